Source: an optimization exercise on an open RTL-to-GDS flow (aim: small area, a short achievable clock period and few clock cycles). Production flows keep margins and buffers that such runs may drop. Where RTL was checked, it was by simulation tests only, not by an equivalence proof against the original. Order is by start time. A run may have started before the one above it ended, and the first run may already hold edits. The series may have gaps, and a smaller design here may also do less where the tests do not look. For runs 2, 3, 5, 14, 17 to 19, 23 and 26, only the layout was checked, not whether the RTL still works. In runs 11 to 30 the design's own scripts or RTL, not TritonCTS, make the clock network. The clock port is modelled as an ideal driver, which makes a skipped or thinned clock tree look cheaper than it is; a real chip needs a root buffer or a tree.

<file path="config.mk">
export PLATFORM = sky130hd
export DESIGN_NAME = HT_TOP
export DESIGN_NICKNAME = HT_TOP
export VERILOG_FILES = /design/flow/design.v
export SDC_FILE = /design/flow/constraint.sdc
export NUM_CORES = 4
export LEC_CHECK = 0
export CAP_MARGIN = 20
export CELL_PAD_IN_SITES_DETAIL_PLACEMENT = 2
export CELL_PAD_IN_SITES_GLOBAL_PLACEMENT = 2
export CORE_MARGIN = 2
export CORE_UTILIZATION = 25
export PLACE_DENSITY = 0.3
export SLEW_MARGIN = 20
</file>
<file path="constraint.sdc">
create_clock -name core_clock -period 20.0 [get_ports {clk}]
set_input_delay 4.0000 -clock core_clock [delete_from_list [all_inputs] [get_ports {clk}]]
set_output_delay 4.0000 -clock core_clock [all_outputs]
set_load 0.01 [all_outputs]
</file>
<file path="design.v">
module SORT_IP #(parameter IP_WIDTH = 8) (
    IN_character, IN_weight,
    OUT_character
);
input [IP_WIDTH*4-1:0]  IN_character;
input [IP_WIDTH*5-1:0]  IN_weight;
output reg [IP_WIDTH*4-1:0] OUT_character;
genvar a, b;
integer i,j;
wire [3:0] array_char [IP_WIDTH:0][IP_WIDTH - 1:0];
wire [4:0] array_weight [IP_WIDTH:0][IP_WIDTH - 1:0];
reg [3:0] temp_char;
reg [4:0] temp_weight;
generate
    for(a = 1; a <= IP_WIDTH; a = a + 1)begin
        assign array_char[0][a - 1] = IN_character[a*4 - 1 -: 4];
        assign array_weight[0][a - 1] = IN_weight[a*5 - 1 -: 5];
    end
    if(IP_WIDTH % 2 == 0)begin
        for(a = 0; a < IP_WIDTH; a = a + 1)begin
            if(a % 2 == 0)begin
                for(b = 0; b < IP_WIDTH - 1;b = b + 2)begin
                    assign array_weight[a + 1][b] = (array_weight[a][b] > array_weight[a][b + 1])? array_weight[a][b + 1] : array_weight[a][b];
                    assign array_weight[a + 1][b + 1] = (array_weight[a][b] > array_weight[a][b + 1])? array_weight[a][b] : array_weight[a][b + 1];
                    assign array_char[a + 1][b] = (array_weight[a][b] > array_weight[a][b + 1])? array_char[a][b + 1] : array_char[a][b];
                    assign array_char[a + 1][b + 1] = (array_weight[a][b] > array_weight[a][b + 1])? array_char[a][b] : array_char[a][b + 1];
                end
            end
            else begin
                assign array_weight[a + 1][0] = array_weight[a][0];
                assign array_weight[a + 1][IP_WIDTH - 1] = array_weight[a][IP_WIDTH - 1];
                assign array_char[a + 1][0] = array_char[a][0]; 
                assign array_char[a + 1][IP_WIDTH-1] = array_char[a][IP_WIDTH - 1];
                for(b = 1; b < IP_WIDTH - 1;b = b + 2)begin
                    assign array_weight[a + 1][b] = (array_weight[a][b] > array_weight[a][b + 1])? array_weight[a][b + 1] : array_weight[a][b];
                    assign array_weight[a + 1][b + 1] = (array_weight[a][b] > array_weight[a][b + 1])? array_weight[a][b] : array_weight[a][b + 1];
                    assign array_char[a + 1][b] = (array_weight[a][b] > array_weight[a][b + 1])? array_char[a][b + 1] : array_char[a][b] ;
                    assign array_char[a + 1][b + 1] = (array_weight[a][b] > array_weight[a][b + 1])? array_char[a][b] : array_char[a][b + 1];
                end
            end
        end
    end
    else begin
        for(a = 0; a < IP_WIDTH; a = a + 1)begin
            if(a % 2 == 0)begin
                assign array_weight[a + 1][IP_WIDTH - 1] = array_weight[a][IP_WIDTH - 1];
                assign array_char[a + 1][IP_WIDTH - 1] = array_char[a][IP_WIDTH - 1]; 
                for(b = 0; b < IP_WIDTH - 1;b = b + 2)begin
                    assign array_weight[a + 1][b] = (array_weight[a][b] > array_weight[a][b + 1])? array_weight[a][b + 1] : array_weight[a][b];
                    assign array_weight[a + 1][b + 1] = (array_weight[a][b] > array_weight[a][b + 1])? array_weight[a][b] : array_weight[a][b + 1];
                    assign array_char[a + 1][b] = (array_weight[a][b] > array_weight[a][b + 1])? array_char[a][b + 1] : array_char[a][b];
                    assign array_char[a + 1][b + 1] = (array_weight[a][b] > array_weight[a][b + 1])? array_char[a][b] : array_char[a][b + 1];
                end
            end
            else begin
                assign array_weight[a + 1][0] = array_weight[a][0];
                assign array_char[a + 1][0] = array_char[a][0]; 
                for(b = 1; b < IP_WIDTH - 1;b = b + 2)begin
                    assign array_weight[a + 1][b] = (array_weight[a][b] > array_weight[a][b + 1])? array_weight[a][b + 1] : array_weight[a][b];
                    assign array_weight[a + 1][b + 1] = (array_weight[a][b] > array_weight[a][b + 1])? array_weight[a][b] : array_weight[a][b + 1];
                    assign array_char[a + 1][b] = (array_weight[a][b] > array_weight[a][b + 1])? array_char[a][b + 1] : array_char[a][b] ;
                    assign array_char[a + 1][b + 1] = (array_weight[a][b] > array_weight[a][b + 1])? array_char[a][b] : array_char[a][b + 1];
                end
            end
        end
    end
    for(a = 1; a <= IP_WIDTH; a = a + 1)begin
        assign OUT_character[a*4-1 -: 4] = array_char[IP_WIDTH][a-1];
    end
endgenerate
endmodule
module HT_TOP(
    clk,
	rst_n,
	in_valid,
    in_weight, 
	out_mode,
    out_valid, 
	out_code
);
input clk, rst_n, in_valid, out_mode;
input [2:0] in_weight;
output reg out_valid, out_code;
parameter Input = 0;
parameter Sort_Huffman = 1;
parameter Huffman = 2;
parameter Out1 = 3;
parameter Out2 = 4;
parameter Out3 = 5;
parameter Out4 = 6;
parameter Out5 = 7;
integer i,j;
reg [4:0] array_weight    [7:0];
reg [4:0] array_weight_dff[7:0];
reg [7:0] Node    [7:0];
reg [7:0] Node_dff[7:0];
reg [3:0] count_8, count_8_dff;
reg [2:0] cur_state, nxt_state;
reg [6:0] huffman    [7:0];
reg [6:0] huffman_dff[7:0];
reg [3:0] length     [7:0];
reg [3:0] length_dff [7:0];
reg [31:0] IN_character;
wire [31:0] OUT_character;
reg [39:0] IN_weight;
reg out_valid_comb, out_code_comb, mode, mode_dff;
always @(posedge clk or negedge rst_n) begin
    if(!rst_n)begin
        cur_state <= 0;
        count_8_dff <= 0;
        mode_dff <= 0;
        Node_dff[7] <= 8'b1000_0000;
        Node_dff[6] <= 8'b0100_0000;
        Node_dff[5] <= 8'b0010_0000;
        Node_dff[4] <= 8'b0001_0000;
        Node_dff[3] <= 8'b0000_1000;
        Node_dff[2] <= 8'b0000_0100;
        Node_dff[1] <= 8'b0000_0010;
        Node_dff[0] <= 8'b0000_0001;
        for(i = 0; i <= 7; i = i + 1)begin
            length_dff[i] <= 0;
            huffman_dff[i] <= 0;
            array_weight_dff[i] <= 0;
        end
    end
    else begin
        cur_state <= nxt_state;
        count_8_dff <= count_8;
        mode_dff <= mode;
        for(i = 0; i <= 7; i = i + 1)begin
            huffman_dff[i] <= huffman[i];
            length_dff[i] <= length[i];
            Node_dff[i] <= Node[i]; 
            array_weight_dff[i] <= array_weight[i];
        end
    end
end
SORT_IP #(.IP_WIDTH(8)) I_SORT_IP(.IN_character(IN_character), .IN_weight(IN_weight), .OUT_character(OUT_character));
assign IN_character = { 4'd7, 4'd6, 4'd5, 4'd4, 4'd3, 4'd2, 4'd1, 4'd0};
assign IN_weight = {array_weight_dff[7], array_weight_dff[6], array_weight_dff[5], array_weight_dff[4], array_weight_dff[3], array_weight_dff[2], array_weight_dff[1], array_weight_dff[0]};
always @(*) begin
    if(cur_state == Input)begin
        out_code = 0;
        out_valid = 0;
        count_8 = 0;
        if(in_valid)begin
            count_8 = count_8_dff + 1;
        end
        if(count_8_dff == 7)begin
            nxt_state = Sort_Huffman;  
            count_8 = 7;   
        end
        else begin
            nxt_state = Input;
        end
    end
    else if(cur_state == Sort_Huffman)begin
        out_code = 0;
        out_valid = 0;
        nxt_state = Huffman;
        count_8 = count_8_dff - 1;
        if(count_8_dff == 0)begin
            nxt_state = Out1;
        end
        else begin
            nxt_state = Sort_Huffman;
        end
    end
    else if(cur_state == Out1)begin
        count_8 = 0;
        out_valid = 1;
        out_code = huffman_dff[3][6];
        if(length_dff[3] == 1)begin
            nxt_state = Out2;
        end
        else begin
            nxt_state = Out1;
        end
    end
    else if(cur_state == Out2)begin
        count_8 = 0;
        out_valid = 1;
        if(mode_dff == 0)begin
            out_code = huffman_dff[2][6];
            if(length_dff[2] == 1)begin
                nxt_state = Out3;
            end
            else begin
                nxt_state = Out2;
            end
        end
        else begin
            out_code = huffman_dff[5][6];
            if(length_dff[5] == 1)begin
                nxt_state = Out3;
            end
            else begin
                nxt_state = Out2;
            end
        end
    end
    else if(cur_state == Out3)begin
        count_8 = 0;
        out_valid = 1;
        if(mode_dff == 0)begin
            out_code = huffman_dff[1][6];
            if(length_dff[1] == 1)begin
                nxt_state = Out4;
            end
            else begin
                nxt_state = Out3;
            end
        end
        else begin
            out_code = huffman_dff[2][6];
            if(length_dff[2] == 1)begin
                nxt_state = Out4;
            end
            else begin
                nxt_state = Out3;
            end
        end
    end
    else if(cur_state == Out4)begin
        count_8 = 0;
        out_valid = 1;
        if(mode_dff == 0)begin
            out_code = huffman_dff[0][6];
            if(length_dff[0] == 1)begin
                nxt_state = Out5;
            end
            else begin
                nxt_state = Out4;
            end
        end
        else begin
            out_code = huffman_dff[7][6];
            if(length_dff[7] == 1)begin
                nxt_state = Out5;
            end
            else begin
                nxt_state = Out4;
            end
        end
    end
    else begin
        count_8 = 0;
        out_valid = 1;
        if(mode_dff == 0)begin
            out_code = huffman_dff[4][6];
            if(length_dff[4] == 1)begin
                nxt_state = Input;
            end
            else begin
                nxt_state = Out5;
            end
        end
        else begin
            out_code = huffman_dff[6][6];
            if(length_dff[6] == 1)begin
                nxt_state = Input;
            end
            else begin
                nxt_state = Out5;
            end
        end
    end
end
always @(*) begin
    if(cur_state == Input)begin
        for(i = 0; i < 8; i = i + 1)begin
            array_weight[i] = array_weight_dff[i];
        end
        mode = mode_dff;
        if(in_valid)begin
            for(i = 7; i > 0; i = i - 1)begin
                array_weight[i] = array_weight_dff[i - 1];
            end
            array_weight[0] = in_weight;
        end
        if(in_valid && count_8_dff == 0)begin
            mode = out_mode;
        end
    end
    else if(cur_state == Sort_Huffman)begin
        mode = mode_dff;
        for(i = 0; i < 8; i = i + 1)begin
            array_weight[i] = array_weight_dff[i];
        end
        if(count_8_dff == 7)begin
            for(i = 7; i >= 0; i = i - 1)begin
                case(OUT_character[(i + 1)*4 - 1 -: 4])
                    0:array_weight[i] = array_weight_dff[0];
                    1:array_weight[i] = array_weight_dff[1];
                    2:array_weight[i] = array_weight_dff[2];
                    3:array_weight[i] = array_weight_dff[3];
                    4:array_weight[i] = array_weight_dff[4];
                    5:array_weight[i] = array_weight_dff[5];
                    6:array_weight[i] = array_weight_dff[6];
                    7:array_weight[i] = array_weight_dff[7];
                    default:array_weight[i] = 0;
                endcase
            end
            array_weight[0] = 0;
            array_weight[1] = array_weight_dff[OUT_character[3:0]] + array_weight_dff[OUT_character[7:4]];
        end
        else if(count_8_dff == 6)begin
            for(i = 7; i >= 1; i = i - 1)begin
                case(OUT_character[(i + 1)*4 - 1 -: 4])
                    1:array_weight[i] = array_weight_dff[1];
                    2:array_weight[i] = array_weight_dff[2];
                    3:array_weight[i] = array_weight_dff[3];
                    4:array_weight[i] = array_weight_dff[4];
                    5:array_weight[i] = array_weight_dff[5];
                    6:array_weight[i] = array_weight_dff[6];
                    7:array_weight[i] = array_weight_dff[7];
                    default:array_weight[i] = 0;
                endcase
            end
            array_weight[1] = 0;
            array_weight[2] = array_weight_dff[OUT_character[7:4]] + array_weight_dff[OUT_character[11:8]];
        end
        else if(count_8_dff == 5)begin
            for(i = 7; i >= 2; i = i - 1)begin
                case(OUT_character[(i + 1)*4 - 1 -: 4])
                    2:array_weight[i] = array_weight_dff[2];
                    3:array_weight[i] = array_weight_dff[3];
                    4:array_weight[i] = array_weight_dff[4];
                    5:array_weight[i] = array_weight_dff[5];
                    6:array_weight[i] = array_weight_dff[6];
                    7:array_weight[i] = array_weight_dff[7];
                    default:array_weight[i] = 0;
                endcase
            end
            array_weight[2] = 0;
            array_weight[3] = array_weight_dff[OUT_character[11:8]] + array_weight_dff[OUT_character[15:12]];
        end
        else if(count_8_dff == 4)begin
            for(i = 7; i >= 3; i = i - 1)begin
                case(OUT_character[(i + 1)*4 - 1 -: 4])
                    3:array_weight[i] = array_weight_dff[3];
                    4:array_weight[i] = array_weight_dff[4];
                    5:array_weight[i] = array_weight_dff[5];
                    6:array_weight[i] = array_weight_dff[6];
                    7:array_weight[i] = array_weight_dff[7];
                    default:array_weight[i] = 0;
                endcase
            end
            array_weight[3] = 0;
            array_weight[4] = array_weight_dff[OUT_character[15:12]] + array_weight_dff[OUT_character[19:16]];
        end
        else if(count_8_dff == 3)begin
            for(i = 7; i >= 4; i = i - 1)begin
                case(OUT_character[(i + 1)*4 - 1 -: 4])
                    4:array_weight[i] = array_weight_dff[4];
                    5:array_weight[i] = array_weight_dff[5];
                    6:array_weight[i] = array_weight_dff[6];
                    7:array_weight[i] = array_weight_dff[7];
                    default:array_weight[i] = 0;
                endcase
            end
            array_weight[4] = 0;
            array_weight[5] = array_weight_dff[OUT_character[19:16]] + array_weight_dff[OUT_character[23:20]];
        end
        else if(count_8_dff == 2)begin
            for(i = 7; i >= 5; i = i - 1)begin
                case(OUT_character[(i + 1)*4 - 1 -: 4])
                    5:array_weight[i] = array_weight_dff[5];
                    6:array_weight[i] = array_weight_dff[6];
                    7:array_weight[i] = array_weight_dff[7];
                    default:array_weight[i] = 0;
                endcase
            end
            array_weight[5] = 0;
            array_weight[6] = array_weight_dff[OUT_character[23:20]] + array_weight_dff[OUT_character[27:24]];
        end
        else if(count_8_dff == 1)begin
            for(i = 0; i < 8; i = i + 1)begin
                array_weight[i] = array_weight_dff[i];
            end
        end
        else begin
            array_weight[6] = 0;
            array_weight[7] = 0;
        end
    end
    else begin
        for(i = 0; i < 8; i = i + 1)begin
            array_weight[i] = array_weight_dff[i];
        end
        mode = mode_dff;
    end
end
always @(*) begin
    if(cur_state == Sort_Huffman)begin
        for(i = 0 ; i < 8; i = i + 1)begin
            Node[i] = Node_dff[i];
            huffman[i] = huffman_dff[i];
            length[i] = length_dff[i];
        end
        if(count_8_dff == 7)begin
            for(i = 7 ; i >= 0 ; i = i - 1)begin
                case(OUT_character[(i + 1)*4 - 1 -: 4])
                    0:Node[i] = Node_dff[0];
                    1:Node[i] = Node_dff[1];
                    2:Node[i] = Node_dff[2];
                    3:Node[i] = Node_dff[3];
                    4:Node[i] = Node_dff[4];
                    5:Node[i] = Node_dff[5];
                    6:Node[i] = Node_dff[6];
                    7:Node[i] = Node_dff[7];
                    default:Node[i] = 0;
                endcase
            end
        end
        else if(count_8_dff == 6)begin
            for(i = 7; i >= 0; i = i - 1)begin
                if(Node_dff[0][i] == 1)begin
                    huffman[i] = huffman_dff[i] >> 1;
                    huffman[i][6] = 1'b1;
                    length[i] = length_dff[i] + 1;
                end
            end
            for(i = 7;i >= 0;i = i - 1)begin
                if(Node_dff[1][i] == 1)begin
                    huffman[i] = huffman_dff[i] >> 1;
                    huffman[i][6] = 1'b0;
                    length[i] = length_dff[i] + 1;
                end
            end
            Node[0] = 0;
            for(i = 7 ; i >= 1; i = i - 1)begin
                case(OUT_character[(i+1)*4 -1 -: 4])
                    7:Node[i] = Node_dff[7];
                    6:Node[i] = Node_dff[6];
                    5:Node[i] = Node_dff[5];
                    4:Node[i] = Node_dff[4];
                    3:Node[i] = Node_dff[3];
                    2:Node[i] = Node_dff[2];
                    1:Node[i] = Node_dff[0] | Node_dff[1];
                    default: Node[i] = 0;
                endcase
            end
        end
        else if(count_8_dff == 5)begin
            for(i = 7; i >= 0; i = i - 1)begin
                if(Node_dff[1][i] == 1)begin
                    huffman[i] = huffman_dff[i] >> 1;
                    huffman[i][6] = 1'b1;
                    length[i] = length_dff[i] + 1;
                end
            end
            for(i = 7; i >= 0; i = i - 1)begin
                if(Node_dff[2][i] == 1)begin
                    huffman[i] = huffman_dff[i] >> 1;
                    huffman[i][6] = 1'b0;
                    length[i] = length_dff[i] + 1;
                end
            end
            Node[1] = 0;
            for(i = 7 ; i >= 2; i = i - 1)begin
                case(OUT_character[(i+1)*4 -1 -: 4])
                    7:Node[i] = Node_dff[7];
                    6:Node[i] = Node_dff[6];
                    5:Node[i] = Node_dff[5];
                    4:Node[i] = Node_dff[4];
                    3:Node[i] = Node_dff[3];
                    2:Node[i] = Node_dff[2] | Node_dff[1];
                    default: Node[i] = 0;
                endcase
            end
        end
        else if(count_8_dff == 4)begin
            for(i = 7; i >= 0; i = i - 1)begin
                if(Node_dff[2][i] == 1)begin
                    huffman[i] = huffman_dff[i] >> 1;
                    huffman[i][6] = 1'b1;
                    length[i] = length_dff[i] + 1;
                end
            end
            for(i = 7; i >= 0; i = i - 1)begin
                if(Node_dff[3][i] == 1)begin
                    huffman[i] = huffman_dff[i] >> 1;
                    huffman[i][6] = 1'b0;
                    length[i] = length_dff[i] + 1;
                end
            end
            Node[2] = 0;
            for(i = 7;i >= 3; i = i - 1)begin
                case(OUT_character[(i+1)*4 -1 -: 4])
                    7:Node[i] = Node_dff[7];
                    6:Node[i] = Node_dff[6];
                    5:Node[i] = Node_dff[5];
                    4:Node[i] = Node_dff[4];
                    3:Node[i] = Node_dff[3] | Node_dff[2];
                    default: Node[i] = 0;
                endcase
            end
        end
        else if(count_8_dff == 3)begin
            for(i = 7; i >= 0; i = i - 1)begin
                if(Node_dff[3][i] == 1)begin
                    huffman[i] = huffman_dff[i] >> 1;
                    huffman[i][6] = 1'b1;
                    length[i] = length_dff[i] + 1;
                end
            end
            for(i = 7;i >= 0;i = i - 1)begin
                if(Node_dff[4][i] == 1)begin
                    huffman[i] = huffman_dff[i] >> 1;
                    huffman[i][6] = 1'b0;
                    length[i] = length_dff[i] + 1;
                end
            end
            Node[3] = 0;
            for(i = 7;i >= 4; i = i - 1)begin
                case(OUT_character[(i+1)*4 -1 -: 4])
                    7:Node[i] = Node_dff[7];
                    6:Node[i] = Node_dff[6];
                    5:Node[i] = Node_dff[5];
                    4:Node[i] = Node_dff[4] | Node_dff[3];
                    default: Node[i] = 0;
                endcase
            end
        end
        else if(count_8_dff == 2)begin
            for(i = 7; i >= 0;i = i - 1)begin
                if(Node_dff[4][i] == 1)begin
                    huffman[i] = huffman_dff[i] >> 1;
                    huffman[i][6] = 1'b1;
                    length[i] = length_dff[i] + 1;
                end
            end
            for(i = 7; i >= 0;i = i - 1)begin
                if(Node_dff[5][i] == 1)begin
                    huffman[i] = huffman_dff[i] >> 1;
                    huffman[i][6] = 1'b0;
                    length[i] = length_dff[i] + 1;
                end
            end
            Node[4] = 0;
            for(i = 7;i >= 5; i = i - 1)begin
                case(OUT_character[(i+1)*4 -1 -: 4])
                    7:Node[i] = Node_dff[7];
                    6:Node[i] = Node_dff[6];
                    5:Node[i] = Node_dff[5] | Node_dff[4];
                    default: Node[i] = 0;
                endcase
            end
        end
        else if(count_8_dff == 1)begin
            for(i = 7 ; i >= 0; i = i - 1)begin
                if(Node_dff[5][i] == 1)begin
                    huffman[i] = huffman_dff[i] >> 1;
                    huffman[i][6] = 1'b1;
                    length[i] = length_dff[i] + 1;
                end
            end
            for(i = 7; i >= 0;i = i - 1)begin
                if(Node_dff[6][i] == 1)begin
                    huffman[i] = huffman_dff[i] >> 1;
                    huffman[i][6] = 1'b0;
                    length[i] = length_dff[i] + 1;
                end
            end
            Node[5] = 0;
            if(array_weight_dff[7] < array_weight_dff[6])begin
                Node[7] = Node_dff[6] | Node_dff[5];
                Node[6] = Node_dff[7];
            end
            else begin
                Node[7] = Node_dff[7];
                Node[6] = Node_dff[6] | Node_dff[5]; 
            end
        end
        else if(count_8_dff == 0)begin
            for(i = 7 ; i >= 0; i = i - 1)begin
                if(Node_dff[7][i] == 1)begin
                    huffman[i] = huffman_dff[i] >> 1;
                    huffman[i][6] = 1'b0;
                    length[i] = length_dff[i] + 1;
                end
            end
            for(i = 7; i >= 0;i = i - 1)begin
                if(Node_dff[6][i] == 1)begin
                    huffman[i] = huffman_dff[i] >> 1;
                    huffman[i][6] = 1'b1;
                    length[i] = length_dff[i] + 1;
                end
            end
            Node[6] = 0;
            Node[7] = 0; 
        end
    end
    else if(cur_state == Out1)begin
        Node[7] = 8'b1000_0000;
        Node[6] = 8'b0100_0000;
        Node[5] = 8'b0010_0000;
        Node[4] = 8'b0001_0000;
        Node[3] = 8'b0000_1000;
        Node[2] = 8'b0000_0100;
        Node[1] = 8'b0000_0010;
        Node[0] = 8'b0000_0001;
        for(i = 0; i < 8;i = i + 1)begin
            huffman[i] = huffman_dff[i];
            length[i] = length_dff[i];
        end
        for(i = 6;i > 0; i = i - 1)begin
            huffman[3][i] = huffman_dff[3][i - 1];
        end
        huffman[3][0] = 0;
        length[3] = length_dff[3] - 1;
    end
    else if(cur_state == Out2)begin
        for(i = 0; i < 8;i = i + 1)begin
            huffman[i] = huffman_dff[i];
            length[i] = length_dff[i];
            Node[i] = Node_dff[i];
        end
        if(mode_dff == 0)begin
            for(i = 6;i > 0; i = i - 1)begin
                huffman[2][i] = huffman_dff[2][i - 1];
            end
            huffman[2][0] = 0;
            length[2] = length_dff[2] - 1;
        end
        else begin
            for(i = 6;i > 0; i = i - 1)begin
                huffman[5][i] = huffman_dff[5][i - 1];
            end
            huffman[5][0] = 0;
            length[5] = length_dff[5] - 1;
        end
    end
    else if(cur_state == Out3)begin
        for(i = 0; i < 8;i = i + 1)begin
            huffman[i] = huffman_dff[i];
            length[i] = length_dff[i];
            Node[i] = Node_dff[i];
        end
        if(mode_dff == 0)begin
            for(i = 6;i > 0; i = i - 1)begin
                huffman[1][i] = huffman_dff[1][i - 1];
            end
            huffman[1][0] = 0;
            length[1] = length_dff[1] - 1;
        end
        else begin
            for(i = 6;i > 0; i = i - 1)begin
                huffman[2][i] = huffman_dff[2][i - 1];
            end
            huffman[2][0] = 0;
            length[2] = length_dff[2] - 1;
        end
    end
    else if(cur_state == Out4)begin
        for(i = 0; i < 8;i = i + 1)begin
            huffman[i] = huffman_dff[i];
            length[i] = length_dff[i];
            Node[i] = Node_dff[i];
        end
        if(mode_dff == 0)begin
            for(i = 6;i > 0; i = i - 1)begin
                huffman[0][i] = huffman_dff[0][i - 1];
            end
            huffman[0][0] = 0;
            length[0] = length_dff[0] - 1;
        end
        else begin
            for(i = 6;i > 0; i = i - 1)begin
                huffman[7][i] = huffman_dff[7][i - 1];
            end
            huffman[7][0] = 0;
            length[7] = length_dff[7] - 1;
        end
    end
    else if(cur_state == Out5)begin
        for(i = 0; i < 8;i = i + 1)begin
            huffman[i] = huffman_dff[i];
            length[i] = length_dff[i];
            Node[i] = Node_dff[i];
        end
        if(mode_dff == 0)begin
            for(i = 6;i > 0; i = i - 1)begin
                huffman[4][i] = huffman_dff[4][i - 1];
            end
            huffman[4][0] = 0;
            length[4] = length_dff[4] - 1;
        end
        else begin
            for(i = 6;i > 0; i = i - 1)begin
                huffman[6][i] = huffman_dff[6][i - 1];
            end
            huffman[6][0] = 0;
            length[6] = length_dff[6] - 1;
        end
    end
    else begin
        for(i = 0; i < 8; i = i + 1)begin
            Node[i] = Node_dff[i];
            huffman[i] = 0;
            length[i] = 0;
        end
    end
end
endmodule
</file>
<file path="run.sh">
#!/bin/bash
# synth_recipe.tcl (not shown) runs the flow's synth.tcl, then flattens the netlist and writes it again
# the make line also repeats each setting of config.mk as NAME=value (left out here)
make -C /OpenROAD-flow-scripts/flow DESIGN_CONFIG=/design/flow/config.mk WORK_HOME=/design/flow/orfs CLKGATE_MAP_FILE= SYNTH_SCRIPT=/design/flow/synth_recipe.tcl finish
</file>
==> results of run 1 <==
## worst max-delay path by stage
| stage | end | cells past startpoint | slack, ps |
|---|---|---|---|
| after CTS | array_weight_dff[3][4] | 63 | 680 |
| after detailed placement | array_weight_dff[3][4] | 63 | 780 |
| after floorplan | array_weight_dff[3][4] | 78 | 3560 |
| after global placement | array_weight_dff[6][3] | 63 | 1520 |
| after global routing | array_weight_dff[3][4] | 65 | 30 |
| final | array_weight_dff[3][4] | 62 | 1010 |
## metal layers
layer	up-vias	track usage	share of wire
li1	16000	-	-
met1	19600	0.400	0.42
met2	1342	0.551	0.48
met3	475	0.0435	0.047
met4	4	0.171	0.057
met5	-	0	0.00014
## cells in the mapped netlist, types with 39 or more instances
| cell type | instances |
|---|---|
| inv_1 | 157 |
| ha_1 | 190 |
| a211oi_1 | 60 |
| mux2i_1 | 248 |
| a22oi_1 | 154 |
| a21o_1 | 46 |
| o21ai_0 | 371 |
| nand2_1 | 395 |
| and3_1 | 40 |
| o221ai_1 | 47 |
| a22o_1 | 45 |
| nor3_1 | 93 |
| o211ai_1 | 62 |
| o22ai_1 | 50 |
| a21oi_1 | 364 |
| dfrtp_1 | 190 |
| buf_2 | 56 |
| mux2_2 | 46 |
| nor2_1 | 398 |
| nand3_1 | 108 |
| a221oi_1 | 42 |
| nand2b_1 | 39 |
| clkbuf_1 | 304 |
| o21a_1 | 41 |
| a31oi_1 | 56 |
## worst register-to-register path: cells and delay by family, from the launching register on
kind / cells / cell delay, ps
AOI/OAI and AO/OA: 20 / 6400
and+or+nand+nor: 19 / 3990
muxes: 8 / 3690
adders and majority gates: 10 / 3290
buffers and inverters: 5 / 840
DFF: 1 / 660
## stage by stage
step	setup WS [ps]	util
floorplan	3560	-
global route	30.8	0.281
finish	1010	0.281
CTS	683	0.280
detailed placement	775	0.276
global placement	1520	0.276
## final cells by class
type	count	area, um2
inverter	158	593
multi-input combinational	3519	23900
clock buffer	20	437
fill	14300	87800
antenna	3	7.51
tap	1625	2030
timing repair buffer	285	2170
clock inverter	12	151
sequential	198	4960
## cell families after synthesis
kind of cell | Yosys count
buffers and inverters | 548
DFF | 198
AOI/OAI and AO/OA | 1700
adders and majority gates | 196
other | 1
muxes | 321
and+or+nand+nor | 1270
xor gates and xnor gates | 29
## what timing repair did
item	4_1_cts	5_1_grt
gates resized for setup	0	3
setup endpoints to repair	0	11
buffers inserted	0	0
==> impl_metrics.py, run 1 <==
metrics = {
    "outcome": {
        "status": "timing/DRC/antenna clean",
    },
    "timing": {
        "max_freq_mhz": 52.7,
        "slew_violations": 0,
        "hold_ws_ps": 494,
        "rsz0062_at_grt": "false",
        "setup_tns_ps": 0,
        "max_slew_margin": 0.264,
        "tightest_slew_ps": 1100,
        "fin_crit_sh": 0.950,
        "setup_viol": 0,
        "hold_violations": 0,
        "min_period_ps": 18990,
        "finClkSkew_ps": 27.7,
    },
    "logic_synthesis": {
        "synth-warning-count": 20,
        "avgSynthCellArea_um2": 7.22,
        "synth_compound_area_frac": 0.375,
        "synthAdderAreaFrac": 0.0811,
        "async_flop_share": 1.00,
        "synth_top_family_by_area": "compound AO/OA/AOI/OAI gates",
        "synth_ff_type": "dfrtp_1",
        "yosysUniqueCellTypes": 105,
        "ys_top_cells_by_area": "dfrtp_1 15%, mux2i_1 8.1%, ha_1 7.7%",
        "yosysTopAreaCell": "dfrtp_1",
        "synth_edf_count": 0,
        "synthXorXnorAreaFrac": 0.00825,
        "syn_inst": 4263,
        "synth_mux_area_frac": 0.116,
        "synth-simple-area-share": 0.189,
        "yosys_register_bits": 198,
        "synth_top_area_frac": 0.154,
        "syn-cell-area_um2": 30800,
        "seq_area_frac_synth": 0.161,
    },
    "die": {
        "ios": 9,
        "rows": 128,
        "fp.dieW_um": 355,
        "dieArea_um2": 126000,
        "core_um2": 122000,
        "die_y_um": 355,
        "start_util": 0.252,
    },
    "min_path": {
        "whs_path_depth": 1,
        "holdCritStartpoint": "length_dff[4][3]",
        "min_path_type": "flop to flop",
        "holdPathEnd": "length_dff[4][3]",
    },
    "route": {
        "drtIter0Drc": 3100,
        "num_vias": 37400,
        "firstDrtPassIters": 6,
        "wl_per_cell_um": 36.0,
        "vias_per_cell": 6.43,
        "ant_nets": 0,
        "postRouteWirelength_um": 210000,
        "drc_errors": 0,
    },
    "critical_path": {
        "cp_slowest_cell": "dfrtp_1",
        "cp_common_cell": "ha_1",
        "worst-setup-path-type": "flop to flop",
        "crit_path_max_fanout": 14,
        "regToRegSetupSlack_ps": 1010,
        "cp.required_ps": 20410,
        "cp.arrival_ps": 19400,
        "critPathTopFamily": "compound AO/OA/AOI/OAI gates",
        "critPathMaxStageDelay_ps": 660,
        "crit_buf_inv": 5,
        "critPathLaunch": "array_weight_dff[5][4]",
        "rr_worst_depth": 62,
        "timing.rr.end": "array_weight_dff[3][4]",
        "critPathCaptureType": "flop",
        "r2r-start": "array_weight_dff[5][4]",
        "critPathLaunchType": "flop",
    },
    "cells_and_area": {
        "final_nets": 4382,
        "regMostFlops": "Node_dff",
        "final_common_cell": "nand2_1",
        "largest_registers": "Node_dff (64), huffman_dff (56), array_weight_dff (38)",
        "final_cells": 5820,
        "drive_gt1_frac": 0.120,
        "final_cell_mix": "391 x nand2_1, 389 x nor2_1, 370 x o21ai_0, 361 x a21oi_1, 274 x buf_4",
        "fin_area_um2": 34300,
        "area_growth_pct": 11.4,
        "largest_reg_flops": 64,
    },
    "clocking": {
        "clk_latency_ps": 560,
        "cts_max_level": 4,
        "root_buffer": "clkbuf_16",
        "cts-buffers-inserted": 17,
        "cts_hold_buf": 0,
        "path_clk_slew_ps": 90,
        "cts_tree": "built",
        "cts_max_path_buffers": 2,
        "clkSinkCount": 198,
    },
    "placement": {
        "globalplace.congestion": 0.955,
        "dp_hpwl_um": 156000,
        "placed_cells": 5783,
        "io_buffer_count": 8,
        "place_area_um2": 33600,
    },
    "global_route": {
        "grt_max_degree": 121,
        "globalRouteOverflowTotal": 0,
        "grt_pass1_wl_um": 299000,
        "grt_pass1_vias": 39800,
        "grt_usage": 0.325,
        "antenna_found_initial": 8,
    },
    "job": {
        "maxCapViolCount": 0,
    },
}
Testbench counts, summed over its fixed seeds: cycles 40,138.
Power of run 1 is not shown: default switching activity piles up to over one toggle a cycle in this logic, so the estimate is an artifact.
==> run 2: changes to the inputs <==
==> design.v (replaced) <==
module HT_TOP(
    clk,
    rst_n,
    in_valid,
    in_weight,
    out_mode,
    out_valid,
    out_code
);
input clk, rst_n, in_valid, out_mode;
input [2:0] in_weight;
output out_valid, out_code;
integer i;
reg       iv_r;
reg [2:0] w_in;
reg       mode;
reg [3:0] s;
reg [2:0] ci;
reg       inbody;
reg       ov_r, oc_r;
reg [2:0] w0, w1, w2, w3;
reg [3:0] w4, w5, w6;
reg [4:0] w7;
wire [4:0] w [0:7];
assign w[0] = {2'b0, w0};
assign w[1] = {2'b0, w1};
assign w[2] = {2'b0, w2};
assign w[3] = {2'b0, w3};
assign w[4] = {1'b0, w4};
assign w[5] = {1'b0, w5};
assign w[6] = {1'b0, w6};
assign w[7] = w7;
reg [2:0] pos [0:4];
reg [6:0] c   [0:4];
wire in_ph  = (s[3] == 1'b0) & iv_r;
wire mg_ph  = (s[3] == 1'b1) & (s != 4'd14) & (s != 4'd15);
wire out_ph = (s == 4'd14);
wire upd    = in_ph | mg_ph;
wire [2:0] k = s[2:0];
reg [4:0] x;
always @(*) begin
    if (!s[3]) x = {2'b0, w_in};
    else begin
        case (k)
            3'd0: x = w[0] + w[1];
            3'd1: x = w[1] + w[2];
            3'd2: x = w[2] + w[3];
            3'd3: x = w[3] + w[4];
            3'd4: x = w[4] + w[5];
            default: x = w[5] + w[6];
        endcase
    end
end
reg [8:0] lt;
always @(*) begin
    for (i = 0; i < 8; i = i + 1) begin
        if (!s[3]) lt[i] = (i + s < 8) | (w[i] < x);
        else       lt[i] = (i + 6 < s) | (w[i] < x);
    end
    lt[8] = 1'b0;
end
wire [2:0] p;
assign p[2] = lt[4];
assign p[1] = lt[6] | (lt[2] & ~lt[4]);
assign p[0] = lt[7] | (lt[5] & ~lt[6]) | (lt[3] & ~lt[4]) | (lt[1] & ~lt[2]);
reg [2:0] arr [0:4];
always @(*) begin
    arr[0] = 3'd4;
    arr[1] = mode ? 3'd2 : 3'd5;
    arr[2] = mode ? 3'd5 : 3'd6;
    arr[3] = mode ? 3'd0 : 3'd7;
    arr[4] = mode ? 3'd1 : 3'd3;
end
reg [2:0] npos [0:4];
reg       rem  [0:4];
always @(*) begin
    for (i = 0; i < 5; i = i + 1) begin
        rem[i] = mg_ph & (pos[i] <= k + 3'd1);
        if ((in_ph & (s[2:0] == arr[i])) | rem[i]) npos[i] = p;
        else if (pos[i] <= p) npos[i] = pos[i] - 3'd1;
        else npos[i] = pos[i];
    end
end
wire [6:0] cc   = c[ci];
wire       root_nxt = ~pos[ci + 3'd1][0];
wire       last = inbody ? (cc[6:1] == 6'd1) : (cc == 7'd1);
always @(posedge clk or negedge rst_n) begin
    if (!rst_n) begin
        iv_r <= 1'b0;
        s    <= 4'd0;
        ov_r <= 1'b0;
        oc_r <= 1'b0;
    end else begin
        iv_r <= in_valid;
        if (upd) s <= s + 4'd1;
        if (mg_ph && k == 3'd5) begin
            ov_r <= 1'b1;
            oc_r <= ~npos[0][0];
        end else if (out_ph) begin
            if (last) begin
                if (ci == 3'd4) begin
                    s    <= 4'd0;
                    ov_r <= 1'b0;
                    oc_r <= 1'b0;
                end else
                    oc_r <= root_nxt;
            end else
                oc_r <= inbody ? cc[1] : cc[0];
        end
    end
end
always @(posedge clk) begin
    w_in <= in_weight;
    if (in_valid & ~iv_r) mode <= out_mode;
    if (mg_ph && k == 3'd5) begin
        ci     <= 3'd0;
        inbody <= 1'b0;
    end else if (out_ph) begin
        if (last) begin
            ci     <= ci + 3'd1;
            inbody <= 1'b0;
        end else
            inbody <= 1'b1;
    end
    if (upd) begin
        w0 <= lt[1] ? w[1][2:0] : (lt[0] ? x[2:0] : w0);
        w1 <= lt[2] ? w[2][2:0] : (lt[1] ? x[2:0] : w1);
        w2 <= lt[3] ? w[3][2:0] : (lt[2] ? x[2:0] : w2);
        w3 <= lt[4] ? w[4][2:0] : (lt[3] ? x[2:0] : w3);
        w4 <= lt[5] ? w[5][3:0] : (lt[4] ? x[3:0] : w4);
        w5 <= lt[6] ? w[6][3:0] : (lt[5] ? x[3:0] : w5);
        w6 <= lt[7] ? w[7][3:0] : (lt[6] ? x[3:0] : w6);
        w7 <= lt[7] ? x : w7;
    end
    for (i = 0; i < 5; i = i + 1) begin
        if (upd) pos[i] <= npos[i];
        if (in_ph) c[i] <= 7'd1;
        else if (rem[i]) c[i] <= {c[i][5:0], pos[i] == k};
        else if (out_ph && inbody && !last && ci == i) c[i] <= c[i] >> 1;
    end
end
assign out_valid = ov_r;
assign out_code  = oc_r;
endmodule
==> run 2 against run 1 <==
  * Routed wire length is 89% lower
  * First-iteration DRC count decreased by 91%
  * Sequential share of layout area up 18 points
  * Utilization grew 0.081 points
  * Flip-flop and latch count decreased by 104
  * Die area is 78% lower
  * Count of clock-buffer cells in the layout down 9
  * Via count down 85%
  * Critical endpoint is now pos[0][2]
  * Highest routed layer is now met4
==> impl_metrics.py, run 2 <==
metrics = {
    "logic_synthesis": {
        "yosys_register_bits": 94,
        "seq_area_frac_synth": 0.360,
        "yosysMostFrequentCell": "ha_1",
        "syn-cell-area_um2": 6580,
        "yosysTopAreaCell": "edfxtp_1",
        "synth_ff_type": "edfxtp_1",
        "yosysUniqueCellTypes": 67,
        "avgSynthCellArea_um2": 9.42,
        "synth_top_area_frac": 0.205,
        "synth_commonest_cells": "73 x ha_1, 71 x a21oi_1, 54 x nand2_1, 48 x nor2_1, 45 x edfxtp_1",
        "async_flop_share": 0.0745,
        "synth-warning-count": 6,
        "ys_top_cells_by_area": "edfxtp_1 21%, ha_1 14%, dfxtp_1 13%",
        "synth_edf_count": 45,
        "syn_inst": 698,
    },
    "route": {
        "drc_errors": 0,
        "firstDrtPassIters": 4,
        "num_vias": 5446,
        "ant_nets": 0,
        "wl_per_cell_um": 22.9,
        "postRouteWirelength_um": 23800,
        "drtIter0Drc": 268,
        "vias_per_cell": 5.24,
    },
    "cells_and_area": {
        "num_antenna_cells": 0,
        "regArea_um2": 2370,
        "drive_gt1_frac": 0.0866,
        "nFillCells": 2880,
        "largest_registers": "c (35), pos (15), w7 (5)",
        "regMostFlops": "c",
        "final_nets": 783,
        "final_cell_mix": "73 x ha_1, 70 x a21oi_1, 54 x nand2_1, 47 x nor2_1, 45 x edfxtp_1",
        "multiInputGateArea_um2": 3940,
        "final_common_cell": "ha_1",
        "final_cells": 1039,
        "fin_area_um2": 7300,
        "largest_reg_flops": 35,
        "area_growth_pct": 11.0,
    },
    "placement": {
        "place_area_um2": 7020,
        "dp_hpwl_um": 18500,
        "placed_cells": 1023,
        "io_buffer_count": 8,
        "globalplace.congestion": 0.757,
        "dp_slack_ps": 11890,
    },
    "critical_path": {
        "cp.arrival_ps": 8140,
        "r2r-start": "s[1]",
        "crit_path_max_fanout": 20,
        "critPathCaptureType": "flop",
        "regToRegSetupSlack_ps": 11920,
        "critPathLaunchType": "flop",
        "cp.required_ps": 20060,
        "crit_end": "pos[0][2]",
        "worst-setup-path-type": "flop to flop",
        "timing.rr.end": "pos[0][2]",
        "rr_worst_depth": 24,
        "critPathLaunch": "s[1]",
    },
    "timing": {
        "slew_violations": 0,
        "hold_violations": 0,
        "fin_crit_sh": 0.404,
        "tightest_slew_ps": 1100,
        "rsz0062_at_grt": "false",
        "max_freq_mhz": 124,
        "min_period_ps": 8080,
        "setup_viol": 0,
        "max_slew_margin": 0.265,
        "setup_tns_ps": 0,
        "fin_ws_ps": 11920,
        "finClkSkew_ps": 16.1,
    },
    "die": {
        "ios": 9,
        "start_util": 0.254,
        "rows": 59,
        "core_um2": 25900,
        "dieArea_um2": 27600,
        "fp.dieW_um": 166,
        "die_y_um": 166,
    },
    "clocking": {
        "cts_max_level": 3,
        "cts-buffers-inserted": 9,
        "clk_latency_ps": 360,
        "cts_hold_buf": 0,
        "post_cts_buffers": 0,
        "ctsResizeCount": 0,
        "cts_tree": "built",
        "path_clk_slew_ps": 80,
        "root_buffer": "clkbuf_16",
        "clkSinkCount": 94,
        "cts_max_path_buffers": 2,
    },
    "global_route": {
        "globalRouteOverflowTotal": 0,
        "grt_usage": 0.177,
        "grt_max_degree": 26,
        "antenna_found_initial": 1,
        "grt_pass1_vias": 6015,
        "grt_pass1_wl_um": 37600,
    },
    "min_path": {
        "whs_path_depth": 2,
        "min_path_type": "flop to flop",
    },
    "outcome": {
        "status": "timing/DRC/antenna clean",
    },
    "job": {
        "maxCapViolCount": 0,
    },
}
-- run 2: worst max-delay path, stage by stage, from the launching register on --
cell and delay [ps]:
dfrtp_1 830, inv_1 220, ha_1 400, nand2_1 250
mux2_2 360, ha_1 210, fa_1 430, xnor2_1 150
o32ai_1 120, a21oi_1 80, a21oi_1 580, inv_1 400
ha_1 390, o21a_1 120, o211ai_1 80, a211oi_1 770
nand2b_1 210, o2111a_1 480, inv_1 250, ha_1 350
nand2_1 70, a211o_1 260, a32oi_1 310, nand2_1 190
a21oi_1 260
-- run 2: cell families (layout without fill, tap and decap cells) --
family          after synthesis  count (layout)  share of synthesized area
buf+inv                      70              76                     0.0422
xor+xnor                     30              30                     0.0399
fa+ha+maj                    81              81                      0.157
simple gates                168             168                      0.119
flops                        94              94                      0.360
mux                          43              43                     0.0700
compound gates              212             212                      0.212
-- run 2: area by class of cell --
| class | count | share of cell area |
|---|---|---|
| sequential | 94 | 0.324 |
| clock inverter | 5 | 0.00429 |
| timing repair buffer | 14 | 0.0171 |
| inverter | 46 | 0.0237 |
| clock buffer | 11 | 0.0333 |
| tap | 335 | 0.0574 |
| multi-input combinational | 534 | 0.540 |
-- run 2: worst min-delay path by stage --
stage                 start  slack, ps  endpoint
floorplan           c[2][0]        430   c[2][0]
global placement    c[1][0]        450   c[1][0]
detailed placement  c[1][0]        470   c[1][0]
CTS                 c[1][0]        480   c[1][0]
global route        c[1][0]        500   c[1][0]
finish              c[1][0]        470   c[1][0]
-- run 2: per-layer routing --
metal / up-vias / track usage / wire [um]
li1: 2579 / - / -
met1: 2788 / 0.259 / 12400
met2: 60 / 0.277 / 10600
met3: 19 / 0.0219 / 566
met4: 0 / 0.0382 / 296
met5: - / 0 / 0
-- run 2: metrics by stage --
| stage | hold slack (ps) | util |
|---|---|---|
| final | 475 | 0.282 |
| after global routing | 501 | 0.282 |
| after CTS | 482 | 0.282 |
| after detailed placement | 472 | 0.271 |
| after global placement | 454 | 0.271 |
| after floorplan | 431 | - |
Power of run 2 is left out for the same reason.
==> run 3: changes to the inputs <==
--- a/design.v
+++ b/design.v
@@ -37,20 +37,8 @@
 wire out_ph = (s == 4'd14);
 wire upd    = in_ph | mg_ph;
 wire [2:0] k = s[2:0];
-reg [4:0] x;
-always @(*) begin
-    if (!s[3]) x = {2'b0, w_in};
-    else begin
-        case (k)
-            3'd0: x = w[0] + w[1];
-            3'd1: x = w[1] + w[2];
-            3'd2: x = w[2] + w[3];
-            3'd3: x = w[3] + w[4];
-            3'd4: x = w[4] + w[5];
-            default: x = w[5] + w[6];
-        endcase
-    end
-end
+reg  [4:0] xr;
+wire [4:0] x = s[3] ? xr : {2'b0, w_in};
 reg [8:0] lt;
 always @(*) begin
     for (i = 0; i < 8; i = i + 1) begin
@@ -63,6 +51,21 @@
 assign p[2] = lt[4];
 assign p[1] = lt[6] | (lt[2] & ~lt[4]);
 assign p[0] = lt[7] | (lt[5] & ~lt[6]) | (lt[3] & ~lt[4]) | (lt[1] & ~lt[2]);
+reg [4:0] wm, wm1;
+reg       ltm1;
+always @(*) begin
+    case (s)
+        4'd8:  begin wm = w[2]; wm1 = w[3]; ltm1 = lt[3]; end
+        4'd9:  begin wm = w[3]; wm1 = w[4]; ltm1 = lt[4]; end
+        4'd10: begin wm = w[4]; wm1 = w[5]; ltm1 = lt[5]; end
+        4'd11: begin wm = w[5]; wm1 = w[6]; ltm1 = lt[6]; end
+        4'd12: begin wm = w[6]; wm1 = w[7]; ltm1 = lt[7]; end
+        default: begin wm = w[1]; wm1 = w[2]; ltm1 = lt[2]; end
+    endcase
+end
+wire [4:0] sa = wm + wm1;
+wire [4:0] sb = wm + x;
+wire [4:0] xr_nxt = ltm1 ? sa : sb;
 reg [2:0] arr [0:4];
 always @(*) begin
     arr[0] = 3'd4;
@@ -111,6 +114,7 @@
 end
 always @(posedge clk) begin
     w_in <= in_weight;
+    if (upd) xr <= xr_nxt;
     if (in_valid & ~iv_r) mode <= out_mode;
     if (mg_ph && k == 3'd5) begin
         ci     <= 3'd0;
==> run 3 against run 2 <==
  * Die area hardly changed
  * Sequential share of layout area grew 0.83 points
  * First-iteration DRC count grew 13%
  * Maximum frequency rose by 53%
  * Still clean on timing, DRC and antenna
==> impl_metrics.py, run 3 <==
metrics = {
    "critical_path": {
        "critPathMaxStageDelay_ps": 550,
        "critPathCaptureType": "output pin",
        "worst-setup-path-type": "flop to output pin",
        "cp.required_ps": 16000,
        "cp.arrival_ps": 1290,
        "cp_slowest_cell": "clkdlybuf4s50_1",
        "crit_path_max_fanout": 2,
        "crit_chain": "clkdlybuf4s50_1",
        "critPathTopFamily": "buffers and inverters",
        "critPathLaunchType": "flop",
        "crit_buf_inv": 1,
    },
    "placement": {
        "io_buffer_count": 8,
        "dp_slack_ps": 15070,
        "placed_cells": 1029,
        "dp_hpwl_um": 18000,
        "globalplace.congestion": 0.757,
    },
    "route": {
        "num_vias": 5456,
        "ant_nets": 0,
        "drc_errors": 0,
        "drtIter0Drc": 303,
        "firstDrtPassIters": 5,
        "postRouteWirelength_um": 23700,
        "wl_per_cell_um": 22.7,
        "vias_per_cell": 5.22,
    },
    "timing": {
        "setup_tns_ps": 0,
        "fin_crit_sh": 0.264,
        "max_freq_mhz": 189,
        "hold_violations": 0,
        "finClkSkew_ps": 7.87,
        "min_period_ps": 5290,
        "tightest_slew_ps": 1080,
        "rsz0062_at_grt": "false",
        "setup_viol": 0,
        "slew_violations": 0,
        "fin_ws_ps": 14710,
        "max_slew_margin": 0.275,
    },
    "clocking": {
        "cts_max_path_buffers": 2,
        "root_buffer": "clkbuf_16",
        "clk_latency_ps": 360,
        "cts-buffers-inserted": 9,
        "ctsResizeCount": 0,
        "cts_tree": "built",
        "path_clk_slew_ps": 70,
        "cts_hold_buf": 0,
        "clkSinkCount": 96,
        "post_cts_buffers": 0,
        "cts_max_level": 3,
    },
    "cells_and_area": {
        "regMostFlops": "c",
        "multiInputGateArea_um2": 3820,
        "final_nets": 781,
        "num_antenna_cells": 0,
        "largest_reg_flops": 35,
        "nFillCells": 2904,
        "area_growth_pct": 10.8,
        "largest_registers": "c (35), pos (15)",
        "final_cell_mix": "89 x a21oi_1, 68 x ha_1, 66 x nor2_1, 47 x edfxtp_1, 42 x dfxtp_1",
        "final_cells": 1045,
        "final_common_cell": "a21oi_1",
        "drive_gt1_frac": 0.0831,
        "regArea_um2": 2430,
    },
    "logic_synthesis": {
        "yosysUniqueCellTypes": 77,
        "synth_commonest_cells": "89 x a21oi_1, 68 x ha_1, 66 x nor2_1, 47 x edfxtp_1, 42 x dfxtp_1",
        "synth_top_area_frac": 0.214,
        "synth_ff_type": "edfxtp_1",
        "syn_inst": 705,
        "yosysMostFrequentCell": "a21oi_1",
        "avgSynthCellArea_um2": 9.34,
        "synth_edf_count": 47,
        "syn-cell-area_um2": 6580,
        "async_flop_share": 0.0729,
        "seq_area_frac_synth": 0.369,
        "ys_top_cells_by_area": "edfxtp_1 21%, ha_1 13%, dfxtp_1 13%",
        "yosysTopAreaCell": "edfxtp_1",
        "yosys_register_bits": 96,
        "synth-warning-count": 6,
    },
    "die": {
        "die_y_um": 166,
        "dieArea_um2": 27600,
        "core_um2": 26000,
        "start_util": 0.253,
        "ios": 9,
        "rows": 59,
        "fp.dieW_um": 166,
    },
    "global_route": {
        "antenna_found_initial": 0,
        "grt_max_degree": 32,
        "grt_usage": 0.175,
        "grt_pass1_vias": 5854,
        "grt_pass1_wl_um": 37100,
        "globalRouteOverflowTotal": 0,
    },
    "outcome": {
        "status": "timing/DRC/antenna clean",
    },
    "job": {
        "maxCapViolCount": 0,
    },
    "min_path": {
        "min_path_type": "flop to flop",
    },
}
[run 3: area by class of cell]
cell class	count	area share
Timing Repair Buffer	22	0.0250
Clock buffer	12	0.0341
Multi-Input combinational cell	537	0.524
Sequential cell	96	0.333
Inverter	39	0.0201
Clock inverter	4	0.00686
Tap cell	335	0.0574
[run 3: cell families (layout without fill, tap and decap cells)]
kind of cell | count (synthesis) | after routing | synth area share
flip-flops | 96 | 96 | 0.369
multiplexers | 35 | 35 | 0.0559
buffers and inverters | 72 | 77 | 0.0507
adder cells (fa/ha/maj) | 69 | 69 | 0.132
AND/OR/NAND/NOR | 180 | 180 | 0.132
AO/OA/AOI/OAI | 228 | 228 | 0.227
XOR/XNOR | 25 | 25 | 0.0333
[run 3: path summary, 6_finish.rpt]
check	from	slack (ps)	endpoint	cells past startpoint
max	oc_r	14710	out_code	1
min	c[0][5]	500	c[0][5]	2
max reg2reg	s[3]	15290	oc_r	14
min reg2reg	c[0][5]	500	c[0][5]	2
max in group asynchronous	rst_n	15720	oc_r	1
min in group asynchronous	rst_n	3960	ov_r	1
[run 3: routing by layer]
layer | wire (um) | up-vias | GRT usage
met5 | 0 | - | 0
met4 | 295 | 0 | 0.0397
met3 | 455 | 16 | 0.0214
met2 | 10600 | 56 | 0.273
met1 | 12400 | 2761 | 0.259
li1 | - | 2623 | -
[run 3: per-stage QoR]
step	util	hold WS (ps)	area [um2]
6_report	0.281	503	7300
5_1_grt	0.281	529	7300
4_1_cts	0.281	509	7300
3_5_place_dp	0.269	495	7000
3_3_place_gp	0.269	479	6990
2_1_floorplan	-	454	6580
Power of run 3 is left out for the same reason.
==> run 4: changes to the inputs <==
==> design.v (replaced) <==
module HT_TOP(
    clk,
    rst_n,
    in_valid,
    in_weight,
    out_mode,
    out_valid,
    out_code
);
input clk, rst_n, in_valid, out_mode;
input [2:0] in_weight;
output out_valid, out_code;
integer i;
function lt5;
    input [4:0] a, b;
    integer n;
    reg r;
    begin
        r = 1'b0;
        for (n = 0; n < 5; n = n + 1)
            r = (~a[n] & b[n]) | ((~a[n] | b[n]) & r);
        lt5 = r;
    end
endfunction
reg       iv_r;
reg [2:0] w_in;
reg       mode;
reg [3:0] s;
reg       inbody;
reg       ov_r, oc_r;
reg [2:0] w1, w2, w3;
reg [3:0] w4, w5, w6;
reg [4:0] w7;
wire [4:0] w [1:7];
assign w[1] = {2'b0, w1};
assign w[2] = {2'b0, w2};
assign w[3] = {2'b0, w3};
assign w[4] = {1'b0, w4};
assign w[5] = {1'b0, w5};
assign w[6] = {1'b0, w6};
assign w[7] = w7;
reg [2:0] pos [0:4];
reg [6:0] c   [0:4];
wire in_ph  = ~s[3] & iv_r;
wire mg_ph  = s[3] & ~(s[2] & s[1]);
wire out_ph = s[3] & s[2] & s[1] & ~s[0];
wire upd    = in_ph | mg_ph;
wire [2:0] k = s[2:0];
reg [7:0] force_lo;
reg [5:0] kh;
always @(*) begin
    case (s)
        4'd0:  force_lo = 8'b1111_1111;
        4'd1:  force_lo = 8'b0111_1111;
        4'd2:  force_lo = 8'b0011_1111;
        4'd3:  force_lo = 8'b0001_1111;
        4'd4:  force_lo = 8'b0000_1111;
        4'd5:  force_lo = 8'b0000_0111;
        4'd6:  force_lo = 8'b0000_0011;
        4'd7:  force_lo = 8'b0000_0001;
        4'd8:  force_lo = 8'b0000_0011;
        4'd9:  force_lo = 8'b0000_0111;
        4'd10: force_lo = 8'b0000_1111;
        4'd11: force_lo = 8'b0001_1111;
        4'd12: force_lo = 8'b0011_1111;
        default: force_lo = 8'b0111_1111;
    endcase
    case (s)
        4'd8:  kh = 6'b000001;
        4'd9:  kh = 6'b000010;
        4'd10: kh = 6'b000100;
        4'd11: kh = 6'b001000;
        4'd12: kh = 6'b010000;
        4'd13: kh = 6'b100000;
        default: kh = 6'b000000;
    endcase
end
reg  [4:0] xr;
wire [4:0] x = s[3] ? xr : {2'b0, w_in};
reg [8:0] lt;
always @(*) begin
    lt[0] = 1'b1;
    for (i = 1; i < 8; i = i + 1)
        lt[i] = force_lo[i] | lt5(w[i], x);
    lt[8] = 1'b0;
end
wire [2:0] p;
assign p[2] = lt[4];
assign p[1] = lt[6] | (lt[2] & ~lt[4]);
assign p[0] = lt[7] | (lt[5] & ~lt[6]) | (lt[3] & ~lt[4]) | (lt[1] & ~lt[2]);
reg [4:0] wm, wm1;
reg       ltm1;
always @(*) begin
    case (s)
        4'd8:  begin wm = w[2]; wm1 = w[3]; ltm1 = lt[3]; end
        4'd9:  begin wm = w[3]; wm1 = w[4]; ltm1 = lt[4]; end
        4'd10: begin wm = w[4]; wm1 = w[5]; ltm1 = lt[5]; end
        4'd11: begin wm = w[5]; wm1 = w[6]; ltm1 = lt[6]; end
        4'd12: begin wm = w[6]; wm1 = w[7]; ltm1 = lt[7]; end
        default: begin wm = w[1]; wm1 = w[2]; ltm1 = lt[2]; end
    endcase
end
wire [4:0] xr_nxt = wm + (ltm1 ? wm1 : x);
reg [2:0] arr [0:4];
always @(*) begin
    arr[0] = 3'd4;
    arr[1] = mode ? 3'd2 : 3'd5;
    arr[2] = mode ? 3'd5 : 3'd6;
    arr[3] = mode ? 3'd0 : 3'd7;
    arr[4] = mode ? 3'd1 : 3'd3;
end
reg [2:0] pdec [0:4];
reg [2:0] npos [0:4];
reg       rem  [0:4];
reg       bit0 [0:4];
always @(*) begin
    for (i = 0; i < 5; i = i + 1) begin
        case (pos[i])
            3'd0: pdec[i] = 3'd7;
            3'd1: pdec[i] = 3'd0;
            3'd2: pdec[i] = 3'd1;
            3'd3: pdec[i] = 3'd2;
            3'd4: pdec[i] = 3'd3;
            3'd5: pdec[i] = 3'd4;
            3'd6: pdec[i] = 3'd5;
            default: pdec[i] = 3'd6;
        endcase
        rem[i]  = mg_ph & force_lo[pos[i]];
        bit0[i] = ~(pos[i][0] ^ k[0]);
        if ((in_ph & (k == arr[i])) | rem[i]) npos[i] = p;
        else if (lt[pos[i]]) npos[i] = pdec[i];
        else npos[i] = pos[i];
    end
end
wire cur_done = inbody ? (c[0][6:1] == 6'd1) : (c[0] == 7'd1);
wire rot      = out_ph & cur_done;
always @(posedge clk or negedge rst_n) begin
    if (!rst_n) begin
        iv_r <= 1'b0;
        s    <= 4'd0;
        ov_r <= 1'b0;
        oc_r <= 1'b0;
    end else begin
        iv_r <= in_valid;
        if (upd) s <= s + 4'd1;
        if (kh[5]) begin
            ov_r <= 1'b1;
            oc_r <= ~npos[0][0];
        end else if (out_ph) begin
            if (cur_done) begin
                if (c[1] == 7'd0) begin
                    s    <= 4'd0;
                    ov_r <= 1'b0;
                    oc_r <= 1'b0;
                end else
                    oc_r <= ~pos[1][0];
            end else
                oc_r <= inbody ? c[0][1] : c[0][0];
        end
    end
end
always @(posedge clk) begin
    w_in <= in_weight;
    if (in_valid & ~iv_r) mode <= out_mode;
    if (upd) xr <= xr_nxt;
    if (kh[5] | rot) inbody <= 1'b0;
    else if (out_ph) inbody <= 1'b1;
    if (upd) begin
        w1 <= lt[2] ? w[2][2:0] : (lt[1] ? x[2:0] : w1);
        w2 <= lt[3] ? w[3][2:0] : (lt[2] ? x[2:0] : w2);
        w3 <= lt[4] ? w[4][2:0] : (lt[3] ? x[2:0] : w3);
        w4 <= lt[5] ? w[5][3:0] : (lt[4] ? x[3:0] : w4);
        w5 <= lt[6] ? w[6][3:0] : (lt[5] ? x[3:0] : w5);
        w6 <= lt[7] ? w[7][3:0] : (lt[6] ? x[3:0] : w6);
        w7 <= lt[7] ? x : w7;
    end
    for (i = 0; i < 5; i = i + 1) begin
        if (upd) pos[i] <= npos[i];
        else if (rot && i < 4) pos[i][0] <= pos[i + 1][0];
        if (in_ph) c[i] <= 7'd1;
        else if (rem[i]) c[i] <= {c[i][5:0], bit0[i]};
        else if (rot) c[i] <= (i < 4) ? c[i + 1] : 7'd0;
        else if (i == 0 && out_ph && inbody) c[i] <= c[i] >> 1;
    end
end
assign out_valid = ov_r;
assign out_code  = oc_r;
endmodule
==> run 4 against run 3 <==
  * Sequential share of layout area fell by 0.22 points
  * Count of clock-buffer cells in the layout fell by 1
  * Utilization fell by 0.34 points
  * Still clean on timing, DRC and antenna
==> impl_metrics.py, run 4 <==
metrics = {
    "outcome": {
        "status": "timing/DRC/antenna clean",
    },
    "logic_synthesis": {
        "synth_ff_type": "edfxtp_1",
        "ys_top_cells_by_area": "edfxtp_1 22%, dfxtp_1 12%, a21oi_1 7.3%",
        "syn_inst": 780,
        "synth_top_area_frac": 0.216,
        "async_flop_share": 0.0753,
        "synth-warning-count": 8,
        "synth_edf_count": 47,
        "seq_area_frac_synth": 0.362,
        "yosysTopAreaCell": "edfxtp_1",
        "syn-cell-area_um2": 6540,
        "yosysMostFrequentCell": "nand2_1",
        "synth_commonest_cells": "99 x nand2_1, 95 x a21oi_1, 76 x nor2_1, 47 x edfxtp_1, 40 x o21ai_0",
        "avgSynthCellArea_um2": 8.38,
        "yosys_register_bits": 93,
        "yosysUniqueCellTypes": 80,
    },
    "die": {
        "rows": 59,
        "core_um2": 25800,
        "ios": 9,
        "die_y_um": 166,
        "dieArea_um2": 27500,
        "start_util": 0.253,
        "fp.dieW_um": 166,
    },
    "clocking": {
        "cts_max_level": 3,
        "clkSinkCount": 93,
        "root_buffer": "clkbuf_16",
        "path_clk_slew_ps": 80,
        "cts_max_path_buffers": 2,
        "ctsResizeCount": 0,
        "clk_latency_ps": 360,
        "cts-buffers-inserted": 9,
        "post_cts_buffers": 0,
        "cts_hold_buf": 0,
        "cts_tree": "built",
    },
    "critical_path": {
        "rr_worst_depth": 17,
        "crit_chain": "clkdlybuf4s50_1",
        "critPathLaunchType": "flop",
        "critPathMaxStageDelay_ps": 550,
        "cp.arrival_ps": 1260,
        "regToRegSetupSlack_ps": 14820,
        "cp.required_ps": 16000,
        "cp_slowest_cell": "clkdlybuf4s50_1",
        "crit_buf_inv": 1,
        "critPathCaptureType": "output pin",
        "worst-setup-path-type": "flop to output pin",
        "r2r-start": "s[1]",
        "worst-path-stages": 1,
        "critPathTopFamily": "buffers and inverters",
        "timing.rr.end": "xr[4]",
        "crit_path_max_fanout": 2,
    },
    "cells_and_area": {
        "nFillCells": 2937,
        "fin_util": 0.277,
        "largest_reg_flops": 35,
        "largest_registers": "c (35), pos (15)",
        "fin_area_um2": 7170,
        "final_cell_mix": "99 x nand2_1, 94 x a21oi_1, 76 x nor2_1, 47 x edfxtp_1, 40 x o21ai_0",
        "regMostFlops": "c",
        "area_growth_pct": 9.62,
        "drive_gt1_frac": 0.0819,
        "num_antenna_cells": 0,
        "final_common_cell": "nand2_1",
        "final_nets": 772,
    },
    "global_route": {
        "grt_pass1_vias": 6468,
        "grt_pass1_wl_um": 40600,
        "globalRouteOverflowTotal": 0,
        "grt_max_degree": 52,
        "antenna_found_initial": 0,
        "grt_usage": 0.194,
    },
    "placement": {
        "io_buffer_count": 8,
        "dp_hpwl_um": 19800,
        "globalplace.congestion": 0.755,
        "dp_slack_ps": 14910,
        "place_area_um2": 6860,
    },
    "timing": {
        "rsz0062_at_grt": "false",
        "max_slew_margin": 0.344,
        "fin_ws_ps": 14740,
        "setup_tns_ps": 0,
        "setup_viol": 0,
        "tightest_slew_ps": 980,
        "slew_violations": 0,
        "fin_crit_sh": 0.263,
        "finClkSkew_ps": 10.2,
        "max_freq_mhz": 190,
        "min_period_ps": 5260,
        "hold_violations": 0,
    },
    "min_path": {
        "min_path_type": "flop to flop",
        "holdCritStartpoint": "c[0][6]",
        "holdPathEnd": "c[0][6]",
        "whs_path_depth": 2,
    },
    "route": {
        "wl_met1_um": 11200,
        "num_vias": 5899,
        "firstDrtPassIters": 5,
        "wl_met2_um": 14600,
        "postRouteWirelength_um": 26500,
        "ant_nets": 0,
        "vias_per_cell": 5.40,
        "wl_met3_um": 275,
        "top_layer_used": "met4",
        "drc_errors": 0,
        "wl_per_cell_um": 24.3,
        "drtIter0Drc": 297,
    },
    "job": {
        "maxCapViolCount": 0,
    },
}
-- run 4: cell types whose count changed after synthesis, moves of 9 or more --
cell / delta
ha_1: -56
nand2_1: +60
xor2_1: -14
nor2_1: +10
clkbuf_1: +22
a221oi_1: +9
a21o_1: -12
nor2b_1: +14
-- run 4: area by class of cell --
| cell class | instances | area, um2 | share of cell area |
|---|---|---|---|
| clock buffer | 11 | 254 | 0.0354 |
| clock inverter | 5 | 43.8 | 0.00611 |
| inverter | 35 | 131 | 0.0183 |
| multi-input combinational | 594 | 3790 | 0.529 |
| sequential | 93 | 2370 | 0.330 |
| tap | 335 | 419 | 0.0585 |
| timing repair buffer | 19 | 163 | 0.0227 |
-- run 4: metal layers --
metal,vias to the layer above,GRT usage
met5,-,0
met3,17,0.0198
met4,0,0.0473
met1,3046,0.226
li1,2802,-
met2,34,0.377
-- run 4: how the worst max path moves through the flow --
stage	from	end	slack [ps]
finish	oc_r	out_code	14740
global route	s[1]	xr[4]	14390
CTS	oc_r	out_code	14710
detailed placement	s[1]	xr[4]	14910
global placement	s[1]	xr[4]	15070
floorplan	in_valid	mode	15590
-- run 4: tightest hold or removal path: stages (launching register included) --
cell,delay (ps)
dfxtp_1,330
nand2_1,60
a21oi_1,50
-- run 4: kinds of logic after synthesis --
logic type,Yosys count,share of synthesized area
adders and majority gates,14,0.0276
xor gates and xnor gates,19,0.0254
DFF,93,0.362
buffers and inverters,93,0.0595
muxes,37,0.0731
AOI/OAI and AO/OA,266,0.270
and+or+nand+nor,258,0.182
-- run 4: metrics by stage --
step,cells,hold slack (ps)
after global placement,1075,462
after CTS,1091,483
after global routing,1092,506
after detailed placement,1075,477
after floorplan,780,439
final,1092,480
Testbench counts for the RTL of run 4, summed over its fixed seeds: cycles 38,938.
Power of run 4 is not shown: the default activity estimate is doubtful for this run.
==> run 5: changes to the inputs <==
==> design.v (replaced) <==
module HT_TOP(
    clk,
    rst_n,
    in_valid,
    in_weight,
    out_mode,
    out_valid,
    out_code
);
input clk, rst_n, in_valid, out_mode;
input [2:0] in_weight;
output out_valid, out_code;
integer i;
function lt5;
    input [4:0] a, b;
    integer n;
    reg r;
    begin
        r = 1'b0;
        for (n = 0; n < 5; n = n + 1)
            r = (~a[n] & b[n]) | ((~a[n] | b[n]) & r);
        lt5 = r;
    end
endfunction
reg       iv_r;
reg [2:0] w_in;
reg       mode;
reg [3:0] s;
reg       inbody;
reg       ov_r, oc_r;
reg [4:0] w0;
reg [3:0] w1, w2, w3, w4;
reg [2:0] w5, w6;
wire [4:0] w [0:8];
assign w[0] = w0;
assign w[1] = {1'b0, w1};
assign w[2] = {1'b0, w2};
assign w[3] = {1'b0, w3};
assign w[4] = {1'b0, w4};
assign w[5] = {2'b0, w5};
assign w[6] = {2'b0, w6};
assign w[7] = 5'd0;
assign w[8] = 5'd0;
reg [2:0] q [0:4];
reg [6:0] c [0:4];
wire in_ph  = ~s[3] & iv_r;               
wire mg_ph  = s[3] & ~(s[2] & s[1]);      
wire out_ph = s[3] & s[2] & s[1] & ~s[0];
wire upd    = in_ph | mg_ph;
wire mform  = (s[3] | (s[2] & s[1] & s[0]));   
wire last_m = (s == 4'd13);
reg [6:0] lo_in, in_r;
always @(*) begin
    case (s[2:0])
        3'd0: lo_in = 7'b111_1111;
        3'd1: lo_in = 7'b011_1111;
        3'd2: lo_in = 7'b001_1111;
        3'd3: lo_in = 7'b000_1111;
        3'd4: lo_in = 7'b000_0111;
        3'd5: lo_in = 7'b000_0011;
        default: lo_in = 7'b000_0001;
    endcase
    case (s)
        4'd7:  in_r = 7'b111_1111;
        4'd8:  in_r = 7'b011_1111;
        4'd9:  in_r = 7'b001_1111;
        4'd10: in_r = 7'b000_1111;
        4'd11: in_r = 7'b000_0111;
        4'd12: in_r = 7'b000_0011;
        default: in_r = 7'b000_0001;
    endcase
end
reg  [4:0] xr;
wire [4:0] x = s[3] ? xr : {2'b0, w_in};
reg [8:0] lt;
always @(*) begin
    for (i = 0; i < 7; i = i + 1) begin
        if (mform) lt[i] = in_r[i] & lt5(w[i], x);
        else       lt[i] = lo_in[i] | lt5(w[i], x);
    end
    lt[7] = 1'b0;
    lt[8] = 1'b0;
end
wire [2:0] pc;
assign pc[2] = lt[3];
assign pc[1] = (lt[1] & ~lt[3]) | lt[5];
assign pc[0] = (lt[0] & ~lt[1]) | (lt[2] & ~lt[3]) | (lt[4] & ~lt[5]) | lt[6];
wire [4:0] xr_nxt = w[0] + (lt[1] ? w[1] : x);
reg [2:0] arr [0:4];
always @(*) begin
    arr[0] = 3'd4;
    arr[1] = mode ? 3'd2 : 3'd5;
    arr[2] = mode ? 3'd5 : 3'd6;
    arr[3] = mode ? 3'd0 : 3'd7;
    arr[4] = mode ? 3'd1 : 3'd3;
end
wire [7:0] ltq = s[3] ? {lt[5:0], 2'b00} : {lt[6:0], 1'b0};
reg [2:0] nq  [0:4];
reg       rem [0:4];
always @(*) begin
    for (i = 0; i < 5; i = i + 1) begin
        rem[i] = s[3] & ~q[i][2] & ~q[i][1];
        if ((in_ph & (s[2:0] == arr[i])) | rem[i]) nq[i] = pc;
        else case ({s[3], ltq[q[i]]})
            2'b00: nq[i] = q[i];
            2'b01, 2'b10: nq[i] = q[i] - 3'd1;
            default: nq[i] = q[i] - 3'd2;
        endcase
    end
end
wire cur_done = inbody ? (c[0][6:1] == 6'd1) : (c[0] == 7'd1);
wire rot      = out_ph & cur_done;
always @(posedge clk or negedge rst_n) begin
    if (!rst_n) begin
        iv_r <= 1'b0;
        s    <= 4'd0;
        ov_r <= 1'b0;
        oc_r <= 1'b0;
    end else begin
        iv_r <= in_valid;
        if (upd) s <= s + 4'd1;
        if (last_m) begin
            ov_r <= 1'b1;
            oc_r <= ~nq[0][0];
        end else if (out_ph) begin
            if (cur_done) begin
                if (c[1] == 7'd0) begin
                    s    <= 4'd0;
                    ov_r <= 1'b0;
                    oc_r <= 1'b0;
                end else
                    oc_r <= ~q[1][0];
            end else
                oc_r <= inbody ? c[0][1] : c[0][0];
        end
    end
end
always @(posedge clk) begin
    w_in <= in_weight;
    if (in_valid & ~iv_r) mode <= out_mode;
    if (upd) xr <= xr_nxt;
    if (last_m | rot) inbody <= 1'b0;
    else if (out_ph) inbody <= 1'b1;
    if (upd) begin
        if (mform) begin
            w0 <= lt[2] ? w[2][4:0] : (lt[1] ? x[4:0] : w[1][4:0]);
            w1 <= lt[3] ? w[3][3:0] : (lt[2] ? x[3:0] : w[2][3:0]);
            w2 <= lt[4] ? w[4][3:0] : (lt[3] ? x[3:0] : w[3][3:0]);
            w3 <= lt[5] ? w[5][3:0] : (lt[4] ? x[3:0] : w[4][3:0]);
            w4 <= lt[6] ? w[6][3:0] : (lt[5] ? x[3:0] : w[5][3:0]);
            w5 <= lt[7] ? w[7][2:0] : (lt[6] ? x[2:0] : w[6][2:0]);
        end else begin
            w0 <= lt[1] ? w[1][4:0] : (lt[0] ? x[4:0] : w[0][4:0]);
            w1 <= lt[2] ? w[2][3:0] : (lt[1] ? x[3:0] : w[1][3:0]);
            w2 <= lt[3] ? w[3][3:0] : (lt[2] ? x[3:0] : w[2][3:0]);
            w3 <= lt[4] ? w[4][3:0] : (lt[3] ? x[3:0] : w[3][3:0]);
            w4 <= lt[5] ? w[5][3:0] : (lt[4] ? x[3:0] : w[4][3:0]);
            w5 <= lt[6] ? w[6][2:0] : (lt[5] ? x[2:0] : w[5][2:0]);
            w6 <= lt[6] ? x[2:0] : w6;
        end
    end
    for (i = 0; i < 5; i = i + 1) begin
        if (upd) q[i] <= nq[i];
        else if (rot && i < 4) q[i][0] <= q[i + 1][0];
        if (in_ph) c[i] <= 7'd1;
        else if (rem[i] & mg_ph) c[i] <= {c[i][5:0], ~q[i][0]};
        else if (rot) c[i] <= (i < 4) ? c[i + 1] : 7'd0;
        else if (i == 0 && out_ph && inbody) c[i] <= c[i] >> 1;
    end
end
assign out_valid = ov_r;
assign out_code  = oc_r;
endmodule
==> run 5 against run 4 <==
  * Still clean on timing, DRC and antenna
  * Final area grew 3.2%
  * Via count grew 3.9%
  * Synthesized cell count grew 4.7%
  * Critical path depth is the same
==> impl_metrics.py, run 5 <==
metrics = {
    "outcome": {
        "status": "timing/DRC/antenna clean",
    },
    "route": {
        "firstDrtPassIters": 16,
        "drtIter0Drc": 289,
        "postRouteWirelength_um": 26300,
        "drc_errors": 0,
        "ant_nets": 0,
        "vias_per_cell": 5.37,
        "num_vias": 6128,
        "wl_per_cell_um": 23.0,
    },
    "cells_and_area": {
        "drive_gt1_frac": 0.0756,
        "regArea_um2": 2400,
        "area_growth_pct": 11.0,
        "fin_area_um2": 7400,
        "largest_registers": "c (35), q (15)",
        "nFillCells": 3007,
        "largest_reg_flops": 35,
        "final_cell_mix": "115 x nand2_1, 84 x nor2_1, 75 x a21oi_1, 63 x o21ai_0, 48 x edfxtp_1",
        "regMostFlops": "c",
        "multiInputGateArea_um2": 3940,
        "final_nets": 830,
        "final_common_cell": "nand2_1",
        "num_antenna_cells": 0,
    },
    "clocking": {
        "clkSinkCount": 94,
        "cts-buffers-inserted": 9,
        "cts_max_path_buffers": 2,
        "path_clk_slew_ps": 80,
        "cts_tree": "built",
        "cts_hold_buf": 0,
        "cts_max_level": 3,
        "clk_latency_ps": 360,
        "post_cts_buffers": 0,
        "ctsResizeCount": 0,
        "root_buffer": "clkbuf_16",
    },
    "logic_synthesis": {
        "synth_top_area_frac": 0.216,
        "yosysUniqueCellTypes": 71,
        "ys_top_cells_by_area": "edfxtp_1 22%, dfxtp_1 12%, mux2i_1 6.8%",
        "avgSynthCellArea_um2": 8.16,
        "synth_ff_type": "edfxtp_1",
        "synth_edf_count": 48,
        "seq_area_frac_synth": 0.360,
        "yosysMostFrequentCell": "nand2_1",
        "yosys_register_bits": 94,
        "async_flop_share": 0.0745,
        "yosysTopAreaCell": "edfxtp_1",
        "synth-warning-count": 6,
        "synth_commonest_cells": "115 x nand2_1, 84 x nor2_1, 75 x a21oi_1, 63 x o21ai_0, 48 x edfxtp_1",
        "syn-cell-area_um2": 6670,
        "syn_inst": 817,
    },
    "die": {
        "die_y_um": 167,
        "fp.dieW_um": 167,
        "start_util": 0.255,
        "rows": 59,
        "dieArea_um2": 28000,
        "core_um2": 26100,
        "ios": 9,
    },
    "timing": {
        "tightest_slew_ps": 931,
        "setup_viol": 0,
        "finClkSkew_ps": 11.1,
        "max_slew_margin": 0.380,
        "slew_violations": 0,
        "rsz0062_at_grt": "false",
        "min_period_ps": 5260,
        "max_freq_mhz": 190,
        "setup_tns_ps": 0,
        "fin_crit_sh": 0.263,
        "hold_violations": 0,
    },
    "critical_path": {
        "crit_path_max_fanout": 2,
        "rr_worst_depth": 19,
        "r2r-start": "s[1]",
        "crit_buf_inv": 1,
        "regToRegSetupSlack_ps": 14870,
        "critPathMaxStageDelay_ps": 540,
        "critPathCaptureType": "output pin",
        "cp_slowest_cell": "clkdlybuf4s50_1",
        "crit_chain": "clkdlybuf4s50_1",
        "critPathLaunchType": "flop",
        "cp.required_ps": 16000,
        "timing.rr.end": "q[0][0]",
        "critPathTopFamily": "buffers and inverters",
        "worst-setup-path-type": "flop to output pin",
        "cp.arrival_ps": 1260,
    },
    "global_route": {
        "grt_pass1_wl_um": 41300,
        "grt_max_degree": 54,
        "antenna_found_initial": 0,
        "grt_pass1_vias": 6607,
        "grt_usage": 0.193,
        "globalRouteOverflowTotal": 0,
    },
    "job": {
        "maxCapViolCount": 0,
    },
    "min_path": {
        "whs_path_depth": 2,
        "holdCritStartpoint": "c[4][2]",
        "holdPathEnd": "c[4][3]",
        "min_path_type": "flop to flop",
    },
    "placement": {
        "io_buffer_count": 8,
        "dp_hpwl_um": 19300,
        "place_area_um2": 7100,
        "globalplace.congestion": 0.779,
    },
}
==> run 5: final cells by class <==
cell class / count / area share
flip-flops and latches: 94 / 0.324
multi-input cells: 634 / 0.532
clock buffers: 9 / 0.0305
well taps: 335 / 0.0567
clock inverters: 7 / 0.00863
inverters: 37 / 0.0188
repair buffers: 26 / 0.0291
==> run 5: worst max-delay path by stage <==
stage	startpoint	to	slack [ps]	cells after the start
after global routing	s[1]	q[0][0]	14330	20
after global placement	s[2]	q[0][0]	14970	19
final	oc_r	out_code	14740	1
after detailed placement	s[1]	q[0][0]	14780	19
after CTS	oc_r	out_code	14710	1
after floorplan	s[3]	q[4][2]	15460	20
==> run 5: metrics by stage <==
stage	utilization	std cells	hold slack (ps)	setup slack (ps)
2_1_floorplan	-	817	445	15460
3_3_place_gp	0.272	1126	465	14970
3_5_place_dp	0.272	1126	470	14780
4_1_cts	0.283	1142	482	14710
5_1_grt	0.283	1142	514	14330
6_report	0.283	1142	475	14740
==> run 5: worst register-to-register path: stages (launching register included) <==
cell and delay (ps):
dfrtp_1 610, inv_1 200, nor2_1 260, nand2_1 90, ha_1 190, buf_4 260, a211oi_2 550, a21boi_0 560
a311oi_4 50, buf_4 250, inv_1 460, o211ai_1 150, a21oi_1 190, a311oi_1 70, ha_1 250, or3_1 310
o21ai_0 80, nand2_1 60, o21ai_0 160, a21oi_1 120
==> run 5: per-layer routing <==
layer	global-route usage	wire length (um)	up-vias
li1	-	-	2926
met3	0.0196	535	12
met5	0	0	-
met2	0.311	12000	56
met1	0.280	13500	3134
met4	0.0397	254	0
==> run 5: kinds of logic (layout without fill, tap and decap cells) <==
kind of cell,count (synthesis),in the layout,synth area share
and+or+nand+nor,293,293,0.195
AOI/OAI and AO/OA,247,247,0.240
buffers and inverters,89,79,0.0535
adders and majority gates,22,22,0.0421
xor gates and xnor gates,13,13,0.0171
DFF,94,94,0.360
muxes,59,59,0.0924
Power of run 5 is not shown: default switching activity piles up to over one toggle a cycle in this logic, so the estimate is an artifact.
==> run 6: changes to the inputs <==
==> design.v: back to that of run 4 <==
==> flow/run.sh (new file) <==
#!/bin/bash
# The standard layout (standard.sh, unchanged synthesis), with a
# faster buffer on the ports than the one buffer_ports picks by default.
set -euo pipefail
export BUFFER_PORTS_ARGS="-buffer_cell sky130_fd_sc_hd__buf_4"
bash standard.sh > standard_flow.log 2>&1
==> standard.sh (new file) <==
#!/bin/bash
# synth_recipe.tcl (not shown) runs the flow's synth.tcl, then flattens the netlist and writes it again
# the make line also repeats each setting of config.mk as NAME=value (left out here)
make -C /OpenROAD-flow-scripts/flow DESIGN_CONFIG=/design/flow/config.mk WORK_HOME=/design/flow/orfs CLKGATE_MAP_FILE= SYNTH_SCRIPT=/design/flow/synth_recipe.tcl "${@:-finish}"
removed: run.sh
==> run 6 against run 5 <==
  * Worst hold slack got worse by 1.8 ps
  * Routed wire length increased by 5.2%
  * Final area decreased by 3.5%
  * Worst setup slack improved by 350 ps
  * Count of clock-buffer cells in the layout increased by 3
  * First-iteration DRC count decreased by 25%
  * Sequential share of layout area increased by 0.75 points
==> impl_metrics.py, run 6 <==
metrics = {
    "route": {
        "drtIter0Drc": 218,
        "postRouteWirelength_um": 27600,
        "ant_nets": 0,
        "num_vias": 5918,
        "vias_per_cell": 5.43,
        "drc_errors": 0,
        "firstDrtPassIters": 4,
        "wl_per_cell_um": 25.4,
    },
    "die": {
        "core_um2": 25800,
        "rows": 59,
        "fp.dieW_um": 166,
        "ios": 9,
        "start_util": 0.253,
        "die_y_um": 166,
        "dieArea_um2": 27500,
    },
    "min_path": {
        "whs_path_depth": 2,
        "min_path_type": "flop to flop",
        "holdCritStartpoint": "c[4][2]",
    },
    "clocking": {
        "post_cts_buffers": 0,
        "cts_max_path_buffers": 2,
        "cts_max_level": 3,
        "cts-buffers-inserted": 9,
        "cts_tree": "built",
        "root_buffer": "clkbuf_16",
        "path_clk_slew_ps": 70,
        "cts_hold_buf": 0,
        "ctsResizeCount": 0,
        "clk_latency_ps": 360,
        "clkSinkCount": 93,
    },
    "timing": {
        "max_slew_margin": 0.325,
        "min_period_ps": 4920,
        "rsz0062_at_grt": "false",
        "fin_crit_sh": 0.246,
        "tightest_slew_ps": 1010,
        "max_freq_mhz": 203,
        "hold_violations": 0,
        "setup_tns_ps": 0,
        "slew_violations": 0,
        "setup_viol": 0,
        "finClkSkew_ps": 10.0,
    },
    "cells_and_area": {
        "largest_registers": "c (35), pos (15)",
        "final_cell_mix": "99 x nand2_1, 94 x a21oi_1, 76 x nor2_1, 47 x edfxtp_1, 40 x o21ai_0",
        "fin_util": 0.276,
        "largest_reg_flops": 35,
        "nFillCells": 2956,
        "final_cells": 1090,
        "final_common_cell": "nand2_1",
        "regArea_um2": 2370,
        "multiInputGateArea_um2": 3790,
        "drive_gt1_frac": 0.0901,
        "area_growth_pct": 9.17,
        "num_antenna_cells": 0,
        "final_nets": 770,
        "regMostFlops": "c",
    },
    "critical_path": {
        "critPathLaunch": "oc_r",
        "critPathLaunchType": "flop",
        "cp.arrival_ps": 920,
        "r2r-start": "s[1]",
        "cp.required_ps": 16000,
        "cp_slowest_cell": "dfrtp_1",
        "worst-path-stages": 1,
        "rr_worst_depth": 17,
        "critPathCaptureType": "output pin",
        "critPathTopFamily": "flip-flops",
        "worst-setup-path-type": "flop to output pin",
        "crit_path_max_fanout": 2,
        "critPathMaxStageDelay_ps": 410,
        "regToRegSetupSlack_ps": 15170,
        "crit_chain": "buf_4",
        "crit_buf_inv": 1,
    },
    "logic_synthesis": {
        "synth-warning-count": 8,
        "synth_top_area_frac": 0.216,
        "synth_commonest_cells": "99 x nand2_1, 95 x a21oi_1, 76 x nor2_1, 47 x edfxtp_1, 40 x o21ai_0",
        "synth_ff_type": "edfxtp_1",
        "avgSynthCellArea_um2": 8.38,
        "synth_compound_area_frac": 0.270,
        "ys_top_cells_by_area": "edfxtp_1 22%, dfxtp_1 12%, a21oi_1 7.3%",
        "synthXorXnorAreaFrac": 0.0254,
        "yosys_register_bits": 93,
        "syn_inst": 780,
        "synth_top_family_by_area": "compound AO/OA/AOI/OAI gates",
        "synth_mux_area_frac": 0.0731,
        "synthAdderAreaFrac": 0.0276,
        "syn-cell-area_um2": 6540,
        "yosysTopAreaCell": "edfxtp_1",
        "synth-simple-area-share": 0.182,
        "yosysMostFrequentCell": "nand2_1",
        "seq_area_frac_synth": 0.362,
        "yosysUniqueCellTypes": 80,
        "async_flop_share": 0.0753,
        "synth_edf_count": 47,
    },
    "outcome": {
        "status": "timing/DRC/antenna clean",
    },
    "global_route": {
        "grt_pass1_wl_um": 41900,
        "antenna_found_initial": 0,
        "grt_max_degree": 52,
        "grt_usage": 0.201,
        "globalRouteOverflowTotal": 0,
        "grt_pass1_vias": 6442,
    },
    "job": {
        "maxCapViolCount": 0,
    },
    "placement": {
        "dp_hpwl_um": 20800,
        "placed_cells": 1074,
        "io_buffer_count": 8,
        "globalplace.congestion": 0.776,
    },
}
[run 6: logic make-up after synthesis]
group	count (synthesis)
and+or+nand+nor	258
AOI/OAI and AO/OA	266
buffers and inverters	93
xor gates and xnor gates	19
adders and majority gates	14
muxes	37
DFF	93
[run 6: worst paths after layout]
| path | to |
|---|---|
| worst min register to register | c[4][3] |
| worst min-delay path | c[4][3] |
| max in group asynchronous | s[3] |
| worst max register to register | xr[4] |
| min in group asynchronous | ov_r |
| worst max-delay path | out_code |
[run 6: through the flow]
step / setup WS [ps] / hold slack (ps) / instance area [um2]
2_1_floorplan: 15590 / 439 / 6540
3_3_place_gp: 15370 / 467 / 6840
3_5_place_dp: 15250 / 473 / 6840
5_1_grt: 14740 / 503 / 7140
6_report: 15080 / 474 / 7140
4_1_cts: 15070 / 482 / 7140
[run 6: layer usage]
layer  track usage  routed length [um]  vias to the layer above
li1              -                   -                     2801
met1         0.235               11700                     3036
met2         0.389               15200                       58
met3        0.0201                 384                       23
met4        0.0526                 449                        0
met5             0                   0                        -
[run 6: layout make-up]
type	count	share of cell area
multi-input cells	594	0.531
flip-flops and latches	93	0.332
well taps	335	0.0587
clock buffers	12	0.0375
inverters	35	0.0184
repair buffers	17	0.0179
clock inverters	4	0.00491
Testbench counts for the RTL of run 6, summed over its fixed seeds: cycles 38,938.
Power of run 6 is not shown: the default activity estimate is doubtful for this run.
==> run 7: changes to the inputs <==
--- a/config.mk
+++ b/config.mk
@@ -5,6 +5,7 @@
 export SDC_FILE = /design/flow/constraint.sdc
 export NUM_CORES = 4
 export LEC_CHECK = 0
+export ABC_AREA = 1
 export CAP_MARGIN = 20
 export CELL_PAD_IN_SITES_DETAIL_PLACEMENT = 2
 export CELL_PAD_IN_SITES_GLOBAL_PLACEMENT = 2
==> run 7 against run 6 <==
  * Synthesized area shrank 5.4%
  * Clock skew grew 2.8 ps
  * Maximum frequency grew 0.51%
  * Routed wire length shrank 14%
  * Worst setup slack gained 25 ps
  * Non-clock buffer count shrank 8
  * Die area shrank 5.3%
  * Worst hold slack lost 6.1 ps
  * Critical path depth is the same
  * Flip-flop and latch count is the same
==> impl_metrics.py, run 7 <==
metrics = {
    "logic_synthesis": {
        "async_flop_share": 0.0753,
        "synth_top_area_frac": 0.228,
        "synth_edf_count": 47,
        "seq_area_frac_synth": 0.383,
        "syn-cell-area_um2": 6180,
        "ys_top_cells_by_area": "edfxtp_1 23%, nand2_1 14%, dfxtp_1 13%",
        "syn_inst": 852,
        "synth_commonest_cells": "226 x nand2_1, 112 x inv_1, 65 x o21ai_0, 53 x nor2_1, 47 x edfxtp_1",
        "yosysTopAreaCell": "edfxtp_1",
        "synth_ff_type": "edfxtp_1",
        "yosysMostFrequentCell": "nand2_1",
        "synth-warning-count": 8,
        "avgSynthCellArea_um2": 7.26,
        "yosysUniqueCellTypes": 52,
        "yosys_register_bits": 93,
    },
    "clocking": {
        "cts-buffers-inserted": 9,
        "clk_latency_ps": 360,
        "cts_max_path_buffers": 2,
        "cts_hold_buf": 0,
        "post_cts_buffers": 0,
        "clkSinkCount": 93,
        "root_buffer": "clkbuf_16",
        "ctsResizeCount": 0,
        "cts_max_level": 3,
        "path_clk_slew_ps": 80,
        "cts_tree": "built",
    },
    "die": {
        "fp.dieW_um": 161,
        "ios": 9,
        "dieArea_um2": 26000,
        "die_y_um": 161,
        "start_util": 0.254,
        "rows": 57,
        "core_um2": 24300,
    },
    "route": {
        "wl_per_cell_um": 20.1,
        "ant_nets": 0,
        "drtIter0Drc": 206,
        "wl_met2_um": 12800,
        "postRouteWirelength_um": 23800,
        "wl_met3_um": 425,
        "vias_per_cell": 4.95,
        "drc_errors": 0,
        "num_vias": 5850,
        "firstDrtPassIters": 5,
        "wl_met1_um": 10100,
        "top_layer_used": "met4",
    },
    "global_route": {
        "grt_usage": 0.190,
        "grt_pass1_wl_um": 37600,
        "grt_max_degree": 33,
        "antenna_found_initial": 0,
        "globalRouteOverflowTotal": 0,
        "grt_pass1_vias": 6291,
    },
    "cells_and_area": {
        "regMostFlops": "c",
        "area_growth_pct": 11.0,
        "num_antenna_cells": 0,
        "drive_gt1_frac": 0.121,
        "largest_reg_flops": 35,
        "final_cell_mix": "226 x nand2_1, 112 x inv_1, 65 x o21ai_0, 53 x nor2_1, 47 x edfxtp_1",
        "final_common_cell": "nand2_1",
        "final_nets": 873,
        "largest_registers": "c (35), pos (15)",
    },
    "critical_path": {
        "cp.required_ps": 16000,
        "cp.arrival_ps": 890,
        "cp_slowest_cell": "dfrtp_1",
        "timing.rr.end": "xr[4]",
        "critPathCaptureType": "output pin",
        "crit_chain": "buf_4",
        "critPathMaxStageDelay_ps": 390,
        "rr_worst_depth": 21,
        "critPathTopFamily": "flip-flops",
        "worst-setup-path-type": "flop to output pin",
        "crit_buf_inv": 1,
        "regToRegSetupSlack_ps": 15910,
        "r2r-start": "s[0]",
        "crit_path_max_fanout": 2,
        "critPathLaunchType": "flop",
    },
    "timing": {
        "finClkSkew_ps": 12.8,
        "rsz0062_at_grt": "false",
        "max_slew_margin": 0.536,
        "hold_violations": 0,
        "fin_crit_sh": 0.245,
        "setup_viol": 0,
        "max_freq_mhz": 204,
        "tightest_slew_ps": 695,
        "slew_violations": 0,
        "setup_tns_ps": 0,
        "min_period_ps": 4890,
    },
    "job": {
        "maxCapViolCount": 0,
    },
    "min_path": {
        "whs_path_depth": 2,
        "holdCritStartpoint": "c[4][6]",
        "holdPathEnd": "c[4][6]",
        "min_path_type": "flop to flop",
    },
    "placement": {
        "globalplace.congestion": 0.784,
        "dp_hpwl_um": 18600,
        "io_buffer_count": 8,
    },
    "outcome": {
        "status": "timing/DRC/antenna clean",
    },
}
run 7: cell count changes after synthesis, moves of 10 or more:
cell      before  now
nand2_1       99  226
inv_1         32  112
a21oi_1       95   46
clkbuf_1      38    7
nand3_1       12   39
o21ai_0       40   65
nor2_1        76   53
mux2i_1       23    1
nor2b_1       20    0
nand2_2        0   19
inv_2          3   19
o22ai_1        7   21
a31oi_1        9   19
xnor2_1       16    6
run 7: worst max-delay path by stage:
stage | from | endpoint | cells after the start
after global placement | in_valid | mode | 3
after CTS | oc_r | out_code | 1
after floorplan | in_valid | mode | 2
after detailed placement | in_valid | mode | 3
after global routing | ov_r | out_valid | 1
final | ov_r | out_valid | 1
run 7: layout make-up:
class                           instances  area (um2)
Tap cell                              324         405
Multi-Input combinational cell        606        3200
Sequential cell                        93        2370
Timing Repair Buffer                    9        67.6
Fill cell                            2889       17500
Clock buffer                            9         225
Inverter                              134         508
Clock inverter                          7        92.6
run 7: cell families after synthesis:
| group | after synthesis | synth area share |
|---|---|---|
| flops | 93 | 0.383 |
| xor+xnor | 10 | 0.0142 |
| compound gates | 208 | 0.202 |
| buf+inv | 153 | 0.100 |
| fa+ha+maj | 13 | 0.0275 |
| mux | 1 | 0.00162 |
| simple gates | 374 | 0.271 |
run 7: per-stage QoR:
stage          std cells  utilization  hold slack [ps]  instance area (um2)  setup WS, ps
2_1_floorplan        852            -              440                 6180         15610
3_3_place_gp        1166        0.269              457                 6540         15490
3_5_place_dp        1166        0.269              461                 6540         15440
4_1_cts             1182        0.282              474                 6860         15090
5_1_grt             1182        0.282              495                 6860         15080
6_report            1182        0.282              468                 6860         15110
run 7: routing by layer:
metal  global-route usage  vias up
met2                0.367       49
met3               0.0200       22
met5                    0        -
met4               0.0483        0
li1                     -     2848
met1                0.222     2931
Power of run 7 is left out: the tool's default activity adds up to more than one toggle a clock period on the data nets, which glitch-free logic cannot reach.
==> run 8: changes to the inputs <==
--- a/config.mk
+++ b/config.mk
@@ -10,6 +10,8 @@
 export CELL_PAD_IN_SITES_DETAIL_PLACEMENT = 2
 export CELL_PAD_IN_SITES_GLOBAL_PLACEMENT = 2
 export CORE_MARGIN = 2
-export CORE_UTILIZATION = 25
-export PLACE_DENSITY = 0.3
+export CORE_UTILIZATION = 50
+export CTS_CLUSTER_DIAMETER = 300
+export CTS_CLUSTER_SIZE = 60
+export PLACE_DENSITY = 0.6
 export SLEW_MARGIN = 20
==> run 8 against run 7 <==
  * The run now fails in global placement without I/O
  * Synthesized area stayed put
  * Synthesized cell count stayed put
==> impl_metrics.py, run 8 <==
metrics = {
    "outcome": {
        "status": "stopped before the end",
        "haltStage": "global placement without I/O",
        "error": "[ERROR GPL-0301] Utilization 100.500 % exceeds 100%.",
    },
    "logic_synthesis": {
        "synth_top_area_frac": 0.228,
        "syn_inst": 852,
        "yosysTopAreaCell": "edfxtp_1",
        "synth-warning-count": 8,
        "yosysUniqueCellTypes": 52,
        "yosysMostFrequentCell": "nand2_1",
        "yosys_register_bits": 93,
        "async_flop_share": 0.0753,
        "synth_edf_count": 47,
        "synth_ff_type": "edfxtp_1",
        "synth_commonest_cells": "226 x nand2_1, 112 x inv_1, 65 x o21ai_0, 53 x nor2_1, 47 x edfxtp_1",
        "syn-cell-area_um2": 6180,
        "ys_top_cells_by_area": "edfxtp_1 23%, nand2_1 14%, dfxtp_1 13%",
        "seq_area_frac_synth": 0.383,
        "avgSynthCellArea_um2": 7.26,
    },
    "die": {
        "die_y_um": 115,
        "rows": 40,
        "start_util": 0.513,
        "fp.dieW_um": 115,
    },
}
## run 8: cell counts after synthesis
Identical to the previous run, type by type.
## run 8: cell families after synthesis
| group | after synthesis | share of synthesized area |
|---|---|---|
| XOR/XNOR | 10 | 0.0142 |
| flip-flops | 93 | 0.383 |
| AO/OA/AOI/OAI | 208 | 0.202 |
| buffers and inverters | 153 | 0.100 |
| multiplexers | 1 | 0.00162 |
| adder cells (fa/ha/maj) | 13 | 0.0275 |
| AND/OR/NAND/NOR | 374 | 0.271 |
==> run 9: changes to the inputs <==
--- a/config.mk
+++ b/config.mk
@@ -10,8 +10,7 @@
 export CELL_PAD_IN_SITES_DETAIL_PLACEMENT = 2
 export CELL_PAD_IN_SITES_GLOBAL_PLACEMENT = 2
 export CORE_MARGIN = 2
-export CORE_UTILIZATION = 50
-export CTS_CLUSTER_DIAMETER = 300
-export CTS_CLUSTER_SIZE = 60
-export PLACE_DENSITY = 0.6
+export CORE_UTILIZATION = 25
+export CTS_BUF_LIST = sky130_fd_sc_hd__clkbuf_8
+export PLACE_DENSITY = 0.3
 export SLEW_MARGIN = 20
==> run 9 against run 8 <==
  * The run now finishes clean
  * Synthesized area unchanged
  * Synthesized cell count stayed put
==> impl_metrics.py, run 9 <==
metrics = {
    "outcome": {
        "status": "timing/DRC/antenna clean",
    },
    "route": {
        "wl_per_cell_um": 20.1,
        "vias_per_cell": 4.93,
        "drc_errors": 0,
        "firstDrtPassIters": 4,
        "num_vias": 5831,
        "drtIter0Drc": 179,
        "postRouteWirelength_um": 23800,
        "ant_nets": 0,
    },
    "timing": {
        "setup_tns_ps": 0,
        "max_freq_mhz": 203,
        "min_period_ps": 4930,
        "slew_violations": 0,
        "setup_viol": 0,
        "fin_crit_sh": 0.247,
        "max_slew_margin": 0.534,
        "hold_violations": 0,
        "rsz0062_at_grt": "false",
        "tightest_slew_ps": 698,
        "finClkSkew_ps": 13.9,
        "hold_ws_ps": 473,
    },
    "cells_and_area": {
        "num_antenna_cells": 0,
        "largest_reg_flops": 35,
        "final_cell_mix": "226 x nand2_1, 112 x inv_1, 65 x o21ai_0, 53 x nor2_1, 47 x edfxtp_1",
        "largest_registers": "c (35), pos (15)",
        "fin_area_um2": 6760,
        "drive_gt1_frac": 0.121,
        "final_common_cell": "nand2_1",
        "regMostFlops": "c",
        "final_nets": 873,
        "area_growth_pct": 9.33,
    },
    "critical_path": {
        "worst-setup-path-type": "flop to output pin",
        "critPathMaxStageDelay_ps": 400,
        "crit_chain": "buf_4",
        "cp.required_ps": 16000,
        "crit_buf_inv": 1,
        "critPathLaunchType": "flop",
        "critPathTopFamily": "flip-flops",
        "cp.arrival_ps": 930,
        "cp_slowest_cell": "dfrtp_1",
        "crit_path_max_fanout": 2,
        "critPathCaptureType": "output pin",
    },
    "global_route": {
        "met2_usage": 0.367,
        "grt-busiest-layer": "met2",
        "grt_pass1_wl_um": 37500,
        "grt_util_met3": 0.0200,
        "grt_max_degree": 33,
        "grt_usage": 0.189,
        "globalRouteOverflowTotal": 0,
        "antenna_found_initial": 0,
        "grt_pass1_vias": 6300,
        "met1_usage": 0.221,
    },
    "clocking": {
        "cts_tree": "built",
        "cts_hold_buf": 0,
        "root_buffer": "clkbuf_8",
        "cts-buffers-inserted": 9,
        "clkSinkCount": 93,
        "post_cts_buffers": 0,
        "ctsResizeCount": 0,
        "cts_max_path_buffers": 2,
        "path_clk_slew_ps": 120,
        "clk_latency_ps": 390,
        "cts_max_level": 3,
    },
    "logic_synthesis": {
        "yosys_register_bits": 93,
        "synth_commonest_cells": "226 x nand2_1, 112 x inv_1, 65 x o21ai_0, 53 x nor2_1, 47 x edfxtp_1",
        "async_flop_share": 0.0753,
        "ys_top_cells_by_area": "edfxtp_1 23%, nand2_1 14%, dfxtp_1 13%",
        "synth-warning-count": 8,
        "syn-cell-area_um2": 6180,
        "yosysUniqueCellTypes": 52,
        "avgSynthCellArea_um2": 7.26,
        "seq_area_frac_synth": 0.383,
        "synth_top_area_frac": 0.228,
        "syn_inst": 852,
        "synth_edf_count": 47,
        "yosysTopAreaCell": "edfxtp_1",
        "yosysMostFrequentCell": "nand2_1",
        "synth_ff_type": "edfxtp_1",
    },
    "placement": {
        "dp_hpwl_um": 18600,
        "globalplace.congestion": 0.784,
        "io_buffer_count": 8,
        "place_area_um2": 6540,
    },
    "die": {
        "rows": 57,
        "ios": 9,
        "start_util": 0.254,
        "fp.dieW_um": 161,
        "dieArea_um2": 26000,
        "die_y_um": 161,
        "core_um2": 24300,
    },
    "min_path": {
        "min_path_type": "flop to flop",
    },
    "job": {
        "maxCapViolCount": 0,
    },
}
## run 9: stage by stage
stage          worst slack [ps]  std cells  utilization
6_report                  15070       1182        0.278
5_1_grt                   15030       1182        0.278
4_1_cts                   15040       1182        0.278
3_5_place_dp              15440       1166        0.269
3_3_place_gp              15490       1166        0.269
2_1_floorplan             15610        852            -
## run 9: final timing paths
path / endpoint / slack (ps) / cells past startpoint / startpoint
min: c[4][6] / 470 / 2 / c[4][6]
max reg2reg: xr[4] / 15900 / 16 / s[0]
min reg2reg: c[4][6] / 470 / 2 / c[4][6]
max in group asynchronous: s[3] / 16470 / 1 / rst_n
max: out_valid / 15070 / 1 / ov_r
min in group asynchronous: s[1] / 3400 / 1 / rst_n
## run 9: layer usage
metal  vias up  part of all wire  routed length [um]
li1       2847                 -                   -
met2        42              0.54               12800
met4         0             0.015                 367
met5         -                 0                   0
met1      2924              0.43               10100
met3        18             0.019                 444
## run 9: final cells by class
class / instances / area [um2]
repair buffers: 9 / 67.6
flip-flops and latches: 93 / 2370
clock buffers: 9 / 124
inverters: 134 / 508
fillers: 2894 / 17600
well taps: 324 / 405
clock inverters: 7 / 92.6
multi-input cells: 606 / 3200
## run 9: kinds of logic (layout without fill, tap and decap cells)
family / count (synthesis) / in the layout / share of synthesized area
muxes: 1 / 1 / 0.00162
xor gates and xnor gates: 10 / 10 / 0.0142
buffers and inverters: 153 / 159 / 0.100
and+or+nand+nor: 374 / 374 / 0.271
AOI/OAI and AO/OA: 208 / 208 / 0.202
DFF: 93 / 93 / 0.383
adders and majority gates: 13 / 13 / 0.0275
Power of run 9 is left out for the same reason.
==> run 10: changes to the inputs <==
--- a/config.mk
+++ b/config.mk
@@ -10,7 +10,8 @@
 export CELL_PAD_IN_SITES_DETAIL_PLACEMENT = 2
 export CELL_PAD_IN_SITES_GLOBAL_PLACEMENT = 2
 export CORE_MARGIN = 2
-export CORE_UTILIZATION = 25
-export CTS_BUF_LIST = sky130_fd_sc_hd__clkbuf_8
-export PLACE_DENSITY = 0.3
+export CORE_UTILIZATION = 35
+export CTS_CLUSTER_DIAMETER = 300
+export CTS_CLUSTER_SIZE = 60
+export PLACE_DENSITY = 0.5
 export SLEW_MARGIN = 20
==> run 10 against run 9 <==
  * Clock skew fell by 5.5 ps
  * Via count up 0.21%
  * First-iteration DRC count is 28% higher
  * Flip-flop and latch count is the same
  * Synthesized area is the same
  * Utilization increased by 11 points
  * Routed wire length shrank 7.2%
  * Non-clock buffer count down 1
  * Worst hold slack better by 4.3 ps
  * Register-to-register slack hardly changed
==> impl_metrics.py, run 10 <==
metrics = {
    "critical_path": {
        "worst-setup-path-type": "flop to output pin",
        "worst-path-stages": 1,
        "rr_worst_depth": 19,
        "critPathMaxStageDelay_ps": 390,
        "cp.required_ps": 16000,
        "critPathTopFamily": "flip-flops",
        "crit_path_max_fanout": 2,
        "cp_slowest_cell": "dfrtp_1",
        "critPathLaunchType": "flop",
        "crit_chain": "buf_4",
        "critPathCaptureType": "output pin",
        "cp.arrival_ps": 890,
        "crit_buf_inv": 1,
    },
    "cells_and_area": {
        "final_common_cell": "nand2_1",
        "regMostFlops": "c",
        "final_cell_mix": "226 x nand2_1, 112 x inv_1, 65 x o21ai_0, 53 x nor2_1, 47 x edfxtp_1",
        "fin_util": 0.388,
        "num_antenna_cells": 0,
        "fin_area_um2": 6700,
        "drive_gt1_frac": 0.118,
        "area_growth_pct": 8.42,
        "largest_reg_flops": 35,
        "final_nets": 872,
        "largest_registers": "c (35), pos (15)",
    },
    "min_path": {
        "min_path_type": "flop to flop",
        "whs_path_depth": 2,
    },
    "die": {
        "dieArea_um2": 18700,
        "core_um2": 17300,
        "start_util": 0.357,
        "rows": 48,
        "die_y_um": 137,
        "fp.dieW_um": 137,
        "ios": 9,
    },
    "placement": {
        "globalplace.congestion": 0.841,
        "dp_slack_ps": 15490,
        "place_area_um2": 6410,
        "dp_hpwl_um": 17200,
        "io_buffer_count": 8,
    },
    "global_route": {
        "grt_pass1_vias": 6487,
        "antenna_found_initial": 0,
        "grt_pass1_wl_um": 35400,
        "grt_max_degree": 33,
        "grt_usage": 0.248,
        "globalRouteOverflowTotal": 0,
    },
    "timing": {
        "min_period_ps": 4890,
        "setup_tns_ps": 0,
        "max_slew_margin": 0.452,
        "fin_crit_sh": 0.244,
        "finClkSkew_ps": 8.39,
        "fin_ws_ps": 15110,
        "tightest_slew_ps": 820,
        "hold_violations": 0,
        "setup_viol": 0,
        "slew_violations": 0,
        "rsz0062_at_grt": "false",
        "max_freq_mhz": 205,
    },
    "route": {
        "vias_per_cell": 5.40,
        "num_vias": 5843,
        "wl_per_cell_um": 20.4,
        "firstDrtPassIters": 6,
        "ant_nets": 0,
        "postRouteWirelength_um": 22100,
        "drtIter0Drc": 230,
        "drc_errors": 0,
    },
    "logic_synthesis": {
        "async_flop_share": 0.0753,
        "syn_inst": 852,
        "yosysUniqueCellTypes": 52,
        "yosysMostFrequentCell": "nand2_1",
        "syn-cell-area_um2": 6180,
        "yosys_register_bits": 93,
        "synth_edf_count": 47,
        "synth-warning-count": 8,
        "synth_top_area_frac": 0.228,
        "avgSynthCellArea_um2": 7.26,
        "synth_ff_type": "edfxtp_1",
        "seq_area_frac_synth": 0.383,
        "synth_commonest_cells": "226 x nand2_1, 112 x inv_1, 65 x o21ai_0, 53 x nor2_1, 47 x edfxtp_1",
        "ys_top_cells_by_area": "edfxtp_1 23%, nand2_1 14%, dfxtp_1 13%",
        "yosysTopAreaCell": "edfxtp_1",
    },
    "clocking": {
        "post_cts_buffers": 0,
        "cts-buffers-inserted": 9,
        "cts_hold_buf": 0,
        "clkSinkCount": 93,
        "root_buffer": "clkbuf_16",
        "cts_max_level": 3,
        "cts_max_path_buffers": 2,
        "path_clk_slew_ps": 70,
        "clk_latency_ps": 360,
        "cts_tree": "built",
        "ctsResizeCount": 0,
    },
    "job": {
        "maxCapViolCount": 0,
    },
    "outcome": {
        "status": "timing/DRC/antenna clean",
    },
}
-- run 10: worst paths after layout --
kind,from,end,slack (ps)
max,ov_r,out_valid,15110
min,c[4][0],c[4][1],480
max reg2reg,s[0],xr[4],15900
min reg2reg,c[4][0],c[4][1],480
max in group asynchronous,rst_n,s[3],16420
min in group asynchronous,rst_n,s[1],3450
-- run 10: layout make-up --
| cell class | count | area [um2] |
|---|---|---|
| sequential | 93 | 2370 |
| clock inverter | 2 | 15.0 |
| clock buffer | 14 | 277 |
| fill | 2088 | 10600 |
| inverter | 134 | 508 |
| multi-input combinational | 606 | 3200 |
| tap | 225 | 282 |
| timing repair buffer | 8 | 60.1 |
-- run 10: metal layers --
layer  vias up  GRT usage  part of all wire
met5         -          0                 0
met3        39     0.0233             0.016
met1      2897      0.289              0.42
li1       2849          -                 -
met2        58      0.463              0.52
met4         0      0.103             0.035
-- run 10: per-stage QoR --
step | cells | hold slack (ps)
after floorplan | 852 | 440
after global placement | 1066 | 458
after detailed placement | 1066 | 472
after CTS | 1082 | 482
after global routing | 1082 | 505
final | 1082 | 477
-- run 10: logic make-up after synthesis --
family / after synthesis / share of synthesized area
compound gates: 208 / 0.202
xor+xnor: 10 / 0.0142
fa+ha+maj: 13 / 0.0275
buf+inv: 153 / 0.100
flops: 93 / 0.383
mux: 1 / 0.00162
simple gates: 374 / 0.271
Power of run 10 is left out for the same reason.
==> run 11: changes to the inputs <==
==> flow/run.sh (replaced) <==
#!/bin/bash
# The standard layout (standard.sh, unchanged synthesis), with a
# faster buffer on the ports than the one buffer_ports picks by default,
# and a single-level clock tree in place of TritonCTS's two levels
# (flow/cts_post.tcl, run at the end of the CTS step).
set -euo pipefail
export BUFFER_PORTS_ARGS="-buffer_cell sky130_fd_sc_hd__buf_4"
export POST_CTS_TCL="$(pwd)/flow/cts_post.tcl"
bash standard.sh > standard_flow.log 2>&1
==> flow/cts_post.tcl (new file) <==
# Runs at the end of ORFS's CTS step (POST_CTS_TCL hook).
# Replaces the two-level tree TritonCTS built with a single level: the clock
# port drives four clkbuf_16 buffers, each driving the flip-flops of one
# quadrant of the placed flip-flops, so every flip-flop sees one buffer delay.
set block [ord::get_db_block]
set db [ord::get_db]
set master [$db findMaster sky130_fd_sc_hd__clkbuf_16]
set port_net [$block findNet clk]

# clock sinks: the CLK pins of all flip-flops
set sinks {}
foreach inst [$block getInsts] {
  set mname [[$inst getMaster] getName]
  if {![string match "sky130_fd_sc_hd__*df*" $mname]} { continue }
  set it [$inst findITerm CLK]
  if {$it eq "NULL" || $it eq ""} { continue }
  set bb [$inst getBBox]
  lappend sinks [list $it [expr {([$bb xMin] + [$bb xMax]) / 2}] [expr {([$bb yMin] + [$bb yMax]) / 2}]]
}
puts "manual cts: [llength $sinks] sinks"

# remove TritonCTS's buffers and their nets
set old_nets {}
foreach inst [$block getInsts] {
  if {[string match "clkbuf_*" [$inst getName]] || [string match "clkload*" [$inst getName]]} {
    set out [$inst findITerm X]
    if {$out ne "NULL" && $out ne ""} {
      set n [$out getNet]
      if {$n ne "NULL" && $n ne ""} { lappend old_nets $n }
    }
    puts "manual cts: removing [$inst getName] ([[$inst getMaster] getName])"
    odb::dbInst_destroy $inst
  }
}
foreach s $sinks { [lindex $s 0] disconnect }
foreach n [lsort -unique $old_nets] {
  if {[$n getName] ne "clk"} { odb::dbNet_destroy $n }
}

# split the sinks into quadrants: halves by x, then each half by y
set sorted [lsort -integer -index 1 $sinks]
set half [expr {[llength $sorted] / 2}]
set groups {}
foreach part [list [lrange $sorted 0 [expr {$half - 1}]] [lrange $sorted $half end]] {
  set ys [lsort -integer -index 2 $part]
  set h2 [expr {[llength $ys] / 2}]
  lappend groups [lrange $ys 0 [expr {$h2 - 1}]] [lrange $ys $h2 end]
}
set g 0
foreach grp $groups {
  if {[llength $grp] == 0} { continue }
  set sx 0; set sy 0
  foreach s $grp { incr sx [lindex $s 1]; incr sy [lindex $s 2] }
  set cx [expr {$sx / [llength $grp]}]
  set cy [expr {$sy / [llength $grp]}]
  set inst [odb::dbInst_create $block $master "clkbuf_manual_$g"]
  $inst setLocation $cx $cy
  $inst setPlacementStatus PLACED
  set net [odb::dbNet_create $block "clknet_manual_$g"]
  $net setSigType CLOCK
  [$inst findITerm A] connect $port_net
  [$inst findITerm X] connect $net
  foreach s $grp { [lindex $s 0] connect $net }
  puts "manual cts: buffer $g at ($cx, $cy) drives [llength $grp] sinks"
  incr g
}
$port_net setSigType CLOCK

detailed_placement
check_placement -verbose
estimate_parasitics -placement
report_clock_skew
repair_timing -hold -verbose
detailed_placement
check_placement -verbose
report_checks -path_delay max -to [all_outputs]
--- a/config.mk
+++ b/config.mk
@@ -10,8 +10,6 @@
 export CELL_PAD_IN_SITES_DETAIL_PLACEMENT = 2
 export CELL_PAD_IN_SITES_GLOBAL_PLACEMENT = 2
 export CORE_MARGIN = 2
-export CORE_UTILIZATION = 35
-export CTS_CLUSTER_DIAMETER = 300
-export CTS_CLUSTER_SIZE = 60
-export PLACE_DENSITY = 0.5
+export CORE_UTILIZATION = 25
+export PLACE_DENSITY = 0.3
 export SLEW_MARGIN = 20
==> run 11 against run 10 <==
  * Final cell count increased by 8.1%
  * Critical endpoint unchanged
  * Worst setup slack gained 190 ps
  * Synthesized area unchanged
  * Global-route usage decreased by 6.1 points
  * Via count shrank 0.60%
  * Still clean on timing, DRC and antenna
  * Maximum frequency grew 4.1%
  * Routed wire length up 7.1%
  * Critical path type unchanged
  * Critical path depth unchanged
  * Register-to-register slack about the same
  * Sequential share of layout area up 0.32 points
==> impl_metrics.py, run 11 <==
metrics = {
    "logic_synthesis": {
        "seq_area_frac_synth": 0.383,
        "synth-warning-count": 8,
        "syn-cell-area_um2": 6180,
        "avgSynthCellArea_um2": 7.26,
        "yosysMostFrequentCell": "nand2_1",
        "synth_top_area_frac": 0.228,
        "yosysTopAreaCell": "edfxtp_1",
        "synth_ff_type": "edfxtp_1",
        "syn_inst": 852,
        "yosys_register_bits": 93,
        "ys_top_cells_by_area": "edfxtp_1 23%, nand2_1 14%, dfxtp_1 13%",
        "yosysUniqueCellTypes": 52,
        "async_flop_share": 0.0753,
        "synth_commonest_cells": "226 x nand2_1, 112 x inv_1, 65 x o21ai_0, 53 x nor2_1, 47 x edfxtp_1",
        "synth_edf_count": 47,
    },
    "cells_and_area": {
        "fin_area_um2": 6640,
        "regMostFlops": "c",
        "final_nets": 868,
        "drive_gt1_frac": 0.109,
        "largest_reg_flops": 35,
        "nFillCells": 2897,
        "num_antenna_cells": 0,
        "final_cells": 1170,
        "final_cell_mix": "226 x nand2_1, 112 x inv_1, 65 x o21ai_0, 53 x nor2_1, 47 x edfxtp_1",
        "final_common_cell": "nand2_1",
        "area_growth_pct": 7.45,
        "largest_registers": "c (35), pos (15)",
    },
    "route": {
        "num_vias": 5808,
        "drc_errors": 0,
        "firstDrtPassIters": 4,
        "vias_per_cell": 4.96,
        "postRouteWirelength_um": 23600,
        "wl_per_cell_um": 20.2,
        "drtIter0Drc": 178,
        "ant_nets": 0,
    },
    "timing": {
        "max_freq_mhz": 213,
        "setup_viol": 0,
        "slew_violations": 0,
        "rsz0062_at_grt": "false",
        "min_period_ps": 4700,
        "fin_crit_sh": 0.235,
        "tightest_slew_ps": 691,
        "finClkSkew_ps": 24.6,
        "max_slew_margin": 0.538,
        "setup_tns_ps": 0,
        "hold_violations": 0,
    },
    "global_route": {
        "grt_pass1_wl_um": 37300,
        "antenna_found_initial": 0,
        "grt_usage": 0.187,
        "grt_pass1_vias": 6232,
        "globalRouteOverflowTotal": 0,
        "grt_max_degree": 33,
    },
    "critical_path": {
        "worst-setup-path-type": "flop to output pin",
        "regToRegSetupSlack_ps": 15890,
        "cp.required_ps": 16000,
        "critPathLaunchType": "flop",
        "critPathLaunch": "ov_r",
        "crit_chain": "buf_4",
        "r2r-start": "s[0]",
        "crit_buf_inv": 1,
        "crit_path_max_fanout": 2,
        "critPathTopFamily": "flip-flops",
        "cp_slowest_cell": "dfrtp_1",
        "critPathMaxStageDelay_ps": 390,
        "critPathCaptureType": "output pin",
        "cp.arrival_ps": 700,
    },
    "clocking": {
        "path_clk_slew_ps": 100,
        "clk_latency_ps": 180,
        "clkSinkCount": 93,
    },
    "min_path": {
        "holdCritStartpoint": "c[4][6]",
        "min_path_type": "flop to flop",
    },
    "placement": {
        "dp_hpwl_um": 18600,
        "io_buffer_count": 8,
        "place_area_um2": 6540,
        "globalplace.congestion": 0.784,
        "placed_cells": 1166,
    },
    "outcome": {
        "status": "timing/DRC/antenna clean",
    },
    "job": {
        "maxCapViolCount": 0,
    },
    "die": {
        "rows": 57,
        "ios": 9,
        "core_um2": 24300,
        "start_util": 0.254,
        "die_y_um": 161,
        "fp.dieW_um": 161,
        "dieArea_um2": 26000,
    },
}
-- run 11: cells by family after synthesis --
family          synth area share
buf+inv                    0.100
compound gates             0.202
simple gates               0.271
flops                      0.383
fa+ha+maj                 0.0275
xor+xnor                  0.0142
mux                      0.00162
-- run 11: worst paths after layout --
path | to | cells past startpoint
hold / removal | c[4][6] | 2
hold reg to reg | c[4][6] | 2
min in group asynchronous | s[2] | 1
setup reg to reg | xr[4] | 16
max in group asynchronous | ov_r | 1
setup / recovery | out_valid | 1
-- run 11: per-layer routing --
layer / GRT usage / share of wire
met5: 0 / 0
met4: 0.0345 / 0.014
met3: 0.0223 / 0.017
met2: 0.364 / 0.54
met1: 0.222 / 0.43
-- run 11: per-stage QoR --
step	hold slack (ps)	setup WS (ps)	util
final	469	15300	0.273
after global routing	497	15270	0.273
after detailed placement	461	15440	0.269
after global placement	457	15490	0.269
after floorplan	440	15610	-
-- run 11: final cells by class --
type                       count  area, um2  share of cell area
inverter                     134        508              0.0765
buffer                         4        100              0.0151
timing repair buffer           9       67.6              0.0102
multi-input combinational    606       3200               0.481
tap                          324        405              0.0610
sequential                    93       2370               0.356
-- run 11: tightest hold or removal path, delay by kind of cell, from the launching register on --
family	cells	cell delay, ps
DFF	1	320
and+or+nand+nor	1	60
AOI/OAI and AO/OA	1	50
Power of run 11 is left out for the same reason.
==> run 12: changes to the inputs <==
--- a/flow/cts_post.tcl
+++ b/flow/cts_post.tcl
@@ -66,6 +66,17 @@
 }
 $port_net setSigType CLOCK
 
+# the output flip-flops drive the output buffers: use a stronger drive
+foreach inst [$block getInsts] {
+  set n [$inst getName]
+  if {[string match "ov_r*" $n] || [string match "oc_r*" $n]} {
+    set m [[$inst getMaster] getName]
+    regsub {_[0-9]+$} $m {_4} m4
+    puts "manual cts: $n $m -> $m4"
+    $inst swapMaster [$db findMaster $m4]
+  }
+}
+
 detailed_placement
 check_placement -verbose
 estimate_parasitics -placement
==> run 12 against run 11 <==
  * Global-route usage is the same
  * Still clean on timing, DRC and antenna
  * Sequential share of layout area rose by 0.073 points
  * Worst setup slack worse by 92 ps
  * Worst hold slack is essentially flat
  * Maximum frequency shrank 1.9%
  * Highest routed layer unchanged
  * Critical endpoint is now out_code
==> impl_metrics.py, run 12 <==
metrics = {
    "outcome": {
        "status": "timing/DRC/antenna clean",
    },
    "critical_path": {
        "timing.rr.end": "xr[4]",
        "critPathLaunchType": "flop",
        "r2r-start": "s[0]",
        "crit_end": "out_code",
        "critPathCaptureType": "output pin",
        "cp.arrival_ps": 790,
        "worst-path-stages": 1,
        "rr_worst_depth": 16,
        "cp_slowest_cell": "dfrtp_4",
        "critPathTopFamily": "flip-flops",
        "crit_path_max_fanout": 2,
        "critPathMaxStageDelay_ps": 480,
        "worst-setup-path-type": "flop to output pin",
        "crit_chain": "buf_4",
        "cp.required_ps": 16000,
        "critPathLaunch": "oc_r",
        "regToRegSetupSlack_ps": 15880,
        "crit_buf_inv": 1,
    },
    "placement": {
        "io_buffer_count": 8,
        "globalplace.congestion": 0.784,
        "dp_hpwl_um": 18600,
    },
    "clocking": {
        "clkSinkCount": 93,
        "path_clk_slew_ps": 100,
        "clk_latency_ps": 180,
    },
    "logic_synthesis": {
        "async_flop_share": 0.0753,
        "synth_top_area_frac": 0.228,
        "ys_top_cells_by_area": "edfxtp_1 23%, nand2_1 14%, dfxtp_1 13%",
        "yosys_register_bits": 93,
        "yosysUniqueCellTypes": 52,
        "seq_area_frac_synth": 0.383,
        "synth_ff_type": "edfxtp_1",
        "synth_edf_count": 47,
        "syn-cell-area_um2": 6180,
        "synth_commonest_cells": "226 x nand2_1, 112 x inv_1, 65 x o21ai_0, 53 x nor2_1, 47 x edfxtp_1",
        "synth-warning-count": 8,
        "yosysMostFrequentCell": "nand2_1",
        "syn_inst": 852,
        "avgSynthCellArea_um2": 7.26,
        "yosysTopAreaCell": "edfxtp_1",
    },
    "global_route": {
        "antenna_found_initial": 0,
        "grt_usage": 0.187,
        "grt_pass1_wl_um": 37300,
        "grt_pass1_vias": 6232,
        "grt_max_degree": 33,
        "globalRouteOverflowTotal": 0,
    },
    "cells_and_area": {
        "final_common_cell": "nand2_1",
        "num_antenna_cells": 0,
        "final_nets": 868,
        "area_growth_pct": 7.57,
        "drive_gt1_frac": 0.111,
        "largest_registers": "c (35), pos (15)",
        "fin_util": 0.273,
        "largest_reg_flops": 35,
        "final_cell_mix": "226 x nand2_1, 112 x inv_1, 65 x o21ai_0, 53 x nor2_1, 47 x edfxtp_1",
        "regMostFlops": "c",
    },
    "die": {
        "dieArea_um2": 26000,
        "die_y_um": 161,
        "ios": 9,
        "start_util": 0.254,
        "core_um2": 24300,
        "fp.dieW_um": 161,
        "rows": 57,
    },
    "job": {
        "maxCapViolCount": 0,
    },
    "timing": {
        "setup_viol": 0,
        "slew_violations": 0,
        "fin_crit_sh": 0.239,
        "max_slew_margin": 0.540,
        "rsz0062_at_grt": "false",
        "min_period_ps": 4790,
        "finClkSkew_ps": 24.7,
        "max_freq_mhz": 209,
        "setup_tns_ps": 0,
        "hold_violations": 0,
        "tightest_slew_ps": 689,
    },
    "min_path": {
        "min_path_type": "flop to flop",
        "holdCritStartpoint": "c[4][6]",
    },
    "route": {
        "postRouteWirelength_um": 23600,
        "wl_per_cell_um": 20.2,
        "vias_per_cell": 4.95,
        "drc_errors": 0,
        "drtIter0Drc": 173,
        "num_vias": 5787,
        "firstDrtPassIters": 4,
        "ant_nets": 0,
    },
}
[run 12: cell count changes in the layout (fill, tap and decap cells not counted)]
cell / before / now
dfrtp_4: 0 / 2
dfrtp_1: 7 / 5
[run 12: stage by stage]
step	hold WS, ps	std cells	setup WS, ps	area (um2)
detailed placement	461	1166	15440	6540
global placement	457	1166	15490	6540
floorplan	440	852	15610	6180
global route	497	1170	15180	6650
finish	469	1170	15210	6650
[run 12: cell type report]
type | instances | area (um2)
plain buffers | 4 | 100
fillers | 2895 | 17700
inverters | 134 | 508
multi-input cells | 606 | 3200
flip-flops and latches | 93 | 2370
well taps | 324 | 405
repair buffers | 9 | 67.6
[run 12: how the worst min path moves through the flow]
| stage | end | slack (ps) | cells past startpoint |
|---|---|---|---|
| 6_report | c[4][6] | 470 | 2 |
| 5_1_grt | c[4][6] | 500 | 2 |
| 3_5_place_dp | c[4][6] | 460 | 2 |
| 3_3_place_gp | c[4][6] | 460 | 2 |
| 2_1_floorplan | c[4][6] | 440 | 2 |
[run 12: logic make-up after synthesis]
family	share of synthesized area
AO/OA/AOI/OAI	0.202
adder cells (fa/ha/maj)	0.0275
AND/OR/NAND/NOR	0.271
flip-flops	0.383
buffers and inverters	0.100
XOR/XNOR	0.0142
multiplexers	0.00162
[run 12: metal layers]
metal	GRT usage	routed length, um	vias up
met5	0	0	-
met4	0.0345	319	0
met3	0.0223	432	14
met2	0.364	12700	32
met1	0.222	10100	2911
li1	-	-	2830
Power of run 12 is left out for the same reason.
==> run 13: changes to the inputs <==
--- a/flow/cts_post.tcl
+++ b/flow/cts_post.tcl
@@ -66,17 +66,6 @@
 }
 $port_net setSigType CLOCK
 
-# the output flip-flops drive the output buffers: use a stronger drive
-foreach inst [$block getInsts] {
-  set n [$inst getName]
-  if {[string match "ov_r*" $n] || [string match "oc_r*" $n]} {
-    set m [[$inst getMaster] getName]
-    regsub {_[0-9]+$} $m {_4} m4
-    puts "manual cts: $n $m -> $m4"
-    $inst swapMaster [$db findMaster $m4]
-  }
-}
-
 detailed_placement
 check_placement -verbose
 estimate_parasitics -placement
--- a/config.mk
+++ b/config.mk
@@ -10,6 +10,6 @@
 export CELL_PAD_IN_SITES_DETAIL_PLACEMENT = 2
 export CELL_PAD_IN_SITES_GLOBAL_PLACEMENT = 2
 export CORE_MARGIN = 2
-export CORE_UTILIZATION = 25
-export PLACE_DENSITY = 0.3
+export CORE_UTILIZATION = 35
+export PLACE_DENSITY = 0.5
 export SLEW_MARGIN = 20
==> run 13 against run 12 <==
  * Worst setup slack improved by 85 ps
  * Register-to-register slack better by 20 ps
  * Synthesized cell count unchanged
  * Utilization increased by 10 points
  * Critical path depth is the same
  * Synthesized area is the same
  * Maximum frequency increased by 1.8%
  * Final area decreased by 2.1%
  * First-iteration DRC count grew 47%
  * Clock skew decreased by 9.3 ps
  * Die area fell by 28%
  * Via count rose by 0.76%
  * Critical endpoint is now out_valid
  * Largest cell class unchanged
==> impl_metrics.py, run 13 <==
metrics = {
    "cells_and_area": {
        "area_growth_pct": 5.32,
        "num_antenna_cells": 0,
        "drive_gt1_frac": 0.108,
        "final_cell_mix": "226 x nand2_1, 112 x inv_1, 65 x o21ai_0, 53 x nor2_1, 47 x edfxtp_1",
        "regArea_um2": 2370,
        "regMostFlops": "c",
        "largest_registers": "c (35), pos (15)",
        "final_common_cell": "nand2_1",
        "nFillCells": 2099,
        "final_nets": 867,
        "largest_reg_flops": 35,
        "multiInputGateArea_um2": 3200,
    },
    "placement": {
        "globalplace.congestion": 0.841,
        "dp_hpwl_um": 17200,
        "io_buffer_count": 8,
    },
    "logic_synthesis": {
        "yosys_register_bits": 93,
        "ys_top_cells_by_area": "edfxtp_1 23%, nand2_1 14%, dfxtp_1 13%",
        "synth_edf_count": 47,
        "yosysUniqueCellTypes": 52,
        "async_flop_share": 0.0753,
        "yosysMostFrequentCell": "nand2_1",
        "avgSynthCellArea_um2": 7.26,
        "synth_top_area_frac": 0.228,
        "synth_ff_type": "edfxtp_1",
        "synth_commonest_cells": "226 x nand2_1, 112 x inv_1, 65 x o21ai_0, 53 x nor2_1, 47 x edfxtp_1",
        "seq_area_frac_synth": 0.383,
        "syn_inst": 852,
        "yosysTopAreaCell": "edfxtp_1",
        "synth-warning-count": 8,
        "syn-cell-area_um2": 6180,
    },
    "critical_path": {
        "crit_path_max_fanout": 2,
        "critPathCaptureType": "output pin",
        "crit_buf_inv": 1,
        "worst-setup-path-type": "flop to output pin",
        "rr_worst_depth": 19,
        "cp.required_ps": 16000,
        "cp.arrival_ps": 700,
        "r2r-start": "s[0]",
        "regToRegSetupSlack_ps": 15900,
        "critPathLaunchType": "flop",
        "crit_chain": "buf_4",
        "cp_slowest_cell": "dfrtp_1",
        "timing.rr.end": "xr[4]",
        "critPathTopFamily": "flip-flops",
        "critPathMaxStageDelay_ps": 400,
    },
    "die": {
        "ios": 9,
        "start_util": 0.357,
        "fp.dieW_um": 137,
        "core_um2": 17300,
        "dieArea_um2": 18700,
        "rows": 48,
        "die_y_um": 137,
    },
    "timing": {
        "setup_tns_ps": 0,
        "slew_violations": 0,
        "max_freq_mhz": 213,
        "min_period_ps": 4700,
        "fin_crit_sh": 0.235,
        "rsz0062_at_grt": "false",
        "max_slew_margin": 0.460,
        "hold_violations": 0,
        "setup_viol": 0,
        "finClkSkew_ps": 15.5,
        "tightest_slew_ps": 808,
    },
    "route": {
        "firstDrtPassIters": 6,
        "postRouteWirelength_um": 21900,
        "num_vias": 5831,
        "drc_errors": 0,
        "ant_nets": 0,
        "drtIter0Drc": 254,
        "wl_per_cell_um": 20.5,
        "vias_per_cell": 5.45,
    },
    "clocking": {
        "clkSinkCount": 93,
        "clk_latency_ps": 170,
        "path_clk_slew_ps": 100,
    },
    "job": {
        "maxCapViolCount": 0,
    },
    "min_path": {
        "whs_path_depth": 2,
        "min_path_type": "flop to flop",
        "holdCritStartpoint": "c[4][0]",
        "holdPathEnd": "c[4][1]",
    },
    "global_route": {
        "grt_max_degree": 33,
        "grt_pass1_wl_um": 35300,
        "antenna_found_initial": 0,
        "grt_usage": 0.246,
        "globalRouteOverflowTotal": 0,
        "grt_pass1_vias": 6440,
    },
    "outcome": {
        "status": "timing/DRC/antenna clean",
    },
}
-- run 13: changes by cell type in the layout (fill, tap and decap cells not counted), sizes merged --
cell,before,now
buf,9,8
-- run 13: layer usage --
layer  global-route usage  vias to the layer above  share of wire
li1                     -                     2820              -
met1                0.288                     2929           0.43
met2                0.464                       53           0.53
met3               0.0289                       29          0.017
met4               0.0745                        0          0.028
met5                    0                        -              0
-- run 13: worst max-delay path by stage --
stage	to	slack, ps	cells after the start	from
3_3_place_gp	mode	15500	3	in_valid
2_1_floorplan	mode	15610	2	in_valid
6_report	out_valid	15300	1	ov_r
5_1_grt	out_code	15270	1	oc_r
3_5_place_dp	mode	15490	3	in_valid
-- run 13: kinds of logic (layout without fill, tap and decap cells) --
kind of cell,count (synthesis),in the layout,synth area share
buffers and inverters,153,146,0.100
muxes,1,1,0.00162
DFF,93,93,0.383
adders and majority gates,13,13,0.0275
and+or+nand+nor,374,374,0.271
xor gates and xnor gates,10,10,0.0142
AOI/OAI and AO/OA,208,208,0.202
-- run 13: area by class of cell --
cell class / count / share of cell area
plain buffers: 4 / 0.0154
inverters: 134 / 0.0780
multi-input cells: 606 / 0.491
flip-flops and latches: 93 / 0.363
well taps: 225 / 0.0432
repair buffers: 8 / 0.00922
-- run 13: worst reg2reg max path, cell delays in order (launching register included) --
cell and delay, ps:
dfrtp_1 610, inv_1 270, ha_1 280, inv_1 130, nor2_2 390, inv_1 190, nand3_1 130, nor3_2 80
inv_2 170, nor2_1 50, a2111oi_0 360, o21ai_0 150, ha_1 240, inv_1 80, fa_1 210, inv_1 70
a31oi_1 270, inv_1 90, nand2_1 70, nand2_1 50
-- run 13: through the flow --
step / utilization / instances / setup slack (ps) / hold slack [ps] / instance area (um2)
after global placement: 0.371 / 1066 / 15500 / 458 / 6410
after detailed placement: 0.371 / 1066 / 15490 / 472 / 6410
final: 0.377 / 1070 / 15300 / 482 / 6510
after global routing: 0.377 / 1070 / 15270 / 509 / 6510
after floorplan: - / 852 / 15610 / 440 / 6180
Power of run 13 is left out for the same reason.
==> run 14: changes to the inputs <==
==> design.v (replaced) <==
module HT_TOP(
    clk,
    rst_n,
    in_valid,
    in_weight,
    out_mode,
    out_valid,
    out_code
);
input clk, rst_n, in_valid, out_mode;
input [2:0] in_weight;
output out_valid, out_code;
integer i;
function lt5;
    input [4:0] a, b;
    integer n;
    reg r;
    begin
        r = 1'b0;
        for (n = 0; n < 5; n = n + 1)
            r = (~a[n] & b[n]) | ((~a[n] | b[n]) & r);
        lt5 = r;
    end
endfunction
reg       mode;
reg [3:0] s;
reg       inbody;
reg       ov_r, oc_r;
reg [2:0] w1, w2, w3;
reg [3:0] w4, w5, w6;
reg [4:0] w7;
wire [4:0] w [1:7];
assign w[1] = {2'b0, w1};
assign w[2] = {2'b0, w2};
assign w[3] = {2'b0, w3};
assign w[4] = {1'b0, w4};
assign w[5] = {1'b0, w5};
assign w[6] = {1'b0, w6};
assign w[7] = w7;
reg [2:0] pos [0:4];
reg [6:0] c   [0:4];
wire in_ph  = (s != 4'd0) & ((~s[3]) | (s == 4'd8));
wire mg_ph  = s[3] & (s != 4'd8) & (s != 4'd15);
wire out_ph = (s == 4'd15);
wire upd    = in_ph | mg_ph;
wire last_m = (s == 4'd14);
reg [7:0] force_lo;
reg [5:0] kh;
always @(*) begin
    case (s)
        4'd2:  force_lo = 8'b0111_1111;
        4'd3:  force_lo = 8'b0011_1111;
        4'd4:  force_lo = 8'b0001_1111;
        4'd5:  force_lo = 8'b0000_1111;
        4'd6:  force_lo = 8'b0000_0111;
        4'd7:  force_lo = 8'b0000_0011;
        4'd8:  force_lo = 8'b0000_0001;
        4'd9:  force_lo = 8'b0000_0011;
        4'd10: force_lo = 8'b0000_0111;
        4'd11: force_lo = 8'b0000_1111;
        4'd12: force_lo = 8'b0001_1111;
        4'd13: force_lo = 8'b0011_1111;
        4'd14: force_lo = 8'b0111_1111;
        default: force_lo = 8'b1111_1111;
    endcase
    case (s)
        4'd9:  kh = 6'b000001;
        4'd10: kh = 6'b000010;
        4'd11: kh = 6'b000100;
        4'd12: kh = 6'b001000;
        4'd13: kh = 6'b010000;
        4'd14: kh = 6'b100000;
        default: kh = 6'b000000;
    endcase
end
reg  [4:0] xr;
wire [4:0] x = xr;
reg [8:0] lt;
always @(*) begin
    lt[0] = 1'b1;
    for (i = 1; i < 8; i = i + 1)
        lt[i] = force_lo[i] | lt5(w[i], x);
    lt[8] = 1'b0;
end
wire [2:0] p;
assign p[2] = lt[4];
assign p[1] = lt[6] | (lt[2] & ~lt[4]);
assign p[0] = lt[7] | (lt[5] & ~lt[6]) | (lt[3] & ~lt[4]) | (lt[1] & ~lt[2]);
reg [4:0] wm, wm1;
reg       ltm1;
always @(*) begin
    case (s)
        4'd9:  begin wm = w[2]; wm1 = w[3]; ltm1 = lt[3]; end
        4'd10: begin wm = w[3]; wm1 = w[4]; ltm1 = lt[4]; end
        4'd11: begin wm = w[4]; wm1 = w[5]; ltm1 = lt[5]; end
        4'd12: begin wm = w[5]; wm1 = w[6]; ltm1 = lt[6]; end
        4'd13: begin wm = w[6]; wm1 = w[7]; ltm1 = lt[7]; end
        default: begin wm = w[1]; wm1 = w[2]; ltm1 = lt[2]; end
    endcase
end
wire [4:0] xr_nxt = wm + (ltm1 ? wm1 : x);
wire [4:0] newc;
assign newc[0] = in_ph & (s == 4'd5);
assign newc[1] = in_ph & (s == (mode ? 4'd3 : 4'd6));
assign newc[2] = in_ph & (s == (mode ? 4'd6 : 4'd7));
assign newc[3] = in_ph & (s == (mode ? 4'd1 : 4'd8));
assign newc[4] = in_ph & (s == (mode ? 4'd2 : 4'd4));
reg [2:0] pdec [0:4];
reg [2:0] npos [0:4];
reg       rem  [0:4];
reg       bit0 [0:4];
always @(*) begin
    for (i = 0; i < 5; i = i + 1) begin
        case (pos[i])
            3'd0: pdec[i] = 3'd7;
            3'd1: pdec[i] = 3'd0;
            3'd2: pdec[i] = 3'd1;
            3'd3: pdec[i] = 3'd2;
            3'd4: pdec[i] = 3'd3;
            3'd5: pdec[i] = 3'd4;
            3'd6: pdec[i] = 3'd5;
            default: pdec[i] = 3'd6;
        endcase
        rem[i]  = mg_ph & force_lo[pos[i]];
        bit0[i] = pos[i][0] ^ s[0];      
        if (newc[i] | rem[i]) npos[i] = p;
        else if (lt[pos[i]]) npos[i] = pdec[i];
        else npos[i] = pos[i];
    end
end
wire cur_done = inbody ? (c[0][6:1] == 6'd1) : (c[0] == 7'd1);
wire rot      = out_ph & cur_done;
reg [6:0] cn [0:4];
reg       shr0, hold;
always @(*) begin
    shr0 = out_ph & inbody & ~cur_done;
    for (i = 0; i < 5; i = i + 1) begin
        hold = ~in_ph & ~rem[i] & ~rot & ~(i == 0 && shr0);
        cn[i] = ({6'd0, in_ph})
              | ({7{rem[i]}} & {c[i][5:0], bit0[i]})
              | ({7{rot & (i < 4)}} & c[(i < 4) ? i + 1 : 4])
              | ({7{(i == 0) & shr0}} & {1'b0, c[i][6:1]})
              | ({7{hold}} & c[i]);
    end
end
always @(posedge clk or negedge rst_n) begin
    if (!rst_n) begin
        s    <= 4'd0;
        ov_r <= 1'b0;
        oc_r <= 1'b0;
    end else begin
        if (s == 4'd0) begin
            if (in_valid) s <= 4'd1;
        end else if (!out_ph)
            s <= s + 4'd1;
        if (last_m) begin
            ov_r <= 1'b1;
            oc_r <= ~npos[0][0];
        end else if (out_ph) begin
            if (cur_done) begin
                if (c[1] == 7'd0) begin
                    s    <= 4'd0;
                    ov_r <= 1'b0;
                    oc_r <= 1'b0;
                end else
                    oc_r <= ~pos[1][0];
            end else
                oc_r <= inbody ? c[0][1] : c[0][0];
        end
    end
end
always @(posedge clk) begin
    if (in_valid & (s == 4'd0)) mode <= out_mode;
    xr <= in_valid ? {2'b0, in_weight} : xr_nxt;
    if (last_m | rot) inbody <= 1'b0;
    else if (out_ph) inbody <= 1'b1;
    w1 <= lt[2] ? w[2][2:0] : (lt[1] ? x[2:0] : w1);
    w2 <= lt[3] ? w[3][2:0] : (lt[2] ? x[2:0] : w2);
    w3 <= lt[4] ? w[4][2:0] : (lt[3] ? x[2:0] : w3);
    w4 <= lt[5] ? w[5][3:0] : (lt[4] ? x[3:0] : w4);
    w5 <= lt[6] ? w[6][3:0] : (lt[5] ? x[3:0] : w5);
    w6 <= lt[7] ? w[7][3:0] : (lt[6] ? x[3:0] : w6);
    w7 <= lt[7] ? x : w7;
    for (i = 0; i < 5; i = i + 1) begin
        if (upd) pos[i] <= npos[i];
        else if (rot && i < 4) pos[i][0] <= pos[i + 1][0];
        c[i] <= cn[i];
    end
end
assign out_valid = ov_r;
assign out_code  = oc_r;
endmodule
==> run 14 against run 13 <==
  * Synthesized cell count fell by 5.4%
  * Register-to-register slack worse by 370 ps
  * Worst setup slack improved by 12 ps
  * Critical path depth stayed put
  * Via count fell by 4.5%
  * Maximum frequency is 0.26% higher
  * Die area decreased by 5.6%
  * Clock skew up 5.3 ps
  * Flip-flop and latch count shrank 4
  * Routed wire length is 4.9% lower
  * Final area is 5.0% lower
  * Largest cell class unchanged
==> impl_metrics.py, run 14 <==
metrics = {
    "clocking": {
        "clk_latency_ps": 170,
        "clkSinkCount": 89,
        "path_clk_slew_ps": 90,
    },
    "critical_path": {
        "cp_slowest_cell": "dfrtp_1",
        "crit_chain": "buf_4",
        "r2r-start": "s[0]",
        "cp.required_ps": 16000,
        "worst-setup-path-type": "flop to output pin",
        "critPathCaptureType": "output pin",
        "regToRegSetupSlack_ps": 15530,
        "critPathMaxStageDelay_ps": 390,
        "timing.rr.end": "xr[4]",
        "cp.arrival_ps": 690,
        "crit_buf_inv": 1,
        "rr_worst_depth": 21,
        "critPathLaunchType": "flop",
        "crit_path_max_fanout": 2,
        "critPathTopFamily": "flip-flops",
    },
    "global_route": {
        "met1_usage": 0.290,
        "grt_pass1_vias": 6107,
        "met2_usage": 0.476,
        "grt-busiest-layer": "met2",
        "grt_pass1_wl_um": 34000,
        "globalRouteOverflowTotal": 0,
        "antenna_found_initial": 0,
        "grt_max_degree": 24,
        "grt_usage": 0.247,
        "grt_util_met3": 0.0330,
    },
    "logic_synthesis": {
        "synth_edf_count": 42,
        "yosysTopAreaCell": "edfxtp_1",
        "yosys_register_bits": 89,
        "synthAdderAreaFrac": 0.0292,
        "async_flop_share": 0.0674,
        "seq_area_frac_synth": 0.383,
        "synth_ff_type": "edfxtp_1",
        "synth_compound_area_frac": 0.212,
        "synth-warning-count": 8,
        "syn-cell-area_um2": 5830,
        "synthXorXnorAreaFrac": 0.0120,
        "ys_top_cells_by_area": "edfxtp_1 22%, nand2_1 14%, dfxtp_1 14%",
        "synth_top_family_by_area": "simple AND/OR/NAND/NOR gates",
        "yosysMostFrequentCell": "nand2_1",
        "syn_inst": 806,
        "avgSynthCellArea_um2": 7.23,
        "synth-simple-area-share": 0.254,
        "synth_mux_area_frac": 0.00515,
        "synth_top_area_frac": 0.216,
        "yosysUniqueCellTypes": 49,
        "synth_commonest_cells": "222 x nand2_1, 130 x inv_1, 63 x o21ai_0, 56 x nor2_1, 42 x edfxtp_1",
    },
    "cells_and_area": {
        "regMostFlops": "c",
        "final_cell_mix": "222 x nand2_1, 130 x inv_1, 63 x o21ai_0, 56 x nor2_1, 42 x edfxtp_1",
        "num_antenna_cells": 0,
        "largest_reg_flops": 35,
        "drive_gt1_frac": 0.0722,
        "final_nets": 825,
        "fin_util": 0.377,
        "largest_registers": "c (35), pos (15)",
        "final_common_cell": "nand2_1",
        "nFillCells": 1956,
        "area_growth_pct": 6.14,
    },
    "timing": {
        "fin_crit_sh": 0.235,
        "rsz0062_at_grt": "false",
        "slew_violations": 0,
        "setup_tns_ps": 0,
        "finClkSkew_ps": 20.7,
        "max_slew_margin": 0.465,
        "max_freq_mhz": 213,
        "hold_violations": 0,
        "min_period_ps": 4690,
        "setup_viol": 0,
        "tightest_slew_ps": 800,
    },
    "min_path": {
        "whs_path_depth": 2,
        "holdCritStartpoint": "c[3][3]",
        "min_path_type": "flop to flop",
        "holdPathEnd": "c[3][3]",
    },
    "route": {
        "drtIter0Drc": 198,
        "vias_per_cell": 5.44,
        "wl_per_cell_um": 20.4,
        "ant_nets": 0,
        "drc_errors": 0,
        "postRouteWirelength_um": 20900,
        "firstDrtPassIters": 6,
        "num_vias": 5570,
    },
    "die": {
        "rows": 47,
        "fp.dieW_um": 133,
        "ios": 9,
        "dieArea_um2": 17700,
        "start_util": 0.355,
        "die_y_um": 133,
        "core_um2": 16400,
    },
    "outcome": {
        "status": "timing/DRC/antenna clean",
    },
    "placement": {
        "dp_hpwl_um": 16500,
        "globalplace.congestion": 0.860,
        "io_buffer_count": 8,
    },
    "job": {
        "maxCapViolCount": 0,
    },
}
[run 14: worst max path at each step]
stage	slack, ps	endpoint	cells after the start	start
6_report	15310	out_valid	1	ov_r
5_1_grt	15000	xr[4]	21	s[0]
3_5_place_dp	15110	s[1]	4	in_valid
3_3_place_gp	15190	s[1]	4	in_valid
2_1_floorplan	15440	s[1]	3	in_valid
[run 14: worst reg2reg max path: stages, from the launching register on]
cell and delay (ps):
dfrtp_1 700, inv_1 260, ha_1 270, inv_1 190, nand2_1 140, nand2_1 110, nand2_2 140, nor2_1 120
nand2_1 380, nand2_1 180, nand2_1 80, a21oi_2 150, nand3_2 190, o21ai_0 220, ha_1 190, inv_1 60
fa_1 450, o21ai_0 200, a21oi_1 110, nand3_1 100, nand2_1 70, nor2_1 90
[run 14: logic make-up (layout without fill, tap and decap cells)]
group           Yosys count  count (layout)
xor+xnor                  8               8
simple gates            343             343
mux                       3               3
compound gates          194             194
fa+ha+maj                13              13
flops                    89              89
buf+inv                 156             153
[run 14: through the flow]
step / hold WS [ps] / instances / area, um2 / worst slack, ps
3_3_place_gp: 448 / 1019 / 6080 / 15190
5_1_grt: 516 / 1023 / 6180 / 15000
2_1_floorplan: 436 / 806 / 5830 / 15440
3_5_place_dp: 462 / 1019 / 6080 / 15110
6_report: 477 / 1023 / 6180 / 15310
[run 14: per-layer routing]
metal  share of wire  vias up
met5               0        -
met4           0.015        0
met3           0.016       21
met2            0.54       44
met1            0.43     2802
li1                -     2703
[run 14: final cells by class]
cell class	instances	area, um2	area share
Buffer	4	100	0.0162
Timing Repair Buffer	8	60.1	0.00971
Tap cell	220	275	0.0445
Sequential cell	89	2230	0.361
Multi-Input combinational cell	561	2990	0.483
Inverter	141	532	0.0860
Power of run 14 is not shown: the default activity estimate is doubtful for this run.
==> run 15: changes to the inputs <==
--- a/design.v
+++ b/design.v
@@ -20,6 +20,17 @@
         for (n = 0; n < 5; n = n + 1)
             r = (~a[n] & b[n]) | ((~a[n] | b[n]) & r);
         lt5 = r;
+    end
+endfunction
+function le3;
+    input [2:0] a, b;
+    integer n;
+    reg r;
+    begin
+        r = 1'b1;
+        for (n = 0; n < 3; n = n + 1)
+            r = (~a[n] & b[n]) | ((~a[n] | b[n]) & r);
+        le3 = r;
     end
 endfunction
 reg       mode;
@@ -121,10 +132,10 @@
             3'd6: pdec[i] = 3'd5;
             default: pdec[i] = 3'd6;
         endcase
-        rem[i]  = mg_ph & force_lo[pos[i]];
+        rem[i]  = mg_ph & le3(pos[i], s[2:0]);    
         bit0[i] = pos[i][0] ^ s[0];      
         if (newc[i] | rem[i]) npos[i] = p;
-        else if (lt[pos[i]]) npos[i] = pdec[i];
+        else if (le3(pos[i], p)) npos[i] = pdec[i];
         else npos[i] = pos[i];
     end
 end
==> run 15 against run 14 <==
  * Final area decreased by 5.1%
  * Clock skew decreased by 6.8 ps
  * Sequential share of layout area increased by 1.9 points
  * First-iteration DRC count increased by 23%
  * Critical path depth unchanged
  * Synthesized area decreased by 5.0%
  * Critical endpoint is now out_code
  * Largest cell class unchanged
  * Highest routed layer unchanged
==> impl_metrics.py, run 15 <==
metrics = {
    "clocking": {
        "clkSinkCount": 89,
        "clk_latency_ps": 160,
        "path_clk_slew_ps": 90,
    },
    "logic_synthesis": {
        "seq_area_frac_synth": 0.403,
        "synth-warning-count": 8,
        "synth_commonest_cells": "213 x nand2_1, 109 x inv_1, 56 x o21ai_0, 42 x edfxtp_1, 41 x dfxtp_1",
        "yosysTopAreaCell": "edfxtp_1",
        "synth_ff_type": "edfxtp_1",
        "async_flop_share": 0.0674,
        "syn_inst": 744,
        "yosys_register_bits": 89,
        "avgSynthCellArea_um2": 7.44,
        "ys_top_cells_by_area": "edfxtp_1 23%, dfxtp_1 15%, nand2_1 14%",
        "yosysUniqueCellTypes": 48,
        "yosysMostFrequentCell": "nand2_1",
        "synth_top_area_frac": 0.228,
        "synth_edf_count": 42,
        "syn-cell-area_um2": 5540,
    },
    "global_route": {
        "antenna_found_initial": 0,
        "grt_usage": 0.236,
        "grt_pass1_wl_um": 30800,
        "grt_pass1_vias": 5549,
        "grt_max_degree": 28,
        "globalRouteOverflowTotal": 0,
    },
    "timing": {
        "slew_violations": 0,
        "rsz0062_at_grt": "false",
        "fin_crit_sh": 0.235,
        "max_slew_margin": 0.497,
        "min_period_ps": 4700,
        "finClkSkew_ps": 13.9,
        "max_freq_mhz": 213,
        "hold_violations": 0,
        "setup_tns_ps": 0,
        "tightest_slew_ps": 749,
        "setup_viol": 0,
    },
    "cells_and_area": {
        "largest_registers": "c (35), pos (15)",
        "area_growth_pct": 6.04,
        "multiInputGateArea_um2": 2720,
        "drive_gt1_frac": 0.0863,
        "final_cell_mix": "212 x nand2_1, 109 x inv_1, 56 x o21ai_0, 42 x edfxtp_1, 41 x dfxtp_1",
        "final_nets": 768,
        "nFillCells": 1840,
        "largest_reg_flops": 35,
        "regArea_um2": 2230,
        "num_antenna_cells": 0,
        "final_common_cell": "nand2_1",
        "regMostFlops": "c",
    },
    "placement": {
        "io_buffer_count": 8,
        "globalplace.congestion": 0.857,
        "dp_hpwl_um": 14700,
    },
    "critical_path": {
        "critPathCaptureType": "output pin",
        "critPathLaunchType": "flop",
        "crit_chain": "buf_4",
        "cp.required_ps": 16000,
        "cp_slowest_cell": "dfrtp_1",
        "critPathMaxStageDelay_ps": 400,
        "crit_buf_inv": 1,
        "cp.arrival_ps": 700,
        "worst-setup-path-type": "flop to output pin",
        "critPathTopFamily": "flip-flops",
        "crit_path_max_fanout": 2,
    },
    "job": {
        "maxCapViolCount": 0,
    },
    "die": {
        "ios": 9,
        "start_util": 0.361,
        "core_um2": 15300,
        "rows": 45,
        "die_y_um": 130,
        "dieArea_um2": 16800,
        "fp.dieW_um": 130,
    },
    "route": {
        "num_vias": 5132,
        "ant_nets": 0,
        "wl_per_cell_um": 19.8,
        "postRouteWirelength_um": 18900,
        "firstDrtPassIters": 4,
        "drc_errors": 0,
        "vias_per_cell": 5.39,
        "drtIter0Drc": 244,
    },
    "outcome": {
        "status": "timing/DRC/antenna clean",
    },
    "min_path": {
        "min_path_type": "flop to flop",
    },
}
run 15: routing by layer:
layer,part of all wire,up-vias,GRT usage
li1,-,2491,-
met1,0.52,2595,0.365
met2,0.45,36,0.367
met3,0.021,10,0.0160
met4,0.0080,0,0.0380
met5,0,-,0
run 15: cell families (layout without fill, tap and decap cells):
kind of cell	after synthesis	in the layout	share of synthesized area
flops	89	89	0.403
fa+ha+maj	17	17	0.0398
simple gates	316	316	0.242
xor+xnor	7	7	0.0111
buf+inv	143	141	0.105
compound gates	172	172	0.199
run 15: final cells by class:
| type | instances | share of cell area |
|---|---|---|
| inverter | 129 | 0.0834 |
| timing repair buffer | 8 | 0.0102 |
| sequential | 89 | 0.380 |
| tap | 211 | 0.0450 |
| multi-input combinational | 512 | 0.464 |
| buffer | 4 | 0.0171 |
run 15: worst paths after layout:
path | start | end | slack (ps) | cells after the start
max | oc_r | out_code | 15300 | 1
min | c[2][4] | c[2][4] | 480 | 2
max reg2reg | s[1] | xr[4] | 15880 | 24
min reg2reg | c[2][4] | c[2][4] | 480 | 2
max in group asynchronous | rst_n | oc_r | 16250 | 1
min in group asynchronous | rst_n | s[0] | 3630 | 1
run 15: per-stage QoR:
step	setup WS, ps	util	instance area [um2]	instances	hold WS (ps)
after detailed placement	15180	0.377	5770	949	461
after global placement	15230	0.377	5770	949	448
after floorplan	15480	-	5540	744	409
final	15300	0.383	5870	953	481
after global routing	15270	0.383	5870	953	512
Testbench counts for the RTL of run 15, summed over its fixed seeds: cycles 38,938.
Power of run 15 is not shown: the default activity estimate is doubtful for this run.
==> run 16: changes to the inputs <==
--- a/flow/run.sh
+++ b/flow/run.sh
@@ -4,6 +4,6 @@
 # and a single-level clock tree in place of TritonCTS's two levels
 # (flow/cts_post.tcl, run at the end of the CTS step).
 set -euo pipefail
-export BUFFER_PORTS_ARGS="-buffer_cell sky130_fd_sc_hd__buf_4"
+export BUFFER_PORTS_ARGS="-buffer_cell sky130_fd_sc_hd__buf_1"
 export POST_CTS_TCL="$(pwd)/flow/cts_post.tcl"
 bash standard.sh > standard_flow.log 2>&1
==> run 16 against run 15 <==
  * Worst hold slack gained 2.4 ps
  * Synthesized cell count is the same
  * Maximum frequency shrank 1.9%
  * Critical endpoint is now mode
  * Final area shrank 0.51%
  * Clock skew grew 2.6 ps
  * Highest routed layer unchanged
  * Utilization shrank 0.20 points
==> impl_metrics.py, run 16 <==
metrics = {
    "clocking": {
        "clkSinkCount": 89,
        "clk_latency_ps": 170,
        "path_clk_slew_ps": 110,
    },
    "cells_and_area": {
        "final_cells": 953,
        "final_cell_mix": "212 x nand2_1, 109 x inv_1, 56 x o21ai_0, 42 x edfxtp_1, 41 x dfxtp_1",
        "regMostFlops": "c",
        "largest_registers": "c (35), pos (15)",
        "drive_gt1_frac": 0.0755,
        "final_nets": 768,
        "num_antenna_cells": 0,
        "largest_reg_flops": 35,
        "area_growth_pct": 5.49,
        "fin_util": 0.381,
        "final_common_cell": "nand2_1",
    },
    "die": {
        "start_util": 0.361,
        "dieArea_um2": 16800,
        "ios": 9,
        "core_um2": 15300,
        "die_y_um": 130,
        "fp.dieW_um": 130,
        "rows": 45,
    },
    "route": {
        "drc_errors": 0,
        "vias_per_cell": 5.38,
        "firstDrtPassIters": 4,
        "postRouteWirelength_um": 18900,
        "ant_nets": 0,
        "num_vias": 5128,
        "wl_per_cell_um": 19.9,
        "drtIter0Drc": 267,
    },
    "global_route": {
        "grt_pass1_vias": 5422,
        "antenna_found_initial": 0,
        "grt_pass1_wl_um": 30700,
        "globalRouteOverflowTotal": 0,
        "grt_usage": 0.237,
        "grt_max_degree": 28,
    },
    "logic_synthesis": {
        "synth-warning-count": 8,
        "syn_inst": 744,
        "syn-cell-area_um2": 5540,
        "seq_area_frac_synth": 0.403,
        "avgSynthCellArea_um2": 7.44,
        "synth_top_area_frac": 0.228,
        "yosys_register_bits": 89,
        "async_flop_share": 0.0674,
        "synth_ff_type": "edfxtp_1",
        "synth_commonest_cells": "213 x nand2_1, 109 x inv_1, 56 x o21ai_0, 42 x edfxtp_1, 41 x dfxtp_1",
        "yosysMostFrequentCell": "nand2_1",
        "synth_edf_count": 42,
        "yosysUniqueCellTypes": 48,
        "yosysTopAreaCell": "edfxtp_1",
        "ys_top_cells_by_area": "edfxtp_1 23%, dfxtp_1 15%, nand2_1 14%",
    },
    "critical_path": {
        "crit_chain": "buf_1, inv_1, nor2_1",
        "crit_path_max_fanout": 6,
        "critPathMaxStageDelay_ps": 250,
        "critPathCaptureType": "flop",
        "timing.rr.end": "xr[4]",
        "critPathLaunchType": "primary input",
        "cp.required_ps": 19870,
        "cp_slowest_cell": "nor2_1",
        "cp.arrival_ps": 4660,
        "critPathLaunch": "in_valid",
        "rr_worst_depth": 24,
        "regToRegSetupSlack_ps": 15940,
        "r2r-start": "s[1]",
        "worst-setup-path-type": "primary input to flop",
    },
    "timing": {
        "max_slew_margin": 0.489,
        "fin_crit_sh": 0.240,
        "rsz0062_at_grt": "false",
        "tightest_slew_ps": 760,
        "finClkSkew_ps": 16.5,
        "slew_violations": 0,
        "hold_ws_ps": 483,
        "max_freq_mhz": 209,
        "setup_viol": 0,
        "min_period_ps": 4790,
        "setup_tns_ps": 0,
        "hold_violations": 0,
    },
    "placement": {
        "io_buffer_count": 8,
        "globalplace.congestion": 0.892,
        "placed_cells": 949,
        "dp_hpwl_um": 14600,
    },
    "min_path": {
        "min_path_type": "flop to flop",
        "holdCritStartpoint": "c[1][4]",
        "holdPathEnd": "c[1][4]",
        "whs_path_depth": 2,
    },
    "job": {
        "maxCapViolCount": 0,
    },
    "outcome": {
        "status": "timing/DRC/antenna clean",
    },
}
run 16: cell counts after synthesis:
Identical to the previous run, type by type.
run 16: how the worst max path moves through the flow:
stage | to | slack [ps] | depth (start not counted)
floorplan | mode | 15480 | 2
global route | mode | 15120 | 3
global placement | mode | 15110 | 3
detailed placement | mode | 15020 | 3
finish | mode | 15210 | 3
run 16: routing by layer:
layer,part of all wire,track usage,wire [um]
met1,0.52,0.360,9890
met2,0.44,0.370,8280
met3,0.031,0.0303,588
met4,0.0085,0.0323,161
met5,0,0,0
run 16: per-stage QoR:
step                cell area (um2)  setup slack, ps
floorplan                      5540            15480
global placement               5740            15110
detailed placement             5740            15020
global route                   5840            15120
finish                         5840            15210
run 16: worst max-delay path: cells and delay by family:
kind / cells / cell delay [ps]
buffers and inverters: 2 / 400
AND/OR/NAND/NOR: 1 / 250
run 16: logic make-up (layout without fill, tap and decap cells):
| family | count (synthesis) | in the layout | synth area share |
|---|---|---|---|
| simple gates | 316 | 316 | 0.242 |
| compound gates | 172 | 172 | 0.199 |
| fa+ha+maj | 17 | 17 | 0.0398 |
| xor+xnor | 7 | 7 | 0.0111 |
| buf+inv | 143 | 141 | 0.105 |
| flops | 89 | 89 | 0.403 |
run 16: layout make-up:
class,instances,area [um2]
Buffer,4,100
Fill cell,1856,9480
Inverter,129,489
Multi-Input combinational cell,512,2720
Sequential cell,89,2230
Tap cell,211,264
Timing Repair Buffer,8,30.0
Power of run 16 is not shown: the default activity estimate is doubtful for this run.
==> run 17: changes to the inputs <==
--- a/design.v
+++ b/design.v
@@ -164,19 +164,23 @@
             if (in_valid) s <= 4'd1;
         end else if (!out_ph)
             s <= s + 4'd1;
+        ov_r <= 1'b0;
+        oc_r <= 1'b0;
         if (last_m) begin
             ov_r <= 1'b1;
             oc_r <= ~npos[0][0];
         end else if (out_ph) begin
             if (cur_done) begin
-                if (c[1] == 7'd0) begin
-                    s    <= 4'd0;
-                    ov_r <= 1'b0;
-                    oc_r <= 1'b0;
-                end else
+                if (c[1] == 7'd0)
+                    s <= 4'd0;
+                else begin
+                    ov_r <= 1'b1;
                     oc_r <= ~pos[1][0];
-            end else
+                end
+            end else begin
+                ov_r <= 1'b1;
                 oc_r <= inbody ? c[0][1] : c[0][0];
+            end
         end
     end
 end
--- a/flow/run.sh
+++ b/flow/run.sh
@@ -4,6 +4,6 @@
 # and a single-level clock tree in place of TritonCTS's two levels
 # (flow/cts_post.tcl, run at the end of the CTS step).
 set -euo pipefail
-export BUFFER_PORTS_ARGS="-buffer_cell sky130_fd_sc_hd__buf_1"
+export BUFFER_PORTS_ARGS="-buffer_cell sky130_fd_sc_hd__buf_4"
 export POST_CTS_TCL="$(pwd)/flow/cts_post.tcl"
 bash standard.sh > standard_flow.log 2>&1
==> run 17 against run 16 <==
  * Register-to-register slack worse by 50 ps
  * Synthesized cell count down 0.40%
  * Sequential share of layout area down 0.27 points
==> impl_metrics.py, run 17 <==
metrics = {
    "logic_synthesis": {
        "yosysTopAreaCell": "edfxtp_1",
        "synth_commonest_cells": "213 x nand2_1, 119 x inv_1, 52 x o21ai_0, 42 x edfxtp_1, 41 x dfxtp_1",
        "yosys_register_bits": 89,
        "syn_inst": 741,
        "seq_area_frac_synth": 0.404,
        "synth_edf_count": 42,
        "async_flop_share": 0.0674,
        "synth_top_area_frac": 0.228,
        "synth-warning-count": 8,
        "synth_ff_type": "edfxtp_1",
        "yosysUniqueCellTypes": 49,
        "avgSynthCellArea_um2": 7.45,
        "syn-cell-area_um2": 5520,
        "ys_top_cells_by_area": "edfxtp_1 23%, dfxtp_1 15%, nand2_1 14%",
        "yosysMostFrequentCell": "nand2_1",
    },
    "die": {
        "ios": 9,
        "start_util": 0.361,
        "core_um2": 15300,
        "die_y_um": 130,
        "fp.dieW_um": 130,
        "dieArea_um2": 16800,
        "rows": 45,
    },
    "min_path": {
        "whs_path_depth": 2,
        "holdPathEnd": "c[0][5]",
        "holdCritStartpoint": "c[0][5]",
        "min_path_type": "flop to flop",
    },
    "cells_and_area": {
        "drive_gt1_frac": 0.0769,
        "largest_reg_flops": 35,
        "final_cell_mix": "213 x nand2_1, 119 x inv_1, 52 x o21ai_0, 42 x edfxtp_1, 41 x dfxtp_1",
        "largest_registers": "c (35), pos (15)",
        "multiInputGateArea_um2": 2720,
        "regMostFlops": "c",
        "final_common_cell": "nand2_1",
        "area_growth_pct": 6.50,
        "num_antenna_cells": 0,
        "regArea_um2": 2230,
        "final_nets": 767,
        "fin_util": 0.384,
        "nFillCells": 1810,
    },
    "timing": {
        "finClkSkew_ps": 18.6,
        "max_slew_margin": 0.629,
        "max_freq_mhz": 212,
        "slew_violations": 0,
        "setup_viol": 0,
        "setup_tns_ps": 0,
        "min_period_ps": 4710,
        "tightest_slew_ps": 555,
        "fin_crit_sh": 0.235,
        "hold_violations": 0,
        "rsz0062_at_grt": "false",
    },
    "critical_path": {
        "crit_path_max_fanout": 6,
        "r2r-start": "s[1]",
        "critPathCaptureType": "flop",
        "rr_worst_depth": 22,
        "cp.arrival_ps": 4780,
        "cp.required_ps": 20070,
        "worst-setup-path-type": "primary input to flop",
        "timing.rr.end": "xr[4]",
        "critPathLaunchType": "primary input",
        "regToRegSetupSlack_ps": 15890,
    },
    "global_route": {
        "globalRouteOverflowTotal": 0,
        "antenna_found_initial": 0,
        "grt_usage": 0.239,
        "grt_pass1_vias": 5641,
        "grt_pass1_wl_um": 31200,
        "grt_max_degree": 24,
    },
    "clocking": {
        "clkSinkCount": 89,
        "clk_latency_ps": 170,
        "path_clk_slew_ps": 100,
    },
    "route": {
        "num_vias": 5140,
        "wl_per_cell_um": 19.8,
        "drtIter0Drc": 277,
        "ant_nets": 0,
        "drc_errors": 0,
        "postRouteWirelength_um": 18800,
        "firstDrtPassIters": 4,
        "vias_per_cell": 5.40,
    },
    "job": {
        "maxCapViolCount": 0,
    },
    "placement": {
        "io_buffer_count": 8,
        "globalplace.congestion": 0.888,
        "dp_hpwl_um": 14600,
    },
    "outcome": {
        "status": "timing/DRC/antenna clean",
    },
}
[run 17: cell types whose count changed in the layout (fill, tap and decap cells not counted), sizes merged, moves of 3 or more]
cell / before / now
o211ai: 8 / 11
a22oi: 1 / 4
inv: 126 / 132
nand2: 226 / 219
nor2: 47 / 43
[run 17: area by class of cell]
type,instances,share of cell area
timing repair buffer,9,0.0115
tap,211,0.0449
buffer,4,0.0170
inverter,133,0.0853
multi-input combinational,506,0.462
sequential,89,0.380
[run 17: how the worst max path moves through the flow]
stage / from / end / slack, ps / cells after the start
after floorplan: in_valid / s[0] / 15440 / 4
after global placement: in_valid / s[0] / 15180 / 5
after detailed placement: in_valid / s[0] / 15110 / 5
after global routing: in_valid / s[0] / 15140 / 5
final: in_valid / s[0] / 15290 / 5
[run 17: worst max-delay path, cell delays in order]
cell,delay [ps]
buf_4,110
inv_1,120
nor2_1,230
nor3_1,90
a211oi_1,230
[run 17: per-stage QoR]
step           setup slack [ps]  hold slack, ps  std cells  cell area, um2
2_1_floorplan             15440             409        741            5520
3_3_place_gp              15180             437        948            5780
3_5_place_dp              15110             453        948            5780
5_1_grt                   15140             493        952            5880
6_report                  15290             461        952            5880
[run 17: kinds of logic after synthesis]
| group | count (synthesis) | share of synthesized area |
|---|---|---|
| AND/OR/NAND/NOR | 307 | 0.237 |
| AO/OA/AOI/OAI | 176 | 0.206 |
| buffers and inverters | 146 | 0.104 |
| flip-flops | 89 | 0.404 |
| adder cells (fa/ha/maj) | 17 | 0.0399 |
| XOR/XNOR | 6 | 0.00952 |
[run 17: layer usage]
metal	vias to the layer above	share of wire	GRT usage
met5	-	0	0
met4	0	0.0077	0.0411
met3	8	0.037	0.0314
met2	55	0.46	0.385
met1	2591	0.50	0.349
li1	2486	-	-
Power of run 17 is not shown: the default activity estimate is doubtful for this run.
==> run 18: changes to the inputs <==
--- a/design.v
+++ b/design.v
@@ -33,6 +33,7 @@
         le3 = r;
     end
 endfunction
+reg       iv_r;      
 reg       mode;
 reg [3:0] s;
 reg       inbody;
@@ -50,38 +51,29 @@
 assign w[7] = w7;
 reg [2:0] pos [0:4];
 reg [6:0] c   [0:4];
-wire in_ph  = (s != 4'd0) & ((~s[3]) | (s == 4'd8));
-wire mg_ph  = s[3] & (s != 4'd8) & (s != 4'd15);
-wire out_ph = (s == 4'd15);
+wire in_ph  = ~s[3] & iv_r;
+wire mg_ph  = s[3] & ~(s[2] & s[1]);
+wire out_ph = (s == 4'd14);
 wire upd    = in_ph | mg_ph;
-wire last_m = (s == 4'd14);
+wire last_m = (s == 4'd13);
+wire [2:0] k = s[2:0];
 reg [7:0] force_lo;
-reg [5:0] kh;
 always @(*) begin
     case (s)
-        4'd2:  force_lo = 8'b0111_1111;
-        4'd3:  force_lo = 8'b0011_1111;
-        4'd4:  force_lo = 8'b0001_1111;
-        4'd5:  force_lo = 8'b0000_1111;
-        4'd6:  force_lo = 8'b0000_0111;
-        4'd7:  force_lo = 8'b0000_0011;
-        4'd8:  force_lo = 8'b0000_0001;
-        4'd9:  force_lo = 8'b0000_0011;
-        4'd10: force_lo = 8'b0000_0111;
-        4'd11: force_lo = 8'b0000_1111;
-        4'd12: force_lo = 8'b0001_1111;
-        4'd13: force_lo = 8'b0011_1111;
-        4'd14: force_lo = 8'b0111_1111;
+        4'd1:  force_lo = 8'b0111_1111;
+        4'd2:  force_lo = 8'b0011_1111;
+        4'd3:  force_lo = 8'b0001_1111;
+        4'd4:  force_lo = 8'b0000_1111;
+        4'd5:  force_lo = 8'b0000_0111;
+        4'd6:  force_lo = 8'b0000_0011;
+        4'd7:  force_lo = 8'b0000_0001;
+        4'd8:  force_lo = 8'b0000_0011;
+        4'd9:  force_lo = 8'b0000_0111;
+        4'd10: force_lo = 8'b0000_1111;
+        4'd11: force_lo = 8'b0001_1111;
+        4'd12: force_lo = 8'b0011_1111;
+        4'd13: force_lo = 8'b0111_1111;
         default: force_lo = 8'b1111_1111;
-    endcase
-    case (s)
-        4'd9:  kh = 6'b000001;
-        4'd10: kh = 6'b000010;
-        4'd11: kh = 6'b000100;
-        4'd12: kh = 6'b001000;
-        4'd13: kh = 6'b010000;
-        4'd14: kh = 6'b100000;
-        default: kh = 6'b000000;
     endcase
 end
 reg  [4:0] xr;
@@ -101,21 +93,32 @@
 reg       ltm1;
 always @(*) begin
     case (s)
-        4'd9:  begin wm = w[2]; wm1 = w[3]; ltm1 = lt[3]; end
-        4'd10: begin wm = w[3]; wm1 = w[4]; ltm1 = lt[4]; end
-        4'd11: begin wm = w[4]; wm1 = w[5]; ltm1 = lt[5]; end
-        4'd12: begin wm = w[5]; wm1 = w[6]; ltm1 = lt[6]; end
-        4'd13: begin wm = w[6]; wm1 = w[7]; ltm1 = lt[7]; end
+        4'd8:  begin wm = w[2]; wm1 = w[3]; ltm1 = lt[3]; end
+        4'd9:  begin wm = w[3]; wm1 = w[4]; ltm1 = lt[4]; end
+        4'd10: begin wm = w[4]; wm1 = w[5]; ltm1 = lt[5]; end
+        4'd11: begin wm = w[5]; wm1 = w[6]; ltm1 = lt[6]; end
+        4'd12: begin wm = w[6]; wm1 = w[7]; ltm1 = lt[7]; end
         default: begin wm = w[1]; wm1 = w[2]; ltm1 = lt[2]; end
     endcase
 end
 wire [4:0] xr_nxt = wm + (ltm1 ? wm1 : x);
 wire [4:0] newc;
-assign newc[0] = in_ph & (s == 4'd5);
-assign newc[1] = in_ph & (s == (mode ? 4'd3 : 4'd6));
-assign newc[2] = in_ph & (s == (mode ? 4'd6 : 4'd7));
-assign newc[3] = in_ph & (s == (mode ? 4'd1 : 4'd8));
-assign newc[4] = in_ph & (s == (mode ? 4'd2 : 4'd4));
+assign newc[0] = in_ph & (k == 3'd4);
+assign newc[1] = in_ph & (k == (mode ? 3'd2 : 3'd5));
+assign newc[2] = in_ph & (k == (mode ? 3'd5 : 3'd6));
+assign newc[3] = in_ph & (k == (mode ? 3'd0 : 3'd7));
+assign newc[4] = in_ph & (k == (mode ? 3'd1 : 3'd3));
+reg [2:0] k1;
+always @(*) begin
+    case (k)
+        3'd0: k1 = 3'd1;
+        3'd1: k1 = 3'd2;
+        3'd2: k1 = 3'd3;
+        3'd3: k1 = 3'd4;
+        3'd4: k1 = 3'd5;
+        default: k1 = 3'd6;
+    endcase
+end
 reg [2:0] pdec [0:4];
 reg [2:0] npos [0:4];
 reg       rem  [0:4];
@@ -132,8 +135,8 @@
             3'd6: pdec[i] = 3'd5;
             default: pdec[i] = 3'd6;
         endcase
-        rem[i]  = mg_ph & le3(pos[i], s[2:0]);    
-        bit0[i] = pos[i][0] ^ s[0];      
+        rem[i]  = mg_ph & le3(pos[i], k1);     
+        bit0[i] = ~(pos[i][0] ^ k[0]);         
         if (newc[i] | rem[i]) npos[i] = p;
         else if (le3(pos[i], p)) npos[i] = pdec[i];
         else npos[i] = pos[i];
@@ -156,14 +159,13 @@
 end
 always @(posedge clk or negedge rst_n) begin
     if (!rst_n) begin
+        iv_r <= 1'b0;
         s    <= 4'd0;
         ov_r <= 1'b0;
         oc_r <= 1'b0;
     end else begin
-        if (s == 4'd0) begin
-            if (in_valid) s <= 4'd1;
-        end else if (!out_ph)
-            s <= s + 4'd1;
+        iv_r <= in_valid;
+        if (upd) s <= s + 4'd1;
         ov_r <= 1'b0;
         oc_r <= 1'b0;
         if (last_m) begin
@@ -185,7 +187,7 @@
     end
 end
 always @(posedge clk) begin
-    if (in_valid & (s == 4'd0)) mode <= out_mode;
+    if (in_valid & ~iv_r) mode <= out_mode;
     xr <= in_valid ? {2'b0, in_weight} : xr_nxt;
     if (last_m | rot) inbody <= 1'b0;
     else if (out_ph) inbody <= 1'b1;
==> run 18 against run 17 <==
  * Global-route usage shrank 0.43 points
  * Routed wire length grew 1.3%
  * Critical path depth shrank 4
  * First-iteration DRC count shrank 35%
  * Register-to-register slack gained 140 ps
  * Via count is essentially flat
  * Flip-flop and latch count grew 1
  * Final cell count grew 0.84%
  * Final area grew 0.51%
  * Worst hold slack gained 24 ps
  * Die area grew 1.6%
  * Maximum frequency grew 0.48%
  * Largest cell class unchanged
==> impl_metrics.py, run 18 <==
metrics = {
    "route": {
        "ant_nets": 0,
        "drc_errors": 0,
        "firstDrtPassIters": 5,
        "postRouteWirelength_um": 19100,
        "vias_per_cell": 5.35,
        "drtIter0Drc": 181,
        "wl_per_cell_um": 19.9,
        "num_vias": 5135,
    },
    "logic_synthesis": {
        "avgSynthCellArea_um2": 7.49,
        "async_flop_share": 0.0778,
        "yosysUniqueCellTypes": 51,
        "syn-cell-area_um2": 5610,
        "synth_edf_count": 42,
        "synth-warning-count": 8,
        "yosysTopAreaCell": "edfxtp_1",
        "seq_area_frac_synth": 0.402,
        "yosys_register_bits": 90,
        "synth_ff_type": "edfxtp_1",
        "synth_top_area_frac": 0.225,
        "synth_commonest_cells": "199 x nand2_1, 111 x inv_1, 58 x o21ai_0, 46 x nor2_1, 42 x edfxtp_1",
        "syn_inst": 749,
        "yosysMostFrequentCell": "nand2_1",
        "ys_top_cells_by_area": "edfxtp_1 22%, dfxtp_1 15%, nand2_1 13%",
    },
    "job": {
        "maxCapViolCount": 0,
    },
    "cells_and_area": {
        "regArea_um2": 2260,
        "drive_gt1_frac": 0.0833,
        "final_cell_mix": "199 x nand2_1, 111 x inv_1, 58 x o21ai_0, 46 x nor2_1, 42 x edfxtp_1",
        "nFillCells": 1900,
        "num_antenna_cells": 0,
        "final_nets": 765,
        "fin_area_um2": 5910,
        "multiInputGateArea_um2": 2750,
        "largest_reg_flops": 35,
        "largest_registers": "c (35), pos (15)",
        "area_growth_pct": 5.33,
        "final_common_cell": "nand2_1",
        "regMostFlops": "c",
    },
    "critical_path": {
        "critPathCaptureType": "output pin",
        "worst-setup-path-type": "flop to output pin",
        "critPathLaunchType": "flop",
        "cp_slowest_cell": "dfrtp_1",
        "crit_buf_inv": 1,
        "critPathTopFamily": "flip-flops",
        "crit_chain": "buf_4",
        "worst-path-stages": 1,
        "timing.rr.end": "xr[4]",
        "crit_path_max_fanout": 1,
        "critPathMaxStageDelay_ps": 380,
        "cp.required_ps": 16000,
        "rr_worst_depth": 21,
        "r2r-start": "s[0]",
        "regToRegSetupSlack_ps": 16030,
        "cp.arrival_ps": 690,
    },
    "die": {
        "die_y_um": 131,
        "start_util": 0.356,
        "core_um2": 15800,
        "ios": 9,
        "dieArea_um2": 17100,
        "fp.dieW_um": 131,
        "rows": 46,
    },
    "timing": {
        "setup_viol": 0,
        "max_freq_mhz": 213,
        "finClkSkew_ps": 14.4,
        "rsz0062_at_grt": "false",
        "setup_tns_ps": 0,
        "slew_violations": 0,
        "max_slew_margin": 0.428,
        "fin_crit_sh": 0.234,
        "tightest_slew_ps": 854,
        "min_period_ps": 4690,
        "hold_violations": 0,
    },
    "global_route": {
        "grt_usage": 0.235,
        "antenna_found_initial": 1,
        "grt_max_degree": 24,
        "grt_pass1_wl_um": 30700,
        "grt_pass1_vias": 5580,
        "globalRouteOverflowTotal": 0,
    },
    "min_path": {
        "whs_path_depth": 2,
        "min_path_type": "flop to flop",
        "holdCritStartpoint": "c[2][4]",
        "holdPathEnd": "c[2][4]",
    },
    "placement": {
        "io_buffer_count": 8,
        "place_area_um2": 5810,
        "dp_hpwl_um": 15000,
        "globalplace.congestion": 0.800,
    },
    "clocking": {
        "clkSinkCount": 90,
        "path_clk_slew_ps": 100,
        "clk_latency_ps": 170,
    },
    "outcome": {
        "status": "timing/DRC/antenna clean",
    },
}
## run 18: cell count changes in the layout (fill, tap and decap cells not counted), sizes merged, moves of 5 or more
cell     before  now
o311ai        0    5
ha           16   11
nand2       219  209
a31oi         0    5
inv         132  124
xor2          3    8
o221ai       23   11
nor2         43   59
o2111ai       8    3
o21ai        65   79
o22ai        22   16
o211ai       11   17
## run 18: worst max path at each step
stage,startpoint,to,slack [ps]
after floorplan,in_valid,mode,15570
after global placement,in_valid,mode,15370
after detailed placement,in_valid,mode,15360
after global routing,oc_r,out_code,15300
final,oc_r,out_code,15310
## run 18: cell families (layout without fill, tap and decap cells)
logic type,after synthesis,in the layout,synth area share
simple gates,311,311,0.243
compound gates,183,183,0.203
buf+inv,143,138,0.108
flops,90,90,0.402
fa+ha+maj,12,12,0.0281
xor+xnor,10,10,0.0156
## run 18: stage by stage
stage	instances	worst slack [ps]	utilization	hold slack [ps]
final	960	15310	0.375	485
after global routing	960	15300	0.375	506
after detailed placement	956	15360	0.368	451
after global placement	956	15370	0.368	449
after floorplan	749	15570	-	409
## run 18: area by class of cell
type,count,share of cell area
well taps,216,0.0457
repair buffers,8,0.0102
multi-input cells,516,0.465
flip-flops and latches,90,0.382
plain buffers,4,0.0169
inverters,126,0.0807
## run 18: routing by layer
metal	routed length, um	GRT usage
met1	8140	0.276
met2	10200	0.449
met3	372	0.0248
met4	417	0.0707
met5	13	0
Power of run 18 is not shown: default switching activity piles up to over one toggle a cycle in this logic, so the estimate is an artifact.
==> run 19: changes to the inputs <==
--- a/design.v
+++ b/design.v
@@ -36,7 +36,8 @@
 reg       iv_r;      
 reg       mode;
 reg [3:0] s;
-reg       inbody;
+reg [1:0] ph;        
+reg       rf;
 reg       ov_r, oc_r;
 reg [2:0] w1, w2, w3;
 reg [3:0] w4, w5, w6;
@@ -50,12 +51,12 @@
 assign w[6] = {1'b0, w6};
 assign w[7] = w7;
 reg [2:0] pos [0:4];
-reg [6:0] c   [0:4];
+reg [5:0] c   [0:4];
 wire in_ph  = ~s[3] & iv_r;
-wire mg_ph  = s[3] & ~(s[2] & s[1]);
-wire out_ph = (s == 4'd14);
+wire mg_ph  = s[3] & ~(s[2] & s[0]) & ~(s[2] & s[1]);
+wire out_ph = (s == 4'd13);
 wire upd    = in_ph | mg_ph;
-wire last_m = (s == 4'd13);
+wire last_m = (s == 4'd12);
 wire [2:0] k = s[2:0];
 reg [7:0] force_lo;
 always @(*) begin
@@ -72,7 +73,6 @@
         4'd10: force_lo = 8'b0000_1111;
         4'd11: force_lo = 8'b0001_1111;
         4'd12: force_lo = 8'b0011_1111;
-        4'd13: force_lo = 8'b0111_1111;
         default: force_lo = 8'b1111_1111;
     endcase
 end
@@ -102,6 +102,8 @@
     endcase
 end
 wire [4:0] xr_nxt = wm + (ltm1 ? wm1 : x);
+wire [4:0] r_last = lt[7] ? x : w[7];
+wire       rf_nxt = ~lt5(r_last, xr_nxt);
 wire [4:0] newc;
 assign newc[0] = in_ph & (k == 3'd4);
 assign newc[1] = in_ph & (k == (mode ? 3'd2 : 3'd5));
@@ -142,19 +144,22 @@
         else npos[i] = pos[i];
     end
 end
-wire cur_done = inbody ? (c[0][6:1] == 6'd1) : (c[0] == 7'd1);
+wire has_m5   = ~(pos[0][1] & pos[0][0]);
+wire c0_empty = (c[0] == 6'd1);
+wire cur_done = (ph == 2'd0) ? (~has_m5 & c0_empty) :
+                (ph == 2'd1) ? c0_empty : (c[0][5:1] == 5'd1);
 wire rot      = out_ph & cur_done;
-reg [6:0] cn [0:4];
+reg [5:0] cn [0:4];
 reg       shr0, hold;
 always @(*) begin
-    shr0 = out_ph & inbody & ~cur_done;
+    shr0 = out_ph & (ph == 2'd2) & ~cur_done;
     for (i = 0; i < 5; i = i + 1) begin
         hold = ~in_ph & ~rem[i] & ~rot & ~(i == 0 && shr0);
-        cn[i] = ({6'd0, in_ph})
-              | ({7{rem[i]}} & {c[i][5:0], bit0[i]})
-              | ({7{rot & (i < 4)}} & c[(i < 4) ? i + 1 : 4])
-              | ({7{(i == 0) & shr0}} & {1'b0, c[i][6:1]})
-              | ({7{hold}} & c[i]);
+        cn[i] = ({5'd0, in_ph})
+              | ({6{rem[i]}} & {c[i][4:0], bit0[i]})
+              | ({6{rot & (i < 4)}} & c[(i < 4) ? i + 1 : 4])
+              | ({6{(i == 0) & shr0}} & {1'b0, c[i][5:1]})
+              | ({6{hold}} & c[i]);
     end
 end
 always @(posedge clk or negedge rst_n) begin
@@ -170,18 +175,22 @@
         oc_r <= 1'b0;
         if (last_m) begin
             ov_r <= 1'b1;
-            oc_r <= ~npos[0][0];
+            oc_r <= rf_nxt ^ (npos[0] == 3'd7);
         end else if (out_ph) begin
             if (cur_done) begin
-                if (c[1] == 7'd0)
+                if (c[1] == 6'd0)
                     s <= 4'd0;
                 else begin
                     ov_r <= 1'b1;
-                    oc_r <= ~pos[1][0];
+                    oc_r <= rf ^ (pos[1][1] & pos[1][0]);
                 end
             end else begin
                 ov_r <= 1'b1;
-                oc_r <= inbody ? c[0][1] : c[0][0];
+                case (ph)
+                    2'd0: oc_r <= has_m5 ? ~pos[0][1] : c[0][0];
+                    2'd1: oc_r <= c[0][0];
+                    default: oc_r <= c[0][1];
+                endcase
             end
         end
     end
@@ -189,8 +198,9 @@
 always @(posedge clk) begin
     if (in_valid & ~iv_r) mode <= out_mode;
     xr <= in_valid ? {2'b0, in_weight} : xr_nxt;
-    if (last_m | rot) inbody <= 1'b0;
-    else if (out_ph) inbody <= 1'b1;
+    if (last_m) rf <= rf_nxt;
+    if (last_m | rot) ph <= 2'd0;
+    else if (out_ph) ph <= (ph == 2'd0 && has_m5) ? 2'd1 : 2'd2;
     w1 <= lt[2] ? w[2][2:0] : (lt[1] ? x[2:0] : w1);
     w2 <= lt[3] ? w[3][2:0] : (lt[2] ? x[2:0] : w2);
     w3 <= lt[4] ? w[4][2:0] : (lt[3] ? x[2:0] : w3);
@@ -200,7 +210,7 @@
     w7 <= lt[7] ? x : w7;
     for (i = 0; i < 5; i = i + 1) begin
         if (upd) pos[i] <= npos[i];
-        else if (rot && i < 4) pos[i][0] <= pos[i + 1][0];
+        else if (rot && i < 4) pos[i][1:0] <= pos[i + 1][1:0];
         c[i] <= cn[i];
     end
 end
==> run 19 against run 18 <==
  * Critical path depth unchanged
  * Register-to-register slack got worse by 690 ps
  * Synthesized cell count up 7.6%
  * Global-route usage grew 0.080 points
  * First-iteration DRC count rose by 41%
  * Maximum frequency increased by 0.13%
  * Final area is 1.1% higher
  * Synthesized area increased by 1.1%
  * Die area up 1.1%
==> impl_metrics.py, run 19 <==
metrics = {
    "cells_and_area": {
        "area_growth_pct": 5.29,
        "largest_reg_flops": 30,
        "final_cell_mix": "245 x nand2_1, 115 x inv_1, 70 x o21ai_0, 58 x nor2_1, 42 x dfxtp_1",
        "regMostFlops": "c",
        "drive_gt1_frac": 0.0626,
        "final_nets": 821,
        "num_antenna_cells": 0,
        "final_common_cell": "nand2_1",
        "fin_area_um2": 5980,
        "largest_registers": "c (30), pos (15)",
    },
    "timing": {
        "max_slew_margin": 0.467,
        "setup_viol": 0,
        "tightest_slew_ps": 795,
        "rsz0062_at_grt": "false",
        "min_period_ps": 4680,
        "fin_crit_sh": 0.234,
        "setup_tns_ps": 0,
        "hold_violations": 0,
        "slew_violations": 0,
        "hold_ws_ps": 481,
        "finClkSkew_ps": 12.4,
        "max_freq_mhz": 214,
    },
    "route": {
        "num_vias": 5505,
        "drtIter0Drc": 256,
        "vias_per_cell": 5.42,
        "firstDrtPassIters": 4,
        "postRouteWirelength_um": 19900,
        "drc_errors": 0,
        "ant_nets": 0,
        "wl_per_cell_um": 19.6,
    },
    "die": {
        "rows": 46,
        "dieArea_um2": 17300,
        "fp.dieW_um": 131,
        "ios": 9,
        "core_um2": 15900,
        "die_y_um": 131,
        "start_util": 0.357,
    },
    "global_route": {
        "grt_usage": 0.236,
        "grt_max_degree": 23,
        "globalRouteOverflowTotal": 0,
        "grt_pass1_wl_um": 32300,
        "grt_pass1_vias": 5821,
        "antenna_found_initial": 0,
    },
    "logic_synthesis": {
        "yosysMostFrequentCell": "nand2_1",
        "yosys_register_bits": 87,
        "async_flop_share": 0.0805,
        "ys_top_cells_by_area": "edfxtp_1 20%, nand2_1 16%, dfxtp_1 15%",
        "yosysTopAreaCell": "edfxtp_1",
        "syn_inst": 806,
        "synth_top_area_frac": 0.201,
        "synth_edf_count": 38,
        "yosysUniqueCellTypes": 48,
        "synth_ff_type": "dfxtp_1",
        "synth_commonest_cells": "245 x nand2_1, 115 x inv_1, 70 x o21ai_0, 58 x nor2_1, 42 x dfxtp_1",
        "avgSynthCellArea_um2": 7.04,
        "syn-cell-area_um2": 5680,
        "seq_area_frac_synth": 0.380,
        "synth-warning-count": 8,
    },
    "placement": {
        "place_area_um2": 5880,
        "globalplace.congestion": 0.818,
        "dp_hpwl_um": 15600,
        "io_buffer_count": 8,
    },
    "clocking": {
        "clkSinkCount": 87,
        "clk_latency_ps": 160,
        "path_clk_slew_ps": 90,
    },
    "critical_path": {
        "cp.required_ps": 16000,
        "critPathTopFamily": "flip-flops",
        "crit_buf_inv": 1,
        "critPathCaptureType": "output pin",
        "worst-setup-path-type": "flop to output pin",
        "cp.arrival_ps": 680,
        "crit_path_max_fanout": 1,
        "critPathLaunchType": "flop",
        "critPathMaxStageDelay_ps": 380,
        "crit_chain": "buf_4",
        "cp_slowest_cell": "dfrtp_1",
    },
    "outcome": {
        "status": "timing/DRC/antenna clean",
    },
    "min_path": {
        "min_path_type": "flop to flop",
    },
    "job": {
        "maxCapViolCount": 0,
    },
}
==> run 19: layer usage <==
| metal | vias to the layer above | share of wire | track usage |
|---|---|---|---|
| li1 | 2659 | - | - |
| met1 | 2778 | 0.52 | 0.353 |
| met2 | 57 | 0.45 | 0.375 |
| met3 | 11 | 0.024 | 0.0174 |
| met4 | 0 | 0.0098 | 0.0459 |
| met5 | - | 0 | 0 |
==> run 19: cell type report <==
type	instances	area, um2
repair buffers	10	75.1
well taps	216	270
flip-flops and latches	87	2160
inverters	125	474
fillers	1948	9910
plain buffers	4	100
multi-input cells	573	2900
==> run 19: path summary, 6_finish.rpt <==
kind,from,to,slack [ps],cells after the start
setup / recovery,oc_r,out_code,15320,1
hold / removal,c[2][2],c[2][2],480,2
setup reg to reg,s[0],oc_r,15340,24
hold reg to reg,c[2][2],c[2][2],480,2
max in group asynchronous,rst_n,oc_r,16200,1
min in group asynchronous,rst_n,s[1],3650,1
==> run 19: logic make-up (layout without fill, tap and decap cells) <==
| kind of cell | Yosys count | count (layout) | share of synthesized area |
|---|---|---|---|
| flops | 87 | 87 | 0.380 |
| simple gates | 371 | 371 | 0.269 |
| compound gates | 178 | 178 | 0.194 |
| xor+xnor | 9 | 9 | 0.0139 |
| buf+inv | 146 | 139 | 0.109 |
| fa+ha+maj | 15 | 15 | 0.0339 |
==> run 19: per-stage QoR <==
step	instances	worst slack, ps	utilization
finish	1015	15320	0.376
global route	1015	14860	0.376
detailed placement	1011	15370	0.370
global placement	1011	15410	0.370
floorplan	806	15350	-
Power of run 19 is left out for the same reason.
==> run 20: changes to the inputs <==
--- a/design.v
+++ b/design.v
@@ -103,7 +103,8 @@
 end
 wire [4:0] xr_nxt = wm + (ltm1 ? wm1 : x);
 wire [4:0] r_last = lt[7] ? x : w[7];
-wire       rf_nxt = ~lt5(r_last, xr_nxt);
+wire [4:0] p_last = w[6] + (lt[7] ? w[7] : x);
+wire       rf_nxt = ~lt5(r_last, p_last);
 wire [4:0] newc;
 assign newc[0] = in_ph & (k == 3'd4);
 assign newc[1] = in_ph & (k == (mode ? 3'd2 : 3'd5));
==> run 20 against run 19 <==
  * First-iteration DRC count is 16% lower
  * Die area up 1.2%
  * Register-to-register slack improved by 100 ps
  * Critical path depth did not move
  * Critical endpoint is now out_valid
  * Via count is 0.53% lower
  * Synthesized cell count is 2.1% lower
  * Clock skew increased by 5.6 ps
  * Final cell count is 1.3% lower
  * Critical path type unchanged
  * Flip-flop and latch count stayed put
  * Utilization grew 0.54 points
  * Global-route usage increased by 0.064 points
==> impl_metrics.py, run 20 <==
metrics = {
    "outcome": {
        "status": "timing/DRC/antenna clean",
    },
    "cells_and_area": {
        "fin_util": 0.382,
        "multiInputGateArea_um2": 2970,
        "final_common_cell": "nand2_1",
        "nFillCells": 1944,
        "largest_reg_flops": 30,
        "largest_registers": "c (30), pos (15)",
        "num_antenna_cells": 0,
        "regArea_um2": 2160,
        "drive_gt1_frac": 0.0878,
        "final_cell_mix": "216 x nand2_1, 110 x inv_1, 54 x o21ai_0, 49 x nor2_1, 42 x dfxtp_1",
        "regMostFlops": "c",
        "final_nets": 813,
        "area_growth_pct": 5.83,
    },
    "critical_path": {
        "cp.arrival_ps": 660,
        "r2r-start": "s[0]",
        "critPathMaxStageDelay_ps": 370,
        "critPathCaptureType": "output pin",
        "crit_chain": "buf_4",
        "worst-setup-path-type": "flop to output pin",
        "crit_path_max_fanout": 1,
        "critPathLaunchType": "flop",
        "critPathTopFamily": "flip-flops",
        "cp.required_ps": 16000,
        "crit_buf_inv": 1,
        "critPathLaunch": "ov_r",
        "cp_slowest_cell": "dfrtp_1",
    },
    "global_route": {
        "grt_max_degree": 23,
        "antenna_found_initial": 0,
        "globalRouteOverflowTotal": 0,
        "grt_usage": 0.236,
        "grt_pass1_wl_um": 32700,
        "grt_pass1_vias": 5987,
    },
    "die": {
        "rows": 46,
        "ios": 9,
        "dieArea_um2": 17500,
        "start_util": 0.361,
        "fp.dieW_um": 132,
        "die_y_um": 132,
        "core_um2": 15900,
    },
    "timing": {
        "setup_viol": 0,
        "rsz0062_at_grt": "false",
        "max_slew_margin": 0.328,
        "slew_violations": 0,
        "finClkSkew_ps": 18.0,
        "hold_violations": 0,
        "max_freq_mhz": 215,
        "min_period_ps": 4660,
        "hold_ws_ps": 482,
        "setup_tns_ps": 0,
        "tightest_slew_ps": 999,
        "fin_crit_sh": 0.233,
    },
    "job": {
        "maxCapViolCount": 0,
    },
    "route": {
        "drc_errors": 0,
        "firstDrtPassIters": 4,
        "vias_per_cell": 5.47,
        "drtIter0Drc": 215,
        "num_vias": 5476,
        "ant_nets": 0,
        "postRouteWirelength_um": 19900,
        "wl_per_cell_um": 19.9,
    },
    "logic_synthesis": {
        "yosys_register_bits": 87,
        "synth_ff_type": "dfxtp_1",
        "synth_edf_count": 38,
        "ys_top_cells_by_area": "edfxtp_1 20%, dfxtp_1 15%, nand2_1 14%",
        "yosysTopAreaCell": "edfxtp_1",
        "syn-cell-area_um2": 5750,
        "yosysMostFrequentCell": "nand2_1",
        "syn_inst": 789,
        "avgSynthCellArea_um2": 7.29,
        "synth_top_area_frac": 0.199,
        "async_flop_share": 0.0805,
        "synth-warning-count": 8,
        "yosysUniqueCellTypes": 51,
        "synth_commonest_cells": "216 x nand2_1, 110 x inv_1, 54 x o21ai_0, 49 x nor2_1, 42 x dfxtp_1",
        "seq_area_frac_synth": 0.375,
    },
    "min_path": {
        "min_path_type": "flop to flop",
        "holdCritStartpoint": "c[3][2]",
    },
    "clocking": {
        "clkSinkCount": 87,
        "clk_latency_ps": 160,
        "path_clk_slew_ps": 90,
    },
    "placement": {
        "dp_hpwl_um": 15700,
        "globalplace.congestion": 0.789,
        "io_buffer_count": 8,
    },
}
## run 20: cell types whose count changed after synthesis, moves of 4 or more
| cell | previous run | this run |
|---|---|---|
| a21oi_1 | 26 | 20 |
| ha_1 | 12 | 16 |
| o221ai_1 | 14 | 9 |
| inv_1 | 115 | 110 |
| nand2_1 | 245 | 216 |
| o21ai_0 | 70 | 54 |
| inv_2 | 7 | 17 |
| nor2_1 | 58 | 49 |
| o21ai_1 | 5 | 17 |
| o22ai_1 | 21 | 31 |
| a221oi_1 | 0 | 5 |
| buf_6 | 7 | 3 |
## run 20: final timing paths
kind                              to  slack [ps]  cells past startpoint
min in group asynchronous       iv_r        3650                      1
min                          c[3][2]         480                      2
max in group asynchronous       s[0]       16230                      1
max                        out_valid       15340                      1
max reg2reg                     oc_r       15440                     24
min reg2reg                  c[3][2]         480                      2
## run 20: cell type report
type | instances | share of cell area
Multi-Input combinational cell | 552 | 0.489
Sequential cell | 87 | 0.355
Inverter | 133 | 0.0833
Tap cell | 216 | 0.0444
Buffer | 4 | 0.0165
Timing Repair Buffer | 10 | 0.0123
## run 20: cell families after synthesis
| family | synth area share |
|---|---|
| fa+ha+maj | 0.0418 |
| simple gates | 0.242 |
| flops | 0.375 |
| compound gates | 0.215 |
| buf+inv | 0.107 |
| xor+xnor | 0.0183 |
## run 20: layer usage
layer,share of wire,GRT usage,vias to the layer above,routed length [um]
li1,-,-,2647,-
met1,0.42,0.275,2749,8340
met2,0.54,0.445,49,10700
met3,0.014,0.0250,31,280
met4,0.028,0.0888,0,566
met5,0,0,-,0
## run 20: worst register-to-register path, delay by kind of cell, from the launching register on
family	cells	cell delay (ps)
adders and majority gates	3	1090
and+or+nand+nor	11	1060
AOI/OAI and AO/OA	4	690
DFF	1	760
xor gates and xnor gates	1	90
buffers and inverters	5	770
## run 20: stage by stage
stage	setup WS, ps	std cells	cell area [um2]
final	15340	1002	6080
after global routing	15110	1002	6080
after detailed placement	15360	998	5980
after global placement	15390	998	5980
after floorplan	15560	789	5750
Testbench counts for the RTL of run 20, summed over its fixed seeds: cycles 37,738.
Power of run 20 is left out for the same reason.
==> run 21: changes to the inputs <==
==> config.mk (replaced) <==
export PLATFORM = sky130hd
export DESIGN_NAME = HT_TOP
export DESIGN_NICKNAME = HT_TOP
export VERILOG_FILES = /design/flow/design.v
export SDC_FILE = /design/flow/constraint.sdc
export NUM_CORES = 4
export LEC_CHECK = 0
export ABC_AREA = 1
export CAP_MARGIN = 20
export CELL_PAD_IN_SITES_DETAIL_PLACEMENT = 1
export CELL_PAD_IN_SITES_GLOBAL_PLACEMENT = 1
export CORE_MARGIN = 2
export CORE_UTILIZATION = 45
export PLACE_DENSITY = 0.65
export SLEW_MARGIN = 20
==> run 21 against run 20 <==
  * Still clean on timing, DRC and antenna
  * Flip-flop and latch count is the same
  * Synthesized area is the same
  * Final cell count shrank 4.5%
  * Maximum frequency grew 0.11%
  * First-iteration DRC count grew 12%
  * Final area shrank 1.0%
  * Utilization grew 9.7 points
  * Critical path type unchanged
  * Synthesized cell count is the same
  * Sequential share of layout area grew 0.37 points
  * Routed wire length shrank 12%
  * Die area shrank 22%
  * Via count shrank 1.7%
==> impl_metrics.py, run 21 <==
metrics = {
    "outcome": {
        "status": "timing/DRC/antenna clean",
    },
    "job": {
        "maxCapViolCount": 0,
    },
    "logic_synthesis": {
        "synth_top_area_frac": 0.199,
        "seq_area_frac_synth": 0.375,
        "yosys_register_bits": 87,
        "yosysTopAreaCell": "edfxtp_1",
        "yosysUniqueCellTypes": 51,
        "synth_ff_type": "dfxtp_1",
        "synth-warning-count": 8,
        "ys_top_cells_by_area": "edfxtp_1 20%, dfxtp_1 15%, nand2_1 14%",
        "syn-cell-area_um2": 5750,
        "avgSynthCellArea_um2": 7.29,
        "yosysMostFrequentCell": "nand2_1",
        "syn_inst": 789,
        "async_flop_share": 0.0805,
        "synth_edf_count": 38,
        "synth_commonest_cells": "216 x nand2_1, 110 x inv_1, 54 x o21ai_0, 49 x nor2_1, 42 x dfxtp_1",
    },
    "route": {
        "wl_per_cell_um": 18.3,
        "ant_nets": 0,
        "vias_per_cell": 5.62,
        "postRouteWirelength_um": 17500,
        "drc_errors": 0,
        "drtIter0Drc": 241,
        "firstDrtPassIters": 5,
        "num_vias": 5381,
    },
    "die": {
        "core_um2": 12600,
        "fp.dieW_um": 117,
        "die_y_um": 117,
        "ios": 9,
        "dieArea_um2": 13700,
        "start_util": 0.457,
        "rows": 41,
    },
    "global_route": {
        "antenna_found_initial": 0,
        "globalRouteOverflowTotal": 0,
        "grt_util_met3": 0.0376,
        "grt-busiest-layer": "met2",
        "grt_pass1_wl_um": 28500,
        "met2_usage": 0.501,
        "grt_max_degree": 23,
        "grt_pass1_vias": 5626,
        "met1_usage": 0.312,
        "grt_usage": 0.267,
    },
    "clocking": {
        "path_clk_slew_ps": 90,
        "clkSinkCount": 87,
        "clk_latency_ps": 160,
    },
    "timing": {
        "fin_ws_ps": 15340,
        "max_slew_margin": 0.314,
        "hold_violations": 0,
        "tightest_slew_ps": 1020,
        "min_period_ps": 4660,
        "slew_violations": 0,
        "finClkSkew_ps": 17.0,
        "fin_crit_sh": 0.233,
        "rsz0062_at_grt": "false",
        "setup_tns_ps": 0,
        "max_freq_mhz": 215,
        "setup_viol": 0,
    },
    "cells_and_area": {
        "area_growth_pct": 4.75,
        "final_common_cell": "nand2_1",
        "multiInputGateArea_um2": 2970,
        "num_antenna_cells": 0,
        "final_nets": 812,
        "regMostFlops": "c",
        "nFillCells": 1634,
        "regArea_um2": 2160,
        "drive_gt1_frac": 0.0866,
        "largest_registers": "c (30), pos (15)",
        "largest_reg_flops": 30,
        "final_cell_mix": "216 x nand2_1, 110 x inv_1, 54 x o21ai_0, 49 x nor2_1, 42 x dfxtp_1",
        "fin_area_um2": 6020,
    },
    "critical_path": {
        "critPathTopFamily": "flip-flops",
        "critPathLaunch": "ov_r",
        "cp.arrival_ps": 660,
        "crit_path_max_fanout": 1,
        "rr_worst_depth": 24,
        "cp.required_ps": 16000,
        "crit_chain": "buf_4",
        "critPathCaptureType": "output pin",
        "worst-setup-path-type": "flop to output pin",
        "r2r-start": "s[0]",
        "timing.rr.end": "oc_r",
        "worst-path-stages": 1,
        "critPathMaxStageDelay_ps": 370,
        "regToRegSetupSlack_ps": 15640,
        "crit_buf_inv": 1,
        "cp_slowest_cell": "dfrtp_1",
        "critPathLaunchType": "flop",
    },
    "placement": {
        "globalplace.congestion": 0.894,
        "dp_hpwl_um": 13500,
        "io_buffer_count": 8,
        "place_area_um2": 5920,
        "dp_slack_ps": 15370,
    },
    "min_path": {
        "whs_path_depth": 2,
        "holdCritStartpoint": "c[2][3]",
        "holdPathEnd": "c[2][3]",
        "min_path_type": "flop to flop",
    },
}
[run 21: metrics by stage]
step	cells	utilization	hold WS, ps
2_1_floorplan	789	-	436
3_3_place_gp	953	0.471	450
3_5_place_dp	953	0.471	456
5_1_grt	957	0.479	507
6_report	957	0.479	485
[run 21: logic make-up (layout without fill, tap and decap cells)]
group / Yosys count / count (layout) / synth area share
simple gates: 332 / 332 / 0.242
fa+ha+maj: 18 / 18 / 0.0418
compound gates: 190 / 190 / 0.215
xor+xnor: 12 / 12 / 0.0183
buf+inv: 150 / 146 / 0.107
flops: 87 / 87 / 0.375
[run 21: layout make-up]
class                   instances  area share
plain buffers                   4      0.0166
well taps                     172      0.0357
repair buffers                  9      0.0112
inverters                     133      0.0842
flip-flops and latches         87       0.358
multi-input cells             552       0.494
[run 21: worst max-delay path by stage]
stage / to / slack [ps]
6_report: out_valid / 15340
5_1_grt: out_valid / 15320
3_5_place_dp: mode / 15370
3_3_place_gp: mode / 15390
2_1_floorplan: mode / 15560
[run 21: layer usage]
metal	part of all wire	wire, um
met4	0.030	535
met1	0.42	7430
met2	0.52	9180
met5	0	0
met3	0.023	395
Power of run 21 is left out for the same reason.
==> run 22: changes to the inputs <==
==> flow/run.sh (replaced) <==
#!/bin/bash
# The standard layout (standard.sh, unchanged synthesis) with three
# changes made through ORFS's hooks and variables:
#  - every combinational gate starts at its smallest drive after floorplan
#    (flow/downsize.tcl);
#  - a faster buffer on the ports than the one buffer_ports picks by default;
#  - a single-level clock tree in place of TritonCTS's two levels
#    (flow/cts_post.tcl, run at the end of the CTS step).
set -euo pipefail
export BUFFER_PORTS_ARGS="-buffer_cell sky130_fd_sc_hd__buf_4"
export POST_FLOORPLAN_TCL="$(pwd)/flow/downsize.tcl"
export POST_CTS_TCL="$(pwd)/flow/cts_post.tcl"
bash standard.sh > standard_flow.log 2>&1
==> flow/downsize.tcl (new file) <==
set db [ord::get_db]
set block [ord::get_db_block]
set n 0
foreach inst [$block getInsts] {
  set m [[$inst getMaster] getName]
  if {![regexp {^(sky130_fd_sc_hd__[a-z0-9]+)_([0-9]+)$} $m -> base drv]} { continue }
  if {[string match "*df*" $base] || [string match "*conb*" $base] || [string match "*tap*" $base]} { continue }
  foreach d {0 1 2} {
    if {$d >= $drv} { break }
    set small [$db findMaster ${base}_$d]
    if {$small ne "NULL" && $small ne ""} {
      $inst swapMaster $small
      incr n
      break
    }
  }
}
puts "downsize: $n gates set to their smallest drive"
==> config.mk (replaced) <==
export PLATFORM = sky130hd
export DESIGN_NAME = HT_TOP
export DESIGN_NICKNAME = HT_TOP
export VERILOG_FILES = /design/flow/design.v
export SDC_FILE = /design/flow/constraint.sdc
export NUM_CORES = 4
export LEC_CHECK = 0
export ABC_AREA = 1
export CAP_MARGIN = 20
export CELL_PAD_IN_SITES_DETAIL_PLACEMENT = 2
export CELL_PAD_IN_SITES_GLOBAL_PLACEMENT = 2
export CORE_MARGIN = 2
export CORE_UTILIZATION = 35
export PLACE_DENSITY = 0.5
export SLEW_MARGIN = 20
==> run 22 against run 21 <==
  * Still clean
  * Final cell count rose by 4.9%
  * Synthesized cell count did not move
  * Synthesized area did not move
  * Final area shrank 1.2%
  * Global-route usage down 3.8 points
  * Worst setup slack worse by 23 ps
  * Flip-flop and latch count unchanged
  * Worst hold slack got worse by 6.3 ps
  * Clock skew is 4.4 ps lower
==> impl_metrics.py, run 22 <==
metrics = {
    "critical_path": {
        "cp.required_ps": 16000,
        "critPathMaxStageDelay_ps": 380,
        "rr_worst_depth": 24,
        "crit_path_max_fanout": 1,
        "cp.arrival_ps": 680,
        "worst-path-stages": 1,
        "cp_slowest_cell": "dfrtp_1",
        "worst-setup-path-type": "flop to output pin",
        "critPathCaptureType": "output pin",
        "critPathTopFamily": "flip-flops",
        "critPathLaunchType": "flop",
        "crit_buf_inv": 1,
        "crit_chain": "buf_4",
    },
    "global_route": {
        "grt_pass1_wl_um": 31700,
        "grt_pass1_vias": 5996,
        "grt_max_degree": 23,
        "globalRouteOverflowTotal": 0,
        "grt_usage": 0.230,
        "antenna_found_initial": 0,
    },
    "min_path": {
        "min_path_type": "flop to flop",
        "whs_path_depth": 2,
    },
    "cells_and_area": {
        "area_growth_pct": 3.46,
        "drive_gt1_frac": 0.0203,
        "regArea_um2": 2160,
        "final_nets": 815,
        "final_cell_mix": "230 x nand2_1, 130 x inv_1, 75 x o21ai_0, 53 x nor2_1, 42 x dfxtp_1",
        "regMostFlops": "c",
        "multiInputGateArea_um2": 2830,
        "num_antenna_cells": 0,
        "largest_reg_flops": 30,
        "fin_util": 0.373,
        "final_common_cell": "nand2_1",
        "final_cells": 1004,
        "largest_registers": "c (30), pos (15)",
        "nFillCells": 1958,
    },
    "clocking": {
        "clk_latency_ps": 160,
        "path_clk_slew_ps": 90,
        "clkSinkCount": 87,
    },
    "job": {
        "maxCapViolCount": 0,
    },
    "logic_synthesis": {
        "synth_top_area_frac": 0.199,
        "synth_commonest_cells": "216 x nand2_1, 110 x inv_1, 54 x o21ai_0, 49 x nor2_1, 42 x dfxtp_1",
        "ys_top_cells_by_area": "edfxtp_1 20%, dfxtp_1 15%, nand2_1 14%",
        "yosysMostFrequentCell": "nand2_1",
        "seq_area_frac_synth": 0.375,
        "syn-cell-area_um2": 5750,
        "synth_edf_count": 38,
        "avgSynthCellArea_um2": 7.29,
        "syn_inst": 789,
        "async_flop_share": 0.0805,
        "yosysTopAreaCell": "edfxtp_1",
        "synth_ff_type": "dfxtp_1",
        "synth-warning-count": 8,
        "yosysUniqueCellTypes": 51,
        "yosys_register_bits": 87,
    },
    "placement": {
        "dp_hpwl_um": 15600,
        "io_buffer_count": 8,
        "globalplace.congestion": 0.804,
        "placed_cells": 1000,
    },
    "route": {
        "postRouteWirelength_um": 19500,
        "num_vias": 5382,
        "firstDrtPassIters": 5,
        "vias_per_cell": 5.36,
        "ant_nets": 0,
        "wl_per_cell_um": 19.4,
        "drc_errors": 0,
        "drtIter0Drc": 255,
    },
    "die": {
        "fp.dieW_um": 132,
        "start_util": 0.361,
        "rows": 46,
        "core_um2": 15900,
        "dieArea_um2": 17500,
        "ios": 9,
        "die_y_um": 132,
    },
    "timing": {
        "rsz0062_at_grt": "false",
        "min_period_ps": 4680,
        "setup_viol": 0,
        "setup_tns_ps": 0,
        "max_slew_margin": 0.522,
        "hold_violations": 0,
        "tightest_slew_ps": 712,
        "finClkSkew_ps": 12.6,
        "fin_crit_sh": 0.234,
        "max_freq_mhz": 214,
        "slew_violations": 0,
    },
    "outcome": {
        "status": "timing/DRC/antenna clean",
    },
}
run 22: cell counts after synthesis:
Identical to the previous run, type by type.
run 22: cell families (layout without fill, tap and decap cells):
group,Yosys count,in the layout,share of synthesized area
XOR/XNOR,12,12,0.0183
AND/OR/NAND/NOR,332,332,0.242
adder cells (fa/ha/maj),18,18,0.0418
AO/OA/AOI/OAI,190,190,0.215
buffers and inverters,150,149,0.107
flip-flops,87,87,0.375
run 22: area by class of cell:
type / count / area share
multi-input combinational: 552 / 0.476
timing repair buffer: 12 / 0.0151
sequential: 87 / 0.363
tap: 216 / 0.0454
inverter: 133 / 0.0839
buffer: 4 / 0.0168
run 22: per-stage QoR:
step	cell area, um2	hold slack [ps]	setup WS [ps]
floorplan	5750	436	15560
global placement	5850	450	15390
detailed placement	5850	458	15340
global route	5950	518	14860
finish	5950	479	15320
run 22: metal layers:
layer | part of all wire | global-route usage | up-vias
met5 | 0 | 0 | -
met3 | 0.019 | 0.0196 | 30
met2 | 0.54 | 0.444 | 56
met1 | 0.41 | 0.260 | 2653
met4 | 0.029 | 0.0833 | 0
li1 | - | - | 2643
run 22: worst paths after layout:
check / slack (ps) / endpoint / start
worst min-delay path: 480 / c[3][2] / c[3][2]
worst min register to register: 480 / c[3][2] / c[3][2]
worst max-delay path: 15320 / out_valid / ov_r
worst max register to register: 15440 / oc_r / s[0]
min in group asynchronous: 3650 / iv_r / rst_n
max in group asynchronous: 16220 / s[0] / rst_n
Power of run 22 is left out for the same reason.
==> run 23: changes to the inputs <==
==> design.v (replaced) <==
module HT_TOP(clk, rst_n, in_valid, in_weight, out_mode, out_valid, out_code);
  input clk;
  wire clk;
  input rst_n;
  wire rst_n;
  input in_valid;
  wire in_valid;
  input [2:0] in_weight;
  wire [2:0] in_weight;
  input out_mode;
  wire out_mode;
  output out_valid;
  reg out_valid;
  output out_code;
  reg out_code;
  wire _0000_;
  wire _0001_;
  wire [1:0] _0002_;
  wire [1:0] _0003_;
  wire [1:0] _0004_;
  wire [1:0] _0005_;
  wire [3:0] _0006_;
  wire [2:0] _0007_;
  wire [2:0] _0008_;
  wire [2:0] _0009_;
  wire [3:0] _0010_;
  wire [3:0] _0011_;
  wire [2:0] _0012_;
  wire _0013_;
  wire _0014_;
  wire _0015_;
  wire _0016_;
  wire _0017_;
  wire _0018_;
  wire _0019_;
  wire _0020_;
  wire _0021_;
  wire _0022_;
  wire _0023_;
  wire _0024_;
  wire _0025_;
  wire _0026_;
  wire _0027_;
  wire _0028_;
  wire _0029_;
  wire _0030_;
  wire _0031_;
  wire _0032_;
  wire _0033_;
  wire _0034_;
  wire _0035_;
  wire _0036_;
  wire _0037_;
  wire _0038_;
  wire _0039_;
  wire _0040_;
  wire _0041_;
  wire _0042_;
  wire _0043_;
  wire _0044_;
  wire _0045_;
  wire _0046_;
  wire _0047_;
  wire _0048_;
  wire _0049_;
  wire _0050_;
  wire _0051_;
  wire _0052_;
  wire _0053_;
  wire _0054_;
  wire _0055_;
  wire _0056_;
  wire _0057_;
  wire _0058_;
  wire _0059_;
  wire _0060_;
  wire _0061_;
  wire _0062_;
  wire _0063_;
  wire _0064_;
  wire _0065_;
  wire _0066_;
  wire _0067_;
  wire _0068_;
  wire _0069_;
  wire _0070_;
  wire _0071_;
  wire _0072_;
  wire _0073_;
  wire _0074_;
  wire _0075_;
  wire _0076_;
  wire _0077_;
  wire _0078_;
  wire _0079_;
  wire _0080_;
  wire _0081_;
  wire _0082_;
  wire _0083_;
  wire _0084_;
  wire _0085_;
  wire _0086_;
  wire _0087_;
  wire _0088_;
  wire _0089_;
  wire _0090_;
  wire _0091_;
  wire _0092_;
  wire _0093_;
  wire _0094_;
  wire _0095_;
  wire _0096_;
  wire _0097_;
  wire _0098_;
  wire _0099_;
  wire _0100_;
  wire _0101_;
  wire _0102_;
  wire _0103_;
  wire _0104_;
  wire _0105_;
  wire _0106_;
  wire _0107_;
  wire _0108_;
  wire _0109_;
  wire _0110_;
  wire _0111_;
  wire _0112_;
  wire _0113_;
  wire _0114_;
  wire _0115_;
  wire _0116_;
  wire _0117_;
  wire _0118_;
  wire _0119_;
  wire _0120_;
  wire _0121_;
  wire _0122_;
  wire _0123_;
  wire _0124_;
  wire _0125_;
  wire _0126_;
  wire _0127_;
  wire _0128_;
  wire _0129_;
  wire _0130_;
  wire _0131_;
  wire _0132_;
  wire _0133_;
  wire _0134_;
  wire _0135_;
  wire _0136_;
  wire _0137_;
  wire _0138_;
  wire _0139_;
  wire _0140_;
  wire _0141_;
  wire _0142_;
  wire _0143_;
  wire _0144_;
  wire _0145_;
  wire _0146_;
  wire _0147_;
  wire _0148_;
  wire _0149_;
  wire _0150_;
  wire _0151_;
  wire _0152_;
  wire _0153_;
  wire _0154_;
  wire _0155_;
  wire _0156_;
  wire _0157_;
  wire _0158_;
  wire _0159_;
  wire _0160_;
  wire _0161_;
  wire _0162_;
  wire _0163_;
  wire _0164_;
  wire _0165_;
  wire _0166_;
  wire _0167_;
  wire _0168_;
  wire _0169_;
  wire _0170_;
  wire _0171_;
  wire _0172_;
  wire _0173_;
  wire _0174_;
  wire _0175_;
  wire _0176_;
  wire _0177_;
  wire _0178_;
  wire _0179_;
  wire _0180_;
  wire _0181_;
  wire _0182_;
  wire _0183_;
  wire _0184_;
  wire _0185_;
  wire _0186_;
  wire _0187_;
  wire _0188_;
  wire _0189_;
  wire _0190_;
  wire _0191_;
  wire _0192_;
  wire _0193_;
  wire _0194_;
  wire _0195_;
  wire _0196_;
  wire _0197_;
  wire _0198_;
  wire _0199_;
  wire _0200_;
  wire _0201_;
  wire _0202_;
  wire _0203_;
  wire _0204_;
  wire _0205_;
  wire _0206_;
  wire _0207_;
  wire _0208_;
  wire _0209_;
  wire _0210_;
  wire _0211_;
  wire _0212_;
  wire _0213_;
  wire _0214_;
  wire _0215_;
  wire _0216_;
  wire _0217_;
  wire _0218_;
  wire _0219_;
  wire _0220_;
  wire _0221_;
  wire _0222_;
  wire _0223_;
  wire _0224_;
  wire _0225_;
  wire _0226_;
  wire _0227_;
  wire _0228_;
  wire _0229_;
  wire _0230_;
  wire _0231_;
  wire _0232_;
  wire _0233_;
  wire _0234_;
  wire _0235_;
  wire _0236_;
  wire _0237_;
  wire _0238_;
  wire _0239_;
  wire _0240_;
  wire _0241_;
  wire _0242_;
  wire _0243_;
  wire _0244_;
  wire _0245_;
  wire _0246_;
  wire _0247_;
  wire _0248_;
  wire _0249_;
  wire _0250_;
  wire _0251_;
  wire _0252_;
  wire _0253_;
  wire _0254_;
  wire _0255_;
  wire _0256_;
  wire _0257_;
  wire _0258_;
  wire _0259_;
  wire _0260_;
  wire _0261_;
  wire _0262_;
  wire _0263_;
  wire _0264_;
  wire _0265_;
  wire _0266_;
  wire _0267_;
  wire _0268_;
  wire _0269_;
  wire _0270_;
  wire _0271_;
  wire _0272_;
  wire _0273_;
  wire _0274_;
  wire _0275_;
  wire _0276_;
  wire _0277_;
  wire _0278_;
  wire _0279_;
  wire _0280_;
  wire _0281_;
  wire _0282_;
  wire _0283_;
  wire _0284_;
  wire _0285_;
  wire _0286_;
  wire _0287_;
  wire _0288_;
  wire _0289_;
  wire _0290_;
  wire _0291_;
  wire _0292_;
  wire _0293_;
  wire _0294_;
  wire _0295_;
  wire _0296_;
  wire _0297_;
  wire _0298_;
  wire _0299_;
  wire _0300_;
  wire _0301_;
  wire _0302_;
  wire _0303_;
  wire _0304_;
  wire _0305_;
  wire _0306_;
  wire _0307_;
  wire _0308_;
  wire _0309_;
  wire _0310_;
  wire _0311_;
  wire _0312_;
  wire _0313_;
  wire _0314_;
  wire _0315_;
  wire _0316_;
  wire _0317_;
  wire _0318_;
  wire _0319_;
  wire _0320_;
  wire _0321_;
  wire _0322_;
  wire _0323_;
  wire _0324_;
  wire _0325_;
  wire _0326_;
  wire _0327_;
  wire _0328_;
  wire _0329_;
  wire _0330_;
  wire _0331_;
  wire _0332_;
  wire _0333_;
  wire _0334_;
  wire _0335_;
  wire _0336_;
  wire _0337_;
  wire _0338_;
  wire _0339_;
  wire _0340_;
  wire _0341_;
  wire _0342_;
  wire _0343_;
  wire _0344_;
  wire _0345_;
  wire _0346_;
  wire _0347_;
  wire _0348_;
  wire _0349_;
  wire _0350_;
  wire _0351_;
  wire _0352_;
  wire _0353_;
  wire _0354_;
  wire _0355_;
  wire _0356_;
  wire _0357_;
  wire _0358_;
  wire _0359_;
  wire _0360_;
  wire _0361_;
  wire _0362_;
  wire _0363_;
  wire _0364_;
  wire _0365_;
  wire _0366_;
  wire _0367_;
  wire _0368_;
  wire _0369_;
  wire _0370_;
  wire _0371_;
  wire _0372_;
  wire _0373_;
  wire _0374_;
  wire _0375_;
  wire _0376_;
  wire _0377_;
  wire _0378_;
  wire _0379_;
  wire _0380_;
  wire _0381_;
  wire _0382_;
  wire _0383_;
  wire _0384_;
  wire _0385_;
  wire _0386_;
  wire _0387_;
  wire _0388_;
  wire _0389_;
  wire _0390_;
  wire _0391_;
  wire _0392_;
  wire _0393_;
  wire _0394_;
  wire _0395_;
  wire _0396_;
  wire _0397_;
  wire _0398_;
  wire _0399_;
  wire _0400_;
  wire _0401_;
  wire _0402_;
  wire _0403_;
  wire _0404_;
  wire _0405_;
  wire _0406_;
  wire _0407_;
  wire _0408_;
  wire _0409_;
  wire _0410_;
  wire _0411_;
  wire _0412_;
  wire _0413_;
  wire _0414_;
  wire _0415_;
  wire _0416_;
  wire _0417_;
  wire _0418_;
  wire _0419_;
  wire _0420_;
  wire _0421_;
  wire _0422_;
  wire _0423_;
  wire _0424_;
  wire _0425_;
  wire _0426_;
  wire _0427_;
  wire _0428_;
  wire _0429_;
  wire _0430_;
  wire _0431_;
  wire _0432_;
  wire _0433_;
  wire _0434_;
  wire _0435_;
  wire _0436_;
  wire _0437_;
  wire _0438_;
  wire _0439_;
  wire _0440_;
  wire _0441_;
  wire _0442_;
  wire _0443_;
  wire _0444_;
  wire _0445_;
  wire _0446_;
  wire _0447_;
  wire _0448_;
  wire _0449_;
  wire _0450_;
  wire _0451_;
  wire _0452_;
  wire _0453_;
  wire _0454_;
  wire _0455_;
  wire _0456_;
  wire _0457_;
  wire _0458_;
  wire _0459_;
  wire _0460_;
  wire _0461_;
  wire _0462_;
  wire _0463_;
  wire _0464_;
  wire _0465_;
  wire _0466_;
  wire _0467_;
  wire _0468_;
  wire _0469_;
  wire _0470_;
  wire _0471_;
  wire _0472_;
  wire _0473_;
  wire _0474_;
  wire _0475_;
  wire _0476_;
  wire _0477_;
  wire _0478_;
  wire _0479_;
  wire _0480_;
  wire _0481_;
  wire _0482_;
  wire _0483_;
  wire _0484_;
  wire _0485_;
  wire _0486_;
  wire _0487_;
  wire _0488_;
  wire _0489_;
  wire _0490_;
  wire _0491_;
  wire _0492_;
  wire _0493_;
  wire _0494_;
  wire _0495_;
  wire _0496_;
  wire _0497_;
  wire _0498_;
  wire _0499_;
  wire _0500_;
  wire _0501_;
  wire _0502_;
  wire _0503_;
  wire _0504_;
  wire _0505_;
  wire _0506_;
  wire _0507_;
  wire _0508_;
  wire _0509_;
  wire _0510_;
  wire _0511_;
  wire _0512_;
  wire _0513_;
  wire _0514_;
  wire _0515_;
  wire _0516_;
  wire _0517_;
  wire _0518_;
  wire _0519_;
  wire _0520_;
  wire _0521_;
  wire _0522_;
  wire _0523_;
  wire _0524_;
  wire _0525_;
  wire _0526_;
  wire _0527_;
  wire _0528_;
  wire _0529_;
  wire _0530_;
  wire _0531_;
  wire _0532_;
  wire _0533_;
  wire _0534_;
  wire _0535_;
  wire _0536_;
  wire _0537_;
  wire _0538_;
  wire _0539_;
  wire _0540_;
  wire _0541_;
  wire _0542_;
  wire _0543_;
  wire _0544_;
  wire _0545_;
  wire _0546_;
  wire _0547_;
  wire _0548_;
  wire _0549_;
  wire _0550_;
  wire _0551_;
  wire _0552_;
  wire _0553_;
  wire _0554_;
  wire _0555_;
  wire _0556_;
  wire _0557_;
  wire _0558_;
  wire _0559_;
  wire _0560_;
  wire _0561_;
  wire _0562_;
  wire _0563_;
  wire _0564_;
  wire _0565_;
  wire _0566_;
  wire _0567_;
  wire _0568_;
  wire _0569_;
  wire _0570_;
  wire _0571_;
  wire _0572_;
  wire _0573_;
  wire _0574_;
  wire _0575_;
  wire _0576_;
  wire _0577_;
  wire _0578_;
  wire _0579_;
  wire _0580_;
  wire _0581_;
  wire _0582_;
  wire _0583_;
  wire _0584_;
  wire _0585_;
  wire _0586_;
  wire _0587_;
  wire _0588_;
  wire _0589_;
  wire _0590_;
  wire _0591_;
  wire _0592_;
  wire _0593_;
  wire _0594_;
  wire _0595_;
  wire _0596_;
  wire _0597_;
  wire _0598_;
  wire _0599_;
  wire _0600_;
  wire _0601_;
  wire _0602_;
  wire _0603_;
  wire _0604_;
  wire _0605_;
  wire _0606_;
  wire _0607_;
  wire _0608_;
  wire _0609_;
  wire _0610_;
  wire _0611_;
  wire _0612_;
  wire _0613_;
  wire _0614_;
  wire _0615_;
  wire _0616_;
  wire _0617_;
  wire _0618_;
  wire _0619_;
  wire _0620_;
  wire _0621_;
  wire _0622_;
  wire _0623_;
  wire _0624_;
  wire _0625_;
  wire _0626_;
  wire _0627_;
  wire _0628_;
  wire _0629_;
  wire _0630_;
  wire _0631_;
  wire _0632_;
  wire _0633_;
  wire _0634_;
  wire _0635_;
  wire _0636_;
  wire [4:0] _0637_;
  reg [5:0] \c[0] ;
  reg [5:0] \c[1] ;
  reg [5:0] \c[2] ;
  reg [5:0] \c[3] ;
  reg [5:0] \c[4] ;
  wire [5:0] \cn[0] ;
  wire [5:0] \cn[1] ;
  wire [5:0] \cn[2] ;
  wire [5:0] \cn[3] ;
  wire [5:0] \cn[4] ;
  reg iv_r;
  reg [2:0] k;
  reg mode;
  wire [2:0] \npos[0] ;
  wire [2:0] \npos[1] ;
  wire [2:0] \npos[2] ;
  wire [2:0] \npos[3] ;
  wire [2:0] \npos[4] ;
  reg [1:0] ph;
  reg [2:0] \pos[0] ;
  reg [2:0] \pos[1] ;
  reg [2:0] \pos[2] ;
  reg [2:0] \pos[3] ;
  reg [2:0] \pos[4] ;
  wire [4:0] r_last;
  reg rf;
  wire rf_nxt;
  wire [3:0] s;
  reg [2:0] w1;
  reg [2:0] w2;
  reg [2:0] w3;
  reg [3:0] w4;
  reg [3:0] w5;
  reg [3:0] w6;
  reg [4:0] w7;
  reg [4:0] x;
  wire [4:0] xr_nxt;
  assign _0034_ = (~(k[2])) | (~(s[3]));
  assign _0035_ = (~(k[0]));
  assign _0036_ = (~(k[1]));
  assign _0037_ = (~(_0035_)) | (~(_0036_));
  assign _0029_ = (~(_0034_)&~(_0037_));
  assign _0038_ = (~(k[1])&~(k[2]));
  assign _0039_ = (~(x[0]));
  assign _0040_ = (~(w3[1]));
  assign _0041_ = (~(_0040_)) | (~(x[1]));
  assign _0042_ = (~(w3[0])&~(_0039_)) | (~(_0041_));
  assign _0043_ = (~(x[1]));
  assign _0044_ = (~(_0043_)) | (~(w3[1]));
  assign _0045_ = (~(x[2]));
  assign _0046_ = (~(_0045_)) | (~(w3[2]));
  assign _0047_ = (~(_0042_)) | (~(_0044_)) | (~(_0046_));
  assign _0048_ = (~(_0038_));
  assign _0049_ = (~(x[3])&~(x[4]));
  assign _0050_ = (~(_0049_));
  assign _0051_ = (~(_0048_)&~(_0050_)) | (~(s[3])&~(_0050_));
  assign _0052_ = (~(k[0])&~(k[1])) | (~(k[2]));
  assign _0053_ = (~(s[3]));
  assign _0054_ = (~(_0052_)) | (~(_0053_));
  assign _0055_ = (~(w3[2]));
  assign _0056_ = (~(_0055_)) | (~(x[2]));
  assign _0057_ = (~(_0047_)) | (~(_0051_)) | (~(_0054_)) | (~(_0056_));
  assign _0058_ = (~(k[0])) | (~(k[1]));
  assign _0059_ = (~(_0058_));
  assign _0060_ = (~(k[2]));
  assign _0061_ = (~(_0059_)) | (~(_0060_)) | (~(s[3]));
  assign _0062_ = (~(_0052_)) | (~(s[3]));
  assign _0063_ = (~(_0048_)) | (~(_0053_));
  assign _0064_ = (~(_0062_)) | (~(_0063_));
  assign _0065_ = (~(x[4]));
  assign _0066_ = (~(_0064_)) | (~(_0065_));
  assign _0067_ = (~(w6[2]));
  assign _0068_ = (~(_0067_)) | (~(x[2]));
  assign _0069_ = (~(w6[1]));
  assign _0070_ = (~(_0069_)) | (~(x[1]));
  assign _0071_ = (~(_0068_)) | (~(_0070_));
  assign _0072_ = (~(_0071_));
  assign _0073_ = (~(w6[0])&~(_0039_));
  assign _0074_ = (~(_0043_)) | (~(w6[1]));
  assign _0075_ = (~(_0073_)) | (~(_0074_));
  assign _0076_ = (~(_0072_)) | (~(_0075_));
  assign _0077_ = (~(x[3]));
  assign _0078_ = (~(_0077_)) | (~(w6[3]));
  assign _0079_ = (~(x[2])&~(_0067_)) | (~(_0078_));
  assign _0080_ = (~(_0079_));
  assign _0081_ = (~(_0076_)) | (~(_0080_));
  assign _0082_ = (~(w6[3]));
  assign _0083_ = (~(_0082_)) | (~(x[3]));
  assign _0084_ = (~(_0081_)) | (~(_0083_));
  assign _0085_ = (~(_0066_)&~(_0084_));
  assign _0086_ = (~(_0061_)&~(_0085_));
  assign _0087_ = (~(_0035_)&~(_0086_)) | (~(_0038_)&~(_0086_)) | (~(_0057_)&~(_0086_));
  assign _0088_ = (~(w4[2]));
  assign _0089_ = (~(_0088_)) | (~(x[2]));
  assign _0090_ = (~(w4[1]));
  assign _0091_ = (~(_0090_)) | (~(x[1]));
  assign _0092_ = (~(_0089_)) | (~(_0091_));
  assign _0093_ = (~(_0092_));
  assign _0094_ = (~(_0043_)) | (~(w4[1]));
  assign _0095_ = (~(w4[0]));
  assign _0096_ = (~(_0094_)) | (~(x[0])) | (~(_0095_));
  assign _0097_ = (~(_0093_)) | (~(_0096_));
  assign _0098_ = (~(w4[3]));
  assign _0099_ = (~(_0045_)) | (~(w4[2]));
  assign _0100_ = (~(x[3])&~(_0098_)) | (~(_0099_));
  assign _0101_ = (~(_0100_));
  assign _0102_ = (~(_0097_)) | (~(_0101_));
  assign _0103_ = (~(_0058_)) | (~(_0060_));
  assign _0104_ = (~(w4[3])&~(_0077_)) | (~(_0065_));
  assign _0105_ = (~(s[3])&~(_0104_)) | (~(_0103_)&~(_0104_));
  assign _0106_ = (~(_0035_)&~(_0053_)&~(_0048_));
  assign _0107_ = (~(_0106_));
  assign _0108_ = (~(_0102_)&~(_0107_)) | (~(_0105_)&~(_0107_));
  assign _0109_ = (~(w5[2]));
  assign _0110_ = (~(_0109_)) | (~(x[2]));
  assign _0111_ = (~(w5[1])&~(_0043_)) | (~(_0110_));
  assign _0112_ = (~(_0111_));
  assign _0113_ = (~(_0043_)) | (~(w5[1]));
  assign _0114_ = (~(w5[0]));
  assign _0115_ = (~(_0113_)) | (~(x[0])) | (~(_0114_));
  assign _0116_ = (~(_0112_)) | (~(_0115_));
  assign _0117_ = (~(_0077_)) | (~(w5[3]));
  assign _0118_ = (~(x[2])&~(_0109_)) | (~(_0117_));
  assign _0119_ = (~(_0118_));
  assign _0120_ = (~(_0116_)) | (~(_0119_));
  assign _0121_ = (~(w5[3]));
  assign _0122_ = (~(_0034_)) | (~(_0065_));
  assign _0123_ = (~(_0121_)&~(_0122_)) | (~(x[3])&~(_0122_));
  assign _0124_ = (~(k[0])&~(_0053_));
  assign _0125_ = (~(_0124_)) | (~(k[1])) | (~(_0060_));
  assign _0126_ = (~(_0120_)&~(_0125_)) | (~(_0123_)&~(_0125_));
  assign _0127_ = (~(_0062_)&~(_0108_)&~(_0126_));
  assign _0128_ = (~(_0038_)) | (~(_0035_));
  assign _0129_ = (~(_0128_)) | (~(_0053_));
  assign _0130_ = (~(_0062_)) | (~(_0129_));
  assign _0131_ = (~(_0130_)) | (~(w7[4]));
  assign _0132_ = (~(_0130_)) | (~(_0065_));
  assign _0133_ = (~(_0131_)) | (~(_0132_));
  assign _0134_ = (~(_0045_)) | (~(w7[2]));
  assign _0135_ = (~(_0043_)) | (~(w7[1]));
  assign _0136_ = (~(_0134_)) | (~(_0135_));
  assign _0137_ = (~(_0136_));
  assign _0138_ = (~(w7[1]));
  assign _0139_ = (~(_0138_)) | (~(x[1]));
  assign _0140_ = (~(w7[0])&~(_0039_)) | (~(_0139_));
  assign _0141_ = (~(_0137_)) | (~(_0140_));
  assign _0142_ = (~(w7[2]));
  assign _0143_ = (~(_0142_)) | (~(x[2]));
  assign _0144_ = (~(w7[3])&~(_0077_)) | (~(_0143_));
  assign _0145_ = (~(_0144_));
  assign _0146_ = (~(_0141_)) | (~(_0145_));
  assign _0147_ = (~(w7[3]));
  assign _0148_ = (~(w7[4]));
  assign _0149_ = (~(x[4])&~(_0148_)) | (~(x[3])&~(_0147_));
  assign _0150_ = (~(_0149_));
  assign _0151_ = (~(_0146_)) | (~(_0150_));
  assign _0152_ = (~(_0133_)) | (~(_0151_));
  assign _0153_ = (~(_0152_)) | (~(_0029_));
  assign _0154_ = (~(_0087_)) | (~(_0127_)) | (~(_0153_));
  assign _0155_ = (~(_0124_)) | (~(_0038_));
  assign _0156_ = (~(_0053_)) | (~(k[1])) | (~(k[2]));
  assign _0157_ = (~(_0155_)&~(_0050_)) | (~(_0156_)&~(_0050_));
  assign _0158_ = (~(w2[2]));
  assign _0159_ = (~(_0158_)) | (~(x[2]));
  assign _0160_ = (~(w2[1]));
  assign _0161_ = (~(_0160_)) | (~(x[1]));
  assign _0162_ = (~(w2[0])&~(_0039_)) | (~(_0161_));
  assign _0163_ = (~(_0045_)) | (~(w2[2]));
  assign _0164_ = (~(_0043_)) | (~(w2[1]));
  assign _0165_ = (~(_0162_)) | (~(_0163_)) | (~(_0164_));
  assign _0166_ = (~(_0157_)) | (~(_0159_)) | (~(_0165_));
  assign _0167_ = (~(_0166_));
  assign _0168_ = (~(_0167_)) | (~(_0062_));
  assign _0169_ = (~(_0154_)) | (~(_0168_));
  assign _0170_ = (~(_0169_)) | (~(x[0]));
  assign _0171_ = (~(w2[0]));
  assign _0172_ = (~(w3[0]));
  assign _0173_ = (~(_0062_));
  assign _0174_ = (~(_0172_)&~(_0155_)) | (~(_0173_));
  assign _0175_ = (~(w7[0]));
  assign _0176_ = (~(_0060_)&~(_0037_));
  assign _0177_ = (~(_0176_));
  assign _0178_ = (~(_0175_)&~(_0177_)) | (~(_0114_)&~(_0125_));
  assign _0179_ = (~(w6[0]));
  assign _0180_ = (~(_0095_)&~(_0107_)) | (~(_0179_)&~(_0061_));
  assign _0181_ = (~(_0174_)&~(_0178_)&~(_0180_));
  assign _0182_ = (~(_0171_)&~(_0181_)) | (~(_0062_)&~(_0181_));
  assign _0183_ = (~(_0154_)) | (~(_0168_)) | (~(_0182_));
  assign _0184_ = (~(_0170_)) | (~(_0183_));
  assign _0185_ = (~(_0179_)&~(_0177_)) | (~(_0173_));
  assign _0186_ = (~(_0114_)&~(_0061_)) | (~(_0171_)&~(_0155_));
  assign _0187_ = (~(_0172_)&~(_0107_)) | (~(_0095_)&~(_0125_));
  assign _0188_ = (~(_0185_)&~(_0186_)&~(_0187_)) | (~(w1[0])&~(_0173_));
  assign _0189_ = (~(_0188_));
  assign _0190_ = (~(_0184_)) | (~(_0189_));
  assign _0191_ = (~(_0125_));
  assign _0192_ = (~(w5[1]));
  assign _0193_ = (~(_0192_)&~(_0061_)) | (~(_0160_)&~(_0155_));
  assign _0194_ = (~(w4[1])&~(w3[1])&~(_0193_)) | (~(w4[1])&~(_0106_)&~(_0193_)) | (~(_0191_)&~(w3[1])&~(_0193_)) | (~(_0191_)&~(_0106_)&~(_0193_));
  assign _0195_ = (~(w6[1])&~(_0062_)) | (~(_0176_)&~(_0062_));
  assign _0196_ = (~(w1[1])&~(_0173_));
  assign _0197_ = (~(_0194_)&~(_0196_)) | (~(_0195_)&~(_0196_));
  assign _0198_ = (~(_0169_)) | (~(x[1]));
  assign _0199_ = (~(_0059_)) | (~(_0060_));
  assign _0200_ = (~(_0040_)&~(_0155_)) | (~(_0069_)&~(_0199_));
  assign _0201_ = (~(_0090_)&~(_0107_)) | (~(_0138_)&~(_0177_));
  assign _0202_ = (~(_0200_)&~(_0201_));
  assign _0203_ = (~(_0191_)&~(_0062_)) | (~(w5[1])&~(_0062_));
  assign _0204_ = (~(_0160_)&~(_0202_)) | (~(_0160_)&~(_0203_)) | (~(_0062_)&~(_0202_)) | (~(_0062_)&~(_0203_));
  assign _0205_ = (~(_0154_)) | (~(_0204_)) | (~(_0168_));
  assign _0206_ = (~(_0198_)) | (~(_0205_));
  assign _0207_ = (~(_0197_)&~(_0206_));
  assign _0208_ = (~(_0206_)) | (~(_0197_));
  assign _0209_ = (~(_0190_)&~(_0207_)) | (~(_0208_));
  assign _0210_ = (~(_0169_));
  assign _0211_ = (~(_0158_)&~(_0173_));
  assign _0212_ = (~(_0055_)&~(_0155_));
  assign _0213_ = (~(_0029_));
  assign _0214_ = (~(_0088_)&~(_0107_)) | (~(_0142_)&~(_0213_));
  assign _0215_ = (~(_0109_)&~(_0125_)) | (~(_0067_)&~(_0061_));
  assign _0216_ = (~(_0211_)&~(_0212_)&~(_0214_)&~(_0215_));
  assign _0217_ = (~(_0210_)) | (~(_0216_));
  assign _0218_ = (~(_0169_)) | (~(_0045_));
  assign _0219_ = (~(_0217_)) | (~(_0218_));
  assign _0220_ = (~(_0055_)&~(_0107_)) | (~(_0067_)&~(_0177_));
  assign _0221_ = (~(_0088_)&~(_0125_)) | (~(_0173_));
  assign _0222_ = (~(_0109_)&~(_0061_)) | (~(_0158_)&~(_0155_));
  assign _0223_ = (~(_0220_)&~(_0221_)&~(_0222_)) | (~(w1[2])&~(_0173_));
  assign _0224_ = (~(_0219_)) | (~(_0223_));
  assign _0225_ = ((_0223_)) | (~(_0217_)) | (~(_0218_));
  assign _0226_ = (~(_0224_)) | (~(_0225_));
  assign _0227_ = (~(_0226_));
  assign _0228_ = (~(_0209_)) | (~(_0227_));
  assign _0229_ = (~(_0228_)) | (~(_0225_));
  assign _0230_ = (~(_0191_)) | (~(w4[3]));
  assign _0231_ = (~(_0082_)&~(_0213_)) | (~(_0121_)&~(_0061_)) | (~(_0230_));
  assign _0232_ = (~(_0082_)&~(_0061_));
  assign _0233_ = (~(_0121_)&~(_0125_));
  assign _0234_ = (~(_0098_)&~(_0107_)) | (~(_0147_)&~(_0213_));
  assign _0235_ = (~(_0232_)&~(_0233_)&~(_0234_)) | (~(_0154_));
  assign _0236_ = (~(_0077_)&~(_0210_)) | (~(_0235_));
  assign _0237_ = (~(_0231_)&~(_0236_)) | ((_0231_)&(_0236_));
  assign _0238_ = (~(_0237_));
  assign _0239_ = (~(_0229_)) | (~(_0238_));
  assign _0240_ = (~(_0228_)) | (~(_0225_)) | (~(_0237_));
  assign _0241_ = (~(_0239_)) | (~(_0240_));
  assign xr_nxt[3] = (~(_0241_));
  assign _0242_ = (~(_0152_)) | (~(w7[3]));
  assign _0637_[3] = (~(_0077_)&~(_0152_)) | (~(_0242_));
  assign _0243_ = (~(_0152_)) | (~(w7[1]));
  assign _0244_ = (~(_0133_)) | (~(x[1])) | (~(_0151_));
  assign _0637_[1] = (~(_0243_)) | (~(_0244_));
  assign _0245_ = (~(k[2])&~(s[3]));
  assign _0246_ = (~(_0102_)) | (~(_0105_));
  assign _0247_ = (~(_0245_)&~(_0246_));
  assign _0248_ = (~(_0247_)) | (~(_0166_));
  assign _0249_ = (~(_0248_)) | (~(_0085_));
  assign _0250_ = (~(_0249_));
  assign _0251_ = (~(_0053_)) | (~(iv_r));
  assign _0252_ = (~(k[1])&~(mode)) | ((k[1])&(mode));
  assign _0253_ = (~(_0251_)&~(_0252_));
  assign _0254_ = (~(_0103_));
  assign _0255_ = (~(_0199_)) | (~(_0037_));
  assign _0256_ = (~(_0036_)&~(_0060_)) | (~(_0035_));
  assign _0257_ = ((_0255_)&(\pos[4] [1])) | ((_0256_)&(\pos[4] [0]));
  assign _0258_ = (~(\pos[4] [1])&~(_0255_)) | (~(\pos[4] [2])&~(_0254_)) | (~(_0257_));
  assign _0259_ = (~(\pos[4] [2])&~(_0062_)) | (~(_0254_)&~(_0062_));
  assign _0260_ = (~(_0258_)) | (~(_0259_));
  assign _0261_ = (~(_0260_));
  assign _0262_ = (~(k[0])&~(_0261_)) | (~(_0060_)&~(_0261_)) | (~(_0253_)&~(_0261_));
  assign _0263_ = (~(\pos[4] [1])&~(\pos[4] [0]));
  assign _0264_ = (~(\pos[4] [1])) | (~(\pos[4] [0]));
  assign _0265_ = (~(_0264_));
  assign _0266_ = (~(_0263_)&~(_0265_)) | (~(_0262_));
  assign \npos[4] [1] = (~(_0250_)&~(_0262_)) | (~(_0266_));
  assign _0267_ = (~(_0254_)) | (~(_0053_));
  assign _0268_ = (~(_0120_)) | (~(_0123_)) | (~(_0267_));
  assign _0269_ = (~(_0085_)) | (~(_0268_));
  assign _0270_ = (~(_0152_));
  assign _0271_ = (~(_0269_)) | (~(_0270_));
  assign _0272_ = (~(_0247_)) | (~(_0057_));
  assign _0273_ = (~(_0039_)&~(w1[0])) | (~(w1[1])&~(_0043_));
  assign _0274_ = (~(_0045_)) | (~(w1[2]));
  assign _0275_ = (~(_0043_)) | (~(w1[1]));
  assign _0276_ = (~(_0273_)) | (~(_0274_)) | (~(_0275_));
  assign _0277_ = (~(w1[2])&~(_0045_));
  assign _0278_ = (~(_0049_)) | (~(_0053_));
  assign _0279_ = (~(_0059_)) | (~(k[2]));
  assign _0280_ = (~(_0277_)&~(_0278_)&~(_0279_));
  assign _0281_ = (~(_0276_)) | (~(_0280_));
  assign _0282_ = (~(_0167_)) | (~(_0281_));
  assign _0283_ = (~(_0272_)) | (~(_0282_));
  assign _0284_ = (~(_0271_)&~(_0283_));
  assign _0285_ = (~(\pos[4] [0]));
  assign _0286_ = (~(_0262_)) | (~(_0285_));
  assign \npos[4] [0] = (~(_0284_)&~(_0262_)) | (~(_0286_));
  assign _0287_ = (~(_0251_));
  assign _0030_ = (~(_0287_)&~(_0173_));
  assign _0031_ = (~(k[1])&~(_0035_)&~(_0034_));
  assign _0288_ = (~(_0030_));
  assign _0289_ = (~(_0288_)) | (~(_0059_));
  assign _0290_ = (~(_0289_)) | (~(_0060_));
  assign _0291_ = (~(_0287_)) | (~(k[2])) | (~(_0059_));
  assign _0292_ = (~(_0290_)) | (~(_0291_));
  assign _0293_ = (~(\c[1] [5])&~(\c[1] [4]));
  assign _0294_ = (~(\c[1] [3]));
  assign _0295_ = (~(\c[1] [2]));
  assign _0296_ = (~(_0293_)) | (~(_0294_)) | (~(_0295_));
  assign _0297_ = (~(\c[1] [1])&~(\c[1] [0])&~(_0296_));
  assign _0298_ = (~(_0297_));
  assign _0299_ = (~(_0031_));
  assign _0300_ = (~(\c[0] [1]));
  assign _0301_ = (~(ph[1]));
  assign _0302_ = (~(\pos[0] [1]));
  assign _0303_ = (~(\pos[0] [0]));
  assign _0304_ = (~(ph[0]));
  assign _0305_ = (~(_0302_)&~(_0303_)) | (~(_0304_));
  assign _0306_ = (~(_0305_)) | (~(\c[0] [0])) | (~(_0300_)) | (~(_0301_));
  assign _0307_ = (~(_0300_)&~(_0301_)) | (~(_0306_));
  assign _0308_ = (~(\c[0] [2])&~(\c[0] [3])&~(\c[0] [5])&~(\c[0] [4]));
  assign _0309_ = (~(_0307_)) | (~(_0308_));
  assign _0310_ = (~(_0299_)&~(_0309_));
  assign _0311_ = (~(_0310_));
  assign _0312_ = (~(_0298_)&~(_0311_));
  assign _0006_[2] = (~(_0292_)&~(_0312_));
  assign _0313_ = (~(_0288_)) | (~(k[0]));
  assign _0314_ = (~(_0313_)) | (~(_0036_));
  assign _0315_ = (~(_0314_)) | (~(_0289_));
  assign _0006_[1] = (~(_0315_));
  assign _0316_ = (~(_0312_));
  assign _0317_ = (~(_0030_)) | (~(_0035_));
  assign _0318_ = (~(_0316_)) | (~(_0313_)) | (~(_0317_));
  assign _0006_[0] = (~(_0318_));
  assign _0319_ = (~(_0249_)) | (~(_0302_));
  assign _0320_ = (~(_0284_)) | (~(\pos[0] [0])) | (~(_0319_));
  assign _0321_ = (~(\pos[0] [2]));
  assign _0322_ = (~(_0247_));
  assign _0323_ = (~(_0248_)) | (~(\pos[0] [1])) | (~(_0085_));
  assign _0324_ = (~(_0321_)&~(_0322_)) | (~(_0323_));
  assign _0325_ = (~(_0324_));
  assign _0326_ = (~(_0320_)) | (~(_0325_));
  assign _0327_ = (~(_0322_)) | (~(_0321_));
  assign _0328_ = (~(_0326_)&~(\pos[0] [0])) | (~(_0327_)&~(\pos[0] [0]));
  assign _0329_ = (~(_0326_)) | (~(\pos[0] [0])) | (~(_0327_));
  assign _0330_ = (~(_0321_)&~(_0103_));
  assign _0331_ = (~(_0255_)) | (~(\pos[0] [1]));
  assign _0332_ = (~(_0256_)) | (~(\pos[0] [0]));
  assign _0333_ = (~(_0331_)) | (~(_0332_));
  assign _0334_ = (~(\pos[0] [1])&~(_0255_)) | (~(\pos[0] [2])&~(_0254_)) | (~(_0333_));
  assign _0335_ = (~(_0334_)) | (~(_0173_));
  assign _0336_ = (~(_0330_)&~(_0335_));
  assign _0337_ = (~(_0176_)&~(_0336_)) | (~(_0287_)&~(_0336_));
  assign _0338_ = (~(_0329_)) | (~(_0337_));
  assign _0339_ = (~(_0284_));
  assign _0340_ = (~(_0339_)&~(_0337_));
  assign _0341_ = (~(_0328_)&~(_0338_)) | ((_0340_));
  assign _0342_ = (~(_0030_)) | (~(\pos[1] [0]));
  assign _0002_[0] = (~(_0030_)&~(_0341_)) | (~(_0342_));
  assign _0343_ = (~(\pos[2] [0]));
  assign _0344_ = (~(_0035_)) | (~(mode));
  assign _0345_ = (~(mode)&~(_0035_));
  assign _0346_ = (~(_0060_)&~(_0345_));
  assign _0347_ = (~(_0060_)&~(_0346_)) | (~(_0344_)&~(_0346_));
  assign _0348_ = ((_0255_)&(\pos[1] [1])) | ((_0256_)&(\pos[1] [0]));
  assign _0349_ = (~(\pos[1] [1])&~(_0255_)) | (~(\pos[1] [2])&~(_0254_)) | (~(_0348_));
  assign _0350_ = (~(\pos[1] [2])&~(_0062_)) | (~(_0254_)&~(_0062_));
  assign _0351_ = (~(_0349_)) | (~(_0350_));
  assign _0352_ = (~(_0351_));
  assign _0353_ = (~(_0287_)&~(_0352_)) | (~(_0252_)&~(_0352_)) | (~(_0347_)&~(_0352_));
  assign _0354_ = (~(_0353_)) | (~(\pos[1] [0]));
  assign _0355_ = (~(_0339_)&~(_0353_)) | (~(_0288_)) | (~(_0354_));
  assign _0003_[0] = (~(_0343_)&~(_0288_)) | (~(_0355_));
  assign _0356_ = (~(_0152_)) | (~(_0175_));
  assign _0357_ = (~(_0133_)) | (~(_0039_)) | (~(_0151_));
  assign _0358_ = (~(_0356_)) | (~(_0357_));
  assign _0637_[0] = (~(_0358_));
  assign _0359_ = (~(\pos[3] [0]));
  assign _0360_ = ((_0255_)&(\pos[2] [1])) | ((_0256_)&(\pos[2] [0]));
  assign _0361_ = (~(\pos[2] [1])&~(_0255_)) | (~(\pos[2] [2])&~(_0254_)) | (~(_0360_));
  assign _0362_ = (~(\pos[2] [2])&~(_0062_)) | (~(_0254_)&~(_0062_));
  assign _0363_ = (~(_0361_)) | (~(_0362_));
  assign _0364_ = (~(_0363_));
  assign _0365_ = (~(_0253_)&~(_0364_)) | (~(_0344_)&~(_0364_)) | (~(_0346_)&~(_0364_));
  assign _0366_ = (~(_0365_));
  assign _0367_ = (~(_0343_)&~(_0366_));
  assign _0368_ = (~(_0339_)&~(_0365_)) | (~(_0288_));
  assign _0004_[0] = (~(_0367_)&~(_0368_)) | (~(_0359_)&~(_0288_));
  assign _0369_ = ((_0255_)&(\pos[3] [1])) | ((_0256_)&(\pos[3] [0]));
  assign _0370_ = (~(\pos[3] [1])&~(_0255_)) | (~(\pos[3] [2])&~(_0254_)) | (~(_0369_));
  assign _0371_ = (~(\pos[3] [2])&~(_0062_)) | (~(_0254_)&~(_0062_));
  assign _0372_ = (~(_0370_)) | (~(_0371_));
  assign _0373_ = (~(_0372_));
  assign _0374_ = (~(_0253_)&~(_0373_)) | (~(_0347_)&~(_0373_));
  assign _0375_ = (~(_0374_));
  assign _0376_ = (~(_0359_)&~(_0375_));
  assign _0377_ = (~(_0339_)&~(_0374_)) | (~(_0288_));
  assign _0005_[0] = (~(_0376_)&~(_0377_)) | (~(_0285_)&~(_0288_));
  assign _0378_ = (~(_0152_)) | (~(x[3]));
  assign r_last[3] = (~(_0147_)&~(_0152_)) | (~(_0378_));
  assign _0379_ = (~(_0152_)) | (~(x[2]));
  assign r_last[2] = (~(_0142_)&~(_0152_)) | (~(_0379_));
  assign _0380_ = (~(_0152_)) | (~(_0043_));
  assign _0381_ = (~(w7[1])&~(_0152_)) | (~(_0380_));
  assign r_last[1] = (~(_0381_));
  assign _0382_ = (~(_0152_)) | (~(_0039_));
  assign _0383_ = (~(w7[0])&~(_0152_)) | (~(_0382_));
  assign r_last[0] = (~(_0383_));
  assign _0384_ = (~(_0152_)) | (~(w7[2]));
  assign _0637_[2] = (~(_0045_)&~(_0152_)) | (~(_0384_));
  assign _0385_ = (~(_0085_)) | (~(x[2]));
  assign _0011_[2] = (~(_0067_)&~(_0085_)) | (~(_0385_));
  assign _0386_ = (~(_0085_)) | (~(x[1]));
  assign _0011_[1] = (~(_0069_)&~(_0085_)) | (~(_0386_));
  assign _0387_ = (~(_0085_)) | (~(x[0]));
  assign _0011_[0] = (~(_0179_)&~(_0085_)) | (~(_0387_));
  assign _0388_ = (~(_0268_)) | (~(w5[2]));
  assign _0010_[2] = (~(_0045_)&~(_0268_)) | (~(_0388_));
  assign _0389_ = (~(_0268_)) | (~(w5[1]));
  assign _0010_[1] = (~(_0043_)&~(_0268_)) | (~(_0389_));
  assign _0390_ = (~(_0268_)) | (~(w5[0]));
  assign _0010_[0] = (~(_0039_)&~(_0268_)) | (~(_0390_));
  assign _0391_ = (~(_0247_)) | (~(x[1]));
  assign _0009_[1] = (~(_0090_)&~(_0247_)) | (~(_0391_));
  assign _0392_ = (~(_0247_)) | (~(x[0]));
  assign _0009_[0] = (~(_0095_)&~(_0247_)) | (~(_0392_));
  assign _0393_ = (~(_0057_)) | (~(w3[1]));
  assign _0008_[1] = (~(_0043_)&~(_0057_)) | (~(_0393_));
  assign _0394_ = (~(_0057_)) | (~(w3[0]));
  assign _0008_[0] = (~(_0039_)&~(_0057_)) | (~(_0394_));
  assign _0395_ = (~(_0166_)) | (~(w2[1]));
  assign _0007_[1] = (~(_0043_)&~(_0166_)) | (~(_0395_));
  assign _0396_ = (~(_0166_)) | (~(w2[0]));
  assign _0007_[0] = (~(_0039_)&~(_0166_)) | (~(_0396_));
  assign _0397_ = (~(_0190_));
  assign _0398_ = (~(_0197_)&~(_0206_)) | ((_0197_)&(_0206_));
  assign _0399_ = ((_0397_)&~(_0398_)) | (~(_0397_)&(_0398_));
  assign _0400_ = (~(in_valid));
  assign _0401_ = (~(in_weight[1])&~(_0400_));
  assign _0012_[1] = (~(_0399_)&~(_0401_)) | (~(_0400_)&~(_0401_));
  assign _0402_ = (~(_0189_)&~(_0184_));
  assign _0403_ = (~(in_valid)) | (~(in_weight[0]));
  assign _0012_[0] = (~(in_valid)&~(_0402_)&~(_0397_)) | (~(_0403_));
  assign _0404_ = (~(_0326_)) | (~(_0327_));
  assign _0405_ = (~(_0404_)) | (~(_0302_)) | (~(_0303_));
  assign _0406_ = (~(_0405_)) | (~(\pos[0] [2]));
  assign _0407_ = (~(_0404_)) | (~(_0302_)) | (~(_0303_)) | (~(_0321_));
  assign _0408_ = (~(_0406_)) | (~(_0407_));
  assign _0409_ = (~(_0408_)) | (~(_0337_));
  assign _0410_ = (~(_0337_));
  assign _0411_ = (~(_0410_)) | (~(_0322_));
  assign \npos[0] [2] = (~(_0409_)) | (~(_0411_));
  assign _0412_ = (~(\c[4] [3]));
  assign _0413_ = (~(\c[4] [4]));
  assign _0414_ = (~(_0311_)) | (~(_0251_));
  assign _0415_ = (~(_0414_)&~(_0261_));
  assign _0416_ = (~(_0415_));
  assign \cn[4] [4] = (~(_0413_)&~(_0416_)) | (~(_0412_)&~(_0260_));
  assign _0417_ = (~(\c[4] [2]));
  assign \cn[4] [3] = (~(_0412_)&~(_0416_)) | (~(_0417_)&~(_0260_));
  assign _0418_ = (~(\c[4] [1]));
  assign \cn[4] [2] = (~(_0417_)&~(_0416_)) | (~(_0418_)&~(_0260_));
  assign _0419_ = (~(_0261_)) | (~(\c[4] [0]));
  assign \cn[4] [1] = (~(_0418_)&~(_0416_)) | (~(_0419_));
  assign _0420_ = ((k[0])&~(\pos[4] [0])) | (~(k[0])&(\pos[4] [0]));
  assign _0421_ = (~(_0415_)&~(_0287_)) | (~(\c[4] [0])&~(_0287_));
  assign \cn[4] [0] = (~(_0260_)&~(_0420_)) | (~(_0421_));
  assign _0422_ = (~(\c[3] [3]));
  assign _0423_ = (~(_0414_)&~(_0373_));
  assign _0424_ = (~(_0423_)) | (~(\c[3] [4]));
  assign \cn[3] [4] = (~(_0422_)&~(_0372_)) | (~(_0413_)&~(_0311_)) | (~(_0424_));
  assign _0425_ = (~(\c[3] [2]));
  assign _0426_ = (~(_0423_)) | (~(\c[3] [3]));
  assign \cn[3] [3] = (~(_0425_)&~(_0372_)) | (~(_0412_)&~(_0311_)) | (~(_0426_));
  assign _0427_ = (~(\c[3] [1]));
  assign _0428_ = (~(_0423_)) | (~(\c[3] [2]));
  assign \cn[3] [2] = (~(_0427_)&~(_0372_)) | (~(_0417_)&~(_0311_)) | (~(_0428_));
  assign _0429_ = (~(_0373_)) | (~(\c[3] [0]));
  assign _0430_ = (~(_0423_)) | (~(\c[3] [1]));
  assign \cn[3] [1] = (~(_0418_)&~(_0311_)) | (~(_0429_)) | (~(_0430_));
  assign _0431_ = ((k[0])&~(\pos[3] [0])) | (~(k[0])&(\pos[3] [0]));
  assign _0432_ = (~(_0310_)&~(_0287_)) | (~(\c[4] [0])&~(_0287_));
  assign _0433_ = (~(_0423_)) | (~(\c[3] [0]));
  assign \cn[3] [0] = (~(_0372_)&~(_0431_)) | (~(_0432_)) | (~(_0433_));
  assign _0434_ = (~(\c[3] [4]));
  assign _0435_ = (~(\c[2] [3]));
  assign _0436_ = (~(_0414_)&~(_0364_));
  assign _0437_ = (~(_0436_)) | (~(\c[2] [4]));
  assign \cn[2] [4] = (~(_0435_)&~(_0363_)) | (~(_0434_)&~(_0311_)) | (~(_0437_));
  assign _0438_ = (~(\c[2] [2]));
  assign _0439_ = (~(_0436_)) | (~(\c[2] [3]));
  assign \cn[2] [3] = (~(_0438_)&~(_0363_)) | (~(_0422_)&~(_0311_)) | (~(_0439_));
  assign _0440_ = (~(\c[2] [1]));
  assign _0441_ = (~(_0436_)) | (~(\c[2] [2]));
  assign \cn[2] [2] = (~(_0440_)&~(_0363_)) | (~(_0425_)&~(_0311_)) | (~(_0441_));
  assign _0442_ = (~(_0364_)) | (~(\c[2] [0]));
  assign _0443_ = (~(_0436_)) | (~(\c[2] [1]));
  assign \cn[2] [1] = (~(_0427_)&~(_0311_)) | (~(_0442_)) | (~(_0443_));
  assign _0444_ = ((k[0])&~(\pos[2] [0])) | (~(k[0])&(\pos[2] [0]));
  assign _0445_ = (~(_0310_)&~(_0287_)) | (~(\c[3] [0])&~(_0287_));
  assign _0446_ = (~(_0436_)) | (~(\c[2] [0]));
  assign \cn[2] [0] = (~(_0363_)&~(_0444_)) | (~(_0445_)) | (~(_0446_));
  assign _0447_ = (~(\c[2] [4]));
  assign _0448_ = (~(_0414_)&~(_0352_));
  assign _0449_ = (~(_0448_)) | (~(\c[1] [4]));
  assign \cn[1] [4] = (~(_0447_)&~(_0311_)) | (~(_0294_)&~(_0351_)) | (~(_0449_));
  assign _0450_ = (~(_0448_)) | (~(\c[1] [3]));
  assign \cn[1] [3] = (~(_0435_)&~(_0311_)) | (~(_0295_)&~(_0351_)) | (~(_0450_));
  assign _0451_ = (~(_0352_)) | (~(\c[1] [1]));
  assign _0452_ = (~(_0448_)) | (~(\c[1] [2]));
  assign \cn[1] [2] = (~(_0438_)&~(_0311_)) | (~(_0451_)) | (~(_0452_));
  assign _0453_ = (~(_0352_)) | (~(\c[1] [0]));
  assign _0454_ = (~(_0448_)) | (~(\c[1] [1]));
  assign \cn[1] [1] = (~(_0440_)&~(_0311_)) | (~(_0453_)) | (~(_0454_));
  assign _0455_ = ((k[0])&~(\pos[1] [0])) | (~(k[0])&(\pos[1] [0]));
  assign _0456_ = (~(_0310_)&~(_0287_)) | (~(\c[2] [0])&~(_0287_));
  assign _0457_ = (~(_0448_)) | (~(\c[1] [0]));
  assign \cn[1] [0] = (~(_0351_)&~(_0455_)) | (~(_0456_)) | (~(_0457_));
  assign _0458_ = (~(ph[0])&~(_0301_)&~(_0299_));
  assign _0459_ = (~(_0309_)) | (~(_0458_));
  assign _0460_ = (~(_0459_));
  assign _0461_ = (~(_0460_)&~(_0336_)&~(_0414_));
  assign _0462_ = (~(_0461_)) | (~(\c[0] [4]));
  assign _0463_ = (~(_0336_)) | (~(\c[0] [3]));
  assign _0464_ = (~(_0310_)) | (~(\c[1] [4]));
  assign _0465_ = (~(_0460_)) | (~(\c[0] [5]));
  assign \cn[0] [4] = (~(_0462_)) | (~(_0463_)) | (~(_0464_)) | (~(_0465_));
  assign _0466_ = (~(\c[0] [4]));
  assign _0467_ = (~(_0294_)&~(_0311_)) | (~(_0466_)&~(_0459_));
  assign \cn[0] [3] = ((_0461_)&(\c[0] [3])) | ((\c[0] [2])&(_0336_)) | ((_0467_));
  assign _0468_ = (~(_0336_));
  assign _0469_ = (~(_0310_)) | (~(\c[1] [2]));
  assign _0470_ = (~(_0460_)) | (~(\c[0] [3]));
  assign _0471_ = (~(_0461_)) | (~(\c[0] [2]));
  assign \cn[0] [2] = (~(_0300_)&~(_0468_)) | (~(_0469_)) | (~(_0470_)) | (~(_0471_));
  assign _0472_ = (~(_0461_)) | (~(\c[0] [1]));
  assign _0473_ = (~(_0336_)) | (~(\c[0] [0]));
  assign _0474_ = (~(_0310_)) | (~(\c[1] [1]));
  assign _0475_ = (~(_0460_)) | (~(\c[0] [2]));
  assign \cn[0] [1] = (~(_0472_)) | (~(_0473_)) | (~(_0474_)) | (~(_0475_));
  assign _0476_ = (~(k[0])&~(_0303_));
  assign _0477_ = (~(\pos[0] [0])&~(_0035_));
  assign _0478_ = (~(_0461_)) | (~(\c[0] [0]));
  assign _0479_ = (~(_0310_)&~(_0460_)&~(_0287_)) | (~(_0310_)&~(\c[0] [1])&~(_0287_)) | (~(\c[1] [0])&~(_0460_)&~(_0287_)) | (~(\c[1] [0])&~(\c[0] [1])&~(_0287_));
  assign \cn[0] [0] = (~(_0476_)&~(_0468_)&~(_0477_)) | (~(_0478_)) | (~(_0479_));
  assign _0480_ = (~(_0236_)) | (~(_0231_));
  assign _0481_ = (~(_0239_)) | (~(_0480_));
  assign _0482_ = (~(_0148_)&~(_0213_));
  assign _0483_ = (~(_0482_));
  assign _0484_ = (~(_0169_)) | (~(x[4]));
  assign _0485_ = (~(_0483_)&~(_0169_)) | (~(_0484_));
  assign _0486_ = (~(_0485_));
  assign _0487_ = (~(_0481_)) | (~(_0486_));
  assign _0488_ = (~(_0239_)) | (~(_0480_)) | (~(_0485_));
  assign xr_nxt[4] = (~(_0487_)) | (~(_0488_));
  assign _0489_ = (~(_0366_)) | (~(_0249_));
  assign _0490_ = (~(\pos[2] [0])&~(\pos[2] [1]));
  assign _0491_ = (~(\pos[2] [0])) | (~(\pos[2] [1]));
  assign _0492_ = (~(_0491_));
  assign _0493_ = (~(_0490_)&~(_0492_)) | (~(_0365_));
  assign _0494_ = (~(\pos[3] [1])&~(_0288_));
  assign _0004_[1] = (~(_0489_)&~(_0494_)) | (~(_0493_)&~(_0494_)) | (~(_0288_)&~(_0494_));
  assign _0495_ = (~(\pos[3] [2]));
  assign _0496_ = (~(_0495_)&~(_0375_)) | (~(_0322_)&~(_0375_));
  assign _0497_ = (~(_0250_)) | (~(\pos[3] [1]));
  assign _0498_ = (~(_0359_)&~(_0339_)) | (~(_0497_));
  assign _0499_ = (~(\pos[3] [1])&~(_0250_)) | (~(_0498_));
  assign _0500_ = (~(_0495_)&~(_0322_)) | (~(_0499_));
  assign _0023_ = (~(_0496_)&~(_0030_)) | (~(_0500_)&~(_0030_));
  assign _0501_ = (~(_0310_)) | (~(\c[3] [5]));
  assign _0502_ = (~(_0436_)) | (~(\c[2] [5]));
  assign \cn[2] [5] = (~(_0447_)&~(_0363_)) | (~(_0501_)) | (~(_0502_));
  assign _0014_ = (~(_0311_)) | (~(_0030_));
  assign _0022_ = ((_0310_)) | ((_0023_));
  assign _0503_ = (~(\pos[1] [2]));
  assign _0504_ = (~(\pos[1] [0])&~(\pos[1] [1]));
  assign _0505_ = ((_0503_)&~(_0504_)) | (~(_0503_)&(_0504_));
  assign _0506_ = (~(_0353_));
  assign _0507_ = (~(_0506_)) | (~(_0322_));
  assign \npos[1] [2] = (~(_0505_)&~(_0506_)) | (~(_0507_));
  assign _0508_ = (~(\pos[3] [0])&~(\pos[3] [1]));
  assign _0509_ = (~(\pos[3] [0])) | (~(\pos[3] [1]));
  assign _0510_ = ((_0508_)) | (~(_0374_)) | (~(_0509_));
  assign _0511_ = (~(_0249_)&~(_0374_)) | (~(_0510_));
  assign _0512_ = (~(_0030_)) | (~(\pos[4] [1]));
  assign _0005_[1] = (~(_0030_)&~(_0511_)) | (~(_0512_));
  assign _0513_ = (~(_0057_));
  assign _0019_ = (~(_0513_)) | (~(_0167_));
  assign _0514_ = (~(_0448_)) | (~(\c[1] [5]));
  assign _0515_ = (~(_0352_)) | (~(\c[1] [4]));
  assign _0516_ = (~(_0310_)) | (~(\c[2] [5]));
  assign \cn[1] [5] = (~(_0514_)) | (~(_0515_)) | (~(_0516_));
  assign _0517_ = (~(_0503_)&~(_0506_)) | (~(_0322_)&~(_0506_));
  assign _0518_ = (~(_0250_)) | (~(\pos[1] [1]));
  assign _0519_ = (~(\pos[1] [1])&~(_0250_)) | (~(\pos[1] [0])) | (~(_0284_));
  assign _0520_ = (~(_0503_)&~(_0322_)) | (~(_0518_)) | (~(_0519_));
  assign _0027_ = (~(_0517_)&~(_0030_)) | (~(_0520_)&~(_0030_));
  assign _0020_ = (~(_0167_)) | (~(_0276_)) | (~(_0280_));
  assign _0521_ = (~(_0310_)) | (~(\c[1] [5]));
  assign _0522_ = (~(_0461_)) | (~(\c[0] [5]));
  assign \cn[0] [5] = (~(_0466_)&~(_0468_)) | (~(_0521_)) | (~(_0522_));
  assign _0523_ = (~(\pos[4] [2]));
  assign _0524_ = (~(_0250_)) | (~(\pos[4] [1]));
  assign _0525_ = (~(_0285_)&~(_0339_)) | (~(_0524_));
  assign _0526_ = (~(\pos[4] [1])&~(_0250_)) | (~(_0525_));
  assign _0527_ = (~(_0523_)&~(_0322_)) | (~(_0526_));
  assign _0528_ = (~(_0322_)) | (~(_0523_));
  assign _0021_ = (~(_0527_)&~(_0030_)) | (~(_0262_)&~(_0030_)) | (~(_0528_)&~(_0030_));
  assign r_last[4] = (~(_0131_)) | (~(_0065_));
  assign _0529_ = (~(_0404_)) | (~(_0303_));
  assign _0530_ = (~(_0529_)) | (~(\pos[0] [1]));
  assign _0531_ = (~(_0530_)) | (~(_0337_)) | (~(_0405_));
  assign _0532_ = (~(_0410_)) | (~(_0250_));
  assign _0533_ = (~(_0531_)) | (~(_0532_));
  assign _0534_ = (~(_0030_)) | (~(\pos[1] [1]));
  assign _0002_[1] = (~(_0030_)&~(_0533_)) | (~(_0534_));
  assign _0535_ = (~(\pos[2] [1]));
  assign _0536_ = (~(_0504_));
  assign _0537_ = (~(\pos[1] [0])) | (~(\pos[1] [1]));
  assign _0538_ = (~(_0536_)&~(_0506_)) | (~(_0537_)&~(_0506_));
  assign _0539_ = (~(_0249_)&~(_0030_)&~(_0538_)) | (~(_0506_)&~(_0030_)&~(_0538_));
  assign _0003_[1] = (~(_0535_)&~(_0539_)) | (~(_0030_)&~(_0539_));
  assign _0026_ = ((_0310_)) | ((_0027_));
  assign _0540_ = ((\pos[4] [2])&~(_0263_)) | (~(\pos[4] [2])&(_0263_));
  assign _0541_ = (~(_0262_)) | (~(_0540_));
  assign \npos[4] [2] = (~(_0247_)&~(_0262_)) | (~(_0541_));
  assign _0542_ = (~(\c[4] [5]));
  assign _0543_ = (~(_0423_)) | (~(\c[3] [5]));
  assign \cn[3] [5] = (~(_0542_)&~(_0311_)) | (~(_0434_)&~(_0372_)) | (~(_0543_));
  assign _0015_ = (~(_0270_)) | (~(_0085_));
  assign _0544_ = (~(_0268_));
  assign _0016_ = (~(_0544_)) | (~(_0085_));
  assign _0545_ = (~(\pos[2] [2]));
  assign _0546_ = (~(_0545_)&~(_0366_)) | (~(_0322_)&~(_0366_));
  assign _0547_ = (~(_0343_)&~(_0339_)) | (~(_0535_)&~(_0249_));
  assign _0548_ = (~(\pos[2] [1])&~(_0250_)) | (~(_0547_));
  assign _0549_ = (~(_0545_)&~(_0322_)) | (~(_0548_));
  assign _0025_ = (~(_0546_)&~(_0030_)) | (~(_0549_)&~(_0030_));
  assign _0024_ = ((_0310_)) | ((_0025_));
  assign _0550_ = (~(x[3])&~(_0066_)) | (~(w6[3]));
  assign _0011_[3] = (~(_0550_));
  assign _0551_ = (~(_0268_)) | (~(w5[3]));
  assign _0010_[3] = (~(_0077_)&~(_0268_)) | (~(_0551_));
  assign _0017_ = (~(_0544_)) | (~(_0247_));
  assign _0552_ = (~(_0247_)) | (~(x[2]));
  assign _0009_[2] = (~(_0088_)&~(_0247_)) | (~(_0552_));
  assign _0553_ = (~(_0047_)) | (~(_0051_)) | (~(_0054_));
  assign _0554_ = (~(x[2])&~(_0553_)) | (~(w3[2]));
  assign _0008_[2] = (~(_0554_));
  assign _0007_[2] = (~(_0157_)&~(_0158_)) | (~(_0045_)&~(_0158_));
  assign _0555_ = (~(_0356_)) | (~(w6[0])) | (~(_0357_));
  assign _0556_ = (~(_0243_)) | (~(_0069_)) | (~(_0244_));
  assign _0557_ = (~(_0556_));
  assign _0558_ = (~(_0152_)) | (~(_0138_));
  assign _0559_ = (~(_0133_)) | (~(_0043_)) | (~(_0151_));
  assign _0560_ = (~(_0558_)) | (~(w6[1])) | (~(_0559_));
  assign _0561_ = (~(_0555_)&~(_0557_)) | (~(_0560_));
  assign _0562_ = (~(_0045_)&~(_0152_)) | (~(_0067_)) | (~(_0384_));
  assign _0563_ = (~(_0637_[2])) | (~(w6[2]));
  assign _0564_ = (~(_0562_)) | (~(_0563_));
  assign _0565_ = (~(_0564_));
  assign _0566_ = (~(_0561_)) | (~(_0565_));
  assign _0567_ = (~(_0566_)) | (~(_0563_));
  assign _0568_ = ((_0082_)&~(_0637_[3])) | (~(_0082_)&(_0637_[3]));
  assign _0569_ = (~(_0568_));
  assign _0570_ = (~(_0567_)) | (~(_0569_));
  assign _0571_ = (~(_0637_[3])) | (~(w6[3]));
  assign _0572_ = (~(_0570_)) | (~(_0571_));
  assign _0573_ = (~(_0132_)) | (~(w7[4]));
  assign _0574_ = (~(_0573_));
  assign _0575_ = (~(_0572_)) | (~(_0574_));
  assign _0576_ = (~(r_last[4]));
  assign _0577_ = (~(_0570_)) | (~(_0571_)) | (~(_0573_));
  assign _0578_ = (~(_0575_)) | (~(_0576_)) | (~(_0577_));
  assign _0579_ = (~(_0179_)&~(_0358_));
  assign _0580_ = (~(_0579_)) | (~(_0560_)) | (~(_0556_));
  assign _0581_ = (~(_0560_)) | (~(_0556_));
  assign _0582_ = (~(_0581_)) | (~(r_last[1]));
  assign _0583_ = (~(_0580_)) | (~(_0582_));
  assign _0584_ = (~(_0583_));
  assign _0585_ = (~(r_last[2]));
  assign _0586_ = (~(_0560_)) | (~(_0556_)) | (~(_0381_));
  assign _0587_ = (~(_0358_)) | (~(_0179_));
  assign _0588_ = (~(_0587_)) | (~(_0383_));
  assign _0589_ = (~(_0586_)) | (~(_0555_)) | (~(_0588_));
  assign _0590_ = (~(_0584_)) | (~(_0585_)) | (~(_0589_));
  assign _0591_ = (~(_0580_)) | (~(_0564_)) | (~(_0560_));
  assign _0592_ = (~(_0591_)) | (~(_0566_));
  assign _0593_ = (~(_0590_)) | (~(_0592_));
  assign _0594_ = (~(_0584_)) | (~(_0589_));
  assign _0595_ = (~(_0594_)) | (~(r_last[2]));
  assign _0596_ = (~(_0593_)) | (~(_0595_));
  assign _0597_ = (~(_0596_)) | (~(r_last[3]));
  assign _0598_ = (~(_0566_)) | (~(_0563_)) | (~(_0568_));
  assign _0599_ = (~(_0570_)) | (~(_0598_));
  assign _0600_ = (~(_0599_));
  assign _0601_ = (~(_0597_)) | (~(_0600_));
  assign _0602_ = ((r_last[3])) | (~(_0593_)) | (~(_0595_));
  assign _0603_ = (~(_0578_)) | (~(_0601_)) | (~(_0602_));
  assign _0604_ = (~(_0575_)) | (~(_0577_));
  assign _0605_ = (~(_0604_)) | (~(r_last[4]));
  assign rf_nxt = (~(_0603_)) | (~(_0605_));
  assign _0028_ = (~(ph[1])&~(_0305_));
  assign _0033_ = (~(_0028_));
  assign _0032_ = (~(_0311_)) | (~(_0213_));
  assign _0606_ = (~(_0227_)&~(_0209_));
  assign _0607_ = (~(_0228_)) | (~(_0400_));
  assign _0608_ = (~(in_valid)) | (~(in_weight[2]));
  assign _0012_[2] = (~(_0606_)&~(_0607_)) | (~(_0608_));
  assign _0609_ = (~(_0291_)) | (~(_0053_));
  assign _0610_ = (~(_0316_)) | (~(_0609_));
  assign _0006_[3] = (~(_0610_));
  assign _0013_ = (~(iv_r)&~(_0400_));
  assign \cn[4] [5] = (~(_0542_)&~(_0416_)) | (~(_0413_)&~(_0260_));
  assign _0611_ = ((\pos[2] [2])&~(_0490_)) | (~(\pos[2] [2])&(_0490_));
  assign _0612_ = (~(_0365_)) | (~(_0611_));
  assign \npos[2] [2] = (~(_0247_)&~(_0365_)) | (~(_0612_));
  assign _0018_ = (~(_0513_)) | (~(_0247_));
  assign _0613_ = (~(_0601_)) | (~(_0602_));
  assign _0614_ = (~(_0613_)) | (~(_0605_));
  assign _0615_ = (~(_0406_)) | (~(_0407_)) | (~(_0337_));
  assign _0616_ = (~(_0410_)) | (~(_0247_));
  assign _0617_ = (~(_0615_)) | (~(_0616_));
  assign _0618_ = (~(_0328_)&~(_0338_));
  assign _0619_ = (~(_0340_)&~(_0618_));
  assign _0620_ = (~(_0619_)) | (~(_0531_)) | (~(_0532_));
  assign _0621_ = (~(_0617_)&~(_0620_));
  assign _0622_ = (~(_0614_)) | (~(_0621_)) | (~(_0578_));
  assign _0623_ = (~(_0341_)&~(_0533_));
  assign _0624_ = (~(_0623_)) | (~(\npos[0] [2]));
  assign _0625_ = (~(_0603_)) | (~(_0624_)) | (~(_0605_));
  assign _0626_ = (~(_0622_)) | (~(_0625_)) | (~(_0029_));
  assign _0627_ = ((rf)&~(_0537_)) | (~(rf)&(_0537_));
  assign _0628_ = (~(_0627_)&~(_0297_)) | (~(_0308_)) | (~(_0307_));
  assign _0629_ = (~(\pos[0] [0])&~(ph[0])) | (~(\c[0] [0]));
  assign _0630_ = (~(\pos[0] [1])&~(ph[0])) | (~(_0629_));
  assign _0631_ = (~(_0630_)) | (~(_0301_));
  assign _0632_ = (~(_0300_)&~(_0301_)) | (~(_0631_));
  assign _0633_ = (~(_0628_)) | (~(_0031_)) | (~(_0632_));
  assign _0000_ = (~(_0626_)) | (~(_0633_));
  assign _0634_ = (~(_0298_)&~(_0309_)) | (~(_0031_));
  assign _0001_ = (~(_0634_)) | (~(_0213_));
  assign _0635_ = ((\pos[3] [2])&~(_0508_)) | (~(\pos[3] [2])&(_0508_));
  assign _0636_ = (~(_0374_)) | (~(_0635_));
  assign \npos[3] [2] = (~(_0247_)&~(_0374_)) | (~(_0636_));
  always @(posedge clk)
    if (_0013_) mode <= out_mode;
  always @(posedge clk)
    if (_0032_) ph[0] <= 1'h0;
    else if (_0031_) ph[0] <= _0028_;
  always @(posedge clk)
    if (_0032_) ph[1] <= 1'h0;
    else if (_0031_) ph[1] <= _0033_;
  always @(posedge clk)
    if (_0029_) rf <= rf_nxt;
  always @(posedge clk)
    if (_0020_) w1[0] <= _0007_[0];
  always @(posedge clk)
    if (_0020_) w1[1] <= _0007_[1];
  always @(posedge clk)
    if (_0020_) w1[2] <= _0007_[2];
  always @(posedge clk)
    if (_0019_) w2[0] <= _0008_[0];
  always @(posedge clk)
    if (_0019_) w2[1] <= _0008_[1];
  always @(posedge clk)
    if (_0019_) w2[2] <= _0008_[2];
  always @(posedge clk)
    if (_0018_) w3[0] <= _0009_[0];
  always @(posedge clk)
    if (_0018_) w3[1] <= _0009_[1];
  always @(posedge clk)
    if (_0018_) w3[2] <= _0009_[2];
  always @(posedge clk)
    if (_0017_) w4[0] <= _0010_[0];
  always @(posedge clk)
    if (_0017_) w4[1] <= _0010_[1];
  always @(posedge clk)
    if (_0017_) w4[2] <= _0010_[2];
  always @(posedge clk)
    if (_0017_) w4[3] <= _0010_[3];
  always @(posedge clk)
    if (_0016_) w5[0] <= _0011_[0];
  always @(posedge clk)
    if (_0016_) w5[1] <= _0011_[1];
  always @(posedge clk)
    if (_0016_) w5[2] <= _0011_[2];
  always @(posedge clk)
    if (_0016_) w5[3] <= _0011_[3];
  always @(posedge clk)
    if (_0015_) w6[0] <= _0637_[0];
  always @(posedge clk)
    if (_0015_) w6[1] <= _0637_[1];
  always @(posedge clk)
    if (_0015_) w6[2] <= _0637_[2];
  always @(posedge clk)
    if (_0015_) w6[3] <= _0637_[3];
  always @(posedge clk)
    x[0] <= _0012_[0];
  always @(posedge clk)
    x[1] <= _0012_[1];
  always @(posedge clk)
    x[2] <= _0012_[2];
  always @(posedge clk)
    if (in_valid) x[3] <= 1'h0;
    else x[3] <= xr_nxt[3];
  always @(posedge clk)
    if (in_valid) x[4] <= 1'h0;
    else x[4] <= xr_nxt[4];
  always @(posedge clk)
    if (_0014_) \pos[0] [0] <= _0002_[0];
  always @(posedge clk)
    if (_0014_) \pos[0] [1] <= _0002_[1];
  always @(posedge clk)
    if (!_0030_) \pos[0] [2] <= \npos[0] [2];
  always @(posedge clk)
    if (_0027_) \pos[1] [2] <= \npos[1] [2];
  always @(posedge clk)
    if (_0026_) \pos[1] [0] <= _0003_[0];
  always @(posedge clk)
    if (_0026_) \pos[1] [1] <= _0003_[1];
  always @(posedge clk)
    if (_0025_) \pos[2] [2] <= \npos[2] [2];
  always @(posedge clk)
    if (_0024_) \pos[2] [0] <= _0004_[0];
  always @(posedge clk)
    if (_0024_) \pos[2] [1] <= _0004_[1];
  always @(posedge clk)
    if (_0023_) \pos[3] [2] <= \npos[3] [2];
  always @(posedge clk)
    if (_0022_) \pos[3] [0] <= _0005_[0];
  always @(posedge clk)
    if (_0022_) \pos[3] [1] <= _0005_[1];
  always @(posedge clk)
    if (_0021_) \pos[4] [0] <= \npos[4] [0];
  always @(posedge clk)
    if (_0021_) \pos[4] [1] <= \npos[4] [1];
  always @(posedge clk)
    if (_0021_) \pos[4] [2] <= \npos[4] [2];
  always @(posedge clk)
    w7[0] <= r_last[0];
  always @(posedge clk)
    w7[1] <= r_last[1];
  always @(posedge clk)
    w7[2] <= r_last[2];
  always @(posedge clk)
    w7[3] <= r_last[3];
  always @(posedge clk)
    w7[4] <= r_last[4];
  always @(posedge clk)
    \c[0] [0] <= \cn[0] [0];
  always @(posedge clk)
    \c[0] [1] <= \cn[0] [1];
  always @(posedge clk)
    \c[0] [2] <= \cn[0] [2];
  always @(posedge clk)
    \c[0] [3] <= \cn[0] [3];
  always @(posedge clk)
    \c[0] [4] <= \cn[0] [4];
  always @(posedge clk)
    \c[0] [5] <= \cn[0] [5];
  always @(posedge clk)
    \c[1] [0] <= \cn[1] [0];
  always @(posedge clk)
    \c[1] [1] <= \cn[1] [1];
  always @(posedge clk)
    \c[1] [2] <= \cn[1] [2];
  always @(posedge clk)
    \c[1] [3] <= \cn[1] [3];
  always @(posedge clk)
    \c[1] [4] <= \cn[1] [4];
  always @(posedge clk)
    \c[1] [5] <= \cn[1] [5];
  always @(posedge clk)
    \c[2] [0] <= \cn[2] [0];
  always @(posedge clk)
    \c[2] [1] <= \cn[2] [1];
  always @(posedge clk)
    \c[2] [2] <= \cn[2] [2];
  always @(posedge clk)
    \c[2] [3] <= \cn[2] [3];
  always @(posedge clk)
    \c[2] [4] <= \cn[2] [4];
  always @(posedge clk)
    \c[2] [5] <= \cn[2] [5];
  always @(posedge clk)
    \c[3] [0] <= \cn[3] [0];
  always @(posedge clk)
    \c[3] [1] <= \cn[3] [1];
  always @(posedge clk)
    \c[3] [2] <= \cn[3] [2];
  always @(posedge clk)
    \c[3] [3] <= \cn[3] [3];
  always @(posedge clk)
    \c[3] [4] <= \cn[3] [4];
  always @(posedge clk)
    \c[3] [5] <= \cn[3] [5];
  always @(posedge clk)
    \c[4] [0] <= \cn[4] [0];
  always @(posedge clk)
    \c[4] [1] <= \cn[4] [1];
  always @(posedge clk)
    \c[4] [2] <= \cn[4] [2];
  always @(posedge clk)
    \c[4] [3] <= \cn[4] [3];
  always @(posedge clk)
    \c[4] [4] <= \cn[4] [4];
  always @(posedge clk)
    \c[4] [5] <= \cn[4] [5];
  always @(posedge clk, negedge rst_n)
    if (!rst_n) iv_r <= 1'h0;
    else iv_r <= in_valid;
  always @(posedge clk, negedge rst_n)
    if (!rst_n) k[0] <= 1'h0;
    else k[0] <= _0006_[0];
  always @(posedge clk, negedge rst_n)
    if (!rst_n) k[1] <= 1'h0;
    else k[1] <= _0006_[1];
  always @(posedge clk, negedge rst_n)
    if (!rst_n) k[2] <= 1'h0;
    else k[2] <= _0006_[2];
  reg \s_reg[3] ;
  always @(posedge clk, negedge rst_n)
    if (!rst_n) \s_reg[3]  <= 1'h0;
    else \s_reg[3]  <= _0006_[3];
  assign s[3] = \s_reg[3] ;
  always @(posedge clk, negedge rst_n)
    if (!rst_n) out_valid <= 1'h0;
    else out_valid <= _0001_;
  always @(posedge clk, negedge rst_n)
    if (!rst_n) out_code <= 1'h0;
    else out_code <= _0000_;
  assign s[2:0] = k;
endmodule
==> run 23 against run 22 <==
  * Global-route usage rose by 1.4 points
  * Maximum frequency fell by 1.7%
  * Synthesized cell count rose by 0.76%
  * Sequential share of layout area rose by 0.90 points
  * Register-to-register slack got worse by 200 ps
  * Via count rose by 1.8%
  * Critical path depth rose by 16
  * Synthesized area fell by 2.1%
==> impl_metrics.py, run 23 <==
metrics = {
    "outcome": {
        "status": "timing/DRC/antenna clean",
    },
    "cells_and_area": {
        "final_common_cell": "nand2_1",
        "fin_area_um2": 5800,
        "area_growth_pct": 3.16,
        "final_cells": 1009,
        "largest_registers": "c (30), pos (15)",
        "nFillCells": 1984,
        "regMostFlops": "c",
        "multiInputGateArea_um2": 2760,
        "num_antenna_cells": 0,
        "final_cell_mix": "259 x nand2_1, 116 x inv_1, 67 x o21ai_0, 61 x nand3_1, 52 x nor2_1",
        "largest_reg_flops": 30,
        "regArea_um2": 2160,
        "final_nets": 809,
        "drive_gt1_frac": 0.0177,
    },
    "timing": {
        "fin_crit_sh": 0.238,
        "min_period_ps": 4760,
        "setup_viol": 0,
        "finClkSkew_ps": 11.4,
        "setup_tns_ps": 0,
        "max_slew_margin": 0.429,
        "rsz0062_at_grt": "false",
        "hold_violations": 0,
        "tightest_slew_ps": 851,
        "slew_violations": 0,
        "max_freq_mhz": 210,
    },
    "placement": {
        "placed_cells": 1005,
        "globalplace.congestion": 0.838,
        "place_area_um2": 5700,
        "io_buffer_count": 8,
        "dp_hpwl_um": 15700,
    },
    "route": {
        "num_vias": 5480,
        "drc_errors": 0,
        "postRouteWirelength_um": 20000,
        "firstDrtPassIters": 6,
        "wl_per_cell_um": 19.8,
        "vias_per_cell": 5.43,
        "drtIter0Drc": 189,
        "ant_nets": 0,
    },
    "critical_path": {
        "crit_path_max_fanout": 14,
        "worst-setup-path-type": "flop to flop",
        "cp.required_ps": 20110,
        "cp.arrival_ps": 4870,
        "crit_buf_inv": 3,
        "cp_slowest_cell": "nor2_1",
        "critPathMaxStageDelay_ps": 620,
        "critPathCaptureType": "flop",
        "critPathTopFamily": "simple AND/OR/NAND/NOR gates",
        "crit_chain": "inv_1, nand2_1, nand2_1, nand4_1, nor2_1, o22ai_1, a21oi_1, nand2_1, nand2_1, inv_1, o21ai_0, or2_0, inv_1, fa_1, a21boi_0, fa_1, nor2_1",
        "critPathLaunchType": "flop",
        "cp_common_cell": "nand2_1",
    },
    "clocking": {
        "clk_latency_ps": 170,
        "path_clk_slew_ps": 110,
        "clkSinkCount": 87,
    },
    "logic_synthesis": {
        "ys_top_cells_by_area": "edfxtp_1 20%, nand2_1 16%, dfxtp_1 15%",
        "synth_ff_type": "dfxtp_1",
        "synth_edf_count": 38,
        "seq_area_frac_synth": 0.383,
        "yosysMostFrequentCell": "nand2_1",
        "yosysUniqueCellTypes": 47,
        "yosys_register_bits": 87,
        "avgSynthCellArea_um2": 7.08,
        "synth_commonest_cells": "242 x nand2_1, 102 x inv_1, 62 x o21ai_0, 53 x nand3_1, 46 x nor2_1",
        "async_flop_share": 0.0805,
        "synth-warning-count": 1,
        "yosysTopAreaCell": "edfxtp_1",
        "syn_inst": 795,
        "syn-cell-area_um2": 5630,
        "synth_top_area_frac": 0.203,
    },
    "global_route": {
        "grt_pass1_wl_um": 31800,
        "grt_usage": 0.243,
        "antenna_found_initial": 0,
        "grt_max_degree": 23,
        "globalRouteOverflowTotal": 0,
        "grt_pass1_vias": 5969,
    },
    "die": {
        "die_y_um": 131,
        "start_util": 0.357,
        "dieArea_um2": 17100,
        "core_um2": 15800,
        "fp.dieW_um": 131,
        "ios": 9,
        "rows": 46,
    },
    "min_path": {
        "min_path_type": "flop to flop",
    },
    "job": {
        "maxCapViolCount": 0,
    },
}
## run 23: cell types whose count changed in the layout (fill, tap and decap cells not counted), moves of 4 or more
cell / delta
a31oi_1: -5
xor2_1: -5
nand3_1: +27
o211ai_1: -4
a21oi_1: +8
nor3_1: +5
o21ai_0: -8
ha_1: -12
nand2_1: +29
inv_1: -14
## run 23: path summary, 6_finish.rpt
kind                          from      end  slack [ps]  depth (start not counted)
setup / recovery              k[0]     x[3]       15240                         17
hold reg to reg            c[3][5]  c[3][5]         500                          2
setup reg to reg              k[0]     x[3]       15240                         17
min in group asynchronous    rst_n     k[2]        3630                          1
hold / removal             c[3][5]  c[3][5]         500                          2
max in group asynchronous    rst_n     k[0]       16230                          1
## run 23: logic make-up after synthesis
kind of cell | after synthesis | synth area share
DFF | 87 | 0.383
buffers and inverters | 133 | 0.0952
and+or+nand+nor | 391 | 0.306
AOI/OAI and AO/OA | 170 | 0.184
adders and majority gates | 7 | 0.0196
xor gates and xnor gates | 7 | 0.0109
## run 23: cell type report
cell class	count	share of cell area
multi-input cells	575	0.476
repair buffers	10	0.0129
flip-flops and latches	87	0.372
plain buffers	4	0.0172
inverters	117	0.0757
well taps	216	0.0466
## run 23: stage by stage
step	util	hold slack, ps	setup WS [ps]
floorplan	-	429	15560
global placement	0.362	450	15380
detailed placement	0.362	482	15260
global route	0.368	529	14690
finish	0.368	503	15240
## run 23: per-layer routing
layer  vias up  GRT usage  share of wire
met4         0     0.0788          0.030
li1       2658          -              -
met1      2732      0.283           0.43
met2        59      0.459           0.52
met3        31     0.0338          0.016
met5         -          0              0
## run 23: tightest hold or removal path: stages, from the launching register on
cell and delay (ps):
dfxtp_1 350, nand2_1 60, o211ai_1 70
Power of run 23 is not shown: the default activity estimate is doubtful for this run.
==> run 24: changes to the inputs <==
==> design.v: back to that of run 20 <==
==> flow/run.sh (replaced) <==
#!/bin/bash
# The standard layout (standard.sh, unchanged synthesis) with three
# changes made through ORFS's hooks and variables:
#  - after placement each combinational gate goes to its smallest drive
#    that keeps the worst setup slack (flow/downsize.tcl);
#  - a faster buffer on the ports than the one buffer_ports picks by default;
#  - a single-level clock tree in place of TritonCTS's two levels
#    (flow/cts_post.tcl, run at the end of the CTS step).
set -euo pipefail
export BUFFER_PORTS_ARGS="-buffer_cell sky130_fd_sc_hd__buf_4"
export POST_RESIZE_TCL="$(pwd)/flow/downsize.tcl"
export POST_CTS_TCL="$(pwd)/flow/cts_post.tcl"
bash standard.sh > standard_flow.log 2>&1
==> flow/downsize.tcl (replaced) <==
# Runs at the end of ORFS's resize step (POST_RESIZE_TCL hook), after global
# placement and repair_design.
# Synthesis maps for speed against a delay target far below what the design
# needs, so many gates come out in stronger drives than the clock period
# calls for.  Move each combinational gate to its smallest drive that does
# not make the design's worst setup slack worse than it is now (or than
# 15.45 ns, which leaves room for the clock tree's delay and the routed
# parasitics that come later).
estimate_parasitics -placement
set db [ord::get_db]
set block [ord::get_db_block]
set ws0 [sta::worst_slack -max]
set target [expr {min($ws0, 15.45)}]
puts "downsize: worst slack $ws0, keeping it at or above $target"
set n 0
set kept 0
foreach inst [$block getInsts] {
  set m [[$inst getMaster] getName]
  if {![regexp {^(sky130_fd_sc_hd__[a-z0-9]+)_([0-9]+)$} $m -> base drv]} { continue }
  if {[string match "*df*" $base] || [string match "*conb*" $base] || [string match "*tap*" $base]} { continue }
  set iname [$inst getName]
  if {[string match "input*" $iname] || [string match "output*" $iname]} { continue }
  foreach d {0 1 2 4} {
    if {$d >= $drv} { break }
    set small [$db findMaster ${base}_$d]
    if {$small eq "NULL" || $small eq ""} { continue }
    replace_cell [get_cells $iname] ${base}_$d
    if {[sta::worst_slack -max] >= $target} {
      incr n
      break
    }
    replace_cell [get_cells $iname] $m
    incr kept
  }
}
puts "downsize: $n gates made smaller, $kept tries undone; worst slack now [sta::worst_slack -max]"
==> run 24 against run 23 <==
  * Flip-flop and latch count did not move
  * Still clean
  * Final area rose by 2.1%
  * Clock skew rose by 6.0 ps
  * Global-route usage fell by 0.83 points
  * Critical path depth rose by 7
  * First-iteration DRC count fell by 9.5%
==> impl_metrics.py, run 24 <==
metrics = {
    "outcome": {
        "status": "timing/DRC/antenna clean",
    },
    "timing": {
        "max_slew_margin": 0.375,
        "finClkSkew_ps": 17.4,
        "max_freq_mhz": 206,
        "fin_crit_sh": 0.243,
        "tightest_slew_ps": 928,
        "hold_violations": 0,
        "setup_viol": 0,
        "min_period_ps": 4860,
        "slew_violations": 0,
        "setup_tns_ps": 0,
        "rsz0062_at_grt": "false",
    },
    "cells_and_area": {
        "num_antenna_cells": 0,
        "largest_registers": "c (30), pos (15)",
        "largest_reg_flops": 30,
        "final_cell_mix": "229 x nand2_1, 130 x inv_1, 75 x o21ai_0, 53 x nor2_1, 42 x dfxtp_1",
        "drive_gt1_frac": 0.0165,
        "final_common_cell": "nand2_1",
        "final_nets": 813,
        "area_growth_pct": 3.11,
        "regMostFlops": "c",
    },
    "route": {
        "num_vias": 5441,
        "drc_errors": 0,
        "wl_per_cell_um": 19.8,
        "postRouteWirelength_um": 19800,
        "top_layer_used": "met4",
        "firstDrtPassIters": 4,
        "wl_met1_um": 8380,
        "wl_met3_um": 258,
        "wl_met2_um": 10700,
        "vias_per_cell": 5.43,
        "drtIter0Drc": 171,
        "ant_nets": 0,
    },
    "logic_synthesis": {
        "synth-warning-count": 8,
        "yosys_register_bits": 87,
        "yosysTopAreaCell": "edfxtp_1",
        "synth_top_area_frac": 0.199,
        "yosysUniqueCellTypes": 51,
        "synth_edf_count": 38,
        "syn-cell-area_um2": 5750,
        "async_flop_share": 0.0805,
        "synth_commonest_cells": "216 x nand2_1, 110 x inv_1, 54 x o21ai_0, 49 x nor2_1, 42 x dfxtp_1",
        "seq_area_frac_synth": 0.375,
        "syn_inst": 789,
        "ys_top_cells_by_area": "edfxtp_1 20%, dfxtp_1 15%, nand2_1 14%",
        "yosysMostFrequentCell": "nand2_1",
        "synth_ff_type": "dfxtp_1",
        "avgSynthCellArea_um2": 7.29,
    },
    "die": {
        "dieArea_um2": 17500,
        "start_util": 0.361,
        "fp.dieW_um": 132,
        "ios": 9,
        "die_y_um": 132,
        "core_um2": 15900,
        "rows": 46,
    },
    "global_route": {
        "antenna_found_initial": 0,
        "grt_pass1_vias": 5975,
        "grt_max_degree": 23,
        "grt_usage": 0.235,
        "globalRouteOverflowTotal": 0,
        "grt_pass1_wl_um": 32700,
    },
    "critical_path": {
        "cp.arrival_ps": 4900,
        "critPathLaunchType": "flop",
        "cp_slowest_cell": "dfrtp_1",
        "cp_common_cell": "nand2_1",
        "critPathTopFamily": "simple AND/OR/NAND/NOR gates",
        "crit_buf_inv": 5,
        "critPathCaptureType": "flop",
        "crit_chain": "inv_1, ha_1, inv_1, nand2_1, o21ai_0, inv_1, nand2_1, nand2_1, nand2_2, o21ai_0, ha_1, fa_1, nand2_1, nand2_1, a21oi_1, xor2_1, inv_1, nand2_1, nand2_1, inv_1, a21oi_1, nand4_1, nand3_1, nand2_1",
        "critPathMaxStageDelay_ps": 720,
        "worst-setup-path-type": "flop to flop",
        "crit_path_max_fanout": 19,
        "regToRegSetupSlack_ps": 15140,
        "cp.required_ps": 20040,
    },
    "placement": {
        "io_buffer_count": 8,
        "globalplace.congestion": 0.789,
        "dp_hpwl_um": 15500,
    },
    "clocking": {
        "path_clk_slew_ps": 90,
        "clk_latency_ps": 160,
        "clkSinkCount": 87,
    },
    "job": {
        "maxCapViolCount": 0,
    },
    "min_path": {
        "min_path_type": "flop to flop",
    },
}
[run 24: changes by cell type after synthesis, sizes merged, moves of 3 or more]
cell,before,now
nand2,259,230
nand3,61,34
inv,116,130
ha,4,16
a21oi,32,24
o21ai,67,75
a31oi,3,8
nor3,10,5
xor2,5,10
o211ai,14,18
a21boi,3,0
nand4,6,3
o221ai,7,10
[run 24: per-stage QoR]
stage / cell area, um2 / hold slack [ps] / utilization / setup slack [ps] / instances
after detailed placement: 5830 / 459 / 0.365 / 15050 / 998
after global placement: 5980 / 449 / 0.375 / 15390 / 998
final: 5930 / 486 / 0.372 / 15140 / 1002
after floorplan: 5750 / 436 / - / 15560 / 789
after global routing: 5930 / 524 / 0.372 / 14570 / 1002
[run 24: cell families after synthesis]
kind of cell    count (synthesis)  share of synthesized area
simple gates                  332                      0.242
flops                          87                      0.375
fa+ha+maj                      18                     0.0418
compound gates                190                      0.215
buf+inv                       150                      0.107
xor+xnor                       12                     0.0183
[run 24: worst register-to-register path, cell delays in order, from the launching register on]
cell     delay, ps
dfrtp_1        720
inv_1          390
ha_1           370
inv_1          240
nand2_1        120
o21ai_0         90
inv_1           80
nand2_1         90
nand2_1         70
nand2_2        250
o21ai_0        190
ha_1           260
fa_1           440
nand2_1         90
nand2_1         60
a21oi_1        180
xor2_1         100
inv_1           90
nand2_1         50
nand2_1         60
inv_1           40
a21oi_1        400
nand4_1        170
nand3_1        130
nand2_1         70
[run 24: cell type report]
cell class | instances | area [um2]
inverter | 133 | 499
buffer | 4 | 100
timing repair buffer | 10 | 67.6
sequential | 87 | 2160
multi-input combinational | 552 | 2830
fill | 1913 | 10000
tap | 216 | 270
[run 24: worst paths after layout]
path                              start  endpoint  cells past startpoint
worst min register to register  c[3][1]   c[3][1]                      2
worst max register to register     s[0]      oc_r                     24
min in group asynchronous         rst_n      iv_r                      1
worst min-delay path            c[3][1]   c[3][1]                      2
max in group asynchronous         rst_n      s[2]                      1
worst max-delay path               s[0]      oc_r                     24
[run 24: per-layer routing]
metal  vias up  track usage
li1       2637            -
met1      2737        0.276
met2        44        0.447
met3        23       0.0204
met4         0       0.0779
met5         -            0
Testbench counts for the RTL of run 24, summed over its fixed seeds: cycles 37,738.
Power of run 24 is not shown: default switching activity piles up to over one toggle a cycle in this logic, so the estimate is an artifact.
==> run 25: changes to the inputs <==
==> flow/run.sh (replaced) <==
#!/bin/bash
# The standard layout (standard.sh, unchanged synthesis) with two
# changes made through ORFS's hooks and variables:
#  - a faster buffer on the ports than the one buffer_ports picks by default;
#  - at the end of the CTS step (flow/cts_post.tcl): a single-level clock
#    tree in place of TritonCTS's two levels, then each combinational gate
#    moved to its smallest drive that keeps the setup slack.
set -euo pipefail
export BUFFER_PORTS_ARGS="-buffer_cell sky130_fd_sc_hd__buf_4"
export POST_CTS_TCL="$(pwd)/flow/cts_post.tcl"
bash standard.sh > standard_flow.log 2>&1
--- a/flow/cts_post.tcl
+++ b/flow/cts_post.tcl
@@ -66,6 +66,47 @@
 }
 $port_net setSigType CLOCK
 
+
+# Area recovery: synthesis maps for speed against a delay target far below
+# what the design needs, so many gates come out in stronger drives than the
+# clock period calls for.  Move each combinational gate to its smallest drive
+# that keeps every path at least 0.25 ns better than the present worst setup
+# slack (the output paths, which gate sizes do not change); the margin covers
+# the routed parasitics that come later.
+set_propagated_clock [all_clocks]
+estimate_parasitics -placement
+set ws0 [sta::worst_slack -max]
+set target [expr {$ws0 + 0.25}]
+puts "downsize: worst slack $ws0"
+set n 0
+set undone 0
+foreach inst [$block getInsts] {
+  set m [[$inst getMaster] getName]
+  if {![regexp {^(sky130_fd_sc_hd__[a-z0-9]+)_([0-9]+)$} $m -> base drv]} { continue }
+  if {[string match "*df*" $base] || [string match "*conb*" $base] || [string match "*tap*" $base] || [string match "*clkbuf*" $base]} { continue }
+  set iname [$inst getName]
+  if {[string match "input*" $iname] || [string match "output*" $iname]} { continue }
+  set pins [get_pins -of_objects [get_cells $iname] -filter "direction == output"]
+  foreach d {0 1 2 4} {
+    if {$d >= $drv} { break }
+    set small [$db findMaster ${base}_$d]
+    if {$small eq "NULL" || $small eq ""} { continue }
+    replace_cell [get_cells $iname] ${base}_$d
+    set ok 1
+    foreach p $pins {
+      set path [find_timing_paths -through $p -path_delay max]
+      if {[llength $path] && [get_property [lindex $path 0] slack] < $target} { set ok 0 }
+    }
+    if {$ok && [sta::worst_slack -max] >= $ws0 - 0.001} {
+      incr n
+      break
+    }
+    replace_cell [get_cells $iname] $m
+    incr undone
+  }
+}
+puts "downsize: $n gates made smaller, $undone tries undone; worst slack now [sta::worst_slack -max]"
+
 detailed_placement
 check_placement -verbose
 estimate_parasitics -placement
removed: flow/downsize.tcl
==> run 25 against run 24 <==
  * Maximum frequency rose by 2.7%
  * Global-route usage increased by 0.11 points
  * Final area increased by 0.34%
  * Synthesized area stayed put
  * Worst setup slack improved by 130 ps
  * Largest cell class unchanged
  * Die area did not move
  * Via count up 0.61%
==> impl_metrics.py, run 25 <==
metrics = {
    "critical_path": {
        "r2r-start": "s[0]",
        "critPathMaxStageDelay_ps": 620,
        "critPathLaunch": "s[0]",
        "critPathCaptureType": "flop",
        "cp.required_ps": 20080,
        "rr_worst_depth": 19,
        "crit_path_max_fanout": 14,
        "crit_chain": "ha_1, inv_1, ha_1, o22ai_1, nor2_1, nand2_2, inv_1, o22ai_1, nor2_1, o221ai_1, nor2_1, a31oi_1, ha_1, fa_1, nand2_1, nand2_1, a21oi_1, o21ai_0, a21oi_1",
        "critPathTopFamily": "adder cells",
        "timing.rr.end": "xr[4]",
        "worst-setup-path-type": "flop to flop",
        "cp_slowest_cell": "dfrtp_1",
        "cp.arrival_ps": 4820,
        "crit_buf_inv": 2,
        "regToRegSetupSlack_ps": 15270,
        "critPathLaunchType": "flop",
    },
    "outcome": {
        "status": "timing/DRC/antenna clean",
    },
    "route": {
        "drc_errors": 0,
        "firstDrtPassIters": 4,
        "drtIter0Drc": 265,
        "ant_nets": 0,
        "wl_per_cell_um": 20.0,
        "vias_per_cell": 5.46,
        "postRouteWirelength_um": 20000,
        "num_vias": 5474,
    },
    "logic_synthesis": {
        "yosys_register_bits": 87,
        "synth-warning-count": 8,
        "yosysMostFrequentCell": "nand2_1",
        "async_flop_share": 0.0805,
        "syn_inst": 789,
        "synth_edf_count": 38,
        "synth_ff_type": "dfxtp_1",
        "seq_area_frac_synth": 0.375,
        "yosysTopAreaCell": "edfxtp_1",
        "ys_top_cells_by_area": "edfxtp_1 20%, dfxtp_1 15%, nand2_1 14%",
        "avgSynthCellArea_um2": 7.29,
        "synth_top_area_frac": 0.199,
        "yosysUniqueCellTypes": 51,
        "syn-cell-area_um2": 5750,
        "synth_commonest_cells": "216 x nand2_1, 110 x inv_1, 54 x o21ai_0, 49 x nor2_1, 42 x dfxtp_1",
    },
    "cells_and_area": {
        "final_nets": 813,
        "multiInputGateArea_um2": 2850,
        "area_growth_pct": 3.46,
        "num_antenna_cells": 0,
        "regArea_um2": 2160,
        "largest_reg_flops": 30,
        "drive_gt1_frac": 0.0254,
        "largest_registers": "c (30), pos (15)",
        "final_cell_mix": "226 x nand2_1, 128 x inv_1, 74 x o21ai_0, 53 x nor2_1, 42 x dfxtp_1",
        "regMostFlops": "c",
        "nFillCells": 1970,
        "final_common_cell": "nand2_1",
    },
    "global_route": {
        "grt_pass1_vias": 5992,
        "grt_max_degree": 23,
        "grt_pass1_wl_um": 32700,
        "grt_usage": 0.236,
        "globalRouteOverflowTotal": 0,
        "antenna_found_initial": 0,
    },
    "timing": {
        "slew_violations": 0,
        "setup_tns_ps": 0,
        "setup_viol": 0,
        "tightest_slew_ps": 1000,
        "fin_crit_sh": 0.237,
        "rsz0062_at_grt": "false",
        "finClkSkew_ps": 18.8,
        "hold_violations": 0,
        "hold_ws_ps": 482,
        "min_period_ps": 4730,
        "max_slew_margin": 0.327,
        "max_freq_mhz": 211,
    },
    "clocking": {
        "path_clk_slew_ps": 90,
        "clk_latency_ps": 170,
        "clkSinkCount": 87,
    },
    "min_path": {
        "holdPathEnd": "c[3][2]",
        "min_path_type": "flop to flop",
        "whs_path_depth": 2,
        "holdCritStartpoint": "c[3][2]",
    },
    "placement": {
        "dp_hpwl_um": 15700,
        "globalplace.congestion": 0.789,
        "io_buffer_count": 8,
    },
    "die": {
        "core_um2": 15900,
        "fp.dieW_um": 132,
        "die_y_um": 132,
        "start_util": 0.361,
        "rows": 46,
        "ios": 9,
        "dieArea_um2": 17500,
    },
    "job": {
        "maxCapViolCount": 0,
    },
}
[run 25: cell counts after synthesis]
No cell type changed its count.
[run 25: logic make-up (layout without fill, tap and decap cells)]
group	Yosys count	count (layout)	share of synthesized area
AOI/OAI and AO/OA	190	190	0.215
buffers and inverters	150	147	0.107
DFF	87	87	0.375
and+or+nand+nor	332	332	0.242
xor gates and xnor gates	12	12	0.0183
adders and majority gates	18	18	0.0418
[run 25: worst max path at each step]
stage,to,depth (start not counted)
2_1_floorplan,mode,2
3_3_place_gp,mode,3
3_5_place_dp,xr[3],4
5_1_grt,xr[4],19
6_report,xr[4],19
[run 25: area by class of cell]
class	instances	area share
buffer	4	0.0168
inverter	133	0.0839
multi-input combinational	552	0.480
sequential	87	0.363
tap	216	0.0454
timing repair buffer	10	0.0114
[run 25: layer usage]
layer / GRT usage / vias up / routed length [um] / share of wire
met5: 0 / - / 0 / 0
met4: 0.0906 / 0 / 582 / 0.029
li1: - / 2647 / - / -
met3: 0.0254 / 33 / 314 / 0.016
met1: 0.273 / 2735 / 8420 / 0.42
met2: 0.444 / 59 / 10700 / 0.53
[run 25: metrics by stage]
step,util,setup slack (ps),area [um2],instances
2_1_floorplan,-,15560,5750,789
3_3_place_gp,0.375,15390,5980,998
3_5_place_dp,0.375,15360,5980,998
5_1_grt,0.373,14790,5950,1002
6_report,0.373,15270,5950,1002
[run 25: tightest hold or removal path, stage by stage, from the launching register on]
cell and delay (ps):
dfxtp_1 340, nand2_1 60, o221ai_1 60
Power of run 25 is left out for the same reason.
==> run 26: changes to the inputs <==
==> design.v: back to that of run 23 <==
--- a/flow/cts_post.tcl
+++ b/flow/cts_post.tcl
@@ -70,13 +70,13 @@
 # Area recovery: synthesis maps for speed against a delay target far below
 # what the design needs, so many gates come out in stronger drives than the
 # clock period calls for.  Move each combinational gate to its smallest drive
-# that keeps every path at least 0.25 ns better than the present worst setup
+# that keeps every path at least 0.15 ns better than the present worst setup
 # slack (the output paths, which gate sizes do not change); the margin covers
 # the routed parasitics that come later.
 set_propagated_clock [all_clocks]
 estimate_parasitics -placement
 set ws0 [sta::worst_slack -max]
-set target [expr {$ws0 + 0.25}]
+set target [expr {$ws0 + 0.15}]
 puts "downsize: worst slack $ws0"
 set n 0
 set undone 0
@@ -92,6 +92,7 @@
     set small [$db findMaster ${base}_$d]
     if {$small eq "NULL" || $small eq ""} { continue }
     replace_cell [get_cells $iname] ${base}_$d
+    estimate_parasitics -placement
     set ok 1
     foreach p $pins {
       set path [find_timing_paths -through $p -path_delay max]
@@ -102,6 +103,7 @@
       break
     }
     replace_cell [get_cells $iname] $m
+    estimate_parasitics -placement
     incr undone
   }
 }
==> run 26 against run 25 <==
  * Critical path depth fell by 18
  * Register-to-register slack improved by 230 ps
  * Final area down 2.4%
  * Still clean on timing, DRC and antenna
  * Routed wire length rose by 0.81%
==> impl_metrics.py, run 26 <==
metrics = {
    "job": {
        "maxCapViolCount": 0,
    },
    "cells_and_area": {
        "num_antenna_cells": 0,
        "drive_gt1_frac": 0.0215,
        "final_cells": 1008,
        "fin_util": 0.368,
        "largest_reg_flops": 30,
        "final_common_cell": "nand2_1",
        "final_cell_mix": "256 x nand2_1, 115 x inv_1, 67 x o21ai_0, 61 x nand3_1, 51 x nor2_1",
        "area_growth_pct": 3.14,
        "final_nets": 808,
        "regMostFlops": "c",
        "nFillCells": 1983,
        "largest_registers": "c (30), pos (15)",
    },
    "global_route": {
        "grt_pass1_wl_um": 32500,
        "grt_max_degree": 23,
        "grt_usage": 0.247,
        "globalRouteOverflowTotal": 0,
        "antenna_found_initial": 0,
        "grt_pass1_vias": 6032,
    },
    "critical_path": {
        "cp.required_ps": 16000,
        "cp_slowest_cell": "dfrtp_1",
        "worst-setup-path-type": "flop to output pin",
        "crit_chain": "buf_4",
        "crit_path_max_fanout": 1,
        "regToRegSetupSlack_ps": 15500,
        "critPathCaptureType": "output pin",
        "critPathTopFamily": "flip-flops",
        "critPathLaunchType": "flop",
        "cp.arrival_ps": 690,
        "critPathMaxStageDelay_ps": 380,
        "crit_buf_inv": 1,
    },
    "placement": {
        "io_buffer_count": 8,
        "globalplace.congestion": 0.893,
        "placed_cells": 1004,
        "dp_hpwl_um": 15900,
    },
    "logic_synthesis": {
        "synth_edf_count": 38,
        "async_flop_share": 0.0805,
        "yosysTopAreaCell": "edfxtp_1",
        "yosysUniqueCellTypes": 47,
        "seq_area_frac_synth": 0.383,
        "synth_top_area_frac": 0.203,
        "ys_top_cells_by_area": "edfxtp_1 20%, nand2_1 16%, dfxtp_1 15%",
        "synth-warning-count": 1,
        "syn-cell-area_um2": 5630,
        "yosys_register_bits": 87,
        "synth_ff_type": "dfxtp_1",
        "synth_commonest_cells": "242 x nand2_1, 102 x inv_1, 62 x o21ai_0, 53 x nand3_1, 46 x nor2_1",
        "yosysMostFrequentCell": "nand2_1",
        "syn_inst": 795,
        "avgSynthCellArea_um2": 7.08,
    },
    "die": {
        "ios": 9,
        "dieArea_um2": 17100,
        "rows": 46,
        "core_um2": 15800,
        "die_y_um": 131,
        "fp.dieW_um": 131,
        "start_util": 0.357,
    },
    "clocking": {
        "path_clk_slew_ps": 100,
        "clkSinkCount": 87,
        "clk_latency_ps": 160,
    },
    "route": {
        "postRouteWirelength_um": 20200,
        "ant_nets": 0,
        "drtIter0Drc": 193,
        "firstDrtPassIters": 5,
        "wl_per_cell_um": 20.0,
        "vias_per_cell": 5.44,
        "drc_errors": 0,
        "num_vias": 5486,
    },
    "outcome": {
        "status": "timing/DRC/antenna clean",
    },
    "timing": {
        "slew_violations": 0,
        "max_freq_mhz": 213,
        "setup_viol": 0,
        "finClkSkew_ps": 13.4,
        "min_period_ps": 4690,
        "rsz0062_at_grt": "false",
        "tightest_slew_ps": 956,
        "hold_violations": 0,
        "hold_ws_ps": 476,
        "fin_crit_sh": 0.234,
        "max_slew_margin": 0.358,
        "setup_tns_ps": 0,
    },
    "min_path": {
        "min_path_type": "flop to flop",
    },
}
## run 26: cell types whose count changed in the layout (fill, tap and decap cells not counted), moves of 4 or more
cell      change
a21oi_1       +9
nand2_1      +30
o21ai_0       -7
ha_1         -12
xor2_1        -5
a31oi_1       -5
nand3_1      +27
nor3_1        +5
inv_1        -13
o211ai_1      -4
## run 26: path summary, 6_finish.rpt
check | endpoint | start | depth (start not counted)
worst max-delay path | out_valid | out_valid | 1
worst min register to register | c[2][5] | c[2][5] | 2
min in group asynchronous | out_code | rst_n | 1
worst min-delay path | c[2][5] | c[2][5] | 2
max in group asynchronous | iv_r | rst_n | 1
worst max register to register | x[3] | k[0] | 17
## run 26: kinds of logic (layout without fill, tap and decap cells)
| group | after synthesis | after routing | share of synthesized area |
|---|---|---|---|
| xor+xnor | 7 | 7 | 0.0109 |
| simple gates | 391 | 391 | 0.306 |
| buf+inv | 133 | 130 | 0.0952 |
| compound gates | 170 | 170 | 0.184 |
| fa+ha+maj | 7 | 7 | 0.0196 |
| flops | 87 | 87 | 0.383 |
## run 26: through the flow
| step | cell area [um2] | setup slack [ps] |
|---|---|---|
| final | 5800 | 15310 |
| after global routing | 5800 | 15050 |
| after detailed placement | 5870 | 15340 |
| after global placement | 5870 | 15370 |
| after floorplan | 5630 | 15560 |
## run 26: final cells by class
class | count | area (um2) | area share
multi-input cells | 575 | 2770 | 0.478
flip-flops and latches | 87 | 2160 | 0.372
inverters | 117 | 439 | 0.0757
well taps | 216 | 270 | 0.0466
plain buffers | 4 | 100 | 0.0173
repair buffers | 9 | 63.8 | 0.0110
## run 26: per-layer routing
| layer | part of all wire | routed length (um) | GRT usage |
|---|---|---|---|
| met1 | 0.42 | 8450 | 0.283 |
| met2 | 0.54 | 10800 | 0.479 |
| met3 | 0.016 | 317 | 0.0228 |
| met4 | 0.027 | 548 | 0.0832 |
| met5 | 0 | 0 | 0 |
Power of run 26 is not shown: the default activity estimate is doubtful for this run.
==> run 27: changes to the inputs <==
==> design.v (replaced) <==
module HT_TOP(clk, rst_n, in_valid, in_weight, out_mode, out_valid, out_code);
  input clk;
  wire clk;
  input rst_n;
  wire rst_n;
  input in_valid;
  wire in_valid;
  input [2:0] in_weight;
  wire [2:0] in_weight;
  input out_mode;
  wire out_mode;
  output out_valid;
  reg out_valid;
  output out_code;
  reg out_code;
  wire gw0000;
  wire gw0001;
  wire [1:0] gw0002;
  wire [1:0] gw0003;
  wire [1:0] gw0004;
  wire [1:0] gw0005;
  wire [3:0] gw0006;
  wire [2:0] gw0007;
  wire [2:0] gw0008;
  wire [2:0] gw0009;
  wire [3:0] gw0010;
  wire [3:0] gw0011;
  wire [2:0] gw0012;
  wire gw0013;
  wire gw0014;
  wire gw0015;
  wire gw0016;
  wire gw0017;
  wire gw0018;
  wire gw0019;
  wire gw0020;
  wire gw0021;
  wire gw0022;
  wire gw0023;
  wire gw0024;
  wire gw0025;
  wire gw0026;
  wire gw0027;
  wire gw0028;
  wire gw0029;
  wire gw0030;
  wire gw0031;
  wire gw0032;
  wire gw0033;
  wire gw0034;
  wire gw0035;
  wire gw0036;
  wire gw0037;
  wire gw0038;
  wire gw0039;
  wire gw0040;
  wire gw0041;
  wire gw0042;
  wire gw0043;
  wire gw0044;
  wire gw0045;
  wire gw0046;
  wire gw0047;
  wire gw0048;
  wire gw0049;
  wire gw0050;
  wire gw0051;
  wire gw0052;
  wire gw0053;
  wire gw0054;
  wire gw0055;
  wire gw0056;
  wire gw0057;
  wire gw0058;
  wire gw0059;
  wire gw0060;
  wire gw0061;
  wire gw0062;
  wire gw0063;
  wire gw0064;
  wire gw0065;
  wire gw0066;
  wire gw0067;
  wire gw0068;
  wire gw0069;
  wire gw0070;
  wire gw0071;
  wire gw0072;
  wire gw0073;
  wire gw0074;
  wire gw0075;
  wire gw0076;
  wire gw0077;
  wire gw0078;
  wire gw0079;
  wire gw0080;
  wire gw0081;
  wire gw0082;
  wire gw0083;
  wire gw0084;
  wire gw0085;
  wire gw0086;
  wire gw0087;
  wire gw0088;
  wire gw0089;
  wire gw0090;
  wire gw0091;
  wire gw0092;
  wire gw0093;
  wire gw0094;
  wire gw0095;
  wire gw0096;
  wire gw0097;
  wire gw0098;
  wire gw0099;
  wire gw0100;
  wire gw0101;
  wire gw0102;
  wire gw0103;
  wire gw0104;
  wire gw0105;
  wire gw0106;
  wire gw0107;
  wire gw0108;
  wire gw0109;
  wire gw0110;
  wire gw0111;
  wire gw0112;
  wire gw0113;
  wire gw0114;
  wire gw0115;
  wire gw0116;
  wire gw0117;
  wire gw0118;
  wire gw0119;
  wire gw0120;
  wire gw0121;
  wire gw0122;
  wire gw0123;
  wire gw0124;
  wire gw0125;
  wire gw0126;
  wire gw0127;
  wire gw0128;
  wire gw0129;
  wire gw0130;
  wire gw0131;
  wire gw0132;
  wire gw0133;
  wire gw0134;
  wire gw0135;
  wire gw0136;
  wire gw0137;
  wire gw0138;
  wire gw0139;
  wire gw0140;
  wire gw0141;
  wire gw0142;
  wire gw0143;
  wire gw0144;
  wire gw0145;
  wire gw0146;
  wire gw0147;
  wire gw0148;
  wire gw0149;
  wire gw0150;
  wire gw0151;
  wire gw0152;
  wire gw0153;
  wire gw0154;
  wire gw0155;
  wire gw0156;
  wire gw0157;
  wire gw0158;
  wire gw0159;
  wire gw0160;
  wire gw0161;
  wire gw0162;
  wire gw0163;
  wire gw0164;
  wire gw0165;
  wire gw0166;
  wire gw0167;
  wire gw0168;
  wire gw0169;
  wire gw0170;
  wire gw0171;
  wire gw0172;
  wire gw0173;
  wire gw0174;
  wire gw0175;
  wire gw0176;
  wire gw0177;
  wire gw0178;
  wire gw0179;
  wire gw0180;
  wire gw0181;
  wire gw0182;
  wire gw0183;
  wire gw0184;
  wire gw0185;
  wire gw0186;
  wire gw0187;
  wire gw0188;
  wire gw0189;
  wire gw0190;
  wire gw0191;
  wire gw0192;
  wire gw0193;
  wire gw0194;
  wire gw0195;
  wire gw0196;
  wire gw0197;
  wire gw0198;
  wire gw0199;
  wire gw0200;
  wire gw0201;
  wire gw0202;
  wire gw0203;
  wire gw0204;
  wire gw0205;
  wire gw0206;
  wire gw0207;
  wire gw0208;
  wire gw0209;
  wire gw0210;
  wire gw0211;
  wire gw0212;
  wire gw0213;
  wire gw0214;
  wire gw0215;
  wire gw0216;
  wire gw0217;
  wire gw0218;
  wire gw0219;
  wire gw0220;
  wire gw0221;
  wire gw0222;
  wire gw0223;
  wire gw0224;
  wire gw0225;
  wire gw0226;
  wire gw0227;
  wire gw0228;
  wire gw0229;
  wire gw0230;
  wire gw0231;
  wire gw0232;
  wire gw0233;
  wire gw0234;
  wire gw0235;
  wire gw0236;
  wire gw0237;
  wire gw0238;
  wire gw0239;
  wire gw0240;
  wire gw0241;
  wire gw0242;
  wire gw0243;
  wire gw0244;
  wire gw0245;
  wire gw0246;
  wire gw0247;
  wire gw0248;
  wire gw0249;
  wire gw0250;
  wire gw0251;
  wire gw0252;
  wire gw0253;
  wire gw0254;
  wire gw0255;
  wire gw0256;
  wire gw0257;
  wire gw0258;
  wire gw0259;
  wire gw0260;
  wire gw0261;
  wire gw0262;
  wire gw0263;
  wire gw0264;
  wire gw0265;
  wire gw0266;
  wire gw0267;
  wire gw0268;
  wire gw0269;
  wire gw0270;
  wire gw0271;
  wire gw0272;
  wire gw0273;
  wire gw0274;
  wire gw0275;
  wire gw0276;
  wire gw0277;
  wire gw0278;
  wire gw0279;
  wire gw0280;
  wire gw0281;
  wire gw0282;
  wire gw0283;
  wire gw0284;
  wire gw0285;
  wire gw0286;
  wire gw0287;
  wire gw0288;
  wire gw0289;
  wire gw0290;
  wire gw0291;
  wire gw0292;
  wire gw0293;
  wire gw0294;
  wire gw0295;
  wire gw0296;
  wire gw0297;
  wire gw0298;
  wire gw0299;
  wire gw0300;
  wire gw0301;
  wire gw0302;
  wire gw0303;
  wire gw0304;
  wire gw0305;
  wire gw0306;
  wire gw0307;
  wire gw0308;
  wire gw0309;
  wire gw0310;
  wire gw0311;
  wire gw0312;
  wire gw0313;
  wire gw0314;
  wire gw0315;
  wire gw0316;
  wire gw0317;
  wire gw0318;
  wire gw0319;
  wire gw0320;
  wire gw0321;
  wire gw0322;
  wire gw0323;
  wire gw0324;
  wire gw0325;
  wire gw0326;
  wire gw0327;
  wire gw0328;
  wire gw0329;
  wire gw0330;
  wire gw0331;
  wire gw0332;
  wire gw0333;
  wire gw0334;
  wire gw0335;
  wire gw0336;
  wire gw0337;
  wire gw0338;
  wire gw0339;
  wire gw0340;
  wire gw0341;
  wire gw0342;
  wire gw0343;
  wire gw0344;
  wire gw0345;
  wire gw0346;
  wire gw0347;
  wire gw0348;
  wire gw0349;
  wire gw0350;
  wire gw0351;
  wire gw0352;
  wire gw0353;
  wire gw0354;
  wire gw0355;
  wire gw0356;
  wire gw0357;
  wire gw0358;
  wire gw0359;
  wire gw0360;
  wire gw0361;
  wire gw0362;
  wire gw0363;
  wire gw0364;
  wire gw0365;
  wire gw0366;
  wire gw0367;
  wire gw0368;
  wire gw0369;
  wire gw0370;
  wire gw0371;
  wire gw0372;
  wire gw0373;
  wire gw0374;
  wire gw0375;
  wire gw0376;
  wire gw0377;
  wire gw0378;
  wire gw0379;
  wire gw0380;
  wire gw0381;
  wire gw0382;
  wire gw0383;
  wire gw0384;
  wire gw0385;
  wire gw0386;
  wire gw0387;
  wire gw0388;
  wire gw0389;
  wire gw0390;
  wire gw0391;
  wire gw0392;
  wire gw0393;
  wire gw0394;
  wire gw0395;
  wire gw0396;
  wire gw0397;
  wire gw0398;
  wire gw0399;
  wire gw0400;
  wire gw0401;
  wire gw0402;
  wire gw0403;
  wire gw0404;
  wire gw0405;
  wire gw0406;
  wire gw0407;
  wire gw0408;
  wire gw0409;
  wire gw0410;
  wire gw0411;
  wire gw0412;
  wire gw0413;
  wire gw0414;
  wire gw0415;
  wire gw0416;
  wire gw0417;
  wire gw0418;
  wire gw0419;
  wire gw0420;
  wire gw0421;
  wire gw0422;
  wire gw0423;
  wire gw0424;
  wire gw0425;
  wire gw0426;
  wire gw0427;
  wire gw0428;
  wire gw0429;
  wire gw0430;
  wire gw0431;
  wire gw0432;
  wire gw0433;
  wire gw0434;
  wire gw0435;
  wire gw0436;
  wire gw0437;
  wire gw0438;
  wire gw0439;
  wire gw0440;
  wire gw0441;
  wire gw0442;
  wire gw0443;
  wire gw0444;
  wire gw0445;
  wire gw0446;
  wire gw0447;
  wire gw0448;
  wire gw0449;
  wire gw0450;
  wire gw0451;
  wire gw0452;
  wire gw0453;
  wire gw0454;
  wire gw0455;
  wire gw0456;
  wire gw0457;
  wire gw0458;
  wire gw0459;
  wire gw0460;
  wire gw0461;
  wire gw0462;
  wire gw0463;
  wire gw0464;
  wire gw0465;
  wire gw0466;
  wire gw0467;
  wire gw0468;
  wire gw0469;
  wire gw0470;
  wire gw0471;
  wire gw0472;
  wire gw0473;
  wire gw0474;
  wire gw0475;
  wire gw0476;
  wire gw0477;
  wire gw0478;
  wire gw0479;
  wire gw0480;
  wire gw0481;
  wire gw0482;
  wire gw0483;
  wire gw0484;
  wire gw0485;
  wire gw0486;
  wire gw0487;
  wire gw0488;
  wire gw0489;
  wire gw0490;
  wire gw0491;
  wire gw0492;
  wire [4:0] gw0493;
  reg [5:0] \c[0] ;
  reg [5:0] \c[1] ;
  reg [5:0] \c[2] ;
  reg [5:0] \c[3] ;
  reg [5:0] \c[4] ;
  wire [5:0] \cn[0] ;
  wire [5:0] \cn[1] ;
  wire [5:0] \cn[2] ;
  wire [5:0] \cn[3] ;
  wire [5:0] \cn[4] ;
  reg iv_r;
  reg [2:0] k;
  reg mode;
  wire [2:0] \npos[0] ;
  wire [2:0] \npos[1] ;
  wire [2:0] \npos[2] ;
  wire [2:0] \npos[3] ;
  wire [2:0] \npos[4] ;
  reg [1:0] ph;
  reg [2:0] \pos[0] ;
  reg [2:0] \pos[1] ;
  reg [2:0] \pos[2] ;
  reg [2:0] \pos[3] ;
  reg [2:0] \pos[4] ;
  wire [4:0] r_last;
  reg rf;
  wire rf_nxt;
  wire [3:0] s;
  reg [2:0] w1;
  reg [2:0] w2;
  reg [2:0] w3;
  reg [3:0] w4;
  reg [3:0] w5;
  reg [3:0] w6;
  reg [4:0] w7;
  reg [4:0] x;
  wire [4:0] xr_nxt;
  assign gw0034 = (~(k[0])&~(k[1]));
  assign gw0035 = (~(gw0034));
  assign gw0036 = (~(k[2]));
  assign gw0037 = (~(s[3]));
  assign gw0038 = (~(gw0036)&~(gw0037));
  assign gw0039 = (~(gw0038));
  assign gw0029 = (~(gw0035)&~(gw0039));
  assign gw0040 = (~(w5[3]));
  assign gw0041 = (~(k[0]));
  assign gw0042 = (~(k[1]));
  assign gw0043 = (~(gw0041)&~(gw0042));
  assign gw0044 = (~(gw0043));
  assign gw0045 = (~(k[2])&~(gw0044));
  assign gw0046 = (~(gw0045));
  assign gw0047 = (~(gw0037)&~(gw0046));
  assign gw0048 = (~(gw0047));
  assign gw0049 = (~(k[2])&~(gw0042));
  assign gw0050 = (~(gw0049)) | (~(gw0041)) | (~(s[3]));
  assign gw0051 = (~(gw0050));
  assign gw0052 = (~(gw0029)&~(w4[3])) | (~(gw0029)&~(gw0051)) | (~(w6[3])&~(w4[3])) | (~(w6[3])&~(gw0051));
  assign gw0053 = (~(gw0040)&~(gw0048)) | (~(gw0052));
  assign gw0054 = (~(x[3]));
  assign gw0055 = (~(gw0035)) | (~(k[2]));
  assign gw0056 = (~(gw0055)) | (~(s[3]));
  assign gw0057 = (~(gw0056));
  assign gw0058 = (~(k[1])) | (~(k[2]));
  assign gw0059 = (~(x[3])&~(x[4]));
  assign gw0060 = (~(gw0059)) | (~(gw0037));
  assign gw0061 = (~(gw0059));
  assign gw0062 = (~(k[2])&~(gw0035));
  assign gw0063 = (~(gw0062));
  assign gw0064 = (~(gw0037)&~(gw0063));
  assign gw0065 = (~(gw0064));
  assign gw0066 = (~(gw0061)&~(gw0065)) | (~(gw0058)&~(gw0060));
  assign gw0067 = (~(w2[2]));
  assign gw0068 = (~(gw0067)) | (~(x[2]));
  assign gw0069 = (~(w2[1]));
  assign gw0070 = (~(x[1]));
  assign gw0071 = (~(x[0]));
  assign gw0072 = (~(w2[0])&~(gw0071)) | (~(w2[1])&~(gw0070));
  assign gw0073 = (~(gw0069)&~(x[1])) | (~(x[2])&~(gw0067)) | (~(gw0072));
  assign gw0074 = (~(gw0066)) | (~(gw0068)) | (~(gw0073));
  assign gw0075 = (~(gw0029));
  assign gw0076 = (~(x[2]));
  assign gw0077 = (~(w7[2]));
  assign gw0078 = (~(w7[1]));
  assign gw0079 = (~(gw0071)&~(w7[0])) | (~(w7[1])&~(gw0070));
  assign gw0080 = (~(x[1])&~(gw0078)) | (~(x[2])&~(gw0077)) | (~(gw0079));
  assign gw0081 = (~(gw0076)&~(w7[2])) | (~(gw0054)&~(w7[3])) | (~(gw0080));
  assign gw0082 = (~(x[4]));
  assign gw0083 = (~(gw0054)&~(gw0082)) | (~(gw0054)&~(w7[4])) | (~(w7[3])&~(gw0082)) | (~(w7[3])&~(w7[4]));
  assign gw0084 = (~(gw0081)) | (~(gw0083));
  assign gw0085 = (~(gw0037)&~(gw0057)) | (~(gw0063)&~(gw0057));
  assign gw0086 = (~(gw0085));
  assign gw0087 = (~(gw0086)) | (~(w7[4]));
  assign gw0088 = (~(gw0086)) | (~(gw0082));
  assign gw0089 = (~(gw0087)) | (~(gw0088));
  assign gw0090 = (~(gw0084)) | (~(gw0089));
  assign gw0091 = (~(gw0090));
  assign gw0092 = (~(k[1])&~(k[2]));
  assign gw0093 = (~(gw0092));
  assign gw0094 = (~(gw0093)) | (~(gw0037));
  assign gw0095 = (~(gw0056)&~(x[4])) | (~(gw0094)&~(x[4]));
  assign gw0096 = (~(gw0095));
  assign gw0097 = (~(w6[3]));
  assign gw0098 = (~(w6[2]));
  assign gw0099 = (~(w6[1]));
  assign gw0100 = (~(w6[0]));
  assign gw0101 = (~(x[1])&~(gw0099)) | (~(x[0])) | (~(gw0100));
  assign gw0102 = (~(gw0070)&~(w6[1])) | (~(gw0076)&~(w6[2])) | (~(gw0101));
  assign gw0103 = (~(x[2])&~(gw0098)) | (~(x[3])&~(gw0097)) | (~(gw0102));
  assign gw0104 = (~(gw0054)&~(w6[3])) | (~(gw0103));
  assign gw0105 = (~(gw0096)&~(gw0104));
  assign gw0106 = (~(gw0105));
  assign gw0107 = (~(w3[2]));
  assign gw0108 = (~(gw0055)) | (~(gw0037));
  assign gw0109 = (~(w3[1]));
  assign gw0110 = (~(gw0071)&~(w3[0])) | (~(w3[1])&~(gw0070));
  assign gw0111 = (~(x[1])&~(gw0109)) | (~(x[2])&~(gw0107)) | (~(gw0110));
  assign gw0112 = (~(gw0037)&~(gw0092)) | (~(gw0059)) | (~(gw0108)) | (~(gw0111));
  assign gw0113 = (~(x[2])&~(gw0112)) | (~(gw0107)&~(gw0112));
  assign gw0114 = (~(gw0063)&~(gw0113));
  assign gw0115 = (~(gw0106)&~(gw0114)) | (~(gw0047)&~(gw0114));
  assign gw0116 = (~(gw0041)&~(gw0037)&~(gw0093));
  assign gw0117 = (~(w4[3]));
  assign gw0118 = (~(w4[2]));
  assign gw0119 = (~(w4[1]));
  assign gw0120 = (~(w4[0]));
  assign gw0121 = (~(x[1])&~(gw0119)) | (~(x[0])) | (~(gw0120));
  assign gw0122 = (~(gw0070)&~(w4[1])) | (~(gw0076)&~(w4[2])) | (~(gw0121));
  assign gw0123 = (~(x[2])&~(gw0118)) | (~(gw0117)&~(x[3])) | (~(gw0122));
  assign gw0124 = (~(k[2])&~(gw0043));
  assign gw0125 = (~(gw0124));
  assign gw0126 = (~(gw0117)&~(gw0125)&~(x[4])) | (~(gw0117)&~(s[3])&~(x[4])) | (~(x[3])&~(gw0125)&~(x[4])) | (~(x[3])&~(s[3])&~(x[4]));
  assign gw0127 = (~(gw0123)) | (~(gw0126));
  assign gw0128 = (~(w5[2]));
  assign gw0129 = (~(w5[1]));
  assign gw0130 = (~(w5[0]));
  assign gw0131 = (~(x[1])&~(gw0129)) | (~(x[0])) | (~(gw0130));
  assign gw0132 = (~(gw0070)&~(w5[1])) | (~(gw0076)&~(w5[2])) | (~(gw0131));
  assign gw0133 = (~(x[2])&~(gw0128)) | (~(gw0040)&~(x[3])) | (~(gw0132));
  assign gw0134 = (~(w5[3])&~(gw0054)) | (~(gw0082)) | (~(gw0039)) | (~(gw0133));
  assign gw0135 = (~(gw0116)&~(gw0134)) | (~(gw0116)&~(gw0051)) | (~(gw0127)&~(gw0134)) | (~(gw0127)&~(gw0051));
  assign gw0136 = (~(gw0075)&~(gw0091)) | (~(gw0057)) | (~(gw0115)) | (~(gw0135));
  assign gw0137 = (~(gw0057)&~(gw0074)) | (~(gw0136));
  assign gw0138 = (~(gw0137));
  assign gw0139 = (~(gw0097)&~(gw0048));
  assign gw0140 = (~(gw0040)&~(gw0050));
  assign gw0141 = (~(w7[3]));
  assign gw0142 = (~(gw0116));
  assign gw0143 = (~(gw0117)&~(gw0142)) | (~(gw0141)&~(gw0075));
  assign gw0144 = (~(gw0139)&~(gw0140)&~(gw0143)) | (~(gw0136));
  assign gw0145 = (~(gw0054)&~(gw0138)) | (~(gw0144));
  assign gw0146 = ((gw0053)&~(gw0145)) | (~(gw0053)&(gw0145));
  assign gw0147 = (~(w3[0]));
  assign gw0148 = (~(gw0036)&~(gw0035));
  assign gw0149 = (~(w7[0])&~(gw0116)) | (~(w7[0])&~(w4[0])) | (~(gw0148)&~(gw0116)) | (~(gw0148)&~(w4[0]));
  assign gw0150 = (~(gw0147)&~(gw0065)) | (~(gw0149));
  assign gw0151 = (~(gw0100)&~(gw0048)) | (~(gw0130)&~(gw0050)) | (~(gw0057));
  assign gw0152 = (~(gw0150)&~(gw0151)) | (~(w2[0])&~(gw0057)) | (~(gw0138));
  assign gw0153 = (~(gw0071)&~(gw0138)) | (~(gw0152));
  assign gw0154 = (~(gw0147)&~(gw0142)) | (~(gw0120)&~(gw0050));
  assign gw0155 = (~(w2[0])&~(w5[0])&~(gw0154)) | (~(w2[0])&~(gw0047)&~(gw0154)) | (~(gw0064)&~(w5[0])&~(gw0154)) | (~(gw0064)&~(gw0047)&~(gw0154));
  assign gw0156 = (~(w6[0])&~(gw0056)) | (~(gw0148)&~(gw0056));
  assign gw0157 = (~(w1[0])&~(gw0057));
  assign gw0158 = (~(gw0155)&~(gw0157)) | (~(gw0156)&~(gw0157));
  assign gw0159 = (~(gw0153)) | (~(gw0158));
  assign gw0160 = (~(w1[1]));
  assign gw0161 = (~(gw0109)&~(gw0142)) | (~(gw0119)&~(gw0050));
  assign gw0162 = (~(w2[1])&~(w5[1])&~(gw0161)) | (~(w2[1])&~(gw0047)&~(gw0161)) | (~(gw0064)&~(w5[1])&~(gw0161)) | (~(gw0064)&~(gw0047)&~(gw0161));
  assign gw0163 = (~(w6[1])&~(gw0056)) | (~(gw0148)&~(gw0056));
  assign gw0164 = (~(gw0160)&~(gw0162)) | (~(gw0160)&~(gw0163)) | (~(gw0056)&~(gw0162)) | (~(gw0056)&~(gw0163));
  assign gw0165 = (~(gw0129)&~(gw0050)) | (~(gw0057));
  assign gw0166 = (~(gw0148));
  assign gw0167 = (~(gw0119)&~(gw0142)) | (~(gw0078)&~(gw0166));
  assign gw0168 = (~(gw0109)&~(gw0065)) | (~(gw0099)&~(gw0046));
  assign gw0169 = (~(gw0056)) | (~(gw0069));
  assign gw0170 = (~(gw0165)&~(gw0167)&~(gw0168)) | (~(gw0169)) | (~(gw0138));
  assign gw0171 = (~(gw0070)&~(gw0138)) | (~(gw0170));
  assign gw0172 = (~(gw0164)&~(gw0171)) | ((gw0164)&(gw0171));
  assign gw0173 = ((gw0159)) | ((gw0172));
  assign gw0174 = (~(gw0171)) | (~(gw0164));
  assign gw0175 = (~(gw0173)) | (~(gw0174));
  assign gw0176 = (~(gw0107)&~(gw0142)) | (~(gw0098)&~(gw0166));
  assign gw0177 = (~(w2[2])&~(w5[2])&~(gw0176)) | (~(w2[2])&~(gw0047)&~(gw0176)) | (~(gw0064)&~(w5[2])&~(gw0176)) | (~(gw0064)&~(gw0047)&~(gw0176));
  assign gw0178 = (~(gw0051)&~(gw0056)) | (~(w4[2])&~(gw0056));
  assign gw0179 = (~(w1[2])&~(gw0057));
  assign gw0180 = (~(gw0177)&~(gw0179)) | (~(gw0178)&~(gw0179));
  assign gw0181 = (~(gw0067)&~(gw0057));
  assign gw0182 = (~(gw0077)&~(gw0075)) | (~(gw0128)&~(gw0050));
  assign gw0183 = (~(gw0107)&~(gw0065)) | (~(gw0118)&~(gw0142));
  assign gw0184 = (~(w6[2])&~(gw0181)&~(gw0182)&~(gw0183)) | (~(gw0047)&~(gw0181)&~(gw0182)&~(gw0183));
  assign gw0185 = (~(gw0137)) | (~(x[2]));
  assign gw0186 = (~(gw0184)&~(gw0137)) | (~(gw0185));
  assign gw0187 = ((gw0180)&~(gw0186)) | (~(gw0180)&(gw0186));
  assign gw0188 = (~(gw0175)) | (~(gw0187));
  assign gw0189 = (~(gw0186)) | (~(gw0180));
  assign gw0190 = (~(gw0188)) | (~(gw0189));
  assign xr_nxt[3] = ((gw0146)&~(gw0190)) | (~(gw0146)&(gw0190));
  assign gw0191 = (~(gw0090)) | (~(w7[3]));
  assign gw0493[3] = (~(gw0054)&~(gw0090)) | (~(gw0191));
  assign gw0192 = (~(gw0090)) | (~(w7[1]));
  assign gw0493[1] = (~(gw0070)&~(gw0090)) | (~(gw0192));
  assign gw0193 = (~(gw0037)) | (~(iv_r));
  assign gw0194 = (~(k[1])&~(mode)) | ((k[1])&(mode));
  assign gw0195 = (~(gw0193)&~(gw0194));
  assign gw0196 = (~(gw0046)) | (~(gw0035));
  assign gw0197 = (~(gw0058)) | (~(gw0041));
  assign gw0198 = ((gw0196)&(\pos[4] [1] )) | ((\pos[4] [0] )&(gw0197));
  assign gw0199 = (~(\pos[4] [1] )&~(gw0196)) | (~(\pos[4] [2] )&~(gw0124)) | (~(gw0198));
  assign gw0200 = (~(gw0124)&~(gw0056)) | (~(\pos[4] [2] )&~(gw0056));
  assign gw0201 = (~(gw0199)) | (~(gw0200));
  assign gw0202 = (~(gw0201));
  assign gw0203 = (~(k[0])&~(gw0202)) | (~(gw0036)&~(gw0202)) | (~(gw0195)&~(gw0202));
  assign gw0204 = (~(gw0036)&~(gw0127)) | (~(gw0037)&~(gw0127));
  assign gw0205 = (~(gw0204)&~(gw0106)) | (~(gw0074)&~(gw0106));
  assign gw0206 = (~(\pos[4] [1] )&~(\pos[4] [0] ));
  assign gw0207 = (~(\pos[4] [1] ));
  assign gw0208 = (~(\pos[4] [0] ));
  assign gw0209 = (~(gw0207)&~(gw0208));
  assign gw0210 = (~(gw0206)&~(gw0209)) | (~(gw0203));
  assign \npos[4] [1]  = (~(gw0203)&~(gw0205)) | (~(gw0210));
  assign gw0211 = (~(gw0203));
  assign gw0212 = (~(w1[2])&~(gw0076)) | (~(k[2])) | (~(gw0043));
  assign gw0213 = (~(gw0071)&~(w1[0])) | (~(w1[1])&~(gw0070));
  assign gw0214 = (~(x[1])&~(gw0160)) | (~(gw0213));
  assign gw0215 = (~(gw0076)&~(gw0214)) | (~(w1[2])&~(gw0214));
  assign gw0216 = (~(gw0060)&~(gw0212)&~(gw0215));
  assign gw0217 = (~(gw0037)&~(gw0134)) | (~(gw0124)&~(gw0134));
  assign gw0218 = ((gw0074)&(gw0106)) | ((gw0216)&(gw0106)) | ((gw0074)&(gw0217)) | ((gw0216)&(gw0217));
  assign gw0219 = (~(gw0204));
  assign gw0220 = (~(gw0113)&~(gw0219));
  assign gw0221 = (~(gw0090)&~(gw0220));
  assign gw0222 = (~(gw0218)) | (~(gw0221));
  assign gw0223 = (~(gw0222)) | (~(gw0211));
  assign \npos[4] [0]  = (~(\pos[4] [0] )&~(gw0211)) | (~(gw0223));
  assign gw0224 = (~(gw0193));
  assign gw0030 = (~(gw0224)&~(gw0057));
  assign gw0031 = (~(k[1])&~(gw0041)&~(gw0039));
  assign gw0225 = (~(gw0041)&~(gw0058)&~(gw0193));
  assign gw0226 = (~(gw0044)&~(gw0030));
  assign gw0227 = (~(k[2])&~(gw0226));
  assign gw0228 = (~(\c[1] [3] )&~(\c[1] [2] )&~(\c[1] [5] )&~(\c[1] [4] ));
  assign gw0229 = (~(\c[1] [1] ));
  assign gw0230 = (~(\c[1] [0] ));
  assign gw0231 = (~(gw0228)) | (~(gw0229)) | (~(gw0230));
  assign gw0232 = (~(gw0031));
  assign gw0233 = (~(\c[0] [1] ));
  assign gw0234 = (~(ph[1]));
  assign gw0235 = (~(\pos[0] [1] ));
  assign gw0236 = (~(\pos[0] [0] ));
  assign gw0237 = (~(ph[0]));
  assign gw0238 = (~(gw0235)&~(gw0236)) | (~(gw0237));
  assign gw0239 = (~(gw0238)) | (~(\c[0] [0] )) | (~(gw0233)) | (~(gw0234));
  assign gw0240 = (~(gw0233)&~(gw0234)) | (~(gw0239));
  assign gw0241 = (~(\c[0] [4] ));
  assign gw0242 = (~(\c[0] [2] )&~(\c[0] [3] )&~(\c[0] [5] ));
  assign gw0243 = (~(gw0240)) | (~(gw0241)) | (~(gw0242));
  assign gw0244 = (~(gw0232)&~(gw0243));
  assign gw0245 = (~(gw0244));
  assign gw0246 = (~(gw0231)&~(gw0245));
  assign gw0006[2] = (~(gw0225)&~(gw0227)&~(gw0246));
  assign gw0247 = (~(gw0041)&~(gw0030));
  assign gw0248 = (~(k[1])&~(gw0247));
  assign gw0006[1] = (~(gw0226)&~(gw0248));
  assign gw0249 = (~(gw0030));
  assign gw0250 = (~(k[0])&~(gw0249));
  assign gw0006[0] = (~(gw0247)&~(gw0250)&~(gw0246));
  assign gw0251 = (~(\pos[0] [2] ));
  assign gw0252 = (~(gw0251)&~(gw0125));
  assign gw0253 = (~(\pos[0] [0] )&~(gw0196)) | (~(\pos[0] [0] )&~(\pos[0] [1] )) | (~(gw0197)&~(gw0196)) | (~(gw0197)&~(\pos[0] [1] ));
  assign gw0254 = (~(\pos[0] [1] )&~(gw0196)) | (~(\pos[0] [2] )&~(gw0124));
  assign gw0255 = (~(gw0253)&~(gw0254)) | (~(s[3])) | (~(gw0055));
  assign gw0256 = (~(gw0252)&~(gw0255));
  assign gw0257 = (~(gw0148)&~(gw0256)) | (~(gw0224)&~(gw0256));
  assign gw0258 = (~(gw0205));
  assign gw0259 = (~(gw0235)&~(gw0258)) | (~(gw0251)&~(gw0219));
  assign gw0260 = (~(gw0235)&~(gw0236)&~(gw0222)) | (~(gw0258)&~(gw0236)&~(gw0222));
  assign gw0261 = (~(gw0259)&~(gw0260)) | (~(\pos[0] [2] )&~(gw0204));
  assign gw0262 = (~(gw0236)&~(gw0261));
  assign gw0263 = (~(gw0261)) | (~(gw0236));
  assign gw0264 = (~(gw0263)) | (~(gw0257));
  assign gw0265 = (~(gw0262)&~(gw0264)) | (~(gw0222)&~(gw0257));
  assign gw0266 = (~(gw0030)) | (~(\pos[1] [0] ));
  assign gw0002[0] = (~(gw0030)&~(gw0265)) | (~(gw0266));
  assign gw0267 = (~(\pos[2] [0] ));
  assign gw0268 = (~(\pos[1] [0] ));
  assign gw0269 = (~(\pos[1] [2] ));
  assign gw0270 = (~(gw0269)&~(gw0125));
  assign gw0271 = (~(\pos[1] [0] )&~(gw0196)) | (~(\pos[1] [0] )&~(\pos[1] [1] )) | (~(gw0197)&~(gw0196)) | (~(gw0197)&~(\pos[1] [1] ));
  assign gw0272 = (~(\pos[1] [1] )&~(gw0196)) | (~(\pos[1] [2] )&~(gw0124));
  assign gw0273 = (~(gw0271)&~(gw0272)) | (~(s[3])) | (~(gw0055));
  assign gw0274 = (~(gw0270)&~(gw0273));
  assign gw0275 = (~(gw0274));
  assign gw0276 = (~(gw0041)) | (~(mode));
  assign gw0277 = (~(mode)&~(gw0041));
  assign gw0278 = (~(gw0036)&~(gw0277));
  assign gw0279 = (~(gw0036)&~(gw0278)) | (~(gw0276)&~(gw0278));
  assign gw0280 = (~(gw0279)) | (~(gw0224)) | (~(gw0194));
  assign gw0281 = (~(gw0275)) | (~(gw0280));
  assign gw0282 = (~(gw0222));
  assign gw0283 = (~(gw0282)&~(gw0030)) | (~(gw0281)&~(gw0030));
  assign gw0284 = (~(gw0268)&~(gw0281)) | (~(gw0283));
  assign gw0003[0] = (~(gw0267)&~(gw0249)) | (~(gw0284));
  assign gw0285 = (~(gw0090)) | (~(w7[0]));
  assign gw0493[0] = (~(gw0071)&~(gw0090)) | (~(gw0285));
  assign gw0286 = (~(\pos[3] [0] ));
  assign gw0287 = ((gw0196)&(\pos[2] [1] )) | ((\pos[2] [0] )&(gw0197));
  assign gw0288 = (~(\pos[2] [1] )&~(gw0196)) | (~(\pos[2] [2] )&~(gw0124)) | (~(gw0287));
  assign gw0289 = (~(gw0124)&~(gw0056)) | (~(\pos[2] [2] )&~(gw0056));
  assign gw0290 = (~(gw0288)) | (~(gw0289));
  assign gw0291 = (~(gw0290));
  assign gw0292 = (~(gw0195)&~(gw0291)) | (~(gw0276)&~(gw0291)) | (~(gw0278)&~(gw0291));
  assign gw0293 = (~(gw0292));
  assign gw0294 = (~(gw0282)&~(gw0030)) | (~(gw0293)&~(gw0030));
  assign gw0295 = (~(gw0267)&~(gw0293)) | (~(gw0294));
  assign gw0004[0] = (~(gw0286)&~(gw0249)) | (~(gw0295));
  assign gw0296 = (~(\pos[3] [2] ));
  assign gw0297 = (~(gw0296)&~(gw0125));
  assign gw0298 = (~(\pos[3] [0] )&~(gw0196)) | (~(\pos[3] [0] )&~(\pos[3] [1] )) | (~(gw0197)&~(gw0196)) | (~(gw0197)&~(\pos[3] [1] ));
  assign gw0299 = (~(\pos[3] [1] )&~(gw0196)) | (~(\pos[3] [2] )&~(gw0124));
  assign gw0300 = (~(gw0298)&~(gw0299)) | (~(s[3])) | (~(gw0055));
  assign gw0301 = (~(gw0297)&~(gw0300));
  assign gw0302 = (~(gw0195)&~(gw0301)) | (~(gw0279)&~(gw0301));
  assign gw0303 = (~(gw0302));
  assign gw0304 = (~(gw0282)&~(gw0030)) | (~(gw0303)&~(gw0030));
  assign gw0305 = (~(gw0286)&~(gw0303)) | (~(gw0304));
  assign gw0005[0] = (~(gw0208)&~(gw0249)) | (~(gw0305));
  assign gw0306 = (~(gw0090)) | (~(x[3]));
  assign r_last[3] = (~(gw0141)&~(gw0090)) | (~(gw0306));
  assign gw0307 = (~(gw0090)) | (~(x[2]));
  assign r_last[2] = (~(gw0077)&~(gw0090)) | (~(gw0307));
  assign gw0308 = (~(gw0090)) | (~(x[1]));
  assign r_last[1] = (~(gw0078)&~(gw0090)) | (~(gw0308));
  assign gw0309 = (~(gw0091)) | (~(w7[0]));
  assign r_last[0] = (~(gw0071)&~(gw0091)) | (~(gw0309));
  assign gw0310 = (~(gw0090)) | (~(w7[2]));
  assign gw0493[2] = (~(gw0076)&~(gw0090)) | (~(gw0310));
  assign gw0311 = (~(gw0105)) | (~(x[2]));
  assign gw0011[2] = (~(gw0098)&~(gw0105)) | (~(gw0311));
  assign gw0312 = (~(gw0105)) | (~(x[1]));
  assign gw0011[1] = (~(gw0099)&~(gw0105)) | (~(gw0312));
  assign gw0313 = (~(gw0105)) | (~(x[0]));
  assign gw0011[0] = (~(gw0100)&~(gw0105)) | (~(gw0313));
  assign gw0314 = (~(gw0217)) | (~(x[2]));
  assign gw0010[2] = (~(gw0128)&~(gw0217)) | (~(gw0314));
  assign gw0315 = (~(gw0217)) | (~(x[1]));
  assign gw0010[1] = (~(gw0129)&~(gw0217)) | (~(gw0315));
  assign gw0316 = (~(gw0217)) | (~(x[0]));
  assign gw0010[0] = (~(gw0130)&~(gw0217)) | (~(gw0316));
  assign gw0317 = (~(gw0204)) | (~(x[1]));
  assign gw0009[1] = (~(gw0119)&~(gw0204)) | (~(gw0317));
  assign gw0318 = (~(gw0204)) | (~(x[0]));
  assign gw0009[0] = (~(gw0120)&~(gw0204)) | (~(gw0318));
  assign gw0319 = (~(gw0113)) | (~(x[1]));
  assign gw0008[1] = (~(gw0109)&~(gw0113)) | (~(gw0319));
  assign gw0320 = (~(gw0113)) | (~(x[0]));
  assign gw0008[0] = (~(gw0147)&~(gw0113)) | (~(gw0320));
  assign gw0321 = (~(gw0074)) | (~(w2[1]));
  assign gw0007[1] = (~(gw0070)&~(gw0074)) | (~(gw0321));
  assign gw0322 = (~(gw0074)) | (~(w2[0]));
  assign gw0007[0] = (~(gw0071)&~(gw0074)) | (~(gw0322));
  assign gw0323 = (~(in_valid));
  assign gw0324 = (~(gw0172)) | (~(gw0159));
  assign gw0325 = (~(gw0173)) | (~(gw0323)) | (~(gw0324));
  assign gw0326 = (~(in_weight[1])) | (~(in_valid));
  assign gw0012[1] = (~(gw0325)) | (~(gw0326));
  assign gw0327 = (~(gw0158)&~(gw0153));
  assign gw0328 = (~(gw0159)) | (~(gw0323));
  assign gw0329 = (~(in_valid)) | (~(in_weight[0]));
  assign gw0012[0] = (~(gw0327)&~(gw0328)) | (~(gw0329));
  assign gw0330 = (~(\pos[0] [1] )&~(gw0263));
  assign gw0331 = (~(gw0330));
  assign gw0332 = (~(gw0331)) | (~(\pos[0] [2] ));
  assign gw0333 = (~(gw0330)) | (~(gw0251));
  assign gw0334 = (~(gw0219)&~(gw0257));
  assign \npos[0] [2]  = (~(gw0332)&~(gw0334)) | (~(gw0333)&~(gw0334)) | (~(gw0257)&~(gw0334));
  assign gw0335 = (~(\c[4] [3] ));
  assign gw0336 = (~(\c[4] [4] ));
  assign gw0337 = (~(gw0224)&~(gw0244));
  assign gw0338 = (~(gw0337));
  assign gw0339 = (~(gw0338)&~(gw0202));
  assign gw0340 = (~(gw0339));
  assign \cn[4] [4]  = (~(gw0336)&~(gw0340)) | (~(gw0335)&~(gw0201));
  assign gw0341 = (~(\c[4] [2] ));
  assign \cn[4] [3]  = (~(gw0335)&~(gw0340)) | (~(gw0341)&~(gw0201));
  assign gw0342 = (~(\c[4] [1] ));
  assign \cn[4] [2]  = (~(gw0341)&~(gw0340)) | (~(gw0342)&~(gw0201));
  assign gw0343 = (~(\c[4] [0] ));
  assign \cn[4] [1]  = (~(gw0342)&~(gw0340)) | (~(gw0343)&~(gw0201));
  assign gw0344 = ((k[0])&~(\pos[4] [0] )) | (~(k[0])&(\pos[4] [0] ));
  assign \cn[4] [0]  = (~(gw0343)&~(gw0340)) | (~(gw0201)&~(gw0344)) | (~(gw0193));
  assign gw0345 = (~(\c[3] [4] ));
  assign gw0346 = (~(gw0338)&~(gw0301));
  assign gw0347 = (~(gw0346));
  assign gw0348 = (~(\c[4] [4] )&~(gw0301)) | (~(\c[4] [4] )&~(\c[3] [3] )) | (~(gw0244)&~(gw0301)) | (~(gw0244)&~(\c[3] [3] ));
  assign \cn[3] [4]  = (~(gw0345)&~(gw0347)) | (~(gw0348));
  assign gw0349 = (~(\c[3] [2] ));
  assign gw0350 = (~(gw0301));
  assign gw0351 = (~(gw0346)) | (~(\c[3] [3] ));
  assign \cn[3] [3]  = (~(gw0349)&~(gw0350)) | (~(gw0335)&~(gw0245)) | (~(gw0351));
  assign gw0352 = (~(\c[4] [2] )&~(gw0301)) | (~(\c[4] [2] )&~(\c[3] [1] )) | (~(gw0244)&~(gw0301)) | (~(gw0244)&~(\c[3] [1] ));
  assign \cn[3] [2]  = (~(gw0349)&~(gw0347)) | (~(gw0352));
  assign gw0353 = (~(\c[3] [0] ));
  assign gw0354 = (~(gw0346)) | (~(\c[3] [1] ));
  assign \cn[3] [1]  = (~(gw0353)&~(gw0350)) | (~(gw0342)&~(gw0245)) | (~(gw0354));
  assign gw0355 = ((k[0])&~(\pos[3] [0] )) | (~(k[0])&(\pos[3] [0] ));
  assign gw0356 = (~(gw0244)&~(gw0224)) | (~(\c[4] [0] )&~(gw0224));
  assign \cn[3] [0]  = (~(gw0353)&~(gw0347)) | (~(gw0350)&~(gw0355)) | (~(gw0356));
  assign gw0357 = (~(\c[2] [3] ));
  assign gw0358 = (~(gw0338)&~(gw0291));
  assign gw0359 = (~(gw0358)) | (~(\c[2] [4] ));
  assign \cn[2] [4]  = (~(gw0357)&~(gw0290)) | (~(gw0345)&~(gw0245)) | (~(gw0359));
  assign gw0360 = (~(gw0358));
  assign gw0361 = (~(\c[3] [3] )&~(gw0291)) | (~(\c[3] [3] )&~(\c[2] [2] )) | (~(gw0244)&~(gw0291)) | (~(gw0244)&~(\c[2] [2] ));
  assign \cn[2] [3]  = (~(gw0357)&~(gw0360)) | (~(gw0361));
  assign gw0362 = (~(\c[2] [2] ));
  assign gw0363 = (~(\c[3] [2] )&~(gw0291)) | (~(\c[3] [2] )&~(\c[2] [1] )) | (~(gw0244)&~(gw0291)) | (~(gw0244)&~(\c[2] [1] ));
  assign \cn[2] [2]  = (~(gw0362)&~(gw0360)) | (~(gw0363));
  assign gw0364 = (~(\c[3] [1] )&~(gw0291)) | (~(\c[3] [1] )&~(\c[2] [0] )) | (~(gw0244)&~(gw0291)) | (~(gw0244)&~(\c[2] [0] ));
  assign gw0365 = (~(gw0358)) | (~(\c[2] [1] ));
  assign \cn[2] [1]  = (~(gw0364)) | (~(gw0365));
  assign gw0366 = ((k[0])&~(\pos[2] [0] )) | (~(k[0])&(\pos[2] [0] ));
  assign gw0367 = (~(gw0244)&~(gw0224)) | (~(\c[3] [0] )&~(gw0224));
  assign gw0368 = (~(gw0358)) | (~(\c[2] [0] ));
  assign \cn[2] [0]  = (~(gw0290)&~(gw0366)) | (~(gw0367)) | (~(gw0368));
  assign gw0369 = (~(\c[1] [4] ));
  assign gw0370 = (~(gw0338)&~(gw0274));
  assign gw0371 = (~(gw0370));
  assign gw0372 = (~(\c[2] [4] )&~(gw0274)) | (~(\c[2] [4] )&~(\c[1] [3] )) | (~(gw0244)&~(gw0274)) | (~(gw0244)&~(\c[1] [3] ));
  assign \cn[1] [4]  = (~(gw0369)&~(gw0371)) | (~(gw0372));
  assign gw0373 = (~(\c[1] [3] ));
  assign gw0374 = (~(\c[2] [3] )&~(gw0274)) | (~(\c[2] [3] )&~(\c[1] [2] )) | (~(gw0244)&~(gw0274)) | (~(gw0244)&~(\c[1] [2] ));
  assign \cn[1] [3]  = (~(gw0373)&~(gw0371)) | (~(gw0374));
  assign gw0375 = (~(gw0370)) | (~(\c[1] [2] ));
  assign \cn[1] [2]  = (~(gw0229)&~(gw0275)) | (~(gw0362)&~(gw0245)) | (~(gw0375));
  assign gw0376 = (~(\c[2] [1] )&~(gw0274)) | (~(\c[2] [1] )&~(\c[1] [0] )) | (~(gw0244)&~(gw0274)) | (~(gw0244)&~(\c[1] [0] ));
  assign \cn[1] [1]  = (~(gw0229)&~(gw0371)) | (~(gw0376));
  assign gw0377 = ((k[0])&~(\pos[1] [0] )) | (~(k[0])&(\pos[1] [0] ));
  assign gw0378 = (~(gw0244)&~(gw0224)) | (~(\c[2] [0] )&~(gw0224));
  assign \cn[1] [0]  = (~(gw0230)&~(gw0371)) | (~(gw0275)&~(gw0377)) | (~(gw0378));
  assign gw0379 = (~(ph[0])&~(gw0234)&~(gw0232));
  assign gw0380 = (~(gw0243)) | (~(gw0379));
  assign gw0381 = (~(gw0380));
  assign gw0382 = (~(\c[0] [5] )&~(gw0256)) | (~(\c[0] [5] )&~(\c[0] [3] )) | (~(gw0381)&~(gw0256)) | (~(gw0381)&~(\c[0] [3] ));
  assign gw0383 = (~(gw0338)&~(gw0381)&~(gw0256));
  assign gw0384 = (~(gw0383)) | (~(\c[0] [4] ));
  assign \cn[0] [4]  = (~(gw0369)&~(gw0245)) | (~(gw0382)) | (~(gw0384));
  assign gw0385 = (~(gw0373)&~(gw0245)) | (~(gw0241)&~(gw0380));
  assign \cn[0] [3]  = ((gw0383)&(\c[0] [3] )) | ((\c[0] [2] )&(gw0256)) | ((gw0385));
  assign gw0386 = (~(gw0256));
  assign gw0387 = (~(gw0244)) | (~(\c[1] [2] ));
  assign gw0388 = (~(gw0381)) | (~(\c[0] [3] ));
  assign gw0389 = (~(gw0383)) | (~(\c[0] [2] ));
  assign \cn[0] [2]  = (~(gw0233)&~(gw0386)) | (~(gw0387)) | (~(gw0388)) | (~(gw0389));
  assign gw0390 = (~(\c[0] [2] )&~(gw0256)) | (~(\c[0] [2] )&~(\c[0] [0] )) | (~(gw0381)&~(gw0256)) | (~(gw0381)&~(\c[0] [0] ));
  assign gw0391 = (~(gw0383)) | (~(\c[0] [1] ));
  assign \cn[0] [1]  = (~(gw0229)&~(gw0245)) | (~(gw0390)) | (~(gw0391));
  assign gw0392 = (~(k[0])&~(\pos[0] [0] ));
  assign gw0393 = (~(gw0041)&~(gw0236));
  assign gw0394 = (~(gw0392)&~(gw0393)) | (~(gw0256));
  assign gw0395 = (~(gw0244)&~(gw0224)) | (~(\c[1] [0] )&~(gw0224));
  assign gw0396 = (~(gw0383)) | (~(\c[0] [0] ));
  assign \cn[0] [0]  = (~(gw0233)&~(gw0380)) | (~(gw0394)) | (~(gw0395)) | (~(gw0396));
  assign gw0397 = (~(gw0138)) | (~(w7[4])) | (~(gw0029));
  assign gw0398 = (~(gw0082)&~(gw0138)) | (~(gw0397));
  assign gw0399 = ((gw0053)&(gw0190)) | ((gw0053)&(gw0145)) | ((gw0190)&(gw0145));
  assign xr_nxt[4] = ((gw0398)&~(gw0399)) | (~(gw0398)&(gw0399));
  assign gw0400 = (~(gw0293)) | (~(gw0258));
  assign gw0401 = (~(\pos[2] [0] )&~(\pos[2] [1] ));
  assign gw0402 = (~(\pos[2] [1] ));
  assign gw0403 = (~(gw0267)&~(gw0402));
  assign gw0404 = (~(gw0401)&~(gw0403)) | (~(gw0292));
  assign gw0405 = (~(\pos[3] [1] )&~(gw0249));
  assign gw0004[1] = (~(gw0400)&~(gw0405)) | (~(gw0404)&~(gw0405)) | (~(gw0249)&~(gw0405));
  assign gw0406 = (~(\pos[3] [1] ));
  assign gw0407 = (~(gw0286)&~(gw0222)) | (~(gw0406)&~(gw0258));
  assign gw0408 = (~(\pos[3] [1] )&~(gw0205)) | (~(gw0407));
  assign gw0409 = (~(gw0296)&~(gw0219)) | (~(gw0408));
  assign gw0410 = (~(gw0219)&~(gw0303)) | (~(gw0296)&~(gw0303));
  assign gw0023 = (~(gw0409)&~(gw0030)) | (~(gw0410)&~(gw0030));
  assign gw0411 = (~(\c[3] [5] )&~(gw0291)) | (~(\c[3] [5] )&~(\c[2] [4] )) | (~(gw0244)&~(gw0291)) | (~(gw0244)&~(\c[2] [4] ));
  assign gw0412 = (~(gw0358)) | (~(\c[2] [5] ));
  assign \cn[2] [5]  = (~(gw0411)) | (~(gw0412));
  assign gw0014 = (~(gw0245)) | (~(gw0030));
  assign gw0022 = ((gw0244)) | ((gw0023));
  assign gw0413 = (~(\pos[1] [0] )&~(\pos[1] [1] ));
  assign gw0414 = ((gw0269)&~(gw0413)) | (~(gw0269)&(gw0413));
  assign gw0415 = (~(gw0281)) | (~(gw0219));
  assign \npos[1] [2]  = (~(gw0414)&~(gw0281)) | (~(gw0415));
  assign gw0416 = (~(\pos[3] [0] )&~(\pos[3] [1] ));
  assign gw0417 = (~(gw0286)&~(gw0406));
  assign gw0418 = (~(gw0303)) | (~(gw0205));
  assign gw0419 = (~(gw0416)&~(gw0417)&~(gw0303)) | (~(gw0249)) | (~(gw0418));
  assign gw0005[1] = (~(gw0207)&~(gw0249)) | (~(gw0419));
  assign gw0420 = (~(gw0074));
  assign gw0019 = (~(gw0113)) | (~(gw0420));
  assign gw0421 = (~(\c[1] [5] ));
  assign gw0422 = (~(\c[2] [5] )&~(gw0274)) | (~(\c[2] [5] )&~(\c[1] [4] )) | (~(gw0244)&~(gw0274)) | (~(gw0244)&~(\c[1] [4] ));
  assign \cn[1] [5]  = (~(gw0421)&~(gw0371)) | (~(gw0422));
  assign gw0423 = (~(\pos[1] [1] ));
  assign gw0424 = (~(gw0268)&~(gw0222)) | (~(gw0423)&~(gw0258));
  assign gw0425 = (~(\pos[1] [1] )&~(gw0205)) | (~(gw0424));
  assign gw0426 = (~(gw0269)&~(gw0219)) | (~(gw0425));
  assign gw0427 = (~(gw0219)&~(gw0281)) | (~(gw0269)&~(gw0281));
  assign gw0027 = (~(gw0426)&~(gw0030)) | (~(gw0427)&~(gw0030));
  assign gw0020 = (~(gw0420)) | (~(gw0216));
  assign gw0428 = (~(gw0383)) | (~(\c[0] [5] ));
  assign \cn[0] [5]  = (~(gw0421)&~(gw0245)) | (~(gw0241)&~(gw0386)) | (~(gw0428));
  assign gw0429 = (~(\pos[4] [2] ));
  assign gw0430 = (~(gw0208)&~(gw0222)) | (~(gw0207)&~(gw0258));
  assign gw0431 = (~(\pos[4] [1] )&~(gw0205)) | (~(gw0430));
  assign gw0432 = (~(gw0429)&~(gw0219)) | (~(gw0431));
  assign gw0433 = (~(gw0219)&~(gw0211)) | (~(gw0429)&~(gw0211));
  assign gw0021 = (~(gw0432)&~(gw0030)) | (~(gw0433)&~(gw0030));
  assign r_last[4] = (~(gw0087)) | (~(gw0082));
  assign gw0434 = (~(gw0263)) | (~(\pos[0] [1] ));
  assign gw0435 = (~(gw0331)) | (~(gw0257)) | (~(gw0434));
  assign gw0436 = (~(gw0258)&~(gw0257)) | (~(gw0435));
  assign gw0437 = (~(gw0030)) | (~(\pos[1] [1] ));
  assign gw0002[1] = (~(gw0030)&~(gw0436)) | (~(gw0437));
  assign gw0438 = (~(gw0268)&~(gw0423));
  assign gw0439 = (~(gw0413)&~(gw0438));
  assign gw0440 = (~(gw0258)) | (~(gw0281));
  assign gw0441 = (~(gw0281)&~(gw0439)) | (~(gw0440));
  assign gw0442 = (~(gw0441)) | (~(gw0249));
  assign gw0003[1] = (~(gw0402)&~(gw0249)) | (~(gw0442));
  assign gw0026 = ((gw0244)) | ((gw0027));
  assign gw0443 = ((\pos[4] [2] )&~(gw0206)) | (~(\pos[4] [2] )&(gw0206));
  assign gw0444 = (~(gw0203)) | (~(gw0443));
  assign \npos[4] [2]  = (~(gw0204)&~(gw0203)) | (~(gw0444));
  assign gw0445 = (~(\c[4] [5] ));
  assign gw0446 = (~(gw0346)) | (~(\c[3] [5] ));
  assign \cn[3] [5]  = (~(gw0345)&~(gw0350)) | (~(gw0445)&~(gw0245)) | (~(gw0446));
  assign gw0015 = (~(gw0105)) | (~(gw0091));
  assign gw0016 = (~(gw0217)) | (~(gw0105));
  assign gw0447 = (~(\pos[2] [2] ));
  assign gw0448 = (~(gw0267)&~(gw0222)) | (~(gw0402)&~(gw0258));
  assign gw0449 = (~(\pos[2] [1] )&~(gw0205)) | (~(gw0448));
  assign gw0450 = (~(gw0447)&~(gw0219)) | (~(gw0449));
  assign gw0451 = (~(gw0219)&~(gw0293)) | (~(gw0447)&~(gw0293));
  assign gw0025 = (~(gw0450)&~(gw0030)) | (~(gw0451)&~(gw0030));
  assign gw0024 = ((gw0244)) | ((gw0025));
  assign gw0011[3] = (~(gw0095)&~(gw0097)) | (~(gw0054)&~(gw0097));
  assign gw0452 = (~(gw0217)) | (~(x[3]));
  assign gw0010[3] = (~(gw0040)&~(gw0217)) | (~(gw0452));
  assign gw0017 = (~(gw0217)) | (~(gw0204));
  assign gw0453 = (~(gw0204)) | (~(x[2]));
  assign gw0009[2] = (~(gw0118)&~(gw0204)) | (~(gw0453));
  assign gw0454 = (~(x[2])&~(gw0112));
  assign gw0008[2] = (~(gw0107)&~(gw0454));
  assign gw0007[2] = (~(gw0066)&~(gw0067)) | (~(gw0076)&~(gw0067));
  assign gw0455 = (~(gw0493[0])) | (~(w6[0]));
  assign gw0456 = ((w6[1])&~(gw0493[1])) | (~(w6[1])&(gw0493[1]));
  assign gw0457 = (~(gw0456));
  assign gw0458 = (~(gw0457)) | (~(r_last[1]));
  assign gw0459 = (~(w6[0])&~(gw0493[0]));
  assign gw0460 = (~(r_last[1])&~(gw0457)) | (~(r_last[0])&~(gw0459)) | (~(gw0455));
  assign gw0461 = (~(gw0455)&~(gw0457)) | (~(gw0458)) | (~(gw0460));
  assign gw0462 = ((w6[2])&~(gw0493[2])) | (~(w6[2])&(gw0493[2]));
  assign gw0463 = (~(gw0493[1])) | (~(w6[1]));
  assign gw0464 = (~(gw0455)&~(gw0457)) | (~(gw0463));
  assign gw0465 = (~(gw0462)&~(gw0464)) | ((gw0462)&(gw0464));
  assign gw0466 = ((r_last[2])&(gw0461)) | ((r_last[2])&(gw0465)) | ((gw0461)&(gw0465));
  assign gw0467 = ((gw0097)&~(gw0493[3])) | (~(gw0097)&(gw0493[3]));
  assign gw0468 = ((w6[2])&(gw0464)) | ((w6[2])&(gw0493[2])) | ((gw0464)&(gw0493[2]));
  assign gw0469 = ((gw0467)&~(gw0468)) | (~(gw0467)&(gw0468));
  assign gw0470 = ((r_last[3])&(gw0466)) | ((r_last[3])&(gw0469)) | ((gw0466)&(gw0469));
  assign gw0471 = (~(gw0088)) | (~(w7[4]));
  assign gw0472 = ((w6[3])&(gw0468)) | ((w6[3])&(gw0493[3])) | ((gw0468)&(gw0493[3]));
  assign gw0473 = (~(gw0471)&~(gw0472)) | ((gw0471)&(gw0472));
  assign gw0474 = (~(gw0473));
  assign rf_nxt = ((r_last[4])&(gw0470)) | ((r_last[4])&(gw0474)) | ((gw0470)&(gw0474));
  assign gw0028 = (~(ph[1])&~(gw0238));
  assign gw0033 = (~(gw0028));
  assign gw0032 = (~(gw0245)) | (~(gw0075));
  assign gw0475 = (~(gw0187)&~(gw0175));
  assign gw0476 = (~(gw0188)) | (~(gw0323));
  assign gw0477 = (~(in_valid)) | (~(in_weight[2]));
  assign gw0012[2] = (~(gw0475)&~(gw0476)) | (~(gw0477));
  assign gw0478 = (~(s[3])&~(gw0225));
  assign gw0006[3] = (~(gw0478)&~(gw0246));
  assign gw0013 = (~(iv_r)&~(gw0323));
  assign \cn[4] [5]  = (~(gw0445)&~(gw0340)) | (~(gw0336)&~(gw0201));
  assign gw0479 = ((\pos[2] [2] )&~(gw0401)) | (~(\pos[2] [2] )&(gw0401));
  assign gw0480 = (~(gw0292)) | (~(gw0479));
  assign \npos[2] [2]  = (~(gw0204)&~(gw0292)) | (~(gw0480));
  assign gw0018 = (~(gw0204)) | (~(gw0113));
  assign gw0481 = (~(\pos[0] [0] )&~(ph[0])) | (~(\c[0] [0] ));
  assign gw0482 = (~(\pos[0] [1] )&~(ph[0])) | (~(gw0481));
  assign gw0483 = (~(gw0233)&~(gw0234));
  assign gw0484 = (~(gw0482)&~(gw0483)) | (~(gw0234)&~(gw0483));
  assign gw0485 = ((rf)&~(gw0438)) | (~(rf)&(gw0438));
  assign gw0486 = (~(gw0231)&~(gw0243)) | (~(gw0485)&~(gw0243));
  assign gw0487 = (~(gw0265)&~(gw0436)&(\npos[0] [2] ));
  assign gw0488 = (~(rf_nxt)&~(gw0075)) | (~(gw0487)&~(gw0075));
  assign gw0489 = (~(rf_nxt)&~(gw0487)) | (~(gw0488));
  assign gw0000 = (~(gw0232)&~(gw0484)&~(gw0486)) | (~(gw0489));
  assign gw0490 = (~(gw0231)&~(gw0243)) | (~(gw0031));
  assign gw0001 = (~(gw0490)) | (~(gw0075));
  assign gw0491 = ((\pos[3] [2] )&~(gw0416)) | (~(\pos[3] [2] )&(gw0416));
  assign gw0492 = (~(gw0302)) | (~(gw0491));
  assign \npos[3] [2]  = (~(gw0204)&~(gw0302)) | (~(gw0492));
  always @(posedge clk)
    if (gw0013) mode <= out_mode;
  always @(posedge clk)
    if (gw0032) ph[0] <= 1'h0;
    else if (gw0031) ph[0] <= gw0028;
  always @(posedge clk)
    if (gw0032) ph[1] <= 1'h0;
    else if (gw0031) ph[1] <= gw0033;
  always @(posedge clk)
    if (gw0029) rf <= rf_nxt;
  always @(posedge clk)
    if (gw0020) w1[0] <= gw0007[0];
  always @(posedge clk)
    if (gw0020) w1[1] <= gw0007[1];
  always @(posedge clk)
    if (gw0020) w1[2] <= gw0007[2];
  always @(posedge clk)
    if (gw0019) w2[0] <= gw0008[0];
  always @(posedge clk)
    if (gw0019) w2[1] <= gw0008[1];
  always @(posedge clk)
    if (gw0019) w2[2] <= gw0008[2];
  always @(posedge clk)
    if (gw0018) w3[0] <= gw0009[0];
  always @(posedge clk)
    if (gw0018) w3[1] <= gw0009[1];
  always @(posedge clk)
    if (gw0018) w3[2] <= gw0009[2];
  always @(posedge clk)
    if (gw0017) w4[0] <= gw0010[0];
  always @(posedge clk)
    if (gw0017) w4[1] <= gw0010[1];
  always @(posedge clk)
    if (gw0017) w4[2] <= gw0010[2];
  always @(posedge clk)
    if (gw0017) w4[3] <= gw0010[3];
  always @(posedge clk)
    if (gw0016) w5[0] <= gw0011[0];
  always @(posedge clk)
    if (gw0016) w5[1] <= gw0011[1];
  always @(posedge clk)
    if (gw0016) w5[2] <= gw0011[2];
  always @(posedge clk)
    if (gw0016) w5[3] <= gw0011[3];
  always @(posedge clk)
    if (gw0015) w6[0] <= gw0493[0];
  always @(posedge clk)
    if (gw0015) w6[1] <= gw0493[1];
  always @(posedge clk)
    if (gw0015) w6[2] <= gw0493[2];
  always @(posedge clk)
    if (gw0015) w6[3] <= gw0493[3];
  always @(posedge clk)
    x[0] <= gw0012[0];
  always @(posedge clk)
    x[1] <= gw0012[1];
  always @(posedge clk)
    x[2] <= gw0012[2];
  always @(posedge clk)
    if (in_valid) x[3] <= 1'h0;
    else x[3] <= xr_nxt[3];
  always @(posedge clk)
    if (in_valid) x[4] <= 1'h0;
    else x[4] <= xr_nxt[4];
  always @(posedge clk)
    if (gw0014) \pos[0] [0] <= gw0002[0];
  always @(posedge clk)
    if (gw0014) \pos[0] [1] <= gw0002[1];
  always @(posedge clk)
    if (!gw0030) \pos[0] [2] <= \npos[0] [2];
  always @(posedge clk)
    if (gw0027) \pos[1] [2] <= \npos[1] [2];
  always @(posedge clk)
    if (gw0026) \pos[1] [0] <= gw0003[0];
  always @(posedge clk)
    if (gw0026) \pos[1] [1] <= gw0003[1];
  always @(posedge clk)
    if (gw0025) \pos[2] [2] <= \npos[2] [2];
  always @(posedge clk)
    if (gw0024) \pos[2] [0] <= gw0004[0];
  always @(posedge clk)
    if (gw0024) \pos[2] [1] <= gw0004[1];
  always @(posedge clk)
    if (gw0023) \pos[3] [2] <= \npos[3] [2];
  always @(posedge clk)
    if (gw0022) \pos[3] [0] <= gw0005[0];
  always @(posedge clk)
    if (gw0022) \pos[3] [1] <= gw0005[1];
  always @(posedge clk)
    if (gw0021) \pos[4] [0] <= \npos[4] [0];
  always @(posedge clk)
    if (gw0021) \pos[4] [1] <= \npos[4] [1];
  always @(posedge clk)
    if (gw0021) \pos[4] [2] <= \npos[4] [2];
  always @(posedge clk)
    w7[0] <= r_last[0];
  always @(posedge clk)
    w7[1] <= r_last[1];
  always @(posedge clk)
    w7[2] <= r_last[2];
  always @(posedge clk)
    w7[3] <= r_last[3];
  always @(posedge clk)
    w7[4] <= r_last[4];
  always @(posedge clk)
    \c[0] [0] <= \cn[0] [0];
  always @(posedge clk)
    \c[0] [1] <= \cn[0] [1];
  always @(posedge clk)
    \c[0] [2] <= \cn[0] [2];
  always @(posedge clk)
    \c[0] [3] <= \cn[0] [3];
  always @(posedge clk)
    \c[0] [4] <= \cn[0] [4];
  always @(posedge clk)
    \c[0] [5] <= \cn[0] [5];
  always @(posedge clk)
    \c[1] [0] <= \cn[1] [0];
  always @(posedge clk)
    \c[1] [1] <= \cn[1] [1];
  always @(posedge clk)
    \c[1] [2] <= \cn[1] [2];
  always @(posedge clk)
    \c[1] [3] <= \cn[1] [3];
  always @(posedge clk)
    \c[1] [4] <= \cn[1] [4];
  always @(posedge clk)
    \c[1] [5] <= \cn[1] [5];
  always @(posedge clk)
    \c[2] [0] <= \cn[2] [0];
  always @(posedge clk)
    \c[2] [1] <= \cn[2] [1];
  always @(posedge clk)
    \c[2] [2] <= \cn[2] [2];
  always @(posedge clk)
    \c[2] [3] <= \cn[2] [3];
  always @(posedge clk)
    \c[2] [4] <= \cn[2] [4];
  always @(posedge clk)
    \c[2] [5] <= \cn[2] [5];
  always @(posedge clk)
    \c[3] [0] <= \cn[3] [0];
  always @(posedge clk)
    \c[3] [1] <= \cn[3] [1];
  always @(posedge clk)
    \c[3] [2] <= \cn[3] [2];
  always @(posedge clk)
    \c[3] [3] <= \cn[3] [3];
  always @(posedge clk)
    \c[3] [4] <= \cn[3] [4];
  always @(posedge clk)
    \c[3] [5] <= \cn[3] [5];
  always @(posedge clk)
    \c[4] [0] <= \cn[4] [0];
  always @(posedge clk)
    \c[4] [1] <= \cn[4] [1];
  always @(posedge clk)
    \c[4] [2] <= \cn[4] [2];
  always @(posedge clk)
    \c[4] [3] <= \cn[4] [3];
  always @(posedge clk)
    \c[4] [4] <= \cn[4] [4];
  always @(posedge clk)
    \c[4] [5] <= \cn[4] [5];
  always @(posedge clk, negedge rst_n)
    if (!rst_n) iv_r <= 1'h0;
    else iv_r <= in_valid;
  always @(posedge clk, negedge rst_n)
    if (!rst_n) k[0] <= 1'h0;
    else k[0] <= gw0006[0];
  always @(posedge clk, negedge rst_n)
    if (!rst_n) k[1] <= 1'h0;
    else k[1] <= gw0006[1];
  always @(posedge clk, negedge rst_n)
    if (!rst_n) k[2] <= 1'h0;
    else k[2] <= gw0006[2];
  reg \s_reg[3] ;
  always @(posedge clk, negedge rst_n)
    if (!rst_n) \s_reg[3]  <= 1'h0;
    else \s_reg[3]  <= gw0006[3];
  assign s[3] = \s_reg[3] ;
  always @(posedge clk, negedge rst_n)
    if (!rst_n) out_valid <= 1'h0;
    else out_valid <= gw0001;
  always @(posedge clk, negedge rst_n)
    if (!rst_n) out_code <= 1'h0;
    else out_code <= gw0000;
  assign s[2:0] = k;
endmodule
==> run 27 against run 26 <==
  * Synthesized cell count shrank 3.5%
  * Flip-flop and latch count is the same
  * Sequential share of layout area grew 0.096 points
  * Worst setup slack gained 10 ps
  * Global-route usage shrank 0.91 points
  * Final cell count shrank 3.0%
  * Maximum frequency grew 0.21%
  * Routed wire length shrank 0.36%
==> impl_metrics.py, run 27 <==
metrics = {
    "placement": {
        "dp_hpwl_um": 15800,
        "io_buffer_count": 8,
        "globalplace.congestion": 0.900,
    },
    "timing": {
        "rsz0062_at_grt": "false",
        "slew_violations": 0,
        "hold_violations": 0,
        "fin_crit_sh": 0.234,
        "tightest_slew_ps": 924,
        "finClkSkew_ps": 8.97,
        "max_freq_mhz": 214,
        "max_slew_margin": 0.383,
        "setup_viol": 0,
        "min_period_ps": 4680,
        "setup_tns_ps": 0,
        "hold_ws_ps": 482,
    },
    "route": {
        "wl_per_cell_um": 20.5,
        "drtIter0Drc": 249,
        "drc_errors": 0,
        "firstDrtPassIters": 5,
        "vias_per_cell": 5.48,
        "num_vias": 5361,
        "ant_nets": 0,
        "postRouteWirelength_um": 20100,
    },
    "critical_path": {
        "crit_path_max_fanout": 1,
        "cp.arrival_ps": 680,
        "worst-setup-path-type": "flop to output pin",
        "critPathCaptureType": "output pin",
        "critPathLaunchType": "flop",
        "crit_buf_inv": 1,
        "critPathMaxStageDelay_ps": 380,
        "cp_slowest_cell": "dfrtp_1",
        "critPathTopFamily": "flip-flops",
        "cp.required_ps": 16000,
        "crit_chain": "buf_4",
    },
    "cells_and_area": {
        "final_nets": 783,
        "final_common_cell": "nand2_1",
        "num_antenna_cells": 0,
        "nFillCells": 1951,
        "final_cell_mix": "209 x nand2_1, 131 x inv_1, 69 x o21ai_0, 67 x nor2_1, 42 x dfxtp_1",
        "drive_gt1_frac": 0.0210,
        "largest_reg_flops": 30,
        "area_growth_pct": 2.05,
        "regMostFlops": "c",
        "largest_registers": "c (30), pos (15)",
    },
    "clocking": {
        "clkSinkCount": 87,
        "clk_latency_ps": 160,
        "path_clk_slew_ps": 100,
    },
    "logic_synthesis": {
        "seq_area_frac_synth": 0.380,
        "async_flop_share": 0.0805,
        "yosys_register_bits": 87,
        "syn-cell-area_um2": 5670,
        "avgSynthCellArea_um2": 7.39,
        "yosysMostFrequentCell": "nand2_1",
        "ys_top_cells_by_area": "edfxtp_1 20%, dfxtp_1 15%, nand2_1 13%",
        "synth_commonest_cells": "194 x nand2_1, 117 x inv_1, 60 x o21ai_0, 59 x nor2_1, 42 x dfxtp_1",
        "synth_ff_type": "dfxtp_1",
        "synth_edf_count": 38,
        "syn_inst": 767,
        "yosysUniqueCellTypes": 51,
        "synth-warning-count": 1,
        "yosysTopAreaCell": "edfxtp_1",
        "synth_top_area_frac": 0.201,
    },
    "die": {
        "core_um2": 15900,
        "ios": 9,
        "rows": 46,
        "fp.dieW_um": 131,
        "die_y_um": 131,
        "start_util": 0.357,
        "dieArea_um2": 17200,
    },
    "global_route": {
        "grt_pass1_vias": 5703,
        "antenna_found_initial": 0,
        "grt_max_degree": 25,
        "grt_usage": 0.238,
        "globalRouteOverflowTotal": 0,
        "grt_pass1_wl_um": 32300,
    },
    "outcome": {
        "status": "timing/DRC/antenna clean",
    },
    "min_path": {
        "min_path_type": "flop to flop",
    },
    "job": {
        "maxCapViolCount": 0,
    },
}
[run 27: cell count changes in the layout (fill, tap and decap cells not counted), moves of 3 or more]
cell      change
a22oi_1       +4
nand3_1      -31
nand2_1      -47
o22ai_1      -14
a21boi_0      -3
a21oi_1       +6
inv_1        +16
o221ai_1     +12
nor2_1       +16
nor3_1        -6
ha_1          +5
[run 27: path summary, 6_finish.rpt]
check,start,end,slack [ps],depth (start not counted)
max,out_valid,out_valid,15320,1
min,c[3][2],c[3][2],480,2
max reg2reg,k[2],x[4],15410,20
min reg2reg,c[3][2],c[3][2],480,2
max in group asynchronous,rst_n,iv_r,16190,1
min in group asynchronous,rst_n,k[1],3660,1
[run 27: area by class of cell]
type / count / area (um2) / share of cell area
flip-flops and latches: 87 / 2160 / 0.373
repair buffers: 9 / 63.8 / 0.0110
inverters: 132 / 495 / 0.0856
plain buffers: 4 / 100 / 0.0173
well taps: 216 / 270 / 0.0467
multi-input cells: 530 / 2700 / 0.467
[run 27: stage by stage]
| step | cells | setup WS [ps] | area [um2] | util |
|---|---|---|---|---|
| 6_report | 978 | 15320 | 5790 | 0.364 |
| 5_1_grt | 978 | 15060 | 5790 | 0.364 |
| 3_5_place_dp | 974 | 15350 | 5880 | 0.370 |
| 3_3_place_gp | 974 | 15360 | 5880 | 0.370 |
| 2_1_floorplan | 767 | 15560 | 5670 | - |
[run 27: kinds of logic after synthesis]
kind of cell             count (synthesis)  share of synthesized area
AO/OA/AOI/OAI                          187                      0.213
XOR/XNOR                                 6                    0.00927
adder cells (fa/ha/maj)                 12                     0.0305
buffers and inverters                  150                      0.113
flip-flops                              87                      0.380
AND/OR/NAND/NOR                        325                      0.254
[run 27: metal layers]
layer  vias up  wire length, um  track usage
li1       2556                -            -
met1      2733            10200        0.349
met2        63             9180        0.389
met3         9              561       0.0208
met4         0              150       0.0393
met5         -                0            0
Testbench counts for the RTL of run 27, summed over its fixed seeds: cycles 37,738.
Power of run 27 is not shown: the default activity estimate is doubtful for this run.
==> run 28: changes to the inputs <==
==> design.v: back to that of run 20 <==
==> run 28 against run 27 <==
  * Still clean on timing, DRC and antenna
  * Synthesized area up 1.4%
  * Maximum frequency up 0.34%
  * First-iteration DRC count down 18%
  * Final cell count up 2.5%
  * Final area up 2.9%
  * Utilization up 0.94 points
  * Worst setup slack better by 16 ps
  * Routed wire length down 0.57%
  * Critical path depth unchanged
  * Sequential share of layout area down 1.1 points
  * Synthesized cell count up 2.9%
  * Via count up 2.0%
  * Critical path type unchanged
==> impl_metrics.py, run 28 <==
metrics = {
    "cells_and_area": {
        "fin_util": 0.374,
        "regMostFlops": "c",
        "largest_reg_flops": 30,
        "area_growth_pct": 3.64,
        "drive_gt1_frac": 0.0293,
        "multiInputGateArea_um2": 2860,
        "largest_registers": "c (30), pos (15)",
        "nFillCells": 1967,
        "final_cell_mix": "226 x nand2_1, 127 x inv_1, 74 x o21ai_0, 53 x nor2_1, 42 x dfxtp_1",
        "num_antenna_cells": 0,
        "final_nets": 813,
        "regArea_um2": 2160,
        "final_common_cell": "nand2_1",
    },
    "timing": {
        "fin_crit_sh": 0.233,
        "hold_violations": 0,
        "slew_violations": 0,
        "max_freq_mhz": 215,
        "setup_viol": 0,
        "tightest_slew_ps": 963,
        "finClkSkew_ps": 18.9,
        "min_period_ps": 4660,
        "rsz0062_at_grt": "false",
        "setup_tns_ps": 0,
        "max_slew_margin": 0.352,
    },
    "route": {
        "num_vias": 5469,
        "wl_per_cell_um": 19.9,
        "drc_errors": 0,
        "ant_nets": 0,
        "vias_per_cell": 5.46,
        "firstDrtPassIters": 4,
        "postRouteWirelength_um": 20000,
        "drtIter0Drc": 204,
    },
    "logic_synthesis": {
        "synth_commonest_cells": "216 x nand2_1, 110 x inv_1, 54 x o21ai_0, 49 x nor2_1, 42 x dfxtp_1",
        "yosys_register_bits": 87,
        "syn-cell-area_um2": 5750,
        "ys_top_cells_by_area": "edfxtp_1 20%, dfxtp_1 15%, nand2_1 14%",
        "yosysUniqueCellTypes": 51,
        "avgSynthCellArea_um2": 7.29,
        "synth_top_area_frac": 0.199,
        "yosysMostFrequentCell": "nand2_1",
        "synth_edf_count": 38,
        "synth-warning-count": 8,
        "async_flop_share": 0.0805,
        "synth_ff_type": "dfxtp_1",
        "syn_inst": 789,
        "seq_area_frac_synth": 0.375,
        "yosysTopAreaCell": "edfxtp_1",
    },
    "critical_path": {
        "critPathLaunch": "ov_r",
        "cp.required_ps": 16000,
        "cp.arrival_ps": 660,
        "crit_chain": "buf_4",
        "cp_slowest_cell": "dfrtp_1",
        "timing.rr.end": "oc_r",
        "worst-setup-path-type": "flop to output pin",
        "crit_path_max_fanout": 1,
        "crit_buf_inv": 1,
        "rr_worst_depth": 24,
        "worst-path-stages": 1,
        "critPathTopFamily": "flip-flops",
        "critPathMaxStageDelay_ps": 370,
        "regToRegSetupSlack_ps": 15510,
        "critPathCaptureType": "output pin",
        "critPathLaunchType": "flop",
        "crit_end": "out_valid",
        "r2r-start": "s[0]",
    },
    "die": {
        "rows": 46,
        "ios": 9,
        "dieArea_um2": 17500,
        "start_util": 0.361,
        "die_y_um": 132,
        "fp.dieW_um": 132,
        "core_um2": 15900,
    },
    "global_route": {
        "grt_max_degree": 23,
        "globalRouteOverflowTotal": 0,
        "antenna_found_initial": 0,
        "grt_usage": 0.236,
        "grt_pass1_vias": 5995,
        "grt_pass1_wl_um": 32700,
    },
    "clocking": {
        "path_clk_slew_ps": 90,
        "clk_latency_ps": 170,
        "clkSinkCount": 87,
    },
    "placement": {
        "dp_hpwl_um": 15700,
        "io_buffer_count": 8,
        "globalplace.congestion": 0.789,
    },
    "job": {
        "maxCapViolCount": 0,
    },
    "outcome": {
        "status": "timing/DRC/antenna clean",
    },
    "min_path": {
        "holdCritStartpoint": "c[3][2]",
        "min_path_type": "flop to flop",
    },
}
[run 28: cell count changes in the layout (fill, tap and decap cells not counted), sizes merged, moves of 6 or more]
cell and delta:
nor2 -16, a21oi -14, ha +7, xor2 +6, nand2 +19, o221ai -9
o22ai +16
[run 28: layout make-up]
type,count,share of cell area
buffer,4,0.0168
inverter,133,0.0838
multi-input combinational,552,0.481
sequential,87,0.362
tap,216,0.0454
timing repair buffer,10,0.0113
[run 28: cell families after synthesis]
kind of cell,synth area share
AND/OR/NAND/NOR,0.242
adder cells (fa/ha/maj),0.0418
flip-flops,0.375
buffers and inverters,0.107
XOR/XNOR,0.0183
AO/OA/AOI/OAI,0.215
[run 28: worst min-delay path, cell delays in order (launching register included)]
cell	delay, ps
dfxtp_1	340
nand2_1	60
o221ai_1	60
[run 28: metrics by stage]
step                cell area (um2)  worst slack, ps  hold slack, ps  instances
global placement               5980            15390             449        998
finish                         5960            15340             482       1002
global route                   5960            15170             524       1002
detailed placement             5980            15360             463        998
floorplan                      5750            15560             436        789
[run 28: routing by layer]
| layer | track usage | part of all wire | up-vias |
|---|---|---|---|
| met1 | 0.273 | 0.42 | 2730 |
| met3 | 0.0254 | 0.017 | 33 |
| li1 | - | - | 2648 |
| met5 | 0 | 0 | - |
| met2 | 0.444 | 0.54 | 58 |
| met4 | 0.0906 | 0.029 | 0 |
[run 28: worst min path at each step]
| stage | endpoint | cells after the start |
|---|---|---|
| global route | c[3][3] | 2 |
| finish | c[3][2] | 2 |
| floorplan | c[2][2] | 2 |
| detailed placement | c[3][5] | 2 |
| global placement | c[3][2] | 2 |
Testbench counts for the RTL of run 28, summed over its fixed seeds: cycles 37,738.
Power of run 28 is left out: the tool's default activity adds up to more than one toggle a clock period on the data nets, which glitch-free logic cannot reach.
==> run 29: changes to the inputs <==
==> design.v: back to that of run 27 <==
--- a/flow/cts_post.tcl
+++ b/flow/cts_post.tcl
@@ -70,13 +70,13 @@
 # Area recovery: synthesis maps for speed against a delay target far below
 # what the design needs, so many gates come out in stronger drives than the
 # clock period calls for.  Move each combinational gate to its smallest drive
-# that keeps every path at least 0.15 ns better than the present worst setup
+# that keeps every path at least 0.35 ns better than the present worst setup
 # slack (the output paths, which gate sizes do not change); the margin covers
 # the routed parasitics that come later.
 set_propagated_clock [all_clocks]
 estimate_parasitics -placement
 set ws0 [sta::worst_slack -max]
-set target [expr {$ws0 + 0.15}]
+set target [expr {$ws0 + 0.35}]
 puts "downsize: worst slack $ws0"
 set n 0
 set undone 0
==> run 29 against run 28 <==
  * Register-to-register slack gained 160 ps
  * First-iteration DRC count grew 14%
  * Global-route usage is 0.19 points higher
  * Highest routed layer unchanged
  * Flip-flop and latch count unchanged
  * Sequential share of layout area increased by 0.98 points
  * Critical path depth stayed put
  * Final area shrank 2.6%
  * Synthesized area shrank 1.3%
  * Utilization is 0.85 points lower
  * Die area is 1.3% lower
==> impl_metrics.py, run 29 <==
metrics = {
    "cells_and_area": {
        "fin_area_um2": 5800,
        "largest_registers": "c (30), pos (15)",
        "num_antenna_cells": 0,
        "area_growth_pct": 2.29,
        "final_cell_mix": "208 x nand2_1, 129 x inv_1, 69 x o21ai_0, 66 x nor2_1, 42 x dfxtp_1",
        "final_nets": 783,
        "regMostFlops": "c",
        "drive_gt1_frac": 0.0276,
        "largest_reg_flops": 30,
        "final_common_cell": "nand2_1",
    },
    "global_route": {
        "grt_pass1_wl_um": 32300,
        "grt_usage": 0.238,
        "globalRouteOverflowTotal": 0,
        "grt_max_degree": 25,
        "met1_usage": 0.349,
        "grt-busiest-layer": "met2",
        "antenna_found_initial": 0,
        "grt_pass1_vias": 5706,
        "grt_util_met3": 0.0208,
        "met2_usage": 0.389,
    },
    "die": {
        "start_util": 0.357,
        "dieArea_um2": 17200,
        "fp.dieW_um": 131,
        "ios": 9,
        "core_um2": 15900,
        "die_y_um": 131,
        "rows": 46,
    },
    "logic_synthesis": {
        "synth-warning-count": 1,
        "syn-cell-area_um2": 5670,
        "yosys_register_bits": 87,
        "avgSynthCellArea_um2": 7.39,
        "ys_top_cells_by_area": "edfxtp_1 20%, dfxtp_1 15%, nand2_1 13%",
        "yosysMostFrequentCell": "nand2_1",
        "synth_ff_type": "dfxtp_1",
        "synth_top_area_frac": 0.201,
        "yosysTopAreaCell": "edfxtp_1",
        "syn_inst": 767,
        "yosysUniqueCellTypes": 51,
        "synth_edf_count": 38,
        "seq_area_frac_synth": 0.380,
        "synth_commonest_cells": "194 x nand2_1, 117 x inv_1, 60 x o21ai_0, 59 x nor2_1, 42 x dfxtp_1",
        "async_flop_share": 0.0805,
    },
    "route": {
        "ant_nets": 0,
        "postRouteWirelength_um": 20100,
        "vias_per_cell": 5.46,
        "num_vias": 5344,
        "wl_per_cell_um": 20.6,
        "drc_errors": 0,
        "drtIter0Drc": 232,
        "firstDrtPassIters": 4,
    },
    "critical_path": {
        "worst-setup-path-type": "flop to output pin",
        "crit_buf_inv": 1,
        "cp.arrival_ps": 680,
        "critPathTopFamily": "flip-flops",
        "critPathLaunchType": "flop",
        "crit_path_max_fanout": 1,
        "cp.required_ps": 16000,
        "crit_chain": "buf_4",
        "critPathCaptureType": "output pin",
        "cp_slowest_cell": "dfrtp_1",
        "critPathMaxStageDelay_ps": 380,
    },
    "timing": {
        "slew_violations": 0,
        "fin_ws_ps": 15320,
        "min_period_ps": 4680,
        "setup_tns_ps": 0,
        "rsz0062_at_grt": "false",
        "max_slew_margin": 0.389,
        "finClkSkew_ps": 9.67,
        "hold_violations": 0,
        "fin_crit_sh": 0.234,
        "tightest_slew_ps": 915,
        "setup_viol": 0,
        "max_freq_mhz": 214,
    },
    "clocking": {
        "path_clk_slew_ps": 100,
        "clk_latency_ps": 160,
        "clkSinkCount": 87,
    },
    "placement": {
        "place_area_um2": 5880,
        "io_buffer_count": 8,
        "globalplace.congestion": 0.900,
        "dp_slack_ps": 15350,
        "dp_hpwl_um": 15800,
    },
    "outcome": {
        "status": "timing/DRC/antenna clean",
    },
    "job": {
        "maxCapViolCount": 0,
    },
    "min_path": {
        "min_path_type": "flop to flop",
    },
}
## run 29: cell count changes in the layout (fill, tap and decap cells not counted), moves of 6 or more
| cell | previous run | this run |
|---|---|---|
| nand2_1 | 226 | 208 |
| a21oi_1 | 22 | 38 |
| o22ai_1 | 31 | 15 |
| nor2_1 | 53 | 66 |
| o221ai_1 | 9 | 19 |
| ha_1 | 16 | 9 |
| xor2_1 | 10 | 4 |
## run 29: per-layer routing
metal	up-vias	wire, um
met2	60	9250
met4	0	150
met1	2714	9990
met5	-	0
li1	2561	-
met3	9	711
## run 29: final timing paths
check / startpoint / to / slack [ps] / cells past startpoint
max: out_valid / out_valid / 15320 / 1
min: c[3][2] / c[3][2] / 480 / 2
max reg2reg: k[2] / x[4] / 15670 / 20
min reg2reg: c[3][2] / c[3][2] / 480 / 2
max in group asynchronous: rst_n / iv_r / 16180 / 1
min in group asynchronous: rst_n / out_code / 3660 / 1
## run 29: logic make-up after synthesis
family,count (synthesis),share of synthesized area
and+or+nand+nor,325,0.254
AOI/OAI and AO/OA,187,0.213
adders and majority gates,12,0.0305
buffers and inverters,150,0.113
DFF,87,0.380
xor gates and xnor gates,6,0.00927
## run 29: cell type report
class	instances	area, um2
well taps	216	270
plain buffers	4	100
multi-input cells	530	2710
flip-flops and latches	87	2160
repair buffers	9	63.8
fillers	1947	10100
inverters	132	495
## run 29: metrics by stage
stage                     cells   util  hold WS [ps]
final                       978  0.365           482
after global routing        978  0.365           518
after detailed placement    974  0.370           461
after global placement      974  0.370           448
after floorplan             767      -           436
Testbench counts for the RTL of run 29, summed over its fixed seeds: cycles 37,738.
Power of run 29 is not shown: the default activity estimate is doubtful for this run.
==> run 30: changes to the inputs <==
--- a/flow/run.sh
+++ b/flow/run.sh
@@ -6,6 +6,6 @@
 #    tree in place of TritonCTS's two levels, then each combinational gate
 #    moved to its smallest drive that keeps the setup slack.
 set -euo pipefail
-export BUFFER_PORTS_ARGS="-buffer_cell sky130_fd_sc_hd__buf_4"
+export BUFFER_PORTS_ARGS="-buffer_cell sky130_fd_sc_hd__buf_2"
 export POST_CTS_TCL="$(pwd)/flow/cts_post.tcl"
 bash standard.sh > standard_flow.log 2>&1
==> run 30 against run 29 <==
  * Flip-flop and latch count is the same
  * Worst hold slack is essentially flat
  * Routed wire length grew 2.8%
  * Largest cell class unchanged
  * Via count shrank 0.37%
  * Die area is the same
  * Sequential share of layout area is the same
  * Register-to-register slack lost 80 ps
  * Still clean
  * Global-route usage grew 0.70 points
  * Maximum frequency grew 0.20%
==> impl_metrics.py, run 30 <==
metrics = {
    "die": {
        "fp.dieW_um": 131,
        "dieArea_um2": 17200,
        "rows": 46,
        "die_y_um": 131,
        "start_util": 0.357,
        "core_um2": 15900,
        "ios": 9,
    },
    "placement": {
        "globalplace.congestion": 0.896,
        "io_buffer_count": 8,
        "dp_hpwl_um": 16200,
    },
    "job": {
        "maxCapViolCount": 0,
    },
    "critical_path": {
        "r2r-start": "k[2]",
        "crit_chain": "buf_2",
        "cp.required_ps": 16000,
        "regToRegSetupSlack_ps": 15590,
        "worst-path-stages": 1,
        "crit_buf_inv": 1,
        "critPathMaxStageDelay_ps": 370,
        "worst-setup-path-type": "flop to output pin",
        "crit_end": "out_code",
        "critPathCaptureType": "output pin",
        "critPathTopFamily": "flip-flops",
        "cp.arrival_ps": 670,
        "critPathLaunch": "out_code",
        "critPathLaunchType": "flop",
        "crit_path_max_fanout": 1,
        "timing.rr.end": "x[4]",
        "cp_slowest_cell": "dfrtp_1",
        "rr_worst_depth": 20,
    },
    "global_route": {
        "grt_usage": 0.245,
        "grt_max_degree": 25,
        "globalRouteOverflowTotal": 0,
        "grt_pass1_wl_um": 33000,
        "antenna_found_initial": 0,
        "grt_pass1_vias": 5738,
    },
    "timing": {
        "max_freq_mhz": 214,
        "hold_violations": 0,
        "setup_viol": 0,
        "min_period_ps": 4670,
        "tightest_slew_ps": 903,
        "setup_tns_ps": 0,
        "fin_crit_sh": 0.233,
        "max_slew_margin": 0.397,
        "hold_ws_ps": 482,
        "finClkSkew_ps": 9.06,
        "rsz0062_at_grt": "false",
        "slew_violations": 0,
    },
    "cells_and_area": {
        "final_common_cell": "nand2_1",
        "area_growth_pct": 2.29,
        "largest_registers": "c (30), pos (15)",
        "final_cell_mix": "206 x nand2_1, 126 x inv_1, 68 x o21ai_0, 66 x nor2_1, 42 x dfxtp_1",
        "final_nets": 783,
        "drive_gt1_frac": 0.0381,
        "num_antenna_cells": 0,
        "largest_reg_flops": 30,
        "regMostFlops": "c",
    },
    "logic_synthesis": {
        "async_flop_share": 0.0805,
        "yosysMostFrequentCell": "nand2_1",
        "syn_inst": 767,
        "synth-warning-count": 1,
        "yosys_register_bits": 87,
        "syn-cell-area_um2": 5670,
        "yosysUniqueCellTypes": 51,
        "seq_area_frac_synth": 0.380,
        "synth_edf_count": 38,
        "synth_commonest_cells": "194 x nand2_1, 117 x inv_1, 60 x o21ai_0, 59 x nor2_1, 42 x dfxtp_1",
        "synth_ff_type": "dfxtp_1",
        "synth_top_area_frac": 0.201,
        "ys_top_cells_by_area": "edfxtp_1 20%, dfxtp_1 15%, nand2_1 13%",
        "avgSynthCellArea_um2": 7.39,
        "yosysTopAreaCell": "edfxtp_1",
    },
    "clocking": {
        "path_clk_slew_ps": 100,
        "clk_latency_ps": 160,
        "clkSinkCount": 87,
    },
    "route": {
        "wl_per_cell_um": 21.1,
        "firstDrtPassIters": 4,
        "drc_errors": 0,
        "ant_nets": 0,
        "postRouteWirelength_um": 20700,
        "drtIter0Drc": 228,
        "num_vias": 5324,
        "vias_per_cell": 5.44,
    },
    "outcome": {
        "status": "timing/DRC/antenna clean",
    },
    "min_path": {
        "min_path_type": "flop to flop",
    },
}
[run 30: changes by cell type in the layout (fill, tap and decap cells not counted)]
cell,change
buf_2,+8
buf_4,-8
inv_1,-3
inv_2,+3
nand3_1,-3
nand3_2,+3
nand2_1,-2
nand2_2,+2
o21ai_0,-1
o21ai_1,+1
[run 30: cell families after synthesis]
kind of cell,share of synthesized area
flip-flops,0.380
adder cells (fa/ha/maj),0.0305
AO/OA/AOI/OAI,0.213
buffers and inverters,0.113
AND/OR/NAND/NOR,0.254
XOR/XNOR,0.00927
[run 30: stage by stage]
stage	area, um2	setup slack [ps]	cells	util
after floorplan	5670	15560	767	-
after global placement	5860	15330	974	0.369
after detailed placement	5860	15310	974	0.369
after global routing	5800	15280	978	0.365
final	5800	15330	978	0.365
[run 30: layer usage]
layer  part of all wire  track usage  vias up
met5                  0            0        -
met4              0.010       0.0543        0
met3              0.028       0.0235       12
met2               0.47        0.401       60
met1               0.50        0.351     2696
li1                   -            -     2556
[run 30: worst min-delay path by stage]
stage | start | end | slack (ps) | cells past startpoint
detailed placement | c[2][2] | c[2][2] | 460 | 2
global placement | c[2][2] | c[2][2] | 450 | 2
finish | c[3][3] | c[3][3] | 480 | 2
global route | c[3][2] | c[3][2] | 510 | 2
floorplan | c[1][4] | c[1][4] | 440 | 2
[run 30: area by class of cell]
type                            count  area [um2]
Timing Repair Buffer                9        43.8
Buffer                              4         100
Tap cell                          216         270
Multi-Input combinational cell    530        2730
Fill cell                        1992       10100
Sequential cell                    87        2160
Inverter                          132         495
Power of run 30 is not shown: the default activity estimate is doubtful for this run.

[afterwards: timing with drivers on the ports]
The flow's constraints put no driver on any port. The routed layouts listed below were extracted and timed again, unchanged, in two steps. Step 1 (the two cells are an assumption about what drives the block):
set clk [get_ports {clk}]
set_driving_cell -lib_cell sky130_fd_sc_hd__clkbuf_16 $clk
set_driving_cell -lib_cell sky130_fd_sc_hd__buf_2 [delete_from_list [all_inputs] $clk]
Step 2 times the ports against the registers' clock, not the clock port: input delays grow and output delays shrink by t, the midpoint of the rising clock arrivals with the driver on. Slacks: ideal ports / drivers / drivers and shift; pairs: ideal ports / drivers.
| run | t, ns | slack for setup (ns) | hold slack, ns |
|---|---|---|---|
| run 1 | 0.619 | 1.010 / 1.010 / 1.010 | 0.494 / 0.494 / 0.494 |
| run 2 | 0.396 | 11.915 / 11.915 / 11.915 | 0.475 / 0.475 / 0.475 |
| run 3 | 0.401 | 14.713 / 14.667 / 15.068 | 0.503 / 0.503 / 0.503 |
| run 4 | 0.403 | 14.739 / 14.691 / 14.824 | 0.480 / 0.480 / 0.480 |
| run 5 | 0.405 | 14.737 / 14.690 / 14.872 | 0.475 / 0.475 / 0.475 |
| run 6 | 0.406 | 15.084 / 15.038 / 15.171 | 0.474 / 0.474 / 0.474 |
| run 7 | 0.404 | 15.109 / 15.062 / 15.443 | 0.468 / 0.468 / 0.468 |
| run 9 | 0.427 | 15.069 / 15.026 / 15.451 | 0.473 / 0.473 / 0.473 |
| run 10 | 0.395 | 15.110 / 15.066 / 15.461 | 0.477 / 0.477 / 0.477 |
| run 11 | 0.269 | 15.303 / 15.198 / 15.456 | 0.469 / 0.469 / 0.469 |
| run 12 | 0.268 | 15.212 / 15.107 / 15.375 | 0.469 / 0.469 / 0.469 |
| run 13 | 0.257 | 15.297 / 15.202 / 15.459 | 0.482 / 0.482 / 0.482 |
| run 14 | 0.256 | 15.309 / 15.212 / 15.156 | 0.477 / 0.477 / 0.477 |
| run 15 | 0.245 | 15.299 / 15.211 / 15.199 | 0.481 / 0.481 / 0.481 |
| run 16 | 0.251 | 15.210 / 15.223 / 15.029 | 0.483 / 0.483 / 0.483 |
| run 17 | 0.244 | 15.292 / 15.254 / 15.108 | 0.461 / 0.461 / 0.461 |
| run 18 | 0.255 | 15.314 / 15.218 / 15.363 | 0.485 / 0.485 / 0.485 |
| run 19 | 0.252 | 15.320 / 15.225 / 15.337 | 0.481 / 0.481 / 0.481 |
| run 20 | 0.248 | 15.338 / 15.246 / 15.368 | 0.482 / 0.482 / 0.482 |
| run 21 | 0.248 | 15.344 / 15.252 / 15.338 | 0.485 / 0.485 / 0.485 |
| run 22 | 0.249 | 15.321 / 15.227 / 15.295 | 0.479 / 0.479 / 0.479 |
| run 23 | 0.257 | 15.240 / 15.220 / 15.240 | 0.503 / 0.504 / 0.504 |
| run 24 | 0.254 | 15.142 / 15.142 / 15.142 | 0.486 / 0.486 / 0.486 |
| run 25 | 0.247 | 15.267 / 15.247 / 15.267 | 0.482 / 0.482 / 0.482 |
| run 26 | 0.252 | 15.313 / 15.218 / 15.336 | 0.476 / 0.476 / 0.476 |
| run 27 | 0.252 | 15.323 / 15.229 / 15.351 | 0.482 / 0.482 / 0.482 |
| run 28 | 0.247 | 15.339 / 15.247 / 15.370 | 0.482 / 0.482 / 0.482 |
| run 29 | 0.254 | 15.322 / 15.226 / 15.347 | 0.482 / 0.482 / 0.482 |
| run 30 | 0.251 | 15.332 / 15.237 / 15.313 | 0.482 / 0.482 / 0.482 |
After both steps setup and hold are still met in every run listed. The setup slack of run 17, which loses most, moves by -0.038 ns with the drivers and by -0.184 ns with both steps.
